This design comes from an exercise in tuning for small area and a short achievable clock period on the open sky130 flow, not from production work.
RTL that was checked went through simulation tests only; none was proved equivalent to the original.
The runs stand in the order in which they began. Some may have run side by side, so a run need not build on the results above it, and the first need not be the original design.
Some runs may be left out. An edit can pass the tests and still lose a function that they never use.
Function not checked in runs 2, 5 to 10, 12, 14, 15, 25, 29, 32 to 35 and 38: the RTL went through the layout flow alone.
Power figures rest on the tool's default switching activity, not on a simulated workload.

File: design/flow/design.v
`timescale 1ns / 10ps
module fir(
    input clk,                               
    input signed [15:0] noisy_signal,        
    output signed [15:0] filtered_signal     
);
    integer i, j;
    localparam [143:0] COEFFS = {16'h04F6,    
                                 16'h0AE4,    
                                 16'h1089,    
                                 16'h1469,    
                                 16'h160F,    
                                 16'h1496,    
                                 16'h1089,    
                                 16'h0AE4,    
                                 16'h04F6};   
    reg signed [15:0] delayed_signal [0:8];
    reg signed [31:0] prod  [0:8];
    reg signed [32:0] sum_0 [0:4];
    reg signed [33:0] sum_1 [0:2];
    reg signed [34:0] sum_2 [0:1];
    reg signed [35:0] sum_3;
    always @(posedge clk) begin
        delayed_signal[0] <= noisy_signal;
        for (i = 1; i <= 8; i = i + 1) begin
            delayed_signal[i] <= delayed_signal[i - 1];
        end
    end
    always @(posedge clk) begin
        for (j = 0; j <= 8; j = j + 1) begin
            prod[j] <= delayed_signal[j] * $signed(COEFFS[16*j +: 16]);
        end
    end
    always @(posedge clk) begin
        sum_0[0] <= prod[0] + prod[1];
        sum_0[1] <= prod[2] + prod[3];
        sum_0[2] <= prod[4] + prod[5];
        sum_0[3] <= prod[6] + prod[7];
        sum_0[4] <= prod[8];
    end
    always @(posedge clk) begin
        sum_1[0] <= sum_0[0] + sum_0[1];
        sum_1[1] <= sum_0[2] + sum_0[3];
        sum_1[2] <= sum_0[4];
    end
    always @(posedge clk) begin
        sum_2[0] <= sum_1[0] + sum_1[1];
        sum_2[1] <= sum_1[2];
    end
    always @(posedge clk) begin
        sum_3 <= sum_2[0] + sum_2[1];
    end
    assign filtered_signal = $signed(sum_3[35:14]);
endmodule
File: design/flow/run.sh
#!/bin/bash
# synth_recipe.tcl (not shown) runs the flow's synth.tcl, then flattens the netlist and writes it again
# the make line also repeats each setting of config.mk as NAME=value (left out here)
make -C /OpenROAD-flow-scripts/flow DESIGN_CONFIG=/design/flow/config.mk WORK_HOME=/design/flow/orfs CLKGATE_MAP_FILE= SYNTH_SCRIPT=/design/flow/synth_recipe.tcl finish
File: design/flow/config.mk
export PLATFORM = sky130hd
export DESIGN_NAME = fir
export DESIGN_NICKNAME = fir
export VERILOG_FILES = /design/flow/design.v
export SDC_FILE = /design/flow/constraint.sdc
export NUM_CORES = 4
export LEC_CHECK = 0
export CAP_MARGIN = 20
export CORE_MARGIN = 2
export CORE_UTILIZATION = 40
export SLEW_MARGIN = 20
File: design/flow/constraint.sdc
create_clock -name core_clock -period 6.0 [get_ports {clk}]
set_input_delay 1.2000 -clock core_clock [delete_from_list [all_inputs] [get_ports {clk}]]
set_output_delay 1.2000 -clock core_clock [all_outputs]
set_load 0.01 [all_outputs]
==> results of run 1 <==
[state kept, by name, indices dropped and copies added, names as in the netlist]
name            cells
sum_1              86
sum_3              16
sum_0             142
prod              239
sum_2              56
delayed_signal    144
[cells by family after synthesis]
| logic type | Yosys count |
|---|---|
| fa+ha+maj | 1504 |
| buf+inv | 1219 |
| compound gates | 1067 |
| simple gates | 820 |
| flops | 683 |
| xor+xnor | 442 |
| mux | 19 |
[cell type report]
| cell class | instances | area, sq um | area share [%] |
|---|---|---|---|
| Timing Repair Buffer | 65 | 568 | 0.918 |
| Antenna cell | 1 | 2.50 | 0.00404 |
| Sequential cell | 683 | 13700 | 22.1 |
| Tap cell | 1876 | 2350 | 3.79 |
| Multi-Input combinational cell | 3852 | 37800 | 61.2 |
| Clock buffer | 107 | 2310 | 3.73 |
| Clock inverter | 42 | 662 | 1.07 |
| Inverter | 1191 | 4470 | 7.23 |
[worst register-to-register path: cells and delay by family, from the launching register on]
family	cells	cell delay [ns]
AOI/OAI and AO/OA	8	1.49
adders and majority gates	7	2.91
buffers and inverters	4	0.19
DFF	1	0.49
and+or+nand+nor	1	0.46
[metrics by stage]
| step | cell area, sq um | cells | setup WS, ns | utilization, % | hold WS, ns |
|---|---|---|---|---|---|
| 3_3_place_gp | 58900 | 7667 | 0.427 | 42.3 | 0.310 |
| 6_report | 61900 | 7817 | 0.387 | 44.4 | 0.323 |
| 2_1_floorplan | 56100 | 5754 | 0.157 | - | 0.310 |
| 3_5_place_dp | 58900 | 7667 | 0.359 | 42.3 | 0.312 |
| 5_1_grt | 61900 | 7816 | 0.0569 | 44.4 | 0.328 |
| 4_1_cts | 61900 | 7816 | 0.358 | 44.4 | 0.326 |
[path summary, 6_finish.rpt]
path	end	slack [ns]	start	cells after the start
max	prod[4][28]	0.39	delayed_signal[4][4]	20
min reg2reg	sum_0[4][5]	0.32	prod[8][5]	0
max reg2reg	prod[4][28]	0.39	delayed_signal[4][4]	20
min	sum_0[4][5]	0.32	prod[8][5]	0
[timing repair]
action	in CTS	in global routing
endpoints found under the setup margin	0	1
buffers inserted	0	0
gates resized for setup	0	1
[routing by layer]
layer | track usage [%] | part of all wire [%] | vias to the layer above
li1 | - | - | 19300
met1 | 23.9 | 48 | 18000
met2 | 29.8 | 47 | 441
met3 | 1.98 | 2.4 | 169
met4 | 4.44 | 2.3 | 0
met5 | 0 | 0 | -
[cells in the final DEF, fill, tap and decap left out, types with 36 or more instances in the layout]
| cell type | netlist | layout |
|---|---|---|
| inv_1 | 1191 | 1191 |
| ha_1 | 991 | 991 |
| dfxtp_1 | 683 | 682 |
| fa_1 | 513 | 513 |
| a21oi_1 | 333 | 333 |
| xnor2_1 | 311 | 311 |
| nor2_1 | 260 | 260 |
| a21o_1 | 209 | 209 |
| nand2_1 | 167 | 167 |
| o21ai_0 | 144 | 144 |
| xor2_1 | 131 | 131 |
| clkbuf_16 | 0 | 83 |
| nor3_1 | 73 | 73 |
| nand3_1 | 65 | 65 |
| o21bai_1 | 61 | 61 |
| o21a_1 | 50 | 50 |
| nand2b_1 | 45 | 45 |
| nor2b_1 | 38 | 38 |
| and3_1 | 36 | 36 |
==> reports/results.tsv, run 1 <==
metric	value	unit
status	timing/DRC/antenna clean	
grt_pass1_vias	39300	
synthTopCellsByArea	dfxtp_1 24%, ha_1 22%, fa_1 18%	
synth.avg_cell_area	9.75	sq um
fin_crit_sh	93.6	%
drive_gt1_share	4.18	%
dp_hpwl	101000	um
vias_per_cell	4.84	
synth-simple-area-share	7.09	%
fp.dieW	378	um
route.vias.total	37900	
gp_congestion	0.871	
ys_seq_elements	683	
yosysSeqAreaShare	24.4	%
slowest_stage	fa_1	
fin_crit	5.61	ns
yosys.area_share.adder	40.4	%
cp_top_family	adder cells	
clk_pin_slew	0.06	ns
hold_buffers	0	
grtUsageTotal	17.6	%
cts.path.max_buffers	3	
tightestPinTransition	1.01	ns
synth.most_common_cell	inv_1	
final-hold-violation-count	0	
ant_nets	0	
cts_buffers	83	
rsz0062_at_grt	false	
syn_inst	5754	
yosys.area.top_type	dfxtp_1	
crit_arrival	6.15	ns
synth_nets	7275	
cp_cell_sequence	ha_1, ha_1, inv_1, fa_1, inv_1, fa_1, fa_1, inv_1, fa_1, inv_1, ha_1, a21o_1, a21o_1, a21oi_1, o21ai_0, a311oi_2, a21boi_1, o31ai_2, or4b_1, o311ai_1	
report.final.slew_viol_count	0	
n_fill_cell	13300	
synth-async-reset-ratio	0	%
synth_compound_area_share	12.7	%
cts_root_buffer	clkbuf_16	
critPathCaptureType	register	
synth.area.mux_share	0.355	%
dieArea	0.143	sq mm
io_pins	33	
worstSetupPathType	register to register	
setup_viol_count_final	0	
slew_headroom	31.9	%
dr.pass1.iters	5	
grt_antenna_before_repair	2	
fin_worst_skew	0.0495	ns
die_y	378	um
ys_types	91	
fmax	178	MHz
rows	137	
wl	122000	um
cts_htree_levels	3	
cts_tree	built	
worst_ep_required_time	6.54	ns
synth_top_area_share	24.4	%
grt_max_degree	26	
syn2layout_area_growth	10.3	%
worst-path-max-fanout	7	
grt_pass1_wl	203000	um
critPathBufInv	4	
yosys-top-cells-count	1191 x inv_1, 991 x ha_1, 683 x dfxtp_1, 513 x fa_1, 333 x a21oi_1	
synth_xor_xnor_area_share	6.90	%
cap_violations	0	
mappedNetlistArea	0.0561	sq mm
wl_per_cell	15.6	um
post-route-drc-count	0	
port_buffers	32	
synth_edf_count	0	
drt_iter0_markers	1745	
cp-start-kind	register	
grt_overflow_total	0	
initial_core_util	40.2	%
tns	0	ns
critPathMaxStageDelay	0.51	ns
synth_top_family_by_area	adder cells	
cts.sinks	683	
fin_nets	7397	
insertion_delay	0.67	ns
placeableCoreArea	0.139	sq mm
yosysWarnings	6	
min-delay-path-class	register to register	
synthFlopType	dfxtp_1	
Power of run 1 is not shown: the default activity estimate is doubtful for this run.
--- run 2: outline of the changes from run 1 ---
design/flow/design.v: 54 -> 2679 lines; modules unchanged: 0
  fir: edited, 53 -> 2679 lines, shown in part
  code outside the modules changed too, not shown
==> module fir, changes in run 2, first 44 of 2728 lines <==
@@ -1,53 +1,2679 @@
 module fir(
-    input clk,                               
-    input signed [15:0] noisy_signal,        
-    output signed [15:0] filtered_signal     
+    input clk,
+    input signed [15:0] noisy_signal,
+    output signed [15:0] filtered_signal
 );
-    integer i, j;
-    localparam [143:0] COEFFS = {16'h04F6,    
-                                 16'h0AE4,    
-                                 16'h1089,    
-                                 16'h1469,    
-                                 16'h160F,    
-                                 16'h1496,    
-                                 16'h1089,    
-                                 16'h0AE4,    
-                                 16'h04F6};   
-    reg signed [15:0] delayed_signal [0:8];
-    reg signed [31:0] prod  [0:8];
-    reg signed [32:0] sum_0 [0:4];
-    reg signed [33:0] sum_1 [0:2];
-    reg signed [34:0] sum_2 [0:1];
-    reg signed [35:0] sum_3;
+    reg [15:0] r0;
+    reg [15:0] r1;
+    reg [15:0] r2;
+    reg [15:0] r3;
+    reg [15:0] r4;
+    reg [15:0] r5;
+    reg [15:0] r6;
+    reg [15:0] r7;
+    reg [15:0] r8;
+    reg [16:0] p1_0;
+    reg [16:0] p0_1;
+    reg [16:0] p2_2;
+    reg q0_0;
+    reg q0_1;
+    reg q0_2;
+    reg q0_3;
+    reg q0_4;
+    reg q0_5;
+    reg q0_6;
==> reports/results.tsv, run 2 <==
metric	value	unit
cts.sinks	440	
final-hold-violation-count	0	
fp.dieW	243	um
tns	0	ns
grt_max_degree	14	
ys_seq_elements	440	
cap_violations	0	
syn2layout_area_growth	12.9	%
placeableCoreArea	0.0564	sq mm
synth_nets	2332	
final_cell_mix	529 x inv_1, 459 x fa_1, 440 x dfxtp_1	
worst_r2r_endpoint	q0_51	
cp_cell_sequence	inv_1, fa_1, inv_1, fa_1, fa_1, inv_1, fa_1	
synth-async-reset-ratio	0	%
ys_types	60	
grt_pass1_vias	13600	
synth.avg_cell_area	12.7	sq um
synth.most_common_cell	inv_1	
yosysWarnings	1	
hold_ws	0.323	ns
wl	49000	um
fin_crit	3.35	ns
hp-start	r1[11]	
drive_gt1_share	5.18	%
io_pins	33	
final_common_cell	inv_1	
report.final.slew_viol_count	0	
grt_overflow_total	0	
worst_ep_required_time	6.45	ns
cts_buffers	48	
critPathMaxStageDelay	0.64	ns
fin_crit_sh	55.8	%
die_y	243	um
gp_congestion	0.923	
synth_top_area_share	40.3	%
syn_inst	1793	
fin_worst_skew	0.0183	ns
slowest_stage	dfxtp_1	
min-delay-path-class	register to register	
post-route-drc-count	0	
fmax	299	MHz
timing.critical_path.mode_cell	fa_1	
yosys-top-cells-count	529 x inv_1, 459 x fa_1, 440 x dfxtp_1, 63 x ha_1, 51 x a21oi_1	
rr_startpoint	r4[10]	
cts_tree	built	
r2r_slack	2.65	ns
min_to	r2[11]	
tightestPinTransition	0.815	ns
cts.path.max_buffers	3	
yosys.area.top_type	fa_1	
grtUsageTotal	17.5	%
port_buffers	32	
drt_iter0_markers	709	
fin_nets	2413	
cp-start-kind	register	
grt_pass1_wl	77700	um
vias_per_cell	4.41	
cts_htree_levels	2	
critPathCaptureType	register	
synthTopCellsByArea	fa_1 40%, dfxtp_1 39%, inv_1 8.7%	
cts_post_setup_buffers_inserted	0	
worst-path-max-fanout	7	
insertion_delay	0.58	ns
slew_headroom	45.6	%
cts_resized	0	
grt_antenna_before_repair	3	
worstSetupPathType	register to register	
rsz0062_at_grt	false	
n_fill_cell	5140	
mappedNetlistArea	0.0228	sq mm
synth_edf_count	0	
hold_buffers	0	
setup_viol_count_final	0	
dieArea	0.0590	sq mm
status	timing/DRC/antenna clean	
clk_pin_slew	0.06	ns
rr_worst_depth	7	
rows	87	
route.vias.total	11800	
whs_path_depth	0	
reg.largest.list	p0_1 (17), p1_0 (17), p2_2 (17)	
initial_core_util	40.5	%
crit_arrival	3.79	ns
dr.pass1.iters	5	
ant_nets	0	
dp_hpwl	40800	um
yosysSeqAreaShare	38.6	%
wl_per_cell	18.4	um
synthFlopType	dfxtp_1	
cts_root_buffer	clkbuf_16	
-- run 2: final cells by class --
type,instances,area [sq um],area share (%)
Multi-Input combinational cell,819,12000,46.6
Clock buffer,66,1360,5.28
Tap cell,756,946,3.67
Clock inverter,21,297,1.15
Timing Repair Buffer,36,350,1.36
Antenna cell,1,2.50,0.00972
Inverter,529,1990,7.71
Sequential cell,440,8810,34.2
-- run 2: cells by family (layout without fill, tap and decap cells) --
| logic type | count (synthesis) | in the layout | synth area share, % |
|---|---|---|---|
| simple gates | 71 | 71 | 1.65 |
| mux | 1 | 1 | 0.0494 |
| xor+xnor | 54 | 54 | 2.07 |
| flops | 440 | 440 | 38.6 |
| compound gates | 170 | 170 | 5.02 |
| fa+ha+maj | 523 | 523 | 43.8 |
| other cells | 0 | 1 | 0 |
| buf+inv | 534 | 652 | 8.80 |
-- run 2: per-layer routing --
| metal | up-vias | GRT usage, % | part of all wire, % | wire length, um |
|---|---|---|---|---|
| met4 | 0 | 5.77 | 2.7 | 1350 |
| li1 | 5412 | - | - | - |
| met5 | - | 0 | 0 | 0 |
| met3 | 86 | 3.59 | 5.8 | 2840 |
| met1 | 5967 | 23.1 | 44 | 21600 |
| met2 | 305 | 29.1 | 47 | 23200 |
-- run 2: worst max-delay path: cells and delay by family, from the launching register on --
family	cells	cell delay [ns]
fa+ha+maj	4	1.98
flops	1	0.64
buf+inv	3	0.59
-- run 2: worst max path at each step --
stage	startpoint	to	slack, ns	depth (start not counted)
final	r4[10]	q0_51	2.65	7
after global routing	r4[9]	q0_41	2.52	6
after CTS	r4[12]	q1_96	2.64	6
after detailed placement	r4[12]	q1_96	2.64	6
after global placement	r4[12]	q1_96	2.71	6
after floorplan	r4[12]	q1_96	2.97	6
-- run 2: through the flow --
step	util, %	setup slack, ns	area [sq um]	std cells
after global routing	45.7	2.52	25700	2667
after CTS	45.7	2.64	25700	2667
after global placement	42.7	2.71	24100	2580
final	45.7	2.65	25700	2668
after detailed placement	42.7	2.64	24100	2580
after floorplan	-	2.97	22800	1793
Power of run 2 is not shown: the default activity estimate is doubtful for this run.
==> run 3: too many edits to list; what changed since run 2 <==
design/flow/design.v: 2679 -> 2131 lines; modules unchanged: 0
  fir: edited, 2679 -> 2127 lines, shown in part
  fa: new, 4 lines
==> module fir, changes in run 3, first 47 of 2373 lines <==
@@ -12,9 +12,9 @@
     reg [15:0] r6;
     reg [15:0] r7;
     reg [15:0] r8;
-    reg [16:0] p1_0;
-    reg [16:0] p0_1;
-    reg [16:0] p2_2;
+    reg [16:0] p0_0;
+    reg [16:0] p1_m1;
+    reg [16:0] p2_m1;
     reg q0_0;
     reg q0_1;
     reg q0_2;
@@ -73,10 +73,10 @@
     reg q0_55;
     reg q0_56;
     reg q0_57;
-    reg q0_58;
-    reg q0_59;
-    reg q0_60;
-    reg q0_61;
+    reg q1_58;
+    reg q1_59;
+    reg q1_60;
+    reg q1_61;
     reg q1_62;
     reg q1_63;
     reg q1_64;
@@ -126,29 +126,29 @@
     reg q1_108;
     reg q1_109;
     reg q1_110;
-    reg q1_111;
-    reg q1_112;
-    reg q1_113;
-    reg q1_114;
-    reg q1_115;
-    reg q1_116;
-    reg q1_117;
-    reg q1_118;
-    reg q1_119;
-    reg q1_120;
-    reg q1_121;
-    reg q1_122;
-    reg q1_123;
-    reg q1_124;
-    reg q1_125;
==> module fa as of run 3 <==
module fa(input a, input b, input c, output s, output co);
    assign s = a ^ b ^ c;
    assign co = (a & b) | (a & c) | (b & c);
endmodule
--- a/design/flow/config.mk
+++ b/design/flow/config.mk
@@ -7,5 +7,8 @@
 export LEC_CHECK = 0
 export CAP_MARGIN = 20
 export CORE_MARGIN = 2
-export CORE_UTILIZATION = 40
+export CORE_UTILIZATION = 60
+export SETUP_SLACK_MARGIN = 3.0
 export SLEW_MARGIN = 20
+export SYNTH_HIERARCHICAL = 1
+export SYNTH_MINIMUM_KEEP_SIZE = 0
==> reports/results.tsv, run 3 <==
metric	value	unit
synth_nets	1956	
hold_buffers	0	
yosysSeqAreaShare	38.6	%
syn_inst	1414	
rsz0062_at_grt	true	
grt_pass1_vias	12100	
io_pins	33	
final_cell_mix	462 x fa_1, 394 x dfxtp_1, 146 x inv_1	
port_buffers	32	
ys_types	67	
cts_htree_levels	2	
gp_congestion	0.880	
report.final.slew_viol_count	0	
grtUsageTotal	27.2	%
yosys-top-cells-count	462 x fa_1, 403 x dfxtp_1, 147 x inv_1, 63 x ha_1, 51 x a21oi_1	
synthFlopType	dfxtp_1	
dr.pass1.iters	5	
status	timing/DRC/antenna clean	
route.vias.total	10600	
fin_worst_skew	0.0128	ns
fp.dieW	191	um
grt_antenna_before_repair	0	
fmax	339	MHz
min-delay-path-class	register to register	
clk_pin_slew	0.06	ns
die_y	191	um
synthTopCellsByArea	fa_1 44%, dfxtp_1 39%, ha_1 3.8%	
insertion_delay	0.56	ns
placeableCoreArea	0.0344	sq mm
cap_violations	0	
tns	0	ns
mappedNetlistArea	0.0209	sq mm
final_common_cell	fa_1	
tightestPinTransition	0.827	ns
n_fill_cell	2495	
rows	68	
final-hold-violation-count	0	
initial_core_util	60.7	%
setup_viol_count_final	0	
cts.path.max_buffers	3	
cts_tree	built	
antennaDiodeCount	0	
worst_ep_required_time	6.43	ns
grt_max_degree	15	
cts_buffers	42	
wl	44300	um
post-route-drc-count	0	
fin_crit	2.95	ns
critPathCaptureType	register	
synth.avg_cell_area	14.8	sq um
ys_seq_elements	403	
dieArea	0.0363	sq mm
reg.largest.list	p0_0 (17), p1_m1 (17), p2_m1 (17)	
vias_per_cell	5.35	
drive_gt1_share	6.96	%
cts.sinks	403	
slew_headroom	44.8	%
cts_root_buffer	clkbuf_16	
yosys.area.top_type	fa_1	
worstSetupPathType	register to register	
fin_crit_sh	49.2	%
grt_overflow_total	0	
cp-start-kind	register	
ant_nets	0	
synth_top_area_share	44.3	%
synth_edf_count	0	
final_core_util	67.7	%
synth.most_common_cell	fa_1	
grt_pass1_wl	70800	um
yosysWarnings	7	
worst-path-max-fanout	5	
wl_per_cell	22.4	um
crit_arrival	3.39	ns
dp_hpwl	35300	um
drt_iter0_markers	571	
syn2layout_area_growth	11.5	%
synth-async-reset-ratio	0	%
fin_nets	2032	
==> run 3: cell count changes after synthesis, moves of 4 or more <==
cell	change
inv_1	-382
dfxtp_1	-37
nand2_1	+20
a21o_1	-14
nor2_1	+12
o211ai_1	+10
xnor2_1	-8
and3_1	+5
xor2_1	+5
a211oi_1	+4
clkbuf_1	-4
nand3_1	+4
==> run 3: kinds of logic after synthesis <==
family / count (synthesis) / synth area share, %
other: 1 / 0.0180
adders and majority gates: 527 / 48.2
xor gates and xnor gates: 51 / 2.14
and+or+nand+nor: 113 / 2.70
DFF: 403 / 38.6
muxes: 3 / 0.144
buffers and inverters: 151 / 2.74
AOI/OAI and AO/OA: 165 / 5.46
==> run 3: critical path, cell delays in order, from the launching register on <==
cell	delay, ns
dfxtp_1	0.31
fa_1	0.61
fa_1	0.44
ha_1	0.28
a211oi_1	0.43
o21ai_2	0.19
a31oi_2	0.24
mux2i_1	0.22
nand4_1	0.09
==> run 3: layout make-up <==
| class | count | area [sq um] | share of cell area (%) |
|---|---|---|---|
| sequential | 403 | 8090 | 34.7 |
| multi-input combinational | 860 | 12300 | 52.7 |
| clock inverter | 17 | 205 | 0.882 |
| inverter | 147 | 556 | 2.39 |
| clock buffer | 60 | 1250 | 5.38 |
| timing repair buffer | 36 | 350 | 1.51 |
| tap | 455 | 569 | 2.45 |
==> run 3: metal layers <==
layer	track usage [%]	part of all wire [%]	routed length, um
met5	0	0	0
met4	6.50	2.1	910
met3	5.17	4.9	2180
met2	44.5	49	21900
met1	38.4	44	19400
==> run 3: metrics by stage <==
stage | cell area [sq um] | hold WS, ns | std cells | setup slack [ns]
2_1_floorplan | 20900 | 0.310 | 1414 | 3.14
3_3_place_gp | 21800 | 0.310 | 1899 | 2.79
3_5_place_dp | 21800 | 0.312 | 1899 | 2.69
4_1_cts | 23200 | 0.324 | 1976 | 3.00
5_1_grt | 23300 | 0.329 | 1978 | 2.89
6_report | 23300 | 0.323 | 1978 | 3.05
==> run 3: repair_timing <==
action,CTS,global route
endpoints found under the setup margin,16,18
setup buffers,0,2
gates resized for setup,3,12
==> run 3: Yosys stat by module, one instance, submodules excluded <==
module / flops+latches / copies in the design / cells inside / cell area [sq um]
fir: 403 / 1 / 956 / 11700
fa: 0 / 458 / 1 / 20.0
==> run 3: final timing paths <==
check / start / end / slack, ns / cells after the start
max: q3_161 / y[15] / 3.05 / 8
min: r2[9] / r3[9] / 0.32 / 0
max reg2reg: q3_161 / y[15] / 3.05 / 8
min reg2reg: r2[9] / r3[9] / 0.32 / 0
Power of run 3 is not shown: the default activity estimate is doubtful for this run.
==> run 4: changes to the inputs <==
--- a/design/flow/config.mk
+++ b/design/flow/config.mk
@@ -7,8 +7,8 @@
 export LEC_CHECK = 0
 export CAP_MARGIN = 20
 export CORE_MARGIN = 2
-export CORE_UTILIZATION = 60
-export SETUP_SLACK_MARGIN = 3.0
+export CORE_UTILIZATION = 40
+export SETUP_SLACK_MARGIN = 3.5
 export SLEW_MARGIN = 20
 export SYNTH_HIERARCHICAL = 1
 export SYNTH_MINIMUM_KEEP_SIZE = 0
==> reports/results.tsv, run 4 <==
metric	value	unit
status	timing/DRC/antenna clean	
yosysSeqAreaShare	38.6	%
port_buffers	32	
cts.sinks	403	
grt_antenna_before_repair	0	
worstSetupPathType	register to register	
synth.most_common_cell	fa_1	
fp.dieW	232	um
fin_crit_sh	44.6	%
multi_input_area	0.0126	sq mm
syn2layout_area_growth	18.7	%
drive_gt1_share	23.0	%
yosys.area.top_type	fa_1	
seqCellArea	0.00834	sq mm
io_pins	33	
rsz0062_at_grt	true	
mappedNetlistArea	0.0209	sq mm
grt_pass1_wl	71700	um
yosysWarnings	7	
final-hold-violation-count	0	
worst-path-max-fanout	5	
route.vias.total	11000	
reg.largest.list	p0_0 (17), p1_m1 (17), p2_m1 (17)	
critPathLaunch	q3_161	
syn_inst	1414	
report.final.slew_viol_count	0	
grt_overflow_total	0	
fin_nets	2119	
grtUsageTotal	18.0	%
dp_hpwl	35300	um
use_met2	31.6	%
critPathCaptureType	register	
grt_max_degree	15	
dr.pass1.iters	5	
final_common_cell	fa_1	
cts_root_buffer	clkbuf_16	
cts_tree	built	
cts.path.max_buffers	3	
cap_violations	0	
ys_seq_elements	403	
post-route-drc-count	0	
n_fill_cell	4515	
fin_worst_skew	0.0247	ns
synthFlopType	dfxtp_1	
gp_congestion	0.856	
synth_edf_count	0	
crit_arrival	3.12	ns
use_met1	23.2	%
min-delay-path-class	register to register	
worst_ep_required_time	6.44	ns
synth-async-reset-ratio	0	%
ant_nets	0	
placedCellCount	2122	
synth.avg_cell_area	14.8	sq um
vias_per_cell	4.80	
cp_cell_sequence	fa_1, fa_1, ha_4, a211oi_2, o21ai_4, a31oi_4, mux2i_1, nand4_1	
final_core_util	48.1	%
dieArea	0.0540	sq mm
insertion_delay	0.57	ns
antennaDiodeCount	0	
synthTopCellsByArea	fa_1 44%, dfxtp_1 39%, ha_1 3.8%	
cp-start-kind	register	
initial_core_util	40.5	%
grt_pass1_vias	12500	
cts_buffers	44	
met3_usage	2.88	%
synth_top_area_share	44.3	%
rr_startpoint	q3_161	
fin_crit	2.68	ns
tns	0	ns
hold_buffers	0	
synth_nets	1956	
rows	83	
clk_pin_slew	0.06	ns
timing.critical_path.mode_cell	fa_1	
wl_per_cell	20.0	um
yosys-top-cells-count	462 x fa_1, 403 x dfxtp_1, 147 x inv_1, 63 x ha_1, 51 x a21oi_1	
fmax	374	MHz
stdcell_count	2290	
slowest_stage	fa_1	
critPathMaxStageDelay	0.56	ns
final_cell_mix	397 x fa_1, 311 x dfxtp_1, 140 x inv_1	
hp-start	r2[8]	
wl	45800	um
r2r_slack	3.32	ns
drt_iter0_markers	510	
placeableCoreArea	0.0515	sq mm
top_usage_layer	met2	
die_y	232	um
cts_htree_levels	2	
setup_viol_count_final	0	
ys_types	67	
-- run 4: cell counts after synthesis --
No cell type changed its count.
-- run 4: layout make-up --
| class | instances | area share, % |
|---|---|---|
| Sequential cell | 403 | 33.6 |
| Inverter | 147 | 2.25 |
| Timing Repair Buffer | 121 | 4.21 |
| Multi-Input combinational cell | 860 | 50.8 |
| Clock buffer | 59 | 4.91 |
| Clock inverter | 20 | 0.767 |
| Tap cell | 680 | 3.43 |
-- run 4: path summary, 6_finish.rpt --
path,to,cells past startpoint
worst max-delay path,y[15],8
worst min-delay path,r3[8],0
worst max register to register,y[15],8
worst min register to register,r3[8],0
-- run 4: Yosys stat by module, one instance, submodules excluded --
module | times used | cells | area (sq um)
fir | 1 | 956 | 11700
fa | 458 | 1 | 20.0
-- run 4: worst max-delay path: cells and delay by family (launching register included) --
| family | cells | cell delay, ns |
|---|---|---|
| adder cells (fa/ha/maj) | 3 | 1.23 |
| AO/OA/AOI/OAI | 3 | 0.72 |
| flip-flops | 1 | 0.31 |
| multiplexers | 1 | 0.21 |
| AND/OR/NAND/NOR | 1 | 0.09 |
-- run 4: repair_timing --
item	in CTS	in global routing
hold endpoints to repair	0	0
endpoints found under the setup margin	120	71
setup buffers	34	55
pin swaps	20	60
resized for setup	150	105
-- run 4: cell families after synthesis --
group | after synthesis | synth area share (%)
flip-flops | 403 | 38.6
XOR/XNOR | 51 | 2.14
AO/OA/AOI/OAI | 165 | 5.46
multiplexers | 3 | 0.144
adder cells (fa/ha/maj) | 527 | 48.2
buffers and inverters | 151 | 2.74
other | 1 | 0.0180
AND/OR/NAND/NOR | 113 | 2.70
-- run 4: metal layers --
metal | vias up | share of wire [%]
met5 | - | 0
met4 | 0 | 2.3
met3 | 68 | 3.6
met2 | 186 | 53
met1 | 5878 | 41
li1 | 4852 | -
-- run 4: stage by stage --
stage / area, sq um / setup slack [ns] / hold WS (ns)
finish: 24800 / 3.32 / 0.319
global route: 24800 / 3.19 / 0.327
CTS: 24100 / 3.31 / 0.321
detailed placement: 22100 / 3.09 / 0.312
global placement: 22100 / 3.12 / 0.310
floorplan: 21000 / 3.45 / 0.310
Power of run 4 is not shown: the default activity estimate is doubtful for this run.
==> run 5: changes to the inputs <==
--- a/design/flow/design.v
+++ b/design/flow/design.v
@@ -207,6 +207,14 @@
     reg q3_189;
     reg q3_190;
     reg q3_191;
+    reg q3_192;
+    reg q3_193;
+    reg q3_194;
+    reg q3_195;
+    reg q3_196;
+    reg q3_197;
+    reg q3_198;
+    reg q3_199;
     reg [15:0] y;
     wire w1;
     wire w2;
@@ -1291,6 +1299,9 @@
     wire w1081;
     wire w1082;
     wire w1083;
+    wire w1084;
+    wire w1085;
+    wire w1086;
     always @(posedge clk) begin
         r0 <= noisy_signal;
         r1 <= r0;
@@ -1461,42 +1472,50 @@
         q3_154 <= w855;
         q3_155 <= w847;
         q3_156 <= w849;
-        q3_157 <= w850;
-        q3_158 <= w871;
+        q3_157 <= w870;
+        q3_158 <= w850;
         q3_159 <= w872;
-        q3_160 <= w889;
-        q3_161 <= w888;
-        q3_162 <= w903;
-        q3_163 <= w905;
-        q3_164 <= w890;
-        q3_165 <= w915;
-        q3_166 <= w906;
-        q3_167 <= w917;
-        q3_168 <= w916;
-        q3_169 <= w918;
-        q3_170 <= w929;
-        q3_171 <= w928;
-        q3_172 <= w942;
-        q3_173 <= w930;
-        q3_174 <= w956;
-        q3_175 <= w957;
-        q3_176 <= w970;
-        q3_177 <= w971;
-        q3_178 <= w985;
-        q3_179 <= w986;
-        q3_180 <= w997;
-        q3_181 <= w998;
-        q3_182 <= w1009;
-        q3_183 <= w1010;
-        q3_184 <= w1021;
-        q3_185 <= w1022;
-        q3_186 <= w1029;
-        q3_187 <= w1030;
-        q3_188 <= w1034;
-        q3_189 <= w1037;
-        q3_190 <= w1038;
-        q3_191 <= w1039;
-        y <= {q3_190, q3_189, w1081, w1079, w1077, w1075, w1073, w1071, w1069, w1067, w1063, w1059, w1055, w1051, w1049, w1045} + {q3_191, w1083, w1082, w1080, w1078, w1076, w1074, w1072, w1070, w1068, w1066, w1062, w1058, w1054, w1050, w1048} + {15'd0, 1'b0} + 16'd0;
+        q3_160 <= w888;
+        q3_161 <= w873;
+        q3_162 <= w890;
+        q3_163 <= w907;
+        q3_164 <= w891;
+        q3_165 <= w909;
+        q3_166 <= w922;
+        q3_167 <= w910;
+        q3_168 <= w924;
+        q3_169 <= w936;
+        q3_170 <= w925;
+        q3_171 <= w938;
+        q3_172 <= w951;
+        q3_173 <= w939;
+        q3_174 <= w953;
+        q3_175 <= w966;
+        q3_176 <= w954;
+        q3_177 <= w968;
+        q3_178 <= w980;
+        q3_179 <= w969;
+        q3_180 <= w982;
+        q3_181 <= w995;
+        q3_182 <= w983;
+        q3_183 <= w997;
+        q3_184 <= w1007;
+        q3_185 <= w998;
+        q3_186 <= w1009;
+        q3_187 <= w1008;
+        q3_188 <= w1010;
+        q3_189 <= w1021;
+        q3_190 <= w1020;
+        q3_191 <= w1032;
+        q3_192 <= w1022;
+        q3_193 <= w1042;
+        q3_194 <= w1043;
+        q3_195 <= w1050;
+        q3_196 <= w1051;
+        q3_197 <= w1053;
+        q3_198 <= w1054;
+        q3_199 <= w1055;
+        y <= {~q3_198, q3_196, q3_194, q3_193, w1084, w1082, w1080, w1078, w1076, w1074, w1072, w1070, w1068, w1066, w1064, w1061} + {q3_199, ~q3_197, q3_195, w1086, w1085, w1083, w1081, w1079, w1077, w1075, w1073, w1071, w1069, w1067, w1065, w1063} + {15'd0, 1'b0} + 16'd0;
     end
     assign w1 = ~r5[0];
     fa uw2 (.a(w1), .b(r4[0]), .c(p2_m1[0]), .s(w2), .co(w3));
@@ -2000,129 +2019,132 @@
     assign w855 = 1'b0 | (w818 & w853);
     assign w856 = w818 & w854;
     fa uw857 (.a(q2_123), .b(q2_124), .c(r6[9]), .s(w857), .co(w858));
-    assign w859 = ~r6[11];
-    fa uw860 (.a(w859), .b(r6[7]), .c(r6[4]), .s(w860), .co(w861));
-    fa uw862 (.a(r6[2]), .b(r7[2]), .c(r7[4]), .s(w862), .co(w863));
-    fa uw864 (.a(w836), .b(w840), .c(w857), .s(w864), .co(w865));
-    assign w866 = ~w838;
-    fa uw867 (.a(w866), .b(w862), .c(w860), .s(w867), .co(w868));
-    fa uw869 (.a(w843), .b(w845), .c(w864), .s(w869), .co(w870));
-    fa uw871 (.a(w867), .b(w848), .c(w869), .s(w871), .co(w872));
-    assign w873 = ~q2_125;
-    fa uw874 (.a(w873), .b(q2_126), .c(q2_127), .s(w874), .co(w875));
-    fa uw876 (.a(q2_128), .b(r6[10]), .c(r6[8]), .s(w876), .co(w877));
-    assign w878 = ~r6[12];
-    fa uw879 (.a(w878), .b(r6[5]), .c(r6[3]), .s(w879), .co(w880));
-    fa uw881 (.a(r7[3]), .b(r7[5]), .c(w858), .s(w881), .co(w882));
-    fa uw883 (.a(w863), .b(w876), .c(w861), .s(w883), .co(w884));
-    fa uw885 (.a(w874), .b(w879), .c(w865), .s(w885), .co(w886));
-    fa uw887 (.a(w881), .b(w868), .c(w883), .s(w887), .co(w888));
-    fa uw889 (.a(w870), .b(w885), .c(w887), .s(w889), .co(w890));
-    assign w891 = ~q2_129;
-    fa uw892 (.a(w891), .b(q2_130), .c(q2_131), .s(w892), .co(w893));
-    assign w894 = ~r6[13];
-    fa uw895 (.a(w894), .b(r6[11]), .c(r6[9]), .s(w895), .co(w896));
-    fa uw897 (.a(r6[6]), .b(r6[4]), .c(r7[4]), .s(w897), .co(w898));
-    fa uw899 (.a(r7[6]), .b(w877), .c(w897), .s(w899), .co(w900));
-    fa uw901 (.a(w875), .b(w880), .c(w892), .s(w901), .co(w902));
-    fa uw903 (.a(w895), .b(w882), .c(w884), .s(w903), .co(w904));
-    fa uw905 (.a(w899), .b(w901), .c(w886), .s(w905), .co(w906));
-    fa uw907 (.a(q2_132), .b(r6[12]), .c(r6[10]), .s(w907), .co(w908));
-    fa uw909 (.a(r6[7]), .b(r6[5]), .c(r7[5]), .s(w909), .co(w910));
-    fa uw911 (.a(r7[7]), .b(r7[8]), .c(w898), .s(w911), .co(w912));
-    fa uw913 (.a(w907), .b(w909), .c(w893), .s(w913), .co(w914));
-    fa uw915 (.a(w896), .b(w900), .c(w911), .s(w915), .co(w916));
-    fa uw917 (.a(w902), .b(w913), .c(w904), .s(w917), .co(w918));
-    fa uw919 (.a(q2_133), .b(q2_134), .c(r6[13]), .s(w919), .co(w920));
-    fa uw921 (.a(r6[11]), .b(r6[8]), .c(r6[6]), .s(w921), .co(w922));
-    fa uw923 (.a(r7[6]), .b(r7[8]), .c(r7[9]), .s(w923), .co(w924));
-    fa uw925 (.a(w908), .b(w910), .c(w919), .s(w925), .co(w926));
-    fa uw927 (.a(w921), .b(w923), .c(w912), .s(w927), .co(w928));
-    fa uw929 (.a(w914), .b(w925), .c(w927), .s(w929), .co(w930));
-    fa uw931 (.a(q2_135), .b(q2_136), .c(r6[12]), .s(w931), .co(w932));
-    fa uw933 (.a(r6[9]), .b(r6[7]), .c(r7[7]), .s(w933), .co(w934));
-    assign w935 = ~r7[15];
-    fa uw936 (.a(r7[9]), .b(r7[10]), .c(w935), .s(w936), .co(w937));
-    fa uw938 (.a(w920), .b(w922), .c(w924), .s(w938), .co(w939));
-    fa uw940 (.a(w931), .b(w933), .c(w936), .s(w940), .co(w941));
-    fa uw942 (.a(w926), .b(w938), .c(w940), .s(w942), .co(w943));
-    fa uw944 (.a(q2_137), .b(q2_138), .c(r6[13]), .s(w944), .co(w945));
-    fa uw946 (.a(r6[10]), .b(r6[8]), .c(r7[8]), .s(w946), .co(w947));
-    fa uw948 (.a(r7[10]), .b(r7[11]), .c(r8[15]), .s(w948), .co(w949));
-    fa uw950 (.a(w932), .b(w934), .c(w944), .s(w950), .co(w951));
-    fa uw952 (.a(w946), .b(w948), .c(w937), .s(w952), .co(w953));
-    fa uw954 (.a(w939), .b(w950), .c(w941), .s(w954), .co(w955));
-    fa uw956 (.a(w952), .b(w943), .c(w954), .s(w956), .co(w957));
-    fa uw958 (.a(q2_139), .b(q2_140), .c(r6[11]), .s(w958), .co(w959));
-    fa uw960 (.a(r6[9]), .b(r7[9]), .c(r7[11]), .s(w960), .co(w961));
-    fa uw962 (.a(r7[12]), .b(r8[14]), .c(r8[11]), .s(w962), .co(w963));
-    fa uw964 (.a(w945), .b(w947), .c(w949), .s(w964), .co(w965));
-    fa uw966 (.a(w958), .b(w960), .c(w962), .s(w966), .co(w967));
-    fa uw968 (.a(w951), .b(w964), .c(w953), .s(w968), .co(w969));
-    fa uw970 (.a(w966), .b(w955), .c(w968), .s(w970), .co(w971));
-    fa uw972 (.a(q2_141), .b(q2_142), .c(r6[12]), .s(w972), .co(w973));
-    fa uw974 (.a(r6[10]), .b(r7[10]), .c(r7[12]), .s(w974), .co(w975));
-    assign w976 = ~r8[15];
-    fa uw977 (.a(r7[13]), .b(w976), .c(r8[12]), .s(w977), .co(w978));
-    fa uw979 (.a(w959), .b(w961), .c(w963), .s(w979), .co(w980));
-    fa uw981 (.a(w972), .b(w974), .c(w977), .s(w981), .co(w982));
-    fa uw983 (.a(w965), .b(w967), .c(w979), .s(w983), .co(w984));
-    fa uw985 (.a(w981), .b(w969), .c(w983), .s(w985), .co(w986));
-    fa uw987 (.a(q2_143), .b(r6[11]), .c(r7[11]), .s(w987), .co(w988));
-    fa uw989 (.a(r7[13]), .b(r7[14]), .c(r8[13]), .s(w989), .co(w990));
-    fa uw991 (.a(r8[11]), .b(w973), .c(w975), .s(w991), .co(w992));
-    fa uw993 (.a(w987), .b(w989), .c(w978), .s(w993), .co(w994));
-    fa uw995 (.a(w980), .b(w991), .c(w982), .s(w995), .co(w996));
-    fa uw997 (.a(w993), .b(w984), .c(w995), .s(w997), .co(w998));
-    fa uw999 (.a(q2_144), .b(q2_145), .c(r6[12]), .s(w999), .co(w1000));
-    fa uw1001 (.a(r7[12]), .b(r7[14]), .c(r8[14]), .s(w1001), .co(w1002));
-    fa uw1003 (.a(w935), .b(r8[12]), .c(w988), .s(w1003), .co(w1004));
-    fa uw1005 (.a(w990), .b(w999), .c(w1001), .s(w1005), .co(w1006));
-    fa uw1007 (.a(w992), .b(w1003), .c(w994), .s(w1007), .co(w1008));
-    fa uw1009 (.a(w1005), .b(w996), .c(w1007), .s(w1009), .co(w1010));
-    fa uw1011 (.a(q2_146), .b(r6[13]), .c(r7[13]), .s(w1011), .co(w1012));
-    assign w1013 = ~r8[13];
-    fa uw1014 (.a(r7[15]), .b(r8[15]), .c(w1013), .s(w1014), .co(w1015));
-    fa uw1016 (.a(w1000), .b(w1002), .c(w1011), .s(w1016), .co(w1017));
-    assign w1018 = ~w1014;
-    fa uw1019 (.a(w1018), .b(w1004), .c(w1006), .s(w1019), .co(w1020));
-    fa uw1021 (.a(w1016), .b(w1008), .c(w1019), .s(w1021), .co(w1022));
-    assign w1023 = ~q2_147;
-    fa uw1024 (.a(w1023), .b(r7[14]), .c(r8[14]), .s(w1024), .co(w1025));
-    assign w1026 = ~w1015;
-    fa uw1027 (.a(w1012), .b(w1026), .c(w1024), .s(w1027), .co(w1028));
-    fa uw1029 (.a(w1017), .b(w1027), .c(w1020), .s(w1029), .co(w1030));
-    fa uw1031 (.a(q2_148), .b(r7[15]), .c(r8[15]), .s(w1031), .co(w1032));
-    assign w1033 = ~w1031;
-    fa uw1034 (.a(w1033), .b(w1025), .c(w1028), .s(w1034), .co(w1035));
-    assign w1036 = ~w1032;
-    fa uw1037 (.a(q2_149), .b(w1036), .c(w1035), .s(w1037), .co(w1038));
-    fa uw1039 (.a(q2_150), .b(q2_151), .c(q2_152), .s(w1039), .co(w1040));
-    assign w1041 = q3_153 & q3_154;
-    assign w1042 = q3_153 | q3_154;
-    assign w1043 = q3_155 & q3_156;
-    assign w1044 = q3_155 | q3_156;
-    assign w1045 = w1043 | (w1044 & w1041);
-    assign w1046 = w1044 & w1042;
-    assign w1047 = ~r7[13];
-    fa uw1048 (.a(q3_157), .b(q3_158), .c(w1047), .s(w1048), .co(w1049));
-    fa uw1050 (.a(q3_159), .b(q3_160), .c(w770), .s(w1050), .co(w1051));
-    fa uw1052 (.a(q3_161), .b(q3_162), .c(q3_163), .s(w1052), .co(w1053));
-    fa uw1054 (.a(q3_164), .b(r7[15]), .c(w1052), .s(w1054), .co(w1055));
-    fa uw1056 (.a(q3_165), .b(q3_166), .c(q3_167), .s(w1056), .co(w1057));
-    fa uw1058 (.a(w770), .b(w1053), .c(w1056), .s(w1058), .co(w1059));
-    fa uw1060 (.a(q3_168), .b(q3_169), .c(q3_170), .s(w1060), .co(w1061));
-    fa uw1062 (.a(r7[15]), .b(w1057), .c(w1060), .s(w1062), .co(w1063));
-    fa uw1064 (.a(q3_171), .b(q3_172), .c(q3_173), .s(w1064), .co(w1065));
-    fa uw1066 (.a(r7[14]), .b(w1061), .c(w1064), .s(w1066), .co(w1067));
-    fa uw1068 (.a(q3_174), .b(w935), .c(w1065), .s(w1068), .co(w1069));
-    fa uw1070 (.a(q3_175), .b(q3_176), .c(r7[14]), .s(w1070), .co(w1071));
-    fa uw1072 (.a(q3_177), .b(q3_178), .c(w935), .s(w1072), .co(w1073));
-    fa uw1074 (.a(q3_179), .b(q3_180), .c(r7[13]), .s(w1074), .co(w1075));
-    fa uw1076 (.a(q3_181), .b(q3_182), .c(r7[14]), .s(w1076), .co(w1077));
-    fa uw1078 (.a(q3_183), .b(q3_184), .c(w935), .s(w1078), .co(w1079));
-    fa uw1080 (.a(q3_185), .b(q3_186), .c(r7[14]), .s(w1080), .co(w1081));
-    fa uw1082 (.a(q3_187), .b(q3_188), .c(w935), .s(w1082), .co(w1083));
+    assign w859 = ~r6[7];
+    fa uw860 (.a(r6[13]), .b(r6[11]), .c(w859), .s(w860), .co(w861));
+    fa uw862 (.a(r6[4]), .b(r6[2]), .c(r7[2]), .s(w862), .co(w863));
+    assign w864 = ~w838;
+    fa uw865 (.a(r7[4]), .b(w836), .c(w864), .s(w865), .co(w866));
+    fa uw867 (.a(w840), .b(w857), .c(w862), .s(w867), .co(w868));
+    assign w869 = ~w860;
+    fa uw870 (.a(w869), .b(w843), .c(w845), .s(w870), .co(w871));
+    fa uw872 (.a(w867), .b(w865), .c(w848), .s(w872), .co(w873));
+    fa uw874 (.a(q2_125), .b(r6[14]), .c(r6[12]), .s(w874), .co(w875));
+    fa uw876 (.a(q2_126), .b(q2_127), .c(q2_128), .s(w876), .co(w877));
+    fa uw878 (.a(r6[10]), .b(r6[8]), .c(r6[5]), .s(w878), .co(w879));
+    fa uw880 (.a(r6[3]), .b(r7[3]), .c(r7[5]), .s(w880), .co(w881));
+    fa uw882 (.a(w858), .b(w863), .c(w876), .s(w882), .co(w883));
+    assign w884 = ~w874;
+    fa uw885 (.a(w884), .b(w878), .c(w880), .s(w885), .co(w886));
+    assign w887 = ~w861;
+    fa uw888 (.a(w887), .b(w868), .c(w866), .s(w888), .co(w889));
+    fa uw890 (.a(w882), .b(w885), .c(w871), .s(w890), .co(w891));
+    assign w892 = ~q2_129;
+    fa uw893 (.a(w892), .b(q2_130), .c(q2_131), .s(w893), .co(w894));
+    fa uw895 (.a(r6[15]), .b(r6[11]), .c(r6[9]), .s(w895), .co(w896));
+    assign w897 = ~r6[13];
+    fa uw898 (.a(w897), .b(r6[6]), .c(r6[4]), .s(w898), .co(w899));
+    assign w900 = ~w875;
+    fa uw901 (.a(r7[4]), .b(r7[6]), .c(w900), .s(w901), .co(w902));
+    fa uw903 (.a(w877), .b(w879), .c(w881), .s(w903), .co(w904));
+    fa uw905 (.a(w895), .b(w893), .c(w898), .s(w905), .co(w906));
+    fa uw907 (.a(w883), .b(w903), .c(w886), .s(w907), .co(w908));
+    fa uw909 (.a(w901), .b(w905), .c(w889), .s(w909), .co(w910));
+    fa uw911 (.a(q2_132), .b(r6[12]), .c(r6[10]), .s(w911), .co(w912));
+    assign w913 = ~r6[14];
+    fa uw914 (.a(w913), .b(r6[7]), .c(r6[5]), .s(w914), .co(w915));
+    fa uw916 (.a(r7[5]), .b(r7[7]), .c(r7[8]), .s(w916), .co(w917));
+    fa uw918 (.a(w896), .b(w911), .c(w916), .s(w918), .co(w919));
+    fa uw920 (.a(w894), .b(w899), .c(w914), .s(w920), .co(w921));
+    fa uw922 (.a(w904), .b(w902), .c(w918), .s(w922), .co(w923));
+    fa uw924 (.a(w906), .b(w920), .c(w908), .s(w924), .co(w925));
+    fa uw926 (.a(q2_133), .b(q2_134), .c(r6[15]), .s(w926), .co(w927));
+    fa uw928 (.a(r6[13]), .b(r6[11]), .c(r6[8]), .s(w928), .co(w929));
+    fa uw930 (.a(r6[6]), .b(r7[6]), .c(r7[8]), .s(w930), .co(w931));
+    fa uw932 (.a(r7[9]), .b(w912), .c(w917), .s(w932), .co(w933));
+    fa uw934 (.a(w926), .b(w928), .c(w930), .s(w934), .co(w935));
+    fa uw936 (.a(w915), .b(w919), .c(w932), .s(w936), .co(w937));
+    fa uw938 (.a(w934), .b(w921), .c(w923), .s(w938), .co(w939));
+    fa uw940 (.a(q2_135), .b(q2_136), .c(r6[14]), .s(w940), .co(w941));
+    fa uw942 (.a(r6[12]), .b(r6[9]), .c(r6[7]), .s(w942), .co(w943));
+    fa uw944 (.a(r7[7]), .b(r7[9]), .c(r7[10]), .s(w944), .co(w945));
+    assign w946 = ~r7[15];
+    fa uw947 (.a(w946), .b(w927), .c(w929), .s(w947), .co(w948));
+    fa uw949 (.a(w931), .b(w940), .c(w942), .s(w949), .co(w950));
+    fa uw951 (.a(w944), .b(w933), .c(w935), .s(w951), .co(w952));
+    fa uw953 (.a(w947), .b(w949), .c(w937), .s(w953), .co(w954));
+    fa uw955 (.a(q2_137), .b(q2_138), .c(r6[13]), .s(w955), .co(w956));
+    assign w957 = ~r6[15];
+    fa uw958 (.a(w957), .b(r6[10]), .c(r6[8]), .s(w958), .co(w959));
+    fa uw960 (.a(r7[8]), .b(r7[10]), .c(r7[11]), .s(w960), .co(w961));
+    fa uw962 (.a(r8[15]), .b(w941), .c(w943), .s(w962), .co(w963));
+    fa uw964 (.a(w945), .b(w955), .c(w960), .s(w964), .co(w965));
+    fa uw966 (.a(w958), .b(w948), .c(w950), .s(w966), .co(w967));
+    fa uw968 (.a(w962), .b(w964), .c(w952), .s(w968), .co(w969));
+    fa uw970 (.a(q2_139), .b(q2_140), .c(r6[14]), .s(w970), .co(w971));
+    fa uw972 (.a(r6[11]), .b(r6[9]), .c(r7[9]), .s(w972), .co(w973));
+    fa uw974 (.a(r7[11]), .b(r7[12]), .c(r8[14]), .s(w974), .co(w975));
+    fa uw976 (.a(r8[11]), .b(w956), .c(w961), .s(w976), .co(w977));
+    fa uw978 (.a(w970), .b(w972), .c(w974), .s(w978), .co(w979));
+    fa uw980 (.a(w959), .b(w963), .c(w965), .s(w980), .co(w981));
+    fa uw982 (.a(w976), .b(w978), .c(w967), .s(w982), .co(w983));
+    fa uw984 (.a(q2_141), .b(q2_142), .c(r6[12]), .s(w984), .co(w985));
+    fa uw986 (.a(w957), .b(r6[10]), .c(r7[10]), .s(w986), .co(w987));
+    fa uw988 (.a(r7[12]), .b(r7[13]), .c(r8[12]), .s(w988), .co(w989));
+    assign w990 = ~r8[15];
+    fa uw991 (.a(w990), .b(w971), .c(w973), .s(w991), .co(w992));
+    fa uw993 (.a(w975), .b(w984), .c(w988), .s(w993), .co(w994));
+    fa uw995 (.a(w986), .b(w977), .c(w979), .s(w995), .co(w996));
+    fa uw997 (.a(w991), .b(w993), .c(w981), .s(w997), .co(w998));
+    fa uw999 (.a(q2_143), .b(r6[13]), .c(r6[11]), .s(w999), .co(w1000));
+    fa uw1001 (.a(r7[11]), .b(r7[13]), .c(r7[14]), .s(w1001), .co(w1002));
+    fa uw1003 (.a(r8[13]), .b(r8[11]), .c(w985), .s(w1003), .co(w1004));
+    fa uw1005 (.a(w989), .b(w999), .c(w1001), .s(w1005), .co(w1006));
+    fa uw1007 (.a(w987), .b(w992), .c(w994), .s(w1007), .co(w1008));
+    fa uw1009 (.a(w1003), .b(w1005), .c(w996), .s(w1009), .co(w1010));
+    fa uw1011 (.a(q2_144), .b(q2_145), .c(r6[14]), .s(w1011), .co(w1012));
+    fa uw1013 (.a(r6[12]), .b(r7[12]), .c(r7[14]), .s(w1013), .co(w1014));
+    fa uw1015 (.a(w946), .b(r8[14]), .c(r8[12]), .s(w1015), .co(w1016));
+    fa uw1017 (.a(w1000), .b(w1002), .c(w1011), .s(w1017), .co(w1018));
+    fa uw1019 (.a(w1013), .b(w1015), .c(w1004), .s(w1019), .co(w1020));
+    fa uw1021 (.a(w1006), .b(w1017), .c(w1019), .s(w1021), .co(w1022));
+    fa uw1023 (.a(q2_146), .b(r6[13]), .c(r7[13]), .s(w1023), .co(w1024));
+    fa uw1025 (.a(r6[15]), .b(r7[15]), .c(r8[15]), .s(w1025), .co(w1026));
+    fa uw1027 (.a(r8[13]), .b(w1012), .c(w1014), .s(w1027), .co(w1028));
+    assign w1029 = ~w1025;
+    fa uw1030 (.a(w1023), .b(w1029), .c(w1016), .s(w1030), .co(w1031));
+    fa uw1032 (.a(w1018), .b(w1027), .c(w1030), .s(w1032), .co(w1033));
+    assign w1034 = ~q2_147;
+    fa uw1035 (.a(w1034), .b(r6[14]), .c(r7[14]), .s(w1035), .co(w1036));
+    assign w1037 = ~w1026;
+    fa uw1038 (.a(r8[14]), .b(w1024), .c(w1037), .s(w1038), .co(w1039));
+    fa uw1040 (.a(w1035), .b(w1028), .c(w1031), .s(w1040), .co(w1041));
+    fa uw1042 (.a(w1038), .b(w1033), .c(w1040), .s(w1042), .co(w1043));
+    fa uw1044 (.a(q2_148), .b(r6[15]), .c(r7[15]), .s(w1044), .co(w1045));
+    assign w1046 = ~w1036;
+    fa uw1047 (.a(r8[15]), .b(w1044), .c(w1046), .s(w1047), .co(w1048));
+    assign w1049 = ~w1047;
+    fa uw1050 (.a(w1039), .b(w1049), .c(w1041), .s(w1050), .co(w1051));
+    assign w1052 = ~q2_149;
+    fa uw1053 (.a(w1052), .b(w1045), .c(w1048), .s(w1053), .co(w1054));
+    fa uw1055 (.a(q2_150), .b(q2_151), .c(q2_152), .s(w1055), .co(w1056));
+    assign w1057 = q3_153 & q3_154;
+    assign w1058 = q3_153 | q3_154;
+    assign w1059 = q3_155 & q3_156;
+    assign w1060 = q3_155 | q3_156;
+    assign w1061 = w1059 | (w1060 & w1057);
+    assign w1062 = w1060 & w1058;
+    fa uw1063 (.a(q3_157), .b(q3_158), .c(q3_159), .s(w1063), .co(w1064));
+    fa uw1065 (.a(q3_160), .b(q3_161), .c(q3_162), .s(w1065), .co(w1066));
+    fa uw1067 (.a(q3_163), .b(q3_164), .c(q3_165), .s(w1067), .co(w1068));
+    fa uw1069 (.a(q3_166), .b(q3_167), .c(q3_168), .s(w1069), .co(w1070));
+    fa uw1071 (.a(q3_169), .b(q3_170), .c(q3_171), .s(w1071), .co(w1072));
+    fa uw1073 (.a(q3_172), .b(q3_173), .c(q3_174), .s(w1073), .co(w1074));
+    fa uw1075 (.a(q3_175), .b(q3_176), .c(q3_177), .s(w1075), .co(w1076));
+    fa uw1077 (.a(q3_178), .b(q3_179), .c(q3_180), .s(w1077), .co(w1078));
+    fa uw1079 (.a(q3_181), .b(q3_182), .c(q3_183), .s(w1079), .co(w1080));
+    fa uw1081 (.a(q3_184), .b(q3_185), .c(q3_186), .s(w1081), .co(w1082));
+    fa uw1083 (.a(q3_187), .b(q3_188), .c(q3_189), .s(w1083), .co(w1084));
+    fa uw1085 (.a(q3_190), .b(q3_191), .c(q3_192), .s(w1085), .co(w1086));
     assign filtered_signal = y;
 endmodule
 module fa(input a, input b, input c, output s, output co);
--- a/design/flow/config.mk
+++ b/design/flow/config.mk
@@ -7,8 +7,8 @@
 export LEC_CHECK = 0
 export CAP_MARGIN = 20
 export CORE_MARGIN = 2
-export CORE_UTILIZATION = 40
-export SETUP_SLACK_MARGIN = 3.5
+export CORE_UTILIZATION = 65
+export SETUP_SLACK_MARGIN = 3.7
 export SLEW_MARGIN = 20
 export SYNTH_HIERARCHICAL = 1
 export SYNTH_MINIMUM_KEEP_SIZE = 0
==> reports/results.tsv, run 5 <==
metric	value	unit
status	timing/DRC/antenna clean	
report.final.slew_viol_count	0	
synth_nets	1942	
ys_types	51	
initial_core_util	66.0	%
synth.most_common_cell	fa_1	
placed_area	0.0219	sq mm
wl_per_cell	22.3	um
fp.dieW	183	um
grt_pass1_vias	12800	
placeableCoreArea	0.0316	sq mm
gp_congestion	0.852	
post-route-drc-count	0	
fin_crit	2.51	ns
syn2layout_area_growth	21.1	%
yosysSeqAreaShare	39.5	%
drive_gt1_share	33.6	%
grtUsageTotal	29.0	%
route.vias.total	11000	
mappedNetlistArea	0.0208	sq mm
dr.pass1.iters	5	
ys_seq_elements	411	
dp_hpwl	33200	um
pre_cts_slack	3.36	ns
hold_ws	0.312	ns
fin_nets	2149	
die_y	183	um
tns	0	ns
reg.largest.list	p0_0 (17), p1_m1 (17), p2_m1 (17)	
rsz0062_at_grt	true	
grt_max_degree	15	
synth_edf_count	0	
worst-path-max-fanout	4	
final_common_cell	dfxtp_1	
synthTopCellsByArea	fa_1 44%, dfxtp_1 40%, ha_1 3.8%	
synth_top_area_share	44.4	%
cts_root_buffer	clkbuf_16	
worstSetupPathType	register to register	
cts_htree_levels	2	
setup_ws	3.49	ns
fmax	399	MHz
setup_viol_count_final	0	
yosysWarnings	7	
io_pins	33	
yosys-top-cells-count	462 x fa_1, 411 x dfxtp_1, 155 x inv_1, 63 x ha_1, 47 x a21oi_1	
ant_nets	0	
fin_crit_sh	41.8	%
synth.avg_cell_area	14.9	sq um
worst_ep_required_time	6.43	ns
port_buffers	32	
wl	45600	um
synthFlopType	dfxtp_1	
crit_arrival	2.93	ns
cts.path.max_buffers	3	
clk_pin_slew	0.06	ns
rows	65	
grt_pass1_wl	70400	um
drt_iter0_markers	576	
grt_overflow_total	0	
finalInstanceArea	0.0252	sq mm
yosys.area.top_type	fa_1	
insertion_delay	0.55	ns
synth-async-reset-ratio	0	%
critPathCaptureType	register	
cap_violations	0	
fin_worst_skew	0.0310	ns
cts.sinks	411	
final_cell_mix	307 x dfxtp_1, 301 x fa_1, 161 x fa_2	
final-hold-violation-count	0	
min-delay-path-class	register to register	
cp-start-kind	register	
cts_tree	built	
hold_buffers	0	
grt_antenna_before_repair	0	
syn_inst	1400	
dieArea	0.0335	sq mm
cts_buffers	42	
antennaDiodeCount	0	
vias_per_cell	5.40	
[run 5: cell count changes after synthesis, sizes merged, moves of 6 or more]
cell | previous run | this run
nor3 | 8 | 14
xnor2 | 33 | 39
dfxtp | 403 | 411
o21ai | 29 | 20
inv | 147 | 155
a211oi | 10 | 2
o21a | 6 | 0
nand4 | 2 | 11
nand2 | 36 | 22
[run 5: final cells by class]
cell class | count | area, sq um
multi-input cells | 828 | 12700
flip-flops and latches | 411 | 8540
fillers | 1790 | 6330
repair buffers | 169 | 1490
clock buffers | 63 | 1250
inverters | 155 | 591
well taps | 402 | 503
clock inverters | 13 | 123
[run 5: stage by stage]
| step | util [%] | instances |
|---|---|---|
| 6_report | 79.9 | 2041 |
| 5_1_grt | 79.9 | 2041 |
| 4_1_cts | 78.1 | 1996 |
| 3_5_place_dp | 69.3 | 1828 |
| 3_3_place_gp | 69.3 | 1828 |
| 2_1_floorplan | - | 1400 |
[run 5: per-layer routing]
metal	global-route usage, %	share of wire [%]	up-vias
li1	-	-	4854
met1	38.6	42	5834
met2	49.2	51	234
met3	4.77	3.8	91
met4	10.0	3.6	0
met5	0	0	-
[run 5: logic make-up (layout without fill, tap and decap cells)]
| logic type | after synthesis | count (layout) | share of synthesized area, % |
|---|---|---|---|
| AOI/OAI and AO/OA | 131 | 131 | 4.19 |
| xor gates and xnor gates | 52 | 52 | 2.19 |
| adders and majority gates | 527 | 527 | 48.3 |
| buffers and inverters | 161 | 400 | 2.90 |
| DFF | 411 | 411 | 39.5 |
| muxes | 1 | 1 | 0.0481 |
| other | 1 | 1 | 0.0180 |
| and+or+nand+nor | 116 | 116 | 2.82 |
[run 5: worst paths after layout]
kind / from / endpoint / slack [ns] / cells after the start
worst min register to register: r3[8] / r4[8] / 0.31 / 0
worst min-delay path: r3[8] / r4[8] / 0.31 / 0
worst max-delay path: p1_m1[2] / q0_15 / 3.49 / 6
worst max register to register: p1_m1[2] / q0_15 / 3.49 / 6
[run 5: what timing repair did]
| action | 4_1_cts | 5_1_grt |
|---|---|---|
| setup endpoints to repair | 140 | 128 |
| setup buffers | 92 | 45 |
| resized for setup | 243 | 107 |
| pin swaps | 79 | 78 |
[run 5: modules after synthesis (local to each module, per instance)]
module | cells inside | flip-flops and latches | cell area [sq um]
fir | 942 | 411 | 11700
fa | 1 | 0 | 20.0
[run 5: critical path, stage by stage, from the launching register on]
cell and delay, ns:
dfxtp_4 0.38, buf_12 0.14, fa_2 0.55, inv_1 0.05, fa_2 0.34, fa_1 0.50, fa_1 0.42
Power of run 5 is not shown: the default activity estimate is doubtful for this run.
==> run 6: changes to the inputs <==
--- a/design/flow/config.mk
+++ b/design/flow/config.mk
@@ -8,6 +8,7 @@
 export CAP_MARGIN = 20
 export CORE_MARGIN = 2
 export CORE_UTILIZATION = 65
+export CTS_BUF_LIST = sky130_fd_sc_hd__clkbuf_4 sky130_fd_sc_hd__clkbuf_8
 export SETUP_SLACK_MARGIN = 3.7
 export SLEW_MARGIN = 20
 export SYNTH_HIERARCHICAL = 1
==> reports/results.tsv, run 6 <==
metric	value	unit
rows	65	
status	timing/DRC/antenna clean	
drt_iter0_markers	658	
synth.most_common_cell	fa_1	
pre_cts_slack	3.36	ns
synth_top_family_by_area	adder cells	
clk_pin_slew	0.06	ns
fin_crit	2.51	ns
dieArea	0.0335	sq mm
final_core_util	80.1	%
cts.path.max_buffers	3	
synth_top_area_share	44.4	%
yosysSeqAreaShare	39.5	%
synth-async-reset-ratio	0	%
wl_per_cell	21.8	um
setup_ws	3.49	ns
min-delay-path-class	register to register	
grt_pass1_vias	13000	
use_met2	49.7	%
cp_cell_sequence	buf_12, fa_2, inv_2, fa_2, fa_1, fa_2	
antennaDiodeCount	0	
synthTopCellsByArea	fa_1 44%, dfxtp_1 40%, ha_1 3.8%	
grt_max_degree	11	
insertion_delay	0.63	ns
final_cell_mix	308 x fa_1, 307 x dfxtp_1, 154 x fa_2	
critPathCaptureType	register	
synth.avg_cell_area	14.9	sq um
reg.largest.list	p0_0 (17), p1_m1 (17), p2_m1 (17)	
crit_arrival	3.02	ns
cts_tree	built	
wl	45600	um
synth.area.mux_share	0.0481	%
rsz0062_at_grt	true	
report.final.slew_viol_count	0	
ant_nets	0	
synthFlopType	dfxtp_1	
cts_root_buffer	clkbuf_8	
yosys.area.top_type	fa_1	
whs_path_depth	0	
grt_pass1_wl	71200	um
cap_violations	0	
ys_types	51	
mappedNetlistArea	0.0208	sq mm
synth_xor_xnor_area_share	2.19	%
yosys.area_share.adder	48.3	%
cts_buffers	68	
cp-start-kind	register	
critPathMaxStageDelay	0.56	ns
synth_edf_count	0	
final_common_cell	fa_1	
grtUsageTotal	29.5	%
tns	0	ns
rr_worst_depth	6	
synth_nets	1942	
worst_ep_required_time	6.51	ns
dr.pass1.iters	5	
met3_usage	6.59	%
fin_worst_skew	0.0363	ns
grt_overflow_total	0	
fp.dieW	183	um
fin_crit_sh	41.9	%
cts_htree_levels	3	
final-hold-violation-count	0	
cts.sinks	411	
worstSetupPathType	register to register	
placeableCoreArea	0.0316	sq mm
die_y	183	um
use_met1	37.9	%
synth-simple-area-share	2.82	%
worst-path-max-fanout	4	
setup_viol_count_final	0	
port_buffers	32	
gp_congestion	0.852	
route.vias.total	11200	
vias_per_cell	5.35	
drive_gt1_share	36.0	%
post-route-drc-count	0	
yosys-top-cells-count	462 x fa_1, 411 x dfxtp_1, 155 x inv_1, 63 x ha_1, 47 x a21oi_1	
syn2layout_area_growth	21.4	%
fin_nets	2174	
top_usage_layer	met2	
slowest_stage	fa_2	
timing.critical_path.mode_cell	fa_2	
initial_core_util	66.0	%
io_pins	33	
syn_inst	1400	
yosysWarnings	7	
fmax	398	MHz
ys_seq_elements	411	
synth_compound_area_share	4.19	%
dp_hpwl	33200	um
grt_antenna_before_repair	0	
[run 6: final timing paths]
path / slack, ns / end / startpoint
max: 3.49 / q0_15 / p1_m1[2]
min reg2reg: 0.30 / r4[8] / r3[8]
min: 0.30 / r4[8] / r3[8]
max reg2reg: 3.49 / q0_15 / p1_m1[2]
[run 6: modules after synthesis, one instance, submodules excluded]
module / times used / flip-flops and latches
fir: 1 / 411
fa: 458 / 0
[run 6: logic make-up after synthesis]
| family | after synthesis |
|---|---|
| AND/OR/NAND/NOR | 116 |
| XOR/XNOR | 52 |
| multiplexers | 1 |
| AO/OA/AOI/OAI | 131 |
| other | 1 |
| flip-flops | 411 |
| adder cells (fa/ha/maj) | 527 |
| buffers and inverters | 161 |
[run 6: per-layer routing]
layer  vias to the layer above  wire length (um)
li1                       4909                 -
met1                      5844             18100
met2                       311             23300
met3                       110              2420
met4                         0              1790
met5                         -                 0
[run 6: final cells by class]
class | instances | area (sq um)
clock buffer | 107 | 1310
clock inverter | 16 | 92.6
fill | 1819 | 6290
inverter | 155 | 588
multi-input combinational | 828 | 12700
sequential | 411 | 8550
tap | 402 | 503
timing repair buffer | 168 | 1480
[run 6: timing repair]
action / CTS / global route
hold endpoints to repair: 0 / 0
setup endpoints to repair: 140 / 111
gates cloned: 0 / 0
hold buffers: 0 / 0
setup buffers: 98 / 38
resized for setup: 266 / 104
pin swaps: 97 / 72
[run 6: worst max-delay path, delay by kind of cell (launching register included)]
family / cells / cell delay [ns]
DFF: 1 / 0.38
adders and majority gates: 4 / 1.84
buffers and inverters: 2 / 0.18
[run 6: per-stage QoR]
step                area [sq um]  hold slack, ns  std cells
floorplan                  21100           0.310       1400
global placement           21900           0.310       1828
detailed placement         21900           0.312       1828
CTS                        24600           0.309       2049
global route               25300           0.313       2087
finish                     25300           0.301       2087
Power of run 6 is not shown: the default activity estimate is doubtful for this run.
## Run 7: large edit since run 6, in outline
design/flow/design.v: 2153 -> 1904 lines; modules unchanged: 1
  fir: edited, 2149 -> 1900 lines, shown in part
==> module fir, changes in run 7, first 59 of 1830 lines <==
@@ -13,8 +13,9 @@
     reg [15:0] r7;
     reg [15:0] r8;
     reg [16:0] p0_0;
-    reg [16:0] p1_m1;
-    reg [16:0] p2_m1;
+    reg [16:0] p1_0;
+    reg [16:0] p2_0;
+    reg [16:0] p3_1;
     reg q0_0;
     reg q0_1;
     reg q0_2;
@@ -48,31 +49,31 @@
     reg q0_30;
     reg q0_31;
     reg q0_32;
-    reg q0_33;
-    reg q0_34;
-    reg q0_35;
-    reg q0_36;
-    reg q0_37;
-    reg q0_38;
-    reg q0_39;
-    reg q0_40;
-    reg q0_41;
-    reg q0_42;
-    reg q0_43;
-    reg q0_44;
-    reg q0_45;
-    reg q0_46;
-    reg q0_47;
-    reg q0_48;
-    reg q0_49;
-    reg q0_50;
-    reg q0_51;
-    reg q0_52;
-    reg q0_53;
-    reg q0_54;
-    reg q0_55;
-    reg q0_56;
-    reg q0_57;
+    reg q1_33;
+    reg q1_34;
+    reg q1_35;
+    reg q1_36;
+    reg q1_37;
+    reg q1_38;
+    reg q1_39;
+    reg q1_40;
+    reg q1_41;
+    reg q1_42;
+    reg q1_43;
+    reg q1_44;
+    reg q1_45;
+    reg q1_46;
+    reg q1_47;
+    reg q1_48;
+    reg q1_49;
+    reg q1_50;
--- a/design/flow/config.mk
+++ b/design/flow/config.mk
@@ -8,7 +8,6 @@
 export CAP_MARGIN = 20
 export CORE_MARGIN = 2
 export CORE_UTILIZATION = 65
-export CTS_BUF_LIST = sky130_fd_sc_hd__clkbuf_4 sky130_fd_sc_hd__clkbuf_8
 export SETUP_SLACK_MARGIN = 3.7
 export SLEW_MARGIN = 20
 export SYNTH_HIERARCHICAL = 1
==> reports/results.tsv, run 7 <==
metric	value	unit
synthFlopType	dfxtp_1	
grt_pass1_vias	12500	
worstSetupPathType	register to register	
yosysSeqAreaShare	40.2	%
grtUsageTotal	30.8	%
hold_buffers	0	
syn_inst	1412	
critPathMaxStageDelay	0.59	ns
setup_ws	3.43	ns
ys_seq_elements	410	
port_buffers	32	
grt_overflow_total	0	
drt_iter0_markers	699	
status	timing/DRC/antenna clean	
synth_edf_count	0	
cts_htree_levels	2	
worst-path-max-fanout	3	
synth.avg_cell_area	14.5	sq um
placeableCoreArea	0.0307	sq mm
fin_crit_sh	42.9	%
worst_ep_required_time	6.46	ns
cts.path.max_buffers	3	
rows	64	
critPathCaptureType	register	
hold_ws	0.325	ns
cap_violations	0	
fin_nets	2054	
synth_top_area_share	40.6	%
initial_core_util	66.4	%
slew_headroom	59.1	%
crit_arrival	3.04	ns
final_common_cell	dfxtp_1	
die_y	181	um
fin_crit	2.57	ns
tightestPinTransition	0.608	ns
ys_types	61	
post-route-drc-count	0	
route.vias.total	11200	
cp-start-kind	register	
clk_pin_slew	0.06	ns
final_cell_mix	301 x dfxtp_1, 293 x fa_1, 121 x fa_2	
synth-async-reset-ratio	0	%
report.final.slew_viol_count	0	
fin_worst_skew	0.0215	ns
ant_nets	0	
io_pins	33	
slowest_stage	fa_1	
pre_cts_slack	3.31	ns
fmax	389	MHz
synthTopCellsByArea	fa_1 41%, dfxtp_1 40%, ha_1 4.8%	
cp_cell_sequence	fa_1, ha_4, o21ai_4, nor3_2, or4b_4, a221o_1, a21oi_2, xnor2_1	
yosys.area.top_type	fa_1	
insertion_delay	0.54	ns
wl	48600	um
grt_antenna_before_repair	1	
vias_per_cell	5.68	
dp_hpwl	37200	um
drive_gt1_share	26.9	%
syn2layout_area_growth	17.7	%
grt_max_degree	14	
cts_root_buffer	clkbuf_16	
synth.most_common_cell	fa_1	
min-delay-path-class	register to register	
final-hold-violation-count	0	
cts_buffers	43	
grt_pass1_wl	72800	um
cts.sinks	410	
mappedNetlistArea	0.0204	sq mm
cts_tree	built	
dr.pass1.iters	6	
yosysWarnings	7	
rsz0062_at_grt	true	
tns	0	ns
yosys-top-cells-count	414 x fa_1, 410 x dfxtp_1, 118 x inv_1, 79 x ha_1, 61 x a21oi_1	
dieArea	0.0328	sq mm
setup_viol_count_final	0	
fp.dieW	181	um
wl_per_cell	24.6	um
gp_congestion	0.942	
synth_nets	1922	
run 7: per-stage QoR:
stage | instance area [sq um] | util [%] | std cells
final | 24000 | 78.1 | 1975
after global routing | 24000 | 78.1 | 1974
after CTS | 23600 | 76.8 | 1943
after detailed placement | 21300 | 69.4 | 1834
after global placement | 21300 | 69.4 | 1834
after floorplan | 20600 | - | 1412
run 7: kinds of logic (layout without fill, tap and decap cells):
group,count (synthesis),count (layout),synth area share (%)
muxes,1,1,0.0490
DFF,410,410,40.2
adders and majority gates,494,494,45.5
xor gates and xnor gates,59,59,2.53
other,0,1,0
buffers and inverters,124,290,2.45
and+or+nand+nor,134,134,3.21
AOI/OAI and AO/OA,190,190,6.04
run 7: critical path, delay by kind of cell (launching register included):
| family | cells | cell delay [ns] |
|---|---|---|
| simple gates | 2 | 0.61 |
| compound gates | 3 | 0.65 |
| xor+xnor | 1 | 0.12 |
| flops | 1 | 0.31 |
| fa+ha+maj | 2 | 0.83 |
run 7: per-module statistics from Yosys, one instance, submodules excluded:
module | flops+latches | cell area [sq um] | copies in the design | cells inside
fa | 0 | 20.0 | 409 | 1
fir | 410 | 12200 | 1 | 1003
run 7: routing by layer:
layer / GRT usage [%] / vias up / wire [um] / part of all wire, %
met4: 9.01 / 0 / 1500 / 3.1
li1: - / 4869 / - / -
met5: 0 / - / 0 / 0
met1: 42.3 / 5828 / 20200 / 42
met3: 10.4 / 93 / 4850 / 10
met2: 47.4 / 423 / 22000 / 45
run 7: cell type report:
type	instances	area, sq um
Clock inverter	14	216
Multi-Input combinational cell	878	12300
Clock buffer	65	1250
Inverter	118	443
Fill cell	1795	6730
Timing Repair Buffer	93	783
Antenna cell	1	2.50
Sequential cell	410	8520
Tap cell	396	495
run 7: timing repair:
item / in CTS / in global routing
gates resized for setup: 247 / 72
setup endpoints to repair: 123 / 87
pin swaps: 51 / 52
setup buffers: 30 / 31
run 7: worst paths after layout:
| kind | from | endpoint | slack, ns | cells past startpoint |
|---|---|---|---|---|
| worst max-delay path | q3_154 | y[13] | 3.43 | 8 |
| worst min-delay path | r3[11] | r4[11] | 0.32 | 0 |
| worst max register to register | q3_154 | y[13] | 3.43 | 8 |
| worst min register to register | r3[11] | r4[11] | 0.32 | 0 |
Power of run 7 is not shown: the default activity estimate is doubtful for this run.
==> run 8: changes to the inputs <==
==> design/flow/design.v: back to that of run 5 <==
--- a/design/flow/config.mk
+++ b/design/flow/config.mk
@@ -8,6 +8,8 @@
 export CAP_MARGIN = 20
 export CORE_MARGIN = 2
 export CORE_UTILIZATION = 65
+export CTS_CLUSTER_DIAMETER = 100
+export CTS_CLUSTER_SIZE = 30
 export SETUP_SLACK_MARGIN = 3.7
 export SLEW_MARGIN = 20
 export SYNTH_HIERARCHICAL = 1
==> reports/results.tsv, run 8 <==
metric	value	unit
status	timing/DRC/antenna clean	
fin_worst_skew	0.0180	ns
grt_antenna_before_repair	0	
vias_per_cell	5.38	
syn_inst	1400	
worstSetupPathType	register to register	
synthFlopType	dfxtp_1	
critPathCaptureType	register	
fin_nets	2142	
grt_max_degree	32	
initial_core_util	66.0	%
synth-async-reset-ratio	0	%
critPathBufInv	1	
final_cell_mix	305 x dfxtp_1, 298 x fa_1, 164 x fa_2	
cts.path.max_buffers	3	
rows	65	
clk_pin_slew	0.12	ns
placeableCoreArea	0.0316	sq mm
yosys.area.top_type	fa_1	
wl_per_cell	21.9	um
grt_pass1_vias	12500	
synth_edf_count	0	
yosysSeqAreaShare	39.5	%
grt_pass1_wl	69100	um
crit_arrival	2.92	ns
post-route-drc-count	0	
ant_nets	0	
yosys-top-cells-count	462 x fa_1, 411 x dfxtp_1, 155 x inv_1, 63 x ha_1, 47 x a21oi_1	
insertion_delay	0.53	ns
fp.dieW	183	um
placed_area	0.0219	sq mm
hold_buffers	0	
reg.largest.list	p0_0 (17), p1_m1 (17), p2_m1 (17)	
setup_viol_count_final	0	
yosysWarnings	7	
drt_iter0_markers	639	
fin_crit	2.50	ns
drive_gt1_share	33.0	%
port_buffers	32	
cp-start-kind	register	
r2r_slack	3.50	ns
cts_tree	built	
grt_overflow_total	0	
cts.sinks	411	
fin_crit_sh	41.7	%
final_common_cell	dfxtp_1	
synth_nets	1942	
report.final.slew_viol_count	0	
fmax	400	MHz
cp_top_family	adder cells	
cts_root_buffer	clkbuf_16	
synth.avg_cell_area	14.9	sq um
cp_cell_sequence	inv_2, fa_1, fa_1, fa_2, fa_2	
synth.most_common_cell	fa_1	
ys_types	51	
synth_top_area_share	44.4	%
n_fill_cell	1903	
tns	0	ns
synthTopCellsByArea	fa_1 44%, dfxtp_1 40%, ha_1 3.8%	
dp_hpwl	33200	um
grtUsageTotal	28.3	%
gp_congestion	0.852	
syn2layout_area_growth	17.6	%
rsz0062_at_grt	true	
critPathMaxStageDelay	0.55	ns
wl	44000	um
finalInstanceArea	0.0245	sq mm
io_pins	33	
min-delay-path-class	register to register	
dieArea	0.0335	sq mm
final-hold-violation-count	0	
worst-path-max-fanout	4	
ys_seq_elements	411	
worst_ep_required_time	6.42	ns
cap_violations	0	
mappedNetlistArea	0.0208	sq mm
route.vias.total	10800	
die_y	183	um
dr.pass1.iters	5	
cts_htree_levels	1	
slowest_stage	fa_2	
cts_buffers	17	
antennaDiodeCount	0	
==> run 8: cell count changes in the layout (fill, tap and decap cells not counted), moves of 17 or more <==
cell       change
buf_4         +70
inv_1         +29
ha_1          -19
o21ai_0       -20
a21oi_1       -17
fa_2          +43
clkbuf_16     -27
==> run 8: area by class of cell <==
class                      instances  area, sq um  share of cell area (%)
multi-input combinational        828        12700                    52.1
sequential                       411         8550                    34.9
timing repair buffer             187         1620                    6.63
inverter                         155          591                    2.41
tap                              402          503                    2.05
clock buffer                      26          459                    1.88
clock inverter                     1         11.3                  0.0460
==> run 8: cells by family after synthesis <==
| group | count (synthesis) | synth area share, % |
|---|---|---|
| AOI/OAI and AO/OA | 131 | 4.19 |
| xor gates and xnor gates | 52 | 2.19 |
| and+or+nand+nor | 116 | 2.82 |
| adders and majority gates | 527 | 48.3 |
| DFF | 411 | 39.5 |
| buffers and inverters | 161 | 2.90 |
| muxes | 1 | 0.0481 |
| other | 1 | 0.0180 |
==> run 8: timing repair <==
action / CTS / global route
endpoints found under the setup margin: 138 / 133
buffers inserted: 117 / 38
pin swaps: 103 / 76
gates resized for setup: 251 / 119
==> run 8: per-module statistics from Yosys, one instance, submodules excluded <==
module / times used / cell area (sq um) / flip-flops and latches
fa: 458 / 20.0 / 0
fir: 1 / 11700 / 411
==> run 8: stage by stage <==
| step | setup slack (ns) | hold WS, ns | util (%) | std cells |
|---|---|---|---|---|
| finish | 3.50 | 0.327 | 77.6 | 2010 |
| global route | 3.45 | 0.332 | 77.6 | 2010 |
| CTS | 3.50 | 0.328 | 75.9 | 1972 |
| detailed placement | 3.36 | 0.312 | 69.3 | 1828 |
| global placement | 3.45 | 0.310 | 69.3 | 1828 |
| floorplan | 3.59 | 0.310 | - | 1400 |
==> run 8: per-layer routing <==
layer  GRT usage (%)  routed length, um
met1            38.3              18300
met4            9.70               1500
met3            3.28               1460
met2            48.4              22800
met5               0                  0
==> run 8: path summary, 6_finish.rpt <==
check | startpoint | to | depth (start not counted)
worst max-delay path | r7[14] | q2_136 | 5
worst max register to register | r7[14] | q2_136 | 5
worst min register to register | r3[12] | r4[12] | 0
worst min-delay path | r3[12] | r4[12] | 0
Power of run 8 is not shown: the default activity estimate is doubtful for this run.
==> run 9: changes to the inputs <==
==> design/flow/design.v: back to that of run 7 <==
--- a/design/flow/config.mk
+++ b/design/flow/config.mk
@@ -8,9 +8,7 @@
 export CAP_MARGIN = 20
 export CORE_MARGIN = 2
 export CORE_UTILIZATION = 65
-export CTS_CLUSTER_DIAMETER = 100
-export CTS_CLUSTER_SIZE = 30
-export SETUP_SLACK_MARGIN = 3.7
+export SETUP_SLACK_MARGIN = 4.0
 export SLEW_MARGIN = 20
 export SYNTH_HIERARCHICAL = 1
 export SYNTH_MINIMUM_KEEP_SIZE = 0
==> reports/results.tsv, run 9 <==
metric	value	unit
rows	64	
syn2layout_area_growth	26.4	%
drt_iter0_markers	782	
grt_overflow_total	0	
use_met2	50.2	%
vias_per_cell	5.73	
worstSetupPathType	register to register	
cts.sinks	410	
syn_inst	1412	
fp.dieW	181	um
tightestPinTransition	0.584	ns
cts.path.max_buffers	3	
die_y	181	um
port_buffers	32	
synth_top_area_share	40.6	%
yosysWarnings	7	
dr.pass1.iters	7	
route.vias.total	11700	
io_pins	33	
cap_violations	0	
slew_headroom	60.8	%
fin_worst_skew	0.0163	ns
fin_crit	2.59	ns
grt_pass1_wl	75600	um
fin_crit_sh	43.2	%
synth.most_common_cell	fa_1	
use_met1	43.2	%
met3_usage	9.96	%
grt_max_degree	16	
cp-start-kind	register	
synth_nets	1922	
initial_core_util	66.4	%
top_usage_layer	met2	
synth_edf_count	0	
grt_pass1_vias	12900	
status	timing/DRC/antenna clean	
fmax	386	MHz
critPathCaptureType	register	
final_cell_mix	261 x dfxtp_1, 213 x fa_2, 201 x fa_1	
gp_congestion	0.942	
rsz0062_at_grt	true	
placeableCoreArea	0.0307	sq mm
final-hold-violation-count	0	
ys_seq_elements	410	
worst-path-max-fanout	5	
grtUsageTotal	32.0	%
synthFlopType	dfxtp_1	
wl_per_cell	25.4	um
wl	51600	um
cts_buffers	42	
final_common_cell	dfxtp_1	
dieArea	0.0328	sq mm
synthTopCellsByArea	fa_1 41%, dfxtp_1 40%, ha_1 4.8%	
cts_root_buffer	clkbuf_16	
r2r_slack	3.41	ns
cts_htree_levels	2	
fin_nets	2113	
min-delay-path-class	register to register	
stdcell_count	2034	
tns	0	ns
yosysSeqAreaShare	40.2	%
crit_arrival	3.02	ns
clk_pin_slew	0.07	ns
yosys.area.top_type	fa_1	
report.final.slew_viol_count	0	
final_core_util	83.9	%
drive_gt1_share	44.2	%
worst_ep_required_time	6.43	ns
ant_nets	0	
grt_antenna_before_repair	2	
setup_viol_count_final	0	
placedCellCount	1834	
ys_types	61	
n_fill_cell	1494	
synth-async-reset-ratio	0	%
yosys-top-cells-count	414 x fa_1, 410 x dfxtp_1, 118 x inv_1, 79 x ha_1, 61 x a21oi_1	
insertion_delay	0.55	ns
cts_tree	built	
mappedNetlistArea	0.0204	sq mm
dp_hpwl	37700	um
synth.avg_cell_area	14.5	sq um
post-route-drc-count	0	
[run 9: changes by cell type after synthesis, sizes merged, moves of 5 or more]
cell    change
o22ai       +6
o21a        +6
ha         +16
a21oi      +12
nand2      +10
fa         -48
nor2        +7
o31ai       +6
nand4       -5
inv        -37
o21ai      +13
a211oi     +11
[run 9: timing repair]
item / CTS / global route
pin swaps: 128 / 136
hold buffers: 0 / 0
setup buffers: 79 / 42
gates resized for setup: 347 / 152
endpoints found under the setup margin: 187 / 173
[run 9: modules after synthesis, one instance, submodules excluded]
module	cells inside	flops+latches	cell area (sq um)	times used
fa	1	0	20.0	409
fir	1003	410	12200	1
[run 9: kinds of logic after synthesis]
logic type,share of synthesized area [%]
flops,40.2
compound gates,6.04
fa+ha+maj,45.5
simple gates,3.21
xor+xnor,2.53
mux,0.0490
buf+inv,2.45
[run 9: worst max-delay path, stage by stage (launching register included)]
cell and delay, ns:
dfxtp_4 0.38, buf_6 0.13, fa_2 0.55, fa_2 0.44
fa_2 0.54, fa_2 0.42
[run 9: layout make-up]
type	count	area, sq um	share of cell area (%)
Multi-Input combinational cell	878	13300	51.7
Sequential cell	410	8620	33.4
Timing Repair Buffer	153	1480	5.72
Clock buffer	63	1240	4.81
Tap cell	396	495	1.92
Inverter	118	447	1.73
Clock inverter	15	170	0.660
Antenna cell	1	2.50	0.00970
[run 9: through the flow]
step / hold slack [ns] / cell area [sq um] / setup slack, ns
floorplan: 0.310 / 21000 / 3.58
global placement: 0.310 / 21700 / 3.39
detailed placement: 0.312 / 21700 / 3.37
CTS: 0.325 / 24800 / 3.40
global route: 0.330 / 25800 / 3.38
finish: 0.322 / 25800 / 3.41
[run 9: routing by layer]
metal	part of all wire (%)	routed length (um)
met1	41	20900
met2	47	24300
met3	8.8	4560
met4	3.4	1730
met5	0	0
[run 9: final timing paths]
| path | cells past startpoint | startpoint | end |
|---|---|---|---|
| min | 0 | r5[15] | r6[15] |
| min reg2reg | 0 | r5[15] | r6[15] |
| max reg2reg | 5 | r4[1] | q0_27 |
| max | 5 | r4[1] | q0_27 |
Power of run 9 is not shown: the default activity estimate is doubtful for this run.
--- run 10: outline of the changes from run 9 ---
design/flow/design.v: 1904 -> 3393 lines; modules unchanged: 0
  fir: edited, 1900 -> 3387 lines, shown in part
  x2: new, 3 lines
  mj: new, 3 lines
  removed: fa
==> module fir, changes in run 10, first 42 of 3117 lines <==
@@ -49,14 +49,14 @@
     reg q0_30;
     reg q0_31;
     reg q0_32;
-    reg q1_33;
-    reg q1_34;
-    reg q1_35;
-    reg q1_36;
-    reg q1_37;
-    reg q1_38;
-    reg q1_39;
-    reg q1_40;
+    reg q0_33;
+    reg q0_34;
+    reg q0_35;
+    reg q0_36;
+    reg q0_37;
+    reg q0_38;
+    reg q0_39;
+    reg q0_40;
     reg q1_41;
     reg q1_42;
     reg q1_43;
@@ -121,34 +121,34 @@
     reg q1_102;
     reg q1_103;
     reg q1_104;
-    reg q2_105;
-    reg q2_106;
-    reg q2_107;
-    reg q2_108;
-    reg q2_109;
-    reg q2_110;
-    reg q2_111;
-    reg q2_112;
-    reg q2_113;
-    reg q2_114;
-    reg q2_115;
-    reg q2_116;
-    reg q2_117;
-    reg q2_118;
-    reg q2_119;
==> module x2 as of run 10 <==
module x2(input a, input b, output y);
    assign y = a ^ b;
endmodule
==> module mj as of run 10 <==
module mj(input a, input b, input c, output y);
    assign y = (a & b) | (a & c) | (b & c);
endmodule
--- a/design/flow/config.mk
+++ b/design/flow/config.mk
@@ -8,7 +8,9 @@
 export CAP_MARGIN = 20
 export CORE_MARGIN = 2
 export CORE_UTILIZATION = 65
-export SETUP_SLACK_MARGIN = 4.0
+export CTS_CLUSTER_DIAMETER = 100
+export CTS_CLUSTER_SIZE = 20
+export SETUP_SLACK_MARGIN = 4.2
 export SLEW_MARGIN = 20
 export SYNTH_HIERARCHICAL = 1
 export SYNTH_MINIMUM_KEEP_SIZE = 0
==> reports/results.tsv, run 10 <==
metric	value	unit
status	timing/DRC/antenna clean	
die_y	202	um
drt_iter0_markers	1294	
fin_worst_skew	0.0258	ns
report.final.slew_viol_count	0	
grt_pass1_vias	18100	
clk_pin_slew	0.09	ns
yosys-top-cells-count	827 x xor2_1, 457 x dfxtp_1, 408 x maj3_2, 215 x inv_1, 79 x ha_1	
route.vias.total	19000	
cts.path.max_buffers	3	
placedCellCount	2937	
synthTopCellsByArea	dfxtp_1 36%, xor2_1 29%, maj3_2 18%	
ys_seq_elements	457	
yosysSeqAreaShare	36.0	%
fin_nets	2908	
hold_ws	0.323	ns
seqCellArea	0.00959	sq mm
crit_cells	12	
cp_cell_sequence	nor2_1, o21ai_1, maj3_2, ha_4, inv_2, fa_2, nor2b_4, o31ai_4, a21bo_4, o41ai_4, a21oi_2, xnor2_1	
vias_per_cell	5.71	
insertion_delay	0.61	ns
mappedNetlistArea	0.0254	sq mm
wl_per_cell	22.6	um
synth_edf_count	0	
critPathBufInv	1	
grt_max_degree	22	
cap_violations	0	
fin_crit_sh	38.6	%
synth_top_area_share	36.0	%
yosysWarnings	7	
fp.dieW	202	um
syn_inst	2393	
wl	75500	um
rows	72	
critPathCaptureType	register	
port_buffers	32	
fmax	432	MHz
final_cell_mix	678 x xor2_1, 409 x maj3_2, 292 x dfxtp_1	
final-hold-violation-count	0	
rr_worst_depth	12	
slew_headroom	67.1	%
dp_hpwl	45900	um
dr.pass1.iters	6	
syn2layout_area_growth	30.3	%
synth_nets	2494	
whs_path_depth	0	
grt_overflow_total	0	
synth.avg_cell_area	10.6	sq um
tightestPinTransition	0.493	ns
synth.most_common_cell	xor2_1	
fin_crit	2.31	ns
cts.sinks	457	
min-delay-path-class	register to register	
initial_core_util	65.7	%
cts_root_buffer	clkbuf_16	
grtUsageTotal	31.4	%
drive_gt1_share	45.4	%
stdcell_count	3335	
cts_htree_levels	1	
yosys.area.top_type	dfxtp_1	
multi_input_area	0.0179	sq mm
critPathMaxStageDelay	0.36	ns
grt_antenna_before_repair	1	
gp_congestion	0.913	
ant_nets	0	
worstSetupPathType	register to register	
synthFlopType	dfxtp_1	
worst_ep_required_time	6.49	ns
ys_types	64	
io_pins	33	
rsz0062_at_grt	true	
placeableCoreArea	0.0386	sq mm
post-route-drc-count	0	
slowest_stage	fa_2	
synth-async-reset-ratio	0	%
cts_tree	built	
cts_buffers	27	
worst-path-max-fanout	4	
cp-start-kind	register	
grt_pass1_wl	99200	um
antennaDiodeCount	0	
dieArea	0.0407	sq mm
cp_top_family	compound AO/OA/AOI/OAI gates	
setup_viol_count_final	0	
final_common_cell	xor2_1	
tns	0	ns
n_fill_cell	1859	
crit_arrival	2.80	ns
-- run 10: cell count changes after synthesis, sizes merged, moves of 5 or more --
cell   change
fa       -409
maj3     +408
o21ai      +8
a31oi      +5
nand2      +8
xor2     +810
inv       +97
dfxtp     +47
a21o      +10
-- run 10: final timing paths --
| check | from | end | slack, ns |
|---|---|---|---|
| worst max-delay path | q3_192 | y[14] | 3.69 |
| worst min-delay path | r3[11] | r4[11] | 0.32 |
| worst max register to register | q3_192 | y[14] | 3.69 |
| worst min register to register | r3[11] | r4[11] | 0.32 |
-- run 10: what timing repair did --
action | 4_1_cts | 5_1_grt
hold buffers | 0 | 0
setup buffers | 215 | 144
pin swaps | 222 | 357
setup endpoints to repair | 197 | 199
resized for setup | 342 | 325
hold endpoints to repair | 0 | 0
-- run 10: worst register-to-register path, stage by stage, from the launching register on --
cell and delay, ns:
dfxtp_2 0.33, nor2_1 0.04, o21ai_1 0.13, maj3_2 0.22, ha_4 0.14, inv_2 0.04
fa_2 0.36, nor2b_4 0.15, o31ai_4 0.08, a21bo_4 0.26, o41ai_4 0.23, a21oi_2 0.10
xnor2_1 0.13
-- run 10: routing by layer --
metal	global-route usage, %	routed length, um	share of wire [%]
met4	10.6	3210	4.2
met1	41.8	30200	40
met3	2.61	4690	6.2
met2	53.8	37400	50
met5	0	0	0
-- run 10: cell type report --
| class | instances | area share (%) |
|---|---|---|
| multi-input cells | 1714 | 54.0 |
| clock buffers | 35 | 2.13 |
| repair buffers | 392 | 10.4 |
| flip-flops and latches | 457 | 28.9 |
| well taps | 518 | 1.96 |
| inverters | 215 | 2.44 |
| clock inverters | 4 | 0.117 |
-- run 10: kinds of logic after synthesis --
group / Yosys count / share of synthesized area [%]
xor+xnor: 868 / 29.9
simple gates: 135 / 2.54
mux: 1 / 0.0394
buf+inv: 222 / 3.28
flops: 457 / 36.0
fa+ha+maj: 493 / 22.4
compound gates: 217 / 5.80
-- run 10: Yosys stat by module, one instance, submodules excluded --
module / area (sq um) / flops+latches / copies in the design
fir: 13700 / 457 / 1
mj: 11.3 / 0 / 408
x2: 8.76 / 0 / 810
-- run 10: stage by stage --
step / setup WS [ns] / utilization [%] / cell area (sq um)
final: 3.69 / 85.7 / 33100
after global routing: 3.56 / 85.7 / 33100
after CTS: 3.65 / 77.9 / 30100
after detailed placement: 3.58 / 69.0 / 26700
after global placement: 3.65 / 69.0 / 26700
after floorplan: 3.80 / - / 25800
Power of run 10 is not shown: the default activity estimate is doubtful for this run.
==> run 11: changes to the inputs <==
==> design/flow/design.v (replaced) <==
module fir(
    input clk,
    input signed [15:0] noisy_signal,
    output signed [15:0] filtered_signal
);
    reg [15:0] r0;
    reg [15:0] r1;
    reg [15:0] r2;
    reg [15:0] r3;
    reg [15:0] r4;
    reg [15:0] r5;
    reg [15:0] r6;
    reg [15:0] r7;
    reg [15:0] r8;
    reg [16:0] p0_0;
    reg [16:0] p1_0;
    reg [16:0] p2_0;
    reg [16:0] p3_1;
    reg q0_0;
    reg q0_1;
    reg q0_2;
    reg q0_3;
    reg q0_4;
    reg q0_5;
    reg q0_6;
    reg q0_7;
    reg q0_8;
    reg q0_9;
    reg q0_10;
    reg q0_11;
    reg q0_12;
    reg q0_13;
    reg q0_14;
    reg q0_15;
    reg q0_16;
    reg q0_17;
    reg q0_18;
    reg q0_19;
    reg q0_20;
    reg q0_21;
    reg q0_22;
    reg q0_23;
    reg q0_24;
    reg q0_25;
    reg q0_26;
    reg q0_27;
    reg q0_28;
    reg q0_29;
    reg q0_30;
    reg q0_31;
    reg q0_32;
    reg q1_33;
    reg q1_34;
    reg q1_35;
    reg q1_36;
    reg q1_37;
    reg q1_38;
    reg q1_39;
    reg q1_40;
    reg q1_41;
    reg q1_42;
    reg q1_43;
    reg q1_44;
    reg q1_45;
    reg q1_46;
    reg q1_47;
    reg q1_48;
    reg q1_49;
    reg q1_50;
    reg q1_51;
    reg q1_52;
    reg q1_53;
    reg q1_54;
    reg q1_55;
    reg q1_56;
    reg q1_57;
    reg q1_58;
    reg q1_59;
    reg q1_60;
    reg q1_61;
    reg q1_62;
    reg q1_63;
    reg q1_64;
    reg q1_65;
    reg q1_66;
    reg q1_67;
    reg q1_68;
    reg q1_69;
    reg q1_70;
    reg q1_71;
    reg q1_72;
    reg q1_73;
    reg q1_74;
    reg q1_75;
    reg q1_76;
    reg q1_77;
    reg q1_78;
    reg q1_79;
    reg q1_80;
    reg q1_81;
    reg q1_82;
    reg q1_83;
    reg q1_84;
    reg q1_85;
    reg q1_86;
    reg q1_87;
    reg q1_88;
    reg q1_89;
    reg q1_90;
    reg q1_91;
    reg q1_92;
    reg q1_93;
    reg q1_94;
    reg q1_95;
    reg q1_96;
    reg q1_97;
    reg q1_98;
    reg q1_99;
    reg q1_100;
    reg q1_101;
    reg q1_102;
    reg q1_103;
    reg q1_104;
    reg q2_105;
    reg q2_106;
    reg q2_107;
    reg q2_108;
    reg q2_109;
    reg q2_110;
    reg q2_111;
    reg q2_112;
    reg q2_113;
    reg q2_114;
    reg q2_115;
    reg q2_116;
    reg q2_117;
    reg q2_118;
    reg q2_119;
    reg q2_120;
    reg q2_121;
    reg q2_122;
    reg q2_123;
    reg q2_124;
    reg q2_125;
    reg q2_126;
    reg q2_127;
    reg q2_128;
    reg q2_129;
    reg q2_130;
    reg q2_131;
    reg q2_132;
    reg q2_133;
    reg q2_134;
    reg q2_135;
    reg q2_136;
    reg q2_137;
    reg q2_138;
    reg q2_139;
    reg q2_140;
    reg q2_141;
    reg q2_142;
    reg q2_143;
    reg q2_144;
    reg q2_145;
    reg q2_146;
    reg q2_147;
    reg q2_148;
    reg q2_149;
    reg q3_150;
    reg q3_151;
    reg q3_152;
    reg q3_153;
    reg q3_154;
    reg q3_155;
    reg q3_156;
    reg q3_157;
    reg q3_158;
    reg q3_159;
    reg q3_160;
    reg q3_161;
    reg q3_162;
    reg q3_163;
    reg q3_164;
    reg q3_165;
    reg q3_166;
    reg q3_167;
    reg q3_168;
    reg q3_169;
    reg q3_170;
    reg q3_171;
    reg q3_172;
    reg q3_173;
    reg q3_174;
    reg q3_175;
    reg q3_176;
    reg q3_177;
    reg q3_178;
    reg q3_179;
    reg q3_180;
    reg q3_181;
    reg [15:0] y;
    wire w1;
    wire w2;
    wire w3;
    wire w4;
    wire w5;
    wire w6;
    wire w7;
    wire w8;
    wire w9;
    wire w10;
    wire w11;
    wire w12;
    wire w13;
    wire w14;
    wire w15;
    wire w16;
    wire w17;
    wire w18;
    wire w19;
    wire w20;
    wire w21;
    wire w22;
    wire w23;
    wire w24;
    wire w25;
    wire w26;
    wire w27;
    wire w28;
    wire w29;
    wire w30;
    wire w31;
    wire w32;
    wire w33;
    wire w34;
    wire w35;
    wire w36;
    wire w37;
    wire w38;
    wire w39;
    wire w40;
    wire w41;
    wire w42;
    wire w43;
    wire w44;
    wire w45;
    wire w46;
    wire w47;
    wire w48;
    wire w49;
    wire w50;
    wire w51;
    wire w52;
    wire w53;
    wire w54;
    wire w55;
    wire w56;
    wire w57;
    wire w58;
    wire w59;
    wire w60;
    wire w61;
    wire w62;
    wire w63;
    wire w64;
    wire w65;
    wire w66;
    wire w67;
    wire w68;
    wire w69;
    wire w70;
    wire w71;
    wire w72;
    wire w73;
    wire w74;
    wire w75;
    wire w76;
    wire w77;
    wire w78;
    wire w79;
    wire w80;
    wire w81;
    wire w82;
    wire w83;
    wire w84;
    wire w85;
    wire w86;
    wire w87;
    wire w88;
    wire w89;
    wire w90;
    wire w91;
    wire w92;
    wire w93;
    wire w94;
    wire w95;
    wire w96;
    wire w97;
    wire w98;
    wire w99;
    wire w100;
    wire w101;
    wire w102;
    wire w103;
    wire w104;
    wire w105;
    wire w106;
    wire w107;
    wire w108;
    wire w109;
    wire w110;
    wire w111;
    wire w112;
    wire w113;
    wire w114;
    wire w115;
    wire w116;
    wire w117;
    wire w118;
    wire w119;
    wire w120;
    wire w121;
    wire w122;
    wire w123;
    wire w124;
    wire w125;
    wire w126;
    wire w127;
    wire w128;
    wire w129;
    wire w130;
    wire w131;
    wire w132;
    wire w133;
    wire w134;
    wire w135;
    wire w136;
    wire w137;
    wire w138;
    wire w139;
    wire w140;
    wire w141;
    wire w142;
    wire w143;
    wire w144;
    wire w145;
    wire w146;
    wire w147;
    wire w148;
    wire w149;
    wire w150;
    wire w151;
    wire w152;
    wire w153;
    wire w154;
    wire w155;
    wire w156;
    wire w157;
    wire w158;
    wire w159;
    wire w160;
    wire w161;
    wire w162;
    wire w163;
    wire w164;
    wire w165;
    wire w166;
    wire w167;
    wire w168;
    wire w169;
    wire w170;
    wire w171;
    wire w172;
    wire w173;
    wire w174;
    wire w175;
    wire w176;
    wire w177;
    wire w178;
    wire w179;
    wire w180;
    wire w181;
    wire w182;
    wire w183;
    wire w184;
    wire w185;
    wire w186;
    wire w187;
    wire w188;
    wire w189;
    wire w190;
    wire w191;
    wire w192;
    wire w193;
    wire w194;
    wire w195;
    wire w196;
    wire w197;
    wire w198;
    wire w199;
    wire w200;
    wire w201;
    wire w202;
    wire w203;
    wire w204;
    wire w205;
    wire w206;
    wire w207;
    wire w208;
    wire w209;
    wire w210;
    wire w211;
    wire w212;
    wire w213;
    wire w214;
    wire w215;
    wire w216;
    wire w217;
    wire w218;
    wire w219;
    wire w220;
    wire w221;
    wire w222;
    wire w223;
    wire w224;
    wire w225;
    wire w226;
    wire w227;
    wire w228;
    wire w229;
    wire w230;
    wire w231;
    wire w232;
    wire w233;
    wire w234;
    wire w235;
    wire w236;
    wire w237;
    wire w238;
    wire w239;
    wire w240;
    wire w241;
    wire w242;
    wire w243;
    wire w244;
    wire w245;
    wire w246;
    wire w247;
    wire w248;
    wire w249;
    wire w250;
    wire w251;
    wire w252;
    wire w253;
    wire w254;
    wire w255;
    wire w256;
    wire w257;
    wire w258;
    wire w259;
    wire w260;
    wire w261;
    wire w262;
    wire w263;
    wire w264;
    wire w265;
    wire w266;
    wire w267;
    wire w268;
    wire w269;
    wire w270;
    wire w271;
    wire w272;
    wire w273;
    wire w274;
    wire w275;
    wire w276;
    wire w277;
    wire w278;
    wire w279;
    wire w280;
    wire w281;
    wire w282;
    wire w283;
    wire w284;
    wire w285;
    wire w286;
    wire w287;
    wire w288;
    wire w289;
    wire w290;
    wire w291;
    wire w292;
    wire w293;
    wire w294;
    wire w295;
    wire w296;
    wire w297;
    wire w298;
    wire w299;
    wire w300;
    wire w301;
    wire w302;
    wire w303;
    wire w304;
    wire w305;
    wire w306;
    wire w307;
    wire w308;
    wire w309;
    wire w310;
    wire w311;
    wire w312;
    wire w313;
    wire w314;
    wire w315;
    wire w316;
    wire w317;
    wire w318;
    wire w319;
    wire w320;
    wire w321;
    wire w322;
    wire w323;
    wire w324;
    wire w325;
    wire w326;
    wire w327;
    wire w328;
    wire w329;
    wire w330;
    wire w331;
    wire w332;
    wire w333;
    wire w334;
    wire w335;
    wire w336;
    wire w337;
    wire w338;
    wire w339;
    wire w340;
    wire w341;
    wire w342;
    wire w343;
    wire w344;
    wire w345;
    wire w346;
    wire w347;
    wire w348;
    wire w349;
    wire w350;
    wire w351;
    wire w352;
    wire w353;
    wire w354;
    wire w355;
    wire w356;
    wire w357;
    wire w358;
    wire w359;
    wire w360;
    wire w361;
    wire w362;
    wire w363;
    wire w364;
    wire w365;
    wire w366;
    wire w367;
    wire w368;
    wire w369;
    wire w370;
    wire w371;
    wire w372;
    wire w373;
    wire w374;
    wire w375;
    wire w376;
    wire w377;
    wire w378;
    wire w379;
    wire w380;
    wire w381;
    wire w382;
    wire w383;
    wire w384;
    wire w385;
    wire w386;
    wire w387;
    wire w388;
    wire w389;
    wire w390;
    wire w391;
    wire w392;
    wire w393;
    wire w394;
    wire w395;
    wire w396;
    wire w397;
    wire w398;
    wire w399;
    wire w400;
    wire w401;
    wire w402;
    wire w403;
    wire w404;
    wire w405;
    wire w406;
    wire w407;
    wire w408;
    wire w409;
    wire w410;
    wire w411;
    wire w412;
    wire w413;
    wire w414;
    wire w415;
    wire w416;
    wire w417;
    wire w418;
    wire w419;
    wire w420;
    wire w421;
    wire w422;
    wire w423;
    wire w424;
    wire w425;
    wire w426;
    wire w427;
    wire w428;
    wire w429;
    wire w430;
    wire w431;
    wire w432;
    wire w433;
    wire w434;
    wire w435;
    wire w436;
    wire w437;
    wire w438;
    wire w439;
    wire w440;
    wire w441;
    wire w442;
    wire w443;
    wire w444;
    wire w445;
    wire w446;
    wire w447;
    wire w448;
    wire w449;
    wire w450;
    wire w451;
    wire w452;
    wire w453;
    wire w454;
    wire w455;
    wire w456;
    wire w457;
    wire w458;
    wire w459;
    wire w460;
    wire w461;
    wire w462;
    wire w463;
    wire w464;
    wire w465;
    wire w466;
    wire w467;
    wire w468;
    wire w469;
    wire w470;
    wire w471;
    wire w472;
    wire w473;
    wire w474;
    wire w475;
    wire w476;
    wire w477;
    wire w478;
    wire w479;
    wire w480;
    wire w481;
    wire w482;
    wire w483;
    wire w484;
    wire w485;
    wire w486;
    wire w487;
    wire w488;
    wire w489;
    wire w490;
    wire w491;
    wire w492;
    wire w493;
    wire w494;
    wire w495;
    wire w496;
    wire w497;
    wire w498;
    wire w499;
    wire w500;
    wire w501;
    wire w502;
    wire w503;
    wire w504;
    wire w505;
    wire w506;
    wire w507;
    wire w508;
    wire w509;
    wire w510;
    wire w511;
    wire w512;
    wire w513;
    wire w514;
    wire w515;
    wire w516;
    wire w517;
    wire w518;
    wire w519;
    wire w520;
    wire w521;
    wire w522;
    wire w523;
    wire w524;
    wire w525;
    wire w526;
    wire w527;
    wire w528;
    wire w529;
    wire w530;
    wire w531;
    wire w532;
    wire w533;
    wire w534;
    wire w535;
    wire w536;
    wire w537;
    wire w538;
    wire w539;
    wire w540;
    wire w541;
    wire w542;
    wire w543;
    wire w544;
    wire w545;
    wire w546;
    wire w547;
    wire w548;
    wire w549;
    wire w550;
    wire w551;
    wire w552;
    wire w553;
    wire w554;
    wire w555;
    wire w556;
    wire w557;
    wire w558;
    wire w559;
    wire w560;
    wire w561;
    wire w562;
    wire w563;
    wire w564;
    wire w565;
    wire w566;
    wire w567;
    wire w568;
    wire w569;
    wire w570;
    wire w571;
    wire w572;
    wire w573;
    wire w574;
    wire w575;
    wire w576;
    wire w577;
    wire w578;
    wire w579;
    wire w580;
    wire w581;
    wire w582;
    wire w583;
    wire w584;
    wire w585;
    wire w586;
    wire w587;
    wire w588;
    wire w589;
    wire w590;
    wire w591;
    wire w592;
    wire w593;
    wire w594;
    wire w595;
    wire w596;
    wire w597;
    wire w598;
    wire w599;
    wire w600;
    wire w601;
    wire w602;
    wire w603;
    wire w604;
    wire w605;
    wire w606;
    wire w607;
    wire w608;
    wire w609;
    wire w610;
    wire w611;
    wire w612;
    wire w613;
    wire w614;
    wire w615;
    wire w616;
    wire w617;
    wire w618;
    wire w619;
    wire w620;
    wire w621;
    wire w622;
    wire w623;
    wire w624;
    wire w625;
    wire w626;
    wire w627;
    wire w628;
    wire w629;
    wire w630;
    wire w631;
    wire w632;
    wire w633;
    wire w634;
    wire w635;
    wire w636;
    wire w637;
    wire w638;
    wire w639;
    wire w640;
    wire w641;
    wire w642;
    wire w643;
    wire w644;
    wire w645;
    wire w646;
    wire w647;
    wire w648;
    wire w649;
    wire w650;
    wire w651;
    wire w652;
    wire w653;
    wire w654;
    wire w655;
    wire w656;
    wire w657;
    wire w658;
    wire w659;
    wire w660;
    wire w661;
    wire w662;
    wire w663;
    wire w664;
    wire w665;
    wire w666;
    wire w667;
    wire w668;
    wire w669;
    wire w670;
    wire w671;
    wire w672;
    wire w673;
    wire w674;
    wire w675;
    wire w676;
    wire w677;
    wire w678;
    wire w679;
    wire w680;
    wire w681;
    wire w682;
    wire w683;
    wire w684;
    wire w685;
    wire w686;
    wire w687;
    wire w688;
    wire w689;
    wire w690;
    wire w691;
    wire w692;
    wire w693;
    wire w694;
    wire w695;
    wire w696;
    wire w697;
    wire w698;
    wire w699;
    wire w700;
    wire w701;
    wire w702;
    wire w703;
    wire w704;
    wire w705;
    wire w706;
    wire w707;
    wire w708;
    wire w709;
    wire w710;
    wire w711;
    wire w712;
    wire w713;
    wire w714;
    wire w715;
    wire w716;
    wire w717;
    wire w718;
    wire w719;
    wire w720;
    wire w721;
    wire w722;
    wire w723;
    wire w724;
    wire w725;
    wire w726;
    wire w727;
    wire w728;
    wire w729;
    wire w730;
    wire w731;
    wire w732;
    wire w733;
    wire w734;
    wire w735;
    wire w736;
    wire w737;
    wire w738;
    wire w739;
    wire w740;
    wire w741;
    wire w742;
    wire w743;
    wire w744;
    wire w745;
    wire w746;
    wire w747;
    wire w748;
    wire w749;
    wire w750;
    wire w751;
    wire w752;
    wire w753;
    wire w754;
    wire w755;
    wire w756;
    wire w757;
    wire w758;
    wire w759;
    wire w760;
    wire w761;
    wire w762;
    wire w763;
    wire w764;
    wire w765;
    wire w766;
    wire w767;
    wire w768;
    wire w769;
    wire w770;
    wire w771;
    wire w772;
    wire w773;
    wire w774;
    wire w775;
    wire w776;
    wire w777;
    wire w778;
    wire w779;
    wire w780;
    wire w781;
    wire w782;
    wire w783;
    wire w784;
    wire w785;
    wire w786;
    wire w787;
    wire w788;
    wire w789;
    wire w790;
    wire w791;
    wire w792;
    wire w793;
    wire w794;
    wire w795;
    wire w796;
    wire w797;
    wire w798;
    wire w799;
    wire w800;
    wire w801;
    wire w802;
    wire w803;
    wire w804;
    wire w805;
    wire w806;
    wire w807;
    wire w808;
    wire w809;
    wire w810;
    wire w811;
    wire w812;
    wire w813;
    wire w814;
    wire w815;
    wire w816;
    wire w817;
    wire w818;
    wire w819;
    wire w820;
    wire w821;
    wire w822;
    wire w823;
    wire w824;
    wire w825;
    wire w826;
    wire w827;
    wire w828;
    wire w829;
    wire w830;
    wire w831;
    wire w832;
    wire w833;
    wire w834;
    wire w835;
    wire w836;
    wire w837;
    wire w838;
    wire w839;
    wire w840;
    wire w841;
    wire w842;
    wire w843;
    wire w844;
    wire w845;
    wire w846;
    wire w847;
    wire w848;
    wire w849;
    wire w850;
    wire w851;
    wire w852;
    wire w853;
    wire w854;
    wire w855;
    wire w856;
    wire w857;
    wire w858;
    wire w859;
    wire w860;
    wire w861;
    wire w862;
    wire w863;
    wire w864;
    wire w865;
    wire w866;
    wire w867;
    wire w868;
    wire w869;
    wire w870;
    wire w871;
    wire w872;
    wire w873;
    wire w874;
    wire w875;
    wire w876;
    wire w877;
    wire w878;
    wire w879;
    wire w880;
    wire w881;
    wire w882;
    wire w883;
    wire w884;
    wire w885;
    wire w886;
    wire w887;
    wire w888;
    wire w889;
    wire w890;
    wire w891;
    wire w892;
    wire w893;
    wire w894;
    wire w895;
    wire w896;
    wire w897;
    wire w898;
    wire w899;
    wire w900;
    wire w901;
    wire w902;
    wire w903;
    wire w904;
    wire w905;
    wire w906;
    wire w907;
    wire w908;
    wire w909;
    wire w910;
    wire w911;
    wire w912;
    wire w913;
    wire w914;
    wire w915;
    wire w916;
    wire w917;
    wire w918;
    wire w919;
    wire w920;
    wire w921;
    wire w922;
    wire w923;
    wire w924;
    wire w925;
    wire w926;
    wire w927;
    wire w928;
    wire w929;
    wire w930;
    wire w931;
    wire w932;
    wire w933;
    wire w934;
    wire w935;
    wire w936;
    wire w937;
    wire w938;
    wire w939;
    wire w940;
    wire w941;
    wire w942;
    wire w943;
    wire w944;
    wire w945;
    wire w946;
    always @(posedge clk) begin
        r0 <= noisy_signal;
        r1 <= r0;
        r2 <= r1;
        r3 <= r2;
        r4 <= r3;
        r5 <= r4;
        r6 <= r5;
        r7 <= r6;
        r8 <= r7;
        p0_0 <= {r0[15], r0} + {r8[15], r8};
        p1_0 <= {r1[15], r1} + {r7[15], r7};
        p2_0 <= {r2[15], r2} + {r6[15], r6};
        p3_1 <= {r4[15], r4} + {r6[15], r6};
        q0_0 <= r4[0];
        q0_1 <= r5[0];
        q0_2 <= r5[1];
        q0_3 <= w2;
        q0_4 <= w3;
        q0_5 <= w7;
        q0_6 <= w15;
        q0_7 <= w27;
        q0_8 <= w25;
        q0_9 <= w39;
        q0_10 <= w28;
        q0_11 <= w52;
        q0_12 <= w51;
        q0_13 <= w65;
        q0_14 <= w53;
        q0_15 <= w66;
        q0_16 <= w80;
        q0_17 <= w79;
        q0_18 <= w95;
        q0_19 <= w81;
        q0_20 <= w94;
        q0_21 <= w109;
        q0_22 <= w96;
        q0_23 <= w125;
        q0_24 <= w126;
        q0_25 <= w141;
        q0_26 <= w142;
        q0_27 <= w157;
        q0_28 <= w158;
        q0_29 <= w163;
        q0_30 <= w164;
        q0_31 <= w166;
        q0_32 <= w167;
        q1_33 <= w183;
        q1_34 <= w231;
        q1_35 <= w193;
        q1_36 <= w194;
        q1_37 <= w203;
        q1_38 <= w217;
        q1_39 <= w215;
        q1_40 <= w229;
        q1_41 <= w218;
        q1_42 <= w247;
        q1_43 <= w248;
        q1_44 <= w265;
        q1_45 <= w283;
        q1_46 <= w285;
        q1_47 <= w266;
        q1_48 <= w305;
        q1_49 <= w286;
        q1_50 <= w307;
        q1_51 <= w327;
        q1_52 <= w308;
        q1_53 <= w329;
        q1_54 <= w351;
        q1_55 <= w330;
        q1_56 <= w353;
        q1_57 <= w375;
        q1_58 <= w352;
        q1_59 <= w378;
        q1_60 <= w354;
        q1_61 <= w376;
        q1_62 <= w400;
        q1_63 <= w379;
        q1_64 <= w402;
        q1_65 <= w401;
        q1_66 <= w424;
        q1_67 <= w403;
        q1_68 <= w426;
        q1_69 <= w450;
        q1_70 <= w427;
        q1_71 <= w452;
        q1_72 <= w473;
        q1_73 <= w451;
        q1_74 <= w453;
        q1_75 <= w475;
        q1_76 <= w492;
        q1_77 <= w476;
        q1_78 <= w494;
        q1_79 <= w511;
        q1_80 <= w495;
        q1_81 <= w513;
        q1_82 <= w525;
        q1_83 <= w512;
        q1_84 <= w527;
        q1_85 <= w514;
        q1_86 <= w528;
        q1_87 <= w540;
        q1_88 <= w541;
        q1_89 <= w552;
        q1_90 <= w551;
        q1_91 <= w563;
        q1_92 <= w553;
        q1_93 <= w564;
        q1_94 <= w574;
        q1_95 <= w575;
        q1_96 <= w584;
        q1_97 <= w585;
        q1_98 <= w591;
        q1_99 <= w592;
        q1_100 <= w596;
        q1_101 <= w597;
        q1_102 <= w598;
        q1_103 <= p2_0[16];
        q1_104 <= w599;
        q2_105 <= w603;
        q2_106 <= w657;
        q2_107 <= w604;
        q2_108 <= w605;
        q2_109 <= w609;
        q2_110 <= w610;
        q2_111 <= w615;
        q2_112 <= w623;
        q2_113 <= w624;
        q2_114 <= w633;
        q2_115 <= w634;
        q2_116 <= w645;
        q2_117 <= w670;
        q2_118 <= w646;
        q2_119 <= w672;
        q2_120 <= w673;
        q2_121 <= w689;
        q2_122 <= w703;
        q2_123 <= w705;
        q2_124 <= w690;
        q2_125 <= w702;
        q2_126 <= w704;
        q2_127 <= w719;
        q2_128 <= w706;
        q2_129 <= w732;
        q2_130 <= w733;
        q2_131 <= w742;
        q2_132 <= w743;
        q2_133 <= w752;
        q2_134 <= w753;
        q2_135 <= w760;
        q2_136 <= w759;
        q2_137 <= w766;
        q2_138 <= w761;
        q2_139 <= w775;
        q2_140 <= w776;
        q2_141 <= w781;
        q2_142 <= w787;
        q2_143 <= w786;
        q2_144 <= w791;
        q2_145 <= w788;
        q2_146 <= w795;
        q2_147 <= w799;
        q2_148 <= w800;
        q2_149 <= w801;
        q3_150 <= w823;
        q3_151 <= w832;
        q3_152 <= w833;
        q3_153 <= w842;
        q3_154 <= w843;
        q3_155 <= w854;
        q3_156 <= w855;
        q3_157 <= w869;
        q3_158 <= w870;
        q3_159 <= w882;
        q3_160 <= w883;
        q3_161 <= w896;
        q3_162 <= w897;
        q3_163 <= w907;
        q3_164 <= w908;
        q3_165 <= w915;
        q3_166 <= w916;
        q3_167 <= w923;
        q3_168 <= w924;
        q3_169 <= w929;
        q3_170 <= w930;
        q3_171 <= w935;
        q3_172 <= w936;
        q3_173 <= w939;
        q3_174 <= w940;
        q3_175 <= w943;
        q3_176 <= w944;
        q3_177 <= w945;
        q3_178 <= q2_147;
        q3_179 <= w946;
        q3_180 <= q2_148;
        q3_181 <= q2_149;
        y <= {q3_180, q3_178, q3_176, q3_174, q3_172, q3_170, q3_168, q3_166, q3_164, q3_162, q3_160, q3_158, q3_156, q3_154, q3_152, q3_150} + {q3_181, q3_179, q3_177, q3_175, q3_173, q3_171, q3_169, q3_167, q3_165, q3_163, q3_161, q3_159, q3_157, q3_155, q3_153, q3_151} + {15'd0, 1'b0} + 16'd0;
    end
    assign w1 = ~r4[1];
    fa uw2 (.a(w1), .b(r3[0]), .c(r5[0]), .s(w2), .co(w3));
    fa uw4 (.a(r5[2]), .b(r3[0]), .c(r3[1]), .s(w4), .co(w5));
    assign w6 = ~r4[2];
    fa uw7 (.a(w6), .b(r5[1]), .c(w4), .s(w7), .co(w8));
    fa uw9 (.a(r5[3]), .b(r3[1]), .c(r3[2]), .s(w9), .co(w10));
    assign w11 = ~w5;
    fa uw12 (.a(r4[3]), .b(r5[0]), .c(w11), .s(w12), .co(w13));
    assign w14 = ~w12;
    fa uw15 (.a(w9), .b(w8), .c(w14), .s(w15), .co(w16));
    fa uw17 (.a(r5[1]), .b(r5[4]), .c(r4[0]), .s(w17), .co(w18));
    assign w19 = ~r4[4];
    fa uw20 (.a(w19), .b(r3[0]), .c(r3[2]), .s(w20), .co(w21));
    fa uw22 (.a(r3[3]), .b(r5[0]), .c(w10), .s(w22), .co(w23));
    fa uw24 (.a(w17), .b(w20), .c(w22), .s(w24), .co(w25));
    assign w26 = ~w13;
    fa uw27 (.a(w26), .b(w24), .c(w16), .s(w27), .co(w28));
    assign w29 = ~r5[0];
    fa uw30 (.a(w29), .b(r5[2]), .c(r5[5]), .s(w30), .co(w31));
    fa uw32 (.a(r4[1]), .b(r3[1]), .c(r3[3]), .s(w32), .co(w33));
    assign w34 = ~r4[5];
    fa uw35 (.a(w34), .b(r3[4]), .c(w18), .s(w35), .co(w36));
    fa uw37 (.a(w32), .b(w21), .c(w30), .s(w37), .co(w38));
    fa uw39 (.a(w23), .b(w35), .c(w37), .s(w39), .co(w40));
    fa uw41 (.a(r5[3]), .b(r5[6]), .c(r4[2]), .s(w41), .co(w42));
    assign w43 = ~r4[6];
    fa uw44 (.a(w43), .b(r3[2]), .c(r3[4]), .s(w44), .co(w45));
    fa uw46 (.a(r3[5]), .b(r5[1]), .c(w33), .s(w46), .co(w47));
    fa uw48 (.a(w41), .b(w31), .c(w44), .s(w48), .co(w49));
    fa uw50 (.a(w36), .b(w46), .c(w38), .s(w50), .co(w51));
    fa uw52 (.a(w48), .b(w40), .c(w50), .s(w52), .co(w53));
    fa uw54 (.a(r5[2]), .b(r4[7]), .c(r5[1]), .s(w54), .co(w55));
    fa uw56 (.a(r5[4]), .b(r5[7]), .c(r4[3]), .s(w56), .co(w57));
    fa uw58 (.a(r3[3]), .b(r3[5]), .c(r3[6]), .s(w58), .co(w59));
    fa uw60 (.a(w42), .b(w56), .c(w58), .s(w60), .co(w61));
    assign w62 = ~w54;
    fa uw63 (.a(w62), .b(w45), .c(w47), .s(w63), .co(w64));
    fa uw65 (.a(w60), .b(w49), .c(w63), .s(w65), .co(w66));
    assign w67 = ~r5[3];
    fa uw68 (.a(w67), .b(r5[5]), .c(r5[8]), .s(w68), .co(w69));
    fa uw70 (.a(r4[4]), .b(r3[4]), .c(r3[6]), .s(w70), .co(w71));
    assign w72 = ~r3[7];
    fa uw73 (.a(r4[8]), .b(w72), .c(w55), .s(w73), .co(w74));
    fa uw75 (.a(w57), .b(w59), .c(w70), .s(w75), .co(w76));
    assign w77 = ~w73;
    fa uw78 (.a(w68), .b(w61), .c(w77), .s(w78), .co(w79));
    fa uw80 (.a(w75), .b(w64), .c(w78), .s(w80), .co(w81));
    assign w82 = ~r5[4];
    fa uw83 (.a(w82), .b(r5[6]), .c(r5[9]), .s(w83), .co(w84));
    fa uw85 (.a(r4[0]), .b(r4[5]), .c(r3[5]), .s(w85), .co(w86));
    assign w87 = ~r4[9];
    fa uw88 (.a(w87), .b(r3[7]), .c(r3[8]), .s(w88), .co(w89));
    fa uw90 (.a(w71), .b(w85), .c(w69), .s(w90), .co(w91));
    assign w92 = ~w74;
    fa uw93 (.a(w83), .b(w88), .c(w92), .s(w93), .co(w94));
    fa uw95 (.a(w76), .b(w90), .c(w93), .s(w95), .co(w96));
    assign w97 = ~r5[5];
    fa uw98 (.a(w97), .b(r5[7]), .c(r5[10]), .s(w98), .co(w99));
    fa uw100 (.a(r4[0]), .b(r4[1]), .c(r4[6]), .s(w100), .co(w101));
    assign w102 = ~r4[10];
    fa uw103 (.a(w102), .b(r3[6]), .c(r3[8]), .s(w103), .co(w104));
    fa uw105 (.a(w86), .b(w100), .c(w84), .s(w105), .co(w106));
    fa uw107 (.a(w89), .b(w98), .c(w103), .s(w107), .co(w108));
    fa uw109 (.a(w91), .b(w105), .c(w107), .s(w109), .co(w110));
    assign w111 = ~r5[6];
    fa uw112 (.a(w111), .b(r5[8]), .c(r5[11]), .s(w112), .co(w113));
    fa uw114 (.a(r4[1]), .b(r4[2]), .c(r4[7]), .s(w114), .co(w115));
    assign w116 = ~r4[11];
    fa uw117 (.a(w116), .b(r3[7]), .c(r3[9]), .s(w117), .co(w118));
    fa uw119 (.a(w101), .b(w114), .c(w99), .s(w119), .co(w120));
    fa uw121 (.a(w104), .b(w112), .c(w117), .s(w121), .co(w122));
    fa uw123 (.a(w106), .b(w108), .c(w119), .s(w123), .co(w124));
    fa uw125 (.a(w121), .b(w110), .c(w123), .s(w125), .co(w126));
    assign w127 = ~r5[7];
    fa uw128 (.a(w127), .b(r5[9]), .c(r5[12]), .s(w128), .co(w129));
    fa uw130 (.a(r4[0]), .b(r4[2]), .c(r4[3]), .s(w130), .co(w131));
    assign w132 = ~r4[12];
    fa uw133 (.a(r4[8]), .b(w132), .c(r3[8]), .s(w133), .co(w134));
    fa uw135 (.a(w115), .b(w130), .c(w113), .s(w135), .co(w136));
    fa uw137 (.a(w118), .b(w128), .c(w133), .s(w137), .co(w138));
    fa uw139 (.a(w120), .b(w122), .c(w135), .s(w139), .co(w140));
    fa uw141 (.a(w137), .b(w124), .c(w139), .s(w141), .co(w142));
    assign w143 = ~r5[8];
    fa uw144 (.a(w143), .b(r5[10]), .c(r5[13]), .s(w144), .co(w145));
    fa uw146 (.a(r4[1]), .b(r4[3]), .c(r4[4]), .s(w146), .co(w147));
    assign w148 = ~r4[13];
    fa uw149 (.a(r4[9]), .b(w148), .c(r3[9]), .s(w149), .co(w150));
    fa uw151 (.a(w131), .b(w146), .c(w129), .s(w151), .co(w152));
    fa uw153 (.a(w134), .b(w144), .c(w149), .s(w153), .co(w154));
    fa uw155 (.a(w136), .b(w138), .c(w151), .s(w155), .co(w156));
    fa uw157 (.a(w153), .b(w140), .c(w155), .s(w157), .co(w158));
    fa uw159 (.a(r5[14]), .b(w147), .c(w145), .s(w159), .co(w160));
    fa uw161 (.a(w150), .b(w152), .c(w154), .s(w161), .co(w162));
    fa uw163 (.a(w159), .b(w156), .c(w161), .s(w163), .co(w164));
    assign w165 = ~r5[15];
    fa uw166 (.a(w165), .b(w160), .c(w162), .s(w166), .co(w167));
    assign w168 = ~p2_0[0];
    fa uw169 (.a(q0_0), .b(q0_1), .c(w168), .s(w169), .co(w170));
    assign w171 = ~q0_3;
    fa uw172 (.a(q0_2), .b(w171), .c(p0_0[0]), .s(w172), .co(w173));
    assign w174 = ~p2_0[1];
    fa uw175 (.a(w174), .b(w170), .c(w172), .s(w175), .co(w176));
    fa uw177 (.a(q0_4), .b(q0_5), .c(p1_0[0]), .s(w177), .co(w178));
    assign w179 = ~p0_0[1];
    fa uw180 (.a(w179), .b(p2_0[2]), .c(w177), .s(w180), .co(w181));
    assign w182 = ~w180;
    fa uw183 (.a(w173), .b(w182), .c(w176), .s(w183), .co(w184));
    fa uw185 (.a(q0_6), .b(p1_0[1]), .c(p2_0[3]), .s(w185), .co(w186));
    fa uw187 (.a(p0_0[2]), .b(p0_0[0]), .c(w168), .s(w187), .co(w188));
    assign w189 = ~w187;
    fa uw190 (.a(w178), .b(w185), .c(w189), .s(w190), .co(w191));
    assign w192 = ~w184;
    fa uw193 (.a(w181), .b(w190), .c(w192), .s(w193), .co(w194));
    fa uw195 (.a(q0_7), .b(p1_0[2]), .c(p2_0[4]), .s(w195), .co(w196));
    fa uw197 (.a(p0_0[3]), .b(p0_0[1]), .c(w174), .s(w197), .co(w198));
    assign w199 = ~w188;
    fa uw200 (.a(w186), .b(w195), .c(w199), .s(w200), .co(w201));
    assign w202 = ~w197;
    fa uw203 (.a(w202), .b(w200), .c(w191), .s(w203), .co(w204));
    fa uw205 (.a(q0_8), .b(q0_9), .c(q0_10), .s(w205), .co(w206));
    fa uw207 (.a(p0_0[4]), .b(p0_0[2]), .c(p1_0[0]), .s(w207), .co(w208));
    fa uw209 (.a(p1_0[3]), .b(p2_0[5]), .c(p2_0[2]), .s(w209), .co(w210));
    fa uw211 (.a(w196), .b(w205), .c(w209), .s(w211), .co(w212));
    assign w213 = ~w211;
    fa uw214 (.a(w207), .b(w198), .c(w213), .s(w214), .co(w215));
    assign w216 = ~w214;
    fa uw217 (.a(w201), .b(w204), .c(w216), .s(w217), .co(w218));
    fa uw219 (.a(q0_11), .b(p1_0[4]), .c(p2_0[6]), .s(w219), .co(w220));
    fa uw221 (.a(p0_0[5]), .b(p0_0[3]), .c(p1_0[1]), .s(w221), .co(w222));
    assign w223 = ~w208;
    fa uw224 (.a(p2_0[3]), .b(w206), .c(w223), .s(w224), .co(w225));
    assign w226 = ~w221;
    fa uw227 (.a(w210), .b(w219), .c(w226), .s(w227), .co(w228));
    fa uw229 (.a(w212), .b(w224), .c(w227), .s(w229), .co(w230));
    assign w231 = 1'b0 | (~w175 & 1'b0);
    assign w232 = ~w175 & ~w169;
    fa uw233 (.a(q0_12), .b(q0_13), .c(q0_14), .s(w233), .co(w234));
    fa uw235 (.a(p0_0[6]), .b(p0_0[4]), .c(p1_0[2]), .s(w235), .co(w236));
    fa uw237 (.a(p1_0[5]), .b(p2_0[7]), .c(p2_0[4]), .s(w237), .co(w238));
    assign w239 = ~w222;
    fa uw240 (.a(p2_0[0]), .b(w220), .c(w239), .s(w240), .co(w241));
    assign w242 = ~w235;
    fa uw243 (.a(w233), .b(w242), .c(w237), .s(w243), .co(w244));
    fa uw245 (.a(w225), .b(w228), .c(w240), .s(w245), .co(w246));
    fa uw247 (.a(w243), .b(w230), .c(w245), .s(w247), .co(w248));
    fa uw249 (.a(q0_15), .b(q0_16), .c(p0_0[0]), .s(w249), .co(w250));
    fa uw251 (.a(p0_0[7]), .b(p0_0[5]), .c(p1_0[3]), .s(w251), .co(w252));
    fa uw253 (.a(p1_0[0]), .b(p1_0[6]), .c(p2_0[8]), .s(w253), .co(w254));
    fa uw255 (.a(p2_0[5]), .b(p2_0[1]), .c(w234), .s(w255), .co(w256));
    assign w257 = ~w236;
    fa uw258 (.a(w257), .b(w238), .c(w249), .s(w258), .co(w259));
    assign w260 = ~w251;
    fa uw261 (.a(w260), .b(w253), .c(w255), .s(w261), .co(w262));
    fa uw263 (.a(w241), .b(w244), .c(w258), .s(w263), .co(w264));
    fa uw265 (.a(w261), .b(w246), .c(w263), .s(w265), .co(w266));
    fa uw267 (.a(q0_17), .b(q0_18), .c(q0_19), .s(w267), .co(w268));
    fa uw269 (.a(p0_0[8]), .b(p0_0[6]), .c(p1_0[4]), .s(w269), .co(w270));
    fa uw271 (.a(p0_0[1]), .b(p1_0[0]), .c(p1_0[1]), .s(w271), .co(w272));
    fa uw273 (.a(p1_0[7]), .b(p2_0[9]), .c(p2_0[6]), .s(w273), .co(w274));
    assign w275 = ~w252;
    fa uw276 (.a(p2_0[2]), .b(w250), .c(w275), .s(w276), .co(w277));
    fa uw278 (.a(w254), .b(w267), .c(w271), .s(w278), .co(w279));
    assign w280 = ~w269;
    fa uw281 (.a(w280), .b(w273), .c(w256), .s(w281), .co(w282));
    fa uw283 (.a(w259), .b(w278), .c(w276), .s(w283), .co(w284));
    fa uw285 (.a(w281), .b(w262), .c(w264), .s(w285), .co(w286));
    fa uw287 (.a(q0_20), .b(q0_21), .c(q0_22), .s(w287), .co(w288));
    fa uw289 (.a(p0_0[9]), .b(p0_0[7]), .c(p1_0[5]), .s(w289), .co(w290));
    fa uw291 (.a(p0_0[2]), .b(p0_0[0]), .c(p1_0[1]), .s(w291), .co(w292));
    fa uw293 (.a(p1_0[2]), .b(p1_0[8]), .c(p2_0[10]), .s(w293), .co(w294));
    fa uw295 (.a(p2_0[7]), .b(p2_0[3]), .c(w268), .s(w295), .co(w296));
    assign w297 = ~w270;
    fa uw298 (.a(w297), .b(w272), .c(w274), .s(w298), .co(w299));
    fa uw300 (.a(w287), .b(w291), .c(w293), .s(w300), .co(w301));
    assign w302 = ~w289;
    fa uw303 (.a(w302), .b(w279), .c(w295), .s(w303), .co(w304));
    fa uw305 (.a(w277), .b(w300), .c(w298), .s(w305), .co(w306));
    fa uw307 (.a(w282), .b(w303), .c(w284), .s(w307), .co(w308));
    fa uw309 (.a(q0_23), .b(p0_0[3]), .c(p0_0[1]), .s(w309), .co(w310));
    fa uw311 (.a(p0_0[10]), .b(p0_0[8]), .c(p1_0[6]), .s(w311), .co(w312));
    fa uw313 (.a(p1_0[0]), .b(p1_0[2]), .c(p1_0[3]), .s(w313), .co(w314));
    fa uw315 (.a(p1_0[9]), .b(p2_0[11]), .c(p2_0[8]), .s(w315), .co(w316));
    assign w317 = ~w290;
    fa uw318 (.a(p2_0[4]), .b(w288), .c(w317), .s(w318), .co(w319));
    fa uw320 (.a(w292), .b(w294), .c(w309), .s(w320), .co(w321));
    assign w322 = ~w311;
    fa uw323 (.a(w322), .b(w313), .c(w315), .s(w323), .co(w324));
    fa uw325 (.a(w296), .b(w301), .c(w299), .s(w325), .co(w326));
    fa uw327 (.a(w320), .b(w318), .c(w323), .s(w327), .co(w328));
    fa uw329 (.a(w304), .b(w306), .c(w325), .s(w329), .co(w330));
    fa uw331 (.a(q0_24), .b(q0_25), .c(p0_0[4]), .s(w331), .co(w332));
    fa uw333 (.a(p0_0[11]), .b(p0_0[9]), .c(p1_0[7]), .s(w333), .co(w334));
    fa uw335 (.a(p0_0[2]), .b(p1_0[1]), .c(p1_0[3]), .s(w335), .co(w336));
    fa uw337 (.a(p1_0[4]), .b(p1_0[10]), .c(p2_0[12]), .s(w337), .co(w338));
    fa uw339 (.a(p2_0[9]), .b(p2_0[5]), .c(p2_0[0]), .s(w339), .co(w340));
    fa uw341 (.a(w310), .b(w314), .c(w316), .s(w341), .co(w342));
    assign w343 = ~w331;
    fa uw344 (.a(w312), .b(w343), .c(w333), .s(w344), .co(w345));
    fa uw346 (.a(w335), .b(w337), .c(w339), .s(w346), .co(w347));
    fa uw348 (.a(w321), .b(w341), .c(w319), .s(w348), .co(w349));
    assign w350 = ~w344;
    fa uw351 (.a(w346), .b(w324), .c(w350), .s(w351), .co(w352));
    fa uw353 (.a(w326), .b(w348), .c(w328), .s(w353), .co(w354));
    fa uw355 (.a(q0_26), .b(q0_27), .c(p0_0[5]), .s(w355), .co(w356));
    fa uw357 (.a(p0_0[12]), .b(p0_0[10]), .c(p1_0[8]), .s(w357), .co(w358));
    fa uw359 (.a(p0_0[3]), .b(p1_0[2]), .c(p1_0[4]), .s(w359), .co(w360));
    fa uw361 (.a(p1_0[5]), .b(p1_0[11]), .c(p2_0[13]), .s(w361), .co(w362));
    fa uw363 (.a(p2_0[10]), .b(p2_0[6]), .c(p2_0[1]), .s(w363), .co(w364));
    fa uw365 (.a(w332), .b(w336), .c(w338), .s(w365), .co(w366));
    assign w367 = ~w334;
    fa uw368 (.a(w367), .b(w340), .c(w355), .s(w368), .co(w369));
    assign w370 = ~w357;
    fa uw371 (.a(w370), .b(w359), .c(w361), .s(w371), .co(w372));
    fa uw373 (.a(w363), .b(w342), .c(w347), .s(w373), .co(w374));
    fa uw375 (.a(w365), .b(w368), .c(w371), .s(w375), .co(w376));
    assign w377 = ~w345;
    fa uw378 (.a(w377), .b(w349), .c(w373), .s(w378), .co(w379));
    fa uw380 (.a(q0_28), .b(q0_29), .c(p0_0[6]), .s(w380), .co(w381));
    fa uw382 (.a(p0_0[13]), .b(p0_0[11]), .c(p1_0[9]), .s(w382), .co(w383));
    fa uw384 (.a(p0_0[4]), .b(p1_0[3]), .c(p1_0[5]), .s(w384), .co(w385));
    fa uw386 (.a(p1_0[6]), .b(p1_0[12]), .c(p2_0[14]), .s(w386), .co(w387));
    fa uw388 (.a(p2_0[11]), .b(p2_0[7]), .c(p2_0[2]), .s(w388), .co(w389));
    fa uw390 (.a(w356), .b(w360), .c(w362), .s(w390), .co(w391));
    assign w392 = ~w358;
    fa uw393 (.a(w392), .b(w364), .c(w380), .s(w393), .co(w394));
    assign w395 = ~w382;
    fa uw396 (.a(w395), .b(w384), .c(w386), .s(w396), .co(w397));
    fa uw398 (.a(w388), .b(w366), .c(w390), .s(w398), .co(w399));
    fa uw400 (.a(w369), .b(w372), .c(w393), .s(w400), .co(w401));
    fa uw402 (.a(w396), .b(w374), .c(w398), .s(w402), .co(w403));
    fa uw404 (.a(q0_30), .b(q0_31), .c(p0_0[7]), .s(w404), .co(w405));
    fa uw406 (.a(p0_0[14]), .b(p0_0[12]), .c(p1_0[10]), .s(w406), .co(w407));
    fa uw408 (.a(p0_0[5]), .b(p1_0[4]), .c(p1_0[6]), .s(w408), .co(w409));
    fa uw410 (.a(p1_0[7]), .b(p1_0[13]), .c(p2_0[15]), .s(w410), .co(w411));
    fa uw412 (.a(p2_0[12]), .b(p2_0[8]), .c(p2_0[3]), .s(w412), .co(w413));
    fa uw414 (.a(w381), .b(w385), .c(w387), .s(w414), .co(w415));
    assign w416 = ~w383;
    fa uw417 (.a(w416), .b(w389), .c(w404), .s(w417), .co(w418));
    assign w419 = ~w406;
    fa uw420 (.a(w419), .b(w408), .c(w410), .s(w420), .co(w421));
    fa uw422 (.a(w412), .b(w391), .c(w414), .s(w422), .co(w423));
    fa uw424 (.a(w394), .b(w397), .c(w417), .s(w424), .co(w425));
    fa uw426 (.a(w420), .b(w399), .c(w422), .s(w426), .co(w427));
    fa uw428 (.a(p0_0[15]), .b(p0_0[13]), .c(p1_0[11]), .s(w428), .co(w429));
    fa uw430 (.a(p0_0[8]), .b(p0_0[6]), .c(p1_0[5]), .s(w430), .co(w431));
    fa uw432 (.a(p1_0[7]), .b(p1_0[8]), .c(p1_0[14]), .s(w432), .co(w433));
    assign w434 = ~p2_0[16];
    fa uw435 (.a(w434), .b(p2_0[13]), .c(p2_0[9]), .s(w435), .co(w436));
    assign w437 = ~q0_32;
    fa uw438 (.a(p2_0[4]), .b(w437), .c(w405), .s(w438), .co(w439));
    assign w440 = ~w407;
    fa uw441 (.a(w440), .b(w409), .c(w411), .s(w441), .co(w442));
    fa uw443 (.a(w413), .b(w430), .c(w432), .s(w443), .co(w444));
    assign w445 = ~w428;
    fa uw446 (.a(w445), .b(w435), .c(w415), .s(w446), .co(w447));
    fa uw448 (.a(w438), .b(w418), .c(w443), .s(w448), .co(w449));
    fa uw450 (.a(w421), .b(w441), .c(w446), .s(w450), .co(w451));
    fa uw452 (.a(w423), .b(w425), .c(w448), .s(w452), .co(w453));
    fa uw454 (.a(p0_0[16]), .b(p0_0[9]), .c(p0_0[7]), .s(w454), .co(w455));
    assign w456 = ~p0_0[14];
    fa uw457 (.a(w456), .b(p1_0[6]), .c(p1_0[8]), .s(w457), .co(w458));
    fa uw459 (.a(p1_0[9]), .b(p1_0[15]), .c(p2_0[14]), .s(w459), .co(w460));
    assign w461 = ~p1_0[12];
    fa uw462 (.a(w461), .b(p2_0[10]), .c(p2_0[5]), .s(w462), .co(w463));
    assign w464 = ~w429;
    fa uw465 (.a(q0_32), .b(w464), .c(w431), .s(w465), .co(w466));
    fa uw467 (.a(w433), .b(w454), .c(w459), .s(w467), .co(w468));
    fa uw469 (.a(w436), .b(w457), .c(w462), .s(w469), .co(w470));
    fa uw471 (.a(w439), .b(w444), .c(w442), .s(w471), .co(w472));
    fa uw473 (.a(w467), .b(w465), .c(w469), .s(w473), .co(w474));
    fa uw475 (.a(w447), .b(w449), .c(w471), .s(w475), .co(w476));
    fa uw477 (.a(p0_0[15]), .b(p1_0[13]), .c(p1_0[16]), .s(w477), .co(w478));
    fa uw479 (.a(p0_0[10]), .b(p0_0[8]), .c(p1_0[7]), .s(w479), .co(w480));
    fa uw481 (.a(p1_0[9]), .b(p1_0[10]), .c(p2_0[15]), .s(w481), .co(w482));
    fa uw483 (.a(p2_0[11]), .b(p2_0[6]), .c(w455), .s(w483), .co(w484));
    fa uw485 (.a(w460), .b(w479), .c(w481), .s(w485), .co(w486));
    assign w487 = ~w477;
    fa uw488 (.a(w487), .b(w458), .c(w463), .s(w488), .co(w489));
    fa uw490 (.a(w468), .b(w483), .c(w466), .s(w490), .co(w491));
    fa uw492 (.a(w485), .b(w470), .c(w488), .s(w492), .co(w493));
    fa uw494 (.a(w472), .b(w490), .c(w474), .s(w494), .co(w495));
    fa uw496 (.a(p0_0[16]), .b(p0_0[11]), .c(p0_0[9]), .s(w496), .co(w497));
    fa uw498 (.a(p1_0[8]), .b(p1_0[10]), .c(p1_0[11]), .s(w498), .co(w499));
    assign w500 = ~p2_0[12];
    fa uw501 (.a(p1_0[14]), .b(p2_0[16]), .c(w500), .s(w501), .co(w502));
    assign w503 = ~w478;
    fa uw504 (.a(p2_0[7]), .b(w503), .c(w480), .s(w504), .co(w505));
    fa uw506 (.a(w482), .b(w496), .c(w498), .s(w506), .co(w507));
    assign w508 = ~w501;
    fa uw509 (.a(w508), .b(w484), .c(w486), .s(w509), .co(w510));
    fa uw511 (.a(w506), .b(w489), .c(w504), .s(w511), .co(w512));
    fa uw513 (.a(w491), .b(w509), .c(w493), .s(w513), .co(w514));
    fa uw515 (.a(p0_0[12]), .b(p0_0[10]), .c(p1_0[9]), .s(w515), .co(w516));
    fa uw517 (.a(p1_0[11]), .b(p1_0[12]), .c(p2_0[13]), .s(w517), .co(w518));
    assign w519 = ~p1_0[15];
    fa uw520 (.a(w519), .b(p2_0[8]), .c(w497), .s(w520), .co(w521));
    fa uw522 (.a(w499), .b(w515), .c(w517), .s(w522), .co(w523));
    assign w524 = ~w502;
    fa uw525 (.a(w524), .b(w507), .c(w520), .s(w525), .co(w526));
    fa uw527 (.a(w505), .b(w522), .c(w510), .s(w527), .co(w528));
    fa uw529 (.a(p0_0[11]), .b(p1_0[10]), .c(p1_0[12]), .s(w529), .co(w530));
    fa uw531 (.a(p1_0[13]), .b(p1_0[16]), .c(p2_0[14]), .s(w531), .co(w532));
    assign w533 = ~p0_0[13];
    fa uw534 (.a(p2_0[9]), .b(w533), .c(w516), .s(w534), .co(w535));
    fa uw536 (.a(w518), .b(w529), .c(w531), .s(w536), .co(w537));
    fa uw538 (.a(w521), .b(w523), .c(w534), .s(w538), .co(w539));
    fa uw540 (.a(w536), .b(w526), .c(w538), .s(w540), .co(w541));
    fa uw542 (.a(p0_0[14]), .b(p0_0[12]), .c(p1_0[11]), .s(w542), .co(w543));
    fa uw544 (.a(p1_0[13]), .b(p1_0[14]), .c(p2_0[15]), .s(w544), .co(w545));
    fa uw546 (.a(p2_0[10]), .b(p0_0[13]), .c(w530), .s(w546), .co(w547));
    fa uw548 (.a(w532), .b(w542), .c(w544), .s(w548), .co(w549));
    fa uw550 (.a(w535), .b(w537), .c(w546), .s(w550), .co(w551));
    fa uw552 (.a(w548), .b(w539), .c(w550), .s(w552), .co(w553));
    fa uw554 (.a(p0_0[13]), .b(p1_0[12]), .c(p1_0[14]), .s(w554), .co(w555));
    fa uw556 (.a(p1_0[15]), .b(w434), .c(p2_0[11]), .s(w556), .co(w557));
    assign w558 = ~p0_0[15];
    fa uw559 (.a(w558), .b(w543), .c(w545), .s(w559), .co(w560));
    fa uw561 (.a(w554), .b(w556), .c(w547), .s(w561), .co(w562));
    fa uw563 (.a(w549), .b(w559), .c(w561), .s(w563), .co(w564));
    fa uw565 (.a(p0_0[14]), .b(p1_0[13]), .c(p1_0[15]), .s(w565), .co(w566));
    assign w567 = ~p1_0[16];
    fa uw568 (.a(w567), .b(p2_0[12]), .c(p0_0[15]), .s(w568), .co(w569));
    fa uw570 (.a(p0_0[16]), .b(w555), .c(w565), .s(w570), .co(w571));
    fa uw572 (.a(w557), .b(w568), .c(w560), .s(w572), .co(w573));
    fa uw574 (.a(w570), .b(w562), .c(w572), .s(w574), .co(w575));
    fa uw576 (.a(p1_0[14]), .b(w567), .c(p2_0[13]), .s(w576), .co(w577));
    assign w578 = ~w566;
    fa uw579 (.a(p0_0[16]), .b(p0_0[15]), .c(w578), .s(w579), .co(w580));
    fa uw581 (.a(w569), .b(w576), .c(w571), .s(w581), .co(w582));
    assign w583 = ~w579;
    fa uw584 (.a(w583), .b(w573), .c(w581), .s(w584), .co(w585));
    fa uw586 (.a(p1_0[15]), .b(p2_0[14]), .c(p0_0[15]), .s(w586), .co(w587));
    fa uw588 (.a(p0_0[16]), .b(w586), .c(w577), .s(w588), .co(w589));
    assign w590 = ~w580;
    fa uw591 (.a(w590), .b(w588), .c(w582), .s(w591), .co(w592));
    assign w593 = ~p0_0[16];
    fa uw594 (.a(p2_0[15]), .b(w593), .c(p1_0[16]), .s(w594), .co(w595));
    fa uw596 (.a(w587), .b(w594), .c(w589), .s(w596), .co(w597));
    fa uw598 (.a(w567), .b(p2_0[16]), .c(w595), .s(w598), .co(w599));
    assign w600 = ~q1_39;
    fa uw601 (.a(w600), .b(q1_40), .c(q1_41), .s(w601), .co(w602));
    fa uw603 (.a(q1_42), .b(p3_1[0]), .c(w602), .s(w603), .co(w604));
    fa uw605 (.a(q1_43), .b(q1_44), .c(p3_1[1]), .s(w605), .co(w606));
    fa uw607 (.a(q1_45), .b(q1_46), .c(q1_47), .s(w607), .co(w608));
    fa uw609 (.a(p3_1[2]), .b(w606), .c(w607), .s(w609), .co(w610));
    fa uw611 (.a(q1_48), .b(q1_49), .c(q1_50), .s(w611), .co(w612));
    fa uw613 (.a(p3_1[0]), .b(p3_1[3]), .c(r5[9]), .s(w613), .co(w614));
    fa uw615 (.a(w608), .b(w611), .c(w613), .s(w615), .co(w616));
    fa uw617 (.a(q1_51), .b(q1_52), .c(q1_53), .s(w617), .co(w618));
    fa uw619 (.a(p3_1[1]), .b(p3_1[4]), .c(r5[10]), .s(w619), .co(w620));
    fa uw621 (.a(w612), .b(w614), .c(w617), .s(w621), .co(w622));
    fa uw623 (.a(w619), .b(w616), .c(w621), .s(w623), .co(w624));
    fa uw625 (.a(q1_54), .b(q1_55), .c(q1_56), .s(w625), .co(w626));
    fa uw627 (.a(p3_1[0]), .b(p3_1[2]), .c(p3_1[5]), .s(w627), .co(w628));
    fa uw629 (.a(r5[10]), .b(r5[11]), .c(w618), .s(w629), .co(w630));
    fa uw631 (.a(w620), .b(w625), .c(w627), .s(w631), .co(w632));
    fa uw633 (.a(w622), .b(w629), .c(w631), .s(w633), .co(w634));
    fa uw635 (.a(q1_57), .b(q1_58), .c(q1_59), .s(w635), .co(w636));
    fa uw637 (.a(q1_60), .b(p3_1[1]), .c(p3_1[3]), .s(w637), .co(w638));
    fa uw639 (.a(p3_1[6]), .b(r5[11]), .c(r5[12]), .s(w639), .co(w640));
    fa uw641 (.a(w626), .b(w628), .c(w635), .s(w641), .co(w642));
    fa uw643 (.a(w637), .b(w639), .c(w630), .s(w643), .co(w644));
    fa uw645 (.a(w632), .b(w641), .c(w643), .s(w645), .co(w646));
    assign w647 = ~q1_33 & q1_34;
    assign w648 = ~q1_33 | q1_34;
    assign w649 = q1_36 & q1_37;
    assign w650 = q1_36 | q1_37;
    assign w651 = 1'b0 | (q1_35 & w647);
    assign w652 = q1_35 & w648;
    assign w653 = 1'b0 | (q1_38 & w649);
    assign w654 = q1_38 & w650;
    assign w655 = w653 | (w654 & w651);
    assign w656 = w654 & w652;
    assign w657 = 1'b0 | (w601 & w655);
    assign w658 = w601 & w656;
    fa uw659 (.a(q1_61), .b(q1_62), .c(q1_63), .s(w659), .co(w660));
    fa uw661 (.a(q1_64), .b(p3_1[2]), .c(p3_1[4]), .s(w661), .co(w662));
    fa uw663 (.a(p3_1[7]), .b(r5[12]), .c(r5[13]), .s(w663), .co(w664));
    assign w665 = ~r7[9];
    fa uw666 (.a(w665), .b(r7[11]), .c(w636), .s(w666), .co(w667));
    fa uw668 (.a(w638), .b(w640), .c(w659), .s(w668), .co(w669));
    fa uw670 (.a(w661), .b(w663), .c(w642), .s(w670), .co(w671));
    fa uw672 (.a(w666), .b(w668), .c(w644), .s(w672), .co(w673));
    fa uw674 (.a(q1_65), .b(q1_66), .c(q1_67), .s(w674), .co(w675));
    fa uw676 (.a(q1_68), .b(p3_1[3]), .c(p3_1[5]), .s(w676), .co(w677));
    fa uw678 (.a(p3_1[8]), .b(r5[13]), .c(r5[14]), .s(w678), .co(w679));
    assign w680 = ~r7[10];
    fa uw681 (.a(w680), .b(r7[12]), .c(w660), .s(w681), .co(w682));
    fa uw683 (.a(w662), .b(w664), .c(w674), .s(w683), .co(w684));
    fa uw685 (.a(w676), .b(w678), .c(w667), .s(w685), .co(w686));
    fa uw687 (.a(w669), .b(w681), .c(w683), .s(w687), .co(w688));
    fa uw689 (.a(w685), .b(w671), .c(w687), .s(w689), .co(w690));
    fa uw691 (.a(q1_69), .b(q1_70), .c(q1_71), .s(w691), .co(w692));
    fa uw693 (.a(p3_1[4]), .b(p3_1[6]), .c(p3_1[9]), .s(w693), .co(w694));
    assign w695 = ~r7[13];
    fa uw696 (.a(r5[15]), .b(r7[11]), .c(w695), .s(w696), .co(w697));
    fa uw698 (.a(w675), .b(w677), .c(w679), .s(w698), .co(w699));
    assign w700 = ~w696;
    fa uw701 (.a(w691), .b(w693), .c(w700), .s(w701), .co(w702));
    fa uw703 (.a(w682), .b(w684), .c(w698), .s(w703), .co(w704));
    fa uw705 (.a(w701), .b(w686), .c(w688), .s(w705), .co(w706));
    fa uw707 (.a(q1_72), .b(q1_73), .c(q1_74), .s(w707), .co(w708));
    fa uw709 (.a(q1_75), .b(p3_1[5]), .c(p3_1[7]), .s(w709), .co(w710));
    assign w711 = ~r7[12];
    fa uw712 (.a(p3_1[10]), .b(w711), .c(r7[14]), .s(w712), .co(w713));
    fa uw714 (.a(w692), .b(w694), .c(w707), .s(w714), .co(w715));
    assign w716 = ~w697;
    fa uw717 (.a(w709), .b(w716), .c(w712), .s(w717), .co(w718));
    fa uw719 (.a(w699), .b(w714), .c(w717), .s(w719), .co(w720));
    fa uw721 (.a(q1_76), .b(q1_77), .c(q1_78), .s(w721), .co(w722));
    fa uw723 (.a(p3_1[6]), .b(p3_1[8]), .c(p3_1[11]), .s(w723), .co(w724));
    assign w725 = ~r7[15];
    fa uw726 (.a(w725), .b(w708), .c(w710), .s(w726), .co(w727));
    fa uw728 (.a(w721), .b(w723), .c(w713), .s(w728), .co(w729));
    fa uw730 (.a(w715), .b(w726), .c(w728), .s(w730), .co(w731));
    fa uw732 (.a(w718), .b(w730), .c(w720), .s(w732), .co(w733));
    fa uw734 (.a(q1_79), .b(q1_80), .c(q1_81), .s(w734), .co(w735));
    fa uw736 (.a(p3_1[7]), .b(p3_1[9]), .c(p3_1[12]), .s(w736), .co(w737));
    fa uw738 (.a(w722), .b(w724), .c(w734), .s(w738), .co(w739));
    fa uw740 (.a(w736), .b(w727), .c(w729), .s(w740), .co(w741));
    fa uw742 (.a(w738), .b(w731), .c(w740), .s(w742), .co(w743));
    fa uw744 (.a(q1_82), .b(q1_83), .c(q1_84), .s(w744), .co(w745));
    fa uw746 (.a(q1_85), .b(p3_1[8]), .c(p3_1[10]), .s(w746), .co(w747));
    fa uw748 (.a(p3_1[13]), .b(w735), .c(w737), .s(w748), .co(w749));
    fa uw750 (.a(w744), .b(w746), .c(w739), .s(w750), .co(w751));
    fa uw752 (.a(w748), .b(w741), .c(w750), .s(w752), .co(w753));
    fa uw754 (.a(q1_86), .b(q1_87), .c(p3_1[9]), .s(w754), .co(w755));
    fa uw756 (.a(p3_1[11]), .b(p3_1[14]), .c(w745), .s(w756), .co(w757));
    fa uw758 (.a(w747), .b(w754), .c(w749), .s(w758), .co(w759));
    fa uw760 (.a(w756), .b(w758), .c(w751), .s(w760), .co(w761));
    fa uw762 (.a(q1_88), .b(q1_89), .c(p3_1[10]), .s(w762), .co(w763));
    fa uw764 (.a(p3_1[12]), .b(p3_1[15]), .c(w755), .s(w764), .co(w765));
    fa uw766 (.a(w762), .b(w757), .c(w764), .s(w766), .co(w767));
    fa uw768 (.a(q1_90), .b(q1_91), .c(q1_92), .s(w768), .co(w769));
    assign w770 = ~p3_1[16];
    fa uw771 (.a(p3_1[11]), .b(p3_1[13]), .c(w770), .s(w771), .co(w772));
    fa uw773 (.a(w763), .b(w768), .c(w771), .s(w773), .co(w774));
    fa uw775 (.a(w765), .b(w773), .c(w767), .s(w775), .co(w776));
    fa uw777 (.a(q1_93), .b(q1_94), .c(p3_1[12]), .s(w777), .co(w778));
    fa uw779 (.a(p3_1[14]), .b(w769), .c(w777), .s(w779), .co(w780));
    fa uw781 (.a(w772), .b(w779), .c(w774), .s(w781), .co(w782));
    fa uw783 (.a(q1_95), .b(q1_96), .c(p3_1[13]), .s(w783), .co(w784));
    fa uw785 (.a(p3_1[15]), .b(w778), .c(w783), .s(w785), .co(w786));
    fa uw787 (.a(w780), .b(w785), .c(w782), .s(w787), .co(w788));
    fa uw789 (.a(q1_97), .b(q1_98), .c(p3_1[14]), .s(w789), .co(w790));
    fa uw791 (.a(w770), .b(w784), .c(w789), .s(w791), .co(w792));
    fa uw793 (.a(q1_99), .b(q1_100), .c(p3_1[15]), .s(w793), .co(w794));
    fa uw795 (.a(w790), .b(w793), .c(w792), .s(w795), .co(w796));
    fa uw797 (.a(q1_101), .b(q1_102), .c(w770), .s(w797), .co(w798));
    fa uw799 (.a(w794), .b(w797), .c(w796), .s(w799), .co(w800));
    fa uw801 (.a(q1_103), .b(q1_104), .c(w798), .s(w801), .co(w802));
    assign w803 = q2_105 & q2_106;
    assign w804 = q2_105 | q2_106;
    assign w805 = q2_107 & q2_108;
    assign w806 = q2_107 | q2_108;
    assign w807 = q2_110 & q2_111;
    assign w808 = q2_110 | q2_111;
    assign w809 = q2_113 & q2_114;
    assign w810 = q2_113 | q2_114;
    assign w811 = q2_115 & q2_116;
    assign w812 = q2_115 | q2_116;
    assign w813 = w805 | (w806 & w803);
    assign w814 = w806 & w804;
    assign w815 = w807 | (w808 & 1'b0);
    assign w816 = w808 & q2_109;
    assign w817 = w809 | (w810 & 1'b0);
    assign w818 = w810 & q2_112;
    assign w819 = w815 | (w816 & w813);
    assign w820 = w816 & w814;
    assign w821 = w811 | (w812 & w817);
    assign w822 = w812 & w818;
    assign w823 = w821 | (w822 & w819);
    assign w824 = w822 & w820;
    fa uw825 (.a(q2_117), .b(q2_118), .c(q2_119), .s(w825), .co(w826));
    fa uw827 (.a(r7[2]), .b(r7[4]), .c(r7[5]), .s(w827), .co(w828));
    assign w829 = ~r7[14];
    fa uw830 (.a(r7[10]), .b(w829), .c(r6[10]), .s(w830), .co(w831));
    fa uw832 (.a(w825), .b(w827), .c(w830), .s(w832), .co(w833));
    fa uw834 (.a(q2_120), .b(q2_121), .c(r7[3]), .s(w834), .co(w835));
    fa uw836 (.a(r7[5]), .b(r7[6]), .c(r7[11]), .s(w836), .co(w837));
    fa uw838 (.a(r7[15]), .b(r6[11]), .c(w826), .s(w838), .co(w839));
    fa uw840 (.a(w828), .b(w834), .c(w836), .s(w840), .co(w841));
    fa uw842 (.a(w831), .b(w838), .c(w840), .s(w842), .co(w843));
    fa uw844 (.a(q2_122), .b(q2_123), .c(q2_124), .s(w844), .co(w845));
    fa uw846 (.a(r7[4]), .b(r7[6]), .c(r7[7]), .s(w846), .co(w847));
    fa uw848 (.a(r7[12]), .b(r6[12]), .c(r6[14]), .s(w848), .co(w849));
    fa uw850 (.a(w835), .b(w837), .c(w844), .s(w850), .co(w851));
    fa uw852 (.a(w846), .b(w848), .c(w839), .s(w852), .co(w853));
    fa uw854 (.a(w841), .b(w850), .c(w852), .s(w854), .co(w855));
    fa uw856 (.a(q2_125), .b(q2_126), .c(q2_127), .s(w856), .co(w857));
    fa uw858 (.a(q2_128), .b(r7[5]), .c(r7[7]), .s(w858), .co(w859));
    fa uw860 (.a(r7[8]), .b(r7[13]), .c(r6[13]), .s(w860), .co(w861));
    assign w862 = ~r6[15];
    fa uw863 (.a(w862), .b(w845), .c(w847), .s(w863), .co(w864));
    fa uw865 (.a(w849), .b(w856), .c(w858), .s(w865), .co(w866));
    fa uw867 (.a(w860), .b(w851), .c(w863), .s(w867), .co(w868));
    fa uw869 (.a(w865), .b(w853), .c(w867), .s(w869), .co(w870));
    fa uw871 (.a(q2_129), .b(r7[6]), .c(r7[8]), .s(w871), .co(w872));
    fa uw873 (.a(r7[9]), .b(r7[14]), .c(r6[14]), .s(w873), .co(w874));
    assign w875 = ~r8[13];
    fa uw876 (.a(w875), .b(w857), .c(w859), .s(w876), .co(w877));
    fa uw878 (.a(w861), .b(w871), .c(w873), .s(w878), .co(w879));
    fa uw880 (.a(w864), .b(w866), .c(w876), .s(w880), .co(w881));
    fa uw882 (.a(w878), .b(w868), .c(w880), .s(w882), .co(w883));
    fa uw884 (.a(q2_130), .b(q2_131), .c(r7[7]), .s(w884), .co(w885));
    fa uw886 (.a(r7[9]), .b(r7[10]), .c(w725), .s(w886), .co(w887));
    assign w888 = ~w872;
    fa uw889 (.a(r6[15]), .b(r8[14]), .c(w888), .s(w889), .co(w890));
    fa uw891 (.a(w874), .b(w884), .c(w886), .s(w891), .co(w892));
    fa uw893 (.a(w877), .b(w879), .c(w891), .s(w893), .co(w894));
    assign w895 = ~w889;
    fa uw896 (.a(w895), .b(w881), .c(w893), .s(w896), .co(w897));
    fa uw898 (.a(q2_132), .b(q2_133), .c(r7[8]), .s(w898), .co(w899));
    fa uw900 (.a(r7[10]), .b(r7[11]), .c(r8[15]), .s(w900), .co(w901));
    fa uw902 (.a(w885), .b(w898), .c(w900), .s(w902), .co(w903));
    assign w904 = ~w890;
    fa uw905 (.a(w887), .b(w904), .c(w902), .s(w905), .co(w906));
    fa uw907 (.a(w892), .b(w894), .c(w905), .s(w907), .co(w908));
    fa uw909 (.a(q2_134), .b(q2_135), .c(r7[9]), .s(w909), .co(w910));
    fa uw911 (.a(r7[11]), .b(r7[12]), .c(w899), .s(w911), .co(w912));
    fa uw913 (.a(w901), .b(w909), .c(w903), .s(w913), .co(w914));
    fa uw915 (.a(w911), .b(w913), .c(w906), .s(w915), .co(w916));
    fa uw917 (.a(q2_136), .b(q2_137), .c(q2_138), .s(w917), .co(w918));
    fa uw919 (.a(r7[10]), .b(r7[12]), .c(r7[13]), .s(w919), .co(w920));
    fa uw921 (.a(w910), .b(w917), .c(w919), .s(w921), .co(w922));
    fa uw923 (.a(w912), .b(w921), .c(w914), .s(w923), .co(w924));
    fa uw925 (.a(q2_139), .b(r7[11]), .c(r7[13]), .s(w925), .co(w926));
    fa uw927 (.a(r7[14]), .b(w918), .c(w920), .s(w927), .co(w928));
    fa uw929 (.a(w925), .b(w922), .c(w927), .s(w929), .co(w930));
    fa uw931 (.a(q2_140), .b(q2_141), .c(r7[12]), .s(w931), .co(w932));
    fa uw933 (.a(r7[14]), .b(w725), .c(w926), .s(w933), .co(w934));
    fa uw935 (.a(w931), .b(w928), .c(w933), .s(w935), .co(w936));
    fa uw937 (.a(q2_142), .b(r7[13]), .c(w725), .s(w937), .co(w938));
    fa uw939 (.a(w932), .b(w937), .c(w934), .s(w939), .co(w940));
    fa uw941 (.a(q2_143), .b(q2_144), .c(q2_145), .s(w941), .co(w942));
    fa uw943 (.a(r7[14]), .b(w941), .c(w938), .s(w943), .co(w944));
    fa uw945 (.a(q2_146), .b(w725), .c(w942), .s(w945), .co(w946));
    assign filtered_signal = y;
endmodule
module fa(input a, input b, input c, output s, output co);
    assign s = a ^ b ^ c;
    assign co = (a & b) | (a & c) | (b & c);
endmodule
--- a/design/flow/config.mk
+++ b/design/flow/config.mk
@@ -10,7 +10,7 @@
 export CORE_UTILIZATION = 65
 export CTS_CLUSTER_DIAMETER = 100
 export CTS_CLUSTER_SIZE = 20
-export SETUP_SLACK_MARGIN = 4.2
+export SETUP_SLACK_MARGIN = 3.7
 export SLEW_MARGIN = 20
 export SYNTH_HIERARCHICAL = 1
 export SYNTH_MINIMUM_KEEP_SIZE = 0
==> reports/results.tsv, run 11 <==
metric	value	unit
fin_worst_skew	0.0197	ns
ant_nets	0	
critPathCaptureType	register	
insertion_delay	0.56	ns
slew_headroom	58.6	%
fin_crit	2.52	ns
fin_nets	2020	
io_pins	33	
yosysSeqAreaShare	39.9	%
endpoint	q2_129	
worst_r2r_endpoint	q2_129	
clk_pin_slew	0.09	ns
setup_viol_count_final	0	
initial_core_util	66.0	%
route.vias.total	10900	
drive_gt1_share	28.2	%
synth.avg_cell_area	14.7	sq um
synthTopCellsByArea	fa_1 41%, dfxtp_1 40%, ha_1 4.9%	
syn_inst	1381	
final_common_cell	dfxtp_1	
worstSetupPathType	register to register	
antennaDiodeCount	0	
grt_max_degree	22	
cts_buffers	24	
yosys.area.top_type	fa_1	
grtUsageTotal	30.1	%
wl	46900	um
tns	0	ns
die_y	181	um
drt_iter0_markers	781	
crit_arrival	2.96	ns
grt_pass1_wl	71900	um
rr_startpoint	p3_1[6]	
synth.most_common_cell	fa_1	
rsz0062_at_grt	true	
synth-async-reset-ratio	0	%
yosysWarnings	7	
fin_crit_sh	42.1	%
syn2layout_area_growth	14.7	%
synth_edf_count	0	
dieArea	0.0326	sq mm
mappedNetlistArea	0.0203	sq mm
worst-path-max-fanout	3	
synthFlopType	dfxtp_1	
cts_root_buffer	clkbuf_16	
synth_top_area_share	40.9	%
grt_pass1_vias	12200	
ys_types	60	
status	timing/DRC/antenna clean	
synth_nets	1891	
cts_htree_levels	1	
dp_hpwl	37000	um
cp-start-kind	register	
tightestPinTransition	0.619	ns
final-hold-violation-count	0	
final_cell_mix	284 x dfxtp_1, 271 x fa_1, 143 x fa_2	
vias_per_cell	5.67	
r2r_slack	3.48	ns
dr.pass1.iters	5	
gp_congestion	0.928	
cts_tree	built	
report.final.slew_viol_count	0	
min-delay-path-class	register to register	
hold_buffers	0	
fmax	396	MHz
wl_per_cell	24.5	um
cts.sinks	404	
rows	64	
fp.dieW	181	um
rr_worst_depth	4	
worst_ep_required_time	6.43	ns
grt_antenna_before_repair	0	
grt_overflow_total	0	
yosys-top-cells-count	414 x fa_1, 404 x dfxtp_1, 110 x inv_1, 79 x ha_1, 60 x a21oi_1	
critPathLaunch	p3_1[6]	
port_buffers	32	
post-route-drc-count	0	
cap_violations	0	
cts.path.max_buffers	3	
placeableCoreArea	0.0307	sq mm
ys_seq_elements	404	
[run 11: cell types whose count changed in the layout (fill, tap and decap cells not counted), sizes merged, moves of 53 or more]
cell | previous run | this run
dfxtp | 457 | 404
maj3 | 409 | 0
xor2 | 827 | 23
fa | 5 | 414
buf | 376 | 88
inv | 218 | 111
[run 11: logic make-up (layout without fill, tap and decap cells)]
logic type / count (synthesis) / after routing / synth area share (%)
DFF: 404 / 404 / 39.9
AOI/OAI and AO/OA: 195 / 195 / 6.49
xor gates and xnor gates: 63 / 63 / 2.72
buffers and inverters: 112 / 250 / 2.09
adders and majority gates: 493 / 493 / 45.8
and+or+nand+nor: 114 / 114 / 2.95
[run 11: metal layers]
| layer | vias to the layer above | part of all wire [%] | track usage, % |
|---|---|---|---|
| li1 | 4743 | - | - |
| met2 | 417 | 46 | 47.4 |
| met5 | - | 0 | 0 |
| met1 | 5631 | 44 | 43.2 |
| met3 | 72 | 8.0 | 6.95 |
| met4 | 0 | 2.7 | 7.65 |
[run 11: how the worst min path moves through the flow]
stage          cells past startpoint  slack [ns]   start      to
5_1_grt                            0        0.33  r3[11]  r4[11]
3_5_place_dp                       0        0.31  r3[14]  r4[14]
2_1_floorplan                      0        0.31  q2_147  q3_178
6_report                           0        0.33  r3[10]  r4[10]
4_1_cts                            0        0.33  r3[11]  r4[11]
3_3_place_gp                       0        0.31  r3[13]  r4[13]
[run 11: worst max-delay path: stages, from the launching register on]
cell and delay, ns:
dfxtp_4 0.39, fa_2 0.59, fa_2 0.45, fa_2 0.55, fa_2 0.42
[run 11: layout make-up]
cell class / count / area (sq um)
multi-input cells: 865 / 12300
fillers: 1936 / 7450
repair buffers: 105 / 880
clock inverters: 2 / 32.5
inverters: 110 / 418
clock buffers: 33 / 634
well taps: 396 / 495
flip-flops and latches: 404 / 8430
[run 11: Yosys stat by module (local to each module, per instance)]
| module | cell area (sq um) | copies in the design | flops+latches | cells inside |
|---|---|---|---|---|
| fir | 12100 | 1 | 404 | 972 |
| fa | 20.0 | 409 | 0 | 1 |
[run 11: what timing repair did]
action                     4_1_cts  5_1_grt
pin swaps                       69       89
resized for setup              251      101
setup endpoints to repair      115      105
buffers inserted                45       28
[run 11: per-stage QoR]
step | hold WS [ns] | cells | setup slack (ns) | util (%) | cell area [sq um]
after floorplan | 0.310 | 1381 | 3.60 | - | 20400
after global placement | 0.311 | 1807 | 3.37 | 69.3 | 21200
after detailed placement | 0.312 | 1807 | 3.34 | 69.3 | 21200
after CTS | 0.329 | 1887 | 3.50 | 74.1 | 22700
after global routing | 0.334 | 1915 | 3.44 | 75.7 | 23200
final | 0.329 | 1915 | 3.48 | 75.7 | 23200
Power of run 11 is not shown: the default activity estimate is doubtful for this run.
--- run 12: outline of the changes from run 11 ---
design/flow/design.v: 1888 -> 2795 lines; modules unchanged: 1
  fir: edited, 1884 -> 2785 lines, shown in part
  x2: new, 3 lines
  mj: new, 3 lines
==> module fir, changes in run 12, first 43 of 2415 lines <==
@@ -116,11 +116,11 @@
     reg q1_97;
     reg q1_98;
     reg q1_99;
-    reg q1_100;
-    reg q1_101;
-    reg q1_102;
-    reg q1_103;
-    reg q1_104;
+    reg q2_100;
+    reg q2_101;
+    reg q2_102;
+    reg q2_103;
+    reg q2_104;
     reg q2_105;
     reg q2_106;
     reg q2_107;
@@ -156,16 +156,16 @@
     reg q2_137;
     reg q2_138;
     reg q2_139;
-    reg q2_140;
-    reg q2_141;
-    reg q2_142;
-    reg q2_143;
-    reg q2_144;
-    reg q2_145;
-    reg q2_146;
-    reg q2_147;
-    reg q2_148;
-    reg q2_149;
+    reg q3_140;
+    reg q3_141;
+    reg q3_142;
+    reg q3_143;
+    reg q3_144;
+    reg q3_145;
+    reg q3_146;
+    reg q3_147;
+    reg q3_148;
+    reg q3_149;
     reg q3_150;
     reg q3_151;
==> module x2 as of run 12 <==
module x2(input a, input b, output y);
    assign y = a ^ b;
endmodule
==> module mj as of run 12 <==
module mj(input a, input b, input c, output y);
    assign y = (a & b) | (a & c) | (b & c);
endmodule
--- a/design/flow/config.mk
+++ b/design/flow/config.mk
@@ -10,7 +10,7 @@
 export CORE_UTILIZATION = 65
 export CTS_CLUSTER_DIAMETER = 100
 export CTS_CLUSTER_SIZE = 20
-export SETUP_SLACK_MARGIN = 3.7
+export SETUP_SLACK_MARGIN = 3.85
 export SLEW_MARGIN = 20
 export SYNTH_HIERARCHICAL = 1
 export SYNTH_MINIMUM_KEEP_SIZE = 0
==> reports/results.tsv, run 12 <==
metric	value	unit
status	timing/DRC/antenna clean	
insertion_delay	0.57	ns
hold_ws	0.326	ns
grt_pass1_vias	15000	
grt_overflow_total	0	
fmax	369	MHz
crit_arrival	3.16	ns
wl	55500	um
final_common_cell	xor2_1	
fp.dieW	190	um
synth.most_common_cell	xor2_1	
met1_length	23600	um
critPathLaunch	q1_66	
rr_startpoint	q1_66	
grt_pass1_wl	83600	um
dr.pass1.iters	5	
wl_met2	26600	um
report.final.slew_viol_count	0	
synth_nets	2239	
tns	0	ns
post-route-drc-count	0	
placeableCoreArea	0.0337	sq mm
yosysWarnings	7	
cts_tree	built	
cts_htree_levels	1	
placedCellCount	2403	
fin_crit	2.71	ns
vias_per_cell	5.47	
mappedNetlistArea	0.0224	sq mm
top_layer_used	met5	
multi_input_area	0.0144	sq mm
initial_core_util	66.5	%
hp-start	r3[12]	
min-delay-path-class	register to register	
syn_inst	1930	
hold_buffers	0	
cp-start-kind	register	
synth.area.mux_share	0.134	%
drive_gt1_share	33.2	%
synth-simple-area-share	2.84	%
fin_worst_skew	0.0356	ns
rows	67	
io_pins	33	
final_cell_mix	376 x xor2_1, 272 x dfxtp_1, 217 x inv_1	
ys_seq_elements	393	
die_y	190	um
yosys.area.top_type	dfxtp_1	
port_buffers	32	
dp_hpwl	42600	um
synth_xor_xnor_area_share	18.1	%
cap_violations	0	
cts.path.max_buffers	3	
tightestPinTransition	0.623	ns
slew_headroom	58.1	%
seqCellArea	0.00819	sq mm
synth_top_area_share	35.1	%
worst_ep_required_time	6.45	ns
worst-path-max-fanout	2	
route.vias.total	14400	
grt_antenna_before_repair	3	
yosysSeqAreaShare	35.1	%
clk_pin_slew	0.09	ns
drt_iter0_markers	651	
cts_buffers	23	
cts_root_buffer	clkbuf_16	
grt_max_degree	22	
yosys.area_share.adder	33.7	%
gp_congestion	0.941	
synth_top_family_by_area	adder cells	
n_fill_cell	2119	
wl_per_cell	21.1	um
synth_compound_area_share	6.01	%
rsz0062_at_grt	true	
ys_types	62	
routed-wl-met3	3680	um
ant_nets	0	
stdcell_count	2629	
cts.sinks	393	
synthFlopType	dfxtp_1	
syn2layout_area_growth	18.5	%
grtUsageTotal	31.0	%
synth.avg_cell_area	11.6	sq um
synth-async-reset-ratio	0	%
fin_nets	2478	
final-hold-violation-count	0	
final_core_util	78.8	%
critPathCaptureType	register	
r2r_slack	3.29	ns
yosys-top-cells-count	424 x xor2_1, 393 x dfxtp_1, 239 x inv_1, 213 x fa_1, 202 x maj3_2	
worstSetupPathType	register to register	
fin_crit_sh	45.2	%
setup_viol_count_final	0	
synthTopCellsByArea	dfxtp_1 35%, fa_1 19%, xor2_1 17%	
synth_edf_count	0	
dieArea	0.0360	sq mm
==> run 12: changes by cell type after synthesis, sizes merged, moves of 6 or more <==
cell | before | now
dfxtp | 404 | 393
inv | 110 | 239
nor2b | 11 | 3
maj3 | 0 | 204
fa | 414 | 213
nor2 | 28 | 44
o21a | 9 | 15
a21o | 27 | 17
xor2 | 23 | 424
nand2 | 20 | 33
o21ai | 30 | 39
clkbuf | 0 | 6
==> run 12: cell type report <==
class,instances,share of cell area [%]
antenna,2,0.0189
clock buffer,33,2.38
clock inverter,2,0.0518
inverter,239,3.39
multi-input combinational,1291,54.2
sequential,393,30.9
tap,448,2.11
timing repair buffer,221,6.98
==> run 12: final timing paths <==
kind              endpoint  cells after the start
setup / recovery    q2_116                     12
hold / removal      r4[12]                      0
setup reg to reg    q2_116                     12
hold reg to reg     r4[12]                      0
==> run 12: critical path, stage by stage, from the launching register on <==
cell	delay [ns]
dfxtp_2	0.33
fa_1	0.56
xor2_1	0.19
xor2_1	0.29
buf_4	0.17
buf_6	0.08
buf_6	0.08
buf_6	0.08
buf_6	0.08
maj3_2	0.17
inv_2	0.04
fa_2	0.51
inv_1	0.03
==> run 12: metal layers <==
layer  global-route usage (%)  up-vias
met5                        0        -
met4                     8.91        2
met3                     6.05      112
met2                     51.5      436
met1                     41.6     7169
li1                         -     6673
==> run 12: timing repair <==
item                       CTS  global route
setup endpoints to repair  146           149
pin swaps                  202           187
setup buffers              125            64
resized for setup          245           115
==> run 12: modules after synthesis (local to each module, per instance) <==
module  times used  flip-flops and latches  area, sq um
fa             208                       0         20.0
fir              1                     393        12400
mj             202                       0         11.3
x2             402                       0         8.76
==> run 12: cells by family after synthesis <==
kind of cell / count (synthesis)
fa+ha+maj: 496
xor+xnor: 462
flops: 393
buf+inv: 246
compound gates: 195
simple gates: 135
mux: 3
==> run 12: stage by stage <==
stage / worst slack [ns] / instance area (sq um)
after detailed placement: 3.35 / 23400
after global routing: 3.18 / 26500
after global placement: 3.41 / 23400
final: 3.29 / 26500
after floorplan: 3.54 / 22600
after CTS: 3.38 / 25500
Power of run 12 is not shown: the default activity estimate is doubtful for this run.
==> run 13: changes to the inputs <==
==> design/flow/design.v: back to that of run 11 <==
--- a/design/flow/config.mk
+++ b/design/flow/config.mk
@@ -7,10 +7,10 @@
 export LEC_CHECK = 0
 export CAP_MARGIN = 20
 export CORE_MARGIN = 2
-export CORE_UTILIZATION = 65
+export CORE_UTILIZATION = 78
 export CTS_CLUSTER_DIAMETER = 100
 export CTS_CLUSTER_SIZE = 20
-export SETUP_SLACK_MARGIN = 3.85
+export SETUP_SLACK_MARGIN = 3.7
 export SLEW_MARGIN = 20
 export SYNTH_HIERARCHICAL = 1
 export SYNTH_MINIMUM_KEEP_SIZE = 0
==> reports/results.tsv, run 13 <==
metric	value	unit
yosysSeqAreaShare	39.9	%
ys_types	60	
cts_htree_levels	1	
grtUsageTotal	75.4	%
cts_buffers	24	
rows	58	
synth_nets	1891	
gp_congestion	0.991	
synth-async-reset-ratio	0	%
yosysWarnings	7	
synth_edf_count	0	
initial_core_util	80.0	%
grt_antenna_before_repair	8	
synthFlopType	dfxtp_1	
cts.sinks	404	
mappedNetlistArea	0.0203	sq mm
synthTopCellsByArea	fa_1 41%, dfxtp_1 40%, ha_1 4.9%	
syn_inst	1381	
cts.path.max_buffers	3	
port_buffers	32	
synth.most_common_cell	fa_1	
grt_overflow_total	56	
dp_hpwl	41200	um
error_message	[ERROR GRT-0232] Routing congestion too high. Check the congestion heatmap in the GUI.	
hold_buffers	0	
cts_root_buffer	clkbuf_16	
worst-ep-kind	register input	
pre_cts_slack	3.32	ns
status	aborted with a tool error	
fp.dieW	165	um
crit_endpoint	q0_27$_DFF_P_/D	
synth_top_area_share	40.9	%
yosys-top-cells-count	414 x fa_1, 404 x dfxtp_1, 110 x inv_1, 79 x ha_1, 60 x a21oi_1	
synth.avg_cell_area	14.7	sq um
die_y	165	um
ys_seq_elements	404	
grt_max_degree	22	
haltStage	global routing	
yosys.area.top_type	fa_1	
io_pins	33	
## run 13: logic make-up after synthesis
family,count (synthesis),synth area share [%]
fa+ha+maj,493,45.8
flops,404,39.9
compound gates,195,6.49
simple gates,114,2.95
buf+inv,112,2.09
xor+xnor,63,2.72
## run 13: per-stage QoR
step	std cells	instance area (sq um)	utilization, %
2_1_floorplan	1381	20400	-
3_3_place_gp	1741	21200	83.5
3_5_place_dp	1741	21200	83.5
4_1_cts	1829	22900	90.5
## run 13: modules after synthesis (local to each module, per instance)
module,times used,cells
fir,1,972
fa,409,1
## run 13: routing by layer
layer	GRT usage, %	GRT overflow
met2	89.8	24
met5	44.5	0
met4	72.6	29
met3	63.6	2
met1	74.3	1
## run 13: worst max path at each step
stage / startpoint / end / slack [ns] / depth (start not counted)
2_1_floorplan: p2_0[2] / q1_38 / 3.60 / 6
4_1_cts: r4[2] / q0_25 / 3.40 / 4
3_5_place_dp: r6[0] / p3_1[14] / 3.32 / 8
3_3_place_gp: r6[0] / p3_1[16] / 3.37 / 8
## run 13: what timing repair did
action	4_1_cts
setup endpoints to repair	133
setup buffers	53
pin swaps	86
gates resized for setup	313
==> run 14: too many edits to list; what changed since run 13 <==
design/flow/design.v: 1888 -> 2140 lines; modules unchanged: 1
  fir: edited, 1884 -> 2136 lines, shown in part
==> module fir, changes in run 14, first 54 of 2068 lines <==
@@ -16,188 +16,312 @@
     reg [16:0] p1_0;
     reg [16:0] p2_0;
     reg [16:0] p3_1;
-    reg q0_0;
-    reg q0_1;
-    reg q0_2;
-    reg q0_3;
-    reg q0_4;
-    reg q0_5;
-    reg q0_6;
-    reg q0_7;
-    reg q0_8;
-    reg q0_9;
-    reg q0_10;
-    reg q0_11;
-    reg q0_12;
-    reg q0_13;
-    reg q0_14;
-    reg q0_15;
-    reg q0_16;
-    reg q0_17;
-    reg q0_18;
-    reg q0_19;
-    reg q0_20;
-    reg q0_21;
-    reg q0_22;
-    reg q0_23;
-    reg q0_24;
-    reg q0_25;
-    reg q0_26;
-    reg q0_27;
-    reg q0_28;
-    reg q0_29;
-    reg q0_30;
-    reg q0_31;
-    reg q0_32;
-    reg q1_33;
-    reg q1_34;
-    reg q1_35;
-    reg q1_36;
-    reg q1_37;
-    reg q1_38;
-    reg q1_39;
-    reg q1_40;
-    reg q1_41;
-    reg q1_42;
-    reg q1_43;
-    reg q1_44;
-    reg q1_45;
-    reg q1_46;
-    reg q1_47;
-    reg q1_48;
-    reg q1_49;
--- a/design/flow/config.mk
+++ b/design/flow/config.mk
@@ -7,10 +7,10 @@
 export LEC_CHECK = 0
 export CAP_MARGIN = 20
 export CORE_MARGIN = 2
-export CORE_UTILIZATION = 78
+export CORE_UTILIZATION = 65
 export CTS_CLUSTER_DIAMETER = 100
 export CTS_CLUSTER_SIZE = 20
-export SETUP_SLACK_MARGIN = 3.7
+export SETUP_SLACK_MARGIN = 3.9
 export SLEW_MARGIN = 20
 export SYNTH_HIERARCHICAL = 1
 export SYNTH_MINIMUM_KEEP_SIZE = 0
==> reports/results.tsv, run 14 <==
metric	value	unit
insertion_delay	0.59	ns
synth.most_common_cell	dfxtp_1	
yosysWarnings	7	
timing.critical_path.mode_cell	buf_6	
status	timing/DRC/antenna clean	
final_cell_mix	427 x dfxtp_1, 404 x fa_1, 112 x inv_1	
tightestPinTransition	0.509	ns
initial_core_util	65.8	%
grt_antenna_before_repair	1	
n_fill_cell	2257	
dp_hpwl	38100	um
met1_length	21500	um
port_buffers	32	
drt_iter0_markers	692	
synthFlopType	dfxtp_1	
fin_nets	2137	
worst_ep_required_time	6.48	ns
ys_types	55	
cts_buffers	30	
post-route-drc-count	0	
crit_arrival	3.31	ns
dieArea	0.0364	sq mm
critPathMaxStageDelay	0.37	ns
pre_cts_slack	3.07	ns
grtUsageTotal	27.8	%
leakage	10.5	nW
rows	68	
fin_worst_skew	0.0174	ns
syn_inst	1520	
synthTopCellsByArea	dfxtp_1 46%, fa_1 37%, ha_1 4.4%	
route.vias.total	11400	
wl_met2	22400	um
cp_top_family	adder cells	
slew_headroom	66.0	%
yosys.area.top_type	dfxtp_1	
ant_nets	0	
placeableCoreArea	0.0345	sq mm
slowest_stage	fa_2	
cts_htree_levels	1	
final_common_cell	dfxtp_1	
ys_seq_elements	522	
synth.avg_cell_area	14.9	sq um
fmax	353	MHz
syn2layout_area_growth	11.6	%
grt_overflow_total	0	
dr.pass1.iters	5	
fp.dieW	191	um
critPathCaptureType	register	
vias_per_cell	5.47	
gp_congestion	0.912	
vdd_drop_max	0.415	mV
fin_crit	2.83	ns
cp-start-kind	register	
synth_top_area_share	46.1	%
wl	47600	um
synth-async-reset-ratio	0	%
setup_viol_count_final	0	
cp_cell_sequence	o211ai_1, a21boi_1, maj3_2, maj3_2, ha_4, fa_2, a21oi_4, buf_4, buf_6, buf_6, buf_6, buf_6, buf_6, buf_6, o21bai_1, xor2_1	
clk_pin_slew	0.08	ns
final-hold-violation-count	0	
tns	0	ns
synth_nets	2030	
worstSetupPathType	register to register	
critPathBufInv	7	
worst-path-max-fanout	2	
rsz0062_at_grt	true	
setup_ws	3.17	ns
cts_tree	built	
yosysSeqAreaShare	46.1	%
die_y	191	um
hold_buffers	0	
wl_per_cell	22.9	um
fin_crit_sh	47.2	%
yosys-top-cells-count	522 x dfxtp_1, 414 x fa_1, 119 x inv_1, 79 x ha_1, 55 x a21oi_1	
synth_edf_count	0	
cts.path.max_buffers	3	
p_per_area	563	mW/mm^2
top_layer_used	met4	
routed-wl-met3	2770	um
grt_max_degree	21	
grt_pass1_wl	72900	um
drive_gt1_share	16.7	%
cts.sinks	522	
report.final.slew_viol_count	0	
mappedNetlistArea	0.0227	sq mm
io_pins	33	
grt_pass1_vias	12500	
antennaDiodeCount	0	
cts_root_buffer	clkbuf_16	
cap_violations	0	
min-delay-path-class	register to register	
## run 14: cell count changes after synthesis, moves of 5 or more
cell      previous run  this run
o21ai_0             26        20
nor3_1               8        13
xor2_1              23        17
nor2_1              28        36
nand2_1             20        30
dfxtp_1            404       522
o31ai_1              2         7
a21oi_1             60        55
inv_1              110       119
a21boi_0             1         7
## run 14: report_power, final
group | leakage [nW] | internal (mW) | total [mW] | switching (mW)
registers | 4.42 | 4.93 | 5.80 | 0.875
clock network | 0.392 | 0.920 | 2.00 | 1.08
logic | 5.66 | 3.17 | 6.45 | 3.28
total | 10.5 | 9.01 | 14.2 | 5.24
## run 14: final timing paths
check | start | end | depth (start not counted) | slack [ns]
worst max-delay path | q3_269 | y[4] | 16 | 3.17
worst min-delay path | qm1_41 | q0_71 | 0 | 0.33
worst max register to register | q3_269 | y[4] | 16 | 3.17
worst min register to register | qm1_41 | q0_71 | 0 | 0.33
## run 14: cells by family (layout without fill, tap and decap cells)
family | after synthesis | after routing | share of synthesized area [%]
AO/OA/AOI/OAI | 178 | 178 | 5.34
XOR/XNOR | 59 | 59 | 2.28
adder cells (fa/ha/maj) | 496 | 496 | 41.0
buffers and inverters | 120 | 227 | 1.99
flip-flops | 522 | 522 | 46.1
multiplexers | 3 | 3 | 0.132
AND/OR/NAND/NOR | 142 | 142 | 3.17
## run 14: routing by layer
layer / global-route usage, % / up-vias
li1: - / 5089
met1: 40.7 / 5944
met5: 0 / -
met2: 44.5 / 312
met4: 6.32 / 0
met3: 4.42 / 52
## run 14: per-module statistics from Yosys (local to each module, per instance)
module	copies in the design	flip-flops and latches
fa	409	0
fir	1	522
## run 14: metrics by stage
stage / total power [mW] / instances / instance area (sq um) / hold WS (ns) / util (%)
floorplan: 9.77 / 1520 / 22700 / 0.310 / -
global placement: 11.8 / 2006 / 23600 / 0.310 / 68.5
detailed placement: 12.0 / 2006 / 23600 / 0.312 / 68.5
CTS: 14.2 / 2068 / 25000 / 0.324 / 72.4
global route: 15.5 / 2082 / 25300 / 0.332 / 73.5
finish: 14.2 / 2082 / 25300 / 0.326 / 73.5
## run 14: layout make-up
cell class | instances | area, sq um | area share [%]
well taps | 455 | 569 | 2.25
flip-flops and latches | 522 | 10600 | 42.1
repair buffers | 76 | 644 | 2.54
multi-input cells | 878 | 12200 | 48.2
clock inverters | 1 | 20.0 | 0.0791
inverters | 119 | 447 | 1.76
clock buffers | 31 | 776 | 3.06
## run 14: what timing repair did
item / CTS / global route
gates resized for setup: 214 / 84
setup endpoints to repair: 120 / 78
buffers inserted: 30 / 14
pin swaps: 49 / 46
==> run 15: too many edits to list; what changed since run 14 <==
design/flow/design.v: 2140 -> 2167 lines; modules unchanged: 1
  fir: edited, 2136 -> 2163 lines, not shown
--- a/design/flow/config.mk
+++ b/design/flow/config.mk
@@ -10,7 +10,7 @@
 export CORE_UTILIZATION = 65
 export CTS_CLUSTER_DIAMETER = 100
 export CTS_CLUSTER_SIZE = 20
-export SETUP_SLACK_MARGIN = 3.9
+export SETUP_SLACK_MARGIN = 3.7
 export SLEW_MARGIN = 20
 export SYNTH_HIERARCHICAL = 1
 export SYNTH_MINIMUM_KEEP_SIZE = 0
==> reports/results.tsv, run 15 <==
metric	value	unit
cts_buffers	24	
worstSetupPathType	register to register	
cp-start-kind	register	
synth_top_area_share	46.9	%
critPathBufInv	0	
grt_pass1_vias	10900	
timing.critical_path.mode_cell	fa_2	
fin_crit	2.67	ns
final-hold-violation-count	0	
dp_hpwl	32800	um
ant_nets	0	
min-delay-path-class	register to register	
worst_ep_required_time	6.43	ns
grtUsageTotal	29.5	%
cts_htree_levels	1	
gp_congestion	0.919	
tightestPinTransition	0.594	ns
n_fill_cell	1804	
dr.pass1.iters	5	
syn2layout_area_growth	14.4	%
grt_pass1_wl	65300	um
fin_crit_sh	44.6	%
insertion_delay	0.56	ns
dieArea	0.0314	sq mm
cts_tree	built	
cp_cell_sequence	fa_2, fa_2, fa_2, fa_2, fa_2, fa_1	
syn_inst	1214	
crit_arrival	3.10	ns
yosysWarnings	7	
ys_seq_elements	413	
cts_root_buffer	clkbuf_16	
status	timing/DRC/antenna clean	
fp.dieW	177	um
post-route-drc-count	0	
setup_viol_count_final	0	
grt_antenna_before_repair	3	
final_core_util	75.4	%
cap_violations	0	
tns	0	ns
drive_gt1_share	30.2	%
critPathCaptureType	register	
largest_reg_flops	17	
final_cell_mix	302 x dfxtp_1, 299 x fa_1, 157 x fa_2	
initial_core_util	65.9	%
clk_pin_slew	0.08	ns
wl	42000	um
ys_types	46	
synthFlopType	dfxtp_1	
rows	63	
fin_worst_skew	0.0200	ns
worst-path-max-fanout	2	
grt_overflow_total	0	
cp_top_family	adder cells	
synth.avg_cell_area	16.0	sq um
yosysSeqAreaShare	42.4	%
mappedNetlistArea	0.0195	sq mm
synth_nets	1721	
vias_per_cell	5.38	
fmax	374	MHz
synth_edf_count	0	
slew_headroom	60.0	%
yosys.area.top_type	fa_1	
synth.most_common_cell	fa_1	
final_common_cell	dfxtp_1	
rsz0062_at_grt	true	
io_pins	33	
largest-register	p0_0	
fin_nets	1847	
report.final.slew_viol_count	0	
slowest_stage	fa_1	
placeableCoreArea	0.0296	sq mm
critPathMaxStageDelay	0.42	ns
drt_iter0_markers	614	
die_y	177	um
wl_per_cell	24.1	um
synthTopCellsByArea	fa_1 47%, dfxtp_1 42%, ha_1 2.2%	
cts.path.max_buffers	3	
grt_max_degree	22	
route.vias.total	9362	
cts.sinks	413	
port_buffers	32	
synth-async-reset-ratio	0	%
yosys-top-cells-count	456 x fa_1, 413 x dfxtp_1, 108 x inv_1, 34 x ha_1, 30 x nor2_1	
==> run 15: changes by cell type after synthesis, sizes merged, moves of 14 or more <==
cell,change
dfxtp,-109
ha,-45
fa,+42
a21oi,-33
xnor2,-19
a21o,-17
nand2,-14
==> run 15: path summary, 6_finish.rpt <==
kind	to	slack, ns	cells after the start	startpoint
hold / removal	r2[5]	0.31	0	r1[5]
setup / recovery	rp1_12	3.33	6	r1[6]
hold reg to reg	r2[5]	0.31	0	r1[5]
setup reg to reg	rp1_12	3.33	6	r1[6]
==> run 15: cells by family (layout without fill, tap and decap cells) <==
family / count (synthesis) / count (layout) / share of synthesized area, %
AO/OA/AOI/OAI: 81 / 81 / 2.79
AND/OR/NAND/NOR: 78 / 78 / 1.91
adder cells (fa/ha/maj): 492 / 492 / 49.1
XOR/XNOR: 31 / 31 / 1.39
multiplexers: 1 / 1 / 0.0514
buffers and inverters: 117 / 252 / 2.27
flip-flops: 413 / 413 / 42.4
other: 1 / 2 / 0.0192
==> run 15: per-stage QoR <==
step	setup slack (ns)	instances	hold WS (ns)	cell area, sq um
global route	3.28	1739	0.332	22300
finish	3.33	1740	0.314	22300
global placement	3.23	1627	0.310	20500
floorplan	3.40	1214	0.309	19700
detailed placement	3.22	1627	0.312	20500
CTS	3.34	1720	0.319	22100
==> run 15: what timing repair did <==
item	CTS	global route
setup endpoints to repair	129	105
resized for setup	252	69
setup buffers	58	19
pin swaps	34	25
hold buffers	0	0
==> run 15: metal layers <==
metal | global-route usage [%] | part of all wire (%)
met5 | 0 | 0
met4 | 6.47 | 2.0
met3 | 4.90 | 6.1
met2 | 46.0 | 47
met1 | 44.8 | 45
==> run 15: modules after synthesis (local to each module, per instance) <==
| module | flip-flops and latches | times used |
|---|---|---|
| fa | 0 | 454 |
| fir | 413 | 1 |
==> run 15: area by class of cell <==
type	instances	area [sq um]	share of cell area, %
well taps	390	488	2.19
clock buffers	34	659	2.96
repair buffers	109	902	4.05
diodes	1	2.50	0.0112
flip-flops and latches	413	8590	38.5
inverters	108	408	1.83
multi-input cells	684	11200	50.4
clock inverters	1	8.76	0.0393
==> run 15: worst reg2reg max path, cell delays in order (launching register included) <==
cell     delay, ns
dfxtp_2       0.34
fa_2          0.38
fa_2          0.35
fa_2          0.35
fa_2          0.35
fa_2          0.35
fa_1          0.42
Power of run 15 is not shown: the default activity estimate is doubtful for this run.
==> run 16: too many edits to list; what changed since run 15 <==
design/flow/design.v: 2167 -> 2144 lines; modules unchanged: 1
  fir: edited, 2163 -> 2140 lines, not shown
--- a/design/flow/config.mk
+++ b/design/flow/config.mk
@@ -10,7 +10,7 @@
 export CORE_UTILIZATION = 65
 export CTS_CLUSTER_DIAMETER = 100
 export CTS_CLUSTER_SIZE = 20
-export SETUP_SLACK_MARGIN = 3.7
+export SETUP_SLACK_MARGIN = 3.9
 export SLEW_MARGIN = 20
 export SYNTH_HIERARCHICAL = 1
 export SYNTH_MINIMUM_KEEP_SIZE = 0
==> reports/results.tsv, run 16 <==
metric	value	unit
rr_worst_depth	8	
n_fill_cell	2199	
critPathBufInv	1	
critPathCaptureType	primary output	
wl_per_cell	23.4	um
slew_headroom	64.0	%
cap_violations	0	
drt_iter0_markers	695	
final_common_cell	dfxtp_1	
status	timing/DRC/antenna clean	
cp_top_family	flip-flops	
setup_viol_count_final	0	
yosysWarnings	7	
crit_arrival	1.02	ns
synth_nets	2074	
fmax	451	MHz
synth_xor_xnor_area_share	2.22	%
gp_congestion	0.922	
final-hold-violation-count	0	
grt_max_degree	21	
whs_path_depth	0	
syn2layout_area_growth	11.0	%
cts_root_buffer	clkbuf_16	
yosys.area.top_type	dfxtp_1	
drive_gt1_share	16.1	%
worstSetupPathType	register to primary output	
grtUsageTotal	28.7	%
critPathMaxStageDelay	0.33	ns
tightestPinTransition	0.539	ns
dr.pass1.iters	4	
setup_ws	3.78	ns
synth_edf_count	0	
cts_tree	built	
cp-start-kind	register	
yosys-top-cells-count	525 x dfxtp_1, 414 x fa_1, 117 x inv_1, 79 x ha_1, 52 x a21oi_1	
final_cell_mix	431 x dfxtp_1, 407 x fa_1, 116 x inv_1	
placed_area	0.0238	sq mm
yosys.area_share.adder	40.6	%
grt_pass1_vias	13100	
syn_inst	1564	
hold_buffers	0	
min-delay-path-class	register to register	
worst_ep_required_time	4.80	ns
rows	68	
ant_nets	0	
finalInstanceArea	0.0254	sq mm
report.final.slew_viol_count	0	
pre_cts_slack	3.36	ns
synth_top_area_share	45.9	%
total_power	14.5	mW
final_core_util	73.4	%
route.vias.total	11700	
fin_worst_skew	0.0197	ns
dieArea	0.0367	sq mm
dp_hpwl	39200	um
die_y	192	um
p_per_area	570	mW/mm^2
yosysSeqAreaShare	45.9	%
worst-path-max-fanout	1	
synth.most_common_cell	dfxtp_1	
port_buffers	32	
slowest_stage	dfxtp_2	
tns	0	ns
rsz0062_at_grt	true	
ys_types	63	
crit_cells	1	
grt_pass1_wl	75700	um
synth_top_family_by_area	adder cells	
fin_crit	2.22	ns
synth.area.mux_share	0.0437	%
grt_antenna_before_repair	2	
ys_seq_elements	525	
initial_core_util	66.1	%
synthFlopType	dfxtp_1	
synth-simple-area-share	3.08	%
leakage	10.3	nW
synth.avg_cell_area	14.6	sq um
cts.sinks	525	
grt_overflow_total	0	
post-route-drc-count	0	
cts.path.max_buffers	3	
io_pins	33	
cts_buffers	30	
clk_pin_slew	0.08	ns
cts_htree_levels	1	
synth-async-reset-ratio	0	%
vias_per_cell	5.53	
synth_compound_area_share	5.96	%
fin_nets	2170	
mappedNetlistArea	0.0229	sq mm
wl	49500	um
vdd_drop_max	0.401	mV
insertion_delay	0.60	ns
fin_crit_sh	36.9	%
fp.dieW	192	um
cp_cell_sequence	buf_6	
synthTopCellsByArea	dfxtp_1 46%, fa_1 36%, ha_1 4.3%	
placeableCoreArea	0.0346	sq mm
run 16: cell types whose count changed after synthesis, moves of 10 or more:
| cell | previous run | this run |
|---|---|---|
| nor2_1 | 30 | 45 |
| xor2_1 | 8 | 18 |
| nand2_1 | 16 | 39 |
| o21a_1 | 2 | 13 |
| a21oi_1 | 20 | 52 |
| o21ai_0 | 17 | 45 |
| xnor2_1 | 23 | 40 |
| fa_1 | 456 | 414 |
| dfxtp_1 | 413 | 525 |
| ha_1 | 34 | 79 |
run 16: final timing paths:
check	startpoint	endpoint	slack, ns
max	y[2]	filtered_signal[2]	3.78
min	qm2_6	qm1_39	0.33
max reg2reg	r1[0]	p1_0[14]	3.84
min reg2reg	qm2_6	qm1_39	0.33
run 16: per-module statistics from Yosys, one instance, submodules excluded:
module / cell area (sq um) / times used
fir: 14700 / 1
fa: 20.0 / 409
run 16: power by group:
group	total (mW)	leakage, nW	internal, mW	switching [mW]
Sequential	5.85	4.44	4.95	0.902
Clock	2.01	0.389	0.918	1.09
Combinational	6.63	5.50	3.17	3.46
Total	14.5	10.3	9.03	5.46
run 16: kinds of logic (layout without fill, tap and decap cells):
logic type,Yosys count,after routing
other,1,3
adder cells (fa/ha/maj),496,496
buffers and inverters,129,225
AND/OR/NAND/NOR,148,148
XOR/XNOR,58,58
flip-flops,525,525
multiplexers,1,1
AO/OA/AOI/OAI,206,206
run 16: per-layer routing:
metal	up-vias	routed length, um	track usage (%)
li1	5262	-	-
met1	6044	21200	39.4
met2	305	24500	48.9
met3	94	2430	3.98
met4	0	1420	7.19
met5	-	0	0
run 16: layout make-up:
cell class                 instances  area (sq um)  share of cell area, %
inverter                         117           439                   1.73
tap                              455           569                   2.24
clock inverter                     1          16.3                 0.0640
timing repair buffer              76           606                   2.38
antenna                            2          5.00                 0.0197
multi-input combinational        910         12300                   48.5
sequential                       525         10700                   42.0
clock buffer                      31           776                   3.05
run 16: through the flow:
stage | instances | hold WS, ns
global route | 2115 | 0.332
finish | 2117 | 0.326
CTS | 2090 | 0.329
global placement | 2039 | 0.310
floorplan | 1564 | 0.310
detailed placement | 2039 | 0.312
run 16: repair_timing:
item,CTS,global route
setup endpoints to repair,128,72
resized for setup,181,91
pin swaps,33,54
buffers inserted,19,25
--- run 17: outline of the changes from run 16 ---
design/flow/design.v: 2144 -> 2360 lines; modules unchanged: 1
  fir: edited, 2140 -> 2356 lines, shown in part
==> module fir as of run 17, first 78 of 2356 lines <==
module fir(
    input clk,
    input signed [15:0] noisy_signal,
    output signed [15:0] filtered_signal
);
    reg [15:0] r0;
    reg [15:0] r1;
    reg [15:0] r2;
    reg [15:0] r3;
    reg [15:0] r4;
    reg [15:0] r5;
    reg [15:0] r6;
    reg [15:0] r7;
    reg [15:0] r8;
    reg [16:0] p0_0;
    reg [16:0] p1_m1;
    reg rp2_0;
    reg rp2_1;
    reg rp2_2;
    reg rp2_3;
    reg rc2_4;
    reg rp2_5;
    reg rp2_6;
    reg rp2_7;
    reg rp2_8;
    reg rc2_9;
    reg rp2_10;
    reg rp2_11;
    reg rp2_12;
    reg rc2_13;
    reg rp2_14;
    reg rp2_15;
    reg rp2_16;
    reg rc2_17;
    reg rp2_18;
    reg rp2_19;
    reg rp2_20;
    reg rp3_21;
    reg rp3_22;
    reg rp3_23;
    reg rc3_24;
    reg rp3_25;
    reg rp3_26;
    reg rp3_27;
    reg rc3_28;
    reg rp3_29;
    reg rp3_30;
    reg rp3_31;
    reg rc3_32;
    reg rp3_33;
    reg rp3_34;
    reg rp3_35;
    reg rc3_36;
    reg rp3_37;
    reg rp3_38;
    reg rp3_39;
    reg rc3_40;
    reg rp3_41;
    reg rp3_42;
    reg qm2_43;
    reg qm2_44;
    reg qm2_45;
    reg qm2_46;
    reg qm2_47;
    reg qm2_48;
    reg qm2_49;
    reg qm2_50;
    reg qm2_51;
    reg qm2_52;
    reg qm2_53;
    reg qm2_54;
    reg qm2_55;
    reg qm2_56;
    reg qm2_57;
    reg qm2_58;
    reg qm2_59;
    reg qm2_60;
    reg qm2_61;
==> reports/results.tsv, run 17 <==
metric	value	unit
grt_overflow_total	0	
slew_headroom	59.4	%
wl	44400	um
slowest_stage	dfxtp_2	
cap_violations	0	
worst-path-max-fanout	1	
dieArea	0.0357	sq mm
fin_nets	1992	
report.final.slew_viol_count	0	
drive_gt1_share	12.6	%
cp-start-kind	register	
yosys-top-cells-count	536 x dfxtp_1, 442 x fa_1, 123 x inv_1, 49 x ha_1, 34 x a21oi_1	
ys_seq_elements	536	
fp.dieW	189	um
cts_root_buffer	clkbuf_16	
final_core_util	72.8	%
mappedNetlistArea	0.0222	sq mm
reg.largest.list	p0_0 (17), p1_m1 (17)	
stdcell_count	1932	
final_common_cell	dfxtp_1	
grt_pass1_wl	68400	um
yosysWarnings	7	
ant_nets	0	
status	timing/DRC/antenna clean	
ys_types	51	
placed_area	0.0231	sq mm
finalInstanceArea	0.0245	sq mm
tns	0	ns
cts.path.max_buffers	3	
initial_core_util	66.0	%
antennaDiodeCount	0	
cts.sinks	536	
synth.avg_cell_area	16.0	sq um
cts_htree_levels	1	
fmax	452	MHz
post-route-drc-count	0	
drt_iter0_markers	501	
rows	67	
dr.pass1.iters	4	
synth_top_area_share	48.3	%
synth_edf_count	0	
gp_congestion	0.894	
synth_nets	1900	
syn2layout_area_growth	10.3	%
setup_viol_count_final	0	
synth-async-reset-ratio	0	%
clk_pin_slew	0.09	ns
final_cell_mix	478 x dfxtp_1, 436 x fa_1, 123 x inv_1	
insertion_delay	0.58	ns
worstSetupPathType	register to primary output	
critPathCaptureType	primary output	
yosys.area.top_type	dfxtp_1	
grt_max_degree	21	
cp_cell_sequence	buf_6	
die_y	189	um
yosysSeqAreaShare	48.3	%
critPathBufInv	1	
synthFlopType	dfxtp_1	
wl_per_cell	23.0	um
critPathMaxStageDelay	0.33	ns
fin_crit_sh	36.8	%
final-hold-violation-count	0	
placedCellCount	1872	
worst_ep_required_time	4.80	ns
rsz0062_at_grt	true	
synthTopCellsByArea	dfxtp_1 48%, fa_1 40%, ha_1 2.8%	
crit_arrival	1.01	ns
r2r_slack	3.81	ns
tightestPinTransition	0.607	ns
placeableCoreArea	0.0336	sq mm
port_buffers	32	
cts_tree	built	
io_pins	33	
cp_top_family	flip-flops	
fin_worst_skew	0.0118	ns
grt_antenna_before_repair	0	
route.vias.total	10300	
grtUsageTotal	26.5	%
vias_per_cell	5.32	
synth.most_common_cell	dfxtp_1	
dp_hpwl	35900	um
syn_inst	1392	
fin_crit	2.21	ns
grt_pass1_vias	11500	
min-delay-path-class	register to register	
cts_buffers	30	
==> run 17: cells by family after synthesis <==
| family | Yosys count | share of synthesized area [%] |
|---|---|---|
| and+or+nand+nor | 89 | 1.92 |
| adders and majority gates | 491 | 42.6 |
| buffers and inverters | 123 | 2.08 |
| other | 1 | 0.0169 |
| DFF | 536 | 48.3 |
| AOI/OAI and AO/OA | 110 | 3.38 |
| muxes | 1 | 0.0451 |
| xor gates and xnor gates | 41 | 1.62 |
==> run 17: through the flow <==
stage               hold WS [ns]  setup WS [ns]
detailed placement         0.312           3.53
CTS                        0.326           3.75
global route               0.334           3.72
floorplan                  0.310           3.89
global placement           0.310           3.61
finish                     0.322           3.79
==> run 17: layout make-up <==
class,count,area (sq um)
Fill cell,2183,9130
Inverter,123,462
Timing Repair Buffer,60,478
Multi-Input combinational cell,733,11400
Clock inverter,1,30.0
Clock buffer,31,776
Tap cell,448,561
Sequential cell,536,10800
==> run 17: worst paths after layout <==
kind          from                   to  cells past startpoint
max          y[10]  filtered_signal[10]                      1
min          r4[9]                r5[9]                      0
max reg2reg  r0[0]             p0_0[14]                      8
min reg2reg  r4[9]                r5[9]                      0
==> run 17: routing by layer <==
layer	global-route usage (%)	wire, um
met5	0	0
met4	5.50	830
met3	3.41	1980
met2	45.0	22300
met1	37.6	19400
==> run 17: repair_timing <==
item / in CTS / in global routing
resized for setup: 124 / 65
setup buffers: 23 / 5
pin swaps: 20 / 26
endpoints found under the setup margin: 73 / 53
hold buffers: 0 / 0
==> run 17: Yosys stat by module, one instance, submodules excluded <==
module,flip-flops and latches,area (sq um),cells inside
fa,0,20.0,1
fir,536,13400,953
Power of run 17 is not shown: the default activity estimate is doubtful for this run.
==> run 18: changes to the inputs <==
--- a/design/flow/config.mk
+++ b/design/flow/config.mk
@@ -10,7 +10,7 @@
 export CORE_UTILIZATION = 65
 export CTS_CLUSTER_DIAMETER = 100
 export CTS_CLUSTER_SIZE = 20
-export SETUP_SLACK_MARGIN = 3.9
+export SETUP_SLACK_MARGIN = 4.0
 export SLEW_MARGIN = 20
 export SYNTH_HIERARCHICAL = 1
 export SYNTH_MINIMUM_KEEP_SIZE = 0
==> reports/results.tsv, run 18 <==
metric	value	unit
synth.avg_cell_area	16.0	sq um
tns	0	ns
fmax	452	MHz
synthTopCellsByArea	dfxtp_1 48%, fa_1 40%, ha_1 2.8%	
wl	45800	um
cts.path.max_buffers	3	
worst_ep_required_time	4.80	ns
setup_viol_count_final	0	
grt_max_degree	21	
cts_htree_levels	1	
cts.sinks	536	
initial_core_util	66.0	%
synthFlopType	dfxtp_1	
n_fill_cell	2139	
status	timing/DRC/antenna clean	
clk_pin_slew	0.08	ns
io_pins	33	
critPathBufInv	1	
yosys.area.top_type	dfxtp_1	
worstSetupPathType	register to primary output	
slowest_stage	dfxtp_1	
synth.most_common_cell	dfxtp_1	
critPathLaunch	y[5]	
die_y	189	um
gp_congestion	0.884	
drt_iter0_markers	497	
tightestPinTransition	0.567	ns
ant_nets	0	
crit_arrival	1.01	ns
grt_antenna_before_repair	0	
synth-async-reset-ratio	0	%
cts_tree	built	
grt_pass1_vias	11800	
final_common_cell	dfxtp_1	
yosysWarnings	7	
antennaDiodeCount	0	
dieArea	0.0357	sq mm
hold_buffers	0	
yosys-top-cells-count	536 x dfxtp_1, 442 x fa_1, 123 x inv_1, 49 x ha_1, 34 x a21oi_1	
critPathMaxStageDelay	0.32	ns
fp.dieW	189	um
synth_edf_count	0	
synth_top_area_share	48.3	%
grtUsageTotal	27.2	%
rsz0062_at_grt	true	
cap_violations	0	
worst-path-max-fanout	1	
grt_pass1_wl	70200	um
route.vias.total	10300	
fin_crit	2.21	ns
syn2layout_area_growth	11.9	%
critPathCaptureType	primary output	
wl_per_cell	23.6	um
final-hold-violation-count	0	
insertion_delay	0.57	ns
rr_startpoint	r0[0]	
port_buffers	32	
cts_root_buffer	clkbuf_16	
report.final.slew_viol_count	0	
ys_types	51	
cts_buffers	30	
fin_crit_sh	36.9	%
dp_hpwl	37000	um
mappedNetlistArea	0.0222	sq mm
synth_nets	1900	
yosysSeqAreaShare	48.3	%
hp-start	r4[9]	
syn_inst	1392	
fin_worst_skew	0.0108	ns
cp_top_family	flip-flops	
reg.largest.list	p0_0 (17), p1_m1 (17)	
final_cell_mix	429 x dfxtp_1, 424 x fa_1, 123 x inv_1	
cp_cell_sequence	buf_2	
cp-start-kind	register	
drive_gt1_share	17.8	%
ys_seq_elements	536	
vias_per_cell	5.31	
dr.pass1.iters	4	
fin_nets	2005	
min-delay-path-class	register to register	
placeableCoreArea	0.0336	sq mm
rows	67	
slew_headroom	62.1	%
grt_overflow_total	0	
post-route-drc-count	0	
-- run 18: cell types whose count changed in the layout (fill, tap and decap cells not counted), moves of 3 or more --
cell	before	now
dfxtp_4	5	38
dfxtp_1	478	429
fa_2	6	18
buf_4	24	38
fa_1	436	424
dfxtp_2	53	69
ha_1	35	32
ha_4	10	14
-- run 18: logic make-up after synthesis --
logic type                 after synthesis  share of synthesized area [%]
buffers and inverters                  123                           2.08
other                                    1                         0.0169
DFF                                    536                           48.3
AOI/OAI and AO/OA                      110                           3.38
xor gates and xnor gates                41                           1.62
adders and majority gates              491                           42.6
muxes                                    1                         0.0451
and+or+nand+nor                         89                           1.92
-- run 18: path summary, 6_finish.rpt --
check	slack, ns	end	cells past startpoint
worst min register to register	0.33	r5[9]	0
worst min-delay path	0.33	r5[9]	0
worst max-delay path	3.79	filtered_signal[5]	1
worst max register to register	3.84	p0_0[14]	8
-- run 18: modules after synthesis (local to each module, per instance) --
module	area, sq um	cells	flip-flops and latches	times used
fa	20.0	1	0	439
fir	13400	953	536	1
-- run 18: per-stage QoR --
step                      hold WS, ns  utilization (%)  cells  setup WS [ns]  area [sq um]
after CTS                       0.330             72.3   1922           3.76         24300
after detailed placement        0.312             68.8   1872           3.70         23100
after global placement          0.310             68.8   1872           3.71         23100
final                           0.329             73.9   1945           3.79         24800
after floorplan                 0.310                -   1392           3.89         22300
after global routing            0.334             73.9   1945           3.72         24800
-- run 18: timing repair --
action                                  CTS  global route
endpoints found under the setup margin  121            79
gates resized for setup                 189            95
pin swaps                                32            37
buffers inserted                         18            23
-- run 18: cell type report --
cell class	count	area, sq um	share of cell area, %
Multi-Input combinational cell	733	11500	46.2
Clock inverter	1	30.0	0.121
Inverter	123	462	1.86
Tap cell	448	561	2.26
Timing Repair Buffer	73	581	2.34
Clock buffer	31	776	3.12
Sequential cell	536	11000	44.1
-- run 18: metal layers --
metal  vias up  GRT usage, %  routed length, um
li1       4560             -                  -
met1      5533          39.1              20200
met2       195          46.4              23100
met3        46          3.04               1800
met4         0          4.99                754
met5         -             0                  0
Power of run 18 is not shown: the default activity estimate is doubtful for this run.
==> run 19: changes to the inputs <==
--- a/design/flow/config.mk
+++ b/design/flow/config.mk
@@ -7,10 +7,10 @@
 export LEC_CHECK = 0
 export CAP_MARGIN = 20
 export CORE_MARGIN = 2
-export CORE_UTILIZATION = 65
+export CORE_UTILIZATION = 72
 export CTS_CLUSTER_DIAMETER = 100
 export CTS_CLUSTER_SIZE = 20
-export SETUP_SLACK_MARGIN = 4.0
+export SETUP_SLACK_MARGIN = 3.9
 export SLEW_MARGIN = 20
 export SYNTH_HIERARCHICAL = 1
 export SYNTH_MINIMUM_KEEP_SIZE = 0
==> reports/results.tsv, run 19 <==
metric	value	unit
status	timing/DRC/antenna clean	
dieArea	0.0323	sq mm
worst_r2r_endpoint	p0_0[14]	
crit_arrival	2.72	ns
cts_root_buffer	clkbuf_16	
post-route-drc-count	0	
yosys.area.top_type	dfxtp_1	
synth-async-reset-ratio	0	%
wl_per_cell	25.0	um
rows	64	
critPathMaxStageDelay	0.37	ns
fp.dieW	180	um
synth.most_common_cell	dfxtp_1	
grt_max_degree	21	
synth_nets	1900	
cts_buffers	30	
final_common_cell	dfxtp_1	
grt_antenna_before_repair	0	
synth_top_area_share	48.3	%
fin_nets	1989	
fmax	445	MHz
fin_worst_skew	0.0182	ns
slowest_stage	dfxtp_4	
r2r_slack	3.75	ns
grt_pass1_vias	12300	
min_to	r2[9]	
clk_pin_slew	0.08	ns
io_pins	33	
critPathCaptureType	register	
rsz0062_at_grt	true	
route.vias.total	10500	
rr_worst_depth	8	
cts.path.max_buffers	3	
drive_gt1_share	12.4	%
dp_hpwl	36100	um
cts.sinks	536	
critPathBufInv	0	
grt_pass1_wl	72000	um
cp_cell_sequence	ha_4, fa_2, a21oi_4, o21ai_2, a221o_1, a221oi_2, o21ai_2, xor2_1	
mappedNetlistArea	0.0222	sq mm
grt_overflow_total	0	
ys_seq_elements	536	
antennaDiodeCount	0	
cts_htree_levels	1	
yosys-top-cells-count	536 x dfxtp_1, 442 x fa_1, 123 x inv_1, 49 x ha_1, 34 x a21oi_1	
worst-path-max-fanout	2	
insertion_delay	0.59	ns
fin_crit	2.25	ns
final_cell_mix	473 x dfxtp_1, 434 x fa_1, 123 x inv_1	
vias_per_cell	5.62	
grtUsageTotal	30.3	%
worstSetupPathType	register to register	
timing.critical_path.mode_cell	o21ai_2	
drt_iter0_markers	610	
reg.largest.list	p0_0 (17), p1_m1 (17)	
syn_inst	1392	
cts_tree	built	
wl	47000	um
gp_congestion	0.919	
slew_headroom	64.2	%
yosysWarnings	7	
min-delay-path-class	register to register	
hp-start	r1[9]	
cp_top_family	compound AO/OA/AOI/OAI gates	
fin_crit_sh	37.4	%
initial_core_util	72.8	%
yosysSeqAreaShare	48.3	%
placedCellCount	1820	
cp-start-kind	register	
whs_path_depth	0	
rr_startpoint	r0[0]	
port_buffers	32	
tightestPinTransition	0.536	ns
die_y	180	um
synth.avg_cell_area	16.0	sq um
placeableCoreArea	0.0305	sq mm
synth_edf_count	0	
setup_viol_count_final	0	
syn2layout_area_growth	9.79	%
synthTopCellsByArea	dfxtp_1 48%, fa_1 40%, ha_1 2.8%	
tns	0	ns
final-hold-violation-count	0	
dr.pass1.iters	4	
hold_buffers	0	
worst_ep_required_time	6.47	ns
stdcell_count	1877	
ys_types	51	
synthFlopType	dfxtp_1	
report.final.slew_viol_count	0	
cap_violations	0	
ant_nets	0	
-- run 19: worst max path at each step --
stage	endpoint	start	cells after the start
finish	p0_0[14]	r0[0]	8
detailed placement	p1_m1[14]	r0[0]	8
floorplan	p0_0[14]	r0[0]	8
global placement	p1_m1[16]	r0[1]	6
global route	p0_0[14]	r0[0]	8
CTS	p0_0[14]	r0[0]	8
-- run 19: per-module statistics from Yosys, one instance, submodules excluded --
module  copies in the design  cells  flip-flops and latches  cell area [sq um]
fa                       439      1                       0               20.0
fir                        1    953                     536              13400
-- run 19: logic make-up after synthesis --
logic type	synth area share, %
DFF	48.3
adders and majority gates	42.6
buffers and inverters	2.08
AOI/OAI and AO/OA	3.38
and+or+nand+nor	1.92
xor gates and xnor gates	1.62
other	0.0169
muxes	0.0451
-- run 19: per-stage QoR --
step	area [sq um]	hold WS, ns	setup WS [ns]	utilization (%)
after floorplan	22200	0.310	3.89	-
after global placement	23000	0.310	3.63	75.5
after detailed placement	23000	0.312	3.59	75.5
after CTS	24000	0.331	3.74	78.7
after global routing	24400	0.336	3.69	79.9
final	24400	0.329	3.75	79.9
-- run 19: layout make-up --
cell class	instances	area, sq um
Multi-Input combinational cell	733	11300
Sequential cell	536	10800
Fill cell	1601	6130
Clock buffer	31	776
Tap cell	396	495
Timing Repair Buffer	57	480
Inverter	123	462
Clock inverter	1	30.0
-- run 19: worst register-to-register path, delay by kind of cell (launching register included) --
kind / cells / cell delay [ns]
flops: 1 / 0.37
compound gates: 5 / 1.10
fa+ha+maj: 2 / 0.53
xor+xnor: 1 / 0.15
-- run 19: per-layer routing --
layer | track usage (%) | part of all wire (%)
met1 | 40.6 | 40
met2 | 53.5 | 52
met3 | 3.16 | 4.5
met4 | 9.24 | 3.5
met5 | 0 | 0
-- run 19: timing repair --
item | in CTS | in global routing
gates resized for setup | 129 | 65
buffers inserted | 12 | 13
pin swaps | 20 | 28
cloned | 0 | 0
setup endpoints to repair | 86 | 50
Power of run 19 is not shown: the default activity estimate is doubtful for this run.
==> run 20: changes to the inputs <==
--- a/design/flow/config.mk
+++ b/design/flow/config.mk
@@ -7,10 +7,10 @@
 export LEC_CHECK = 0
 export CAP_MARGIN = 20
 export CORE_MARGIN = 2
-export CORE_UTILIZATION = 72
+export CORE_UTILIZATION = 65
 export CTS_CLUSTER_DIAMETER = 100
 export CTS_CLUSTER_SIZE = 20
-export SETUP_SLACK_MARGIN = 3.9
+export SETUP_SLACK_MARGIN = 3.8
 export SLEW_MARGIN = 20
 export SYNTH_HIERARCHICAL = 1
 export SYNTH_MINIMUM_KEEP_SIZE = 0
==> reports/results.tsv, run 20 <==
metric	value	unit
status	timing/DRC/antenna clean	
vias_per_cell	5.35	
syn_inst	1392	
cts.sinks	536	
cts_tree	built	
dp_hpwl	36100	um
gp_congestion	0.896	
grt_antenna_before_repair	1	
yosysSeqAreaShare	48.3	%
synth_nets	1900	
ant_nets	0	
tns	0	ns
rows	67	
rr_worst_depth	8	
port_buffers	32	
post-route-drc-count	0	
grt_max_degree	21	
drt_iter0_markers	519	
final_cell_mix	506 x dfxtp_1, 438 x fa_1, 123 x inv_1	
fin_worst_skew	0.0211	ns
initial_core_util	66.0	%
fin_crit_sh	37.0	%
cp_top_family	flip-flops	
grt_overflow_total	0	
synth.avg_cell_area	16.0	sq um
placeableCoreArea	0.0336	sq mm
crit_cells	1	
final_core_util	72.0	%
hold_buffers	0	
critPathMaxStageDelay	0.33	ns
synth-async-reset-ratio	0	%
rsz0062_at_grt	true	
route.vias.total	10300	
cp-start-kind	register	
reg.largest.list	p0_0 (17), p1_m1 (17)	
clk_pin_slew	0.09	ns
min-delay-path-class	register to register	
fmax	450	MHz
wl_per_cell	23.1	um
crit_arrival	1.02	ns
cts_htree_levels	1	
grt_pass1_wl	69200	um
syn2layout_area_growth	9.02	%
ys_types	51	
cap_violations	0	
critPathLaunch	y[14]	
synth_edf_count	0	
drive_gt1_share	8.76	%
synthFlopType	dfxtp_1	
yosys-top-cells-count	536 x dfxtp_1, 442 x fa_1, 123 x inv_1, 49 x ha_1, 34 x a21oi_1	
setup_viol_count_final	0	
die_y	189	um
critPathBufInv	1	
dr.pass1.iters	4	
ys_seq_elements	536	
synth_top_area_share	48.3	%
slowest_stage	dfxtp_2	
antennaDiodeCount	0	
report.final.slew_viol_count	0	
grt_pass1_vias	11800	
tightestPinTransition	0.532	ns
n_fill_cell	2244	
io_pins	33	
slew_headroom	64.5	%
mappedNetlistArea	0.0222	sq mm
worst-path-max-fanout	1	
worst_r2r_endpoint	p0_0[14]	
yosysWarnings	7	
hold_ws	0.322	ns
worst_ep_required_time	4.80	ns
fin_crit	2.22	ns
final_common_cell	dfxtp_1	
dieArea	0.0357	sq mm
endpoint	filtered_signal[14]	
synth.most_common_cell	dfxtp_1	
cts_buffers	30	
fin_nets	1980	
critPathCaptureType	primary output	
yosys.area.top_type	dfxtp_1	
synthTopCellsByArea	dfxtp_1 48%, fa_1 40%, ha_1 2.8%	
cts_root_buffer	clkbuf_16	
cts.path.max_buffers	3	
grtUsageTotal	26.7	%
fp.dieW	189	um
r2r_slack	3.82	ns
worstSetupPathType	register to primary output	
wl	44300	um
rr_startpoint	r0[0]	
cp_cell_sequence	buf_6	
final-hold-violation-count	0	
insertion_delay	0.59	ns
-- run 20: per-module statistics from Yosys (local to each module, per instance) --
module | copies in the design | cells | area (sq um)
fa | 439 | 1 | 20.0
fir | 1 | 953 | 13400
-- run 20: worst min-delay path by stage --
stage / start / to / slack, ns / cells after the start
after global placement: r1[12] / r2[12] / 0.31 / 0
after detailed placement: qm1_89 / q0_133 / 0.31 / 0
after floorplan: qm1_89 / q0_133 / 0.31 / 0
final: r4[9] / r5[9] / 0.32 / 0
after global routing: r4[9] / r5[9] / 0.33 / 0
after CTS: r4[9] / r5[9] / 0.33 / 0
-- run 20: repair_timing --
action / 4_1_cts / 5_1_grt
buffers inserted: 10 / 6
setup endpoints to repair: 35 / 52
pin swaps: 15 / 23
resized for setup: 93 / 44
-- run 20: through the flow --
| step | cells | cell area [sq um] | setup slack [ns] |
|---|---|---|---|
| global route | 1920 | 24200 | 3.72 |
| CTS | 1914 | 24000 | 3.75 |
| detailed placement | 1872 | 23100 | 3.48 |
| global placement | 1872 | 23100 | 3.55 |
| floorplan | 1392 | 22200 | 3.81 |
| finish | 1920 | 24200 | 3.78 |
-- run 20: area by class of cell --
| class | count | area (sq um) | area share (%) |
|---|---|---|---|
| Clock buffer | 31 | 776 | 3.20 |
| Tap cell | 448 | 561 | 2.32 |
| Timing Repair Buffer | 48 | 373 | 1.54 |
| Clock inverter | 1 | 30.0 | 0.124 |
| Sequential cell | 536 | 10800 | 44.5 |
| Inverter | 123 | 462 | 1.91 |
| Multi-Input combinational cell | 733 | 11200 | 46.4 |
-- run 20: logic make-up after synthesis --
group                    after synthesis  share of synthesized area, %
multiplexers                           1                        0.0451
flip-flops                           536                          48.3
adder cells (fa/ha/maj)              491                          42.6
other                                  1                        0.0169
AND/OR/NAND/NOR                       89                          1.92
XOR/XNOR                              41                          1.62
AO/OA/AOI/OAI                        110                          3.38
buffers and inverters                123                          2.08
-- run 20: worst register-to-register path: cells and delay by family, from the launching register on --
family / cells / cell delay [ns]
AO/OA/AOI/OAI: 5 / 1.05
XOR/XNOR: 1 / 0.15
adder cells (fa/ha/maj): 2 / 0.52
flip-flops: 1 / 0.37
-- run 20: metal layers --
layer,up-vias,GRT usage [%],share of wire (%)
li1,4492,-,-
met1,5482,38.1,44
met2,226,45.6,50
met3,64,2.25,3.8
met4,0,5.89,2.4
met5,-,0,0
Power of run 20 is not shown: the default activity estimate is doubtful for this run.
==> run 21: changes to the inputs <==
--- a/design/flow/config.mk
+++ b/design/flow/config.mk
@@ -10,7 +10,7 @@
 export CORE_UTILIZATION = 65
 export CTS_CLUSTER_DIAMETER = 100
 export CTS_CLUSTER_SIZE = 20
-export SETUP_SLACK_MARGIN = 3.8
+export SETUP_SLACK_MARGIN = 3.7
 export SLEW_MARGIN = 20
 export SYNTH_HIERARCHICAL = 1
 export SYNTH_MINIMUM_KEEP_SIZE = 0
==> reports/results.tsv, run 21 <==
metric	value	unit
n_fill_cell	2252	
dp_hpwl	36000	um
wl_per_cell	22.8	um
synth.most_common_cell	dfxtp_1	
ys_seq_elements	536	
placedCellCount	1872	
worst-path-max-fanout	3	
fp.dieW	189	um
cts.sinks	536	
syn_inst	1392	
synth-async-reset-ratio	0	%
min-delay-path-class	register to register	
post-route-drc-count	0	
cap_violations	0	
use_met2	44.7	%
grt_max_degree	21	
cts_htree_levels	1	
final_cell_mix	531 x dfxtp_1, 440 x fa_1, 123 x inv_1	
mappedNetlistArea	0.0222	sq mm
setup_viol_count_final	0	
dr.pass1.iters	4	
status	timing/DRC/antenna clean	
syn2layout_area_growth	7.91	%
stdcell_count	1910	
report.final.slew_viol_count	0	
hold_ws	0.327	ns
fin_crit_sh	37.4	%
cp_top_family	compound AO/OA/AOI/OAI gates	
met3_usage	3.65	%
synthFlopType	dfxtp_1	
synth.avg_cell_area	16.0	sq um
tns	0	ns
final-hold-violation-count	0	
die_y	189	um
ant_nets	0	
grt_overflow_total	0	
route.vias.total	10100	
final_common_cell	dfxtp_1	
reg.largest.list	p0_0 (17), p1_m1 (17)	
grt_antenna_before_repair	2	
critPathMaxStageDelay	0.58	ns
port_buffers	32	
initial_core_util	66.0	%
worst_ep_required_time	6.47	ns
io_pins	33	
gp_congestion	0.896	
placeableCoreArea	0.0336	sq mm
critPathBufInv	0	
wl	43500	um
synth_nets	1900	
cp-start-kind	register	
fin_nets	1970	
cts_root_buffer	clkbuf_16	
fin_crit	2.25	ns
worstSetupPathType	register to register	
rows	67	
cp_cell_sequence	ha_1, fa_1, a21oi_2, o21ai_1, a2111oi_2, or4_1, a41o_1	
drive_gt1_share	5.54	%
antennaDiodeCount	0	
vias_per_cell	5.28	
ys_types	51	
yosysWarnings	7	
rsz0062_at_grt	true	
cts.path.max_buffers	3	
use_met1	35.8	%
dieArea	0.0357	sq mm
grt_pass1_wl	67200	um
yosys-top-cells-count	536 x dfxtp_1, 442 x fa_1, 123 x inv_1, 49 x ha_1, 34 x a21oi_1	
clk_pin_slew	0.08	ns
synth_top_area_share	48.3	%
insertion_delay	0.58	ns
top_usage_layer	met2	
crit_arrival	2.72	ns
fin_worst_skew	0.0140	ns
tightestPinTransition	0.579	ns
yosys.area.top_type	dfxtp_1	
grtUsageTotal	26.1	%
synth_edf_count	0	
critPathCaptureType	register	
grt_pass1_vias	11600	
yosysSeqAreaShare	48.3	%
slew_headroom	61.4	%
slowest_stage	or4_1	
synthTopCellsByArea	dfxtp_1 48%, fa_1 40%, ha_1 2.8%	
drt_iter0_markers	460	
cts_buffers	30	
fmax	445	MHz
cts_tree	built	
-- run 21: Yosys stat by module, one instance, submodules excluded --
module  cell area [sq um]  times used  flip-flops and latches
fa                   20.0         439                       0
fir                 13400           1                     536
-- run 21: timing repair --
item	CTS	global route
hold buffers	0	0
buffers inserted	5	1
gates resized for setup	80	12
pin swaps	8	4
endpoints found under the setup margin	26	10
-- run 21: logic make-up after synthesis --
kind of cell	after synthesis	share of synthesized area (%)
flip-flops	536	48.3
adder cells (fa/ha/maj)	491	42.6
buffers and inverters	123	2.08
AO/OA/AOI/OAI	110	3.38
AND/OR/NAND/NOR	89	1.92
XOR/XNOR	41	1.62
other	1	0.0169
multiplexers	1	0.0451
-- run 21: worst paths after layout --
check,start,endpoint,slack [ns],cells after the start
min,q0_200,q1_270,0.33,0
max reg2reg,r0[0],p1_m1[16],3.75,7
min reg2reg,q0_200,q1_270,0.33,0
max,r0[0],p1_m1[16],3.75,7
-- run 21: area by class of cell --
cell class	count	area (sq um)	share of cell area [%]
Multi-Input combinational cell	733	11100	46.4
Sequential cell	536	10700	44.8
Clock buffer	31	776	3.24
Tap cell	448	561	2.34
Inverter	123	462	1.93
Timing Repair Buffer	38	285	1.19
Clock inverter	1	30.0	0.125
-- run 21: metal layers --
layer / share of wire (%) / routed length [um]
met1: 44 / 19000
met2: 49 / 21400
met3: 4.3 / 1880
met5: 0 / 0
met4: 2.8 / 1210
-- run 21: through the flow --
step	worst slack [ns]	instance area [sq um]	util, %
finish	3.75	24000	71.3
CTS	3.72	23900	71.1
global route	3.67	24000	71.3
floorplan	3.70	22200	-
detailed placement	3.40	23100	68.7
global placement	3.46	23100	68.7
Power of run 21 is not shown: the default activity estimate is doubtful for this run.
==> run 22: changes to the inputs <==
--- a/design/flow/config.mk
+++ b/design/flow/config.mk
@@ -9,8 +9,8 @@
 export CORE_MARGIN = 2
 export CORE_UTILIZATION = 65
 export CTS_CLUSTER_DIAMETER = 100
-export CTS_CLUSTER_SIZE = 20
-export SETUP_SLACK_MARGIN = 3.7
+export CTS_CLUSTER_SIZE = 25
+export SETUP_SLACK_MARGIN = 3.8
 export SLEW_MARGIN = 20
 export SYNTH_HIERARCHICAL = 1
 export SYNTH_MINIMUM_KEEP_SIZE = 0
==> reports/results.tsv, run 22 <==
metric	value	unit
status	timing/DRC/antenna clean	
crit_arrival	1.00	ns
clk_pin_slew	0.10	ns
fp.dieW	189	um
critPathMaxStageDelay	0.33	ns
gp_congestion	0.896	
dr.pass1.iters	4	
ys_types	51	
cts_tree	built	
cap_violations	0	
mappedNetlistArea	0.0222	sq mm
syn_inst	1392	
synth_top_area_share	48.3	%
ys_seq_elements	536	
ant_nets	0	
report.final.slew_viol_count	0	
fin_crit	2.20	ns
rows	67	
setup_viol_count_final	0	
dp_hpwl	36100	um
cp-start-kind	register	
drt_iter0_markers	518	
dieArea	0.0357	sq mm
worst_ep_required_time	4.80	ns
rsz0062_at_grt	true	
n_fill_cell	2249	
wl	44000	um
synthFlopType	dfxtp_1	
synth.most_common_cell	dfxtp_1	
slew_headroom	64.6	%
grt_overflow_total	0	
placeableCoreArea	0.0336	sq mm
final_cell_mix	504 x dfxtp_1, 438 x fa_1, 123 x inv_1	
cts_htree_levels	1	
cts.path.max_buffers	3	
fmax	454	MHz
cp_top_family	flip-flops	
synth_nets	1900	
drive_gt1_share	8.54	%
yosys-top-cells-count	536 x dfxtp_1, 442 x fa_1, 123 x inv_1, 49 x ha_1, 34 x a21oi_1	
cp_cell_sequence	buf_6	
fin_worst_skew	0.0217	ns
grt_pass1_wl	68600	um
wl_per_cell	23.0	um
worst-path-max-fanout	1	
vias_per_cell	5.33	
synth.avg_cell_area	16.0	sq um
seqCellArea	0.0108	sq mm
route.vias.total	10200	
yosysWarnings	7	
cts_root_buffer	clkbuf_16	
cts.sinks	536	
critPathBufInv	1	
synth_edf_count	0	
insertion_delay	0.58	ns
yosysSeqAreaShare	48.3	%
final_common_cell	dfxtp_1	
tns	0	ns
port_buffers	32	
fin_nets	1972	
hold_ws	0.333	ns
fin_crit_sh	36.7	%
antennaDiodeCount	0	
final-hold-violation-count	0	
grt_max_degree	26	
tightestPinTransition	0.530	ns
grt_pass1_vias	11700	
cts_buffers	25	
worstSetupPathType	register to primary output	
syn2layout_area_growth	8.26	%
initial_core_util	66.0	%
reg.largest.list	p0_0 (17), p1_m1 (17)	
post-route-drc-count	0	
yosys.area.top_type	dfxtp_1	
grt_antenna_before_repair	1	
grtUsageTotal	26.5	%
critPathCaptureType	primary output	
slowest_stage	dfxtp_2	
min-delay-path-class	register to register	
synth-async-reset-ratio	0	%
die_y	189	um
io_pins	33	
synthTopCellsByArea	dfxtp_1 48%, fa_1 40%, ha_1 2.8%	
multi_input_area	0.0112	sq mm
run 22: cell counts after synthesis:
Identical to the previous run, type by type.
run 22: final timing paths:
| check | startpoint | endpoint | slack (ns) | cells after the start |
|---|---|---|---|---|
| max | y[14] | filtered_signal[14] | 3.80 | 1 |
| min reg2reg | r1[15] | r2[15] | 0.33 | 0 |
| min | r1[15] | r2[15] | 0.33 | 0 |
| max reg2reg | r0[0] | p0_0[14] | 3.81 | 8 |
run 22: through the flow:
stage          setup slack (ns)  area [sq um]  instances  utilization, %
2_1_floorplan              3.81         22200       1392               -
3_3_place_gp               3.55         23100       1872            68.7
3_5_place_dp               3.48         23100       1872            68.7
4_1_cts                    3.75         23800       1909            70.9
5_1_grt                    3.71         24000       1912            71.5
6_report                   3.80         24000       1912            71.5
run 22: routing by layer:
metal	global-route usage [%]	vias to the layer above	routed length, um
met1	37.6	5440	19500
li1	-	4474	-
met2	45.3	207	22100
met4	6.07	0	1110
met5	0	-	0
met3	2.35	63	1340
run 22: cell type report:
class,instances,area share (%)
clock buffer,25,2.60
clock inverter,2,0.104
inverter,123,1.92
multi-input combinational,733,46.7
sequential,536,44.8
tap,448,2.33
timing repair buffer,45,1.46
run 22: timing repair:
item                                    CTS  global route
hold endpoints to repair                  0             0
gates resized for setup                  94            47
pin swaps                                15            21
endpoints found under the setup margin   36            48
buffers inserted                         10             3
hold buffers                              0             0
run 22: cell families (layout without fill, tap and decap cells):
family                     count (synthesis)  count (layout)  synth area share (%)
AOI/OAI and AO/OA                        110             110                  3.38
xor gates and xnor gates                  41              41                  1.62
adders and majority gates                491             491                  42.6
buffers and inverters                    123             195                  2.08
DFF                                      536             536                  48.3
muxes                                      1               1                0.0451
other                                      1               1                0.0169
and+or+nand+nor                           89              89                  1.92
run 22: modules after synthesis, one instance, submodules excluded:
module / times used / flops+latches / area, sq um / cells inside
fa: 439 / 0 / 20.0 / 1
fir: 1 / 536 / 13400 / 953
Power of run 22 is not shown: the default activity estimate is doubtful for this run.
## Run 23: large edit since run 22, in outline
design/flow/design.v: 2360 -> 2266 lines; modules unchanged: 1
  fir: edited, 2356 -> 2262 lines, shown in part
==> module fir, changes in run 23, first 73 of 2085 lines <==
@@ -13,7 +13,7 @@
     reg [15:0] r7;
     reg [15:0] r8;
     reg [16:0] p0_0;
-    reg [16:0] p1_m1;
+    reg [16:0] p1_0;
     reg rp2_0;
     reg rp2_1;
     reg rp2_2;
@@ -89,20 +89,20 @@
     reg qm2_72;
     reg qm2_73;
     reg qm2_74;
-    reg qm2_75;
-    reg qm2_76;
-    reg qm2_77;
-    reg qm2_78;
-    reg qm2_79;
-    reg qm2_80;
-    reg qm2_81;
-    reg qm2_82;
-    reg qm2_83;
-    reg qm2_84;
-    reg qm2_85;
-    reg qm2_86;
-    reg qm2_87;
-    reg qm2_88;
+    reg qm1_75;
+    reg qm1_76;
+    reg qm1_77;
+    reg qm1_78;
+    reg qm1_79;
+    reg qm1_80;
+    reg qm1_81;
+    reg qm1_82;
+    reg qm1_83;
+    reg qm1_84;
+    reg qm1_85;
+    reg qm1_86;
+    reg qm1_87;
+    reg qm1_88;
     reg qm1_89;
     reg qm1_90;
     reg qm1_91;
@@ -123,30 +123,30 @@
     reg qm1_106;
     reg qm1_107;
     reg qm1_108;
-    reg qm1_109;
-    reg qm1_110;
-    reg qm1_111;
-    reg qm1_112;
-    reg qm1_113;
-    reg qm1_114;
-    reg qm1_115;
-    reg qm1_116;
-    reg qm1_117;
-    reg qm1_118;
-    reg qm1_119;
-    reg qm1_120;
-    reg qm1_121;
-    reg qm1_122;
-    reg qm1_123;
-    reg qm1_124;
-    reg qm1_125;
-    reg qm1_126;
-    reg qm1_127;
-    reg qm1_128;
-    reg qm1_129;
-    reg qm1_130;
-    reg qm1_131;
-    reg qm1_132;
+    reg q0_109;
==> reports/results.tsv, run 23 <==
metric	value	unit
reg.largest.list	p0_0 (17), p1_0 (17)	
grtUsageTotal	26.7	%
worst-path-max-fanout	1	
drt_iter0_markers	532	
yosysWarnings	7	
grt_pass1_wl	65500	um
critPathMaxStageDelay	0.32	ns
synth.most_common_cell	dfxtp_1	
synth_top_area_share	47.0	%
synth-async-reset-ratio	0	%
dr.pass1.iters	4	
cts_htree_levels	1	
slowest_stage	dfxtp_1	
grt_pass1_vias	11000	
min-delay-path-class	register to register	
stdcell_count	1865	
insertion_delay	0.56	ns
port_buffers	32	
initial_core_util	66.1	%
cap_violations	0	
synth_edf_count	0	
dieArea	0.0346	sq mm
cts.path.max_buffers	3	
cts.sinks	505	
grt_overflow_total	0	
cp_cell_sequence	buf_2	
wl_per_cell	22.9	um
syn2layout_area_growth	9.43	%
status	timing/DRC/antenna clean	
n_fill_cell	2185	
mappedNetlistArea	0.0215	sq mm
placedCellCount	1821	
hold_buffers	0	
fin_crit_sh	36.6	%
vias_per_cell	5.28	
post-route-drc-count	0	
worst_ep_required_time	4.80	ns
slew_headroom	61.9	%
cp_top_family	flip-flops	
fin_crit	2.20	ns
yosys.area.top_type	dfxtp_1	
cts_buffers	24	
placeableCoreArea	0.0325	sq mm
fin_worst_skew	0.0243	ns
synthFlopType	dfxtp_1	
final-hold-violation-count	0	
io_pins	33	
wl	42700	um
synthTopCellsByArea	dfxtp_1 47%, fa_1 41%, ha_1 2.9%	
report.final.slew_viol_count	0	
ant_nets	0	
yosysSeqAreaShare	47.0	%
gp_congestion	0.931	
cts_tree	built	
fin_nets	1931	
synth_nets	1858	
setup_viol_count_final	0	
critPathCaptureType	primary output	
cts_root_buffer	clkbuf_16	
rows	66	
grt_antenna_before_repair	2	
crit_arrival	1.00	ns
ys_seq_elements	505	
ys_types	41	
clk_pin_slew	0.10	ns
syn_inst	1350	
cp-start-kind	register	
die_y	186	um
tightestPinTransition	0.571	ns
fp.dieW	186	um
grt_max_degree	26	
route.vias.total	9839	
rsz0062_at_grt	true	
dp_hpwl	35000	um
antennaDiodeCount	0	
worstSetupPathType	register to primary output	
drive_gt1_share	12.9	%
final_common_cell	fa_1	
critPathBufInv	1	
fmax	455	MHz
synth.avg_cell_area	15.9	sq um
tns	0	ns
final_cell_mix	437 x fa_1, 426 x dfxtp_1, 110 x inv_1	
yosys-top-cells-count	505 x dfxtp_1, 442 x fa_1, 111 x inv_1, 49 x ha_1, 37 x a21oi_1	
[run 23: cell count changes after synthesis, sizes merged, moves of 3 or more]
cell    delta
dfxtp     -31
inv       -12
clkbuf     +4
maj3       +4
nor2       -4
a21o       -3
a21oi      +3
xor2       +3
[run 23: cells by family (layout without fill, tap and decap cells)]
kind of cell | Yosys count | after routing | synth area share, %
buffers and inverters | 115 | 188 | 2.01
multiplexers | 1 | 1 | 0.0465
flip-flops | 505 | 505 | 47.0
XOR/XNOR | 43 | 43 | 1.75
AO/OA/AOI/OAI | 105 | 105 | 3.18
AND/OR/NAND/NOR | 85 | 85 | 1.83
other | 1 | 1 | 0.0174
adder cells (fa/ha/maj) | 495 | 495 | 44.2
[run 23: path summary, 6_finish.rpt]
path,start,end,slack (ns),cells after the start
max,y[4],filtered_signal[4],3.80,1
min,r6[3],r7[3],0.33,0
max reg2reg,r5[14],q0_139,3.84,3
min reg2reg,r6[3],r7[3],0.33,0
[run 23: repair_timing]
item / 4_1_cts / 5_1_grt
endpoints found under the setup margin: 75 / 61
gates resized for setup: 135 / 86
pin swaps: 11 / 24
setup buffers: 7 / 11
gates cloned: 0 / 0
[run 23: layer usage]
metal,global-route usage (%),part of all wire [%],routed length [um]
met5,0,0,0
met4,5.61,2.2,932
met3,3.68,4.7,1990
met2,42.1,47,19900
met1,40.7,47,19900
[run 23: layout make-up]
cell class                      instances  area [sq um]  share of cell area [%]
Tap cell                              442           553                    2.35
Timing Repair Buffer                   51           433                    1.84
Multi-Input combinational cell        730         11300                    47.8
Clock inverter                          1          20.0                  0.0850
Inverter                              111           417                    1.77
Clock buffer                           25           626                    2.66
Sequential cell                       505         10200                    43.5
[run 23: modules after synthesis (local to each module, per instance)]
module / flip-flops and latches / area, sq um / times used
fa: 0 / 20.0 / 439
fir: 505 / 12700 / 1
[run 23: worst reg2reg max path: stages (launching register included)]
cell and delay, ns:
dfxtp_1 0.59, fa_1 0.51, fa_1 0.52, fa_1 0.42
[run 23: per-stage QoR]
| step | setup slack [ns] | utilization [%] | area, sq um | hold WS [ns] |
|---|---|---|---|---|
| 5_1_grt | 3.76 | 72.4 | 23500 | 0.335 |
| 3_3_place_gp | 2.94 | 68.8 | 22400 | 0.310 |
| 6_report | 3.80 | 72.4 | 23500 | 0.329 |
| 2_1_floorplan | 3.82 | - | 21500 | 0.310 |
| 4_1_cts | 3.77 | 71.3 | 23200 | 0.334 |
| 3_5_place_dp | 3.25 | 68.8 | 22400 | 0.312 |
Power of run 23 is not shown: the default activity estimate is doubtful for this run.
==> run 24: changes to the inputs <==
==> design/flow/design.v: back to that of run 17 <==
--- a/design/flow/config.mk
+++ b/design/flow/config.mk
@@ -7,7 +7,7 @@
 export LEC_CHECK = 0
 export CAP_MARGIN = 20
 export CORE_MARGIN = 2
-export CORE_UTILIZATION = 65
+export CORE_UTILIZATION = 58
 export CTS_CLUSTER_DIAMETER = 100
 export CTS_CLUSTER_SIZE = 25
 export SETUP_SLACK_MARGIN = 3.8
==> reports/results.tsv, run 24 <==
metric	value	unit
final_cell_mix	495 x dfxtp_1, 439 x fa_1, 123 x inv_1	
drive_gt1_share	8.73	%
dp_hpwl	37600	um
clk_pin_slew	0.10	ns
initial_core_util	58.9	%
slowest_stage	dfxtp_2	
grt_max_degree	26	
io_pins	33	
fp.dieW	200	um
synth_edf_count	0	
synthTopCellsByArea	dfxtp_1 48%, fa_1 40%, ha_1 2.8%	
critPathBufInv	1	
fin_crit	2.21	ns
fin_nets	1974	
dieArea	0.0399	sq mm
gp_congestion	0.859	
rows	71	
final_core_util	64.0	%
report.final.slew_viol_count	0	
rr_startpoint	r0[0]	
synth_top_area_share	48.3	%
cts_htree_levels	1	
status	timing/DRC/antenna clean	
yosys.area.top_type	dfxtp_1	
fin_crit_sh	36.9	%
vias_per_cell	5.05	
cts.sinks	536	
synth.most_common_cell	dfxtp_1	
tightestPinTransition	0.581	ns
die_y	200	um
final_common_cell	dfxtp_1	
synthFlopType	dfxtp_1	
min-delay-path-class	register to register	
placeableCoreArea	0.0377	sq mm
post-route-drc-count	0	
fin_worst_skew	0.0257	ns
critPathCaptureType	primary output	
insertion_delay	0.58	ns
cap_violations	0	
tns	0	ns
ys_seq_elements	536	
hp-start	r4[9]	
grt_pass1_wl	68700	um
synth.avg_cell_area	16.0	sq um
syn2layout_area_growth	8.57	%
worst_ep_required_time	4.80	ns
yosysWarnings	7	
reg.largest.list	p0_0 (17), p1_m1 (17)	
ant_nets	0	
placed_area	0.0232	sq mm
route.vias.total	9993	
ys_types	51	
grtUsageTotal	24.6	%
cp_cell_sequence	buf_6	
port_buffers	32	
slew_headroom	61.2	%
yosys-top-cells-count	536 x dfxtp_1, 442 x fa_1, 123 x inv_1, 49 x ha_1, 34 x a21oi_1	
synth-async-reset-ratio	0	%
final-hold-violation-count	0	
grt_overflow_total	0	
cp-start-kind	register	
worstSetupPathType	register to primary output	
antennaDiodeCount	0	
cts.path.max_buffers	3	
wl_per_cell	22.9	um
synth_nets	1900	
cp_top_family	flip-flops	
syn_inst	1392	
drt_iter0_markers	382	
fmax	452	MHz
critPathMaxStageDelay	0.33	ns
wl	45300	um
rsz0062_at_grt	true	
setup_viol_count_final	0	
crit_arrival	1.01	ns
dr.pass1.iters	4	
critPathLaunch	y[7]	
cts_tree	built	
mappedNetlistArea	0.0222	sq mm
grt_antenna_before_repair	3	
grt_pass1_vias	11300	
cts_root_buffer	clkbuf_16	
yosysSeqAreaShare	48.3	%
worst-path-max-fanout	1	
cts_buffers	25	
finalInstanceArea	0.0241	sq mm
[run 24: cell types whose count changed after synthesis, moves of 3 or more]
cell      previous run  this run
nor2_1              22        26
maj3_1               4         0
a21o_1              14        17
o21ai_0             19        16
clkbuf_1             4         0
a21oi_1             37        34
xor2_1              15        12
dfxtp_1            505       536
inv_1              111       123
[run 24: cell families after synthesis]
kind of cell             synth area share (%)
AO/OA/AOI/OAI                            3.38
XOR/XNOR                                 1.62
adder cells (fa/ha/maj)                  42.6
buffers and inverters                    2.08
flip-flops                               48.3
multiplexers                           0.0451
other                                  0.0169
AND/OR/NAND/NOR                          1.92
[run 24: final timing paths]
check                                           to  slack, ns  depth (start not counted)
worst min register to register               r5[9]       0.33                          0
worst max-delay path            filtered_signal[7]       3.79                          1
worst min-delay path                         r5[9]       0.33                          0
worst max register to register            p0_0[14]       3.82                          8
[run 24: area by class of cell]
type | instances | area, sq um
multi-input combinational | 733 | 11200
clock buffer | 25 | 626
tap | 511 | 639
fill | 2862 | 13600
inverter | 123 | 462
clock inverter | 2 | 25.0
timing repair buffer | 47 | 409
sequential | 536 | 10800
[run 24: timing repair]
action,4_1_cts,5_1_grt
hold buffers,0,0
hold endpoints to repair,0,0
pin swaps,16,15
setup endpoints to repair,42,51
resized for setup,94,53
buffers inserted,10,5
[run 24: per-layer routing]
layer / share of wire [%] / GRT usage (%)
met1: 43 / 33.7
met2: 51 / 42.2
met3: 3.3 / 2.82
met4: 2.9 / 6.78
met5: 0 / 0
[run 24: metrics by stage]
step                std cells  hold WS [ns]  worst slack [ns]
floorplan                1392         0.310              3.81
global placement         1935         0.309              3.55
detailed placement       1935         0.312              3.53
CTS                      1972         0.328              3.70
global route             1977         0.341              3.73
finish                   1977         0.329              3.79
[run 24: Yosys stat by module (local to each module, per instance)]
module  cells  flops+latches  copies in the design
fir       953            536                     1
fa          1              0                   439
Power of run 24 is not shown: the default activity estimate is doubtful for this run.
==> run 25: too many edits to list; what changed since run 24 <==
design/flow/design.v: 2360 -> 2428 lines; modules unchanged: 1
  fir: edited, 2356 -> 2424 lines, not shown
--- a/design/flow/config.mk
+++ b/design/flow/config.mk
@@ -7,7 +7,7 @@
 export LEC_CHECK = 0
 export CAP_MARGIN = 20
 export CORE_MARGIN = 2
-export CORE_UTILIZATION = 58
+export CORE_UTILIZATION = 65
 export CTS_CLUSTER_DIAMETER = 100
 export CTS_CLUSTER_SIZE = 25
 export SETUP_SLACK_MARGIN = 3.8
==> reports/results.tsv, run 25 <==
metric	value	unit
min-delay-path-class	register to register	
multi_input_area	0.0108	sq mm
synthTopCellsByArea	dfxtp_1 49%, fa_1 41%, ha_1 2.7%	
grt_overflow_total	0	
n_fill_cell	2314	
grt_antenna_before_repair	1	
synth-async-reset-ratio	0	%
wl	40400	um
dp_hpwl	33800	um
worst_ep_required_time	4.80	ns
setup_viol_count_final	0	
die_y	187	um
slowest_stage	dfxtp_2	
critPathBufInv	1	
vias_per_cell	5.22	
status	timing/DRC/antenna clean	
mappedNetlistArea	0.0219	sq mm
critPathLaunch	y[11]	
final_common_cell	dfxtp_1	
synth_top_area_share	48.6	%
io_pins	33	
ant_nets	0	
cap_violations	0	
route.vias.total	9603	
synth_edf_count	0	
cp-start-kind	register	
ys_types	46	
hp-start	r5[0]	
yosysSeqAreaShare	48.6	%
drive_gt1_share	8.05	%
crit_cells	1	
grt_max_degree	26	
fin_crit_sh	36.7	%
yosysWarnings	7	
fin_crit	2.20	ns
worst-path-max-fanout	1	
yosys-top-cells-count	531 x dfxtp_1, 446 x fa_1, 129 x inv_1, 47 x ha_1, 28 x xnor2_1	
slew_headroom	60.0	%
cts_post_setup_buffers_inserted	0	
fin_worst_skew	0.0208	ns
cts.path.max_buffers	3	
critPathMaxStageDelay	0.33	ns
wl_per_cell	22.0	um
whs_path_depth	0	
gp_congestion	0.860	
rr_startpoint	rp2_53	
syn2layout_area_growth	7.38	%
ys_seq_elements	531	
dieArea	0.0351	sq mm
yosys.area.top_type	dfxtp_1	
placeableCoreArea	0.0334	sq mm
dr.pass1.iters	5	
initial_core_util	65.5	%
grt_pass1_vias	11400	
cts_tree	built	
synth.most_common_cell	dfxtp_1	
cts_buffers	25	
tightestPinTransition	0.599	ns
rows	67	
worstSetupPathType	register to primary output	
final_cell_mix	484 x dfxtp_1, 443 x fa_1, 129 x inv_1	
synth.avg_cell_area	16.4	sq um
tns	0	ns
syn_inst	1335	
fp.dieW	187	um
seqCellArea	0.0107	sq mm
crit_arrival	1.00	ns
post-route-drc-count	0	
report.final.slew_viol_count	0	
clk_pin_slew	0.09	ns
antennaDiodeCount	0	
fin_nets	1902	
cp_top_family	flip-flops	
final-hold-violation-count	0	
drt_iter0_markers	560	
cp_cell_sequence	buf_6	
fmax	454	MHz
cts_root_buffer	clkbuf_16	
rsz0062_at_grt	true	
grtUsageTotal	25.6	%
cts.sinks	531	
grt_pass1_wl	65300	um
insertion_delay	0.57	ns
synth_nets	1845	
critPathCaptureType	primary output	
rr_worst_depth	3	
cts_htree_levels	1	
synthFlopType	dfxtp_1	
port_buffers	32	
run 25: cell types whose count changed after synthesis, sizes merged, moves of 5 or more:
| cell | previous run | this run |
|---|---|---|
| a21o | 17 | 10 |
| a21oi | 36 | 25 |
| dfxtp | 536 | 531 |
| inv | 123 | 129 |
| nand2b | 3 | 9 |
| nand3 | 8 | 3 |
| nor2 | 26 | 10 |
| nor3 | 7 | 2 |
run 25: timing repair:
action	CTS	global route
hold buffers	0	0
setup endpoints to repair	28	61
pin swaps	0	5
resized for setup	78	56
run 25: metal layers:
| metal | part of all wire [%] | track usage (%) | vias to the layer above |
|---|---|---|---|
| li1 | - | - | 4181 |
| met1 | 46 | 37.9 | 5170 |
| met2 | 47 | 40.0 | 204 |
| met3 | 5.5 | 5.38 | 48 |
| met4 | 2.2 | 5.78 | 0 |
| met5 | 0 | 0 | - |
run 25: logic make-up after synthesis:
kind of cell	Yosys count	share of synthesized area (%)
DFF	531	48.6
adders and majority gates	496	43.7
buffers and inverters	131	2.26
AOI/OAI and AO/OA	81	2.57
and+or+nand+nor	54	1.20
xor gates and xnor gates	41	1.64
other	1	0.0172
run 25: area by class of cell:
| class | instances | area share (%) |
|---|---|---|
| tap | 448 | 2.39 |
| sequential | 531 | 45.5 |
| clock buffer | 25 | 2.67 |
| clock inverter | 2 | 0.123 |
| inverter | 129 | 2.06 |
| multi-input combinational | 673 | 46.0 |
| timing repair buffer | 32 | 1.21 |
run 25: final timing paths:
| kind | endpoint | slack (ns) |
|---|---|---|
| worst max-delay path | filtered_signal[11] | 3.80 |
| worst min-delay path | r6[0] | 0.33 |
| worst max register to register | q1_267 | 3.85 |
| worst min register to register | r6[0] | 0.33 |
run 25: metrics by stage:
stage	utilization, %	area, sq um	worst slack [ns]	hold slack [ns]	cells
2_1_floorplan	-	21900	3.88	0.310	1335
3_3_place_gp	68.1	22700	3.77	0.311	1813
3_5_place_dp	68.1	22700	3.74	0.313	1813
4_1_cts	70.0	23400	3.75	0.334	1840
5_1_grt	70.4	23500	3.69	0.343	1840
6_report	70.4	23500	3.80	0.329	1840
run 25: per-module statistics from Yosys, one instance, submodules excluded:
module	times used	cell area, sq um
fir	1	13100
fa	439	20.0
Power of run 25 is not shown: the default activity estimate is doubtful for this run.
==> run 26: changes to the inputs <==
==> design/flow/design.v: back to that of run 23 <==
--- a/design/flow/config.mk
+++ b/design/flow/config.mk
@@ -7,7 +7,7 @@
 export LEC_CHECK = 0
 export CAP_MARGIN = 20
 export CORE_MARGIN = 2
-export CORE_UTILIZATION = 65
+export CORE_UTILIZATION = 58
 export CTS_CLUSTER_DIAMETER = 100
 export CTS_CLUSTER_SIZE = 25
 export SETUP_SLACK_MARGIN = 3.8
==> reports/results.tsv, run 26 <==
metric	value	unit
final-hold-violation-count	0	
yosys-top-cells-count	505 x dfxtp_1, 442 x fa_1, 111 x inv_1, 49 x ha_1, 37 x a21oi_1	
ys_seq_elements	505	
power_frac_seq	41.2	%
grtUsageTotal	24.8	%
drt_iter0_markers	564	
total_power	13.7	mW
r2r_slack	3.85	ns
gp_congestion	0.870	
ys_types	41	
synthFlopType	dfxtp_1	
vdd_drop_max	0.377	mV
worstSetupPathType	register to primary output	
syn2layout_area_growth	8.57	%
fin_crit_sh	36.6	%
route.vias.total	9699	
drive_gt1_share	10.7	%
cts_tree	built	
min-delay-path-class	register to register	
critPathCaptureType	primary output	
synthTopCellsByArea	dfxtp_1 47%, fa_1 41%, ha_1 2.9%	
ant_nets	0	
cts.sinks	505	
top_usage_layer	met2	
critPathBufInv	1	
rsz0062_at_grt	true	
port_buffers	32	
fin_nets	1922	
yosysWarnings	7	
clk_pin_slew	0.09	ns
fp.dieW	197	um
report.final.slew_viol_count	0	
power.internal	8.61	mW
cts_root_buffer	clkbuf_16	
syn_inst	1350	
rr_startpoint	rp2_15	
p_sw_share	37.3	%
io_pins	33	
grt_pass1_vias	11200	
synth.avg_cell_area	15.9	sq um
final_core_util	63.8	%
synth.most_common_cell	dfxtp_1	
grt_overflow_total	0	
clkPwrFrac	13.0	%
cp-start-kind	register	
grt_max_degree	26	
slowest_stage	dfxtp_2	
hold_buffers	0	
fin_crit	2.20	ns
worst_ep_required_time	4.80	ns
wl	44300	um
leakage	9.55	nW
worst_r2r_endpoint	q2_249	
synth-async-reset-ratio	0	%
worst-path-max-fanout	1	
use_met2	40.2	%
fin_worst_skew	0.0269	ns
dr.pass1.iters	5	
cap_violations	0	
critPathMaxStageDelay	0.33	ns
p_switching	5.12	mW
cts.path.max_buffers	3	
synth_edf_count	0	
use_met1	37.0	%
die_y	197	um
rr_worst_depth	3	
met3_usage	3.46	%
dp_hpwl	36600	um
slew_headroom	59.1	%
final_cell_mix	439 x fa_1, 436 x dfxtp_1, 111 x inv_1	
antennaDiodeCount	0	
fmax	455	MHz
endpoint	filtered_signal[7]	
yosysSeqAreaShare	47.0	%
synth_top_area_share	47.0	%
setup_viol_count_final	0	
cp_top_family	flip-flops	
yosys.area.top_type	dfxtp_1	
cts_buffers	24	
initial_core_util	58.8	%
vias_per_cell	5.15	
pwr-share-comb	45.8	%
placeableCoreArea	0.0366	sq mm
rows	70	
reg.largest.list	p0_0 (17), p1_0 (17)	
grt_antenna_before_repair	1	
status	timing/DRC/antenna clean	
crit_arrival	1.00	ns
crit_cells	1	
mappedNetlistArea	0.0215	sq mm
tightestPinTransition	0.613	ns
p_per_area	588	mW/mm^2
insertion_delay	0.56	ns
tns	0	ns
grt_pass1_wl	68600	um
wl_per_cell	23.5	um
cp_cell_sequence	buf_6	
dieArea	0.0386	sq mm
synth_nets	1858	
cts_htree_levels	1	
final_common_cell	fa_1	
critPathLaunch	y[7]	
post-route-drc-count	0	
-- run 26: cell families after synthesis --
logic type	after synthesis	share of synthesized area [%]
flops	505	47.0
fa+ha+maj	495	44.2
buf+inv	115	2.01
compound gates	105	3.18
simple gates	85	1.83
xor+xnor	43	1.75
other cells	1	0.0174
mux	1	0.0465
-- run 26: through the flow --
stage,hold WS (ns),instance area [sq um],std cells,setup slack (ns)
6_report,0.330,23400,1882,3.80
3_5_place_dp,0.312,22400,1846,3.38
3_3_place_gp,0.310,22400,1846,3.42
5_1_grt,0.337,23400,1882,3.74
2_1_floorplan,0.310,21500,1350,3.82
4_1_cts,0.331,23200,1879,3.77
-- run 26: Yosys stat by module (local to each module, per instance) --
module	cells inside	copies in the design	flip-flops and latches
fa	1	439	0
fir	911	1	505
-- run 26: final cells by class --
cell class	instances	area (sq um)
Fill cell	2726	13300
Multi-Input combinational cell	730	11200
Sequential cell	505	10200
Clock buffer	25	626
Tap cell	468	586
Inverter	111	417
Timing Repair Buffer	42	328
Clock inverter	1	20.0
-- run 26: repair_timing --
| item | 4_1_cts | 5_1_grt |
|---|---|---|
| resized for setup | 128 | 55 |
| endpoints found under the hold margin | 0 | 0 |
| pin swaps | 10 | 12 |
| setup endpoints to repair | 92 | 62 |
| buffers inserted | 7 | 3 |
-- run 26: per-layer routing --
| layer | routed length [um] | vias up |
|---|---|---|
| li1 | - | 4326 |
| met1 | 21000 | 5132 |
| met2 | 20600 | 193 |
| met3 | 1910 | 48 |
| met4 | 737 | 0 |
| met5 | 0 | - |
-- run 26: power by group through the flow --
| stage | clock, mW | combinational [mW] | sequential, mW |
|---|---|---|---|
| after detailed placement | 0 | 6.26 | 5.75 |
| after global routing | 1.96 | 7.39 | 5.81 |
| final | 1.79 | 6.30 | 5.65 |
| after global placement | 0 | 6.11 | 5.73 |
| after CTS | 1.83 | 6.29 | 5.68 |
| after floorplan | 0 | 4.34 | 5.46 |
-- run 26: worst min path at each step --
stage	to	cells past startpoint	startpoint
2_1_floorplan	q0_109	0	qm1_75
3_3_place_gp	r3[15]	0	r2[15]
3_5_place_dp	r3[12]	0	r2[12]
4_1_cts	r3[12]	0	r2[12]
5_1_grt	r7[4]	0	r6[4]
6_report	r7[4]	0	r6[4]
==> run 27: changes to the inputs <==
--- a/design/flow/config.mk
+++ b/design/flow/config.mk
@@ -10,6 +10,7 @@
 export CORE_UTILIZATION = 58
 export CTS_CLUSTER_DIAMETER = 100
 export CTS_CLUSTER_SIZE = 25
+export PLACE_DENSITY = 0.75
 export SETUP_SLACK_MARGIN = 3.8
 export SLEW_MARGIN = 20
 export SYNTH_HIERARCHICAL = 1
==> reports/results.tsv, run 27 <==
metric	value	unit
cts_buffers	24	
worst_r2r_endpoint	q2_255	
slew_headroom	57.7	%
critPathLaunch	y[12]	
gp_congestion	0.903	
post-route-drc-count	0	
status	timing/DRC/antenna clean	
rows	70	
synth.most_common_cell	dfxtp_1	
cts_htree_levels	1	
grt_pass1_vias	11300	
critPathCaptureType	primary output	
reg.largest.list	p0_0 (17), p1_0 (17)	
die_y	197	um
r2r_slack	3.83	ns
synth_top_area_share	47.0	%
final_cell_mix	443 x dfxtp_1, 437 x fa_1, 111 x inv_1	
endpoint	filtered_signal[12]	
vias_per_cell	5.30	
setup_viol_count_final	0	
slowest_stage	dfxtp_1	
synth-async-reset-ratio	0	%
min-delay-path-class	register to register	
synth.avg_cell_area	15.9	sq um
pre_cts_slack	3.41	ns
rr_startpoint	r5[14]	
yosysSeqAreaShare	47.0	%
placeableCoreArea	0.0366	sq mm
dp_hpwl	35000	um
report.final.slew_viol_count	0	
io_pins	33	
cp_top_family	flip-flops	
ant_nets	0	
mappedNetlistArea	0.0215	sq mm
synthFlopType	dfxtp_1	
cts.sinks	505	
cts_root_buffer	clkbuf_16	
cp-start-kind	register	
cap_violations	0	
fp.dieW	197	um
drive_gt1_share	10.2	%
syn2layout_area_growth	8.51	%
ys_seq_elements	505	
wl	42900	um
grtUsageTotal	23.5	%
cts_tree	built	
stdcell_count	1883	
grt_antenna_before_repair	1	
synthTopCellsByArea	dfxtp_1 47%, fa_1 41%, ha_1 2.9%	
synth_edf_count	0	
worst_ep_required_time	4.80	ns
fin_worst_skew	0.0212	ns
dieArea	0.0386	sq mm
setup_ws	3.80	ns
placedCellCount	1846	
wl_per_cell	22.8	um
fmax	454	MHz
insertion_delay	0.56	ns
critPathMaxStageDelay	0.32	ns
crit_arrival	1.00	ns
grt_max_degree	26	
tns	0	ns
syn_inst	1350	
fin_nets	1921	
grt_pass1_wl	66000	um
dr.pass1.iters	5	
grt_overflow_total	0	
worst-path-max-fanout	1	
crit_cells	1	
clk_pin_slew	0.10	ns
fin_crit	2.20	ns
rr_worst_depth	3	
ys_types	41	
synth_nets	1858	
cp_cell_sequence	clkbuf_2	
final-hold-violation-count	0	
worstSetupPathType	register to primary output	
cts.path.max_buffers	3	
yosysWarnings	7	
critPathBufInv	1	
yosys.area.top_type	dfxtp_1	
drt_iter0_markers	531	
final_common_cell	dfxtp_1	
route.vias.total	9972	
fin_crit_sh	36.7	%
port_buffers	32	
rsz0062_at_grt	true	
yosys-top-cells-count	505 x dfxtp_1, 442 x fa_1, 111 x inv_1, 49 x ha_1, 37 x a21oi_1	
initial_core_util	58.8	%
tightestPinTransition	0.633	ns
[run 27: cell counts after synthesis]
Identical to the previous run, type by type.
[run 27: area by class of cell]
| cell class | instances | area, sq um |
|---|---|---|
| diodes | 1 | 2.50 |
| flip-flops and latches | 505 | 10200 |
| inverters | 111 | 417 |
| fillers | 2586 | 13300 |
| repair buffers | 41 | 333 |
| clock buffers | 25 | 626 |
| clock inverters | 2 | 46.3 |
| well taps | 468 | 586 |
| multi-input cells | 730 | 11100 |
[run 27: timing repair]
action                     4_1_cts  5_1_grt
resized for setup              117       54
buffers inserted                 4        5
pin swaps                        9       14
hold buffers                     0        0
hold endpoints to repair         0        0
setup endpoints to repair       75       52
gates cloned                     0        0
[run 27: kinds of logic after synthesis]
logic type	after synthesis	share of synthesized area, %
multiplexers	1	0.0465
flip-flops	505	47.0
AO/OA/AOI/OAI	105	3.18
AND/OR/NAND/NOR	85	1.83
adder cells (fa/ha/maj)	495	44.2
other	1	0.0174
buffers and inverters	115	2.01
XOR/XNOR	43	1.75
[run 27: how the worst min path moves through the flow]
stage,from,endpoint,slack [ns],cells past startpoint
after floorplan,qm1_75,q0_109,0.31,0
after global placement,r4[10],r5[10],0.31,0
after detailed placement,r4[5],r5[5],0.31,0
after CTS,r6[0],r7[0],0.32,0
after global routing,r6[0],r7[0],0.32,0
final,r6[0],r7[0],0.32,0
[run 27: per-module statistics from Yosys (local to each module, per instance)]
| module | cell area, sq um | flip-flops and latches |
|---|---|---|
| fa | 20.0 | 0 |
| fir | 12700 | 505 |
[run 27: stage by stage]
step	area, sq um	hold WS [ns]	utilization, %
6_report	23300	0.315	63.8
4_1_cts	23100	0.317	63.2
2_1_floorplan	21500	0.310	-
3_3_place_gp	22400	0.310	61.2
5_1_grt	23300	0.322	63.7
3_5_place_dp	22400	0.312	61.2
[run 27: per-layer routing]
| metal | up-vias | routed length, um | track usage (%) | part of all wire [%] |
|---|---|---|---|---|
| met5 | - | 0 | 0 | 0 |
| met4 | 0 | 1270 | 6.77 | 3.0 |
| met3 | 75 | 2420 | 4.36 | 5.6 |
| met2 | 274 | 21400 | 40.2 | 50 |
| met1 | 5304 | 17800 | 31.1 | 42 |
| li1 | 4319 | - | - | - |
Power of run 27 is not shown: the default activity estimate is doubtful for this run.
==> run 28: changes to the inputs <==
--- a/design/flow/config.mk
+++ b/design/flow/config.mk
@@ -7,10 +7,9 @@
 export LEC_CHECK = 0
 export CAP_MARGIN = 20
 export CORE_MARGIN = 2
-export CORE_UTILIZATION = 58
+export CORE_UTILIZATION = 52
 export CTS_CLUSTER_DIAMETER = 100
 export CTS_CLUSTER_SIZE = 25
-export PLACE_DENSITY = 0.75
 export SETUP_SLACK_MARGIN = 3.8
 export SLEW_MARGIN = 20
 export SYNTH_HIERARCHICAL = 1
==> reports/results.tsv, run 28 <==
metric	value	unit
status	timing/DRC/antenna clean	
tns	0	ns
port_buffers	32	
cap_violations	0	
insertion_delay	0.57	ns
syn_inst	1350	
synth_nets	1858	
cts_htree_levels	1	
syn2layout_area_growth	8.96	%
io_pins	33	
dieArea	0.0430	sq mm
min-delay-path-class	register to register	
synth.avg_cell_area	15.9	sq um
hold_buffers	0	
critPathMaxStageDelay	0.33	ns
yosysWarnings	7	
fin_nets	1924	
yosysSeqAreaShare	47.0	%
antennaDiodeCount	0	
setup_viol_count_final	0	
wl_per_cell	22.4	um
mappedNetlistArea	0.0215	sq mm
clk_pin_slew	0.10	ns
synth_edf_count	0	
crit_arrival	1.00	ns
fmax	454	MHz
drive_gt1_share	11.1	%
route.vias.total	9643	
ys_types	41	
grtUsageTotal	21.4	%
slew_headroom	62.9	%
ys_seq_elements	505	
worstSetupPathType	register to primary output	
gp_congestion	0.842	
synth_top_area_share	47.0	%
multi_input_area	0.0111	sq mm
final-hold-violation-count	0	
fp.dieW	207	um
wl	43700	um
rsz0062_at_grt	true	
cp-start-kind	register	
final_common_cell	fa_1	
grt_pass1_vias	11100	
drt_iter0_markers	479	
yosys-top-cells-count	505 x dfxtp_1, 442 x fa_1, 111 x inv_1, 49 x ha_1, 37 x a21oi_1	
cts_tree	built	
post-route-drc-count	0	
synthFlopType	dfxtp_1	
n_fill_cell	3216	
synthTopCellsByArea	dfxtp_1 47%, fa_1 41%, ha_1 2.9%	
fin_crit	2.20	ns
die_y	207	um
slowest_stage	dfxtp_2	
final_cell_mix	438 x fa_1, 431 x dfxtp_1, 111 x inv_1	
grt_pass1_wl	67100	um
grt_max_degree	26	
cts.sinks	505	
cts.path.max_buffers	3	
worst_ep_required_time	4.80	ns
yosys.area.top_type	dfxtp_1	
reg.largest.list	p0_0 (17), p1_0 (17)	
fin_crit_sh	36.7	%
cp_cell_sequence	buf_6	
report.final.slew_viol_count	0	
cp_top_family	flip-flops	
rows	74	
tightestPinTransition	0.556	ns
grt_overflow_total	0	
cts_root_buffer	clkbuf_16	
critPathBufInv	1	
ant_nets	0	
critPathCaptureType	primary output	
dr.pass1.iters	7	
initial_core_util	52.7	%
worst-path-max-fanout	1	
vias_per_cell	4.95	
synth.most_common_cell	dfxtp_1	
dp_hpwl	36500	um
synth-async-reset-ratio	0	%
cts_buffers	24	
grt_antenna_before_repair	3	
fin_worst_skew	0.0252	ns
placeableCoreArea	0.0408	sq mm
seqCellArea	0.0102	sq mm
==> run 28: cell counts after synthesis <==
Identical to the previous run, type by type.
==> run 28: worst paths after layout <==
| check | cells after the start | slack [ns] | endpoint | from |
|---|---|---|---|---|
| worst max-delay path | 1 | 3.80 | filtered_signal[13] | y[13] |
| worst min-delay path | 0 | 0.32 | r6[8] | r5[8] |
| worst max register to register | 4 | 3.85 | q1_161 | p0_0[8] |
| worst min register to register | 0 | 0.32 | r6[8] | r5[8] |
==> run 28: stage by stage <==
step / cell area [sq um] / hold slack, ns / util (%) / instances / setup WS [ns]
floorplan: 21500 / 0.310 / - / 1350 / 3.82
global placement: 22500 / 0.310 / 55.1 / 1910 / 3.43
detailed placement: 22500 / 0.312 / 55.1 / 1910 / 3.36
CTS: 23200 / 0.326 / 56.8 / 1940 / 3.70
global route: 23400 / 0.330 / 57.4 / 1948 / 3.72
finish: 23400 / 0.323 / 57.4 / 1948 / 3.80
==> run 28: per-module statistics from Yosys, one instance, submodules excluded <==
module  cell area (sq um)  times used
fa                   20.0         439
fir                 12700           1
==> run 28: cells by family after synthesis <==
family                     after synthesis  share of synthesized area [%]
buffers and inverters                  115                           2.01
xor gates and xnor gates                43                           1.75
other                                    1                         0.0174
and+or+nand+nor                         85                           1.83
muxes                                    1                         0.0465
DFF                                    505                           47.0
AOI/OAI and AO/OA                      105                           3.18
adders and majority gates              495                           44.2
==> run 28: layout make-up <==
class / instances / share of cell area (%)
Clock inverter: 1 / 0.0854
Timing Repair Buffer: 44 / 1.46
Tap cell: 532 / 2.84
Sequential cell: 505 / 43.6
Clock buffer: 25 / 2.67
Multi-Input combinational cell: 730 / 47.5
Inverter: 111 / 1.78
==> run 28: timing repair <==
action,CTS,global route
setup endpoints to repair,88,52
pin swaps,9,16
cloned,0,0
buffers inserted,4,8
gates resized for setup,132,55
==> run 28: routing by layer <==
metal  up-vias  wire, um  GRT usage [%]
met5         -         0              0
met4         0      1110           5.67
met3        55      1660           2.63
met2       169     20900           34.8
met1      5092     20000           30.9
li1       4327         -              -
Power of run 28 is not shown: the default activity estimate is doubtful for this run.
## Run 29: large edit since run 28, in outline
design/flow/design.v: 2266 -> 2198 lines; modules unchanged: 1
  fir: edited, 2262 -> 2194 lines, shown in part
==> module fir, changes in run 29, first 59 of 1769 lines <==
@@ -89,7 +89,7 @@
     reg qm2_72;
     reg qm2_73;
     reg qm2_74;
-    reg qm1_75;
+    reg qm2_75;
     reg qm1_76;
     reg qm1_77;
     reg qm1_78;
@@ -120,9 +120,9 @@
     reg qm1_103;
     reg qm1_104;
     reg qm1_105;
-    reg qm1_106;
-    reg qm1_107;
-    reg qm1_108;
+    reg q0_106;
+    reg q0_107;
+    reg q0_108;
     reg q0_109;
     reg q0_110;
     reg q0_111;
@@ -152,15 +152,15 @@
     reg q0_135;
     reg q0_136;
     reg q0_137;
-    reg q0_138;
-    reg q0_139;
-    reg q0_140;
-    reg q0_141;
-    reg q0_142;
-    reg q0_143;
-    reg q0_144;
-    reg q0_145;
-    reg q0_146;
+    reg q1_138;
+    reg q1_139;
+    reg q1_140;
+    reg q1_141;
+    reg q1_142;
+    reg q1_143;
+    reg q1_144;
+    reg q1_145;
+    reg q1_146;
     reg q1_147;
     reg q1_148;
     reg q1_149;
@@ -226,23 +226,23 @@
     reg q1_209;
     reg q1_210;
     reg q1_211;
-    reg q1_212;
-    reg q1_213;
-    reg q1_214;
-    reg q1_215;
-    reg q1_216;
-    reg q1_217;
-    reg q1_218;
-    reg q1_219;
--- a/design/flow/config.mk
+++ b/design/flow/config.mk
@@ -7,7 +7,7 @@
 export LEC_CHECK = 0
 export CAP_MARGIN = 20
 export CORE_MARGIN = 2
-export CORE_UTILIZATION = 52
+export CORE_UTILIZATION = 58
 export CTS_CLUSTER_DIAMETER = 100
 export CTS_CLUSTER_SIZE = 25
 export SETUP_SLACK_MARGIN = 3.8
==> reports/results.tsv, run 29 <==
metric	value	unit
port_buffers	32	
grt_antenna_before_repair	1	
n_fill_cell	2565	
cts_tree	built	
rr_worst_depth	4	
crit_arrival	2.77	ns
synth-simple-area-share	2.03	%
synthTopCellsByArea	dfxtp_1 46%, fa_1 42%, ha_1 2.9%	
syn2layout_area_growth	13.9	%
yosysSeqAreaShare	45.6	%
hold_buffers	0	
cts_htree_levels	1	
worst_r2r_endpoint	qm2_71	
yosys.area.top_type	dfxtp_1	
synth_xor_xnor_area_share	1.71	%
synth_compound_area_share	3.52	%
yosys.area_share.adder	45.2	%
final_common_cell	dfxtp_1	
cap_violations	0	
synth_top_family_by_area	adder cells	
cp-start-kind	register	
wl_per_cell	22.9	um
fin_worst_skew	0.0254	ns
grt_max_degree	27	
vdd_drop_max	0.397	mV
gp_congestion	0.902	
wl	44100	um
whs_path_depth	0	
min_to	r3[11]	
placedCellCount	1807	
worstSetupPathType	register to register	
tns	0	ns
route.vias.total	9906	
rsz0062_at_grt	true	
synth_edf_count	0	
initial_core_util	58.9	%
hold_ws	0.330	ns
slowest_stage	fa_2	
r2r_slack	3.67	ns
ant_nets	0	
dieArea	0.0377	sq mm
p_per_area	577	mW/mm^2
fin_nets	1966	
leakage	9.62	nW
cts.sinks	477	
cts_buffers	23	
fin_crit_sh	38.8	%
placeableCoreArea	0.0356	sq mm
slew_headroom	58.7	%
io_pins	33	
syn_inst	1314	
final_cell_mix	370 x dfxtp_1, 339 x fa_1, 103 x fa_2	
drive_gt1_share	25.8	%
reg.largest.list	p0_0 (17), p1_0 (17)	
ys_types	52	
critPathMaxStageDelay	0.54	ns
stdcell_count	1925	
clk_pin_slew	0.10	ns
dr.pass1.iters	5	
post-route-drc-count	0	
hp-start	r2[11]	
fp.dieW	194	um
cts.path.max_buffers	3	
critPathCaptureType	register	
timing.critical_path.mode_cell	fa_2	
dp_hpwl	34600	um
min-delay-path-class	register to register	
grt_pass1_wl	68400	um
ys_seq_elements	477	
synth_top_area_share	45.6	%
setup_viol_count_final	0	
grt_pass1_vias	11300	
die_y	194	um
report.final.slew_viol_count	0	
tightestPinTransition	0.618	ns
cts_root_buffer	clkbuf_16	
status	timing/DRC/antenna clean	
worst_ep_required_time	6.44	ns
vias_per_cell	5.15	
grtUsageTotal	24.7	%
yosysWarnings	7	
cp_cell_sequence	fa_1, fa_2, fa_2, fa_2	
mappedNetlistArea	0.0209	sq mm
yosys-top-cells-count	477 x dfxtp_1, 442 x fa_1, 104 x inv_1, 49 x ha_1, 33 x a21oi_1	
synth.most_common_cell	dfxtp_1	
drt_iter0_markers	448	
synth.area.mux_share	0.0478	%
critPathBufInv	0	
worst-path-max-fanout	6	
cp_top_family	adder cells	
synth-async-reset-ratio	0	%
rr_startpoint	r3[9]	
synth_nets	1822	
synthFlopType	dfxtp_1	
fin_crit	2.33	ns
final-hold-violation-count	0	
fmax	430	MHz
antennaDiodeCount	0	
rows	69	
insertion_delay	0.56	ns
synth.avg_cell_area	15.9	sq um
grt_overflow_total	0	
## run 29: cell count changes after synthesis, sizes merged, moves of 3 or more
cell,delta
nor2,+5
maj3,-3
inv,-7
a21o,+3
clkbuf,-4
dfxtp,-28
a21oi,-4
xor2,-3
## run 29: worst reg2reg max path: stages (launching register included)
cell and delay (ns):
dfxtp_4 0.44, fa_1 0.46, fa_2 0.36, fa_2 0.54, fa_2 0.42
## run 29: final cells by class
cell class / count / area [sq um] / share of cell area (%)
Clock buffer: 29 / 598 / 2.51
Clock inverter: 2 / 28.8 / 0.121
Inverter: 104 / 390 / 1.64
Multi-Input combinational cell: 733 / 11500 / 48.1
Sequential cell: 477 / 9870 / 41.4
Tap cell: 461 / 577 / 2.42
Timing Repair Buffer: 119 / 930 / 3.90
## run 29: cell families (layout without fill, tap and decap cells)
kind of cell | count (synthesis) | after routing
mux | 1 | 1
buf+inv | 104 | 254
xor+xnor | 41 | 41
fa+ha+maj | 492 | 492
flops | 477 | 477
other cells | 1 | 1
simple gates | 90 | 90
compound gates | 108 | 108
## run 29: per-layer routing
| layer | track usage (%) | up-vias | routed length, um |
|---|---|---|---|
| met5 | 0 | - | 0 |
| met3 | 2.26 | 43 | 1270 |
| met2 | 39.5 | 142 | 20600 |
| met1 | 37.9 | 5314 | 21400 |
| met4 | 4.57 | 0 | 865 |
| li1 | - | 4407 | - |
## run 29: Yosys stat by module (local to each module, per instance)
module | cells inside | times used | cell area (sq um)
fir | 875 | 1 | 12200
fa | 1 | 439 | 20.0
## run 29: stage by stage
stage	total power, mW	instance area [sq um]	setup WS (ns)	util, %
floorplan	9.70	21100	3.73	-
global placement	11.7	22000	3.26	61.8
detailed placement	11.9	22000	3.25	61.8
CTS	13.7	23400	3.61	65.8
global route	15.2	23900	3.63	67.1
finish	13.8	23900	3.67	67.1
## run 29: worst max-delay path by stage
stage / depth (start not counted) / slack, ns / to / start
floorplan: 4 / 3.73 / qm2_71 / rp3_23
global placement: 7 / 3.26 / p1_0[16] / r1[0]
detailed placement: 7 / 3.25 / p1_0[16] / r1[0]
CTS: 8 / 3.61 / p0_0[16] / r0[0]
global route: 8 / 3.63 / p0_0[14] / r0[0]
finish: 4 / 3.67 / qm2_71 / r3[9]
## run 29: what timing repair did
| action | 4_1_cts | 5_1_grt |
|---|---|---|
| setup endpoints to repair | 114 | 84 |
| buffers inserted | 61 | 26 |
| pin swaps | 32 | 42 |
| gates resized for setup | 242 | 83 |
## run 29: power by group
| group | internal (mW) | switching (mW) |
|---|---|---|
| logic | 3.36 | 3.41 |
| clock network | 0.715 | 0.992 |
| registers | 4.52 | 0.765 |
==> run 30: changes to the inputs <==
==> design/flow/design.v: back to that of run 23 <==
--- a/design/flow/config.mk
+++ b/design/flow/config.mk
@@ -10,7 +10,7 @@
 export CORE_UTILIZATION = 58
 export CTS_CLUSTER_DIAMETER = 100
 export CTS_CLUSTER_SIZE = 25
-export SETUP_SLACK_MARGIN = 3.8
+export SETUP_SLACK_MARGIN = 3.85
 export SLEW_MARGIN = 20
 export SYNTH_HIERARCHICAL = 1
 export SYNTH_MINIMUM_KEEP_SIZE = 0
==> reports/results.tsv, run 30 <==
metric	value	unit
cap_violations	0	
reg.largest.list	p0_0 (17), p1_0 (17)	
synth.area.mux_share	0.0465	%
setup_viol_count_final	0	
yosysWarnings	7	
rsz0062_at_grt	true	
yosys.area_share.adder	44.2	%
synth_nets	1858	
whs_path_depth	0	
vdd_drop_max	0.371	mV
tns	0	ns
grt_overflow_total	0	
slowest_stage	dfxtp_1	
final_common_cell	fa_1	
worstSetupPathType	register to primary output	
dp_hpwl	36700	um
min_to	r3[11]	
syn2layout_area_growth	9.11	%
fin_worst_skew	0.0238	ns
route.vias.total	9729	
ys_types	41	
rr_startpoint	rp2_2	
critPathCaptureType	primary output	
slew_headroom	60.7	%
grt_pass1_wl	68500	um
port_buffers	32	
worst_r2r_endpoint	qm1_89	
cp_cell_sequence	buf_2	
wl_per_cell	23.5	um
critPathBufInv	1	
crit_arrival	1.00	ns
fmax	455	MHz
yosysSeqAreaShare	47.0	%
rows	70	
syn_inst	1350	
ant_nets	0	
min-delay-path-class	register to register	
synth_top_area_share	47.0	%
vias_per_cell	5.16	
worst-path-max-fanout	1	
dieArea	0.0386	sq mm
worst_ep_required_time	4.80	ns
grt_pass1_vias	11300	
synth_compound_area_share	3.18	%
cp_top_family	flip-flops	
tightestPinTransition	0.588	ns
insertion_delay	0.57	ns
cts_root_buffer	clkbuf_16	
grtUsageTotal	24.7	%
synthTopCellsByArea	dfxtp_1 47%, fa_1 41%, ha_1 2.9%	
cp-start-kind	register	
synth-async-reset-ratio	0	%
mappedNetlistArea	0.0215	sq mm
synth.most_common_cell	dfxtp_1	
grt_antenna_before_repair	2	
synth_xor_xnor_area_share	1.75	%
initial_core_util	58.8	%
post-route-drc-count	0	
final_cell_mix	437 x fa_1, 415 x dfxtp_1, 111 x inv_1	
cts_htree_levels	1	
ys_seq_elements	505	
r2r_slack	3.86	ns
total_power	13.7	mW
drt_iter0_markers	483	
dr.pass1.iters	4	
drive_gt1_share	12.8	%
synth-simple-area-share	1.83	%
rr_worst_depth	3	
placeableCoreArea	0.0366	sq mm
cts.sinks	505	
fin_crit_sh	36.6	%
gp_congestion	0.847	
cts.path.max_buffers	3	
status	timing/DRC/antenna clean	
fin_nets	1925	
report.final.slew_viol_count	0	
leakage	9.56	nW
yosys-top-cells-count	505 x dfxtp_1, 442 x fa_1, 111 x inv_1, 49 x ha_1, 37 x a21oi_1	
grt_max_degree	26	
synth_edf_count	0	
hp-start	r2[11]	
cts_tree	built	
p_per_area	585	mW/mm^2
synthFlopType	dfxtp_1	
fin_crit	2.20	ns
synth.avg_cell_area	15.9	sq um
cts_buffers	24	
synth_top_family_by_area	adder cells	
io_pins	33	
wl	44300	um
fp.dieW	197	um
critPathMaxStageDelay	0.32	ns
yosys.area.top_type	dfxtp_1	
clk_pin_slew	0.10	ns
final-hold-violation-count	0	
die_y	197	um
run 30: cell count changes after synthesis, moves of 4 or more:
| cell | previous run | this run |
|---|---|---|
| clkbuf_1 | 0 | 4 |
| a21oi_1 | 33 | 37 |
| dfxtp_1 | 477 | 505 |
| inv_1 | 104 | 111 |
| nor2_1 | 27 | 22 |
run 30: cells by family (layout without fill, tap and decap cells):
logic type	count (synthesis)	count (layout)
buf+inv	115	182
mux	1	1
compound gates	105	105
other cells	1	2
fa+ha+maj	495	495
xor+xnor	43	43
simple gates	85	85
flops	505	505
run 30: worst max path at each step:
| stage | start | endpoint | slack, ns | depth (start not counted) |
|---|---|---|---|---|
| after CTS | y[10] | filtered_signal[10] | 3.76 | 1 |
| after detailed placement | r1[0] | p1_0[14] | 3.35 | 8 |
| final | y[7] | filtered_signal[7] | 3.80 | 1 |
| after floorplan | r0[0] | p0_0[14] | 3.87 | 8 |
| after global placement | r1[0] | p1_0[14] | 3.42 | 8 |
| after global routing | y[12] | filtered_signal[12] | 3.73 | 1 |
run 30: layer usage:
layer  GRT usage, %  share of wire [%]  vias to the layer above  routed length (um)
met5              0                  0                        -                   0
met4           5.49                2.4                        0                1060
met3           3.46                3.8                       56                1680
met2           39.3                 46                      163               20300
met1           36.9                 48                     5179               21200
li1               -                  -                     4331                   -
run 30: power breakdown:
| part | total, mW | switching, mW | internal [mW] |
|---|---|---|---|
| clock network | 1.78 | 1.03 | 0.753 |
| registers | 5.67 | 0.902 | 4.77 |
| logic | 6.28 | 3.20 | 3.08 |
run 30: per-module statistics from Yosys (local to each module, per instance):
module  flops+latches  cells inside  times used  cell area, sq um
fir               505           911           1             12700
fa                  0             1         439              20.0
run 30: cell type report:
type,count,area (sq um)
antenna,1,2.50
clock buffer,25,626
clock inverter,1,20.0
fill,2706,13100
inverter,111,417
multi-input combinational,730,11200
sequential,505,10300
tap,468,586
timing repair buffer,45,350
run 30: stage by stage:
step | instance area, sq um | utilization [%] | std cells | setup WS, ns | hold WS [ns]
4_1_cts | 23200 | 63.4 | 1876 | 3.76 | 0.331
2_1_floorplan | 21500 | - | 1350 | 3.87 | 0.310
5_1_grt | 23500 | 64.1 | 1886 | 3.73 | 0.334
6_report | 23500 | 64.1 | 1886 | 3.80 | 0.330
3_5_place_dp | 22400 | 61.2 | 1847 | 3.35 | 0.312
3_3_place_gp | 22400 | 61.2 | 1847 | 3.42 | 0.310
run 30: what timing repair did:
| item | in CTS | in global routing |
|---|---|---|
| buffers inserted | 3 | 9 |
| gates resized for setup | 161 | 60 |
| hold buffers | 0 | 0 |
| setup endpoints to repair | 116 | 60 |
| pin swaps | 16 | 12 |
==> run 31: changes to the inputs <==
--- a/design/flow/config.mk
+++ b/design/flow/config.mk
@@ -8,9 +8,10 @@
 export CAP_MARGIN = 20
 export CORE_MARGIN = 2
 export CORE_UTILIZATION = 58
-export CTS_CLUSTER_DIAMETER = 100
+export CTS_BUF_LIST = sky130_fd_sc_hd__clkbuf_16 sky130_fd_sc_hd__clkbuf_8
+export CTS_CLUSTER_DIAMETER = 60
 export CTS_CLUSTER_SIZE = 25
-export SETUP_SLACK_MARGIN = 3.85
+export SETUP_SLACK_MARGIN = 3.8
 export SLEW_MARGIN = 20
 export SYNTH_HIERARCHICAL = 1
 export SYNTH_MINIMUM_KEEP_SIZE = 0
==> reports/results.tsv, run 31 <==
metric	value	unit
status	timing/DRC/antenna clean	
insertion_delay	0.56	ns
min-delay-path-class	register to register	
final_cell_mix	439 x fa_1, 436 x dfxtp_1, 113 x inv_1	
die_y	197	um
worst-path-max-fanout	1	
drt_iter0_markers	499	
worst_ep_required_time	4.80	ns
ys_types	41	
fmax	460	MHz
synth.area.mux_share	0.0465	%
yosysWarnings	7	
clkPwrFrac	17.8	%
p_switching	5.32	mW
synth-async-reset-ratio	0	%
wl_per_cell	23.3	um
drive_gt1_share	12.7	%
report.final.slew_viol_count	0	
synth_edf_count	0	
grt_pass1_vias	11300	
dp_hpwl	36600	um
crit_arrival	0.98	ns
yosys.area.top_type	dfxtp_1	
pwr-share-comb	43.3	%
grtUsageTotal	25.2	%
cts_tree	built	
io_pins	33	
rsz0062_at_grt	true	
synthTopCellsByArea	dfxtp_1 47%, fa_1 41%, ha_1 2.9%	
whs_path_depth	0	
grt_pass1_wl	69000	um
cp_cell_sequence	buf_2	
vdd_drop_max	0.321	mV
placed_area	0.0224	sq mm
synth_top_family_by_area	adder cells	
gp_congestion	0.870	
synth.most_common_cell	dfxtp_1	
worstSetupPathType	register to primary output	
post-route-drc-count	0	
yosys-top-cells-count	505 x dfxtp_1, 442 x fa_1, 111 x inv_1, 49 x ha_1, 37 x a21oi_1	
power_frac_seq	38.9	%
p_per_area	608	mW/mm^2
finalInstanceArea	0.0239	sq mm
synth_compound_area_share	3.18	%
critPathBufInv	1	
syn2layout_area_growth	11.3	%
fin_nets	1933	
grt_overflow_total	0	
initial_core_util	58.8	%
yosysSeqAreaShare	47.0	%
grt_max_degree	24	
mappedNetlistArea	0.0215	sq mm
crit_cells	1	
setup_viol_count_final	0	
pre_cts_slack	3.38	ns
cap_violations	0	
tns	0	ns
antennaDiodeCount	0	
route.vias.total	9859	
critPathCaptureType	primary output	
rows	70	
wl	44600	um
slowest_stage	dfxtp_1	
leakage	9.82	nW
cts.path.max_buffers	3	
synth_nets	1858	
cp_top_family	flip-flops	
fin_crit	2.18	ns
yosys.area_share.adder	44.2	%
dieArea	0.0386	sq mm
reg.largest.list	p0_0 (17), p1_0 (17)	
setup_ws	3.82	ns
ant_nets	0	
cp-start-kind	register	
placeableCoreArea	0.0366	sq mm
vias_per_cell	5.14	
hold_buffers	0	
cts.sinks	505	
cts_buffers	36	
dr.pass1.iters	4	
final_common_cell	fa_1	
tightestPinTransition	0.628	ns
fp.dieW	197	um
cts_htree_levels	2	
ys_seq_elements	505	
fin_crit_sh	36.3	%
hold_ws	0.321	ns
critPathMaxStageDelay	0.31	ns
rr_worst_depth	8	
final-hold-violation-count	0	
synth-simple-area-share	1.83	%
synth_top_area_share	47.0	%
p_sw_share	36.5	%
clk_pin_slew	0.08	ns
synth.avg_cell_area	15.9	sq um
synth_xor_xnor_area_share	1.75	%
cts_root_buffer	clkbuf_16	
fin_worst_skew	0.0224	ns
grt_antenna_before_repair	1	
power.internal	9.25	mW
port_buffers	32	
synthFlopType	dfxtp_1	
syn_inst	1350	
slew_headroom	58.1	%
## run 31: cell types whose count changed in the layout (fill, tap and decap cells not counted), sizes merged
cell	before	now
diode	1	0
clkbuf	25	41
bufinv	0	4
clkinv	0	3
buf	29	25
inv	112	119
clkinvlp	0	8
## run 31: through the flow
stage	power, mW	utilization, %	std cells
after detailed placement	12.0	61.2	1846
final	14.6	65.4	1919
after global placement	11.8	61.2	1846
after global routing	16.0	65.4	1919
after floorplan	9.80	-	1350
after CTS	14.6	64.8	1917
## run 31: worst reg2reg max path, stage by stage, from the launching register on
cell and delay (ns):
dfxtp_1 0.31, ha_1 0.22, fa_2 0.40, a211oi_4 0.24, o21a_1 0.17, o21ai_1 0.11, a2111oi_1 0.35, nor3_1 0.11
xor2_1 0.15
## run 31: timing repair
item,4_1_cts,5_1_grt
setup buffers,7,2
pin swaps,9,9
endpoints found under the setup margin,92,58
resized for setup,123,57
cloned,0,0
## run 31: cells by family (layout without fill, tap and decap cells)
| group | count (synthesis) | in the layout |
|---|---|---|
| XOR/XNOR | 43 | 43 |
| AND/OR/NAND/NOR | 85 | 85 |
| AO/OA/AOI/OAI | 105 | 105 |
| buffers and inverters | 115 | 216 |
| adder cells (fa/ha/maj) | 495 | 495 |
| multiplexers | 1 | 1 |
| flip-flops | 505 | 505 |
| other | 1 | 1 |
## run 31: power by group through the flow
stage | Combinational, mW | Sequential (mW) | Clock [mW]
global route | 7.39 | 5.82 | 2.79
finish | 6.31 | 5.66 | 2.59
global placement | 6.11 | 5.73 | 0
CTS | 6.30 | 5.69 | 2.65
detailed placement | 6.26 | 5.75 | 0
floorplan | 4.34 | 5.46 | 0
## run 31: path summary, 6_finish.rpt
kind                              from            endpoint  slack [ns]
worst max register to register  q3_283               y[12]        3.84
worst min-delay path             r5[3]               r6[3]        0.32
worst min register to register   r5[3]               r6[3]        0.32
worst max-delay path              y[4]  filtered_signal[4]        3.82
## run 31: routing by layer
metal | wire length [um] | vias up | track usage [%]
li1 | - | 4370 | -
met1 | 21100 | 5225 | 37.3
met2 | 20900 | 215 | 40.5
met3 | 1800 | 49 | 3.59
met4 | 783 | 0 | 5.96
met5 | 0 | - | 0
## run 31: modules after synthesis (local to each module, per instance)
module	copies in the design	cell area, sq um	flip-flops and latches	cells inside
fa	439	20.0	0	1
fir	1	12700	505	911
## run 31: final cells by class
class	count	area, sq um
fill	2679	12700
inverter	111	417
timing repair buffer	41	320
clock buffer	41	981
sequential	505	10200
tap	468	586
clock inverter	23	268
multi-input combinational	730	11100
## Run 32: large edit since run 31, in outline
design/flow/design.v: 2266 -> 2413 lines; modules unchanged: 1
  fir: edited, 2262 -> 2409 lines, not shown
--- a/design/flow/config.mk
+++ b/design/flow/config.mk
@@ -8,8 +8,7 @@
 export CAP_MARGIN = 20
 export CORE_MARGIN = 2
 export CORE_UTILIZATION = 58
-export CTS_BUF_LIST = sky130_fd_sc_hd__clkbuf_16 sky130_fd_sc_hd__clkbuf_8
-export CTS_CLUSTER_DIAMETER = 60
+export CTS_CLUSTER_DIAMETER = 100
 export CTS_CLUSTER_SIZE = 25
 export SETUP_SLACK_MARGIN = 3.8
 export SLEW_MARGIN = 20
==> reports/results.tsv, run 32 <==
metric	value	unit
min_to	r2[11]	
vias_per_cell	5.20	
worst_r2r_endpoint	rp2_32	
route.vias.total	9570	
fin_crit_sh	38.6	%
setup_viol_count_final	0	
io_pins	33	
wl	42600	um
yosys-top-cells-count	520 x dfxtp_1, 456 x fa_1, 120 x inv_1, 34 x ha_1, 26 x a21oi_1	
cts.path.max_buffers	3	
rr_worst_depth	5	
yosys.area.top_type	dfxtp_1	
cts_tree	built	
worstSetupPathType	register to register	
placeableCoreArea	0.0367	sq mm
cts_buffers	24	
cap_violations	0	
mappedNetlistArea	0.0216	sq mm
gp_congestion	0.832	
min-delay-path-class	register to register	
drive_gt1_share	11.4	%
antennaDiodeCount	0	
r2r_slack	3.68	ns
grt_overflow_total	0	
grtUsageTotal	24.3	%
port_buffers	32	
cts_htree_levels	1	
cp-start-kind	register	
fin_worst_skew	0.0169	ns
fin_nets	1881	
grt_pass1_vias	11300	
synth_edf_count	0	
synth.avg_cell_area	16.6	sq um
dr.pass1.iters	5	
synth_nets	1813	
slew_headroom	63.4	%
dp_hpwl	35300	um
cts.sinks	520	
grt_pass1_wl	67200	um
die_y	197	um
initial_core_util	58.9	%
whs_path_depth	0	
largest-register	p0_0	
final_cell_mix	456 x dfxtp_1, 441 x fa_1, 120 x inv_1	
hold_buffers	0	
stdcell_count	1842	
fmax	432	MHz
ys_types	54	
grt_max_degree	26	
rsz0062_at_grt	true	
clk_pin_slew	0.10	ns
placed_area	0.0226	sq mm
hold_ws	0.330	ns
wl_per_cell	23.1	um
crit_arrival	2.77	ns
synthTopCellsByArea	dfxtp_1 48%, fa_1 42%, inv_1 2.1%	
cts_root_buffer	clkbuf_16	
report.final.slew_viol_count	0	
hp-start	r1[11]	
yosysSeqAreaShare	48.1	%
synth-async-reset-ratio	0	%
fp.dieW	197	um
dieArea	0.0388	sq mm
syn2layout_area_growth	8.18	%
fin_crit	2.32	ns
drt_iter0_markers	430	
syn_inst	1306	
ant_nets	0	
final_common_cell	dfxtp_1	
synthFlopType	dfxtp_1	
ys_seq_elements	520	
worst_ep_required_time	6.45	ns
post-route-drc-count	0	
insertion_delay	0.57	ns
finalInstanceArea	0.0234	sq mm
final-hold-violation-count	0	
tns	0	ns
yosysWarnings	7	
synth_top_area_share	48.1	%
placedCellCount	1805	
rr_startpoint	r5[4]	
synth.most_common_cell	dfxtp_1	
critPathCaptureType	register	
grt_antenna_before_repair	1	
tightestPinTransition	0.549	ns
worst-path-max-fanout	2	
rows	70	
largest_reg_flops	17	
status	timing/DRC/antenna clean	
[run 32: cell count changes after synthesis, moves of 6 or more]
cell | before | now
nor2_1 | 22 | 5
dfxtp_1 | 505 | 520
ha_1 | 49 | 34
fa_1 | 442 | 456
nand2_1 | 25 | 13
a21oi_1 | 37 | 26
o21ai_0 | 19 | 8
inv_1 | 111 | 120
xor2_1 | 15 | 6
nor3_1 | 9 | 3
[run 32: what timing repair did]
action,in CTS,in global routing
gates resized for setup,108,48
gates cloned,0,0
pin swaps,2,7
buffers inserted,5,6
endpoints found under the setup margin,65,65
[run 32: layout make-up]
cell class	count	area, sq um
fillers	2684	13300
multi-input cells	665	10900
flip-flops and latches	520	10500
clock buffers	25	626
well taps	468	586
inverters	120	450
repair buffers	43	342
clock inverters	1	7.51
[run 32: worst max path at each step]
stage / from / end / slack (ns)
6_report: r5[4] / rp2_32 / 3.68
2_1_floorplan: rc2_27 / rp2_32 / 3.73
4_1_cts: r5[4] / rp2_32 / 3.68
3_5_place_dp: r0[1] / p0_0[13] / 3.62
3_3_place_gp: r0[1] / p0_0[13] / 3.65
5_1_grt: r5[4] / rp2_32 / 3.64
[run 32: worst max-delay path, cell delays in order (launching register included)]
cell and delay (ns):
dfxtp_2 0.34, fa_2 0.39, fa_2 0.35, fa_2 0.35, fa_2 0.34, fa_1 0.43
[run 32: metrics by stage]
stage	setup slack (ns)	utilization, %
final	3.68	63.8
after global routing	3.64	63.8
after CTS	3.68	63.3
after detailed placement	3.62	61.5
after global placement	3.65	61.5
after floorplan	3.73	-
[run 32: cell families (layout without fill, tap and decap cells)]
| group | after synthesis | count (layout) | synth area share [%] |
|---|---|---|---|
| AOI/OAI and AO/OA | 83 | 83 | 2.75 |
| and+or+nand+nor | 60 | 60 | 1.55 |
| adders and majority gates | 490 | 490 | 44.2 |
| other | 1 | 1 | 0.0173 |
| xor gates and xnor gates | 29 | 29 | 1.17 |
| buffers and inverters | 121 | 189 | 2.10 |
| muxes | 2 | 2 | 0.0926 |
| DFF | 520 | 520 | 48.1 |
[run 32: modules after synthesis, one instance, submodules excluded]
module  area (sq um)  flops+latches  times used
fir            12500            520           1
fa              20.0              0         454
[run 32: per-layer routing]
metal	up-vias	track usage [%]	share of wire, %
met5	-	0	0
met4	0	4.54	1.9
met3	39	4.47	5.0
met2	179	38.9	47
met1	5193	35.6	46
li1	4159	-	-
Power of run 32 is not shown: the default activity estimate is doubtful for this run.
==> run 33: too many edits to list; what changed since run 32 <==
design/flow/design.v: 2413 -> 2880 lines; modules unchanged: 1
  fir: edited, 2409 -> 2876 lines, not shown
==> reports/results.tsv, run 33 <==
metric	value	unit
vias_per_cell	5.04	
synth-async-reset-ratio	0	%
cts_root_buffer	clkbuf_16	
drive_gt1_share	13.1	%
final-hold-violation-count	0	
fmax	430	MHz
slowest_stage	fa_1	
crit_arrival	2.78	ns
synth_nets	1808	
synth_top_area_share	47.4	%
tns	0	ns
final_cell_mix	450 x fa_1, 427 x dfxtp_1, 139 x inv_1	
setup_viol_count_final	0	
ys_types	41	
mappedNetlistArea	0.0213	sq mm
cap_violations	0	
grt_pass1_vias	11000	
hold_buffers	0	
dp_hpwl	35100	um
wl	42100	um
synthFlopType	dfxtp_1	
cts_buffers	24	
fin_worst_skew	0.0287	ns
grtUsageTotal	23.9	%
n_fill_cell	2702	
rows	70	
syn_inst	1283	
grt_pass1_wl	65600	um
critPathMaxStageDelay	0.43	ns
fp.dieW	196	um
rsz0062_at_grt	true	
synthTopCellsByArea	dfxtp_1 47%, fa_1 43%, ha_1 2.6%	
cp_cell_sequence	ha_4, inv_2, fa_2, nor2b_2, o211ai_1, a31oi_4, buf_4, o22ai_4, o21bai_1, fa_1	
final_common_cell	fa_1	
placeableCoreArea	0.0364	sq mm
synth.avg_cell_area	16.6	sq um
yosys-top-cells-count	505 x dfxtp_1, 463 x fa_1, 143 x inv_1, 45 x ha_1, 16 x nand2_1	
status	timing/DRC/antenna clean	
ys_seq_elements	505	
cts_htree_levels	1	
slew_headroom	58.2	%
min-delay-path-class	register to register	
yosysSeqAreaShare	47.4	%
io_pins	33	
gp_congestion	0.846	
grt_max_degree	27	
cts.path.max_buffers	3	
drt_iter0_markers	499	
dieArea	0.0383	sq mm
stdcell_count	1825	
worst_ep_required_time	6.45	ns
synth.most_common_cell	dfxtp_1	
tightestPinTransition	0.625	ns
grt_antenna_before_repair	2	
fin_nets	1880	
critPathCaptureType	register	
grt_overflow_total	0	
clk_pin_slew	0.10	ns
worstSetupPathType	register to register	
yosys.area.top_type	dfxtp_1	
port_buffers	32	
route.vias.total	9192	
die_y	196	um
insertion_delay	0.57	ns
dr.pass1.iters	4	
ant_nets	0	
worst-path-max-fanout	2	
placedCellCount	1783	
yosysWarnings	7	
initial_core_util	58.5	%
cts_tree	built	
setup_ws	3.67	ns
reg.largest.list	p0_0 (17), p1_0 (17)	
syn2layout_area_growth	9.11	%
pre_cts_slack	3.34	ns
cts.sinks	505	
wl_per_cell	23.1	um
fin_crit	2.33	ns
report.final.slew_viol_count	0	
synth_edf_count	0	
post-route-drc-count	0	
fin_crit_sh	38.8	%
cp-start-kind	register	
[run 33: cells by family (layout without fill, tap and decap cells)]
logic type	count (synthesis)	after routing	synth area share (%)
buffers and inverters	143	216	2.52
adders and majority gates	510	510	46.2
DFF	505	505	47.4
AOI/OAI and AO/OA	47	47	1.55
and+or+nand+nor	51	51	1.23
xor gates and xnor gates	26	26	1.07
other	1	2	0.0176
[run 33: layer usage]
metal  GRT usage, %  share of wire, %  up-vias
met5              0                 0        -
met4           4.88               1.8        0
met3           3.76               5.4       50
met2           37.8                46      167
met1           36.1                47     4956
li1               -                 -     4019
[run 33: critical path: cells and delay by family (launching register included)]
kind                     cells  cell delay, ns
adder cells (fa/ha/maj)      3            0.90
AO/OA/AOI/OAI                4            0.62
flip-flops                   1            0.36
buffers and inverters        2            0.19
AND/OR/NAND/NOR              1            0.15
[run 33: path summary, 6_finish.rpt]
| check | start | to | slack [ns] | depth (start not counted) |
|---|---|---|---|---|
| hold reg to reg | r2[13] | r3[13] | 0.33 | 0 |
| setup / recovery | r7[0] | p1_0[10] | 3.67 | 10 |
| setup reg to reg | r7[0] | p1_0[10] | 3.67 | 10 |
| hold / removal | r2[13] | r3[13] | 0.33 | 0 |
[run 33: modules after synthesis (local to each module, per instance)]
module	copies in the design	flops+latches	area [sq um]	cells
fir	1	505	12500	844
fa	439	0	20.0	1
[run 33: repair_timing]
action / CTS / global route
endpoints found under the setup margin: 97 / 73
hold endpoints to repair: 0 / 0
pin swaps: 26 / 21
buffers inserted: 6 / 8
resized for setup: 150 / 48
[run 33: final cells by class]
type	count	area [sq um]	share of cell area, %
Inverter	143	537	2.31
Clock buffer	26	629	2.71
Sequential cell	505	10200	44.0
Multi-Input combinational cell	635	10900	46.8
Clock inverter	1	20.0	0.0860
Antenna cell	1	2.50	0.0108
Timing Repair Buffer	46	372	1.60
Tap cell	468	586	2.52
[run 33: through the flow]
stage	instance area (sq um)	hold WS, ns	utilization, %
finish	23300	0.331	63.9
global route	23300	0.334	63.8
CTS	23100	0.334	63.5
detailed placement	22300	0.312	61.1
global placement	22300	0.310	61.1
floorplan	21400	0.310	-
Power of run 33 is not shown: the default activity estimate is doubtful for this run.
==> run 34: changes to the inputs <==
--- a/design/flow/design.v
+++ b/design/flow/design.v
@@ -1448,214 +1448,6 @@
     wire w1116;
     wire w1117;
     wire w1118;
-    wire w1119;
-    wire w1120;
-    wire w1121;
-    wire w1122;
-    wire w1123;
-    wire w1124;
-    wire w1125;
-    wire w1126;
-    wire w1127;
-    wire w1128;
-    wire w1129;
-    wire w1130;
-    wire w1131;
-    wire w1132;
-    wire w1133;
-    wire w1134;
-    wire w1135;
-    wire w1136;
-    wire w1137;
-    wire w1138;
-    wire w1139;
-    wire w1140;
-    wire w1141;
-    wire w1142;
-    wire w1143;
-    wire w1144;
-    wire w1145;
-    wire w1146;
-    wire w1147;
-    wire w1148;
-    wire w1149;
-    wire w1150;
-    wire w1151;
-    wire w1152;
-    wire w1153;
-    wire w1154;
-    wire w1155;
-    wire w1156;
-    wire w1157;
-    wire w1158;
-    wire w1159;
-    wire w1160;
-    wire w1161;
-    wire w1162;
-    wire w1163;
-    wire w1164;
-    wire w1165;
-    wire w1166;
-    wire w1167;
-    wire w1168;
-    wire w1169;
-    wire w1170;
-    wire w1171;
-    wire w1172;
-    wire w1173;
-    wire w1174;
-    wire w1175;
-    wire w1176;
-    wire w1177;
-    wire w1178;
-    wire w1179;
-    wire w1180;
-    wire w1181;
-    wire w1182;
-    wire w1183;
-    wire w1184;
-    wire w1185;
-    wire w1186;
-    wire w1187;
-    wire w1188;
-    wire w1189;
-    wire w1190;
-    wire w1191;
-    wire w1192;
-    wire w1193;
-    wire w1194;
-    wire w1195;
-    wire w1196;
-    wire w1197;
-    wire w1198;
-    wire w1199;
-    wire w1200;
-    wire w1201;
-    wire w1202;
-    wire w1203;
-    wire w1204;
-    wire w1205;
-    wire w1206;
-    wire w1207;
-    wire w1208;
-    wire w1209;
-    wire w1210;
-    wire w1211;
-    wire w1212;
-    wire w1213;
-    wire w1214;
-    wire w1215;
-    wire w1216;
-    wire w1217;
-    wire w1218;
-    wire w1219;
-    wire w1220;
-    wire w1221;
-    wire w1222;
-    wire w1223;
-    wire w1224;
-    wire w1225;
-    wire w1226;
-    wire w1227;
-    wire w1228;
-    wire w1229;
-    wire w1230;
-    wire w1231;
-    wire w1232;
-    wire w1233;
-    wire w1234;
-    wire w1235;
-    wire w1236;
-    wire w1237;
-    wire w1238;
-    wire w1239;
-    wire w1240;
-    wire w1241;
-    wire w1242;
-    wire w1243;
-    wire w1244;
-    wire w1245;
-    wire w1246;
-    wire w1247;
-    wire w1248;
-    wire w1249;
-    wire w1250;
-    wire w1251;
-    wire w1252;
-    wire w1253;
-    wire w1254;
-    wire w1255;
-    wire w1256;
-    wire w1257;
-    wire w1258;
-    wire w1259;
-    wire w1260;
-    wire w1261;
-    wire w1262;
-    wire w1263;
-    wire w1264;
-    wire w1265;
-    wire w1266;
-    wire w1267;
-    wire w1268;
-    wire w1269;
-    wire w1270;
-    wire w1271;
-    wire w1272;
-    wire w1273;
-    wire w1274;
-    wire w1275;
-    wire w1276;
-    wire w1277;
-    wire w1278;
-    wire w1279;
-    wire w1280;
-    wire w1281;
-    wire w1282;
-    wire w1283;
-    wire w1284;
-    wire w1285;
-    wire w1286;
-    wire w1287;
-    wire w1288;
-    wire w1289;
-    wire w1290;
-    wire w1291;
-    wire w1292;
-    wire w1293;
-    wire w1294;
-    wire w1295;
-    wire w1296;
-    wire w1297;
-    wire w1298;
-    wire w1299;
-    wire w1300;
-    wire w1301;
-    wire w1302;
-    wire w1303;
-    wire w1304;
-    wire w1305;
-    wire w1306;
-    wire w1307;
-    wire w1308;
-    wire w1309;
-    wire w1310;
-    wire w1311;
-    wire w1312;
-    wire w1313;
-    wire w1314;
-    wire w1315;
-    wire w1316;
-    wire w1317;
-    wire w1318;
-    wire w1319;
-    wire w1320;
-    wire w1321;
-    wire w1322;
-    wire w1323;
-    wire w1324;
-    wire w1325;
-    wire w1326;
     always @(posedge clk) begin
         r0 <= noisy_signal;
         r1 <= r0;
@@ -1666,8 +1458,8 @@
         r6 <= r5;
         r7 <= r6;
         r8 <= r7;
-        p0_0 <= {w1123, w1122, w1121, w1120, w1119, w1118, w1117, w1116, w1115, w1114, w1113, w1112, w1111, w1110, w1109, w1108, w1021};
-        p1_0 <= {w1227, w1226, w1225, w1224, w1223, w1222, w1221, w1220, w1219, w1218, w1217, w1216, w1215, w1214, w1213, w1212, w1125};
+        p0_0 <= {r0[15], r0} + {r8[15], r8};
+        p1_0 <= {r1[15], r1} + {r7[15], r7};
         rp2_0 <= w1;
         rp2_1 <= w3;
         rp2_2 <= w5;
@@ -1983,7 +1775,7 @@
         q3_312 <= w1015;
         q3_313 <= w1016;
         q3_314 <= w1018;
-        y <= {w1326, w1325, w1324, w1323, w1322, w1321, w1320, w1319, w1318, w1317, w1316, w1315, w1314, w1313, w1312, w1229};
+        y <= {w1118, w1117, w1116, w1115, w1114, w1113, w1112, w1111, w1110, w1109, w1108, w1107, w1106, w1105, w1104, w1021};
     end
     assign w1 = r0[0] ^ r4[0];
     assign w2 = r0[0] & r4[0];
@@ -2565,313 +2357,105 @@
     fa uw1015 (.a(w1006), .b(w1014), .c(w1008), .s(w1015), .co(w1016));
     assign w1017 = ~w1013;
     fa uw1018 (.a(q2_281), .b(q2_282), .c(w1017), .s(w1018), .co(w1019));
-    assign w1020 = r0[0] & r8[0];
-    assign w1021 = r0[0] ^ r8[0];
-    assign w1022 = r0[1] & r8[1];
-    assign w1023 = r0[1] ^ r8[1];
-    assign w1024 = r0[2] & r8[2];
-    assign w1025 = r0[2] ^ r8[2];
-    assign w1026 = r0[3] & r8[3];
-    assign w1027 = r0[3] ^ r8[3];
-    assign w1028 = r0[4] & r8[4];
-    assign w1029 = r0[4] ^ r8[4];
-    assign w1030 = r0[5] & r8[5];
-    assign w1031 = r0[5] ^ r8[5];
-    assign w1032 = r0[6] & r8[6];
-    assign w1033 = r0[6] ^ r8[6];
-    assign w1034 = r0[7] & r8[7];
-    assign w1035 = r0[7] ^ r8[7];
-    assign w1036 = r0[8] & r8[8];
-    assign w1037 = r0[8] ^ r8[8];
-    assign w1038 = r0[9] & r8[9];
-    assign w1039 = r0[9] ^ r8[9];
-    assign w1040 = r0[10] & r8[10];
-    assign w1041 = r0[10] ^ r8[10];
-    assign w1042 = r0[11] & r8[11];
-    assign w1043 = r0[11] ^ r8[11];
-    assign w1044 = r0[12] & r8[12];
-    assign w1045 = r0[12] ^ r8[12];
-    assign w1046 = r0[13] & r8[13];
-    assign w1047 = r0[13] ^ r8[13];
-    assign w1048 = r0[14] & r8[14];
-    assign w1049 = r0[14] ^ r8[14];
-    assign w1050 = r0[15] & r8[15];
-    assign w1051 = r0[15] ^ r8[15];
-    assign w1052 = r0[15] & r8[15];
-    assign w1053 = r0[15] ^ r8[15];
-    assign w1054 = w1022 | (w1023 & w1020);
-    assign w1055 = w1023 & w1021;
-    assign w1056 = w1026 | (w1027 & w1024);
-    assign w1057 = w1027 & w1025;
-    assign w1058 = w1030 | (w1031 & w1028);
-    assign w1059 = w1031 & w1029;
-    assign w1060 = w1034 | (w1035 & w1032);
-    assign w1061 = w1035 & w1033;
-    assign w1062 = w1038 | (w1039 & w1036);
-    assign w1063 = w1039 & w1037;
-    assign w1064 = w1042 | (w1043 & w1040);
-    assign w1065 = w1043 & w1041;
-    assign w1066 = w1046 | (w1047 & w1044);
-    assign w1067 = w1047 & w1045;
-    assign w1068 = w1050 | (w1051 & w1048);
-    assign w1069 = w1051 & w1049;
-    assign w1070 = w1056 | (w1057 & w1054);
-    assign w1071 = w1057 & w1055;
-    assign w1072 = w1060 | (w1061 & w1058);
-    assign w1073 = w1061 & w1059;
-    assign w1074 = w1064 | (w1065 & w1062);
-    assign w1075 = w1065 & w1063;
-    assign w1076 = w1068 | (w1069 & w1066);
-    assign w1077 = w1069 & w1067;
-    assign w1078 = w1072 | (w1073 & w1070);
-    assign w1079 = w1073 & w1071;
-    assign w1080 = w1076 | (w1077 & w1074);
-    assign w1081 = w1077 & w1075;
-    assign w1082 = w1080 | (w1081 & w1078);
-    assign w1083 = w1081 & w1079;
-    assign w1084 = w1074 | (w1075 & w1078);
-    assign w1085 = w1075 & w1079;
-    assign w1086 = w1058 | (w1059 & w1070);
-    assign w1087 = w1059 & w1071;
-    assign w1088 = w1062 | (w1063 & w1078);
-    assign w1089 = w1063 & w1079;
-    assign w1090 = w1066 | (w1067 & w1084);
-    assign w1091 = w1067 & w1085;
-    assign w1092 = w1024 | (w1025 & w1054);
-    assign w1093 = w1025 & w1055;
-    assign w1094 = w1028 | (w1029 & w1070);
-    assign w1095 = w1029 & w1071;
-    assign w1096 = w1032 | (w1033 & w1086);
-    assign w1097 = w1033 & w1087;
-    assign w1098 = w1036 | (w1037 & w1078);
-    assign w1099 = w1037 & w1079;
-    assign w1100 = w1040 | (w1041 & w1088);
-    assign w1101 = w1041 & w1089;
-    assign w1102 = w1044 | (w1045 & w1084);
-    assign w1103 = w1045 & w1085;
-    assign w1104 = w1048 | (w1049 & w1090);
-    assign w1105 = w1049 & w1091;
-    assign w1106 = w1052 | (w1053 & w1082);
-    assign w1107 = w1053 & w1083;
-    assign w1108 = w1023 ^ w1020;
-    assign w1109 = w1025 ^ w1054;
-    assign w1110 = w1027 ^ w1092;
-    assign w1111 = w1029 ^ w1070;
-    assign w1112 = w1031 ^ w1094;
-    assign w1113 = w1033 ^ w1086;
-    assign w1114 = w1035 ^ w1096;
-    assign w1115 = w1037 ^ w1078;
-    assign w1116 = w1039 ^ w1098;
-    assign w1117 = w1041 ^ w1088;
-    assign w1118 = w1043 ^ w1100;
-    assign w1119 = w1045 ^ w1084;
-    assign w1120 = w1047 ^ w1102;
-    assign w1121 = w1049 ^ w1090;
-    assign w1122 = w1051 ^ w1104;
-    assign w1123 = w1053 ^ w1082;
-    assign w1124 = r1[0] & r7[0];
-    assign w1125 = r1[0] ^ r7[0];
-    assign w1126 = r1[1] & r7[1];
-    assign w1127 = r1[1] ^ r7[1];
-    assign w1128 = r1[2] & r7[2];
-    assign w1129 = r1[2] ^ r7[2];
-    assign w1130 = r1[3] & r7[3];
-    assign w1131 = r1[3] ^ r7[3];
-    assign w1132 = r1[4] & r7[4];
-    assign w1133 = r1[4] ^ r7[4];
-    assign w1134 = r1[5] & r7[5];
-    assign w1135 = r1[5] ^ r7[5];
-    assign w1136 = r1[6] & r7[6];
-    assign w1137 = r1[6] ^ r7[6];
-    assign w1138 = r1[7] & r7[7];
-    assign w1139 = r1[7] ^ r7[7];
-    assign w1140 = r1[8] & r7[8];
-    assign w1141 = r1[8] ^ r7[8];
-    assign w1142 = r1[9] & r7[9];
-    assign w1143 = r1[9] ^ r7[9];
-    assign w1144 = r1[10] & r7[10];
-    assign w1145 = r1[10] ^ r7[10];
-    assign w1146 = r1[11] & r7[11];
-    assign w1147 = r1[11] ^ r7[11];
-    assign w1148 = r1[12] & r7[12];
-    assign w1149 = r1[12] ^ r7[12];
-    assign w1150 = r1[13] & r7[13];
-    assign w1151 = r1[13] ^ r7[13];
-    assign w1152 = r1[14] & r7[14];
-    assign w1153 = r1[14] ^ r7[14];
-    assign w1154 = r1[15] & r7[15];
-    assign w1155 = r1[15] ^ r7[15];
-    assign w1156 = r1[15] & r7[15];
-    assign w1157 = r1[15] ^ r7[15];
-    assign w1158 = w1126 | (w1127 & w1124);
-    assign w1159 = w1127 & w1125;
-    assign w1160 = w1130 | (w1131 & w1128);
-    assign w1161 = w1131 & w1129;
-    assign w1162 = w1134 | (w1135 & w1132);
-    assign w1163 = w1135 & w1133;
-    assign w1164 = w1138 | (w1139 & w1136);
-    assign w1165 = w1139 & w1137;
-    assign w1166 = w1142 | (w1143 & w1140);
-    assign w1167 = w1143 & w1141;
-    assign w1168 = w1146 | (w1147 & w1144);
-    assign w1169 = w1147 & w1145;
-    assign w1170 = w1150 | (w1151 & w1148);
-    assign w1171 = w1151 & w1149;
-    assign w1172 = w1154 | (w1155 & w1152);
-    assign w1173 = w1155 & w1153;
-    assign w1174 = w1160 | (w1161 & w1158);
-    assign w1175 = w1161 & w1159;
-    assign w1176 = w1164 | (w1165 & w1162);
-    assign w1177 = w1165 & w1163;
-    assign w1178 = w1168 | (w1169 & w1166);
-    assign w1179 = w1169 & w1167;
-    assign w1180 = w1172 | (w1173 & w1170);
-    assign w1181 = w1173 & w1171;
-    assign w1182 = w1176 | (w1177 & w1174);
-    assign w1183 = w1177 & w1175;
-    assign w1184 = w1180 | (w1181 & w1178);
-    assign w1185 = w1181 & w1179;
-    assign w1186 = w1184 | (w1185 & w1182);
-    assign w1187 = w1185 & w1183;
-    assign w1188 = w1178 | (w1179 & w1182);
-    assign w1189 = w1179 & w1183;
-    assign w1190 = w1162 | (w1163 & w1174);
-    assign w1191 = w1163 & w1175;
-    assign w1192 = w1166 | (w1167 & w1182);
-    assign w1193 = w1167 & w1183;
-    assign w1194 = w1170 | (w1171 & w1188);
-    assign w1195 = w1171 & w1189;
-    assign w1196 = w1128 | (w1129 & w1158);
-    assign w1197 = w1129 & w1159;
-    assign w1198 = w1132 | (w1133 & w1174);
-    assign w1199 = w1133 & w1175;
-    assign w1200 = w1136 | (w1137 & w1190);
-    assign w1201 = w1137 & w1191;
-    assign w1202 = w1140 | (w1141 & w1182);
-    assign w1203 = w1141 & w1183;
-    assign w1204 = w1144 | (w1145 & w1192);
-    assign w1205 = w1145 & w1193;
-    assign w1206 = w1148 | (w1149 & w1188);
-    assign w1207 = w1149 & w1189;
-    assign w1208 = w1152 | (w1153 & w1194);
-    assign w1209 = w1153 & w1195;
-    assign w1210 = w1156 | (w1157 & w1186);
-    assign w1211 = w1157 & w1187;
-    assign w1212 = w1127 ^ w1124;
-    assign w1213 = w1129 ^ w1158;
-    assign w1214 = w1131 ^ w1196;
-    assign w1215 = w1133 ^ w1174;
-    assign w1216 = w1135 ^ w1198;
-    assign w1217 = w1137 ^ w1190;
-    assign w1218 = w1139 ^ w1200;
-    assign w1219 = w1141 ^ w1182;
-    assign w1220 = w1143 ^ w1202;
-    assign w1221 = w1145 ^ w1192;
-    assign w1222 = w1147 ^ w1204;
-    assign w1223 = w1149 ^ w1188;
-    assign w1224 = w1151 ^ w1206;
-    assign w1225 = w1153 ^ w1194;
-    assign w1226 = w1155 ^ w1208;
-    assign w1227 = w1157 ^ w1186;
-    assign w1228 = q3_283 & q3_284;
-    assign w1229 = q3_283 ^ q3_284;
-    assign w1230 = q3_285 & q3_286;
-    assign w1231 = q3_285 ^ q3_286;
-    assign w1232 = q3_287 & q3_288;
-    assign w1233 = q3_287 ^ q3_288;
-    assign w1234 = q3_289 & q3_290;
-    assign w1235 = q3_289 ^ q3_290;
-    assign w1236 = q3_291 & q3_292;
-    assign w1237 = q3_291 ^ q3_292;
-    assign w1238 = q3_293 & q3_294;
-    assign w1239 = q3_293 ^ q3_294;
-    assign w1240 = q3_295 & q3_296;
-    assign w1241 = q3_295 ^ q3_296;
-    assign w1242 = q3_297 & q3_298;
-    assign w1243 = q3_297 ^ q3_298;
-    assign w1244 = q3_299 & q3_300;
-    assign w1245 = q3_299 ^ q3_300;
-    assign w1246 = q3_301 & q3_302;
-    assign w1247 = q3_301 ^ q3_302;
-    assign w1248 = q3_303 & q3_304;
-    assign w1249 = q3_303 ^ q3_304;
-    assign w1250 = q3_305 & q3_306;
-    assign w1251 = q3_305 ^ q3_306;
-    assign w1252 = q3_307 & q3_308;
-    assign w1253 = q3_307 ^ q3_308;
-    assign w1254 = q3_309 & q3_310;
-    assign w1255 = q3_309 ^ q3_310;
-    assign w1256 = q3_311 & q3_312;
-    assign w1257 = q3_311 ^ q3_312;
-    assign w1258 = q3_313 & q3_314;
-    assign w1259 = q3_313 ^ q3_314;
-    assign w1260 = w1230 | (w1231 & w1228);
-    assign w1261 = w1231 & w1229;
-    assign w1262 = w1234 | (w1235 & w1232);
-    assign w1263 = w1235 & w1233;
-    assign w1264 = w1238 | (w1239 & w1236);
-    assign w1265 = w1239 & w1237;
-    assign w1266 = w1242 | (w1243 & w1240);
-    assign w1267 = w1243 & w1241;
-    assign w1268 = w1246 | (w1247 & w1244);
-    assign w1269 = w1247 & w1245;
-    assign w1270 = w1250 | (w1251 & w1248);
-    assign w1271 = w1251 & w1249;
-    assign w1272 = w1254 | (w1255 & w1252);
-    assign w1273 = w1255 & w1253;
-    assign w1274 = w1258 | (w1259 & w1256);
-    assign w1275 = w1259 & w1257;
-    assign w1276 = w1262 | (w1263 & w1260);
-    assign w1277 = w1263 & w1261;
-    assign w1278 = w1266 | (w1267 & w1264);
-    assign w1279 = w1267 & w1265;
-    assign w1280 = w1270 | (w1271 & w1268);
-    assign w1281 = w1271 & w1269;
-    assign w1282 = w1274 | (w1275 & w1272);
-    assign w1283 = w1275 & w1273;
-    assign w1284 = w1278 | (w1279 & w1276);
-    assign w1285 = w1279 & w1277;
-    assign w1286 = w1282 | (w1283 & w1280);
-    assign w1287 = w1283 & w1281;
-    assign w1288 = w1286 | (w1287 & w1284);
-    assign w1289 = w1287 & w1285;
-    assign w1290 = w1280 | (w1281 & w1284);
-    assign w1291 = w1281 & w1285;
-    assign w1292 = w1264 | (w1265 & w1276);
-    assign w1293 = w1265 & w1277;
-    assign w1294 = w1268 | (w1269 & w1284);
-    assign w1295 = w1269 & w1285;
-    assign w1296 = w1272 | (w1273 & w1290);
-    assign w1297 = w1273 & w1291;
-    assign w1298 = w1232 | (w1233 & w1260);
-    assign w1299 = w1233 & w1261;
-    assign w1300 = w1236 | (w1237 & w1276);
-    assign w1301 = w1237 & w1277;
-    assign w1302 = w1240 | (w1241 & w1292);
-    assign w1303 = w1241 & w1293;
-    assign w1304 = w1244 | (w1245 & w1284);
-    assign w1305 = w1245 & w1285;
-    assign w1306 = w1248 | (w1249 & w1294);
-    assign w1307 = w1249 & w1295;
-    assign w1308 = w1252 | (w1253 & w1290);
-    assign w1309 = w1253 & w1291;
-    assign w1310 = w1256 | (w1257 & w1296);
-    assign w1311 = w1257 & w1297;
-    assign w1312 = w1231 ^ w1228;
-    assign w1313 = w1233 ^ w1260;
-    assign w1314 = w1235 ^ w1298;
-    assign w1315 = w1237 ^ w1276;
-    assign w1316 = w1239 ^ w1300;
-    assign w1317 = w1241 ^ w1292;
-    assign w1318 = w1243 ^ w1302;
-    assign w1319 = w1245 ^ w1284;
-    assign w1320 = w1247 ^ w1304;
-    assign w1321 = w1249 ^ w1294;
-    assign w1322 = w1251 ^ w1306;
-    assign w1323 = w1253 ^ w1290;
-    assign w1324 = w1255 ^ w1308;
-    assign w1325 = w1257 ^ w1296;
-    assign w1326 = w1259 ^ w1310;
+    assign w1020 = q3_283 & q3_284;
+    assign w1021 = q3_283 ^ q3_284;
+    assign w1022 = q3_285 & q3_286;
+    assign w1023 = q3_285 ^ q3_286;
+    assign w1024 = q3_287 & q3_288;
+    assign w1025 = q3_287 ^ q3_288;
+    assign w1026 = q3_289 & q3_290;
+    assign w1027 = q3_289 ^ q3_290;
+    assign w1028 = q3_291 & q3_292;
+    assign w1029 = q3_291 ^ q3_292;
+    assign w1030 = q3_293 & q3_294;
+    assign w1031 = q3_293 ^ q3_294;
+    assign w1032 = q3_295 & q3_296;
+    assign w1033 = q3_295 ^ q3_296;
+    assign w1034 = q3_297 & q3_298;
+    assign w1035 = q3_297 ^ q3_298;
+    assign w1036 = q3_299 & q3_300;
+    assign w1037 = q3_299 ^ q3_300;
+    assign w1038 = q3_301 & q3_302;
+    assign w1039 = q3_301 ^ q3_302;
+    assign w1040 = q3_303 & q3_304;
+    assign w1041 = q3_303 ^ q3_304;
+    assign w1042 = q3_305 & q3_306;
+    assign w1043 = q3_305 ^ q3_306;
+    assign w1044 = q3_307 & q3_308;
+    assign w1045 = q3_307 ^ q3_308;
+    assign w1046 = q3_309 & q3_310;
+    assign w1047 = q3_309 ^ q3_310;
+    assign w1048 = q3_311 & q3_312;
+    assign w1049 = q3_311 ^ q3_312;
+    assign w1050 = q3_313 & q3_314;
+    assign w1051 = q3_313 ^ q3_314;
+    assign w1052 = w1022 | (w1023 & w1020);
+    assign w1053 = w1023 & w1021;
+    assign w1054 = w1026 | (w1027 & w1024);
+    assign w1055 = w1027 & w1025;
+    assign w1056 = w1030 | (w1031 & w1028);
+    assign w1057 = w1031 & w1029;
+    assign w1058 = w1034 | (w1035 & w1032);
+    assign w1059 = w1035 & w1033;
+    assign w1060 = w1038 | (w1039 & w1036);
+    assign w1061 = w1039 & w1037;
+    assign w1062 = w1042 | (w1043 & w1040);
+    assign w1063 = w1043 & w1041;
+    assign w1064 = w1046 | (w1047 & w1044);
+    assign w1065 = w1047 & w1045;
+    assign w1066 = w1050 | (w1051 & w1048);
+    assign w1067 = w1051 & w1049;
+    assign w1068 = w1054 | (w1055 & w1052);
+    assign w1069 = w1055 & w1053;
+    assign w1070 = w1058 | (w1059 & w1056);
+    assign w1071 = w1059 & w1057;
+    assign w1072 = w1062 | (w1063 & w1060);
+    assign w1073 = w1063 & w1061;
+    assign w1074 = w1066 | (w1067 & w1064);
+    assign w1075 = w1067 & w1065;
+    assign w1076 = w1070 | (w1071 & w1068);
+    assign w1077 = w1071 & w1069;
+    assign w1078 = w1074 | (w1075 & w1072);
+    assign w1079 = w1075 & w1073;
+    assign w1080 = w1078 | (w1079 & w1076);
+    assign w1081 = w1079 & w1077;
+    assign w1082 = w1072 | (w1073 & w1076);
+    assign w1083 = w1073 & w1077;
+    assign w1084 = w1056 | (w1057 & w1068);
+    assign w1085 = w1057 & w1069;
+    assign w1086 = w1060 | (w1061 & w1076);
+    assign w1087 = w1061 & w1077;
+    assign w1088 = w1064 | (w1065 & w1082);
+    assign w1089 = w1065 & w1083;
+    assign w1090 = w1024 | (w1025 & w1052);
+    assign w1091 = w1025 & w1053;
+    assign w1092 = w1028 | (w1029 & w1068);
+    assign w1093 = w1029 & w1069;
+    assign w1094 = w1032 | (w1033 & w1084);
+    assign w1095 = w1033 & w1085;
+    assign w1096 = w1036 | (w1037 & w1076);
+    assign w1097 = w1037 & w1077;
+    assign w1098 = w1040 | (w1041 & w1086);
+    assign w1099 = w1041 & w1087;
+    assign w1100 = w1044 | (w1045 & w1082);
+    assign w1101 = w1045 & w1083;
+    assign w1102 = w1048 | (w1049 & w1088);
+    assign w1103 = w1049 & w1089;
+    assign w1104 = w1023 ^ w1020;
+    assign w1105 = w1025 ^ w1052;
+    assign w1106 = w1027 ^ w1090;
+    assign w1107 = w1029 ^ w1068;
+    assign w1108 = w1031 ^ w1092;
+    assign w1109 = w1033 ^ w1084;
+    assign w1110 = w1035 ^ w1094;
+    assign w1111 = w1037 ^ w1076;
+    assign w1112 = w1039 ^ w1096;
+    assign w1113 = w1041 ^ w1086;
+    assign w1114 = w1043 ^ w1098;
+    assign w1115 = w1045 ^ w1082;
+    assign w1116 = w1047 ^ w1100;
+    assign w1117 = w1049 ^ w1088;
+    assign w1118 = w1051 ^ w1102;
     assign filtered_signal = y;
 endmodule
 module fa(input a, input b, input c, output s, output co);
==> reports/results.tsv, run 34 <==
metric	value	unit
dr.pass1.iters	5	
grt_pass1_vias	11200	
gp_congestion	0.865	
p_per_area	572	mW/mm^2
final_core_util	64.0	%
final-hold-violation-count	0	
min-delay-path-class	register to register	
status	timing/DRC/antenna clean	
initial_core_util	58.9	%
grtUsageTotal	24.0	%
synth.avg_cell_area	16.0	sq um
synth_edf_count	0	
worst-path-max-fanout	1	
fmax	455	MHz
n_fill_cell	2713	
synth-async-reset-ratio	0	%
worst_ep_required_time	4.80	ns
slowest_stage	dfxtp_1	
cp-start-kind	register	
report.final.slew_viol_count	0	
synth_top_area_share	46.8	%
finalInstanceArea	0.0234	sq mm
yosysSeqAreaShare	46.8	%
synthTopCellsByArea	dfxtp_1 47%, fa_1 42%, ha_1 2.7%	
fin_worst_skew	0.0269	ns
critPathMaxStageDelay	0.32	ns
grt_antenna_before_repair	6	
ant_nets	0	
synthFlopType	dfxtp_1	
rows	70	
syn2layout_area_growth	8.55	%
yosysWarnings	7	
cts.sinks	505	
dieArea	0.0388	sq mm
wl	43200	um
final_common_cell	fa_1	
drive_gt1_share	11.3	%
fin_crit_sh	36.7	%
die_y	197	um
synth.most_common_cell	dfxtp_1	
mappedNetlistArea	0.0216	sq mm
wl_per_cell	23.0	um
ys_seq_elements	505	
tns	0	ns
total_power	13.4	mW
setup_ws	3.80	ns
yosys-top-cells-count	505 x dfxtp_1, 449 x fa_1, 122 x inv_1, 47 x ha_1, 25 x a21oi_1	
cts_tree	built	
route.vias.total	9650	
worstSetupPathType	register to primary output	
grt_max_degree	26	
insertion_delay	0.58	ns
hold_ws	0.322	ns
post-route-drc-count	0	
cp_cell_sequence	clkbuf_2	
vias_per_cell	5.13	
tightestPinTransition	0.615	ns
slew_headroom	58.9	%
grt_overflow_total	0	
synth_nets	1859	
cts_buffers	24	
placedCellCount	1843	
setup_viol_count_final	0	
syn_inst	1346	
leakage	9.59	nW
cts_htree_levels	1	
reg.largest.list	p0_0 (17), p1_0 (17)	
hold_buffers	0	
critPathBufInv	1	
crit_arrival	1.00	ns
cts_root_buffer	clkbuf_16	
cts.path.max_buffers	3	
dp_hpwl	36000	um
cap_violations	0	
io_pins	33	
critPathCaptureType	primary output	
clk_pin_slew	0.10	ns
fin_crit	2.20	ns
stdcell_count	1880	
placed_area	0.0225	sq mm
drt_iter0_markers	488	
rsz0062_at_grt	true	
placeableCoreArea	0.0366	sq mm
fp.dieW	197	um
ys_types	54	
pre_cts_slack	3.47	ns
vdd_drop_max	0.372	mV
yosys.area.top_type	dfxtp_1	
fin_nets	1924	
cp_top_family	flip-flops	
final_cell_mix	441 x fa_1, 439 x dfxtp_1, 121 x inv_1	
port_buffers	32	
grt_pass1_wl	66900	um
-- run 34: cell count changes after synthesis, sizes merged, moves of 11 or more --
cell / previous run / this run
a21oi: 11 / 27
nor2: 7 / 18
o21ai: 7 / 26
fa: 463 / 449
inv: 143 / 122
-- run 34: area by class of cell --
| class | count | area [sq um] | area share, % |
|---|---|---|---|
| Multi-Input combinational cell | 716 | 11200 | 47.8 |
| Sequential cell | 505 | 10200 | 43.6 |
| Clock buffer | 25 | 626 | 2.67 |
| Tap cell | 468 | 586 | 2.50 |
| Inverter | 122 | 458 | 1.95 |
| Timing Repair Buffer | 42 | 340 | 1.45 |
| Clock inverter | 1 | 20.0 | 0.0855 |
| Antenna cell | 1 | 2.50 | 0.0107 |
-- run 34: what timing repair did --
item,in CTS,in global routing
setup buffers,9,1
gates resized for setup,133,45
cloned,0,0
pin swaps,15,8
endpoints found under the setup margin,84,58
hold endpoints to repair,0,0
-- run 34: worst paths after layout --
path / end / cells after the start / startpoint / slack [ns]
worst max-delay path: filtered_signal[2] / 1 / y[2] / 3.80
worst min-delay path: r3[12] / 0 / r2[12] / 0.32
worst max register to register: y[14] / 9 / q3_283 / 3.81
worst min register to register: r3[12] / 0 / r2[12] / 0.32
-- run 34: cells by family after synthesis --
kind of cell             synth area share, %
flip-flops                              46.8
multiplexers                          0.0464
buffers and inverters                   2.19
AND/OR/NAND/NOR                         1.76
XOR/XNOR                                1.38
AO/OA/AOI/OAI                           3.34
other                                 0.0174
adder cells (fa/ha/maj)                 44.4
-- run 34: metal layers --
layer	vias up	global-route usage, %	wire [um]
met2	177	38.9	20400
li1	4306	-	-
met4	2	6.60	1210
met3	68	5.13	2170
met1	5097	33.5	19400
met5	-	0	13
-- run 34: per-module statistics from Yosys, one instance, submodules excluded --
module	flops+latches	copies in the design	cells	area, sq um
fir	505	1	907	12800
fa	0	439	1	20.0
-- run 34: power breakdown --
group / switching, mW / internal [mW] / total, mW
Sequential: 0.884 / 4.77 / 5.65
Combinational: 3.02 / 2.97 / 5.98
Clock: 1.02 / 0.753 / 1.77
Total: 4.92 / 8.49 / 13.4
==> run 35: too many edits to list; what changed since run 34 <==
design/flow/design.v: 2464 -> 2262 lines; modules unchanged: 1
  fir: edited, 2460 -> 2258 lines, shown in part
==> module fir, changes in run 35, first 77 of 2034 lines <==
@@ -17,36 +17,36 @@
     reg rp2_0;
     reg rp2_1;
     reg rp2_2;
-    reg rp2_3;
-    reg rc2_4;
+    reg rc2_3;
+    reg rp2_4;
     reg rp2_5;
     reg rp2_6;
     reg rp2_7;
-    reg rp2_8;
-    reg rc2_9;
+    reg rc2_8;
+    reg rp2_9;
     reg rp2_10;
     reg rp2_11;
     reg rp2_12;
-    reg rc2_13;
-    reg rp2_14;
+    reg rp2_13;
+    reg rc2_14;
     reg rp2_15;
     reg rp2_16;
-    reg rc2_17;
-    reg rp2_18;
+    reg rp2_17;
+    reg rc2_18;
     reg rp2_19;
     reg rp2_20;
     reg rp3_21;
     reg rp3_22;
     reg rp3_23;
-    reg rc3_24;
+    reg rp3_24;
     reg rp3_25;
-    reg rp3_26;
+    reg rc3_26;
     reg rp3_27;
-    reg rc3_28;
+    reg rp3_28;
     reg rp3_29;
     reg rp3_30;
-    reg rp3_31;
-    reg rc3_32;
+    reg rc3_31;
+    reg rp3_32;
     reg rp3_33;
     reg rp3_34;
     reg rp3_35;
@@ -54,9 +54,9 @@
     reg rp3_37;
     reg rp3_38;
     reg rp3_39;
-    reg rc3_40;
-    reg rp3_41;
-    reg rp3_42;
+    reg rp3_40;
+    reg qm2_41;
+    reg qm2_42;
     reg qm2_43;
     reg qm2_44;
     reg qm2_45;
@@ -86,9 +86,9 @@
     reg qm2_69;
     reg qm2_70;
     reg qm2_71;
-    reg qm2_72;
-    reg qm2_73;
-    reg qm2_74;
+    reg qm1_72;
+    reg qm1_73;
+    reg qm1_74;
     reg qm1_75;
     reg qm1_76;
     reg qm1_77;
@@ -122,7 +122,7 @@
==> reports/results.tsv, run 35 <==
metric	value	unit
status	timing/DRC/antenna clean	
yosys-top-cells-count	505 x dfxtp_1, 442 x fa_1, 105 x inv_1, 49 x ha_1, 33 x a21oi_1	
cp-start-kind	register	
cts_tree	built	
min_to	r7[4]	
cts.path.max_buffers	3	
die_y	197	um
r2r_slack	3.67	ns
rr_startpoint	rc2_8	
drt_iter0_markers	563	
fin_nets	1932	
synth_edf_count	0	
placeableCoreArea	0.0366	sq mm
initial_core_util	58.8	%
final_common_cell	fa_1	
tightestPinTransition	0.568	ns
fp.dieW	197	um
grt_antenna_before_repair	2	
route.vias.total	9831	
dieArea	0.0387	sq mm
vias_per_cell	5.19	
wl	42900	um
yosys.area.top_type	dfxtp_1	
final-hold-violation-count	0	
wl_per_cell	22.7	um
setup_viol_count_final	0	
cap_violations	0	
critPathCaptureType	register	
gp_congestion	0.901	
grt_pass1_wl	66600	um
critPathLaunch	rc2_8	
synthFlopType	dfxtp_1	
rows	70	
cts_root_buffer	clkbuf_16	
worst-path-max-fanout	1	
worst_ep_required_time	6.52	ns
report.final.slew_viol_count	0	
ant_nets	0	
syn2layout_area_growth	9.32	%
synth_top_area_share	47.0	%
yosysSeqAreaShare	47.0	%
cts_buffers	24	
grt_max_degree	27	
fmax	430	MHz
synth.avg_cell_area	16.0	sq um
grt_overflow_total	0	
cts_htree_levels	1	
reg.largest.list	p0_0 (17), p1_0 (17)	
ys_seq_elements	505	
antennaDiodeCount	0	
grtUsageTotal	23.9	%
tns	0	ns
ys_types	56	
synth-async-reset-ratio	0	%
insertion_delay	0.58	ns
hp-start	r6[4]	
slew_headroom	62.1	%
synth_nets	1854	
fin_crit_sh	38.8	%
worst_r2r_endpoint	rp2_13	
io_pins	33	
fin_worst_skew	0.0320	ns
dp_hpwl	35500	um
mappedNetlistArea	0.0215	sq mm
synth.most_common_cell	dfxtp_1	
port_buffers	32	
post-route-drc-count	0	
yosysWarnings	7	
cts.sinks	505	
min-delay-path-class	register to register	
synthTopCellsByArea	dfxtp_1 47%, fa_1 41%, ha_1 2.8%	
rsz0062_at_grt	true	
rr_worst_depth	5	
dr.pass1.iters	5	
fin_crit	2.33	ns
drive_gt1_share	13.9	%
worstSetupPathType	register to register	
whs_path_depth	0	
clk_pin_slew	0.10	ns
final_cell_mix	427 x fa_1, 423 x dfxtp_1, 105 x inv_1	
grt_pass1_vias	11300	
syn_inst	1346	
crit_arrival	2.85	ns
-- run 35: how the worst max path moves through the flow --
| stage | slack, ns | cells past startpoint | endpoint |
|---|---|---|---|
| final | 3.67 | 5 | rp2_13 |
| after global routing | 3.60 | 5 | rp2_13 |
| after CTS | 3.66 | 1 | filtered_signal[14] |
| after detailed placement | 3.44 | 8 | p1_0[14] |
| after global placement | 3.54 | 8 | p1_0[14] |
| after floorplan | 3.74 | 5 | rp2_13 |
-- run 35: layout make-up --
type                       count  area, sq um
fill                        2697        13100
multi-input combinational    734        11300
sequential                   505        10200
clock buffer                  25          604
tap                          468          586
timing repair buffer          52          404
inverter                     107          402
clock inverter                 2         36.3
-- run 35: cells by family after synthesis --
| group | after synthesis | share of synthesized area (%) |
|---|---|---|
| AOI/OAI and AO/OA | 107 | 3.40 |
| xor gates and xnor gates | 41 | 1.67 |
| adders and majority gates | 492 | 44.0 |
| buffers and inverters | 107 | 1.87 |
| DFF | 505 | 47.0 |
| muxes | 1 | 0.0465 |
| other | 1 | 0.0174 |
| and+or+nand+nor | 92 | 2.03 |
-- run 35: through the flow --
stage	utilization, %	worst slack, ns	hold WS, ns	instance area [sq um]	instances
after floorplan	-	3.74	0.310	21500	1346
after global placement	61.3	3.54	0.310	22500	1846
after detailed placement	61.3	3.44	0.312	22500	1846
after CTS	63.7	3.66	0.331	23300	1885
after global routing	64.3	3.60	0.335	23500	1893
final	64.3	3.67	0.327	23500	1893
-- run 35: timing repair --
item                       in CTS  in global routing
pin swaps                      16                 21
gates resized for setup       150                 52
hold buffers                    0                  0
setup endpoints to repair      95                 60
buffers inserted               12                  8
-- run 35: worst max-delay path, cell delays in order (launching register included) --
cell	delay (ns)
dfxtp_2	0.33
fa_2	0.38
fa_2	0.34
fa_2	0.35
fa_2	0.35
fa_2	0.52
-- run 35: per-module statistics from Yosys, one instance, submodules excluded --
module / times used / cell area (sq um) / flops+latches / cells
fir: 1 / 12700 / 505 / 907
fa: 439 / 20.0 / 0 / 1
-- run 35: per-layer routing --
metal / vias up / GRT usage, % / wire, um
li1: 4367 / - / -
met3: 59 / 3.75 / 1990
met1: 5193 / 34.2 / 19600
met4: 0 / 5.88 / 1120
met2: 212 / 39.2 / 20300
met5: - / 0.255 / 0
Power of run 35 is not shown: the default activity estimate is doubtful for this run.
==> run 36: changes to the inputs <==
==> design/flow/design.v: back to that of run 23 <==
--- a/design/flow/config.mk
+++ b/design/flow/config.mk
@@ -10,6 +10,7 @@
 export CORE_UTILIZATION = 58
 export CTS_CLUSTER_DIAMETER = 100
 export CTS_CLUSTER_SIZE = 25
+export GPL_ROUTABILITY_DRIVEN = 0
 export SETUP_SLACK_MARGIN = 3.8
 export SLEW_MARGIN = 20
 export SYNTH_HIERARCHICAL = 1
==> reports/results.tsv, run 36 <==
metric	value	unit
mappedNetlistArea	0.0215	sq mm
grt_max_degree	26	
vias_per_cell	5.15	
final-hold-violation-count	0	
insertion_delay	0.56	ns
final_cell_mix	439 x fa_1, 436 x dfxtp_1, 111 x inv_1	
hp-start	r6[4]	
rr_startpoint	rp2_15	
cts.path.max_buffers	3	
synth.most_common_cell	dfxtp_1	
cts_htree_levels	1	
worst_r2r_endpoint	q2_249	
p_sw_share	37.3	%
syn_inst	1350	
synth-async-reset-ratio	0	%
synth_top_area_share	47.0	%
leakage	9.55	nW
synthTopCellsByArea	dfxtp_1 47%, fa_1 41%, ha_1 2.9%	
crit_arrival	1.00	ns
setup_viol_count_final	0	
power_frac_seq	41.2	%
ys_types	41	
vdd_drop_max	0.377	mV
tightestPinTransition	0.613	ns
io_pins	33	
grt_pass1_vias	11200	
critPathCaptureType	primary output	
worst_ep_required_time	4.80	ns
cts_tree	built	
grt_antenna_before_repair	1	
status	timing/DRC/antenna clean	
fin_nets	1922	
worst-path-max-fanout	1	
fin_crit_sh	36.6	%
drive_gt1_share	10.7	%
yosysSeqAreaShare	47.0	%
post-route-drc-count	0	
p_switching	5.12	mW
r2r_slack	3.85	ns
cp-start-kind	register	
whs_path_depth	0	
cp_top_family	flip-flops	
route.vias.total	9699	
syn2layout_area_growth	8.57	%
port_buffers	32	
clkPwrFrac	13.0	%
slowest_stage	dfxtp_2	
critPathBufInv	1	
min-delay-path-class	register to register	
ant_nets	0	
slew_headroom	59.1	%
placeableCoreArea	0.0366	sq mm
yosys-top-cells-count	505 x dfxtp_1, 442 x fa_1, 111 x inv_1, 49 x ha_1, 37 x a21oi_1	
dieArea	0.0386	sq mm
rsz0062_at_grt	true	
dr.pass1.iters	5	
dp_hpwl	36600	um
synth.avg_cell_area	15.9	sq um
fmax	455	MHz
yosysWarnings	7	
fp.dieW	197	um
synth_nets	1858	
report.final.slew_viol_count	0	
die_y	197	um
hold_buffers	0	
grtUsageTotal	24.8	%
wl	44300	um
pwr-share-comb	45.8	%
cts_root_buffer	clkbuf_16	
fin_crit	2.20	ns
drt_iter0_markers	564	
final_common_cell	fa_1	
grt_overflow_total	0	
synth_edf_count	0	
cts_buffers	24	
cp_cell_sequence	buf_6	
antennaDiodeCount	0	
pre_cts_slack	3.38	ns
initial_core_util	58.8	%
min_to	r7[4]	
ys_seq_elements	505	
tns	0	ns
yosys.area.top_type	dfxtp_1	
synthFlopType	dfxtp_1	
setup_ws	3.80	ns
rr_worst_depth	3	
fin_worst_skew	0.0269	ns
grt_pass1_wl	68600	um
critPathMaxStageDelay	0.33	ns
power.internal	8.61	mW
worstSetupPathType	register to primary output	
wl_per_cell	23.5	um
p_per_area	588	mW/mm^2
cap_violations	0	
clk_pin_slew	0.09	ns
cts.sinks	505	
rows	70	
reg.largest.list	p0_0 (17), p1_0 (17)	
-- run 36: cell types whose count changed in the layout (fill, tap and decap cells not counted), moves of 6 or more --
cell and change:
a21oi_1 +6, buf_4 -8, dfxtp_1 +13, dfxtp_2 -9, fa_1 +12, fa_2 -12, inv_1 +6, nor2_1 -6
-- run 36: per-module statistics from Yosys (local to each module, per instance) --
| module | area, sq um | cells inside |
|---|---|---|
| fa | 20.0 | 1 |
| fir | 12700 | 911 |
-- run 36: logic make-up after synthesis --
group                      count (synthesis)  share of synthesized area (%)
muxes                                      1                         0.0465
DFF                                      505                           47.0
buffers and inverters                    115                           2.01
and+or+nand+nor                           85                           1.83
xor gates and xnor gates                  43                           1.75
other                                      1                         0.0174
adders and majority gates                495                           44.2
AOI/OAI and AO/OA                        105                           3.18
-- run 36: per-layer routing --
| layer | vias to the layer above | global-route usage [%] | wire length (um) |
|---|---|---|---|
| met5 | - | 0 | 0 |
| met4 | 0 | 4.18 | 737 |
| met3 | 48 | 3.46 | 1910 |
| met2 | 193 | 40.2 | 20600 |
| met1 | 5132 | 37.0 | 21000 |
| li1 | 4326 | - | - |
-- run 36: power by group through the flow --
stage	combinational (mW)	sequential, mW	clock [mW]
after floorplan	4.34	5.46	0
final	6.30	5.65	1.79
after detailed placement	6.26	5.75	0
after global routing	7.39	5.81	1.96
after CTS	6.29	5.68	1.83
after global placement	6.11	5.73	0
-- run 36: through the flow --
step	std cells	cell area (sq um)	total power, mW	utilization (%)	hold slack (ns)
final	1882	23400	13.7	63.8	0.330
after global routing	1882	23400	15.2	63.8	0.337
after CTS	1879	23200	13.8	63.3	0.331
after detailed placement	1846	22400	12.0	61.2	0.312
after global placement	1846	22400	11.8	61.2	0.310
after floorplan	1350	21500	9.80	-	0.310
-- run 36: layout make-up --
type                            count  area (sq um)
Inverter                          111           417
Sequential cell                   505         10200
Tap cell                          468           586
Fill cell                        2726         13300
Clock inverter                      1          20.0
Clock buffer                       25           626
Timing Repair Buffer               42           328
Multi-Input combinational cell    730         11200
-- run 36: timing repair --
item	in CTS	in global routing
setup buffers	7	3
resized for setup	128	55
pin swaps	10	12
setup endpoints to repair	92	62
-- run 36: worst max-delay path by stage --
| stage | from | end | slack [ns] | cells after the start |
|---|---|---|---|---|
| 6_report | y[7] | filtered_signal[7] | 3.80 | 1 |
| 2_1_floorplan | q3_283 | y[12] | 3.82 | 8 |
| 3_3_place_gp | r1[0] | p1_0[14] | 3.42 | 8 |
| 3_5_place_dp | r1[0] | p1_0[14] | 3.38 | 8 |
| 5_1_grt | q3_283 | y[12] | 3.74 | 8 |
| 4_1_cts | y[14] | filtered_signal[14] | 3.77 | 1 |
==> run 37: changes to the inputs <==
--- a/design/flow/config.mk
+++ b/design/flow/config.mk
@@ -7,10 +7,9 @@
 export LEC_CHECK = 0
 export CAP_MARGIN = 20
 export CORE_MARGIN = 2
-export CORE_UTILIZATION = 58
+export CORE_UTILIZATION = 62
 export CTS_CLUSTER_DIAMETER = 100
 export CTS_CLUSTER_SIZE = 25
-export GPL_ROUTABILITY_DRIVEN = 0
 export SETUP_SLACK_MARGIN = 3.8
 export SLEW_MARGIN = 20
 export SYNTH_HIERARCHICAL = 1
==> reports/results.tsv, run 37 <==
metric	value	unit
status	timing/DRC/antenna clean	
synth.most_common_cell	dfxtp_1	
tightestPinTransition	0.601	ns
synth_edf_count	0	
final_common_cell	fa_1	
ant_nets	0	
rr_worst_depth	8	
reg.largest.list	p0_0 (17), p1_0 (17)	
placeableCoreArea	0.0344	sq mm
critPathLaunch	y[8]	
cts_root_buffer	clkbuf_16	
drive_gt1_share	10.7	%
insertion_delay	0.56	ns
synthTopCellsByArea	dfxtp_1 47%, fa_1 41%, ha_1 2.9%	
rows	68	
syn2layout_area_growth	8.28	%
wl_per_cell	23.1	um
dr.pass1.iters	5	
cts_htree_levels	1	
fin_crit	2.20	ns
cts_tree	built	
hold_ws	0.326	ns
stdcell_count	1869	
grt_max_degree	26	
final_cell_mix	439 x fa_1, 432 x dfxtp_1, 111 x inv_1	
grtUsageTotal	25.9	%
worstSetupPathType	register to primary output	
hp-start	r5[8]	
cts_buffers	24	
cp_cell_sequence	buf_6	
n_fill_cell	2468	
die_y	190	um
yosysWarnings	7	
fin_worst_skew	0.0251	ns
drt_iter0_markers	654	
critPathCaptureType	primary output	
route.vias.total	9667	
cp-start-kind	register	
synth_nets	1858	
report.final.slew_viol_count	0	
crit_arrival	1.00	ns
gp_congestion	0.863	
fp.dieW	190	um
cts.path.max_buffers	3	
r2r_slack	3.86	ns
port_buffers	32	
worst_r2r_endpoint	p1_0[14]	
fin_crit_sh	36.6	%
worst-path-max-fanout	1	
min_to	r6[8]	
syn_inst	1350	
synthFlopType	dfxtp_1	
rr_startpoint	r1[0]	
io_pins	33	
grt_overflow_total	0	
clk_pin_slew	0.10	ns
grt_pass1_wl	66600	um
fin_nets	1921	
whs_path_depth	0	
setup_viol_count_final	0	
slew_headroom	59.9	%
yosys.area.top_type	dfxtp_1	
slowest_stage	dfxtp_2	
mappedNetlistArea	0.0215	sq mm
wl	43200	um
post-route-drc-count	0	
cap_violations	0	
cts.sinks	505	
synth.avg_cell_area	15.9	sq um
vias_per_cell	5.17	
fmax	455	MHz
dieArea	0.0362	sq mm
critPathBufInv	1	
hold_buffers	0	
tns	0	ns
rsz0062_at_grt	true	
synth-async-reset-ratio	0	%
min-delay-path-class	register to register	
placedCellCount	1833	
yosys-top-cells-count	505 x dfxtp_1, 442 x fa_1, 111 x inv_1, 49 x ha_1, 37 x a21oi_1	
final-hold-violation-count	0	
cp_top_family	flip-flops	
critPathMaxStageDelay	0.33	ns
grt_antenna_before_repair	1	
ys_seq_elements	505	
grt_pass1_vias	11000	
dp_hpwl	35700	um
synth_top_area_share	47.0	%
yosysSeqAreaShare	47.0	%
worst_ep_required_time	4.80	ns
initial_core_util	62.6	%
ys_types	41	
==> run 37: changes by cell type in the layout (fill, tap and decap cells not counted), sizes merged <==
cell | before | now
buf | 26 | 25
diode | 0 | 1
==> run 37: modules after synthesis (local to each module, per instance) <==
module	area [sq um]	cells inside	flops+latches	times used
fir	12700	911	505	1
fa	20.0	1	0	439
==> run 37: kinds of logic (layout without fill, tap and decap cells) <==
family | count (synthesis) | after routing | share of synthesized area (%)
AOI/OAI and AO/OA | 105 | 105 | 3.18
xor gates and xnor gates | 43 | 43 | 1.75
adders and majority gates | 495 | 495 | 44.2
buffers and inverters | 115 | 178 | 2.01
DFF | 505 | 505 | 47.0
muxes | 1 | 1 | 0.0465
other | 1 | 2 | 0.0174
and+or+nand+nor | 85 | 85 | 1.83
==> run 37: timing repair <==
action                     4_1_cts  5_1_grt
setup endpoints to repair       88       52
setup buffers                    5        4
pin swaps                        8       18
resized for setup              132       45
==> run 37: layer usage <==
metal / up-vias / part of all wire [%] / GRT usage, %
li1: 4318 / - / -
met1: 5096 / 47 / 38.2
met2: 194 / 46 / 41.0
met3: 59 / 4.6 / 4.12
met4: 0 / 2.7 / 6.71
met5: - / 0 / 0
==> run 37: final cells by class <==
cell class	instances	area, sq um	share of cell area [%]
Tap cell	455	569	2.44
Timing Repair Buffer	41	320	1.38
Clock inverter	1	20.0	0.0859
Multi-Input combinational cell	730	11100	47.8
Inverter	111	417	1.79
Clock buffer	25	626	2.69
Antenna cell	1	2.50	0.0107
Sequential cell	505	10200	43.8
==> run 37: worst max path at each step <==
stage,slack (ns),to,cells past startpoint
finish,3.80,filtered_signal[8],1
global route,3.72,p1_0[14],8
CTS,3.76,filtered_signal[10],1
detailed placement,3.33,p1_0[14],8
global placement,3.39,p0_0[15],7
floorplan,3.82,y[12],8
==> run 37: through the flow <==
step / setup slack, ns / utilization, % / instance area (sq um)
3_3_place_gp: 3.39 / 65.1 / 22400
3_5_place_dp: 3.33 / 65.1 / 22400
5_1_grt: 3.72 / 67.8 / 23300
6_report: 3.80 / 67.8 / 23300
2_1_floorplan: 3.82 / - / 21500
4_1_cts: 3.76 / 67.3 / 23100
Power of run 37 is not shown: the default activity estimate is doubtful for this run.
--- run 38: outline of the changes from run 37 ---
design/flow/design.v: 2266 -> 2234 lines; modules unchanged: 1
  fir: edited, 2262 -> 2230 lines, shown in part
==> module fir, changes in run 38, first 59 of 1844 lines <==
@@ -22,17 +22,17 @@
     reg rp2_5;
     reg rp2_6;
     reg rp2_7;
-    reg rp2_8;
-    reg rc2_9;
+    reg rc2_8;
+    reg rp2_9;
     reg rp2_10;
     reg rp2_11;
     reg rp2_12;
-    reg rc2_13;
-    reg rp2_14;
+    reg rp2_13;
+    reg rc2_14;
     reg rp2_15;
     reg rp2_16;
-    reg rc2_17;
-    reg rp2_18;
+    reg rp2_17;
+    reg rc2_18;
     reg rp2_19;
     reg rp2_20;
     reg rp3_21;
@@ -46,16 +46,16 @@
     reg rp3_29;
     reg rp3_30;
     reg rp3_31;
-    reg rc3_32;
-    reg rp3_33;
+    reg rp3_32;
+    reg rc3_33;
     reg rp3_34;
     reg rp3_35;
-    reg rc3_36;
-    reg rp3_37;
+    reg rp3_36;
+    reg rc3_37;
     reg rp3_38;
     reg rp3_39;
-    reg rc3_40;
-    reg rp3_41;
+    reg rp3_40;
+    reg rc3_41;
     reg rp3_42;
     reg qm2_43;
     reg qm2_44;
@@ -121,8 +121,8 @@
     reg qm1_104;
     reg qm1_105;
     reg qm1_106;
-    reg qm1_107;
-    reg qm1_108;
+    reg q0_107;
+    reg q0_108;
     reg q0_109;
     reg q0_110;
     reg q0_111;
@@ -154,13 +154,13 @@
--- a/design/flow/config.mk
+++ b/design/flow/config.mk
@@ -7,7 +7,7 @@
 export LEC_CHECK = 0
 export CAP_MARGIN = 20
 export CORE_MARGIN = 2
-export CORE_UTILIZATION = 62
+export CORE_UTILIZATION = 58
 export CTS_CLUSTER_DIAMETER = 100
 export CTS_CLUSTER_SIZE = 25
 export SETUP_SLACK_MARGIN = 3.8
==> reports/results.tsv, run 38 <==
metric	value	unit
fin_nets	1908	
synth_edf_count	0	
insertion_delay	0.58	ns
rr_worst_depth	5	
critPathCaptureType	register	
rr_startpoint	r2[7]	
initial_core_util	58.7	%
io_pins	33	
fp.dieW	196	um
yosysWarnings	7	
endpoint	rp2_13	
antennaDiodeCount	0	
cts.sinks	495	
synth_nets	1829	
drt_iter0_markers	438	
grt_pass1_vias	11200	
status	timing/DRC/antenna clean	
critPathMaxStageDelay	0.52	ns
die_y	196	um
fin_worst_skew	0.0246	ns
slowest_stage	fa_2	
synth-async-reset-ratio	0	%
syn_inst	1321	
rows	70	
worstSetupPathType	register to register	
syn2layout_area_growth	9.94	%
slew_headroom	53.7	%
cts_htree_levels	1	
grtUsageTotal	25.1	%
gp_congestion	0.870	
r2r_slack	3.61	ns
n_fill_cell	2665	
grt_overflow_total	0	
cts_root_buffer	clkbuf_16	
hold_ws	0.326	ns
yosys-top-cells-count	495 x dfxtp_1, 442 x fa_1, 98 x inv_1, 49 x ha_1, 32 x a21oi_1	
timing.critical_path.mode_cell	fa_2	
route.vias.total	9775	
ant_nets	0	
report.final.slew_viol_count	0	
mappedNetlistArea	0.0214	sq mm
yosysSeqAreaShare	46.4	%
tns	0	ns
fin_crit_sh	39.8	%
dieArea	0.0384	sq mm
worst_r2r_endpoint	rp2_13	
drive_gt1_share	16.0	%
synthFlopType	dfxtp_1	
dp_hpwl	37200	um
ys_types	45	
final_common_cell	fa_1	
multi_input_area	0.0115	sq mm
vias_per_cell	5.23	
yosys.area.top_type	dfxtp_1	
fin_crit	2.39	ns
synthTopCellsByArea	dfxtp_1 46%, fa_1 41%, ha_1 2.9%	
dr.pass1.iters	5	
cp_top_family	adder cells	
cp-start-kind	register	
final_cell_mix	434 x fa_1, 407 x dfxtp_1, 97 x inv_1	
ys_seq_elements	495	
cap_violations	0	
post-route-drc-count	0	
tightestPinTransition	0.692	ns
min-delay-path-class	register to register	
reg.largest.list	p0_0 (17), p1_0 (17)	
grt_antenna_before_repair	2	
cts.path.max_buffers	3	
fmax	419	MHz
rsz0062_at_grt	true	
cts_buffers	23	
port_buffers	32	
critPathLaunch	r2[7]	
worst-path-max-fanout	2	
crit_cells	5	
seqCellArea	0.0100	sq mm
clk_pin_slew	0.10	ns
hold_buffers	0	
worst_ep_required_time	6.50	ns
crit_arrival	2.89	ns
placeableCoreArea	0.0364	sq mm
final-hold-violation-count	0	
critPathBufInv	0	
cp_cell_sequence	fa_2, fa_2, fa_2, fa_2, fa_2	
setup_viol_count_final	0	
wl	45100	um
wl_per_cell	24.1	um
synth.most_common_cell	dfxtp_1	
cts_tree	built	
grt_pass1_wl	68700	um
synth.avg_cell_area	16.2	sq um
synth_top_area_share	46.4	%
grt_max_degree	26	
-- run 38: cell count changes after synthesis, sizes merged, moves of 4 or more --
cell	change
nor2	-5
dfxtp	-10
a21oi	-5
and3	-5
nand2	-6
inv	-13
a21o	+7
nand2b	+4
a31o	+4
-- run 38: logic make-up after synthesis --
kind of cell             count (synthesis)  synth area share [%]
AO/OA/AOI/OAI                          120                  4.15
XOR/XNOR                                45                  1.84
adder cells (fa/ha/maj)                495                  44.5
buffers and inverters                  100                  1.76
flip-flops                             495                  46.4
other                                    1                0.0175
AND/OR/NAND/NOR                         65                  1.41
-- run 38: layout make-up --
type / count / area share, %
multi-input combinational: 726 / 48.8
sequential: 495 / 42.7
tap: 468 / 2.49
clock buffer: 23 / 2.45
timing repair buffer: 56 / 1.86
inverter: 98 / 1.57
clock inverter: 2 / 0.0692
-- run 38: per-stage QoR --
stage                     utilization, %  instance area, sq um  cells  worst slack, ns
after floorplan                        -                 21400   1321             3.73
after CTS                           63.8                 23300   1862             3.60
final                               64.5                 23500   1868             3.61
after detailed placement            61.2                 22300   1819             3.42
after global placement              61.2                 22300   1819             3.45
after global routing                64.5                 23500   1868             3.53
-- run 38: Yosys stat by module, one instance, submodules excluded --
module,times used,area (sq um),flops+latches
fa,439,20.0,0
fir,1,12600,495
-- run 38: worst min-delay path by stage --
stage | start | end | slack (ns) | depth (start not counted)
CTS | r6[0] | r7[0] | 0.33 | 0
finish | r6[0] | r7[0] | 0.33 | 0
floorplan | qm1_75 | q0_107 | 0.31 | 0
global route | r2[13] | r3[13] | 0.34 | 0
global placement | r4[9] | r5[9] | 0.31 | 0
detailed placement | qm1_76 | q0_108 | 0.31 | 0
-- run 38: what timing repair did --
item                                    4_1_cts  5_1_grt
endpoints found under the setup margin       96       66
endpoints found under the hold margin         0        0
setup buffers                                18        6
pin swaps                                    20       25
resized for setup                           156       69
-- run 38: per-layer routing --
layer | track usage, % | up-vias | part of all wire (%) | wire [um]
met1 | 37.0 | 5237 | 47 | 21100
li1 | - | 4293 | - | -
met2 | 39.8 | 197 | 46 | 20700
met4 | 4.04 | 0 | 1.5 | 698
met5 | 0 | - | 0 | 0
met3 | 5.21 | 48 | 5.6 | 2530
Power of run 38 is not shown: the default activity estimate is doubtful for this run.
==> run 39: changes to the inputs <==
==> design/flow/design.v: back to that of run 23 <==
--- a/design/flow/config.mk
+++ b/design/flow/config.mk
@@ -6,6 +6,7 @@
 export NUM_CORES = 4
 export LEC_CHECK = 0
 export CAP_MARGIN = 20
+export CORE_ASPECT_RATIO = 0.5
 export CORE_MARGIN = 2
 export CORE_UTILIZATION = 58
 export CTS_CLUSTER_DIAMETER = 100
==> reports/results.tsv, run 39 <==
metric	value	unit
tns	0	ns
critPathBufInv	1	
syn_inst	1350	
synth_top_family_by_area	adder cells	
slowest_stage	dfxtp_2	
final-hold-violation-count	0	
cts_htree_levels	1	
fp.dieW	276	um
reg.largest.list	p0_0 (17), p1_0 (17)	
grt_pass1_vias	11300	
finalInstanceArea	0.0234	sq mm
dr.pass1.iters	6	
cts_tree	built	
cts_root_buffer	clkbuf_16	
grtUsageTotal	24.8	%
synth-simple-area-share	1.83	%
final_cell_mix	439 x dfxtp_1, 436 x fa_1, 111 x inv_1	
antennaDiodeCount	0	
fin_crit_sh	36.7	%
io_pins	33	
crit_arrival	1.00	ns
drive_gt1_share	11.5	%
worstSetupPathType	register to primary output	
rows	49	
tightestPinTransition	0.672	ns
fin_crit	2.20	ns
status	timing/DRC/antenna clean	
die_y	140	um
slew_headroom	55.1	%
yosys-top-cells-count	505 x dfxtp_1, 442 x fa_1, 111 x inv_1, 49 x ha_1, 37 x a21oi_1	
top_usage_layer	met2	
dieArea	0.0387	sq mm
clk_pin_slew	0.10	ns
worst-path-max-fanout	1	
synth.area.mux_share	0.0465	%
synth_top_area_share	47.0	%
grt_pass1_wl	69500	um
cap_violations	0	
use_met1	36.7	%
synth_compound_area_share	3.18	%
cp_top_family	flip-flops	
fin_worst_skew	0.0291	ns
synth_nets	1858	
met3_usage	6.61	%
grt_overflow_total	0	
insertion_delay	0.59	ns
gp_congestion	0.948	
cts.path.max_buffers	3	
wl_per_cell	24.0	um
yosysWarnings	7	
stdcell_count	1903	
yosys.area.top_type	dfxtp_1	
ant_nets	0	
synthTopCellsByArea	dfxtp_1 47%, fa_1 41%, ha_1 2.9%	
final_core_util	64.7	%
synth.most_common_cell	dfxtp_1	
critPathCaptureType	primary output	
fin_nets	1927	
placeableCoreArea	0.0362	sq mm
final_common_cell	dfxtp_1	
setup_viol_count_final	0	
port_buffers	32	
ys_seq_elements	505	
yosys.area_share.adder	44.2	%
cts.sinks	505	
placedCellCount	1862	
critPathMaxStageDelay	0.33	ns
mappedNetlistArea	0.0215	sq mm
synth.avg_cell_area	15.9	sq um
cp_cell_sequence	buf_6	
hold_buffers	0	
min-delay-path-class	register to register	
yosysSeqAreaShare	47.0	%
wl	45600	um
worst_ep_required_time	4.80	ns
use_met2	37.6	%
route.vias.total	9861	
synth-async-reset-ratio	0	%
cts_buffers	24	
rsz0062_at_grt	true	
synth_edf_count	0	
cp-start-kind	register	
post-route-drc-count	0	
synthFlopType	dfxtp_1	
grt_antenna_before_repair	5	
drt_iter0_markers	507	
fmax	454	MHz
initial_core_util	59.4	%
report.final.slew_viol_count	0	
vias_per_cell	5.18	
grt_max_degree	26	
synth_xor_xnor_area_share	1.75	%
ys_types	41	
syn2layout_area_growth	8.97	%
dp_hpwl	37700	um
placed_area	0.0224	sq mm
[run 39: changes by cell type in the layout (fill, tap and decap cells not counted), moves of 6 or more]
| cell | delta |
|---|---|
| a21o_1 | -7 |
| a21oi_1 | +6 |
| buf_4 | -6 |
| dfxtp_1 | +32 |
| dfxtp_2 | -20 |
| ha_1 | +12 |
| ha_4 | -10 |
| inv_1 | +14 |
| nand2_1 | +7 |
| nor2_1 | +6 |
[run 39: what timing repair did]
| action | in CTS | in global routing |
|---|---|---|
| pin swaps | 12 | 14 |
| resized for setup | 120 | 72 |
| setup endpoints to repair | 75 | 69 |
| buffers inserted | 7 | 8 |
[run 39: worst paths after layout]
kind	start	endpoint	slack, ns	cells after the start
max	y[2]	filtered_signal[2]	3.80	1
min	r2[13]	r3[13]	0.33	0
max reg2reg	p0_0[1]	q1_161	3.82	3
min reg2reg	r2[13]	r3[13]	0.33	0
[run 39: logic make-up (layout without fill, tap and decap cells)]
| logic type | after synthesis | in the layout |
|---|---|---|
| flip-flops | 505 | 505 |
| adder cells (fa/ha/maj) | 495 | 495 |
| buffers and inverters | 115 | 184 |
| AO/OA/AOI/OAI | 105 | 105 |
| AND/OR/NAND/NOR | 85 | 85 |
| XOR/XNOR | 43 | 43 |
| other | 1 | 1 |
| multiplexers | 1 | 1 |
[run 39: final cells by class]
cell class	count	area [sq um]
clock buffer	24	601
clock inverter	2	36.3
fill	2625	12800
inverter	111	417
multi-input combinational	730	11200
sequential	505	10200
tap	484	606
timing repair buffer	47	384
[run 39: per-stage QoR]
step	hold WS, ns	setup slack (ns)
final	0.333	3.80
after global routing	0.339	3.74
after CTS	0.331	3.61
after detailed placement	0.312	3.29
after global placement	0.310	3.33
after floorplan	0.310	3.82
[run 39: metal layers]
layer	up-vias	wire length, um
li1	4345	-
met2	244	20000
met4	0	851
met1	5221	21400
met3	51	3340
met5	-	0
[run 39: modules after synthesis, one instance, submodules excluded]
module,times used,cells inside,area [sq um]
fa,439,1,20.0
fir,1,911,12700
Power of run 39 is not shown: the default activity estimate is doubtful for this run.
==> run 40: changes to the inputs <==
--- a/design/flow/config.mk
+++ b/design/flow/config.mk
@@ -6,7 +6,7 @@
 export NUM_CORES = 4
 export LEC_CHECK = 0
 export CAP_MARGIN = 20
-export CORE_ASPECT_RATIO = 0.5
+export CORE_ASPECT_RATIO = 2.0
 export CORE_MARGIN = 2
 export CORE_UTILIZATION = 58
 export CTS_CLUSTER_DIAMETER = 100
==> reports/results.tsv, run 40 <==
metric	value	unit
vias_per_cell	5.28	
yosys-top-cells-count	505 x dfxtp_1, 442 x fa_1, 111 x inv_1, 49 x ha_1, 37 x a21oi_1	
fin_nets	1924	
hp-start	r6[2]	
post-route-drc-count	0	
slew_headroom	56.4	%
cts_root_buffer	clkbuf_16	
synth.most_common_cell	dfxtp_1	
critPathLaunch	y[9]	
rr_startpoint	q0_131	
grt_max_degree	26	
initial_core_util	58.9	%
yosysSeqAreaShare	47.0	%
synth-async-reset-ratio	0	%
dp_hpwl	41900	um
mappedNetlistArea	0.0215	sq mm
min-delay-path-class	register to register	
wl	49100	um
route.vias.total	9880	
final_common_cell	fa_1	
drt_iter0_markers	313	
placeableCoreArea	0.0365	sq mm
grt_pass1_wl	72900	um
synthTopCellsByArea	dfxtp_1 47%, fa_1 41%, ha_1 2.9%	
antennaDiodeCount	0	
yosys.area.top_type	dfxtp_1	
setup_viol_count_final	0	
cap_violations	0	
fmax	453	MHz
insertion_delay	0.57	ns
cp_cell_sequence	buf_2	
grtUsageTotal	26.8	%
io_pins	33	
cts_buffers	24	
synthFlopType	dfxtp_1	
final_cell_mix	437 x fa_1, 422 x dfxtp_1, 111 x inv_1	
final-hold-violation-count	0	
worstSetupPathType	register to primary output	
drive_gt1_share	12.1	%
tns	0	ns
cts.sinks	505	
grt_pass1_vias	12000	
fin_crit_sh	36.8	%
critPathMaxStageDelay	0.32	ns
cts.path.max_buffers	3	
synth_top_area_share	47.0	%
dr.pass1.iters	6	
rsz0062_at_grt	true	
syn2layout_area_growth	8.77	%
gp_congestion	0.942	
fp.dieW	140	um
report.final.slew_viol_count	0	
fin_crit	2.21	ns
worst-path-max-fanout	1	
ys_seq_elements	505	
dieArea	0.0387	sq mm
critPathBufInv	1	
port_buffers	32	
clk_pin_slew	0.10	ns
reg.largest.list	p0_0 (17), p1_0 (17)	
ant_nets	0	
cp-start-kind	register	
wl_per_cell	26.3	um
ys_types	41	
worst_ep_required_time	4.80	ns
synth.avg_cell_area	15.9	sq um
cts_htree_levels	1	
critPathCaptureType	primary output	
synth_edf_count	0	
slowest_stage	dfxtp_1	
synth_nets	1858	
cts_tree	built	
status	timing/DRC/antenna clean	
die_y	276	um
rows	99	
hold_buffers	0	
syn_inst	1350	
tightestPinTransition	0.654	ns
yosysWarnings	7	
grt_antenna_before_repair	0	
crit_arrival	1.01	ns
fin_worst_skew	0.0262	ns
grt_overflow_total	0	
cp_top_family	flip-flops	
-- run 40: cell counts after synthesis --
No cell type changed its count.
-- run 40: per-module statistics from Yosys (local to each module, per instance) --
module / times used / cells inside / cell area [sq um]
fir: 1 / 911 / 12700
fa: 439 / 1 / 20.0
-- run 40: layout make-up --
type	instances	area, sq um
fill	2727	13100
sequential	505	10200
inverter	111	417
timing repair buffer	44	343
clock inverter	1	20.0
tap	454	568
clock buffer	25	626
multi-input combinational	730	11200
-- run 40: logic make-up after synthesis --
| logic type | synth area share [%] |
|---|---|
| and+or+nand+nor | 1.83 |
| buffers and inverters | 2.01 |
| muxes | 0.0465 |
| DFF | 47.0 |
| AOI/OAI and AO/OA | 3.18 |
| other | 0.0174 |
| xor gates and xnor gates | 1.75 |
| adders and majority gates | 44.2 |
-- run 40: metrics by stage --
step	std cells	utilization, %	instance area [sq um]	hold slack, ns	setup slack, ns
2_1_floorplan	1350	-	21500	0.310	3.82
3_3_place_gp	1832	61.3	22400	0.310	3.32
3_5_place_dp	1832	61.3	22400	0.312	3.32
4_1_cts	1865	63.4	23200	0.315	3.62
5_1_grt	1870	64.0	23400	0.317	3.74
6_report	1870	64.0	23400	0.318	3.79
-- run 40: final timing paths --
kind / slack [ns] / to / cells past startpoint
hold reg to reg: 0.32 / r7[2] / 0
setup reg to reg: 3.80 / q1_185 / 3
hold / removal: 0.32 / r7[2] / 0
setup / recovery: 3.79 / filtered_signal[9] / 1
-- run 40: metal layers --
| layer | track usage (%) | part of all wire (%) | wire length [um] | vias to the layer above |
|---|---|---|---|---|
| met5 | 0 | 0 | 0 | - |
| met4 | 16.0 | 7.3 | 3600 | 0 |
| li1 | - | - | - | 4326 |
| met1 | 23.8 | 29 | 14200 | 5260 |
| met2 | 55.7 | 62 | 30400 | 173 |
| met3 | 1.97 | 1.8 | 893 | 121 |
-- run 40: timing repair --
action / 4_1_cts / 5_1_grt
pin swaps: 11 / 21
setup buffers: 7 / 5
setup endpoints to repair: 102 / 51
endpoints found under the hold margin: 0 / 0
gates resized for setup: 147 / 56
Power of run 40 is not shown: the default activity estimate is doubtful for this run.

## what the ideal ports hide
In the flow no input, the clock included, has a driving cell. The finished layouts below were timed again as built, in two steps.
Step 1 assumes that a clkbuf_16 drives the clock port and a buf_2 every other input.
Step 2 also shifts input and output timing later by t, the mid clock arrival at the registers, as if the neighbouring blocks saw the same clock.
a / b / c = ideal ports / drivers / drivers and shift; a / b = the first two.
run	shift t [ns]	setup slack, ns	worst setup path at the end	worst data-port slew with drivers (ns)
run 1	0.708	0.387 / 0.387 / 0.387	register to register	0.04
run 2	0.628	2.652 / 2.652 / 2.652	register to register	0.04
run 3	0.611	3.048 / 3.048 / 3.048	register to register	0.03
run 4	0.619	3.323 / 3.323 / 3.323	register to register	0.03
run 5	0.591	3.495 / 3.495 / 3.495	register to register	0.03
run 6	0.663	3.487 / 3.487 / 3.487	register to register	0.03
run 7	0.586	3.427 / 3.427 / 3.427	register to register	0.04
run 8	0.575	3.498 / 3.498 / 3.498	register to register	0.03
run 9	0.599	3.409 / 3.409 / 3.409	register to register	0.03
run 10	0.649	3.685 / 3.685 / 3.685	register to register	0.03
run 11	0.605	3.477 / 3.477 / 3.477	register to register	0.04
run 12	0.609	3.287 / 3.287 / 3.287	register to register	0.03
run 14	0.637	3.169 / 3.169 / 3.169	register to register	0.05
run 15	0.606	3.326 / 3.326 / 3.326	register to register	0.05
run 16	0.639	3.784 / 3.730 / 3.843	register to register	0.04
run 17	0.623	3.790 / 3.738 / 3.811	register to register	0.04
run 18	0.621	3.788 / 3.736 / 3.835	register to register	0.04
run 19	0.633	3.753 / 3.723 / 3.753	register to register	0.03
run 20	0.632	3.778 / 3.726 / 3.819	register to register	0.04
run 21	0.623	3.754 / 3.735 / 3.754	register to register	0.04
run 22	0.619	3.797 / 3.746 / 3.812	register to register	0.04
run 23	0.599	3.804 / 3.752 / 3.841	register to register	0.04
run 24	0.627	3.787 / 3.732 / 3.823	register to register	0.04
run 25	0.616	3.798 / 3.742 / 3.848	register to register	0.04
run 26	0.601	3.804 / 3.752 / 3.846	register to register	0.06
run 27	0.603	3.800 / 3.747 / 3.833	register to register	0.05
run 28	0.609	3.796 / 3.742 / 3.848	register to register	0.06
run 29	0.602	3.675 / 3.675 / 3.675	register to register	0.03
run 30	0.606	3.803 / 3.751 / 3.855	register to register	0.07
run 31	0.601	3.824 / 3.772 / 3.842	register to register	0.06
run 32	0.617	3.683 / 3.683 / 3.683	register to register	0.04
run 33	0.605	3.674 / 3.674 / 3.674	register to register	0.03
run 34	0.618	3.800 / 3.748 / 3.806	register to register	0.04
run 35	0.621	3.675 / 3.675 / 3.675	register to register	0.03
run 36	0.601	3.804 / 3.752 / 3.846	register to register	0.06
run 37	0.603	3.801 / 3.747 / 3.860	register to register	0.06
run 38	0.617	3.611 / 3.611 / 3.611	register to register	0.04
run 39	0.630	3.796 / 3.737 / 3.820	register to register	0.04
run 40	0.615	3.790 / 3.733 / 3.801	register to register	0.04
After both steps every run listed still meets setup and hold.
